What follows belongs to an exercise in optimizing a design on an open flow for small area, a short achievable clock period and few clock cycles; a production flow would make more cautious choices. At most, simulation tests tie the RTL to the original design; equivalence was not proved. The runs stand in the order in which they began. Some may have run side by side, so a run need not build on the results above it, and the first need not be the original design. The series may have gaps, and a smaller design here may also do less where the tests do not look. Function not checked in runs 3 to 7, 17, 18, 21, 22, 24 to 27 and 32 to 34: the RTL went through the layout flow alone.

==> design/flow/design.v <==
module JAM #(
	parameter LIST_COUNT=8,
	parameter FULL_ARRANGE=40320
)(
input CLK,
input RST,
output reg [2:0] W,
output reg [2:0] J,
input [6:0] Cost,
output reg [3:0] MatchCount,
output reg [9:0] MinCost,
output reg Valid );
localparam idle=3'd0,dict_algorithm_step1=3'd1,dict_algorithm_step2=3'd2,
		   dict_algorithm_swap=3'd3,dict_algorithm_step3=3'd4,
		   tally_cost=3'd5,compare_cost=3'd6,output_total=3'd7;
reg [2:0] state,next_state;
reg [2:0] list [0:7];
reg [9:0] MinCost_temp;
reg [2:0] worker_count;
reg [2:0] min_point_idx;
reg [2:0] interchange_point_idx;
integer i;
always@(posedge CLK or posedge RST)begin
	if(RST)
		Valid <= 1'd0;
	else if(state == output_total)
		Valid <= 1'd1;
end
always@(*)begin
	case(state)
		idle:next_state = tally_cost;
		dict_algorithm_step1: next_state =dict_algorithm_step2;
		dict_algorithm_step2: next_state = dict_algorithm_swap;
		dict_algorithm_swap: next_state = dict_algorithm_step3;
		dict_algorithm_step3: next_state = tally_cost;
		tally_cost: next_state = (worker_count == LIST_COUNT-1)? compare_cost:tally_cost;
		compare_cost:next_state = ({list[0],list[1],list[2],list[3],list[4],list[5],list[6],list[7]} == {3'd7,3'd6,3'd5,3'd4,3'd3,3'd2,3'd1,3'd0})? output_total:dict_algorithm_step1;
		output_total: next_state = output_total;
		default:next_state = idle;
	endcase
end
always@(posedge CLK or posedge RST)begin
	if(RST)
		state <= idle;
	else
		state <= next_state;
end
always@(posedge CLK or posedge RST)begin
	if(RST)begin
		list[0]<=0; list[1]<=1; list[2]<=2; list[3]<=3;
        list[4]<=4; list[5]<=5; list[6]<=6; list[7]<=7;
		interchange_point_idx <= 3'd0;
	end
	else begin
		if(state == dict_algorithm_step1)begin
			for(i=2;i<=LIST_COUNT;i=i+1)begin
				if(list[i-1] > list[i-2])
					interchange_point_idx <= i-2;
			end
		end
		else if(state == dict_algorithm_swap)begin
			list[interchange_point_idx] <= list[min_point_idx];
			list[min_point_idx] <= list[interchange_point_idx];
			end
		else if(state == dict_algorithm_step3)begin
			for(i=1;i<LIST_COUNT;i=i+1)begin
				if((interchange_point_idx+i) > (LIST_COUNT-i) && interchange_point_idx+i < LIST_COUNT)begin
					list[interchange_point_idx+i] <= list[LIST_COUNT-i];
					list[LIST_COUNT-i] <= list[interchange_point_idx+i];
				end
			end
		end
	end
end
always@(posedge CLK or posedge RST)begin
	if(RST)begin
		min_point_idx <= 3'd0;
	end
	else if(state == dict_algorithm_step2) begin
		for(i=0;i<LIST_COUNT;i=i+1)begin
			if(i>interchange_point_idx && list[i]>list[interchange_point_idx])
				min_point_idx <= i;
		end
	end
end
always@(*)begin
	if(state == tally_cost)
		{W,J} = {worker_count,list[worker_count]};
	else
		{W,J} = 6'd0;
end
always@(posedge CLK or posedge RST)begin
	if(RST)begin
		MinCost_temp <= 10'd0;
		worker_count <=3'd0;
		MinCost <= 10'b1111111111;
		MatchCount <= 4'd0;
	end
	else if (state == tally_cost)begin
		MinCost_temp <= MinCost_temp + Cost;
		worker_count <= worker_count +1;		
	end
	else if(state == compare_cost)begin
		worker_count <= 0;
		MinCost_temp <= 0;
		if(MinCost > MinCost_temp)begin
			MinCost <= MinCost_temp;
			MatchCount <= 1'd1;
		end
		if(MinCost == MinCost_temp)begin
			MatchCount <= MatchCount + 1'd1; 
		end
	end
end
endmodule
==> design/flow/run.sh <==
#!/bin/bash
# synth_recipe.tcl (not shown) runs the flow's synth.tcl, then flattens the netlist and writes it again
# the make line also repeats each setting of config.mk as NAME=value (left out here)
make -C /OpenROAD-flow-scripts/flow DESIGN_CONFIG=/design/flow/config.mk WORK_HOME=/design/flow/orfs CLKGATE_MAP_FILE= SYNTH_SCRIPT=/design/flow/synth_recipe.tcl finish
==> design/flow/config.mk <==
export PLATFORM = sky130hd
export DESIGN_NAME = JAM
export DESIGN_NICKNAME = JAM
export VERILOG_FILES = /design/flow/design.v
export SDC_FILE = /design/flow/constraint.sdc
export NUM_CORES = 4
export LEC_CHECK = 0
export CAP_MARGIN = 20
export CORE_MARGIN = 2
export CORE_UTILIZATION = 40
export SLEW_MARGIN = 20
==> design/flow/constraint.sdc <==
create_clock -name core_clock -period 5.0 [get_ports {CLK}]
set_input_delay 1.0000 -clock core_clock [delete_from_list [all_inputs] [get_ports {CLK}]]
set_output_delay 1.0000 -clock core_clock [all_outputs]
set_load 0.01 [all_outputs]
==> results.txt, run 1 <==
result of the run=finished clean; wirelength, routed=31.5 mm; DR vias=8400; Post-DRT Antenna Nets=0; number of violations of the max-capacitance limit=0; setup TNS after final layout=0 ns; number of storage elements in the synthesis netlist=61; Highest Signal Layer=met4; total of cells resized after clock tree synthesis=0; worst slew margin relative to its limit=27.4%; crit path from=interchange_point_idx[1]$_DFFE_PP0P_; cell depth of the worst flop-to-flop path=14; # H-tree levels=3; Worst Path Arrival=4.60 ns; vias in the first global route=7790; number of nets in the final layout=1069; height of the chip=145 um; Post-Place Worst Slack=approximately 0.74 ns; top achievable clock speed=about 230 MHz; routed length on met1=12.8 mm; sequential cell area fraction in the yosys report=between 15 and 20%; warnings from Yosys=2; cell taking the most area after synthesis=ha_1; # Post-CTS Setup Buffers=0; post-synthesis to final-layout area growth=9.64%; die area=21000 um^2; number of port buffers=29; Initial Utilization=40.7%; Hold-fix buffers, CTS=0; cell types occupying the most area after synthesis=ha_1, dfrtp_1, dfstp_2; capturing element type of the critical path=flop; final worst-path cycle share=between 80% and 90%; wire length of the first global-routing pass=47.2 mm; standard-cell rows=51; RSZ-0062 raised after global routing=no; worst-skew pair later-pin latency=0.35 ns; area of the core region=19500 um^2; hold path startpoint=MinCost_temp[8]$_DFFE_PP0P_; count of flip-flops with a built-in enable after synthesis=0; total instance count after detailed placement=1233; Post-route DRC=0; average wire per standard cell=25.2 um; cells after synthesis=984; worst clock skew=between 0.01 and 0.015 ns; detailed placement HPWL=about 22 mm; number of hold-slack violations in the final timing report=0; number of DRC markers in iteration 0=1345; setup violation total in the final timing report=0; post-synth cell types=104; horizontal die dimension=145 um; number of buffers inserted during clock tree synthesis=9; start of the worst register-to-register path=interchange_point_idx[1]$_DFFE_PP0P_; average vias per placed instance=6.72; clock slew at reported path FFs=0.06 ns; worst hold path depth=1; data required time of the worst path=between 5 and 6 ns; largest net degree at the start of global routing=55; share of the synthesized area in the top cell type=around 13%; met3 WL=4.19 mm; Bufs on Longest Clock Path=2; Mapped Avg Cell Area=8.06 um^2; root cell of the clock tree=clkbuf_16; final count of pins violating max slew=0; remaining global-route overflow=0; Worst Path Class, Setup=reg -> reg; hold slack=slightly above 0.5 ns; GRT Resource Usage Total=between 30% and 40%; final estimated routing congestion in global placement=1.01; number of antenna violations at the first check in global routing=0; fraction of layout instances using a drive strength above 1=12.4%; met2 wirelength from detailed routing=12.7 mm; transition time of the tightest slew-check pin=1.08 ns; most common flop cell mapped by yosys=dfrtp_1; proportion of synthesized flip-flops having asynchronous set or reset=100%; IO Pins=30; clock tree from TritonCTS=yes; Post-Synthesis Net Count=1074; worst path setup slack after routing=0.627 ns; Setup crit start kind=flop; clock period minus worst slack=around 4.4 ns; class of the worst hold path=reg -> reg; number of clock sinks=61; worst-path fanout max=10; combined area of all synthesized cells=7930 um^2; non-filler instance count after layout=1250; drt first pass iters=10
[cell type report]
type / count / area, um^2
Tap cell: 265 / 332
Inverter: 69 / 260
Timing Repair Buffer: 53 / 470
Fill cell: 1941 / 10800
Clock inverter: 7 / 75.1
Clock buffer: 9 / 225
Sequential cell: 61 / 1560
Multi-Input combinational cell: 785 / 5770
Antenna cell: 1 / 2.50
[synthesized netlist by cell type (all sizes together), types with 11 or more instances]
library cell   n
a22oi         19
nand2         84
ha            80
dfrtp         39
a32oi         13
dfstp         22
a21oi         51
clkbuf        35
buf           34
nor4          11
nand3         31
nor2          65
and2          11
o21ai         73
inv           68
o22ai         15
nor3          16
nor2b         27
nand2b        12
o211ai        14
a221oi        12
mux2          22
mux2i         34
a31oi         11
[sequential cells by signal (all words and copies together), names as in the netlist]
register / count
list: 24
interchange_point_idx: 3
state: 3
Valid: 1
MinCost: 10
min_point_idx: 3
worker_count: 3
MatchCount: 4
MinCost_temp: 10
[layout by cell type (no fill, tap or decap), types with 6 or more instances in the layout]
cell,Yosys,routed
a21oi_1,51,51
a22oi_1,19,19
nor3_1,15,15
nand4_1,10,10
a2111oi_0,6,6
a221oi_1,10,10
and3_1,10,10
o211ai_1,14,14
o31ai_1,6,6
o221ai_1,9,9
clkbuf_16,0,9
nand2b_1,12,12
a22o_1,6,6
o21a_1,7,7
mux4_2,6,6
inv_1,63,62
a211oi_1,8,8
o21ai_1,10,10
o22ai_1,15,15
mux2_1,10,10
a221o_1,8,8
a32oi_1,13,13
or3_1,6,6
nand3_1,31,31
dfstp_2,22,22
nand2_1,80,80
nor2_1,62,62
nor2b_1,27,27
nor4_1,9,9
mux2_2,12,12
ha_1,80,80
o21ai_0,62,62
a31oi_1,10,10
clkdlybuf4s50_1,0,29
buf_4,8,24
dfrtp_1,39,38
mux2i_1,34,34
and2_1,10,10
[kinds of logic after synthesis]
family                     count (synthesis)  share of synthesized area [%]
AOI/OAI and AO/OA                        324                           29.2
and+or+nand+nor                          313                           21.1
buffers and inverters                    138                           7.61
adders and majority gates                 81                           12.9
muxes                                     62                           9.12
DFF                                       61                           19.6
xor gates and xnor gates                   5                          0.552
[worst max-delay path, stage by stage (launching register included)]
cell       delay, ns
dfrtp_1         0.50
or2_1           0.32
inv_1           0.27
ha_1            0.38
nor2_1          0.11
and3_1          0.24
a211oi_1        0.38
nor2_1          0.11
inv_1           0.26
ha_1            0.30
and3_1          0.15
a2111oi_2       0.53
nor4_2          0.10
a31oi_2         0.23
mux2_2          0.37
[layer usage]
metal,track usage [%],up-vias
met5,0,-
met4,14.9,0
met3,8.36,156
met2,44.2,638
met1,41.1,3876
li1,-,3730
[path summary, 6_finish.rpt]
kind,end,slack [ns]
min in group asynchronous,MatchCount[2]$_DFFE_PP0P_,1.12
worst max-delay path,min_point_idx[1]$_DFFE_PP0P_,0.63
worst min register to register,MinCost_temp[8]$_DFFE_PP0P_,0.50
worst min-delay path,MinCost_temp[8]$_DFFE_PP0P_,0.50
worst max register to register,min_point_idx[1]$_DFFE_PP0P_,0.63
max in group asynchronous,list[5][0]$_DFFE_PP1P_,3.08
[through the flow]
stage                     instance area [um^2]  util [%]
after floorplan                           7930         -
after global placement                    8390      43.1
after detailed placement                  8390      43.1
after CTS                                 8690      44.6
after global routing                      8690      44.7
final                                     8690      44.7
Testbench counts, summed over its fixed seeds: cycles 4,193,264.
Power of run 1 is not shown: the default activity estimate is doubtful for this run.
==> inputs of run 2 (changes only) <==
==> design/flow/design.v (replaced) <==
module JAM (
input CLK,
input RST,
output reg [2:0] W,
output reg [2:0] J,
input [6:0] Cost,
output reg [3:0] MatchCount,
output reg [9:0] MinCost,
output reg Valid );
localparam PASS1 = 2'd0, PASS2 = 2'd1, SEARCH = 2'd2, DONE = 2'd3;
reg [1:0] ph;
reg [6:0] v [0:7];      
reg [6:0] u [0:7];      
reg [2:0] arg [0:7];    
reg [9:0] Q0;           
reg [9:0] Q [1:7];      
reg [2:0] a [0:6];      
reg [2:0] nxj [0:6];    
reg [6:0] hn;           
reg [6:0] m;            
reg [2:0] am;           
integer k;
wire [2:0] d = W;
wire [2:0] j = J;
wire [6:0] vj = v[j];
wire       c_lt_v = Cost < vj;
wire [6:0] vmin = c_lt_v ? Cost : vj;
wire [6:0] t = Cost - vj;
wire       t_lt_m = (j == 3'd0) || (t < m);
wire [6:0] mnew = t_lt_m ? t : m;
wire [2:0] amnew = t_lt_m ? j : am;
reg [7:0] used;
always @(*) begin
	used = 8'd0;
	for (k = 0; k < 7; k = k + 1)
		if (k < d) used = used | (8'd1 << a[k]);
end
wire [2:0] argd = arg[d];
wire       is_top = (j == argd);
wire [9:0] Qd = (d == 3'd0) ? Q0 : Q[d];
wire [9:0] Y = Qd - {3'd0, u[d]} - {3'd0, vj};
wire [10:0] sum = {1'b0, Y} + {4'd0, Cost};
wire       prune = sum > {1'b0, MinCost};
wire       better = sum < {1'b0, MinCost};
wire       leaf = (d == 3'd7);
reg [7:0] gt;
always @(*) begin
	for (k = 0; k < 8; k = k + 1) gt[k] = is_top | (k > j);
end
wire [7:0] cand = ~used & ~(8'd1 << argd) & gt;
wire       has_nx = |cand;
reg  [2:0] nx;
always @(*) begin
	nx = 3'd0;
	for (k = 7; k >= 0; k = k - 1) if (cand[k]) nx = k;
end
wire [7:0] used2 = used | (8'd1 << j);
wire [2:0] argn = arg[d + 3'd1];
reg  [2:0] fu;
always @(*) begin
	fu = 3'd0;
	for (k = 7; k >= 0; k = k - 1) if (!used2[k]) fu = k;
end
wire [2:0] jdesc = used2[argn] ? fu : argn;
reg       bt_ok;
reg [2:0] bt_d;
always @(*) begin
	bt_ok = 1'b0;
	bt_d = 3'd0;
	for (k = 0; k < 7; k = k + 1)
		if (hn[k] && k < d) begin
			bt_ok = 1'b1;
			bt_d = k;
		end
end
always @(posedge CLK or posedge RST) begin
	if (RST) begin
		ph <= PASS1;
		W <= 3'd0;
		J <= 3'd0;
		Valid <= 1'b0;
		MinCost <= 10'h3ff;
		MatchCount <= 4'd0;
		Q0 <= 10'd0;
	end else begin
		case (ph)
		PASS1: begin
			{W, J} <= {W, J} + 6'd1;
			if (d == 3'd7) Q0 <= Q0 + {3'd0, vmin};
			if (d == 3'd7 && j == 3'd7) ph <= PASS2;
		end
		PASS2: begin
			if (j == 3'd7) begin
				Q0 <= Q0 + {3'd0, mnew};
				if (d == 3'd7) begin
					ph <= SEARCH;
					W <= 3'd0;
					J <= arg[0];
				end else
					{W, J} <= {W, J} + 6'd1;
			end else
				{W, J} <= {W, J} + 6'd1;
		end
		SEARCH: begin
			if (leaf) begin
				if (better) begin
					MinCost <= sum[9:0];
					MatchCount <= 4'd1;
				end else if (!prune)
					MatchCount <= MatchCount + 4'd1;
			end
			if (!leaf && !prune) begin
				W <= d + 3'd1;
				J <= jdesc;
			end else if (prune && !leaf && !is_top && has_nx)
				J <= nx;
			else if (bt_ok) begin
				W <= bt_d;
				J <= nxj[bt_d];
			end else begin
				ph <= DONE;
				Valid <= 1'b1;
			end
		end
		default: ;
		endcase
	end
end
always @(posedge CLK) begin
	if (ph == PASS1) begin
		if (d == 3'd0) v[j] <= Cost;
		else v[j] <= vmin;
	end
	if (ph == PASS2) begin
		m <= mnew;
		am <= amnew;
		if (j == 3'd7) begin
			u[d] <= mnew;
			arg[d] <= amnew;
		end
	end
	if (ph == SEARCH && !leaf && !prune) begin
		a[d] <= j;
		nxj[d] <= nx;
		hn[d] <= has_nx;
		Q[d + 3'd1] <= sum[9:0];
	end
end
endmodule
==> results.txt, run 2 <==
area of the multi-input gates=7810 um^2 (+35%); worst clock skew=0.0249 ns (+0.0107 ns); number of DRC markers in iteration 0=1057 (-21%); number of buffers inserted during clock tree synthesis=34 (+25); final worst-path cycle share=130% (+42 points); combined area of all synthesized cells=16200 um^2 (+100%); Mapped Avg Cell Area=11.7 um^2 (+46%); number of antenna cells inserted=0 (-1); leading registers by flop count=Q x70, u x56, v x56; final estimated routing congestion in global placement=0.903 (-11%); horizontal die dimension=205 um (+42%); worst path setup slack after routing=-1.49 ns (-2.12 ns); data required time of the worst path=5.39 ns (+0.16 ns); most frequent cells in the layout=edfxtp_1, buf_4, nand2_1, nor2_1, inv_1; die area=42200 um^2 (+100%); met3 WL=3.22 mm (-23%); Worst Path Class, Setup=reg -> reg; fraction of layout instances using a drive strength above 1=33.5% (+21 points); most common cell after layout, fill and taps aside=edfxtp_1; vias in the first global route=12500 (+61%); wire length of the first global-routing pass=73.0 mm (+55%); GRT Resource Usage Total=22.9% (-7.4 points); root cell of the clock tree=clkbuf_16; count of flip-flops with a built-in enable after synthesis=265 (+265); setup slack, reg-to-reg=-1.49 ns (-2.12 ns); Hold-fix buffers, CTS=0 (unchanged); area used by sequential logic in the layout=8810 um^2 (+470%); class of the worst hold path=reg -> reg; number of hold-slack violations in the final timing report=0 (unchanged); worst slew margin relative to its limit=21.8% (-5.6 points); Worst Path Arrival=6.89 ns (+2.29 ns); IO Pins=30 (unchanged); average vias per placed instance=5.74 (-15%); register with the highest flop count=Q; top post-synthesis cells by count=edfxtp_1, nand2_1, nor2_1, a21oi_1, o21ai_0; standard-cell rows=73 (+43%); Highest Signal Layer=met4; Placed Instance Area=19000 um^2 (+130%); Setup crit start kind=flop; Hold EP=MinCost[0]$_DFFE_PP1P_; Initial Utilization=40.7% (-0.060 points); family of cells with the greatest summed delay on the critical path=compound AO/OA/AOI/OAI gates; cell depth of the worst flop-to-flop path=31 (+17); RSZ-0062 raised after global routing=yes; most common cell type on the critical path=nor2_1; cells after synthesis=1383 (+41%); area of the core region=39900 um^2 (+110%); sequential cell area fraction in the yosys report=54.2% (+35 points); Largest register FFs=70 (+190%); number of nets in the final layout=1728 (+62%); number of clock sinks=298 (+390%); proportion of synthesized flip-flops having asynchronous set or reset=11.1% (-89 points); cell taking the most area after synthesis=edfxtp_1; Bufs on Longest Clock Path=3 (+1); checks that blocked a clean result=setup timing; share of the synthesized area in the top cell type=49.0% (+36 points); cell count along the critical path=31 (+17); number of storage elements in the synthesis netlist=298 (+390%); setup violation total in the final timing report=151 (+151); drt first pass iters=5 (-5); count leader, synth=edfxtp_1; Post-Place Worst Slack=-1.67 ns (-2.41 ns); DR vias=12600 (+50%); area of all placed cells without fillers=21100 um^2 (+140%); post-synth cell types=95 (-8.7%); Post-route DRC=0 (unchanged); detailed placement HPWL=34.9 mm (+60%); height of the chip=205 um (+42%); Post-Synthesis Net Count=1466 (+36%); post-synthesis to final-layout area growth=30.1%; result of the run=finished with violations; number of antenna violations at the first check in global routing=0 (unchanged); hold path startpoint=MinCost[0]$_DFFE_PP1P_; worst hold path depth=2 (+1); slowest cell on the critical path=dfrtp_4; WP buf/inv=2 (unchanged); clock slew at reported path FFs=0.06 ns (about the same); cell types occupying the most area after synthesis=edfxtp_1, ha_1, dfrtp_1; capturing element type of the critical path=flop; top achievable clock speed=154 MHz (-33%); remaining global-route overflow=0 (unchanged); most common flop cell mapped by yosys=edfxtp_1; routed length on met1=20.4 mm (+60%); hold slack=0.490 ns (-0.0147 ns); final-layout fill cell count=3376 (+74%); clock tree from TritonCTS=yes; Largest stage delay, worst path=0.54 ns (about the same); total instance count after detailed placement=2101 (+70%); # H-tree levels=2 (-1); transition time of the tightest slew-check pin=1.16 ns (+0.0856 ns); final count of pins violating max slew=0 (unchanged); average wire per standard cell=21.9 um (-13%); wirelength, routed=48.1 mm (+53%); clock period minus worst slack=6.49 ns (+2.12 ns); number of port buffers=29 (unchanged); number of violations of the max-capacitance limit=0 (unchanged); met2 wirelength from detailed routing=22.8 mm (+79%); endpoint of the most critical register-to-register path=J[0]$_DFFE_PP0P_; start of the worst register-to-register path=W[0]$_DFFE_PP0P_; warnings from Yosys=1 (-1); worst-skew pair later-pin latency=0.53 ns (+0.18 ns); worst-path fanout max=8 (-2); largest net degree at the start of global routing=39 (-29%); Post-DRT Antenna Nets=0 (unchanged); crit path from=W[0]$_DFFE_PP0P_; non-filler instance count after layout=2194 (+76%)
run 2: tightest hold or removal path, cell delays in order (launching register included):
cell and delay [ns]:
dfstp_2 0.38, nand2_1 0.05, o21ai_1 0.06
run 2: metrics by stage:
stage / utilization [%] / setup TNS [ns]
after floorplan: - / -270.69
after global placement: 47.4 / -210.89
after CTS: 51.7 / -191.45
after global routing: 52.9 / -231.79
after detailed placement: 47.5 / -215.22
final: 52.9 / -195.23
run 2: cell type report:
cell class                 count  share of cell area, %
multi-input combinational    956                   37.0
sequential                   298                   41.7
clock buffer                  39                   4.22
tap                          525                   3.11
inverter                      64                   1.20
clock inverter                21                  0.936
timing repair buffer         291                   11.8
run 2: repair_timing:
action                                  4_1_cts  5_1_grt
cloned                                        1        0
buffers inserted                             22       14
resized for setup                           103      101
endpoints found under the setup margin      151      176
pin swaps                                    40       62
run 2: how the worst max path moves through the flow:
| stage | end |
|---|---|
| after floorplan | Q[1][0]$_DFFE_PP_ |
| after CTS | Q[1][7]$_DFFE_PP_ |
| after global routing | J[0]$_DFFE_PP0P_ |
| after detailed placement | J[1]$_DFFE_PP0P_ |
| after global placement | J[1]$_DFFE_PP0P_ |
| final | J[0]$_DFFE_PP0P_ |
run 2: logic make-up after synthesis:
group,after synthesis,share of synthesized area (%)
xor+xnor,34,1.88
simple gates,393,12.1
buf+inv,129,3.49
compound gates,351,15.0
fa+ha+maj,74,6.16
flops,298,54.2
mux,104,7.21
run 2: metal layers:
| metal | vias up | global-route usage, % |
|---|---|---|
| li1 | 5812 | - |
| met1 | 6221 | 31.1 |
| met2 | 449 | 37.2 |
| met3 | 114 | 3.82 |
| met4 | 0 | 7.99 |
| met5 | - | 0 |
Testbench counts for the RTL of run 2, summed over its fixed seeds: cycles 3,046.
Power of run 2 is not shown: the default activity estimate is doubtful for this run.
==> inputs of run 3 (changes only) <==
==> design/flow/design.v (replaced) <==
module JAM (
input CLK,
input RST,
output reg [2:0] W,
output reg [2:0] J,
input [6:0] Cost,
output reg [3:0] MatchCount,
output reg [9:0] MinCost,
output reg Valid );
localparam PASS1 = 3'd0, PASS2 = 3'd1, INIT = 3'd2, SEARCH = 3'd3, FIX = 3'd4, DONE = 3'd5;
reg [2:0] ph;
reg [6:0] v [0:7];      
reg [6:0] u [0:7];      
reg [2:0] arg [0:7];    
reg [7:0] big [0:7];    
reg [9:0] S0;           
reg [6:0] m;            
reg [2:0] am;           
reg [7:0] used;         
reg signed [11:0] R;    
reg [9:0] S [0:6];      
reg [2:0] a [0:6];      
reg [2:0] nxj [0:6];    
reg [6:0] hn;           
integer k;
wire [2:0] d = W;
wire [2:0] j = J;
wire [2:0] dn = d + 3'd1;
wire [6:0] vj = v[j];
wire       c_lt_v = Cost < vj;
wire [6:0] vmin = c_lt_v ? Cost : vj;
wire [6:0] t = Cost - vj;
wire       t_lt_m = (j == 3'd0) || (t < m);
wire [6:0] mnew = t_lt_m ? t : m;
wire [2:0] amnew = t_lt_m ? j : am;
wire signed [11:0] ts = {5'd0, t};
wire       prune = ts > R;
wire       better = ts < R;
wire       leaf = (d == 3'd7);
wire [2:0] argd = arg[d];
wire [6:0] ud = u[d];
wire [6:0] un = u[dn];
wire       is_top = (j == argd);
wire       skipok = R < 12'sd32;
reg [7:0] gt;
always @(*) begin
	for (k = 0; k < 8; k = k + 1) gt[k] = is_top | (k > j);
end
wire [7:0] cand = ~used & ~(8'd1 << argd) & gt & ~(big[d] & {8{skipok}});
wire       has_nx = |cand;
reg  [2:0] nx;
always @(*) begin
	nx = 3'd0;
	for (k = 7; k >= 0; k = k - 1) if (cand[k]) nx = k;
end
wire [7:0] used2 = used | (8'd1 << j);
wire [2:0] argn = arg[dn];
wire signed [11:0] rn = R + $signed({5'd0, un}) - $signed({5'd0, ud});
wire       skipok2 = rn < 12'sd32;
wire [7:0] cand2 = ~used2 & ~(big[dn] & {8{skipok2}});
reg  [2:0] fu;
always @(*) begin
	fu = 3'd0;
	for (k = 7; k >= 0; k = k - 1) if (cand2[k]) fu = k;
end
wire       argn_free = !used2[argn];
wire       dead = !argn_free && (cand2 == 8'd0);    
wire [2:0] jdesc = argn_free ? argn : fu;
reg       bt_ok;
reg [2:0] bt_d;
always @(*) begin
	bt_ok = 1'b0;
	bt_d = 3'd0;
	for (k = 0; k < 7; k = k + 1)
		if (hn[k] && k < d) begin
			bt_ok = 1'b1;
			bt_d = k;
		end
end
reg [7:0] used_bt;
always @(*) begin
	used_bt = 8'd0;
	for (k = 0; k < 7; k = k + 1)
		if (k < bt_d) used_bt = used_bt | (8'd1 << a[k]);
end
wire descend = !leaf && !prune && !dead;
wire sibling = !leaf && !(is_top && prune) && has_nx;
always @(posedge CLK or posedge RST) begin
	if (RST) begin
		ph <= PASS1;
		W <= 3'd0;
		J <= 3'd0;
		Valid <= 1'b0;
		MinCost <= 10'h3ff;
		MatchCount <= 4'd0;
		S0 <= 10'd0;
	end else begin
		case (ph)
		PASS1: begin
			{W, J} <= {W, J} + 6'd1;
			if (d == 3'd7) S0 <= S0 + {3'd0, vmin};
			if (d == 3'd7 && j == 3'd7) ph <= PASS2;
		end
		PASS2: begin
			{W, J} <= {W, J} + 6'd1;
			if (j == 3'd7 && d != 3'd0) S0 <= S0 + {3'd0, mnew};
			if (d == 3'd7 && j == 3'd7) ph <= INIT;
		end
		INIT: begin
			W <= 3'd0;
			J <= arg[0];
			ph <= SEARCH;
		end
		SEARCH: begin
			if (leaf) begin
				if (better) begin
					MinCost <= MinCost - R[9:0] + {3'd0, t};
					MatchCount <= 4'd1;
				end else if (!prune)
					MatchCount <= MatchCount + 4'd1;
			end
			if (descend) begin
				W <= dn;
				J <= jdesc;
			end else if (sibling)
				J <= nx;
			else if (bt_ok) begin
				W <= bt_d;
				J <= nxj[bt_d];
				if (leaf && better) ph <= FIX;
			end else begin
				ph <= DONE;
				Valid <= 1'b1;
			end
		end
		FIX: ph <= SEARCH;
		default: ;
		endcase
	end
end
always @(posedge CLK) begin
	if (ph == PASS1) begin
		if (d == 3'd0) v[j] <= Cost;
		else v[j] <= vmin;
	end
	if (ph == PASS2) begin
		m <= mnew;
		am <= amnew;
		big[d][j] <= (t[6:5] != 2'd0);
		if (j == 3'd7) begin
			u[d] <= mnew;
			arg[d] <= amnew;
		end
	end
	if (ph == INIT) begin
		R <= $signed({2'd0, MinCost}) - $signed({2'd0, S0});
		used <= 8'd0;
	end
	if (ph == FIX)
		R <= $signed({2'd0, MinCost}) - $signed({2'd0, S[d]});
	if (ph == SEARCH) begin
		if (descend) begin
			a[d] <= j;
			nxj[d] <= nx;
			hn[d] <= has_nx;
			S[d] <= MinCost - R[9:0];
			used <= used2;
			R <= R - ts + $signed({5'd0, un});
		end else if (!sibling) begin
			used <= used_bt;
			R <= $signed({2'd0, MinCost}) - $signed({2'd0, S[bt_d]});
		end
	end
end
endmodule
==> results.txt, run 3 <==
remaining global-route overflow=0 (unchanged); Post-Synthesis Net Count=2219 (+51%); GR Util met3=4.38% (+0.56 points); worst path setup slack after routing=-0.556 ns (+0.936 ns); clock tree from TritonCTS=yes; top post-synthesis cells by count=edfxtp_1, nor2_1, nand2_1, inv_1, a21oi_1; number of storage elements in the synthesis netlist=380 (+28%); hold path startpoint=S0[9]$_DFFE_PP0P_; sequential cell area fraction in the yosys report=48.3% (-5.9 points); final count of pins violating max slew=0 (unchanged); worst clock skew=0.0374 ns (+0.0125 ns); transition time of the tightest slew-check pin=0.970 ns (-0.194 ns); hold slack=0.469 ns (-0.0211 ns); Post-route DRC=0 (unchanged); number of hold-slack violations in the final timing report=0 (unchanged); number of port buffers=29 (unchanged); cell taking the most area after synthesis=edfxtp_1; worst-skew pair later-pin latency=0.60 ns (+0.07 ns); RSZ-0062 raised after global routing=yes; post-synth cell types=97 (+2.1%); height of the chip=243 um (+18%); GRT met1 Usage=35.8% (+4.6 points); share of the synthesized area in the top cell type=42.8% (-6.2 points); Mapped Avg Cell Area=11.0 um^2 (-6.4%); non-filler instance count after layout=3198 (+46%); register with the highest flop count=S; standard-cell rows=87 (+19%); most common cell after layout, fill and taps aside=edfxtp_1; Post-DRT Antenna Nets=0 (unchanged); horizontal die dimension=243 um (+18%); # H-tree levels=2 (unchanged); root cell of the clock tree=clkbuf_16; worst slew margin relative to its limit=34.8% (+13 points); final cell utilization of the core=51.4% (-1.5 points); Worst Path Arrival=6.03 ns (-0.86 ns); count of flip-flops with a built-in enable after synthesis=326 (+23%); largest net degree at the start of global routing=39 (unchanged); number of violations of the max-capacitance limit=0 (unchanged); number of clock sinks=380 (+28%); average wire per standard cell=24.3 um (+11%); number of antenna cells inserted=0 (unchanged); Worst Path Class, Setup=reg -> reg; combined area of all synthesized cells=22900 um^2 (+41%); most common flop cell mapped by yosys=edfxtp_1; Bufs on Longest Clock Path=3 (unchanged); Hold-fix buffers, CTS=0 (unchanged); number of nets in the final layout=2545 (+47%); warnings from Yosys=1 (unchanged); proportion of synthesized flip-flops having asynchronous set or reset=8.95% (-2.1 points); setup slack, reg-to-reg=-0.56 ns (+0.94 ns); capturing element type of the critical path=flop; detailed placement HPWL=56.3 mm (+61%); fraction of layout instances using a drive strength above 1=27.4% (-6.1 points); worst hold path depth=1 (-1); number of buffers inserted during clock tree synthesis=43 (+26%); cell depth of the worst flop-to-flop path=25 (-19%); clock slew at reported path FFs=0.07 ns (about the same); post-synthesis to final-layout area growth=26.9%; class of the worst hold path=reg -> reg; final worst-path cycle share=111% (-19 points); checks that blocked a clean result=setup timing; leading registers by flop count=S x70, big x64; GRT Resource Usage Total=25.9% (+3.0 points); number of DRC markers in iteration 0=1967 (+86%); result of the run=finished with violations; Setup crit start kind=flop; total instance count after detailed placement=3066 (+46%); average vias per placed instance=5.99 (+4.3%); area of the core region=56500 um^2 (+42%); DR vias=19200 (+52%); busiest grt layer=met2; start of the worst register-to-register path=W[0]$_DFFE_PP0P_; Hold EP=S0[9]$_DFFE_PP0P_; fraction of met2 tracks used by global routing=41.3% (+4.1 points); IO Pins=30 (unchanged); top achievable clock speed=180 MHz (+17%); cells after synthesis=2082 (+51%); clock period minus worst slack=5.56 ns (-0.936 ns); cell types occupying the most area after synthesis=edfxtp_1, ha_1, mux4_2; worst-path fanout max=8 (unchanged); count leader, synth=edfxtp_1; die area=59200 um^2 (+40%); endpoint of the most critical register-to-register path=J[1]$_DFFE_PP0P_; drt first pass iters=7 (+2); wire length of the first global-routing pass=116 mm (+59%); Initial Utilization=40.5% (-0.16 points); setup violation total in the final timing report=153 (+1.3%); most frequent cells in the layout=edfxtp_1, buf_4, nor2_1, nand2_1, inv_1; data required time of the worst path=5.47 ns (+0.08 ns); Largest register FFs=70 (unchanged); wirelength, routed=77.8 mm (+62%); vias in the first global route=19000 (+51%); number of antenna violations at the first check in global routing=3 (+3); final estimated routing congestion in global placement=0.912 (+1.0%)
==> run 3: logic make-up after synthesis <==
family | after synthesis | synth area share, %
AOI/OAI and AO/OA | 562 | 17.2
xor gates and xnor gates | 47 | 1.80
adders and majority gates | 128 | 7.65
buffers and inverters | 214 | 3.86
DFF | 380 | 48.3
muxes | 147 | 9.24
and+or+nand+nor | 604 | 12.0
==> run 3: worst max-delay path by stage <==
| stage | from | to | slack [ns] | cells past startpoint |
|---|---|---|---|---|
| floorplan | W[1]$_DFFE_PP0P_ | S[3][0]$_DFFE_PP_ | -0.91 | 24 |
| CTS | J[0]$_DFFE_PP0P_ | S0[8]$_DFFE_PP0P_ | -0.51 | 31 |
| detailed placement | Cost[0] | S0[8]$_DFFE_PP0P_ | -0.73 | 25 |
| finish | W[0]$_DFFE_PP0P_ | J[1]$_DFFE_PP0P_ | -0.56 | 25 |
| global route | J[0]$_DFFE_PP0P_ | S0[8]$_DFFE_PP0P_ | -0.79 | 30 |
| global placement | Cost[0] | S0[6]$_DFFE_PP0P_ | -0.60 | 26 |
==> run 3: repair_timing <==
item                       CTS  global route
setup endpoints to repair  155           193
gates resized for setup    112            61
buffers inserted            37            14
cloned                       5             1
pin swaps                   46            42
==> run 3: through the flow <==
stage                     setup TNS [ns]  area [um^2]  worst slack [ns]
after floorplan                  -119.19        23400            -0.907
after CTS                         -57.55        28700            -0.512
final                             -65.32        29000            -0.556
after global routing              -92.72        29000            -0.786
after detailed placement          -81.05        26400            -0.732
after global placement            -68.96        26400            -0.598
==> run 3: layer usage <==
metal,share of wire (%),wire [um]
met1,43,33100
met5,0.013,10
met3,8.3,6430
met4,3.1,2450
met2,46,35800
==> run 3: final cells by class <==
class | count | area, um^2
fillers | 4890 | 27500
multi-input cells | 1489 | 11800
flip-flops and latches | 380 | 11100
repair buffers | 378 | 3320
clock buffers | 49 | 1140
well taps | 756 | 946
inverters | 116 | 450
clock inverters | 30 | 312
==> run 3: worst max-delay path, cell delays in order (launching register included) <==
cell and delay, ns:
dfrtp_4 0.43, inv_4 0.04, ha_4 0.32, buf_12 0.13
mux4_2 0.48, mux2i_1 0.19, buf_4 0.16, fa_1 0.43
inv_2 0.08, ha_4 0.19, o21a_1 0.21, o2bb2ai_4 0.27
buf_6 0.16, nor3_2 0.04, or4_4 0.52, a41oi_4 0.24
buf_12 0.18, o21ai_4 0.08, nand4_1 0.15, buf_4 0.15
o41ai_4 0.08, buf_4 0.17, a41oi_4 0.32, buf_4 0.18
o2111ai_2 0.09, o21a_1 0.13
Power of run 3 is not shown: the default activity estimate is doubtful for this run.
==> inputs of run 4 (changes only) <==
==> design/flow/design.v (replaced) <==
module JAM (
input CLK,
input RST,
output reg [2:0] W,
output reg [2:0] J,
input [6:0] Cost,
output reg [3:0] MatchCount,
output reg [9:0] MinCost,
output reg Valid );
localparam PASS1 = 3'd0, PASS2 = 3'd1, INIT = 3'd2, SEARCH = 3'd3, FIX = 3'd4, DONE = 3'd5;
reg [2:0] ph;
reg [6:0] v [0:7];      
reg [6:0] u [0:7];      
reg [2:0] arg [0:7];    
reg [7:0] big [0:7];    
reg [9:0] S0;           
reg [6:0] m;            
reg [2:0] am;           
reg signed [11:0] R;    
reg [9:0] S [0:6];      
reg [2:0] a [0:6];      
reg [2:0] nxj [0:6];    
reg [6:0] hn;           
reg       bt_ok;        
reg [2:0] bt_d;         
integer k;
wire [2:0] d = W;
wire [2:0] j = J;
wire [2:0] dn = d + 3'd1;
wire [6:0] vj = v[j];
wire       c_lt_v = Cost < vj;
wire [6:0] vmin = c_lt_v ? Cost : vj;
wire [6:0] t = Cost - vj;
wire       t_lt_m = (j == 3'd0) || (t < m);
wire [6:0] mnew = t_lt_m ? t : m;
wire [2:0] amnew = t_lt_m ? j : am;
wire signed [11:0] ts = {5'd0, t};
wire       prune = ts > R;
wire       better = ts < R;
wire       leaf = (d == 3'd7);
reg [7:0] used;
always @(*) begin
	used = 8'd0;
	for (k = 0; k < 7; k = k + 1)
		if (k < d) used = used | (8'd1 << a[k]);
end
wire [2:0] argd = arg[d];
wire [6:0] ud = u[d];
reg [6:0] un;
reg [2:0] argn;
reg [7:0] bign;
always @(*) begin
	un = u[0];
	argn = arg[0];
	bign = big[0];
	for (k = 0; k < 7; k = k + 1)
		if (d == k) begin
			un = u[k + 1];
			argn = arg[k + 1];
			bign = big[k + 1];
		end
end
wire       is_top = (j == argd);
wire       skipok = R < 12'sd32;
reg [7:0] gt;
always @(*) begin
	for (k = 0; k < 8; k = k + 1) gt[k] = is_top | (k > j);
end
wire [7:0] cand = ~used & ~(8'd1 << argd) & gt & ~(big[d] & {8{skipok}});
wire       has_nx = |cand;
reg  [2:0] nx;
always @(*) begin
	nx = 3'd0;
	for (k = 7; k >= 0; k = k - 1) if (cand[k]) nx = k;
end
wire [7:0] used2 = used | (8'd1 << j);
wire signed [7:0] lim2 = 8'sd32 - $signed({1'b0, un});
wire       skipok2 = R < lim2;
wire [7:0] cand2 = ~used2 & ~(bign & {8{skipok2}});
reg  [2:0] fu;
always @(*) begin
	fu = 3'd0;
	for (k = 7; k >= 0; k = k - 1) if (cand2[k]) fu = k;
end
wire       argn_free = !used2[argn];
wire       dead = !argn_free && (cand2 == 8'd0);    
wire [2:0] jdesc = argn_free ? argn : fu;
reg       bt_ok2;
reg [2:0] bt_d2;
always @(*) begin
	bt_ok2 = 1'b0;
	bt_d2 = 3'd0;
	for (k = 0; k < 7; k = k + 1)
		if (hn[k] && k < bt_d) begin
			bt_ok2 = 1'b1;
			bt_d2 = k;
		end
end
wire [2:0] rd = (ph == FIX) ? d : bt_d;
wire signed [11:0] Rbt = $signed({2'd0, MinCost}) - $signed({2'd0, S[rd]});
wire [9:0] Sd = MinCost - R[9:0];    
wire descend = !leaf && !prune && !dead;
wire sibling = !leaf && !(is_top && prune) && has_nx;
always @(posedge CLK or posedge RST) begin
	if (RST) begin
		ph <= PASS1;
		W <= 3'd0;
		J <= 3'd0;
		Valid <= 1'b0;
		MinCost <= 10'h3ff;
		MatchCount <= 4'd0;
		S0 <= 10'd0;
		bt_ok <= 1'b0;
		bt_d <= 3'd0;
	end else begin
		case (ph)
		PASS1: begin
			{W, J} <= {W, J} + 6'd1;
			if (d == 3'd7 && j == 3'd7) ph <= PASS2;
		end
		PASS2: begin
			{W, J} <= {W, J} + 6'd1;
			if (d == 3'd0) S0 <= S0 + {3'd0, vj};
			else if (j == 3'd0 && d != 3'd1) S0 <= S0 + {3'd0, m};    
			if (d == 3'd7 && j == 3'd7) ph <= INIT;
		end
		INIT: begin
			S0 <= S0 + {3'd0, m};    
			W <= 3'd0;
			J <= arg[0];
			bt_ok <= 1'b0;
			ph <= FIX;
		end
		SEARCH: begin
			if (leaf) begin
				if (better) begin
					MinCost <= Sd + {3'd0, t};
					MatchCount <= 4'd1;
				end else if (!prune)
					MatchCount <= MatchCount + 4'd1;
			end
			if (descend) begin
				W <= dn;
				J <= jdesc;
				if (has_nx) begin
					bt_ok <= 1'b1;
					bt_d <= d;
				end
			end else if (sibling)
				J <= nx;
			else if (bt_ok) begin
				W <= bt_d;
				J <= nxj[bt_d];
				bt_ok <= bt_ok2;
				bt_d <= bt_d2;
				if (leaf && better) ph <= FIX;
			end else begin
				ph <= DONE;
				Valid <= 1'b1;
			end
		end
		FIX: ph <= SEARCH;
		default: ;
		endcase
	end
end
always @(posedge CLK) begin
	if (ph == PASS1) begin
		if (d == 3'd0) v[j] <= Cost;
		else v[j] <= vmin;
	end
	if (ph == PASS2) begin
		m <= mnew;
		am <= amnew;
		big[d][j] <= (t[6:5] != 2'd0);
		if (j == 3'd7) begin
			u[d] <= mnew;
			arg[d] <= amnew;
		end
	end
	if (ph == INIT)
		S[0] <= S0 + {3'd0, m};
	if (ph == FIX)
		R <= Rbt;
	if (ph == SEARCH) begin
		if (!leaf) begin
			a[d] <= j;
			nxj[d] <= nx;
			hn[d] <= has_nx;
			S[d] <= Sd;
		end
		if (descend)
			R <= R - ts + $signed({5'd0, un});
		else if (!sibling)
			R <= Rbt;
	end
end
endmodule
==> results.txt, run 4 <==
vias in the first global route=17100 (-10%); cell types occupying the most area after synthesis=edfxtp_1, ha_1, nor2_1; data required time of the worst path=5.42 ns (-0.05 ns); Largest register FFs=70 (unchanged); count leader, synth=edfxtp_1; worst path setup slack after routing=-0.165 ns (+0.391 ns); wire length of the first global-routing pass=102 mm (-13%); number of antenna violations at the first check in global routing=1 (-2); average wire per standard cell=22.7 um (-6.5%); endpoint of the most critical register-to-register path=ph[0]$_DFFE_PP0P_; top achievable clock speed=194 MHz (+7.6%); Setup crit start kind=flop; proportion of synthesized flip-flops having asynchronous set or reset=10.0% (+1.1 points); Worst Path Arrival=5.59 ns (-0.44 ns); clock period minus worst slack=5.17 ns (-0.391 ns); cell taking the most area after synthesis=edfxtp_1; combined area of all synthesized cells=21900 um^2 (-4.2%); Hold-fix buffers, CTS=0 (unchanged); hold path startpoint=S0[9]$_DFFE_PP0P_; drt first pass iters=7 (unchanged); Post-route DRC=0 (unchanged); number of antenna cells inserted=0 (unchanged); RSZ-0062 raised after global routing=yes; Mapped Avg Cell Area=10.9 um^2 (-1.2%); count of flip-flops with a built-in enable after synthesis=329 (+0.92%); clock tree from TritonCTS=yes; Post-Place Worst Slack=-0.443 ns (+0.289 ns); post-synthesis to final-layout area growth=20.9%; setup violation total in the final timing report=23 (-85%); height of the chip=238 um (-2.1%); DR vias=17300 (-9.5%); worst slew margin relative to its limit=34.4% (-0.36 points); post-synth cell types=102 (+5.2%); root cell of the clock tree=clkbuf_16; GRT Resource Usage Total=23.5% (-2.4 points); Post-DRT Antenna Nets=0 (unchanged); number of port buffers=29 (unchanged); number of storage elements in the synthesis netlist=379 (-0.26%); worst clock skew=0.0265 ns (-0.0109 ns); most common cell after layout, fill and taps aside=edfxtp_1; remaining global-route overflow=0 (unchanged); setup slack, reg-to-reg=-0.17 ns (+0.39 ns); number of hold-slack violations in the final timing report=0 (unchanged); capturing element type of the critical path=flop; checks that blocked a clean result=setup timing; area of the core region=54000 um^2 (-4.4%); class of the worst hold path=reg -> reg; start of the worst register-to-register path=W[0]$_DFFE_PP0P_; Bufs on Longest Clock Path=3 (unchanged); sequential cell area fraction in the yosys report=50.5% (+2.2 points); result of the run=finished with violations; worst-skew pair later-pin latency=0.57 ns (-0.03 ns); number of nets in the final layout=2359 (-7.3%); number of buffers inserted during clock tree synthesis=43 (unchanged); most frequent cells in the layout=edfxtp_1, buf_4, nor2_1, nand2_1, a21oi_1; fraction of layout instances using a drive strength above 1=22.4% (-4.9 points); top post-synthesis cells by count=edfxtp_1, nor2_1, nand2_1, a21oi_1, o21ai_0; most common flop cell mapped by yosys=edfxtp_1; Initial Utilization=40.6% (+0.089 points); leading registers by flop count=S x70, big x64; warnings from Yosys=1 (unchanged); standard-cell rows=85 (-2.3%); number of clock sinks=379 (-0.26%); wirelength, routed=67.2 mm (-14%); number of violations of the max-capacitance limit=0 (unchanged); final worst-path cycle share=103% (-7.8 points); largest net degree at the start of global routing=52 (+33%); share of the synthesized area in the top cell type=45.0% (+2.3 points); final count of pins violating max slew=0 (unchanged); horizontal die dimension=238 um (-2.1%); register with the highest flop count=S; cells after synthesis=2020 (-3.0%); Worst Path Class, Setup=reg -> reg; die area=56700 um^2 (-4.1%); final cell utilization of the core=49.1% (-2.3 points); final estimated routing congestion in global placement=0.931 (+2.0%); number of DRC markers in iteration 0=1398 (-29%); worst-path fanout max=7 (-1); average vias per placed instance=5.86 (-2.2%); Post-Synthesis Net Count=2143 (-3.4%); final-layout fill cell count=4827 (-1.3%); worst hold path depth=1 (unchanged); cell depth of the worst flop-to-flop path=27 (+8.0%); # H-tree levels=2 (unchanged); IO Pins=30 (unchanged); detailed placement HPWL=48.7 mm (-14%); Hold EP=S0[9]$_DFFE_PP0P_; clock slew at reported path FFs=0.06 ns (about the same); transition time of the tightest slew-check pin=0.973 ns (+0.00265 ns)
==> run 4: cell types whose count changed after synthesis, sizes merged, moves of 12 or more <==
cell and change:
mux2i -27, a211oi +24, nor2 -19, a21oi +17, o21a -12, a22oi -18, buf +12, mux4 -28
a221oi -37, a22o -12
==> run 4: critical path, stage by stage, from the launching register on <==
cell,delay (ns)
dfrtp_2,0.43
inv_4,0.09
ha_4,0.15
ha_4,0.22
mux2i_1,0.21
nand2_1,0.07
o211ai_1,0.14
a311oi_2,0.18
a211oi_2,0.21
o31ai_2,0.10
buf_4,0.15
nor3_4,0.17
nand3_4,0.12
a21oi_4,0.18
buf_12,0.14
ha_4,0.20
a21oi_2,0.12
o211ai_1,0.14
a211oi_4,0.32
a21oi_4,0.14
buf_6,0.14
a2111oi_4,0.31
a41o_4,0.31
a21bo_4,0.27
buf_6,0.12
o21ai_2,0.13
nor2b_4,0.18
a31oi_1,0.10
==> run 4: logic make-up (layout without fill, tap and decap cells) <==
kind of cell	Yosys count	in the layout	synth area share [%]
adder cells (fa/ha/maj)	114	114	6.95
AO/OA/AOI/OAI	547	547	16.8
multiplexers	103	103	6.04
AND/OR/NAND/NOR	612	612	13.4
buffers and inverters	210	452	4.14
flip-flops	379	379	50.5
XOR/XNOR	55	55	2.20
==> run 4: how the worst max path moves through the flow <==
stage | start | to | slack [ns] | cells after the start
final | W[0]$_DFFE_PP0P_ | ph[0]$_DFFE_PP0P_ | -0.17 | 27
after global routing | W[1]$_DFFE_PP0P_ | J[0]$_DFFE_PP0P_ | -0.45 | 27
after CTS | J[0]$_DFFE_PP0P_ | J[1]$_DFFE_PP0P_ | -0.01 | 24
after detailed placement | Cost[0] | J[1]$_DFFE_PP0P_ | -0.44 | 20
after global placement | Cost[0] | R[10]$_DFF_P_ | -0.33 | 21
after floorplan | W[0]$_DFFE_PP0P_ | J[1]$_DFFE_PP0P_ | -0.44 | 31
==> run 4: cell type report <==
class                   count  area (um^2)  area share, %
flip-flops and latches    379        11100           41.8
repair buffers            274         2270           8.55
inverters                 107          407           1.53
clock inverters            20          201          0.759
multi-input cells        1431        10600           39.9
well taps                 696          871           3.28
clock buffers              51         1110           4.17
==> run 4: repair_timing <==
action / in CTS / in global routing
resized for setup: 49 / 75
pin swaps: 35 / 21
setup endpoints to repair: 30 / 120
hold endpoints to repair: 0 / 0
buffers inserted: 21 / 20
==> run 4: routing by layer <==
layer / GRT usage [%] / routed length (um) / vias to the layer above / share of wire, %
met1: 31.7 / 29300 / 8590 / 44
met5: 0 / 0 / - / 0
met2: 38.3 / 31000 / 625 / 46
met4: 7.90 / 2290 / 0 / 3.4
li1: - / - / 8002 / -
met3: 3.99 / 4620 / 112 / 6.9
==> run 4: through the flow <==
step	instances	setup TNS, ns	area [um^2]	hold WS, ns
floorplan	2020	-6.44	22100	0.462
global route	2958	-7.36	26500	0.514
finish	2958	-1.68	26500	0.488
detailed placement	2847	-9.32	24300	0.484
CTS	2939	-0.0494	26000	0.496
global placement	2847	-5.35	24300	0.478
Power of run 4 is not shown: the default activity estimate is doubtful for this run.
==> inputs of run 5 (changes only) <==
--- a/design/flow/design.v
+++ b/design/flow/design.v
@@ -16,6 +16,7 @@
 reg [9:0] S0;           
 reg [6:0] m;            
 reg [2:0] am;           
+reg [6:0] Vc;           
 reg signed [11:0] R;    
 reg [9:0] S [0:6];      
 reg [2:0] a [0:6];      
@@ -27,7 +28,7 @@
 wire [2:0] d = W;
 wire [2:0] j = J;
 wire [2:0] dn = d + 3'd1;
-wire [6:0] vj = v[j];
+wire [6:0] vj = Vc;
 wire       c_lt_v = Cost < vj;
 wire [6:0] vmin = c_lt_v ? Cost : vj;
 wire [6:0] t = Cost - vj;
@@ -73,6 +74,8 @@
 	nx = 3'd0;
 	for (k = 7; k >= 0; k = k - 1) if (cand[k]) nx = k;
 end
+wire [2:0] jsib = (ph == SEARCH) ? nx : (ph == INIT) ? arg[0] : j + 3'd1;
+wire [6:0] v_sib = v[jsib];
 wire [7:0] used2 = used | (8'd1 << j);
 wire signed [7:0] lim2 = 8'sd32 - $signed({1'b0, un});
 wire       skipok2 = R < lim2;
@@ -85,6 +88,7 @@
 wire       argn_free = !used2[argn];
 wire       dead = !argn_free && (cand2 == 8'd0);    
 wire [2:0] jdesc = argn_free ? argn : fu;
+wire [6:0] v_desc = v[jdesc];
 reg       bt_ok2;
 reg [2:0] bt_d2;
 always @(*) begin
@@ -98,6 +102,7 @@
 end
 wire [2:0] rd = (ph == FIX) ? d : bt_d;
 wire signed [11:0] Rbt = $signed({2'd0, MinCost}) - $signed({2'd0, S[rd]});
+wire [6:0] v_bt = v[nxj[bt_d]];
 wire [9:0] Sd = MinCost - R[9:0];    
 wire descend = !leaf && !prune && !dead;
 wire sibling = !leaf && !(is_top && prune) && has_nx;
@@ -182,6 +187,8 @@
 		S[0] <= S0 + {3'd0, m};
 	if (ph == FIX)
 		R <= Rbt;
+	if (ph == PASS1 || ph == PASS2 || ph == INIT)
+		Vc <= v_sib;
 	if (ph == SEARCH) begin
 		if (!leaf) begin
 			a[d] <= j;
@@ -189,10 +196,15 @@
 			hn[d] <= has_nx;
 			S[d] <= Sd;
 		end
-		if (descend)
+		if (descend) begin
 			R <= R - ts + $signed({5'd0, un});
-		else if (!sibling)
+			Vc <= v_desc;
+		end else if (sibling)
+			Vc <= v_sib;
+		else begin
 			R <= Rbt;
+			Vc <= v_bt;
+		end
 	end
 end
 endmodule
==> results.txt, run 5 <==
post-synthesis to final-layout area growth=20.4%; most common cell after layout, fill and taps aside=edfxtp_1; combined area of all synthesized cells=23600 um^2 (+7.8%); capturing element type of the critical path=flop; compound-gate portion of the synthesized area=16.1% (-0.67 points); combinational family with the most area after synthesis=compound AO/OA/AOI/OAI gates; cell taking the most area after synthesis=edfxtp_1; worst-path fanout max=8 (+1); DR vias=19200 (+11%); share of cell area taken by muxes after synthesis=9.75% (+3.7 points); top post-synthesis cells by count=edfxtp_1, nor2_1, nand2_1, a21oi_1, o21ai_0; post-synthesis share of cell area spent on xor and xnor gates=2.03% (-0.16 points); simple-gate share of the synthesized area=13.8% (+0.43 points); standard-cell rows=89 (+4.7%); post-synth cell types=104 (+2.0%); Post-Synth Adder-Cell Area=6.45% (-0.50 points); transition time of the tightest slew-check pin=1.12 ns (+0.145 ns); final worst-path cycle share=124% (+21 points); number of clock sinks=386 (+1.8%); Post-route DRC=0 (unchanged); area used by sequential logic in the layout=11300 um^2 (+1.8%); count of flip-flops with a built-in enable after synthesis=336 (+2.1%); count leader, synth=edfxtp_1; final-layout fill cell count=5291 (+9.6%); number of storage elements in the synthesis netlist=386 (+1.8%); number of buffers inserted during clock tree synthesis=42 (-2.3%); clock slew at reported path FFs=0.07 ns (about the same); clock period minus worst slack=6.21 ns (+1.04 ns); number of nets in the final layout=2556 (+8.4%); area of the core region=58700 um^2 (+8.6%); IO Pins=30 (unchanged); worst clock skew=0.0318 ns (+0.00527 ns); clock tree from TritonCTS=yes; Worst Path Arrival=6.53 ns (+0.94 ns); root cell of the clock tree=clkbuf_16; largest net degree at the start of global routing=39 (-25%); Setup crit start kind=flop; class of the worst hold path=reg -> reg; number of antenna violations at the first check in global routing=1 (unchanged); die area=61100 um^2 (+7.7%); RSZ-0062 raised after global routing=yes; warnings from Yosys=1 (unchanged); Bufs on Longest Clock Path=3 (unchanged); share of the synthesized area in the top cell type=42.7% (-2.4 points); drt first pass iters=6 (-1); wire length of the first global-routing pass=115 mm (+13%); cells after synthesis=2215 (+9.7%); proportion of synthesized flip-flops having asynchronous set or reset=9.84% (-0.18 points); Post-Place Worst Slack=-1.32 ns (-0.876 ns); final count of pins violating max slew=0 (unchanged); cell types occupying the most area after synthesis=edfxtp_1, ha_1, mux2i_1; number of DRC markers in iteration 0=2003 (+43%); Mapped Avg Cell Area=10.7 um^2 (-1.7%); height of the chip=247 um (+3.8%); Initial Utilization=40.3% (-0.31 points); Post-DRT Antenna Nets=0 (unchanged); number of port buffers=29 (unchanged); most frequent cells in the layout=edfxtp_1, buf_4, nor2_1, nand2_1, a21oi_1; most common flop cell mapped by yosys=edfxtp_1; register with the highest flop count=S; result of the run=finished with violations; area of the multi-input gates=11900 um^2 (+13%); vias in the first global route=18800 (+10%); checks that blocked a clean result=setup timing; fraction of layout instances using a drive strength above 1=22.2% (-0.17 points); Largest register FFs=70 (unchanged); top achievable clock speed=161 MHz (-17%); number of hold-slack violations in the final timing report=0 (unchanged); worst slew margin relative to its limit=25.2% (-9.3 points); leading registers by flop count=S x70, big x64; setup TNS after final layout=-31.67 ns (-29.99 ns); Worst Path Class, Setup=reg -> reg; number of violations of the max-capacitance limit=0 (unchanged); data required time of the worst path=5.32 ns (-0.10 ns); worst path setup slack after routing=-1.21 ns (-1.04 ns); worst-skew pair later-pin latency=0.59 ns (+0.02 ns); horizontal die dimension=247 um (+3.8%); Post-Synthesis Net Count=2338 (+9.1%); setup violation total in the final timing report=33 (+43%); average wire per standard cell=23.6 um (+3.7%); wirelength, routed=76.4 mm (+14%); remaining global-route overflow=0 (unchanged); average vias per placed instance=5.94 (+1.3%); detailed placement HPWL=56.1 mm (+15%); GRT Resource Usage Total=25.0% (+1.5 points); # H-tree levels=2 (unchanged); final estimated routing congestion in global placement=0.984 (+5.7%); sequential cell area fraction in the yosys report=47.8% (-2.8 points)
-- run 5: final cells by class --
class,instances,area share (%)
Multi-Input combinational cell,1602,41.8
Sequential cell,386,39.7
Timing Repair Buffer,297,8.95
Clock buffer,49,3.78
Tap cell,773,3.40
Inverter,104,1.43
Clock inverter,26,0.931
Antenna cell,1,0.00879
-- run 5: final timing paths --
path / start / to / slack [ns] / cells past startpoint
min: S0[9]$_DFFE_PP0P_ / S0[9]$_DFFE_PP0P_ / 0.49 / 1
min in group asynchronous: RST / MatchCount[1]$_DFFE_PP0P_ / 0.96 / 2
min reg2reg: S0[9]$_DFFE_PP0P_ / S0[9]$_DFFE_PP0P_ / 0.49 / 1
max in group asynchronous: RST / W[1]$_DFFE_PP0P_ / 3.37 / 2
max reg2reg: W[1]$_DFFE_PP0P_ / Vc[6]$_DFFE_PP_ / -1.21 / 26
max: W[1]$_DFFE_PP0P_ / Vc[6]$_DFFE_PP_ / -1.21 / 26
-- run 5: what timing repair did --
item,4_1_cts,5_1_grt
endpoints found under the setup margin,33,33
buffers inserted,17,8
pin swaps,35,40
cloned,3,0
hold buffers,0,0
resized for setup,81,57
-- run 5: layer usage --
layer | GRT usage (%) | part of all wire [%] | up-vias | wire length (um)
met5 | 0 | 0.022 | - | 17
met4 | 7.92 | 3.4 | 2 | 2630
met3 | 3.60 | 7.3 | 174 | 5570
met2 | 41.2 | 47 | 750 | 35600
met1 | 33.8 | 43 | 9508 | 32500
li1 | - | - | 8789 | -
-- run 5: logic make-up after synthesis --
group	count (synthesis)
AO/OA/AOI/OAI	564
XOR/XNOR	54
adder cells (fa/ha/maj)	114
buffers and inverters	227
flip-flops	386
multiplexers	184
AND/OR/NAND/NOR	686
-- run 5: stage by stage --
stage               utilization [%]  cells  hold WS (ns)  cell area (um^2)
floorplan                         -   2215         0.459             23800
global placement               44.8   3137         0.479             26300
detailed placement             44.9   3138         0.480             26300
CTS                            48.0   3232         0.492             28200
global route                   48.5   3237         0.526             28500
finish                         48.5   3238         0.491             28500
-- run 5: critical path: stages, from the launching register on --
cell and delay [ns]:
dfrtp_2 0.41, buf_4 0.14, or3b_4 0.45, a211oi_1 0.24, a21oi_1 0.06, a211oi_1 0.21, a221oi_1 0.08, o31ai_1 0.31
inv_1 0.13, and3_4 0.20, nand3b_1 0.14, a21oi_4 0.12, buf_4 0.15, ha_2 0.17, a21oi_2 0.13, o211ai_1 0.13
or4_4 0.59, a21o_4 0.23, a221o_1 0.35, o211ai_1 0.10, o211ai_1 0.18, mux2i_4 0.28, buf_12 0.19, mux4_2 0.52
a22o_1 0.22, o21ai_1 0.12, o21ai_1 0.08
Power of run 5 is not shown: the default activity estimate is doubtful for this run.
==> inputs of run 6 (changes only) <==
--- a/design/flow/design.v
+++ b/design/flow/design.v
@@ -49,16 +49,13 @@
 wire [6:0] ud = u[d];
 reg [6:0] un;
 reg [2:0] argn;
-reg [7:0] bign;
 always @(*) begin
 	un = u[0];
 	argn = arg[0];
-	bign = big[0];
 	for (k = 0; k < 7; k = k + 1)
 		if (d == k) begin
 			un = u[k + 1];
 			argn = arg[k + 1];
-			bign = big[k + 1];
 		end
 end
 wire       is_top = (j == argd);
@@ -77,16 +74,12 @@
 wire [2:0] jsib = (ph == SEARCH) ? nx : (ph == INIT) ? arg[0] : j + 3'd1;
 wire [6:0] v_sib = v[jsib];
 wire [7:0] used2 = used | (8'd1 << j);
-wire signed [7:0] lim2 = 8'sd32 - $signed({1'b0, un});
-wire       skipok2 = R < lim2;
-wire [7:0] cand2 = ~used2 & ~(bign & {8{skipok2}});
 reg  [2:0] fu;
 always @(*) begin
 	fu = 3'd0;
-	for (k = 7; k >= 0; k = k - 1) if (cand2[k]) fu = k;
+	for (k = 7; k >= 0; k = k - 1) if (!used2[k]) fu = k;
 end
 wire       argn_free = !used2[argn];
-wire       dead = !argn_free && (cand2 == 8'd0);    
 wire [2:0] jdesc = argn_free ? argn : fu;
 wire [6:0] v_desc = v[jdesc];
 reg       bt_ok2;
@@ -104,7 +97,7 @@
 wire signed [11:0] Rbt = $signed({2'd0, MinCost}) - $signed({2'd0, S[rd]});
 wire [6:0] v_bt = v[nxj[bt_d]];
 wire [9:0] Sd = MinCost - R[9:0];    
-wire descend = !leaf && !prune && !dead;
+wire descend = !leaf && !prune;
 wire sibling = !leaf && !(is_top && prune) && has_nx;
 always @(posedge CLK or posedge RST) begin
 	if (RST) begin
==> results.txt, run 6 <==
drt first pass iters=5 (-1); post-synth cell types=86 (-17%); vias in the first global route=16900 (-9.9%); Post-route DRC=0 (unchanged); average vias per placed instance=5.79 (-2.5%); Worst Path Class, Setup=in -> reg; number of antenna cells inserted=0 (-1); hold slack=0.489 ns (-0.00196 ns); class of the worst hold path=reg -> reg; area of the core region=56100 um^2 (-4.5%); area of the multi-input gates=10600 um^2 (-11%); number of buffers inserted during clock tree synthesis=45 (+7.1%); Setup crit start kind=input port; number of port buffers=29 (unchanged); Hold-fix buffers, CTS=0 (unchanged); wirelength, routed=66.4 mm (-13%); IO Pins=30 (unchanged); cell depth of the worst flop-to-flop path=23 (-12%); area of all placed cells without fillers=26200 um^2 (-8.1%); cells after synthesis=2070 (-6.5%); worst slew margin relative to its limit=26.1% (+0.90 points); Largest register FFs=70 (unchanged); clock period minus worst slack=4.86 ns (-1.35 ns); number of violations of the max-capacitance limit=0 (unchanged); Placed Instance Area=24600 um^2 (-6.6%); setup violation total in the final timing report=0 (-100%); endpoint of the most critical register-to-register path=R[10]$_DFF_P_; number of storage elements in the synthesis netlist=386 (unchanged); crit path from=Cost[0]; number of clock sinks=386 (unchanged); most frequent cells in the layout=edfxtp_1, nor2_1, buf_4, nand2_1, a21oi_1; hold path startpoint=S0[9]$_DFFE_PP0P_; Initial Utilization=40.2% (-0.075 points); # H-tree levels=2 (unchanged); worst-skew pair later-pin latency=0.60 ns (about the same); sequential cell area fraction in the yosys report=50.1% (+2.3 points); most common flop cell mapped by yosys=edfxtp_1; cell types occupying the most area after synthesis=edfxtp_1, mux2i_1, ha_1; leading registers by flop count=S x70, big x64; result of the run=finished clean; WP buf/inv=3 (-1); series of cell instances along the critical path=clkdlybuf4s50_1, inv_1, ha_1, inv_1, fa_1, ha_1, nor2b_1, o21a_1, o21a_1, o21ai_0, a21oi_2, o31ai_2, a21oi_2, o31ai_2, o21ai_0, mux2_2, nor2_1, mux2_2; DR vias=17300 (-10%); setup slack, reg-to-reg=0.21 ns (+1.42 ns); warnings from Yosys=1 (unchanged); die area=58300 um^2 (-4.6%); data required time of the worst path=5.48 ns (+0.16 ns); proportion of synthesized flip-flops having asynchronous set or reset=9.84% (unchanged); area used by sequential logic in the layout=11300 um^2 (unchanged); Worst Path Arrival=5.34 ns (-1.19 ns); capturing element type of the critical path=flop; Worst Setup EP=bt_d[0]$_DFFE_PP0P_; Post-DRT Antenna Nets=0 (unchanged); transition time of the tightest slew-check pin=1.10 ns (-0.0134 ns); clock tree from TritonCTS=yes; final count of pins violating max slew=0 (unchanged); detailed placement HPWL=47.8 mm (-15%); largest net degree at the start of global routing=42 (+7.7%); combined area of all synthesized cells=22500 um^2 (-4.7%); slowest cell on the critical path=clkdlybuf4s50_1; final-layout fill cell count=5119 (-3.3%); share of the synthesized area in the top cell type=44.8% (+2.1 points); top post-synthesis cells by count=edfxtp_1, nor2_1, a21oi_1, nand2_1, mux2i_1; height of the chip=241 um (-2.3%); start of the worst register-to-register path=W[1]$_DFFE_PP0P_; standard-cell rows=87 (-2.2%); number of DRC markers in iteration 0=1548 (-23%); post-synthesis to final-layout area growth=16.1%; Largest stage delay, worst path=0.49 ns (-0.10 ns); final worst-path cycle share=97.1% (-27 points); count leader, synth=edfxtp_1; wire length of the first global-routing pass=101 mm (-12%); average wire per standard cell=22.2 um (-5.8%); horizontal die dimension=241 um (-2.3%); cell taking the most area after synthesis=edfxtp_1; GRT Resource Usage Total=22.8% (-2.1 points); family of cells with the greatest summed delay on the critical path=compound AO/OA/AOI/OAI gates; most common cell after layout, fill and taps aside=edfxtp_1; number of hold-slack violations in the final timing report=0 (unchanged); root cell of the clock tree=clkbuf_16; Mapped Avg Cell Area=10.9 um^2 (+2.0%); worst clock skew=0.0255 ns (-0.00633 ns); remaining global-route overflow=0 (unchanged); Post-Place Worst Slack=-0.518 ns (+0.801 ns); clock slew at reported path FFs=0.06 ns (about the same); cell count along the critical path=18 (-31%); count of flip-flops with a built-in enable after synthesis=336 (unchanged); worst-path fanout max=5 (-3); fraction of layout instances using a drive strength above 1=17.3% (-4.9 points); top achievable clock speed=206 MHz (+28%); register with the highest flop count=S; number of nets in the final layout=2311 (-9.6%); worst path setup slack after routing=0.143 ns (+1.35 ns); number of antenna violations at the first check in global routing=1 (unchanged); Post-Synthesis Net Count=2181 (-6.7%); final estimated routing congestion in global placement=0.985 (about the same); Bufs on Longest Clock Path=3 (unchanged)
## run 6: through the flow
step | std cells | TNS, ns | util (%)
floorplan | 2070 | 0 | -
global placement | 2907 | -7.56 | 43.9
detailed placement | 2907 | -8.67 | 43.9
global route | 2988 | -0.0253 | 46.7
CTS | 2986 | 0 | 46.4
finish | 2988 | 0 | 46.7
## run 6: what timing repair did
action,4_1_cts,5_1_grt
setup endpoints to repair,3,21
setup buffers,0,2
pin swaps,0,33
resized for setup,4,42
## run 6: worst min-delay path by stage
| stage | to | cells past startpoint |
|---|---|---|
| 3_5_place_dp | S0[9]$_DFFE_PP0P_ | 1 |
| 4_1_cts | S0[9]$_DFFE_PP0P_ | 1 |
| 3_3_place_gp | S0[9]$_DFFE_PP0P_ | 1 |
| 2_1_floorplan | S0[9]$_DFFE_PP0P_ | 1 |
| 6_report | S0[9]$_DFFE_PP0P_ | 1 |
| 5_1_grt | S0[9]$_DFFE_PP0P_ | 1 |
## run 6: area by class of cell
type | count | area share, %
multi-input combinational | 1476 | 40.5
sequential | 386 | 43.2
tap | 756 | 3.61
timing repair buffer | 195 | 6.05
clock inverter | 22 | 0.727
inverter | 96 | 1.40
clock buffer | 57 | 4.56
## run 6: routing by layer
metal  global-route usage (%)  wire (um)  part of all wire, %
met5                        0          0                    0
met4                     7.88       2370                  3.6
met3                     3.35       3820                  5.8
met2                     38.2      31300                   47
met1                     30.4      28900                   43
## run 6: cell families (layout without fill, tap and decap cells)
group	Yosys count	count (layout)	synth area share [%]
AO/OA/AOI/OAI	542	542	15.9
XOR/XNOR	55	55	2.14
adder cells (fa/ha/maj)	102	102	6.09
buffers and inverters	208	370	3.75
flip-flops	386	386	50.1
multiplexers	202	202	10.5
AND/OR/NAND/NOR	575	575	11.5
Power of run 6 is not shown: the default activity estimate is doubtful for this run.
==> inputs of run 7 (changes only) <==
--- a/design/flow/design.v
+++ b/design/flow/design.v
@@ -47,16 +47,18 @@
 end
 wire [2:0] argd = arg[d];
 wire [6:0] ud = u[d];
-reg [6:0] un;
+reg [6:0] Un;           
 reg [2:0] argn;
 always @(*) begin
-	un = u[0];
 	argn = arg[0];
 	for (k = 0; k < 7; k = k + 1)
-		if (d == k) begin
-			un = u[k + 1];
-			argn = arg[k + 1];
-		end
+		if (d == k) argn = arg[k + 1];
+end
+reg [6:0] un2;          
+always @(*) begin
+	un2 = u[0];
+	for (k = 0; k < 6; k = k + 1)
+		if (d == k) un2 = u[k + 2];
 end
 wire       is_top = (j == argd);
 wire       skipok = R < 12'sd32;
@@ -95,6 +97,7 @@
 end
 wire [2:0] rd = (ph == FIX) ? d : bt_d;
 wire signed [11:0] Rbt = $signed({2'd0, MinCost}) - $signed({2'd0, S[rd]});
+wire [6:0] u_bt = u[bt_d + 3'd1];
 wire [6:0] v_bt = v[nxj[bt_d]];
 wire [9:0] Sd = MinCost - R[9:0];    
 wire descend = !leaf && !prune;
@@ -176,8 +179,10 @@
 			arg[d] <= amnew;
 		end
 	end
-	if (ph == INIT)
+	if (ph == INIT) begin
 		S[0] <= S0 + {3'd0, m};
+		Un <= u[1];
+	end
 	if (ph == FIX)
 		R <= Rbt;
 	if (ph == PASS1 || ph == PASS2 || ph == INIT)
@@ -190,12 +195,14 @@
 			S[d] <= Sd;
 		end
 		if (descend) begin
-			R <= R - ts + $signed({5'd0, un});
+			R <= (R + $signed({5'd0, Un})) - ts;
+			Un <= un2;
 			Vc <= v_desc;
 		end else if (sibling)
 			Vc <= v_sib;
 		else begin
 			R <= Rbt;
+			Un <= u_bt;
 			Vc <= v_bt;
 		end
 	end
==> results.txt, run 7 <==
result of the run=finished clean; average vias per placed instance=5.74 (-0.85%); cell depth of the worst flop-to-flop path=16 (-30%); worst clock skew=0.0287 ns (+0.00326 ns); class of the worst hold path=reg -> reg; top achievable clock speed=207 MHz (+0.41%); fraction of layout instances using a drive strength above 1=16.5% (-0.80 points); Largest register FFs=70 (unchanged); cell types occupying the most area after synthesis=edfxtp_1, mux4_2, ha_1; Initial Utilization=40.5% (+0.31 points); Mapped Avg Cell Area=11.4 um^2 (+5.1%); detailed placement HPWL=46.9 mm (-2.0%); area used by sequential logic in the layout=11400 um^2 (+1.2%); most common flop cell mapped by yosys=edfxtp_1; number of hold-slack violations in the final timing report=0 (unchanged); setup violation total in the final timing report=0 (unchanged); leading registers by flop count=S x70, big x64; worst-path fanout max=15 (+10); share of the synthesized area in the top cell type=45.1% (+0.35 points); data required time of the worst path=5.33 ns (-0.15 ns); total instance count after detailed placement=2777 (-4.5%); clock period minus worst slack=4.84 ns (-0.0200 ns); proportion of synthesized flip-flops having asynchronous set or reset=9.67% (-0.18 points); area of the core region=55200 um^2 (-1.5%); combined area of all synthesized cells=22400 um^2 (-0.77%); number of antenna cells inserted=0 (unchanged); IO Pins=30 (unchanged); DR vias=16400 (-5.0%); Post-Synthesis Net Count=2067 (-5.2%); standard-cell rows=86 (-1.1%); final estimated routing congestion in global placement=0.895 (-9.1%); start of the worst register-to-register path=W[0]$_DFFE_PP0P_; number of DRC markers in iteration 0=1412 (-8.8%); post-synth cell types=90 (+4.7%); GRT Resource Usage Total=22.7% (-0.13 points); vias in the first global route=16300 (-4.0%); register with the highest flop count=S; post-synthesis to final-layout area growth=15.6%; capturing element type of the critical path=flop; hold slack=0.499 ns (+0.00957 ns); Hold-fix buffers, CTS=0 (unchanged); Post-route DRC=0 (unchanged); count of flip-flops with a built-in enable after synthesis=336 (unchanged); drt first pass iters=5 (unchanged); final worst-path cycle share=96.7% (-0.40 points); clock slew at reported path FFs=0.06 ns (about the same); worst-skew pair later-pin latency=0.59 ns (about the same); setup slack, reg-to-reg=0.16 ns (-0.05 ns); clock tree from TritonCTS=yes; die area=57800 um^2 (-0.75%); number of port buffers=29 (unchanged); number of storage elements in the synthesis netlist=393 (+1.8%); Setup crit start kind=flop; hold path startpoint=S0[9]$_DFFE_PP0P_; final count of pins violating max slew=0 (unchanged); cell taking the most area after synthesis=edfxtp_1; number of buffers inserted during clock tree synthesis=45 (unchanged); wirelength, routed=65.1 mm (-1.9%); endpoint of the most critical register-to-register path=Vc[2]$_DFFE_PP_; warnings from Yosys=1 (unchanged); top post-synthesis cells by count=edfxtp_1, nor2_1, a21oi_1, nand2_1, o21ai_0; RSZ-0062 raised after global routing=no; transition time of the tightest slew-check pin=1.16 ns (+0.0567 ns); wire length of the first global-routing pass=98.9 mm (-2.1%); count leader, synth=edfxtp_1; final-layout fill cell count=4978 (-2.8%); horizontal die dimension=241 um (-0.38%); sequential cell area fraction in the yosys report=51.1% (+1.0 points); Hold EP=S0[9]$_DFFE_PP0P_; # H-tree levels=2 (unchanged); non-filler instance count after layout=2864 (-4.1%); area of all placed cells without fillers=25900 um^2 (-1.2%); Placed Instance Area=24300 um^2 (-1.1%); largest net degree at the start of global routing=43 (+2.4%); number of violations of the max-capacitance limit=0 (unchanged); number of antenna violations at the first check in global routing=0 (-1); remaining global-route overflow=0 (unchanged); final cell utilization of the core=46.8% (+0.14 points); area of the multi-input gates=10200 um^2 (-4.0%); average wire per standard cell=22.7 um (+2.4%); height of the chip=241 um (-0.38%); Worst Path Arrival=5.17 ns (-0.17 ns); most frequent cells in the layout=edfxtp_1, nor2_1, buf_4, a21oi_1, nand2_1; number of nets in the final layout=2193 (-5.1%); worst slew margin relative to its limit=22.3% (-3.8 points); worst hold path depth=1 (unchanged); Worst Path Class, Setup=reg -> reg; most common cell after layout, fill and taps aside=edfxtp_1; Post-DRT Antenna Nets=0 (unchanged); cells after synthesis=1955 (-5.6%); root cell of the clock tree=clkbuf_16; number of clock sinks=393 (+1.8%); Bufs on Longest Clock Path=3 (unchanged)
[run 7: cell count changes after synthesis, moves of 8 or more]
cell / before / now
a211oi_1: 58 / 42
a21oi_1: 146 / 136
a31oi_1: 15 / 5
mux2_2: 64 / 33
mux2i_1: 116 / 80
mux4_2: 20 / 55
nor2_1: 244 / 234
nor2b_1: 37 / 25
o211ai_1: 15 / 7
o31ai_1: 14 / 5
[run 7: worst max-delay path by stage]
stage | start | endpoint | slack, ns | cells after the start
floorplan | W[0]$_DFFE_PP0P_ | R[9]$_DFF_P_ | 0.23 | 25
global placement | Cost[0] | R[10]$_DFF_P_ | -0.14 | 21
detailed placement | Cost[0] | Vc[0]$_DFFE_PP_ | -0.25 | 20
CTS | W[0]$_DFFE_PP0P_ | Vc[6]$_DFFE_PP_ | 0.18 | 15
global route | W[0]$_DFFE_PP0P_ | Vc[0]$_DFFE_PP_ | 0.01 | 14
finish | W[0]$_DFFE_PP0P_ | Vc[2]$_DFFE_PP_ | 0.16 | 16
[run 7: critical path, cell delays in order, from the launching register on]
cell and delay [ns]:
dfrtp_2 0.55, clkinvlp_4 0.27, ha_1 0.29, ha_1 0.32
mux2i_1 0.22, nand2_2 0.07, a311oi_2 0.33, o22ai_2 0.23
mux2i_1 0.19, o2bb2ai_1 0.17, a221o_1 0.29, mux2_4 0.41
buf_4 0.18, mux4_2 0.49, mux2i_1 0.16, o22ai_1 0.11
a221o_1 0.28
[run 7: area by class of cell]
cell class	instances	area share, %
clock buffers	58	4.67
clock inverters	24	1.01
inverters	90	1.32
multi-input cells	1372	39.4
flip-flops and latches	393	44.2
well taps	748	3.62
repair buffers	179	5.77
[run 7: kinds of logic after synthesis]
| kind of cell | count (synthesis) | synth area share [%] |
|---|---|---|
| AO/OA/AOI/OAI | 485 | 14.1 |
| XOR/XNOR | 52 | 2.04 |
| adder cells (fa/ha/maj) | 103 | 6.20 |
| buffers and inverters | 190 | 3.59 |
| flip-flops | 393 | 51.1 |
| multiplexers | 176 | 11.6 |
| AND/OR/NAND/NOR | 556 | 11.3 |
[run 7: repair_timing]
| action | CTS | global route |
|---|---|---|
| resized for setup | 0 | 7 |
| buffers inserted | 0 | 5 |
| hold endpoints to repair | 0 | 0 |
| endpoints found under the setup margin | 0 | 8 |
[run 7: metrics by stage]
stage	setup WS, ns	TNS, ns
after floorplan	0.225	0
after global placement	-0.145	-2.60
after detailed placement	-0.249	-6.36
after CTS	0.181	0
after global routing	0.0103	0
final	0.163	0
[run 7: metal layers]
metal	wire length (um)	share of wire, %	track usage (%)	up-vias
met5	0	0	0	-
met4	1820	2.8	7.42	0
met3	3420	5.2	2.94	102
met2	31800	49	38.6	545
met1	28200	43	30.1	8145
li1	-	-	-	7638
Power of run 7 is not shown: the default activity estimate is doubtful for this run.
==> inputs of run 8 (changes only) <==
--- a/design/flow/design.v
+++ b/design/flow/design.v
@@ -48,6 +48,7 @@
 wire [2:0] argd = arg[d];
 wire [6:0] ud = u[d];
 reg [6:0] Un;           
+wire signed [11:0] un_s = {5'd0, Un};
 reg [2:0] argn;
 always @(*) begin
 	argn = arg[0];
@@ -96,7 +97,9 @@
 		end
 end
 wire [2:0] rd = (ph == FIX) ? d : bt_d;
-wire signed [11:0] Rbt = $signed({2'd0, MinCost}) - $signed({2'd0, S[rd]});
+wire signed [11:0] mc_s = {2'd0, MinCost};
+wire signed [11:0] sbt_s = {2'd0, S[rd]};
+wire signed [11:0] Rbt = mc_s - sbt_s;
 wire [6:0] u_bt = u[bt_d + 3'd1];
 wire [6:0] v_bt = v[nxj[bt_d]];
 wire [9:0] Sd = MinCost - R[9:0];    
@@ -195,7 +198,7 @@
 			S[d] <= Sd;
 		end
 		if (descend) begin
-			R <= (R + $signed({5'd0, Un})) - ts;
+			R <= (R + un_s) - ts;
 			Un <= un2;
 			Vc <= v_desc;
 		end else if (sibling)
==> results.txt, run 8 <==
worst slew margin relative to its limit=28.9% (+6.6 points); post-synth cell types=107 (+19%); area of the core region=56300 um^2 (+2.0%); sequential cell area fraction in the yosys report=50.3% (-0.85 points); fraction of layout instances using a drive strength above 1=17.3% (+0.80 points); Worst Path Arrival=5.01 ns (-0.16 ns); Bufs on Longest Clock Path=3 (unchanged); result of the run=finished clean; capturing element type of the critical path=flop; worst path setup slack after routing=0.317 ns (+0.153 ns); number of buffers inserted during clock tree synthesis=45 (unchanged); Mapped Avg Cell Area=11.1 um^2 (-2.6%); largest net degree at the start of global routing=63 (+47%); number of nets in the final layout=2268 (+3.4%); top post-synthesis cells by count=edfxtp_1, nor2_1, nand2_1, a21oi_1, o21ai_0; busiest grt layer=met2; crit path from=W[1]$_DFFE_PP0P_; worst clock skew=0.0350 ns (+0.00633 ns); series of cell instances along the critical path=clkinv_1, ha_1, ha_1, mux2i_1, a211oi_1, nor3_1, o21ai_4, mux2_4, o211ai_4, mux4_1, and2_1, nor4_2, o211ai_1; fraction of met2 tracks used by global routing=37.9% (-0.67 points); class of the worst hold path=reg -> reg; area of all placed cells without fillers=26200 um^2 (+1.3%); register with the highest flop count=S; start of the worst register-to-register path=W[1]$_DFFE_PP0P_; Post-Synthesis Net Count=2153 (+4.2%); most common cell after layout, fill and taps aside=edfxtp_1; wire length of the first global-routing pass=103 mm (+4.6%); final estimated routing congestion in global placement=0.954 (+6.5%); count of flip-flops with a built-in enable after synthesis=336 (unchanged); horizontal die dimension=243 um (+0.83%); detailed placement HPWL=48.4 mm (+3.4%); cell taking the most area after synthesis=edfxtp_1; top achievable clock speed=214 MHz (+3.3%); setup TNS after final layout=0 ns (unchanged); warnings from Yosys=1 (unchanged); combined area of all synthesized cells=22800 um^2 (+1.7%); clock slew at reported path FFs=0.06 ns (about the same); count leader, synth=edfxtp_1; proportion of synthesized flip-flops having asynchronous set or reset=9.67% (unchanged); remaining global-route overflow=0 (unchanged); number of violations of the max-capacitance limit=0 (unchanged); number of clock sinks=393 (unchanged); Largest register FFs=70 (unchanged); IO Pins=30 (unchanged); height of the chip=243 um (+0.83%); final count of pins violating max slew=0 (unchanged); compound-gate portion of the synthesized area=15.0% (+0.90 points); number of antenna violations at the first check in global routing=1 (+1); Post-DRT Antenna Nets=0 (unchanged); post-synthesis to final-layout area growth=15.1%; simple-gate share of the synthesized area=12.2% (+0.89 points); number of antenna cells inserted=0 (unchanged); Post-route DRC=0 (unchanged); average vias per placed instance=5.85 (+1.9%); share of the synthesized area in the top cell type=44.3% (-0.75 points); leading registers by flop count=S x70, big x64; standard-cell rows=87 (+1.2%); wirelength, routed=67.2 mm (+3.1%); number of storage elements in the synthesis netlist=393 (unchanged); worst-skew pair later-pin latency=0.60 ns (about the same); Worst Path Class, Setup=reg -> reg; drt first pass iters=6 (+1); setup violation total in the final timing report=0 (unchanged); vias in the first global route=17000 (+4.5%); post-synthesis share of cell area spent on xor and xnor gates=2.07% (+0.037 points); DR vias=17200 (+4.9%); hold path startpoint=Un[0]$_DFF_P_; share of cell area taken by muxes after synthesis=10.8% (-0.89 points); number of hold-slack violations in the final timing report=0 (unchanged); die area=58800 um^2 (+1.7%); most common flop cell mapped by yosys=edfxtp_1; Post-Place Worst Slack=-0.294 ns (-0.0447 ns); average wire per standard cell=22.8 um (+0.21%); Setup crit start kind=flop; number of port buffers=29 (unchanged); GRT Resource Usage Total=22.7% (about the same); cells after synthesis=2041 (+4.4%); most common cell type on the critical path=ha_1; number of DRC markers in iteration 0=1427 (+1.1%); final worst-path cycle share=93.7% (-3.1 points); transition time of the tightest slew-check pin=1.06 ns (-0.0989 ns); clock tree from TritonCTS=yes; Largest stage delay, worst path=0.68 ns (+0.13 ns); Initial Utilization=40.4% (-0.10 points); GRT met1 Usage=30.5% (+0.41 points); clock period minus worst slack=4.68 ns (-0.153 ns); most frequent cells in the layout=edfxtp_1, nor2_1, nand2_1, buf_4, a21oi_1; cell types occupying the most area after synthesis=edfxtp_1, ha_1, nor2_1; combinational family with the most area after synthesis=compound AO/OA/AOI/OAI gates; Post-Synth Adder-Cell Area=6.09% (-0.10 points); slowest cell on the critical path=o211ai_4; worst-path fanout max=19 (+4); # H-tree levels=2 (unchanged); RSZ-0062 raised after global routing=no; GR Util met3=2.96% (+0.019 points); Placed Instance Area=24700 um^2 (+1.4%); final cell utilization of the core=46.5% (-0.32 points); data required time of the worst path=5.33 ns (about the same); root cell of the clock tree=clkbuf_16
==> run 8: final cells by class <==
cell class	instances	area, um^2
multi-input cells	1455	10500
repair buffers	170	1420
well taps	756	946
clock buffers	51	1200
fillers	5133	30100
flip-flops and latches	393	11400
inverters	91	342
clock inverters	31	299
==> run 8: worst paths after layout <==
| path | to | depth (start not counted) | slack (ns) |
|---|---|---|---|
| min | Un[0]$_DFF_P_ | 2 | 0.48 |
| max in group asynchronous | bt_d[0]$_DFFE_PP0P_ | 3 | 3.65 |
| min reg2reg | Un[0]$_DFF_P_ | 2 | 0.48 |
| min in group asynchronous | MatchCount[2]$_DFFE_PP0P_ | 3 | 0.84 |
| max reg2reg | Vc[2]$_DFFE_PP_ | 13 | 0.32 |
| max | Vc[2]$_DFFE_PP_ | 13 | 0.32 |
==> run 8: logic make-up (layout without fill, tap and decap cells) <==
| logic type | count (synthesis) | after routing |
|---|---|---|
| compound gates | 514 | 514 |
| xor+xnor | 53 | 53 |
| fa+ha+maj | 103 | 103 |
| buf+inv | 193 | 343 |
| flops | 393 | 393 |
| mux | 182 | 182 |
| simple gates | 603 | 603 |
==> run 8: metrics by stage <==
stage,cells,hold WS (ns)
floorplan,2041,0.437
global placement,2865,0.461
detailed placement,2865,0.464
CTS,2947,0.481
global route,2947,0.528
finish,2947,0.477
==> run 8: metal layers <==
layer	routed length [um]	vias to the layer above
li1	-	7917
met1	28900	8540
met2	32000	638
met3	4120	131
met4	2180	2
met5	8	-
==> run 8: critical path: cells and delay by family (launching register included) <==
kind / cells / cell delay [ns]
compound gates: 4 / 1.45
buf+inv: 1 / 0.16
simple gates: 3 / 0.53
fa+ha+maj: 2 / 0.52
mux: 3 / 1.16
flops: 1 / 0.58
==> run 8: timing repair <==
| action | CTS | global route |
|---|---|---|
| resized for setup | 0 | 4 |
| setup endpoints to repair | 0 | 6 |
| hold buffers | 0 | 0 |
| setup buffers | 0 | 0 |
Testbench counts for the RTL of run 8, summed over its fixed seeds: cycles 2,334.
Power of run 8 is not shown: the default activity estimate is doubtful for this run.
==> inputs of run 9 (changes only) <==
--- a/design/flow/config.mk
+++ b/design/flow/config.mk
@@ -5,7 +5,8 @@
 export SDC_FILE = /design/flow/constraint.sdc
 export NUM_CORES = 4
 export LEC_CHECK = 0
+export ABC_AREA = 1
 export CAP_MARGIN = 20
 export CORE_MARGIN = 2
-export CORE_UTILIZATION = 40
+export CORE_UTILIZATION = 60
 export SLEW_MARGIN = 20
==> results.txt, run 9 <==
Post-route DRC=0 (unchanged); proportion of synthesized flip-flops having asynchronous set or reset=9.67% (unchanged); class of the worst hold path=reg -> reg; Worst Path Class, Setup=in -> reg; final count of pins violating max slew=0 (unchanged); most frequent cells in the layout=nand2_1, edfxtp_1, inv_1, nor2_1, nand3_1; Post-Place Worst Slack=-0.219 ns (+0.0750 ns); Post-Synthesis Net Count=2799 (+30%); number of clock sinks=393 (unchanged); sequential cell area fraction in the yosys report=50.0% (-0.28 points); Largest stage delay, worst path=0.43 ns (-0.25 ns); top achievable clock speed=214 MHz (+0.44%); detailed placement HPWL=47.5 mm (-2.0%); Bufs on Longest Clock Path=3 (unchanged); final estimated routing congestion in global placement=0.979 (+2.6%); worst-skew pair later-pin latency=0.57 ns (-0.03 ns); slowest cell on the critical path=fa_1; clock period minus worst slack=4.66 ns (-0.0205 ns); combined area of all synthesized cells=22900 um^2 (+0.57%); cell taking the most area after synthesis=edfxtp_1; die area=39700 um^2 (-32%); area of the core region=37600 um^2 (-33%); Placed Instance Area=24100 um^2 (-2.1%); wire length of the first global-routing pass=101 mm (-2.5%); root cell of the clock tree=clkbuf_16; standard-cell rows=71 (-18%); number of port buffers=29 (unchanged); Initial Utilization=60.9% (+20 points); Post-DRT Antenna Nets=0 (unchanged); worst clock skew=0.0160 ns (-0.0190 ns); number of hold-slack violations in the final timing report=0 (unchanged); average vias per placed instance=5.88 (+0.58%); clock tree from TritonCTS=yes; cell types occupying the most area after synthesis=edfxtp_1, nand2_1, inv_1; height of the chip=199 um (-18%); Mapped Avg Cell Area=8.52 um^2 (-24%); number of storage elements in the synthesis netlist=393 (unchanged); area of the multi-input gates=9830 um^2 (-6.7%); WP buf/inv=5 (+4); Setup crit start kind=input port; Largest register FFs=70 (unchanged); horizontal die dimension=199 um (-18%); count of flip-flops with a built-in enable after synthesis=336 (unchanged); cells after synthesis=2687 (+32%); capturing element type of the critical path=flop; number of antenna cells inserted=0 (unchanged); leading registers by flop count=S x70, big x64; number of buffers inserted during clock tree synthesis=43 (-4.4%); number of violations of the max-capacitance limit=0 (unchanged); area of all placed cells without fillers=25600 um^2 (-2.2%); setup slack, reg-to-reg=0.34 ns (+0.02 ns); final worst-path cycle share=93.3% (-0.41 points); result of the run=finished clean; number of DRC markers in iteration 0=1785 (+25%); setup TNS after final layout=0 ns (unchanged); setup violation total in the final timing report=0 (unchanged); GRT Resource Usage Total=33.4% (+11 points); # H-tree levels=2 (unchanged); post-synthesis to final-layout area growth=12.0%; Worst Path Arrival=5.13 ns (+0.12 ns); vias in the first global route=18200 (+7.4%); most common cell after layout, fill and taps aside=nand2_1; family of cells with the greatest summed delay on the critical path=adder cells; post-synth cell types=55 (-49%); fraction of layout instances using a drive strength above 1=8.53% (-8.8 points); warnings from Yosys=1 (unchanged); largest net degree at the start of global routing=43 (-32%); average wire per standard cell=19.9 um (-13%); number of antenna violations at the first check in global routing=1 (unchanged); data required time of the worst path=5.46 ns (+0.13 ns); transition time of the tightest slew-check pin=1.04 ns (-0.0178 ns); final-layout fill cell count=3078 (-40%); drt first pass iters=6 (unchanged); most common flop cell mapped by yosys=edfxtp_1; IO Pins=30 (unchanged); worst path setup slack after routing=0.337 ns (+0.0205 ns); wirelength, routed=65.7 mm (-2.3%); clock slew at reported path FFs=0.06 ns (about the same); top post-synthesis cells by count=nand2_1, edfxtp_1, inv_1, nor2_1, nand3_1; share of the synthesized area in the top cell type=44.1% (-0.25 points); number of nets in the final layout=2870 (+27%); worst slew margin relative to its limit=30.1% (+1.2 points); DR vias=19400 (+13%); remaining global-route overflow=0 (unchanged); register with the highest flop count=S; # Post-CTS Setup Buffers=0 (unchanged); series of cell instances along the critical path=clkdlybuf4s50_1, inv_1, ha_1, inv_1, fa_1, nand3_1, and2_1, nor2_1, o21ai_0, nand2_1, xnor2_1, buf_4, fa_1, ha_1, a21oi_1, o21bai_1, inv_1, nor2_1, or2_2, a21oi_1, a21oi_1, o21ai_0, nand2_1, a22o_1; area used by sequential logic in the layout=11400 um^2 (about the same); worst-path fanout max=4 (-15); count leader, synth=nand2_1; final cell utilization of the core=68.2% (+22 points); RSZ-0062 raised after global routing=no
-- run 9: per-layer routing --
layer	wire [um]	track usage [%]	share of wire (%)
met1	26900	45.2	41
met2	31300	55.6	48
met3	5500	4.84	8.4
met4	2000	11.0	3.0
met5	0	0	0
-- run 9: metrics by stage --
stage | std cells | hold slack, ns
after detailed placement | 3223 | 0.458
final | 3300 | 0.468
after global routing | 3300 | 0.496
after global placement | 3221 | 0.451
after CTS | 3299 | 0.467
after floorplan | 2687 | 0.497
-- run 9: final timing paths --
| path | from | end | cells past startpoint |
|---|---|---|---|
| hold / removal | MatchCount[3]$_DFFE_PP0P_ | MatchCount[3]$_DFFE_PP0P_ | 1 |
| setup reg to reg | W[1]$_DFFE_PP0P_ | Vc[5]$_DFFE_PP_ | 25 |
| hold reg to reg | MatchCount[3]$_DFFE_PP0P_ | MatchCount[3]$_DFFE_PP0P_ | 1 |
| min in group asynchronous | RST | MatchCount[1]$_DFFE_PP0P_ | 3 |
| setup / recovery | Cost[0] | R[10]$_DFF_P_ | 24 |
| max in group asynchronous | RST | MinCost[1]$_DFFE_PP1P_ | 3 |
-- run 9: cell families after synthesis --
kind of cell	synth area share, %
AND/OR/NAND/NOR	22.1
AO/OA/AOI/OAI	12.6
buffers and inverters	7.34
flip-flops	50.0
adder cells (fa/ha/maj)	6.06
XOR/XNOR	1.68
multiplexers	0.180
-- run 9: area by class of cell --
class | count | share of cell area, %
Multi-Input combinational cell | 1868 | 38.4
Clock buffer | 52 | 4.42
Tap cell | 511 | 2.50
Timing Repair Buffer | 134 | 4.21
Sequential cell | 393 | 44.6
Inverter | 318 | 4.66
Clock inverter | 24 | 1.22
-- run 9: worst register-to-register path, cell delays in order, from the launching register on --
cell and delay [ns]:
dfrtp_1 0.56, nor2_2 0.14, nand2_1 0.62, clkinv_1 0.56, nand2_1 0.16, nand2_1 0.06, nand2_1 0.05, nand2_1 0.05
nand2_1 0.05, nand2_1 0.05, nand2_1 0.15, nand2_1 0.17, nand2_1 0.11, nand3_1 0.07, nand2_1 0.08, nand2_1 0.15
nand2_1 0.12, nand2_1 0.07, nand2_2 0.36, inv_2 0.28, nand3_1 0.15, nand2_1 0.10, nand2_1 0.08, nand3_1 0.08
nand2_1 0.06, nand3_1 0.07
-- run 9: repair_timing --
item / 4_1_cts / 5_1_grt
endpoints found under the setup margin: 0 / 7
hold buffers: 0 / 0
resized for setup: 0 / 3
endpoints found under the hold margin: 0 / 0
Power of run 9 is not shown: the default activity estimate is doubtful for this run.
==> inputs of run 10 (changes only) <==
--- a/design/flow/design.v
+++ b/design/flow/design.v
@@ -39,21 +39,17 @@
 wire       prune = ts > R;
 wire       better = ts < R;
 wire       leaf = (d == 3'd7);
-reg [7:0] used;
-always @(*) begin
-	used = 8'd0;
-	for (k = 0; k < 7; k = k + 1)
-		if (k < d) used = used | (8'd1 << a[k]);
-end
+reg [7:0] used;          
 wire [2:0] argd = arg[d];
 wire [6:0] ud = u[d];
 reg [6:0] Un;           
 wire signed [11:0] un_s = {5'd0, Un};
-reg [2:0] argn;
-always @(*) begin
-	argn = arg[0];
-	for (k = 0; k < 7; k = k + 1)
-		if (d == k) argn = arg[k + 1];
+reg [2:0] argn;          
+reg [2:0] argn2;         
+always @(*) begin
+	argn2 = arg[0];
+	for (k = 0; k < 6; k = k + 1)
+		if (d == k) argn2 = arg[k + 2];
 end
 reg [6:0] un2;          
 always @(*) begin
@@ -101,6 +97,13 @@
 wire signed [11:0] sbt_s = {2'd0, S[rd]};
 wire signed [11:0] Rbt = mc_s - sbt_s;
 wire [6:0] u_bt = u[bt_d + 3'd1];
+wire [2:0] arg_bt = arg[bt_d + 3'd1];
+reg [7:0] used_bt;
+always @(*) begin
+	used_bt = 8'd0;
+	for (k = 0; k < 7; k = k + 1)
+		if (k < bt_d) used_bt = used_bt | (8'd1 << a[k]);
+end
 wire [6:0] v_bt = v[nxj[bt_d]];
 wire [9:0] Sd = MinCost - R[9:0];    
 wire descend = !leaf && !prune;
@@ -185,6 +188,8 @@
 	if (ph == INIT) begin
 		S[0] <= S0 + {3'd0, m};
 		Un <= u[1];
+		argn <= arg[1];
+		used <= 8'd0;
 	end
 	if (ph == FIX)
 		R <= Rbt;
@@ -200,12 +205,16 @@
 		if (descend) begin
 			R <= (R + un_s) - ts;
 			Un <= un2;
+			argn <= argn2;
+			used <= used2;
 			Vc <= v_desc;
 		end else if (sibling)
 			Vc <= v_sib;
 		else begin
 			R <= Rbt;
 			Un <= u_bt;
+			argn <= arg_bt;
+			used <= used_bt;
 			Vc <= v_bt;
 		end
 	end
==> design/flow/config.mk (replaced) <==
export PLATFORM = sky130hd
export DESIGN_NAME = JAM
export DESIGN_NICKNAME = JAM
export VERILOG_FILES = /design/flow/design.v
export SDC_FILE = /design/flow/constraint.sdc
export NUM_CORES = 4
export LEC_CHECK = 0
export CAP_MARGIN = 20
export CORE_MARGIN = 2
export CORE_UTILIZATION = 40
export SLEW_MARGIN = 20
==> results.txt, run 10 <==
cell taking the most area after synthesis=edfxtp_1; detailed placement HPWL=49.5 mm (+4.2%); met2 wirelength from detailed routing=33.9 mm (+8.4%); worst path setup slack after routing=0.291 ns (-0.0464 ns); clock period minus worst slack=4.71 ns (+0.0464 ns); height of the chip=245 um (+23%); transition time of the tightest slew-check pin=1.06 ns (+0.0133 ns); number of clock sinks=404 (+2.8%); most frequent cells in the layout=edfxtp_1, nor2_1, a21oi_1, nand2_1, buf_4; worst-path fanout max=3 (-1); average wire per standard cell=23.0 um (+16%); total of cells resized after clock tree synthesis=0 (unchanged); most common flop cell mapped by yosys=edfxtp_1; number of violations of the max-capacitance limit=0 (unchanged); setup violation total in the final timing report=0 (unchanged); worst slew margin relative to its limit=29.2% (-0.89 points); Worst Path Class, Setup=in -> reg; worst clock skew=0.0232 ns (+0.00723 ns); data required time of the worst path=5.47 ns (about the same); register with the highest flop count=S; final count of pins violating max slew=0 (unchanged); capturing element type of the critical path=flop; area of the core region=57500 um^2 (+53%); final-layout fill cell count=5351 (+74%); cell types occupying the most area after synthesis=edfxtp_1, mux2i_1, ha_1; number of DRC markers in iteration 0=1423 (-20%); Post-Place Worst Slack=-0.300 ns (-0.0811 ns); standard-cell rows=88 (+24%); share of the synthesized area in the top cell type=43.5% (-0.62 points); IO Pins=30 (unchanged); horizontal die dimension=245 um (+23%); number of hold-slack violations in the final timing report=0 (unchanged); post-synthesis to final-layout area growth=14.7%; die area=60000 um^2 (+51%); Worst Path Arrival=5.18 ns (+0.05 ns); number of port buffers=29 (unchanged); drt first pass iters=5 (-1); average vias per placed instance=5.83 (-0.85%); leading registers by flop count=S x70, big x64; Largest register FFs=70 (unchanged); final worst-path cycle share=94.2% (+0.93 points); fraction of layout instances using a drive strength above 1=14.4% (+5.9 points); Hold-fix buffers, CTS=0 (unchanged); cells after synthesis=2147 (-20%); number of antenna cells inserted=0 (unchanged); result of the run=finished clean; top post-synthesis cells by count=edfxtp_1, nor2_1, a21oi_1, nand2_1, mux2i_1; Highest Signal Layer=met4; top achievable clock speed=212 MHz (-0.98%); largest net degree at the start of global routing=39 (-9.3%); Setup crit start kind=input port; Bufs on Longest Clock Path=3 (unchanged); count leader, synth=edfxtp_1; wire length of the first global-routing pass=106 mm (+5.4%); Initial Utilization=40.4% (-21 points); combined area of all synthesized cells=23200 um^2 (+1.4%); root cell of the clock tree=clkbuf_16; DR vias=17700 (-8.7%); number of nets in the final layout=2358 (-18%); Post-route DRC=0 (unchanged); number of storage elements in the synthesis netlist=404 (+2.8%); Post-Synthesis Net Count=2261 (-19%); Post-DRT Antenna Nets=0 (unchanged); proportion of synthesized flip-flops having asynchronous set or reset=9.41% (-0.26 points); worst-skew pair later-pin latency=0.59 ns (+0.02 ns); post-synth cell types=80 (+45%); most common cell after layout, fill and taps aside=edfxtp_1; class of the worst hold path=reg -> reg; vias in the first global route=17800 (-2.4%); wirelength, routed=69.9 mm (+6.5%); sequential cell area fraction in the yosys report=50.2% (+0.25 points); met3 WL=4.20 mm (-24%); GRT Resource Usage Total=23.3% (-10 points); routed length on met1=29.3 mm (+8.8%); number of buffers inserted during clock tree synthesis=46 (+7.0%); final estimated routing congestion in global placement=0.970 (-0.88%); clock tree from TritonCTS=yes; number of antenna violations at the first check in global routing=1 (unchanged); # Post-CTS Setup Buffers=0 (unchanged); clock slew at reported path FFs=0.06 ns (about the same); remaining global-route overflow=0 (unchanged); count of flip-flops with a built-in enable after synthesis=336 (unchanged); # H-tree levels=2 (unchanged); warnings from Yosys=1 (unchanged); Mapped Avg Cell Area=10.8 um^2 (+27%); RSZ-0062 raised after global routing=no
-- run 10: cell families (layout without fill, tap and decap cells) --
kind of cell / after synthesis / in the layout / synth area share (%)
fa+ha+maj: 105 / 105 / 6.08
simple gates: 581 / 581 / 10.9
xor+xnor: 49 / 49 / 1.85
buf+inv: 231 / 357 / 3.96
flops: 404 / 404 / 50.2
compound gates: 581 / 581 / 16.6
mux: 196 / 196 / 10.4
-- run 10: layout make-up --
| type | instances | area (um^2) | area share, % |
|---|---|---|---|
| Inverter | 115 | 432 | 1.62 |
| Multi-Input combinational cell | 1512 | 10700 | 40.3 |
| Clock buffer | 60 | 1270 | 4.79 |
| Clock inverter | 17 | 179 | 0.672 |
| Timing Repair Buffer | 165 | 1390 | 5.21 |
| Tap cell | 765 | 957 | 3.60 |
| Sequential cell | 404 | 11700 | 43.8 |
-- run 10: worst paths after layout --
| kind | from | end | slack, ns | cells after the start |
|---|---|---|---|---|
| max | Cost[0] | R[11]$_DFF_P_ | 0.29 | 21 |
| min | Un[0]$_DFF_P_ | Un[0]$_DFF_P_ | 0.48 | 2 |
| max reg2reg | W[0]$_DFFE_PP0P_ | Vc[5]$_DFFE_PP_ | 0.37 | 14 |
| min reg2reg | Un[0]$_DFF_P_ | Un[0]$_DFF_P_ | 0.48 | 2 |
| max in group asynchronous | RST | W[0]$_DFFE_PP0P_ | 3.41 | 2 |
| min in group asynchronous | RST | S0[0]$_DFFE_PP0P_ | 0.95 | 2 |
-- run 10: per-stage QoR --
step,hold slack (ns),TNS [ns],instance area (um^2),instances,utilization (%)
2_1_floorplan,0.437,0,23200,2147,-
3_3_place_gp,0.462,-2.79,25100,2961,43.7
3_5_place_dp,0.467,-4.28,25100,2961,43.7
4_1_cts,0.480,0,26600,3038,46.3
5_1_grt,0.518,0,26600,3038,46.3
6_report,0.477,0,26600,3038,46.3
-- run 10: per-layer routing --
layer	track usage [%]	up-vias
met5	0	-
met4	9.38	0
met3	3.20	138
met2	39.9	649
met1	29.8	8724
li1	-	8201
-- run 10: worst max-delay path: stages --
cell and delay (ns):
clkdlybuf4s50_1 0.40, inv_1 0.07, ha_1 0.14, inv_1 0.06
fa_1 0.38, buf_4 0.15, xor2_2 0.20, inv_1 0.08
fa_1 0.43, ha_1 0.32, buf_4 0.14, a21oi_1 0.19
o21ai_0 0.11, a21oi_1 0.20, o21ai_0 0.12, a21oi_1 0.24
o21bai_1 0.09, a21oi_1 0.21, o21ai_0 0.15, xnor2_1 0.14
a311o_1 0.34
Testbench counts for the RTL of run 10, summed over its fixed seeds: cycles 2,334.
Power of run 10 is not shown: the default activity estimate is doubtful for this run.
==> inputs of run 11 (changes only) <==
--- a/design/flow/config.mk
+++ b/design/flow/config.mk
@@ -8,4 +8,5 @@
 export CAP_MARGIN = 20
 export CORE_MARGIN = 2
 export CORE_UTILIZATION = 40
+export SETUP_SLACK_MARGIN = 1.5
 export SLEW_MARGIN = 20
==> results.txt, run 11 <==
result of the run=finished clean; drt first pass iters=6 (+1); final count of pins violating max slew=0 (unchanged); Post-Place Worst Slack=-0.376 ns (-0.0760 ns); remaining global-route overflow=0 (unchanged); number of nets in the final layout=2454 (+4.1%); count leader, synth=edfxtp_1; height of the chip=245 um (unchanged); horizontal die dimension=245 um (unchanged); cell taking the most area after synthesis=edfxtp_1; worst clock skew=0.0324 ns (+0.00919 ns); area of all placed cells without fillers=28900 um^2 (+8.8%); most frequent cells in the layout=edfxtp_1, nor2_1, buf_4, nand2_1, a21oi_1; data required time of the worst path=5.51 ns (+0.04 ns); proportion of synthesized flip-flops having asynchronous set or reset=9.41% (unchanged); worst hold path depth=1 (-1); number of port buffers=29 (unchanged); capturing element type of the critical path=flop; area of the core region=57500 um^2 (unchanged); top achievable clock speed=249 MHz (+17%); worst slew margin relative to its limit=32.3% (+3.1 points); cell depth of the worst flop-to-flop path=14 (unchanged); class of the worst hold path=reg -> reg; post-synth cell types=80 (unchanged); clock slew at reported path FFs=0.06 ns (about the same); start of the worst register-to-register path=W[0]$_DFFE_PP0P_; endpoint of the most critical register-to-register path=used[6]$_DFF_P_; DR vias=18500 (+4.3%); IO Pins=30 (unchanged); post-synthesis to final-layout area growth=24.7%; clock tree from TritonCTS=yes; final cell utilization of the core=50.4% (+4.1 points); setup slack, reg-to-reg=1.00 ns (+0.63 ns); count of flip-flops with a built-in enable after synthesis=336 (unchanged); root cell of the clock tree=clkbuf_16; final worst-path cycle share=80.3% (-14 points); number of DRC markers in iteration 0=1681 (+18%); wire length of the first global-routing pass=111 mm (+4.2%); number of antenna cells inserted=0 (unchanged); combined area of all synthesized cells=23200 um^2 (unchanged); most common flop cell mapped by yosys=edfxtp_1; register with the highest flop count=S; GRT Resource Usage Total=24.2% (+0.89 points); leading registers by flop count=S x70, big x64; worst-skew pair later-pin latency=0.60 ns (about the same); # H-tree levels=2 (unchanged); fraction of layout instances using a drive strength above 1=24.5% (+10 points); die area=60000 um^2 (unchanged); Hold-fix buffers, CTS=0 (unchanged); Worst Path Arrival=4.53 ns (-0.65 ns); Largest register FFs=70 (unchanged); Worst Path Class, Setup=in -> reg; Post-DRT Antenna Nets=0 (unchanged); sequential cell area fraction in the yosys report=50.2% (unchanged); Initial Utilization=40.4% (unchanged); number of clock sinks=404 (unchanged); Setup crit start kind=input port; share of the synthesized area in the top cell type=43.5% (unchanged); RSZ-0062 raised after global routing=yes; number of hold-slack violations in the final timing report=0 (unchanged); standard-cell rows=88 (unchanged); final estimated routing congestion in global placement=0.914 (-5.8%); setup violation total in the final timing report=0 (unchanged); number of storage elements in the synthesis netlist=404 (unchanged); average vias per placed instance=5.88 (+0.84%); number of antenna violations at the first check in global routing=0 (-1); final-layout fill cell count=5057 (-5.5%); Hold EP=S0[9]$_DFFE_PP0P_; largest net degree at the start of global routing=39 (unchanged); top post-synthesis cells by count=edfxtp_1, nor2_1, a21oi_1, nand2_1, mux2i_1; hold slack=0.495 ns (+0.0187 ns); average wire per standard cell=23.4 um (+1.9%); Placed Instance Area=25400 um^2 (+0.82%); number of violations of the max-capacitance limit=0 (unchanged); clock period minus worst slack=4.02 ns (-0.693 ns); worst-path fanout max=5 (+2); number of buffers inserted during clock tree synthesis=46 (unchanged); Mapped Avg Cell Area=10.8 um^2 (unchanged); wirelength, routed=73.6 mm (+5.3%); warnings from Yosys=1 (unchanged); Post-Synthesis Net Count=2261 (unchanged); Bufs on Longest Clock Path=3 (unchanged); cell types occupying the most area after synthesis=edfxtp_1, mux2i_1, ha_1; cells after synthesis=2147 (unchanged); most common cell after layout, fill and taps aside=edfxtp_1; transition time of the tightest slew-check pin=1.01 ns (-0.0468 ns); Post-route DRC=0 (unchanged); worst path setup slack after routing=0.984 ns (+0.693 ns); hold path startpoint=S0[9]$_DFFE_PP0P_; vias in the first global route=18200 (+2.1%); detailed placement HPWL=49.7 mm (+0.34%)
## run 11: worst max path at each step
stage,start,to,slack (ns),cells after the start
2_1_floorplan,Cost[0],bt_d[1]$_DFFE_PP0P_,0.60,17
3_3_place_gp,Cost[0],Vc[3]$_DFFE_PP_,-0.25,20
3_5_place_dp,Cost[0],Vc[2]$_DFFE_PP_,-0.38,18
4_1_cts,ph[2]$_DFFE_PP0P_,R[9]$_DFF_P_,0.99,19
5_1_grt,Cost[0],bt_d[0]$_DFFE_PP0P_,0.79,22
6_report,Cost[0],bt_d[0]$_DFFE_PP0P_,0.98,22
## run 11: cell families (layout without fill, tap and decap cells)
group	count (synthesis)	count (layout)	synth area share [%]
XOR/XNOR	49	49	1.85
AO/OA/AOI/OAI	581	588	16.6
adder cells (fa/ha/maj)	105	105	6.08
multiplexers	196	196	10.4
flip-flops	404	404	50.2
buffers and inverters	231	453	3.96
AND/OR/NAND/NOR	581	581	10.9
## run 11: layer usage
layer	global-route usage, %	up-vias	part of all wire (%)
met5	0	-	0
met4	8.90	0	3.5
met3	2.66	155	5.8
met2	41.6	707	49
met1	31.6	9186	41
li1	-	8419	-
## run 11: through the flow
step,std cells,TNS (ns)
after floorplan,2147,0
after global placement,2955,-4.86
after detailed placement,2955,-8.73
after CTS,3116,0
after global routing,3141,0
final,3141,0
## run 11: layout make-up
cell class / instances / area (um^2) / share of cell area (%)
Clock buffer: 54 / 1220 / 4.22
Clock inverter: 30 / 300 / 1.04
Inverter: 115 / 457 / 1.58
Multi-Input combinational cell: 1519 / 11800 / 40.8
Sequential cell: 404 / 11700 / 40.3
Tap cell: 765 / 957 / 3.31
Timing Repair Buffer: 254 / 2520 / 8.71
## run 11: what timing repair did
action / CTS / global route
cloned: 10 / 3
pin swaps: 85 / 64
setup buffers: 67 / 21
resized for setup: 166 / 99
hold endpoints to repair: 0 / 0
endpoints found under the setup margin: 334 / 278
## run 11: worst max-delay path, stage by stage
cell       delay (ns)
buf_8            0.11
inv_12           0.05
ha_4             0.12
inv_2            0.04
fa_2             0.38
a21o_1           0.17
a21oi_2          0.15
o21bai_1         0.10
a21oi_2          0.16
xnor2_2          0.09
ha_1             0.32
nand2_2          0.09
nor3_4           0.15
nor4_1           0.07
o21a_1           0.15
buf_6            0.13
a211o_4          0.33
buf_6            0.14
a2111oi_4        0.38
buf_4            0.20
nor2_1           0.05
a31oi_1          0.15
Power of run 11 is not shown: default switching activity piles up to over one toggle a cycle in this logic, so the estimate is an artifact.
==> inputs of run 12 (changes only) <==
--- a/design/flow/design.v
+++ b/design/flow/design.v
@@ -39,17 +39,21 @@
 wire       prune = ts > R;
 wire       better = ts < R;
 wire       leaf = (d == 3'd7);
-reg [7:0] used;          
+reg [7:0] used;
+always @(*) begin
+	used = 8'd0;
+	for (k = 0; k < 7; k = k + 1)
+		if (k < d) used = used | (8'd1 << a[k]);
+end
 wire [2:0] argd = arg[d];
 wire [6:0] ud = u[d];
 reg [6:0] Un;           
 wire signed [11:0] un_s = {5'd0, Un};
-reg [2:0] argn;          
-reg [2:0] argn2;         
-always @(*) begin
-	argn2 = arg[0];
-	for (k = 0; k < 6; k = k + 1)
-		if (d == k) argn2 = arg[k + 2];
+reg [2:0] argn;
+always @(*) begin
+	argn = arg[0];
+	for (k = 0; k < 7; k = k + 1)
+		if (d == k) argn = arg[k + 1];
 end
 reg [6:0] un2;          
 always @(*) begin
@@ -97,13 +101,6 @@
 wire signed [11:0] sbt_s = {2'd0, S[rd]};
 wire signed [11:0] Rbt = mc_s - sbt_s;
 wire [6:0] u_bt = u[bt_d + 3'd1];
-wire [2:0] arg_bt = arg[bt_d + 3'd1];
-reg [7:0] used_bt;
-always @(*) begin
-	used_bt = 8'd0;
-	for (k = 0; k < 7; k = k + 1)
-		if (k < bt_d) used_bt = used_bt | (8'd1 << a[k]);
-end
 wire [6:0] v_bt = v[nxj[bt_d]];
 wire [9:0] Sd = MinCost - R[9:0];    
 wire descend = !leaf && !prune;
@@ -188,8 +185,6 @@
 	if (ph == INIT) begin
 		S[0] <= S0 + {3'd0, m};
 		Un <= u[1];
-		argn <= arg[1];
-		used <= 8'd0;
 	end
 	if (ph == FIX)
 		R <= Rbt;
@@ -205,16 +200,12 @@
 		if (descend) begin
 			R <= (R + un_s) - ts;
 			Un <= un2;
-			argn <= argn2;
-			used <= used2;
 			Vc <= v_desc;
 		end else if (sibling)
 			Vc <= v_sib;
 		else begin
 			R <= Rbt;
 			Un <= u_bt;
-			argn <= arg_bt;
-			used <= used_bt;
 			Vc <= v_bt;
 		end
 	end
--- a/design/flow/config.mk
+++ b/design/flow/config.mk
@@ -8,5 +8,5 @@
 export CAP_MARGIN = 20
 export CORE_MARGIN = 2
 export CORE_UTILIZATION = 40
-export SETUP_SLACK_MARGIN = 1.5
+export SETUP_SLACK_MARGIN = 1.2
 export SLEW_MARGIN = 20
==> results.txt, run 12 <==
wirelength, routed=71.7 mm (-2.7%); transition time of the tightest slew-check pin=1.18 ns (+0.164 ns); setup TNS after final layout=0 ns (unchanged); clock period minus worst slack=4.06 ns (+0.0482 ns); number of nets in the final layout=2351 (-4.2%); register with the highest flop count=S; number of port buffers=29 (unchanged); fraction of layout instances using a drive strength above 1=27.5% (+3.0 points); post-synth cell types=107 (+34%); warnings from Yosys=1 (unchanged); worst-path fanout max=29 (+24); count leader, synth=edfxtp_1; Worst Path Arrival=4.39 ns (-0.14 ns); post-synthesis to final-layout area growth=24.4%; top post-synthesis cells by count=edfxtp_1, nor2_1, nand2_1, a21oi_1, o21ai_0; GRT Resource Usage Total=23.6% (-0.57 points); top achievable clock speed=246 MHz (-1.2%); capturing element type of the critical path=flop; average vias per placed instance=5.91 (+0.57%); final worst-path cycle share=81.3% (+0.96 points); standard-cell rows=87 (-1.1%); share of cell area taken by muxes after synthesis=10.8% (+0.32 points); leading registers by flop count=S x70, big x64; number of violations of the max-capacitance limit=0 (unchanged); Post-Place Worst Slack=-0.258 ns (+0.118 ns); simple-gate share of the synthesized area=12.2% (+1.3 points); class of the worst hold path=reg -> reg; wire length of the first global-routing pass=107 mm (-3.7%); worst-skew pair later-pin latency=0.59 ns (about the same); worst slew margin relative to its limit=21.4% (-11 points); worst path setup slack after routing=0.936 ns (-0.0482 ns); clock slew at reported path FFs=0.06 ns (about the same); number of storage elements in the synthesis netlist=393 (-2.7%); area of all placed cells without fillers=28300 um^2 (-2.2%); combinational family with the most area after synthesis=compound AO/OA/AOI/OAI gates; cell taking the most area after synthesis=edfxtp_1; RSZ-0062 raised after global routing=yes; Mapped Avg Cell Area=11.1 um^2 (+3.1%); final estimated routing congestion in global placement=0.939 (+2.7%); clock tree from TritonCTS=yes; slowest cell on the critical path=mux4_1; Post-route DRC=0 (unchanged); most common cell type on the critical path=buf_12; final count of pins violating max slew=0 (unchanged); Post-DRT Antenna Nets=0 (unchanged); result of the run=finished clean; drt first pass iters=5 (-1); DR vias=17900 (-3.0%); share of the synthesized area in the top cell type=44.3% (+0.87 points); setup violation total in the final timing report=0 (unchanged); Placed Instance Area=24700 um^2 (-2.5%); height of the chip=243 um (-0.97%); hold slack=0.490 ns (-0.00547 ns); Post-Synthesis Net Count=2153 (-4.8%); Post-Synth Adder-Cell Area=6.09% (+0.011 points); Setup crit start kind=flop; largest net degree at the start of global routing=58 (+49%); number of DRC markers in iteration 0=1529 (-9.0%); number of hold-slack violations in the final timing report=0 (unchanged); Bufs on Longest Clock Path=3 (unchanged); compound-gate portion of the synthesized area=15.0% (-1.5 points); sequential cell area fraction in the yosys report=50.3% (about the same); remaining global-route overflow=0 (unchanged); most common flop cell mapped by yosys=edfxtp_1; proportion of synthesized flip-flops having asynchronous set or reset=9.67% (+0.26 points); Largest stage delay, worst path=0.58 ns (+0.20 ns); Worst Path Class, Setup=reg -> reg; worst clock skew=0.0409 ns (+0.00844 ns); die area=58800 um^2 (-1.9%); data required time of the worst path=5.33 ns (-0.18 ns); horizontal die dimension=243 um (-0.97%); average wire per standard cell=23.7 um (+0.91%); final-layout fill cell count=4959 (-1.9%); Initial Utilization=40.4% (+0.052 points); root cell of the clock tree=clkbuf_16; cells after synthesis=2041 (-4.9%); number of clock sinks=393 (-2.7%); number of antenna cells inserted=0 (unchanged); number of antenna violations at the first check in global routing=0 (unchanged); number of buffers inserted during clock tree synthesis=45 (-2.2%); post-synthesis share of cell area spent on xor and xnor gates=2.07% (+0.22 points); count of flip-flops with a built-in enable after synthesis=336 (unchanged); most frequent cells in the layout=edfxtp_1, nor2_1, buf_4, nand2_1, a21oi_1; # H-tree levels=2 (unchanged); IO Pins=30 (unchanged); combined area of all synthesized cells=22800 um^2 (-2.0%); detailed placement HPWL=48.0 mm (-3.3%); area of the core region=56300 um^2 (-2.1%); vias in the first global route=17500 (-3.5%); series of cell instances along the critical path=buf_12, bufbuf_16, nor3_4, nor3_1, a311o_1, or3b_4, mux2_4, o211ai_4, buf_12, mux4_1, and2_1, nor4_2, o211ai_1; most common cell after layout, fill and taps aside=edfxtp_1; Largest register FFs=70 (unchanged); cell types occupying the most area after synthesis=edfxtp_1, ha_1, nor2_1
==> run 12: cell count changes in the layout (fill, tap and decap cells not counted), sizes merged, moves of 12 or more <==
cell / change
nor2: -24
mux2: +28
a21oi: -33
inv: -18
o21ai: -16
nand3: +13
mux2i: -52
a211oi: -12
nor3: +12
==> run 12: cells by family (layout without fill, tap and decap cells) <==
logic type	after synthesis	count (layout)
AOI/OAI and AO/OA	514	517
and+or+nand+nor	603	603
muxes	182	182
adders and majority gates	103	103
DFF	393	393
xor gates and xnor gates	53	53
buffers and inverters	193	422
==> run 12: final timing paths <==
kind | startpoint | depth (start not counted) | end | slack [ns]
max | W[1]$_DFFE_PP0P_ | 13 | Vc[2]$_DFFE_PP_ | 0.94
min | S0[9]$_DFFE_PP0P_ | 1 | S0[9]$_DFFE_PP0P_ | 0.49
max reg2reg | W[1]$_DFFE_PP0P_ | 13 | Vc[2]$_DFFE_PP_ | 0.94
min in group asynchronous | RST | 2 | MatchCount[1]$_DFFE_PP0P_ | 0.93
min reg2reg | S0[9]$_DFFE_PP0P_ | 1 | S0[9]$_DFFE_PP0P_ | 0.49
max in group asynchronous | RST | 2 | W[0]$_DFFE_PP0P_ | 3.42
==> run 12: repair_timing <==
| item | 4_1_cts | 5_1_grt |
|---|---|---|
| setup buffers | 67 | 21 |
| resized for setup | 156 | 103 |
| pin swaps | 65 | 45 |
| endpoints found under the hold margin | 0 | 0 |
| hold buffers | 0 | 0 |
| cloned | 9 | 4 |
| endpoints found under the setup margin | 152 | 144 |
==> run 12: layout make-up <==
cell class / instances / area [um^2] / area share, %
multi-input cells: 1458 / 11600 / 41.1
flip-flops and latches: 393 / 11400 / 40.4
repair buffers: 250 / 2450 / 8.66
clock buffers: 55 / 1190 / 4.22
well taps: 756 / 946 / 3.34
inverters: 91 / 359 / 1.27
clock inverters: 26 / 270 / 0.955
==> run 12: worst max-delay path, delay by kind of cell, from the launching register on <==
kind,cells,cell delay [ns]
and+or+nand+nor,5,1.11
muxes,2,0.89
AOI/OAI and AO/OA,3,0.68
buffers and inverters,3,0.64
DFF,1,0.44
==> run 12: layer usage <==
layer	track usage (%)	vias to the layer above	routed length (um)	part of all wire, %
li1	-	8094	-	-
met1	31.4	8862	30200	42
met2	38.3	739	33200	46
met3	3.53	215	4750	6.6
met4	10.7	0	3600	5.0
met5	0	-	0	0
==> run 12: stage by stage <==
stage          util (%)  cells
2_1_floorplan         -   2041
3_3_place_gp       43.9   2847
3_5_place_dp       43.9   2847
4_1_cts            49.1   3004
5_1_grt            50.3   3029
6_report           50.3   3029
Testbench counts for the RTL of run 12, summed over its fixed seeds: cycles 2,334.
Power of run 12 is not shown: the default activity estimate is doubtful for this run.
==> inputs of run 13 (changes only) <==
--- a/design/flow/design.v
+++ b/design/flow/design.v
@@ -39,21 +39,17 @@
 wire       prune = ts > R;
 wire       better = ts < R;
 wire       leaf = (d == 3'd7);
-reg [7:0] used;
-always @(*) begin
-	used = 8'd0;
-	for (k = 0; k < 7; k = k + 1)
-		if (k < d) used = used | (8'd1 << a[k]);
-end
+reg [7:0] used;          
 wire [2:0] argd = arg[d];
 wire [6:0] ud = u[d];
 reg [6:0] Un;           
 wire signed [11:0] un_s = {5'd0, Un};
-reg [2:0] argn;
-always @(*) begin
-	argn = arg[0];
-	for (k = 0; k < 7; k = k + 1)
-		if (d == k) argn = arg[k + 1];
+reg [2:0] argn;          
+reg [2:0] argn2;         
+always @(*) begin
+	argn2 = arg[0];
+	for (k = 0; k < 6; k = k + 1)
+		if (d == k) argn2 = arg[k + 2];
 end
 reg [6:0] un2;          
 always @(*) begin
@@ -101,6 +97,13 @@
 wire signed [11:0] sbt_s = {2'd0, S[rd]};
 wire signed [11:0] Rbt = mc_s - sbt_s;
 wire [6:0] u_bt = u[bt_d + 3'd1];
+wire [2:0] arg_bt = arg[bt_d + 3'd1];
+reg [7:0] used_bt;
+always @(*) begin
+	used_bt = 8'd0;
+	for (k = 0; k < 7; k = k + 1)
+		if (k < bt_d) used_bt = used_bt | (8'd1 << a[k]);
+end
 wire [6:0] v_bt = v[nxj[bt_d]];
 wire [9:0] Sd = MinCost - R[9:0];    
 wire descend = !leaf && !prune;
@@ -185,6 +188,8 @@
 	if (ph == INIT) begin
 		S[0] <= S0 + {3'd0, m};
 		Un <= u[1];
+		argn <= arg[1];
+		used <= 8'd0;
 	end
 	if (ph == FIX)
 		R <= Rbt;
@@ -200,12 +205,16 @@
 		if (descend) begin
 			R <= (R + un_s) - ts;
 			Un <= un2;
+			argn <= argn2;
+			used <= used2;
 			Vc <= v_desc;
 		end else if (sibling)
 			Vc <= v_sib;
 		else begin
 			R <= Rbt;
 			Un <= u_bt;
+			argn <= arg_bt;
+			used <= used_bt;
 			Vc <= v_bt;
 		end
 	end
--- a/design/flow/config.mk
+++ b/design/flow/config.mk
@@ -8,5 +8,5 @@
 export CAP_MARGIN = 20
 export CORE_MARGIN = 2
 export CORE_UTILIZATION = 40
-export SETUP_SLACK_MARGIN = 1.2
+export SETUP_SLACK_MARGIN = 0.8
 export SLEW_MARGIN = 20
==> results.txt, run 13 <==
result of the run=finished clean; hold path startpoint=Un[0]$_DFF_P_; Worst Path Class, Setup=in -> reg; area of the multi-input gates=11100 um^2 (-4.4%); GRT Resource Usage Total=23.7% (+0.10 points); Setup crit start kind=input port; Post-route DRC=0 (unchanged); average vias per placed instance=5.83 (-1.4%); share of the synthesized area in the top cell type=43.5% (-0.87 points); register with the highest flop count=S; combined area of all synthesized cells=23200 um^2 (+2.0%); count of flip-flops with a built-in enable after synthesis=336 (unchanged); largest net degree at the start of global routing=39 (-33%); worst-path fanout max=3 (-90%); drt first pass iters=6 (+1); Mapped Avg Cell Area=10.8 um^2 (-3.0%); Post-Synthesis Net Count=2261 (+5.0%); cells after synthesis=2147 (+5.2%); Post-Place Worst Slack=-0.310 ns (-0.0527 ns); endpoint of the most critical register-to-register path=R[10]$_DFF_P_; clock period minus worst slack=4.16 ns (+0.0909 ns); number of hold-slack violations in the final timing report=0 (unchanged); final estimated routing congestion in global placement=0.947 (+0.89%); post-synth cell types=80 (-25%); final worst-path cycle share=83.1% (+1.8 points); worst clock skew=0.0274 ns (-0.0135 ns); # H-tree levels=2 (unchanged); number of storage elements in the synthesis netlist=404 (+2.8%); cell types occupying the most area after synthesis=edfxtp_1, mux2i_1, ha_1; area of the core region=57500 um^2 (+2.1%); series of cell instances along the critical path=buf_2, inv_12, ha_4, inv_2, fa_2, inv_2, fa_1, inv_1, fa_1, nor2b_2, o21ai_2, a21boi_2, o21ai_2, a21boi_1, o21ai_0, nand2b_1, a21oi_1, o21bai_1, xor2_1, a311o_1; count leader, synth=edfxtp_1; number of antenna violations at the first check in global routing=1 (+1); number of antenna cells inserted=0 (unchanged); sequential cell area fraction in the yosys report=50.2% (about the same); detailed placement HPWL=49.7 mm (+3.4%); number of nets in the final layout=2375 (+1.0%); wirelength, routed=71.3 mm (-0.46%); average wire per standard cell=23.3 um (-1.6%); worst slew margin relative to its limit=32.0% (+11 points); final-layout fill cell count=5261 (+6.1%); Post-Synth Adder-Cell Area=6.08% (-0.011 points); die area=60000 um^2 (+2.0%); capturing element type of the critical path=flop; clock tree from TritonCTS=yes; horizontal die dimension=245 um (+0.98%); number of clock sinks=404 (+2.8%); Initial Utilization=40.4% (-0.052 points); post-synthesis share of cell area spent on xor and xnor gates=1.85% (-0.22 points); setup slack, reg-to-reg=0.89 ns (-0.05 ns); worst path setup slack after routing=0.845 ns (-0.0909 ns); top achievable clock speed=241 MHz (-2.2%); standard-cell rows=88 (+1.1%); most common flop cell mapped by yosys=edfxtp_1; DR vias=17900 (-0.29%); post-synthesis to final-layout area growth=17.7%; number of violations of the max-capacitance limit=0 (unchanged); class of the worst hold path=reg -> reg; slowest cell on the critical path=fa_2; leading registers by flop count=S x70, big x64; proportion of synthesized flip-flops having asynchronous set or reset=9.41% (-0.26 points); Hold-fix buffers, CTS=0 (unchanged); compound-gate portion of the synthesized area=16.6% (+1.5 points); cell depth of the worst flop-to-flop path=17 (+4); number of DRC markers in iteration 0=1496 (-2.2%); vias in the first global route=17800 (+1.2%); simple-gate share of the synthesized area=10.9% (-1.3 points); wire length of the first global-routing pass=108 mm (+1.4%); area used by sequential logic in the layout=11700 um^2 (+1.9%); fraction of layout instances using a drive strength above 1=17.4% (-10 points); Bufs on Longest Clock Path=3 (unchanged); worst-skew pair later-pin latency=0.59 ns (about the same); transition time of the tightest slew-check pin=1.02 ns (-0.158 ns); data required time of the worst path=5.47 ns (+0.14 ns); root cell of the clock tree=clkbuf_16; most common cell after layout, fill and taps aside=edfxtp_1; combinational family with the most area after synthesis=compound AO/OA/AOI/OAI gates; final count of pins violating max slew=0 (unchanged); Hold EP=Un[0]$_DFF_P_; Post-DRT Antenna Nets=0 (unchanged); Largest stage delay, worst path=0.58 ns (about the same); start of the worst register-to-register path=Vc[1]$_DFFE_PP_; remaining global-route overflow=0 (unchanged); setup violation total in the final timing report=0 (unchanged); IO Pins=30 (unchanged); Worst Path Arrival=4.63 ns (+0.24 ns); number of buffers inserted during clock tree synthesis=46 (+2.2%); worst hold path depth=2 (+1); Largest register FFs=70 (unchanged); share of cell area taken by muxes after synthesis=10.4% (-0.32 points); top post-synthesis cells by count=edfxtp_1, nor2_1, a21oi_1, nand2_1, mux2i_1; warnings from Yosys=1 (unchanged); height of the chip=245 um (+0.98%); number of port buffers=29 (unchanged); cell taking the most area after synthesis=edfxtp_1; RSZ-0062 raised after global routing=yes; clock slew at reported path FFs=0.06 ns (about the same); most frequent cells in the layout=edfxtp_1, nor2_1, nand2_1, a21oi_1, buf_4
run 13: changes by cell type in the layout (fill, tap and decap cells not counted), sizes merged, moves of 9 or more:
cell,before,now
a211oi,42,54
xor2,22,13
nand3,53,40
mux4,42,32
mux2,62,34
dfxtp,19,30
mux2i,78,130
nor2,236,260
nand2,150,161
inv,94,112
nor3,39,27
a21oi,133,165
buf,217,153
o21ai,109,120
run 13: cells by family after synthesis:
| family | Yosys count |
|---|---|
| mux | 196 |
| flops | 404 |
| compound gates | 581 |
| fa+ha+maj | 105 |
| xor+xnor | 49 |
| simple gates | 581 |
| buf+inv | 231 |
run 13: how the worst max path moves through the flow:
stage / cells past startpoint / slack (ns) / end / from
finish: 20 / 0.84 / R[10]$_DFF_P_ / Cost[0]
global placement: 18 / -0.22 / Un[6]$_DFF_P_ / Cost[0]
CTS: 14 / 0.81 / used[6]$_DFF_P_ / W[2]$_DFFE_PP0P_
floorplan: 17 / 0.60 / bt_d[1]$_DFFE_PP0P_ / Cost[0]
detailed placement: 20 / -0.31 / Un[2]$_DFF_P_ / Cost[0]
global route: 20 / 0.67 / R[10]$_DFF_P_ / Cost[0]
run 13: critical path, delay by kind of cell:
kind                       cells  cell delay [ns]
AOI/OAI and AO/OA              8             1.23
and+or+nand+nor                2             0.27
buffers and inverters          5             0.35
xor gates and xnor gates       1             0.09
adders and majority gates      4             1.68
run 13: final cells by class:
| class | count | area share, % |
|---|---|---|
| sequential | 404 | 42.7 |
| multi-input combinational | 1512 | 40.7 |
| timing repair buffer | 182 | 5.75 |
| clock buffer | 59 | 4.62 |
| tap | 765 | 3.50 |
| inverter | 115 | 1.65 |
| clock inverter | 26 | 1.11 |
run 13: through the flow:
step | cell area (um^2) | std cells | setup TNS, ns | hold slack [ns] | utilization [%]
2_1_floorplan | 23400 | 2147 | 0 | 0.437 | -
3_3_place_gp | 25300 | 2958 | -5.16 | 0.476 | 43.9
3_5_place_dp | 25300 | 2959 | -8.19 | 0.462 | 44.0
4_1_cts | 27000 | 3051 | 0 | 0.479 | 46.9
5_1_grt | 27300 | 3063 | 0 | 0.500 | 47.5
6_report | 27300 | 3063 | 0 | 0.478 | 47.5
run 13: metal layers:
layer	global-route usage [%]	wire length, um
met1	30.7	30400
met2	40.3	34100
met3	3.28	3860
met4	9.34	2960
met5	0	15
run 13: repair_timing:
action / CTS / global route
setup endpoints to repair: 139 / 55
resized for setup: 28 / 54
gates cloned: 0 / 1
pin swaps: 6 / 27
buffers inserted: 7 / 10
Testbench counts for the RTL of run 13, summed over its fixed seeds: cycles 2,334.
Power of run 13 is left out: the tool's default activity adds up to more than one toggle a clock period on the data nets, which glitch-free logic cannot reach.
==> inputs of run 14 (changes only) <==
--- a/design/flow/config.mk
+++ b/design/flow/config.mk
@@ -7,6 +7,8 @@
 export LEC_CHECK = 0
 export CAP_MARGIN = 20
 export CORE_MARGIN = 2
-export CORE_UTILIZATION = 40
+export CORE_UTILIZATION = 60
+export CTS_BUF_LIST = sky130_fd_sc_hd__clkbuf_4 sky130_fd_sc_hd__clkbuf_8
+export CTS_CLUSTER_SIZE = 30
 export SETUP_SLACK_MARGIN = 0.8
 export SLEW_MARGIN = 20
==> results.txt, run 14 <==
result of the run=finished clean; largest net degree at the start of global routing=39 (unchanged); sequential cell area fraction in the yosys report=50.2% (unchanged); area of the multi-input gates=11200 um^2 (+0.97%); cell count along the critical path=22 (+10%); worst slew margin relative to its limit=24.5% (-7.5 points); slowest cell on the critical path=fa_1; leading registers by flop count=S x70, big x64; most common cell after layout, fill and taps aside=edfxtp_1; average vias per placed instance=6.45 (+11%); Mapped Avg Cell Area=10.8 um^2 (unchanged); Worst Setup EP=R[11]$_DFF_P_; final count of pins violating max slew=0 (unchanged); family of cells with the greatest summed delay on the critical path=compound AO/OA/AOI/OAI gates; compound-gate portion of the synthesized area=16.6% (unchanged); drt first pass iters=5 (-1); count of flip-flops with a built-in enable after synthesis=336 (unchanged); Largest register FFs=70 (unchanged); cell types occupying the most area after synthesis=edfxtp_1, mux2i_1, ha_1; start of the worst register-to-register path=W[2]$_DFFE_PP0P_; share of cell area taken by muxes after synthesis=10.4% (unchanged); remaining global-route overflow=0 (unchanged); RSZ-0062 raised after global routing=yes; number of violations of the max-capacitance limit=0 (unchanged); endpoint of the most critical register-to-register path=R[11]$_DFF_P_; number of clock sinks=404 (unchanged); Post-Synth Adder-Cell Area=6.08% (unchanged); area used by sequential logic in the layout=11700 um^2 (about the same); clock tree from TritonCTS=yes; setup slack, reg-to-reg=0.88 ns (about the same); WP buf/inv=7 (+2); wire length of the first global-routing pass=106 mm (-2.1%); top achievable clock speed=242 MHz (+0.47%); detailed placement HPWL=47.2 mm (-4.9%); worst-skew pair later-pin latency=0.64 ns (+0.05 ns); register with the highest flop count=S; final worst-path cycle share=82.7% (-0.39 points); Worst Path Arrival=4.65 ns (+0.02 ns); fraction of layout instances using a drive strength above 1=20.6% (+3.1 points); root cell of the clock tree=clkbuf_8; combinational family with the most area after synthesis=compound AO/OA/AOI/OAI gates; series of cell instances along the critical path=buf_8, inv_12, ha_4, inv_4, fa_2, a21o_1, a21oi_2, o21bai_1, a21oi_2, xnor2_2, buf_4, buf_6, inv_4, fa_1, ha_4, buf_4, a21oi_2, o21bai_1, a21oi_2, o21ai_1, xnor2_1, a311o_1; number of port buffers=29 (unchanged); height of the chip=201 um (-18%); Post-DRT Antenna Nets=0 (unchanged); capturing element type of the critical path=flop; number of DRC markers in iteration 0=2074 (+39%); DR vias=18600 (+3.9%); data required time of the worst path=5.52 ns (+0.05 ns); number of antenna cells inserted=0 (unchanged); worst clock skew=0.0270 ns (-0.000459 ns); cells after synthesis=2147 (unchanged); clock slew at reported path FFs=0.06 ns (about the same); number of buffers inserted during clock tree synthesis=69 (+50%); number of storage elements in the synthesis netlist=404 (unchanged); GRT Resource Usage Total=34.3% (+11 points); post-synth cell types=80 (unchanged); simple-gate share of the synthesized area=10.9% (unchanged); average wire per standard cell=24.3 um (+4.5%); crit path from=Cost[0]; IO Pins=30 (unchanged); number of nets in the final layout=2418 (+1.8%); # H-tree levels=3 (+1); vias in the first global route=18000 (+1.3%); count leader, synth=edfxtp_1; transition time of the tightest slew-check pin=1.13 ns (+0.110 ns); final estimated routing congestion in global placement=0.995 (+5.1%); number of hold-slack violations in the final timing report=0 (unchanged); warnings from Yosys=1 (unchanged); Post-Synthesis Net Count=2261 (unchanged); cell taking the most area after synthesis=edfxtp_1; Setup crit start kind=input port; horizontal die dimension=201 um (-18%); worst-path fanout max=2 (-1); proportion of synthesized flip-flops having asynchronous set or reset=9.41% (unchanged); Initial Utilization=60.5% (+20 points); number of antenna violations at the first check in global routing=0 (-1); share of the synthesized area in the top cell type=43.5% (unchanged); die area=40300 um^2 (-33%); Bufs on Longest Clock Path=3 (unchanged); Worst Path Class, Setup=in -> reg; area of the core region=38400 um^2 (-33%); post-synthesis to final-layout area growth=17.3%; most common cell type on the critical path=a21oi_2; combined area of all synthesized cells=23200 um^2 (unchanged); top post-synthesis cells by count=edfxtp_1, nor2_1, a21oi_1, nand2_1, mux2i_1; post-synthesis share of cell area spent on xor and xnor gates=1.85% (unchanged); final-layout fill cell count=2887 (-45%); wirelength, routed=70.0 mm (-1.9%); Post-route DRC=0 (unchanged); class of the worst hold path=reg -> reg; final cell utilization of the core=71.0% (+23 points); most frequent cells in the layout=edfxtp_1, nor2_1, nand2_1, a21oi_1, buf_4; cell depth of the worst flop-to-flop path=15 (-2); most common flop cell mapped by yosys=edfxtp_1; hold path startpoint=S0[9]$_DFFE_PP0P_; Largest stage delay, worst path=0.55 ns (-0.03 ns); standard-cell rows=72 (-18%); setup violation total in the final timing report=0 (unchanged); clock period minus worst slack=4.14 ns (-0.0196 ns)
[run 14: cell count changes in the layout (fill, tap and decap cells not counted), sizes merged]
cell,previous run,this run
dlymetal6s2s,1,0
clkinv,19,27
inv,112,114
bufinv,7,4
clkinvlp,3,4
buf,153,170
clkbuf,60,95
o21ai,120,121
[run 14: how the worst min path moves through the flow]
stage,to,cells past startpoint
floorplan,Un[0]$_DFF_P_,2
global placement,Un[0]$_DFF_P_,2
detailed placement,Un[0]$_DFF_P_,2
CTS,S0[9]$_DFFE_PP0P_,1
global route,S0[9]$_DFFE_PP0P_,1
finish,S0[9]$_DFFE_PP0P_,1
[run 14: cell type report]
cell class / count / area share [%]
clock inverters: 34 / 0.988
flip-flops and latches: 404 / 42.8
repair buffers: 201 / 6.69
clock buffers: 91 / 4.19
inverters: 115 / 1.69
multi-input cells: 1513 / 41.2
well taps: 518 / 2.38
[run 14: kinds of logic after synthesis]
| logic type | count (synthesis) |
|---|---|
| DFF | 404 |
| AOI/OAI and AO/OA | 581 |
| adders and majority gates | 105 |
| muxes | 196 |
| and+or+nand+nor | 581 |
| xor gates and xnor gates | 49 |
| buffers and inverters | 231 |
[run 14: metrics by stage]
| step | instances | setup WS (ns) | instance area (um^2) | TNS [ns] | hold WS, ns |
|---|---|---|---|---|---|
| after floorplan | 2147 | 0.596 | 23400 | 0 | 0.437 |
| after global placement | 2709 | -0.241 | 24900 | -7.25 | 0.452 |
| after detailed placement | 2709 | -0.317 | 24900 | -11.64 | 0.479 |
| after CTS | 2841 | 0.784 | 26500 | 0 | 0.495 |
| after global routing | 2876 | 0.684 | 27200 | 0 | 0.521 |
| final | 2876 | 0.865 | 27200 | 0 | 0.493 |
[run 14: metal layers]
layer / share of wire, % / vias up / GRT usage [%]
met3: 9.0 / 156 / 5.67
met4: 2.6 / 0 / 10.8
li1: - / 8334 / -
met1: 41 / 9148 / 47.6
met2: 47 / 918 / 55.9
met5: 0 / - / 0
[run 14: worst register-to-register path, stage by stage (launching register included)]
cell	delay (ns)
dfrtp_1	0.45
clkinv_1	0.17
buf_4	0.33
o22ai_1	0.22
a211o_1	0.38
o221a_2	0.32
a211o_1	0.37
a211o_1	0.36
o31ai_4	0.34
a21oi_4	0.10
buf_12	0.15
buf_16	0.15
buf_6	0.17
buf_4	0.16
nor4b_4	0.23
a311o_1	0.15
[run 14: repair_timing]
item / CTS / global route
gates cloned: 1 / 3
hold buffers: 0 / 0
pin swaps: 12 / 45
endpoints found under the setup margin: 68 / 58
gates resized for setup: 45 / 90
buffers inserted: 6 / 32
Power of run 14 is left out for the same reason.
==> inputs of run 15 (changes only) <==
==> design/flow/config.mk (replaced) <==
export PLATFORM = sky130hd
export DESIGN_NAME = JAM
export DESIGN_NICKNAME = JAM
export VERILOG_FILES = /design/flow/design.v
export SDC_FILE = /design/flow/constraint.sdc
export NUM_CORES = 4
export LEC_CHECK = 0
export ABC_AREA = 1
export CAP_MARGIN = 20
export CORE_MARGIN = 2
export CORE_UTILIZATION = 40
export SETUP_SLACK_MARGIN = 0.8
export SLEW_MARGIN = 20
==> results.txt, run 15 <==
result of the run=finished clean; leading registers by flop count=S x70, big x64; worst-skew pair later-pin latency=0.59 ns (-0.05 ns); warnings from Yosys=1 (unchanged); most common cell after layout, fill and taps aside=nand2_1; DR vias=20000 (+8.0%); wirelength, routed=74.4 mm (+6.3%); cell taking the most area after synthesis=edfxtp_1; register with the highest flop count=S; die area=60600 um^2 (+51%); clock tree from TritonCTS=yes; Post-DRT Antenna Nets=0 (unchanged); Setup crit start kind=input port; final worst-path cycle share=81.4% (-1.3 points); average vias per placed instance=5.66 (-12%); Worst Path Arrival=4.59 ns (-0.06 ns); Largest register FFs=70 (unchanged); sequential cell area fraction in the yosys report=49.6% (-0.57 points); clock period minus worst slack=4.07 ns (-0.0652 ns); GRT Resource Usage Total=24.4% (-9.9 points); number of storage elements in the synthesis netlist=404 (unchanged); top achievable clock speed=246 MHz (+1.6%); area of the core region=57800 um^2 (+51%); class of the worst hold path=reg -> reg; horizontal die dimension=246 um (+23%); Bufs on Longest Clock Path=3 (unchanged); proportion of synthesized flip-flops having asynchronous set or reset=9.41% (unchanged); detailed placement HPWL=52.9 mm (+12%); top post-synthesis cells by count=nand2_1, edfxtp_1, nor2_1, inv_1, o21ai_0; most frequent cells in the layout=nand2_1, edfxtp_1, nor2_1, inv_1, o21ai_0; setup slack, reg-to-reg=1.02 ns (+0.14 ns); drt first pass iters=6 (+1); Initial Utilization=40.6% (-20 points); wire length of the first global-routing pass=114 mm (+7.2%); number of nets in the final layout=2850 (+18%); data required time of the worst path=5.52 ns (about the same); combined area of all synthesized cells=23500 um^2 (+1.1%); post-synth cell types=66 (-18%); number of clock sinks=404 (unchanged); average wire per standard cell=21.0 um (-14%); Post-route DRC=0 (unchanged); Highest Signal Layer=met5; number of port buffers=29 (unchanged); met2 wirelength from detailed routing=34.5 mm (+3.9%); final count of pins violating max slew=0 (unchanged); clock slew at reported path FFs=0.07 ns (about the same); transition time of the tightest slew-check pin=1.17 ns (+0.0443 ns); final cell utilization of the core=47.0% (-24 points); cells after synthesis=2650 (+23%); number of buffers inserted during clock tree synthesis=46 (-33%); largest net degree at the start of global routing=64 (+64%); RSZ-0062 raised after global routing=yes; setup violation total in the final timing report=0 (unchanged); # H-tree levels=2 (-1); most common flop cell mapped by yosys=edfxtp_1; root cell of the clock tree=clkbuf_16; Post-Synthesis Net Count=2764 (+22%); final estimated routing congestion in global placement=0.948 (-4.8%); Worst Path Class, Setup=in -> reg; Mapped Avg Cell Area=8.86 um^2 (-18%); height of the chip=246 um (+23%); cell types occupying the most area after synthesis=edfxtp_1, nand2_1, o21ai_0; fraction of layout instances using a drive strength above 1=13.5% (-7.1 points); number of violations of the max-capacitance limit=0 (unchanged); number of hold-slack violations in the final timing report=0 (unchanged); worst clock skew=0.0245 ns (-0.00245 ns); worst slew margin relative to its limit=19.9% (-4.6 points); IO Pins=30 (unchanged); remaining global-route overflow=0 (unchanged); met3 WL=5.58 mm (-11%); worst-path fanout max=4 (+2); number of DRC markers in iteration 0=2032 (-2.0%); capturing element type of the critical path=flop; vias in the first global route=19200 (+6.5%); share of the synthesized area in the top cell type=43.0% (-0.49 points); number of antenna cells inserted=0 (unchanged); count leader, synth=nand2_1; post-synthesis to final-layout area growth=15.7%; routed length on met1=31.8 mm (+11%); count of flip-flops with a built-in enable after synthesis=336 (unchanged); standard-cell rows=88 (+22%); number of antenna violations at the first check in global routing=1 (+1)
## run 15: cell count changes after synthesis, sizes merged, moves of 24 or more
cell,change
a211oi,-50
a21oi,-59
inv,+179
mux2,-33
mux2i,-129
mux4,-32
nand2,+320
nand2b,-24
nand3,+125
nor2,+57
o211ai,+61
o21ai,+180
or2,+25
xnor2,-24
## run 15: kinds of logic after synthesis
family / synth area share, %
buf+inv: 7.12
fa+ha+maj: 6.01
simple gates: 19.3
flops: 49.6
xor+xnor: 1.68
compound gates: 16.1
mux: 0.0906
## run 15: layout make-up
cell class                 instances  area (um^2)
clock buffer                      55         1220
clock inverter                    30          324
fill                            5450        30600
inverter                         294         1150
multi-input combinational       1832        10500
sequential                       404        11700
tap                              765          957
timing repair buffer             156         1300
timing repair inverter             2         12.5
## run 15: worst max-delay path, cell delays in order
cell	delay, ns
clkdlybuf4s50_1	0.49
ha_4	0.33
inv_2	0.05
o21bai_2	0.19
xor2_2	0.21
inv_1	0.10
ha_1	0.30
a21oi_1	0.21
o21ai_2	0.08
nand2_1	0.07
nand2_1	0.05
nand2_1	0.07
nand2_2	0.06
inv_2	0.08
nor2_4	0.05
inv_4	0.09
nor2_4	0.04
nor2_2	0.13
nand2_4	0.10
nor2_4	0.21
inv_4	0.09
nand2_8	0.10
buf_4	0.14
clkinvlp_4	0.15
o21ai_0	0.19
## run 15: metrics by stage
step,setup slack (ns),hold WS (ns),setup TNS (ns),cell area (um^2),std cells
global placement,-0.0670,0.447,-0.179,25100,3428
global route,0.737,0.526,0,27200,3538
floorplan,0.804,0.465,0,23500,2650
detailed placement,-0.224,0.473,-5.74,25100,3429
CTS,0.809,0.484,0,26700,3518
finish,0.930,0.493,0,27200,3538
## run 15: worst paths after layout
kind,start,endpoint,depth (start not counted)
max,Cost[4],R[7]$_DFF_P_,25
min,MatchCount[3]$_DFFE_PP0P_,MatchCount[3]$_DFFE_PP0P_,1
max reg2reg,Vc[0]$_DFFE_PP_,used[7]$_DFF_P_,29
min reg2reg,MatchCount[3]$_DFFE_PP0P_,MatchCount[3]$_DFFE_PP0P_,1
max in group asynchronous,RST,W[2]$_DFFE_PP0P_,2
min in group asynchronous,RST,S0[3]$_DFFE_PP0P_,2
## run 15: repair_timing
| action | in CTS | in global routing |
|---|---|---|
| gates resized for setup | 19 | 80 |
| setup buffers | 4 | 18 |
| setup endpoints to repair | 141 | 105 |
| hold buffers | 0 | 0 |
| pin swaps | 6 | 37 |
| gates cloned | 0 | 2 |
## run 15: metal layers
metal  track usage, %  up-vias
li1                 -     9396
met1             33.2     9667
met4             8.01        2
met5                0        -
met2             39.6      801
met3             4.13      176
Power of run 15 is not shown: the default activity estimate is doubtful for this run.
==> inputs of run 16 (changes only) <==
==> design/flow/config.mk (replaced) <==
export PLATFORM = sky130hd
export DESIGN_NAME = JAM
export DESIGN_NICKNAME = JAM
export VERILOG_FILES = /design/flow/design.v
export SDC_FILE = /design/flow/constraint.sdc
export NUM_CORES = 4
export LEC_CHECK = 0
export CAP_MARGIN = 20
export CORE_MARGIN = 2
export CORE_UTILIZATION = 40
export SETUP_SLACK_MARGIN = 0.6
export SLEW_MARGIN = 20
==> results.txt, run 16 <==
slowest cell on the critical path=dfrtp_4; most frequent cells in the layout=edfxtp_1, nor2_1, nand2_1, a21oi_1, buf_4; total instance count after detailed placement=2957 (-14%); final worst-path cycle share=85.4% (+4.0 points); count leader, synth=edfxtp_1; capturing element type of the critical path=flop; register with the highest flop count=S; cell depth of the worst flop-to-flop path=14 (-52%); number of DRC markers in iteration 0=1553 (-24%); detailed placement HPWL=48.9 mm (-7.5%); DR vias=17700 (-12%); top achievable clock speed=234 MHz (-4.7%); warnings from Yosys=1 (unchanged); Mapped Avg Cell Area=10.8 um^2 (+22%); Largest register FFs=70 (unchanged); die area=60000 um^2 (-1.1%); cells after synthesis=2147 (-19%); post-synthesis to final-layout area growth=16.4%; cell taking the most area after synthesis=edfxtp_1; endpoint of the most critical register-to-register path=used[7]$_DFF_P_; combined area of all synthesized cells=23200 um^2 (-1.1%); number of antenna cells inserted=0 (unchanged); family of cells with the greatest summed delay on the critical path=compound AO/OA/AOI/OAI gates; average wire per standard cell=23.1 um (+9.8%); wirelength, routed=70.5 mm (-5.2%); Hold EP=Un[0]$_DFF_P_; Worst Path Arrival=4.72 ns (+0.13 ns); hold path startpoint=Un[0]$_DFF_P_; Bufs on Longest Clock Path=3 (unchanged); number of violations of the max-capacitance limit=0 (unchanged); Hold-fix buffers, CTS=0 (unchanged); share of the synthesized area in the top cell type=43.5% (+0.49 points); IO Pins=30 (unchanged); worst slew margin relative to its limit=27.9% (+8.0 points); class of the worst hold path=reg -> reg; most common flop cell mapped by yosys=edfxtp_1; remaining global-route overflow=0 (unchanged); top post-synthesis cells by count=edfxtp_1, nor2_1, a21oi_1, nand2_1, mux2i_1; height of the chip=245 um (-0.56%); Post-route DRC=0 (unchanged); vias in the first global route=17600 (-8.4%); final estimated routing congestion in global placement=0.972 (+2.6%); worst path setup slack after routing=0.730 ns (-0.199 ns); number of port buffers=29 (unchanged); cell types occupying the most area after synthesis=edfxtp_1, mux2i_1, ha_1; clock tree from TritonCTS=yes; Initial Utilization=40.4% (-0.23 points); worst clock skew=0.0260 ns (+0.00155 ns); setup slack, reg-to-reg=0.73 ns (-0.29 ns); Largest stage delay, worst path=0.50 ns (about the same); # H-tree levels=2 (unchanged); post-synth cell types=80 (+21%); number of storage elements in the synthesis netlist=404 (unchanged); sequential cell area fraction in the yosys report=50.2% (+0.57 points); Setup crit start kind=flop; setup TNS after final layout=0 ns (unchanged); count of flip-flops with a built-in enable after synthesis=336 (unchanged); fraction of layout instances using a drive strength above 1=16.2% (+2.7 points); clock slew at reported path FFs=0.06 ns (about the same); transition time of the tightest slew-check pin=1.08 ns (-0.0938 ns); wire length of the first global-routing pass=107 mm (-5.8%); number of buffers inserted during clock tree synthesis=46 (unchanged); worst hold path depth=2 (+1); number of hold-slack violations in the final timing report=0 (unchanged); Post-Place Worst Slack=-0.201 ns (+0.0231 ns); drt first pass iters=6 (unchanged); setup violation total in the final timing report=0 (unchanged); WP buf/inv=4 (-4); Post-DRT Antenna Nets=0 (unchanged); worst-path fanout max=22 (+18); worst-skew pair later-pin latency=0.59 ns (about the same); data required time of the worst path=5.45 ns (-0.07 ns); non-filler instance count after layout=3053 (-14%); GRT Resource Usage Total=23.4% (-1.0 points); start of the worst register-to-register path=W[0]$_DFFE_PP0P_; number of nets in the final layout=2365 (-17%); proportion of synthesized flip-flops having asynchronous set or reset=9.41% (unchanged); final cell utilization of the core=47.0% (about the same); largest net degree at the start of global routing=39 (-39%); leading registers by flop count=S x70, big x64; number of clock sinks=404 (unchanged); Worst Path Class, Setup=reg -> reg; standard-cell rows=88 (unchanged); RSZ-0062 raised after global routing=no; average vias per placed instance=5.80 (+2.4%); area of the core region=57500 um^2 (-0.57%); most common cell after layout, fill and taps aside=edfxtp_1; root cell of the clock tree=clkbuf_16; Post-Synthesis Net Count=2261 (-18%); series of cell instances along the critical path=buf_8, mux2i_1, o22ai_1, a211o_1, o221a_2, a211o_1, a211o_1, o31ai_1, buf_4, a21oi_4, buf_4, buf_4, o41ai_1, a21oi_1; final count of pins violating max slew=0 (unchanged); clock period minus worst slack=4.27 ns (+0.199 ns); number of antenna violations at the first check in global routing=0 (-1); horizontal die dimension=245 um (-0.56%); result of the run=finished clean
run 16: how the worst max path moves through the flow:
stage / cells past startpoint / end / startpoint
after floorplan: 20 / Vc[5]$_DFFE_PP_ / Cost[0]
after global placement: 21 / R[10]$_DFF_P_ / Cost[0]
final: 14 / used[7]$_DFF_P_ / W[0]$_DFFE_PP0P_
after global routing: 14 / used[5]$_DFF_P_ / W[0]$_DFFE_PP0P_
after detailed placement: 19 / used[3]$_DFF_P_ / Cost[0]
after CTS: 21 / R[10]$_DFF_P_ / ph[0]$_DFFE_PP0P_
run 16: stage by stage:
stage	cell area (um^2)	hold WS, ns
3_3_place_gp	25200	0.463
5_1_grt	27000	0.537
3_5_place_dp	25200	0.470
6_report	27000	0.486
4_1_cts	26800	0.486
2_1_floorplan	23300	0.437
run 16: layout make-up:
| cell class | count | area (um^2) |
|---|---|---|
| fill | 5280 | 30500 |
| sequential | 404 | 11700 |
| clock inverter | 31 | 350 |
| tap | 765 | 957 |
| inverter | 115 | 447 |
| multi-input combinational | 1512 | 10900 |
| clock buffer | 54 | 1210 |
| timing repair buffer | 172 | 1460 |
run 16: repair_timing:
item,in CTS,in global routing
endpoints found under the setup margin,55,60
gates resized for setup,16,43
pin swaps,3,15
buffers inserted,2,9
run 16: cell families after synthesis:
logic type | count (synthesis) | synth area share, %
buf+inv | 231 | 3.96
compound gates | 581 | 16.6
mux | 196 | 10.4
simple gates | 581 | 10.9
fa+ha+maj | 105 | 6.08
xor+xnor | 49 | 1.85
flops | 404 | 50.2
run 16: metal layers:
metal / vias to the layer above / GRT usage (%) / wire length, um / share of wire [%]
li1: 8205 / - / - / -
met1: 8674 / 30.9 / 29500 / 42
met2: 661 / 38.9 / 33700 / 48
met3: 168 / 2.97 / 4380 / 6.2
met4: 0 / 10.1 / 2920 / 4.1
met5: - / 0 / 0 / 0
run 16: tightest hold or removal path: stages, from the launching register on:
cell	delay, ns
dfxtp_1	0.34
a21oi_1	0.05
nor2_1	0.07
Power of run 16 is not shown: the default activity estimate is doubtful for this run.
==> inputs of run 17 (changes only) <==
--- a/design/flow/design.v
+++ b/design/flow/design.v
@@ -12,10 +12,13 @@
 reg [6:0] v [0:7];      
 reg [6:0] u [0:7];      
 reg [2:0] arg [0:7];    
+reg [2:0] arg2 [0:7];   
 reg [7:0] big [0:7];    
 reg [9:0] S0;           
 reg [6:0] m;            
 reg [2:0] am;           
+reg [6:0] m2;           
+reg [2:0] am2;          
 reg [6:0] Vc;           
 reg signed [11:0] R;    
 reg [9:0] S [0:6];      
@@ -35,6 +38,9 @@
 wire       t_lt_m = (j == 3'd0) || (t < m);
 wire [6:0] mnew = t_lt_m ? t : m;
 wire [2:0] amnew = t_lt_m ? j : am;
+wire       t_lt_m2 = (j == 3'd1) || (t < m2);
+wire [6:0] m2new = t_lt_m ? m : t_lt_m2 ? t : m2;
+wire [2:0] am2new = t_lt_m ? am : t_lt_m2 ? j : am2;
 wire signed [11:0] ts = {5'd0, t};
 wire       prune = ts > R;
 wire       better = ts < R;
@@ -45,11 +51,17 @@
 reg [6:0] Un;           
 wire signed [11:0] un_s = {5'd0, Un};
 reg [2:0] argn;          
+reg [2:0] arg2n;         
 reg [2:0] argn2;         
+reg [2:0] arg2n2;        
 always @(*) begin
 	argn2 = arg[0];
+	arg2n2 = arg2[0];
 	for (k = 0; k < 6; k = k + 1)
-		if (d == k) argn2 = arg[k + 2];
+		if (d == k) begin
+			argn2 = arg[k + 2];
+			arg2n2 = arg2[k + 2];
+		end
 end
 reg [6:0] un2;          
 always @(*) begin
@@ -59,17 +71,23 @@
 end
 wire       is_top = (j == argd);
 wire       skipok = R < 12'sd32;
+wire [2:0] arg2d = arg2[d];
+wire       is_sec = (j == arg2d);
+wire       first2 = is_top | is_sec;
+wire [7:0] bigd = big[d];
 reg [7:0] gt;
 always @(*) begin
-	for (k = 0; k < 8; k = k + 1) gt[k] = is_top | (k > j);
-end
-wire [7:0] cand = ~used & ~(8'd1 << argd) & gt & ~(big[d] & {8{skipok}});
-wire       has_nx = |cand;
-reg  [2:0] nx;
-always @(*) begin
-	nx = 3'd0;
-	for (k = 7; k >= 0; k = k - 1) if (cand[k]) nx = k;
-end
+	for (k = 0; k < 8; k = k + 1) gt[k] = first2 | (k > j);
+end
+wire [7:0] cand = ~used & ~(8'd1 << argd) & ~(8'd1 << arg2d) & gt & ~(bigd & {8{skipok}});
+wire       sec_ok = is_top && !used[arg2d] && !(bigd[arg2d] && skipok);
+wire       has_nx = sec_ok || (|cand);
+reg  [2:0] nx0;
+always @(*) begin
+	nx0 = 3'd0;
+	for (k = 7; k >= 0; k = k - 1) if (cand[k]) nx0 = k;
+end
+wire [2:0] nx = sec_ok ? arg2d : nx0;
 wire [2:0] jsib = (ph == SEARCH) ? nx : (ph == INIT) ? arg[0] : j + 3'd1;
 wire [6:0] v_sib = v[jsib];
 wire [7:0] used2 = used | (8'd1 << j);
@@ -79,7 +97,8 @@
 	for (k = 7; k >= 0; k = k - 1) if (!used2[k]) fu = k;
 end
 wire       argn_free = !used2[argn];
-wire [2:0] jdesc = argn_free ? argn : fu;
+wire       arg2n_free = !used2[arg2n];
+wire [2:0] jdesc = argn_free ? argn : arg2n_free ? arg2n : fu;
 wire [6:0] v_desc = v[jdesc];
 reg       bt_ok2;
 reg [2:0] bt_d2;
@@ -98,6 +117,7 @@
 wire signed [11:0] Rbt = mc_s - sbt_s;
 wire [6:0] u_bt = u[bt_d + 3'd1];
 wire [2:0] arg_bt = arg[bt_d + 3'd1];
+wire [2:0] arg2_bt = arg2[bt_d + 3'd1];
 reg [7:0] used_bt;
 always @(*) begin
 	used_bt = 8'd0;
@@ -107,7 +127,7 @@
 wire [6:0] v_bt = v[nxj[bt_d]];
 wire [9:0] Sd = MinCost - R[9:0];    
 wire descend = !leaf && !prune;
-wire sibling = !leaf && !(is_top && prune) && has_nx;
+wire sibling = !leaf && !(first2 && prune) && has_nx;
 always @(posedge CLK or posedge RST) begin
 	if (RST) begin
 		ph <= PASS1;
@@ -179,16 +199,20 @@
 	if (ph == PASS2) begin
 		m <= mnew;
 		am <= amnew;
+		m2 <= m2new;
+		am2 <= am2new;
 		big[d][j] <= (t[6:5] != 2'd0);
 		if (j == 3'd7) begin
 			u[d] <= mnew;
 			arg[d] <= amnew;
+			arg2[d] <= am2new;
 		end
 	end
 	if (ph == INIT) begin
 		S[0] <= S0 + {3'd0, m};
 		Un <= u[1];
 		argn <= arg[1];
+		arg2n <= arg2[1];
 		used <= 8'd0;
 	end
 	if (ph == FIX)
@@ -206,6 +230,7 @@
 			R <= (R + un_s) - ts;
 			Un <= un2;
 			argn <= argn2;
+			arg2n <= arg2n2;
 			used <= used2;
 			Vc <= v_desc;
 		end else if (sibling)
@@ -214,6 +239,7 @@
 			R <= Rbt;
 			Un <= u_bt;
 			argn <= arg_bt;
+			arg2n <= arg2_bt;
 			used <= used_bt;
 			Vc <= v_bt;
 		end
--- a/design/flow/config.mk
+++ b/design/flow/config.mk
@@ -8,5 +8,5 @@
 export CAP_MARGIN = 20
 export CORE_MARGIN = 2
 export CORE_UTILIZATION = 40
-export SETUP_SLACK_MARGIN = 0.6
+export SETUP_SLACK_MARGIN = 0.8
 export SLEW_MARGIN = 20
==> results.txt, run 17 <==
most common cell after layout, fill and taps aside=edfxtp_1; class of the worst hold path=reg -> reg; Mapped Avg Cell Area=11.3 um^2 (+4.1%); # H-tree levels=2 (unchanged); most common flop cell mapped by yosys=edfxtp_1; drt first pass iters=7 (+1); Initial Utilization=40.6% (+0.26 points); area used by sequential logic in the layout=12700 um^2 (+9.3%); remaining global-route overflow=0 (unchanged); Post-route DRC=0 (unchanged); Post-Synthesis Net Count=2357 (+4.2%); warnings from Yosys=1 (unchanged); clock slew at reported path FFs=0.07 ns (about the same); setup violation total in the final timing report=0 (unchanged); most frequent cells in the layout=edfxtp_1, nor2_1, nand2_1, buf_4; DR vias=19200 (+8.2%); hold path startpoint=Un[0]$_DFF_P_; Largest register FFs=70 (unchanged); share of the synthesized area in the top cell type=44.1% (+0.67 points); worst path setup slack after routing=0.870 ns (+0.140 ns); standard-cell rows=91 (+3.4%); number of storage elements in the synthesis netlist=441 (+9.2%); Worst Path Class, Setup=reg -> reg; horizontal die dimension=255 um (+4.1%); area of the multi-input gates=12100 um^2 (+11%); wire length of the first global-routing pass=117 mm (+9.0%); Hold-fix buffers, CTS=0 (unchanged); number of antenna violations at the first check in global routing=0 (unchanged); Post-DRT Antenna Nets=0 (unchanged); Worst Path Arrival=4.48 ns (-0.24 ns); cell types occupying the most area after synthesis=edfxtp_1, mux2i_1, mux4_2; number of nets in the final layout=2503 (+5.8%); root cell of the clock tree=clkbuf_16; final estimated routing congestion in global placement=0.916 (-5.8%); met2 wirelength from detailed routing=37.1 mm (+10%); count leader, synth=edfxtp_1; number of port buffers=29 (unchanged); transition time of the tightest slew-check pin=1.11 ns (+0.0277 ns); height of the chip=255 um (+4.1%); number of DRC markers in iteration 0=1839 (+18%); proportion of synthesized flip-flops having asynchronous set or reset=8.62% (-0.79 points); clock period minus worst slack=4.13 ns (-0.140 ns); wirelength, routed=78.2 mm (+11%); average vias per placed instance=5.88 (+1.3%); clock tree from TritonCTS=yes; data required time of the worst path=5.35 ns (-0.10 ns); cell depth of the worst flop-to-flop path=15 (+1); total instance count after detailed placement=3132 (+5.9%); count of flip-flops with a built-in enable after synthesis=370 (+10%); number of antenna cells inserted=0 (unchanged); top post-synthesis cells by count=edfxtp_1, nor2_1, nand2_1, a21oi_1, mux2i_1; setup TNS after final layout=0 ns (unchanged); combined area of all synthesized cells=25200 um^2 (+8.5%); cell taking the most area after synthesis=edfxtp_1; fraction of layout instances using a drive strength above 1=20.5% (+4.3 points); setup slack, reg-to-reg=0.87 ns (+0.14 ns); worst clock skew=0.0302 ns (+0.00420 ns); Bufs on Longest Clock Path=3 (unchanged); endpoint of the most critical register-to-register path=Vc[0]$_DFFE_PP_; RSZ-0062 raised after global routing=yes; average wire per standard cell=24.0 um (+3.8%); cells after synthesis=2237 (+4.2%); die area=64900 um^2 (+8.3%); capturing element type of the critical path=flop; Highest Signal Layer=met4; worst slew margin relative to its limit=26.1% (-1.8 points); post-synthesis to final-layout area growth=18.8%; vias in the first global route=18700 (+6.2%); Hold EP=Un[0]$_DFF_P_; final worst-path cycle share=82.6% (-2.8 points); register with the highest flop count=S; top achievable clock speed=242 MHz (+3.4%); met3 WL=5.50 mm (+26%); leading registers by flop count=S x70, big x64; Setup crit start kind=flop; number of hold-slack violations in the final timing report=0 (unchanged); detailed placement HPWL=54.6 mm (+12%); worst-skew pair later-pin latency=0.61 ns (+0.02 ns); largest net degree at the start of global routing=41 (+5.1%); number of buffers inserted during clock tree synthesis=50 (+8.7%); non-filler instance count after layout=3261 (+6.8%); worst-path fanout max=26 (+18%); GRT Resource Usage Total=24.0% (+0.52 points); routed length on met1=32.8 mm (+11%); number of violations of the max-capacitance limit=0 (unchanged); area of the core region=61900 um^2 (+7.8%); Post-Place Worst Slack=-0.283 ns (-0.0813 ns); result of the run=finished clean; number of clock sinks=441 (+9.2%); IO Pins=30 (unchanged); final-layout fill cell count=5620 (+6.4%); post-synth cell types=85 (+6.3%); worst hold path depth=2 (unchanged); start of the worst register-to-register path=W[0]$_DFFE_PP0P_; sequential cell area fraction in the yosys report=50.6% (+0.38 points); final count of pins violating max slew=0 (unchanged)
run 17: cell types whose count changed after synthesis, moves of 13 or more:
| cell | delta |
|---|---|
| a22oi_1 | +23 |
| nor2_1 | -22 |
| mux4_2 | +28 |
| o22ai_1 | +14 |
| a21oi_1 | -13 |
| edfxtp_1 | +34 |
| a211oi_1 | -20 |
| a31oi_1 | +14 |
| mux2i_1 | +15 |
run 17: cell families (layout without fill, tap and decap cells):
logic type               Yosys count  count (layout)  share of synthesized area (%)
flip-flops                       441             441                           50.6
AO/OA/AOI/OAI                    582             582                           14.8
XOR/XNOR                          58              58                           2.05
multiplexers                     241             241                           12.8
buffers and inverters            227             414                           3.76
AND/OR/NAND/NOR                  577             577                           10.2
adder cells (fa/ha/maj)          111             111                           5.91
run 17: layer usage:
metal	up-vias	global-route usage, %
met5	-	0
li1	8697	-
met2	768	39.7
met3	172	3.75
met4	0	8.60
met1	9526	31.9
run 17: area by class of cell:
type,instances,share of cell area (%)
multi-input combinational,1569,40.4
tap,837,3.50
clock buffer,59,4.40
clock inverter,34,1.48
inverter,106,1.39
sequential,441,42.6
timing repair buffer,215,6.23
run 17: timing repair:
item,4_1_cts,5_1_grt
pin swaps,7,34
resized for setup,40,94
setup endpoints to repair,213,79
gates cloned,1,1
setup buffers,10,23
run 17: how the worst max path moves through the flow:
stage / start / endpoint / slack [ns] / cells after the start
after floorplan: Cost[0] / bt_d[1]$_DFFE_PP0P_ / 0.61 / 17
after global placement: Cost[0] / R[10]$_DFF_P_ / -0.22 / 21
after detailed placement: Cost[0] / R[10]$_DFF_P_ / -0.28 / 21
after CTS: Cost[0] / R[10]$_DFF_P_ / 0.74 / 21
after global routing: Cost[0] / Vc[6]$_DFFE_PP_ / 0.73 / 21
final: W[0]$_DFFE_PP0P_ / Vc[0]$_DFFE_PP_ / 0.87 / 15
run 17: metrics by stage:
step | utilization [%] | instance area, um^2 | hold WS, ns
2_1_floorplan | - | 25300 | 0.437
3_3_place_gp | 44.1 | 27300 | 0.478
3_5_place_dp | 44.1 | 27300 | 0.462
4_1_cts | 47.3 | 29300 | 0.477
5_1_grt | 48.3 | 29900 | 0.505
6_report | 48.3 | 29900 | 0.483
run 17: worst max-delay path, cell delays in order, from the launching register on:
cell and delay, ns:
dfrtp_2 0.44, buf_12 0.18, mux2i_2 0.19, mux4_2 0.57
buf_6 0.18, mux4_2 0.43, mux2i_1 0.14, o211a_2 0.28
nor3_4 0.06, buf_12 0.13, a31oi_4 0.23, buf_12 0.16
buf_16 0.16, mux2i_1 0.21, mux2i_1 0.13, a221o_1 0.33
Power of run 17 is not shown: the default activity estimate is doubtful for this run.
==> inputs of run 18 (changes only) <==
--- a/design/flow/config.mk
+++ b/design/flow/config.mk
@@ -5,6 +5,7 @@
 export SDC_FILE = /design/flow/constraint.sdc
 export NUM_CORES = 4
 export LEC_CHECK = 0
+export ABC_AREA = 1
 export CAP_MARGIN = 20
 export CORE_MARGIN = 2
 export CORE_UTILIZATION = 40
==> results.txt, run 18 <==
number of buffers inserted during clock tree synthesis=50 (unchanged); number of port buffers=29 (unchanged); WP buf/inv=4 (-1); wirelength, routed=85.4 mm (+9.2%); GRT Resource Usage Total=25.2% (+1.2 points); sequential cell area fraction in the yosys report=48.6% (-2.0 points); # H-tree levels=2 (unchanged); cell taking the most area after synthesis=edfxtp_1; Post-route DRC=0 (unchanged); root cell of the clock tree=clkbuf_16; number of nets in the final layout=3265 (+30%); drt first pass iters=6 (-1); top post-synthesis cells by count=nand2_1, edfxtp_1, inv_1, o21ai_0, nor2_1; most frequent cells in the layout=nand2_1, edfxtp_1, inv_1, o21ai_0, nor2_1; worst-skew pair later-pin latency=0.63 ns (+0.02 ns); worst-path fanout max=3 (-88%); number of storage elements in the synthesis netlist=441 (unchanged); data required time of the worst path=5.54 ns (+0.19 ns); count leader, synth=nand2_1; slowest cell on the critical path=fa_2; final worst-path cycle share=81.1% (-1.5 points); largest net degree at the start of global routing=74 (+80%); remaining global-route overflow=0 (unchanged); number of violations of the max-capacitance limit=0 (unchanged); cells after synthesis=3025 (+35%); transition time of the tightest slew-check pin=1.12 ns (+0.0115 ns); capturing element type of the critical path=flop; number of DRC markers in iteration 0=2092 (+14%); area used by sequential logic in the layout=12700 um^2 (about the same); warnings from Yosys=1 (unchanged); Post-DRT Antenna Nets=0 (unchanged); horizontal die dimension=260 um (+2.0%); Initial Utilization=40.5% (-0.097 points); count of flip-flops with a built-in enable after synthesis=370 (unchanged); fraction of layout instances using a drive strength above 1=13.5% (-6.9 points); final count of pins violating max slew=0 (unchanged); area of the core region=64600 um^2 (+4.3%); number of antenna cells inserted=0 (unchanged); height of the chip=260 um (+2.0%); Largest stage delay, worst path=0.46 ns (-0.11 ns); area of the multi-input gates=11800 um^2 (-2.2%); clock slew at reported path FFs=0.06 ns (about the same); class of the worst hold path=reg -> reg; worst clock skew=0.0365 ns (+0.00623 ns); die area=67500 um^2 (+4.0%); proportion of synthesized flip-flops having asynchronous set or reset=8.62% (unchanged); cell types occupying the most area after synthesis=edfxtp_1, nand2_1, o21ai_0; Bufs on Longest Clock Path=3 (unchanged); Mapped Avg Cell Area=8.65 um^2 (-23%); Largest register FFs=70 (unchanged); setup violation total in the final timing report=0 (unchanged); clock tree from TritonCTS=yes; Post-Synthesis Net Count=3145 (+33%); Worst Path Arrival=4.60 ns (+0.12 ns); final-layout fill cell count=6161 (+9.6%); standard-cell rows=93 (+2.2%); Worst Path Class, Setup=in -> reg; final estimated routing congestion in global placement=0.974 (+6.4%); average wire per standard cell=21.1 um (-12%); top achievable clock speed=247 MHz (+1.9%); wire length of the first global-routing pass=130 mm (+12%); series of cell instances along the critical path=dlygate4sd2_1, ha_4, buf_4, nand3_2, and2_4, buf_4, xor2_2, buf_4, fa_2, ha_4, nand2_1, o21ai_2, a21oi_2, o21bai_1, a21oi_1, o21bai_1, nand2_1, nand2_1, a21oi_2, a21oi_1, o21ai_1, a41oi_1; clock period minus worst slack=4.05 ns (-0.0757 ns); vias in the first global route=21900 (+18%); result of the run=finished clean; leading registers by flop count=S x70, big x64; share of the synthesized area in the top cell type=42.4% (-1.7 points); number of antenna violations at the first check in global routing=0 (unchanged); Setup crit start kind=input port; number of clock sinks=441 (unchanged); RSZ-0062 raised after global routing=yes; combined area of all synthesized cells=26200 um^2 (+4.0%); IO Pins=30 (unchanged); DR vias=22800 (+19%); post-synthesis to final-layout area growth=16.0%; most common cell after layout, fill and taps aside=nand2_1; worst slew margin relative to its limit=24.8% (-1.4 points); most common flop cell mapped by yosys=edfxtp_1; register with the highest flop count=S; hold slack=0.523 ns (+0.0400 ns); number of hold-slack violations in the final timing report=0 (unchanged); post-synth cell types=68 (-20%); average vias per placed instance=5.64 (-4.0%); detailed placement HPWL=60.3 mm (+11%); family of cells with the greatest summed delay on the critical path=compound AO/OA/AOI/OAI gates
[run 18: final timing paths]
kind                            slack, ns  cells after the start                 startpoint                        end
worst max-delay path                 0.95                     22                    Cost[2]              R[11]$_DFF_P_
worst min-delay path                 0.52                      1  MatchCount[3]$_DFFE_PP0P_  MatchCount[3]$_DFFE_PP0P_
worst max register to register       1.03                     24          ph[0]$_DFFE_PP0P_               R[9]$_DFF_P_
worst min register to register       0.52                      1  MatchCount[3]$_DFFE_PP0P_  MatchCount[3]$_DFFE_PP0P_
max in group asynchronous            3.42                      2                        RST          ph[0]$_DFFE_PP0P_
min in group asynchronous            0.91                      2                        RST          S0[7]$_DFFE_PP0P_
[run 18: layer usage]
layer	vias to the layer above	global-route usage [%]	part of all wire (%)
li1	10700	-	-
met1	11000	34.0	43
met2	956	41.0	46
met3	187	3.95	8.2
met4	0	8.73	3.3
met5	-	0	0
[run 18: logic make-up (layout without fill, tap and decap cells)]
group	count (synthesis)	count (layout)	synth area share (%)
compound gates	730	730	16.4
xor+xnor	48	48	1.61
fa+ha+maj	111	111	5.68
buf+inv	505	665	7.75
mux	10	10	0.397
flops	441	441	48.6
simple gates	1180	1180	19.5
[run 18: layout make-up]
type,count,area share [%]
flip-flops and latches,441,41.9
inverters,370,4.73
repair buffers,203,5.46
clock inverters,31,1.10
multi-input cells,2079,38.9
clock buffers,61,4.39
well taps,855,3.52
[run 18: what timing repair did]
item	CTS	global route
pin swaps	4	31
resized for setup	31	52
hold buffers	0	0
setup endpoints to repair	159	70
setup buffers	8	14
[run 18: through the flow]
step / worst slack, ns / TNS (ns) / utilization [%] / instance area (um^2) / instances
after floorplan: 0.656 / 0 / - / 26300 / 3025
after global placement: -0.235 / -2.94 / 43.7 / 28200 / 3925
after detailed placement: -0.265 / -4.54 / 43.7 / 28200 / 3925
after CTS: 0.788 / 0 / 46.5 / 30100 / 4025
after global routing: 0.728 / 0 / 47.0 / 30400 / 4040
final: 0.946 / 0 / 47.0 / 30400 / 4040
[run 18: worst register-to-register path, stage by stage, from the launching register on]
cell and delay [ns]:
dfrtp_2 0.46, nor2_4 0.15, inv_1 0.07, nor2_1 0.12, buf_6 0.14, nand2_1 0.09
o21ai_4 0.13, buf_6 0.21, nor2_1 0.07, o31ai_2 0.24, o21ai_1 0.14, buf_4 0.15
ha_1 0.26, nand2_1 0.04, nor2_1 0.13, a211oi_2 0.07, o21ai_1 0.20, a21oi_1 0.11
o21bai_1 0.20, a21oi_1 0.08, o21ai_0 0.20, xor2_1 0.29, nand2_1 0.10, o21ai_0 0.10
a22o_1 0.15
Power of run 18 is not shown: default switching activity piles up to over one toggle a cycle in this logic, so the estimate is an artifact.
==> inputs of run 19 (changes only) <==
--- a/design/flow/design.v
+++ b/design/flow/design.v
@@ -7,6 +7,7 @@
 output reg [3:0] MatchCount,
 output reg [9:0] MinCost,
 output reg Valid );
+localparam P = 6;    
 localparam PASS1 = 3'd0, PASS2 = 3'd1, INIT = 3'd2, SEARCH = 3'd3, FIX = 3'd4, DONE = 3'd5;
 reg [2:0] ph;
 reg [6:0] v [0:7];      
@@ -35,11 +36,12 @@
 wire       c_lt_v = Cost < vj;
 wire [6:0] vmin = c_lt_v ? Cost : vj;
 wire [6:0] t = Cost - vj;
-wire       t_lt_m = (j == 3'd0) || (t < m);
-wire [6:0] mnew = t_lt_m ? t : m;
+wire [6:0] tp = (ph == PASS1 && c_lt_v) ? 7'd0 : t;
+wire       t_lt_m = (j == 3'd0) || (tp < m);
+wire [6:0] mnew = t_lt_m ? tp : m;
 wire [2:0] amnew = t_lt_m ? j : am;
-wire       t_lt_m2 = (j == 3'd1) || (t < m2);
-wire [6:0] m2new = t_lt_m ? m : t_lt_m2 ? t : m2;
+wire       t_lt_m2 = (j == 3'd1) || (tp < m2);
+wire [6:0] m2new = t_lt_m ? m : t_lt_m2 ? tp : m2;
 wire [2:0] am2new = t_lt_m ? am : t_lt_m2 ? j : am2;
 wire signed [11:0] ts = {5'd0, t};
 wire       prune = ts > R;
@@ -127,7 +129,7 @@
 wire [6:0] v_bt = v[nxj[bt_d]];
 wire [9:0] Sd = MinCost - R[9:0];    
 wire descend = !leaf && !prune;
-wire sibling = !leaf && !(first2 && prune) && has_nx;
+wire sibling = !leaf && !(first2 && prune && d < P) && has_nx;
 always @(posedge CLK or posedge RST) begin
 	if (RST) begin
 		ph <= PASS1;
@@ -143,13 +145,14 @@
 		case (ph)
 		PASS1: begin
 			{W, J} <= {W, J} + 6'd1;
+			if (d > P && j == 3'd0) S0 <= S0 + {3'd0, m};    
 			if (d == 3'd7 && j == 3'd7) ph <= PASS2;
 		end
 		PASS2: begin
 			{W, J} <= {W, J} + 6'd1;
-			if (d == 3'd0) S0 <= S0 + {3'd0, vj};
+			if (d == 3'd1) S0 <= S0 + {3'd0, vj};
 			else if (j == 3'd0 && d != 3'd1) S0 <= S0 + {3'd0, m};    
-			if (d == 3'd7 && j == 3'd7) ph <= INIT;
+			if (d == P - 1 && j == 3'd7) ph <= INIT;
 		end
 		INIT: begin
 			S0 <= S0 + {3'd0, m};    
@@ -196,12 +199,12 @@
 		if (d == 3'd0) v[j] <= Cost;
 		else v[j] <= vmin;
 	end
-	if (ph == PASS2) begin
+	if (ph == PASS2 || (ph == PASS1 && d >= P)) begin
 		m <= mnew;
 		am <= amnew;
 		m2 <= m2new;
 		am2 <= am2new;
-		big[d][j] <= (t[6:5] != 2'd0);
+		big[d][j] <= (tp[6:5] != 2'd0);
 		if (j == 3'd7) begin
 			u[d] <= mnew;
 			arg[d] <= amnew;
@@ -209,7 +212,7 @@
 		end
 	end
 	if (ph == INIT) begin
-		S[0] <= S0 + {3'd0, m};
+		S[0] <= S0 + {3'd0, m};    
 		Un <= u[1];
 		argn <= arg[1];
 		arg2n <= arg2[1];
==> results.txt, run 19 <==
average vias per placed instance=5.64 (about the same); register with the highest flop count=S; cell depth of the worst flop-to-flop path=18 (-25%); number of port buffers=29 (unchanged); number of storage elements in the synthesis netlist=441 (unchanged); warnings from Yosys=1 (unchanged); detailed placement HPWL=60.9 mm (+0.98%); Worst Path Arrival=4.58 ns (-0.02 ns); hold slack=0.474 ns (-0.0494 ns); largest net degree at the start of global routing=71 (-4.1%); RSZ-0062 raised after global routing=yes; die area=67700 um^2 (+0.20%); result of the run=finished clean; horizontal die dimension=260 um (+0.10%); most common cell after layout, fill and taps aside=nand2_1; start of the worst register-to-register path=J[0]$_DFFE_PP0P_; setup slack, reg-to-reg=0.99 ns (-0.04 ns); remaining global-route overflow=0 (unchanged); most frequent cells in the layout=nand2_1, edfxtp_1, inv_1, o21ai_0, nor2_1; sequential cell area fraction in the yosys report=48.5% (-0.10 points); Largest stage delay, worst path=0.35 ns (-0.11 ns); worst clock skew=0.0287 ns (-0.00778 ns); vias in the first global route=21800 (-0.64%); count leader, synth=nand2_1; most common flop cell mapped by yosys=edfxtp_1; proportion of synthesized flip-flops having asynchronous set or reset=8.62% (unchanged); leading registers by flop count=S x70, big x64; number of hold-slack violations in the final timing report=0 (unchanged); area of the core region=64700 um^2 (+0.18%); Setup crit start kind=input port; clock period minus worst slack=4.04 ns (-0.0114 ns); Hold-fix buffers, CTS=0 (unchanged); most common cell type on the critical path=nand2_2; capturing element type of the critical path=flop; cells after synthesis=3091 (+2.2%); height of the chip=260 um (+0.10%); final worst-path cycle share=80.9% (-0.23 points); wire length of the first global-routing pass=131 mm (+0.35%); share of the synthesized area in the top cell type=42.3% (-0.089 points); cell taking the most area after synthesis=edfxtp_1; final estimated routing congestion in global placement=0.941 (-3.4%); worst slew margin relative to its limit=27.9% (+3.1 points); GRT Resource Usage Total=25.3% (+0.17 points); number of antenna cells inserted=0 (unchanged); Post-Synthesis Net Count=3212 (+2.1%); number of buffers inserted during clock tree synthesis=50 (unchanged); Hold EP=Valid$_DFFE_PP0P_; root cell of the clock tree=clkbuf_16; Worst Path Class, Setup=in -> reg; number of nets in the final layout=3313 (+1.5%); drt first pass iters=6 (unchanged); final count of pins violating max slew=0 (unchanged); transition time of the tightest slew-check pin=1.08 ns (-0.0378 ns); standard-cell rows=93 (unchanged); final-layout fill cell count=6166 (+0.081%); DR vias=23100 (+1.2%); post-synthesis to final-layout area growth=15.5%; endpoint of the most critical register-to-register path=Vc[1]$_DFFE_PP_; class of the worst hold path=reg -> reg; average wire per standard cell=21.3 um (+0.92%); WP buf/inv=9 (+5); hold path startpoint=Valid$_DFFE_PP0P_; top post-synthesis cells by count=nand2_1, edfxtp_1, inv_1, o21ai_0, nor2_1; Bufs on Longest Clock Path=3 (unchanged); cell types occupying the most area after synthesis=edfxtp_1, nand2_1, o21ai_0; IO Pins=30 (unchanged); number of violations of the max-capacitance limit=0 (unchanged); top achievable clock speed=247 MHz (+0.28%); count of flip-flops with a built-in enable after synthesis=370 (unchanged); setup violation total in the final timing report=0 (unchanged); slowest cell on the critical path=fa_2; combined area of all synthesized cells=26200 um^2 (+0.21%); worst-skew pair later-pin latency=0.62 ns (about the same); worst hold path depth=2 (+1); Mapped Avg Cell Area=8.49 um^2 (-1.9%); Largest register FFs=70 (unchanged); family of cells with the greatest summed delay on the critical path=compound AO/OA/AOI/OAI gates; number of antenna violations at the first check in global routing=1 (+1); # H-tree levels=2 (unchanged); Post-DRT Antenna Nets=0 (unchanged); worst-path fanout max=5 (+2); data required time of the worst path=5.54 ns (about the same); number of clock sinks=441 (unchanged); fraction of layout instances using a drive strength above 1=11.8% (-1.7 points); Post-route DRC=0 (unchanged); clock tree from TritonCTS=yes; clock slew at reported path FFs=0.06 ns (about the same); post-synth cell types=71 (+4.4%); number of DRC markers in iteration 0=2637 (+26%); wirelength, routed=87.2 mm (+2.1%); Initial Utilization=40.6% (about the same)
==> run 19: cell types whose count changed after synthesis, sizes merged, moves of 17 or more <==
| cell | delta |
|---|---|
| nand2 | +39 |
| o21ai | +31 |
| nor2 | +36 |
| nand3b | -17 |
| o211ai | -17 |
==> run 19: what timing repair did <==
| item | 4_1_cts | 5_1_grt |
|---|---|---|
| setup endpoints to repair | 179 | 192 |
| cloned | 0 | 3 |
| buffers inserted | 0 | 9 |
| pin swaps | 3 | 14 |
| resized for setup | 21 | 67 |
==> run 19: how the worst max path moves through the flow <==
stage | from | to | slack, ns | cells past startpoint
finish | Cost[0] | Un[6]$_DFF_P_ | 0.96 | 29
global route | ph[0]$_DFFE_PP0P_ | R[11]$_DFF_P_ | 0.71 | 26
CTS | J[0]$_DFFE_PP0P_ | Vc[0]$_DFFE_PP_ | 0.81 | 19
detailed placement | Cost[0] | Vc[4]$_DFFE_PP_ | -0.21 | 25
global placement | Cost[0] | Vc[3]$_DFFE_PP_ | -0.09 | 25
floorplan | Cost[0] | Vc[6]$_DFFE_PP_ | 0.67 | 27
==> run 19: per-stage QoR <==
stage | utilization, % | worst slack, ns | cell area (um^2) | std cells | setup TNS (ns)
after floorplan | - | 0.669 | 26300 | 3091 | 0
after global placement | 43.5 | -0.0860 | 28200 | 3983 | -0.495
after detailed placement | 43.5 | -0.206 | 28200 | 3983 | -4.16
after CTS | 46.3 | 0.807 | 29900 | 4076 | 0
after global routing | 46.8 | 0.707 | 30300 | 4088 | 0
final | 46.8 | 0.957 | 30300 | 4088 | 0
==> run 19: final cells by class <==
class / instances / area [um^2] / area share, %
clock buffer: 63 / 1360 / 4.49
clock inverter: 30 / 329 / 1.09
inverter: 374 / 1430 / 4.73
multi-input combinational: 2145 / 11800 / 38.9
sequential: 441 / 12700 / 42.0
tap: 855 / 1070 / 3.53
timing repair buffer: 179 / 1590 / 5.23
timing repair inverter: 1 / 7.51 / 0.0248
==> run 19: logic make-up (layout without fill, tap and decap cells) <==
logic type      after synthesis  count (layout)  synth area share (%)
flops                       441             441                  48.5
mux                           5               5                 0.200
fa+ha+maj                   112             112                  5.71
buf+inv                     505             647                  7.76
xor+xnor                     48              48                  1.60
compound gates              736             736                  16.1
simple gates               1244            1244                  20.1
==> run 19: worst min-delay path: stages, from the launching register on <==
cell,delay (ns)
dfrtp_1,0.35
inv_1,0.04
nand2_1,0.05
==> run 19: per-layer routing <==
| layer | vias up | wire [um] | global-route usage, % |
|---|---|---|---|
| met2 | 969 | 40200 | 41.0 |
| met1 | 11100 | 38100 | 35.4 |
| met5 | - | 0 | 0 |
| met4 | 0 | 2440 | 7.49 |
| li1 | 10800 | - | - |
| met3 | 176 | 6460 | 3.32 |
Testbench counts for the RTL of run 19, summed over its fixed seeds: cycles 1,829.
Power of run 19 is not shown: the default activity estimate is doubtful for this run.
==> inputs of run 20 (changes only) <==
--- a/design/flow/config.mk
+++ b/design/flow/config.mk
@@ -8,6 +8,7 @@
 export ABC_AREA = 1
 export CAP_MARGIN = 20
 export CORE_MARGIN = 2
-export CORE_UTILIZATION = 40
+export CORE_UTILIZATION = 65
+export CTS_BUF_LIST = sky130_fd_sc_hd__clkbuf_8
 export SETUP_SLACK_MARGIN = 0.8
 export SLEW_MARGIN = 20
==> results.txt, run 20 <==
result of the run=finished clean; most common cell after layout, fill and taps aside=nand2_1; RSZ-0062 raised after global routing=yes; height of the chip=205 um (-21%); post-synth cell types=71 (unchanged); final estimated routing congestion in global placement=0.985 (+4.7%); combined area of all synthesized cells=26200 um^2 (unchanged); WP buf/inv=6 (-3); Initial Utilization=65.9% (+25 points); capturing element type of the critical path=flop; class of the worst hold path=reg -> reg; warnings from Yosys=1 (unchanged); average vias per placed instance=6.39 (+13%); number of buffers inserted during clock tree synthesis=75 (+50%); most common cell type on the critical path=nand2_2; Post-route DRC=0 (unchanged); DR vias=24300 (+5.3%); standard-cell rows=73 (-22%); detailed placement HPWL=58.2 mm (-4.5%); hold slack=0.514 ns (+0.0405 ns); Largest register FFs=70 (unchanged); drt first pass iters=7 (+1); Placed Instance Area=27700 um^2 (-1.7%); number of hold-slack violations in the final timing report=0 (unchanged); clock tree from TritonCTS=yes; IO Pins=30 (unchanged); number of DRC markers in iteration 0=3288 (+25%); final worst-path cycle share=83.3% (+2.5 points); count leader, synth=nand2_1; share of the synthesized area in the top cell type=42.3% (unchanged); Worst Path Class, Setup=reg -> reg; post-synthesis to final-layout area growth=13.0%; final count of pins violating max slew=0 (unchanged); top post-synthesis cells by count=nand2_1, edfxtp_1, inv_1, o21ai_0, nor2_1; Hold-fix buffers, CTS=0 (unchanged); average wire per standard cell=22.5 um (+5.3%); Mapped Avg Cell Area=8.49 um^2 (unchanged); worst clock skew=0.0332 ns (+0.00446 ns); Bufs on Longest Clock Path=3 (unchanged); count of flip-flops with a built-in enable after synthesis=370 (unchanged); clock slew at reported path FFs=0.06 ns (about the same); worst-path fanout max=6 (+1); slowest cell on the critical path=edfxtp_1; transition time of the tightest slew-check pin=1.15 ns (+0.0697 ns); Largest stage delay, worst path=0.50 ns (+0.15 ns); Worst Path Arrival=4.74 ns (+0.16 ns); cell taking the most area after synthesis=edfxtp_1; cell types occupying the most area after synthesis=edfxtp_1, nand2_1, o21ai_0; GRT Resource Usage Total=40.3% (+15 points); clock period minus worst slack=4.17 ns (+0.125 ns); Post-DRT Antenna Nets=0 (unchanged); area of the core region=39800 um^2 (-38%); number of port buffers=29 (unchanged); top achievable clock speed=240 MHz (-3.0%); Post-Place Worst Slack=-0.393 ns (-0.187 ns); number of nets in the final layout=3340 (+0.81%); area of all placed cells without fillers=29700 um^2 (-2.2%); Post-Synthesis Net Count=3212 (unchanged); final-layout fill cell count=2858 (-54%); number of antenna violations at the first check in global routing=2 (+1); vias in the first global route=23100 (+6.1%); family of cells with the greatest summed delay on the critical path=compound AO/OA/AOI/OAI gates; wire length of the first global-routing pass=128 mm (-2.3%); wirelength, routed=85.3 mm (-2.1%); # H-tree levels=3 (+1); setup violation total in the final timing report=0 (unchanged); horizontal die dimension=205 um (-21%); most frequent cells in the layout=nand2_1, edfxtp_1, inv_1, o21ai_0, nor2_1; number of clock sinks=441 (unchanged); root cell of the clock tree=clkbuf_8; sequential cell area fraction in the yosys report=48.5% (unchanged); Setup crit start kind=flop; fraction of layout instances using a drive strength above 1=12.9% (+1.0 points); setup TNS after final layout=0 ns (unchanged); worst path setup slack after routing=0.833 ns (-0.125 ns); number of violations of the max-capacitance limit=0 (unchanged); die area=42000 um^2 (-38%); leading registers by flop count=S x70, big x64; data required time of the worst path=5.57 ns (+0.03 ns); worst-skew pair later-pin latency=0.67 ns (+0.05 ns); number of storage elements in the synthesis netlist=441 (unchanged); remaining global-route overflow=0 (unchanged); most common flop cell mapped by yosys=edfxtp_1; register with the highest flop count=S; cells after synthesis=3091 (unchanged); worst slew margin relative to its limit=23.4% (-4.5 points); largest net degree at the start of global routing=71 (unchanged); proportion of synthesized flip-flops having asynchronous set or reset=8.62% (unchanged)
==> run 20: cell types whose count changed in the layout (fill, tap and decap cells not counted), sizes merged <==
cell	before	now
buf	149	151
bufinv	7	2
clkbuf	66	82
clkdlybuf4s50	25	24
clkinv	26	28
clkinvlp	4	5
diode	0	1
dlygate4sd2	0	3
dlymetal6s2s	2	1
inv	368	392
==> run 20: cell type report <==
cell class,count,area [um^2],area share (%)
inverters,374,1440,4.84
flip-flops and latches,441,12700,43.0
well taps,525,657,2.22
clock buffers,79,1090,3.67
repair buffers,182,1610,5.41
diodes,1,2.50,0.00844
multi-input cells,2145,11800,39.9
clock inverters,53,288,0.970
==> run 20: logic make-up (layout without fill, tap and decap cells) <==
group,count (synthesis),after routing,synth area share [%]
buffers and inverters,505,688,7.76
AND/OR/NAND/NOR,1244,1244,20.1
adder cells (fa/ha/maj),112,112,5.71
AO/OA/AOI/OAI,736,736,16.1
other,0,1,0
flip-flops,441,441,48.5
XOR/XNOR,48,48,1.60
multiplexers,5,5,0.200
==> run 20: timing repair <==
action,in CTS,in global routing
resized for setup,28,74
gates cloned,1,3
pin swaps,9,18
endpoints found under the setup margin,174,174
buffers inserted,6,12
==> run 20: metrics by stage <==
stage,utilization [%],cells
floorplan,-,3091
global placement,69.5,3644
detailed placement,69.5,3644
CTS,73.4,3783
global route,74.5,3799
finish,74.5,3800
==> run 20: worst paths after layout <==
check / start / to / slack [ns] / cells past startpoint
max in group asynchronous: RST / W[2]$_DFFE_PP0P_ / 3.77 / 3
setup / recovery: Vc[0]$_DFFE_PP_ / J[2]$_DFFE_PP0P_ / 0.83 / 26
hold / removal: MatchCount[2]$_DFFE_PP0P_ / MatchCount[2]$_DFFE_PP0P_ / 0.51 / 1
hold reg to reg: MatchCount[2]$_DFFE_PP0P_ / MatchCount[2]$_DFFE_PP0P_ / 0.51 / 1
setup reg to reg: Vc[0]$_DFFE_PP_ / J[2]$_DFFE_PP0P_ / 0.83 / 26
min in group asynchronous: RST / S0[7]$_DFFE_PP0P_ / 0.78 / 3
==> run 20: worst reg2reg max path, stage by stage, from the launching register on <==
cell      delay (ns)
edfxtp_1        0.50
ha_4            0.18
inv_2           0.04
fa_2            0.35
a21oi_2         0.16
o21bai_2        0.11
a21oi_2         0.15
o21ai_2         0.08
xnor2_2         0.23
inv_1           0.09
ha_1            0.30
nand2_2         0.08
o21ai_2         0.14
nand2_1         0.08
nand2_2         0.09
xor2_2          0.16
o21ai_2         0.09
nand2_2         0.11
inv_2           0.07
o21ai_4         0.17
buf_4           0.16
buf_4           0.10
buf_4           0.10
nand3_1         0.10
nand2_2         0.18
nor2_1          0.07
a21oi_1         0.19
==> run 20: per-layer routing <==
layer / global-route usage, % / part of all wire, %
met2: 64.2 / 46
met1: 51.6 / 36
met5: 0 / 0.015
met4: 20.7 / 5.5
met3: 9.64 / 13
Power of run 20 is not shown: the default activity estimate is doubtful for this run.
==> inputs of run 21 (changes only) <==
--- a/design/flow/design.v
+++ b/design/flow/design.v
@@ -44,8 +44,11 @@
 wire [6:0] m2new = t_lt_m ? m : t_lt_m2 ? tp : m2;
 wire [2:0] am2new = t_lt_m ? am : t_lt_m2 ? j : am2;
 wire signed [11:0] ts = {5'd0, t};
-wire       prune = ts > R;
-wire       better = ts < R;
+wire signed [11:0] vc_s = {5'd0, Vc};
+wire signed [11:0] Z = R + vc_s;
+wire signed [11:0] cost_s = {5'd0, Cost};
+wire       prune = cost_s > Z;
+wire       better = cost_s < Z;
 wire       leaf = (d == 3'd7);
 reg [7:0] used;          
 wire [2:0] argd = arg[d];
@@ -164,7 +167,7 @@
 		SEARCH: begin
 			if (leaf) begin
 				if (better) begin
-					MinCost <= Sd + {3'd0, t};
+					MinCost <= (MinCost - Z[9:0]) + {3'd0, Cost};    
 					MatchCount <= 4'd1;
 				end else if (!prune)
 					MatchCount <= MatchCount + 4'd1;
@@ -230,7 +233,7 @@
 			S[d] <= Sd;
 		end
 		if (descend) begin
-			R <= (R + un_s) - ts;
+			R <= (Z + un_s) - cost_s;    
 			Un <= un2;
 			argn <= argn2;
 			arg2n <= arg2n2;
--- a/design/flow/config.mk
+++ b/design/flow/config.mk
@@ -8,7 +8,6 @@
 export ABC_AREA = 1
 export CAP_MARGIN = 20
 export CORE_MARGIN = 2
-export CORE_UTILIZATION = 65
-export CTS_BUF_LIST = sky130_fd_sc_hd__clkbuf_8
+export CORE_UTILIZATION = 40
 export SETUP_SLACK_MARGIN = 0.8
 export SLEW_MARGIN = 20
==> results.txt, run 21 <==
result of the run=finished clean; number of buffers inserted during clock tree synthesis=48 (-36%); number of hold-slack violations in the final timing report=0 (unchanged); top post-synthesis cells by count=nand2_1, edfxtp_1, inv_1, nor2_1, o21ai_0; Post-DRT Antenna Nets=0 (unchanged); number of nets in the final layout=3405 (+1.9%); warnings from Yosys=1 (unchanged); leading registers by flop count=S x70, big x64; Largest register FFs=70 (unchanged); horizontal die dimension=265 um (+29%); average vias per placed instance=5.64 (-12%); area used by sequential logic in the layout=12700 um^2 (about the same); Bufs on Longest Clock Path=3 (unchanged); most common cell after layout, fill and taps aside=nand2_1; worst-path fanout max=7 (+1); root cell of the clock tree=clkbuf_16; start of the worst register-to-register path=Vc[2]$_DFFE_PP_; final estimated routing congestion in global placement=0.969 (-1.7%); post-synthesis share of cell area spent on xor and xnor gates=1.84% (+0.23 points); Initial Utilization=40.4% (-25 points); DR vias=23500 (-3.2%); proportion of synthesized flip-flops having asynchronous set or reset=8.62% (unchanged); clock period minus worst slack=4.15 ns (-0.0146 ns); final-layout fill cell count=6431 (+130%); most common flop cell mapped by yosys=edfxtp_1; wirelength, routed=88.3 mm (+3.4%); routed length on met1=37.4 mm (+22%); worst slew margin relative to its limit=22.0% (-1.4 points); average wire per standard cell=21.2 um (-5.8%); number of antenna cells inserted=0 (-1); cell taking the most area after synthesis=edfxtp_1; height of the chip=265 um (+29%); register with the highest flop count=S; worst clock skew=0.0522 ns (+0.0191 ns); cell depth of the worst flop-to-flop path=24 (-7.7%); WP buf/inv=6 (unchanged); non-filler instance count after layout=4170 (+9.7%); final worst-path cycle share=83.1% (-0.29 points); number of port buffers=29 (unchanged); sequential cell area fraction in the yosys report=46.8% (-1.7 points); capturing element type of the critical path=flop; total instance count after detailed placement=4019 (+10%); wire length of the first global-routing pass=133 mm (+3.8%); count leader, synth=nand2_1; series of cell instances along the critical path=ha_4, a21oi_1, nand2_1, xor2_2, inv_1, ha_1, nand2_1, o21a_1, nor2_1, nor2_1, o21ai_2, nand4_1, xnor2_2, inv_2, o21ai_4, buf_6, nand2_8, clkinv_8, buf_4, o21ai_2, o211ai_1, buf_4, nor2_2, a21oi_2; area of the core region=67300 um^2 (+69%); Setup crit start kind=flop; post-synth cell types=75 (+5.6%); largest net degree at the start of global routing=77 (+8.5%); Highest Signal Layer=met5; met2 wirelength from detailed routing=40.0 mm (+2.9%); number of antenna violations at the first check in global routing=1 (-1); remaining global-route overflow=0 (unchanged); number of DRC markers in iteration 0=2620 (-20%); number of storage elements in the synthesis netlist=441 (unchanged); compound-gate portion of the synthesized area=16.3% (+0.15 points); Post-route DRC=0 (unchanged); combinational family with the most area after synthesis=simple AND/OR/NAND/NOR gates; fraction of layout instances using a drive strength above 1=16.3% (+3.5 points); clock tree from TritonCTS=yes; final count of pins violating max slew=0 (unchanged); standard-cell rows=95 (+30%); Mapped Avg Cell Area=8.67 um^2 (+2.1%); cell types occupying the most area after synthesis=edfxtp_1, nand2_1, o21ai_0; class of the worst hold path=reg -> reg; Worst Path Class, Setup=reg -> reg; most frequent cells in the layout=nand2_1, edfxtp_1, inv_1, nor2_1, o21ai_0; hold path startpoint=MatchCount[3]$_DFFE_PP0P_; RSZ-0062 raised after global routing=yes; Hold-fix buffers, CTS=0 (unchanged); IO Pins=30 (unchanged); Post-Synth Adder-Cell Area=6.81% (+1.1 points); post-synthesis to final-layout area growth=17.5%; drt first pass iters=6 (-1); number of clock sinks=441 (unchanged); share of the synthesized area in the top cell type=40.9% (-1.5 points); Largest stage delay, worst path=0.49 ns (about the same); simple-gate share of the synthesized area=20.2% (+0.14 points); count of flip-flops with a built-in enable after synthesis=370 (unchanged); number of violations of the max-capacitance limit=0 (unchanged); vias in the first global route=21900 (-5.5%); worst-skew pair later-pin latency=0.62 ns (-0.05 ns); transition time of the tightest slew-check pin=1.16 ns (+0.00929 ns); met3 WL=7.94 mm (-29%); worst hold path depth=1 (unchanged); setup violation total in the final timing report=0 (unchanged); cell count along the critical path=24 (-7.7%); slowest cell on the critical path=edfxtp_1; Worst Path Arrival=4.64 ns (-0.10 ns); # H-tree levels=2 (-1); die area=70100 um^2 (+67%); share of cell area taken by muxes after synthesis=0.271% (+0.071 points); crit path from=Vc[2]$_DFFE_PP_; top achievable clock speed=241 MHz (+0.35%); GRT Resource Usage Total=24.6% (-16 points); cells after synthesis=3137 (+1.5%); detailed placement HPWL=59.8 mm (+2.9%); family of cells with the greatest summed delay on the critical path=compound AO/OA/AOI/OAI gates; area of the multi-input gates=13200 um^2 (+11%); Post-Synthesis Net Count=3282 (+2.2%); clock slew at reported path FFs=0.07 ns (about the same); combined area of all synthesized cells=27200 um^2 (+3.6%); data required time of the worst path=5.48 ns (-0.09 ns)
[run 21: cell count changes in the layout (fill, tap and decap cells not counted), sizes merged, moves of 12 or more]
cell    change
buf        +29
nor2       +25
o211ai     +15
o21ai      -29
clkbuf     -13
nand2      -29
nand3      +12
ha         +17
inv        -34
[run 21: cell type report]
cell class                      count  area share, %
Clock buffer                       69           4.26
Clock inverter                     18          0.756
Inverter                          364           4.54
Multi-Input combinational cell   2193           41.2
Sequential cell                   441           39.9
Tap cell                          873           3.42
Timing Repair Buffer              209           5.82
Timing Repair inverter              3          0.153
[run 21: kinds of logic after synthesis]
kind of cell	after synthesis
fa+ha+maj	136
buf+inv	504
mux	7
flops	441
simple gates	1248
xor+xnor	57
compound gates	744
[run 21: stage by stage]
stage	setup TNS [ns]	hold WS (ns)	worst slack [ns]	utilization, %	cell area, um^2
floorplan	0	0.470	0.908	-	27200
global placement	-1.88	0.459	-0.0949	42.8	28800
detailed placement	-4.60	0.465	-0.180	42.8	28800
CTS	0	0.478	0.597	46.2	31100
global route	0	0.506	0.598	47.5	31900
finish	0	0.478	0.847	47.5	31900
[run 21: what timing repair did]
item | 4_1_cts | 5_1_grt
gates resized for setup | 116 | 134
cloned | 5 | 0
pin swaps | 58 | 63
endpoints found under the setup margin | 148 | 196
buffers inserted | 22 | 37
[run 21: final timing paths]
path                            slack, ns                   endpoint
worst max-delay path                 0.85          ph[1]$_DFFE_PP0P_
max in group asynchronous            3.43           J[0]$_DFFE_PP0P_
worst min register to register       0.48  MatchCount[3]$_DFFE_PP0P_
worst max register to register       0.85          ph[1]$_DFFE_PP0P_
worst min-delay path                 0.48  MatchCount[3]$_DFFE_PP0P_
min in group asynchronous            0.91  MatchCount[3]$_DFFE_PP0P_
[run 21: layer usage]
layer,track usage (%),up-vias
met3,3.86,170
met4,8.12,2
met2,39.1,1048
met5,0,-
li1,-,11100
met1,34.5,11200
[run 21: worst register-to-register path, cell delays in order (launching register included)]
cell      delay, ns
edfxtp_1       0.49
ha_4           0.29
a21oi_1        0.17
nand2_1        0.16
xor2_2         0.25
inv_1          0.11
ha_1           0.31
nand2_1        0.08
o21a_1         0.18
nor2_1         0.10
nor2_1         0.06
o21ai_2        0.15
nand4_1        0.18
xnor2_2        0.20
inv_2          0.09
o21ai_4        0.09
buf_6          0.14
nand2_8        0.12
clkinv_8       0.09
buf_4          0.14
o21ai_2        0.18
o211ai_1       0.12
buf_4          0.17
nor2_2         0.11
a21oi_2        0.04
Power of run 21 is not shown: the default activity estimate is doubtful for this run.
==> inputs of run 22 (changes only) <==
--- a/design/flow/design.v
+++ b/design/flow/design.v
@@ -44,11 +44,6 @@
 wire [6:0] m2new = t_lt_m ? m : t_lt_m2 ? tp : m2;
 wire [2:0] am2new = t_lt_m ? am : t_lt_m2 ? j : am2;
 wire signed [11:0] ts = {5'd0, t};
-wire signed [11:0] vc_s = {5'd0, Vc};
-wire signed [11:0] Z = R + vc_s;
-wire signed [11:0] cost_s = {5'd0, Cost};
-wire       prune = cost_s > Z;
-wire       better = cost_s < Z;
 wire       leaf = (d == 3'd7);
 reg [7:0] used;          
 wire [2:0] argd = arg[d];
@@ -131,6 +126,38 @@
 end
 wire [6:0] v_bt = v[nxj[bt_d]];
 wire [9:0] Sd = MinCost - R[9:0];    
+wire [12:0] pa = {6'd0, Cost};
+wire [12:0] pb = ~{6'd0, Vc};
+wire [12:0] pc = ~{R[11], R};
+wire [12:0] ps = pa ^ pb ^ pc;
+wire [12:0] pcy = {(pa[11:0] & pb[11:0]) | (pa[11:0] & pc[11:0]) | (pb[11:0] & pc[11:0]), 1'b1};
+wire [12:0] pd = ps + pcy;
+wire       prune = !pd[12];
+wire [12:0] ba = {R[11], R};
+wire [12:0] bb = {6'd0, Vc};
+wire [12:0] bc = ~{6'd0, Cost};
+wire [12:0] bs = ba ^ bb ^ bc;
+wire [12:0] bcy = {(ba[11:0] & bb[11:0]) | (ba[11:0] & bc[11:0]) | (bb[11:0] & bc[11:0]), 1'b0};
+wire [12:0] bd = bs + bcy;
+wire       better = !bd[12];
+wire [11:0] r1x = R;
+wire [11:0] r1y = {5'd0, Un};
+wire [11:0] r1z = {5'd0, Vc};
+wire [11:0] r1s = r1x ^ r1y ^ r1z;
+wire [11:0] r1c = {(r1x[10:0] & r1y[10:0]) | (r1x[10:0] & r1z[10:0]) | (r1y[10:0] & r1z[10:0]), 1'b0};
+wire [11:0] r2w = ~{5'd0, Cost};
+wire [11:0] r2s = r1s ^ r1c ^ r2w;
+wire [11:0] r2c = {(r1s[10:0] & r1c[10:0]) | (r1s[10:0] & r2w[10:0]) | (r1c[10:0] & r2w[10:0]), 1'b1};
+wire [11:0] Rdesc = r2s + r2c;
+wire [9:0] m1x = MinCost;
+wire [9:0] m1y = ~R[9:0];
+wire [9:0] m1z = ~{3'd0, Vc};
+wire [9:0] m1s = m1x ^ m1y ^ m1z;
+wire [9:0] m1c = {(m1x[8:0] & m1y[8:0]) | (m1x[8:0] & m1z[8:0]) | (m1y[8:0] & m1z[8:0]), 1'b1};
+wire [9:0] m2w = {3'd0, Cost};
+wire [9:0] m2s = m1s ^ m1c ^ m2w;
+wire [9:0] m2c = {(m1s[8:0] & m1c[8:0]) | (m1s[8:0] & m2w[8:0]) | (m1c[8:0] & m2w[8:0]), 1'b1};
+wire [9:0] leafcost = m2s + m2c;
 wire descend = !leaf && !prune;
 wire sibling = !leaf && !(first2 && prune && d < P) && has_nx;
 always @(posedge CLK or posedge RST) begin
@@ -167,7 +194,7 @@
 		SEARCH: begin
 			if (leaf) begin
 				if (better) begin
-					MinCost <= (MinCost - Z[9:0]) + {3'd0, Cost};    
+					MinCost <= leafcost;
 					MatchCount <= 4'd1;
 				end else if (!prune)
 					MatchCount <= MatchCount + 4'd1;
@@ -233,7 +260,7 @@
 			S[d] <= Sd;
 		end
 		if (descend) begin
-			R <= (Z + un_s) - cost_s;    
+			R <= Rdesc;
 			Un <= un2;
 			argn <= argn2;
 			arg2n <= arg2n2;
==> results.txt, run 22 <==
setup TNS after final layout=0 ns (unchanged); Post-Synthesis Net Count=3262 (-0.61%); final count of pins violating max slew=0 (unchanged); data required time of the worst path=5.46 ns (-0.02 ns); most common flop cell mapped by yosys=edfxtp_1; number of antenna violations at the first check in global routing=0 (-1); RSZ-0062 raised after global routing=yes; number of port buffers=29 (unchanged); warnings from Yosys=1 (unchanged); Bufs on Longest Clock Path=3 (unchanged); Worst Path Class, Setup=reg -> reg; cell types occupying the most area after synthesis=edfxtp_1, nand2_1, ha_1; cell taking the most area after synthesis=edfxtp_1; clock slew at reported path FFs=0.06 ns (about the same); number of hold-slack violations in the final timing report=0 (unchanged); Initial Utilization=40.3% (-0.16 points); transition time of the tightest slew-check pin=1.12 ns (-0.0404 ns); worst-skew pair later-pin latency=0.63 ns (about the same); Hold-fix buffers, CTS=0 (unchanged); worst slew margin relative to its limit=25.2% (+3.2 points); post-synthesis to final-layout area growth=16.7%; average wire per standard cell=21.3 um (+0.62%); most common cell type on the critical path=nand2_1; final cell utilization of the core=47.0% (-0.50 points); fraction of layout instances using a drive strength above 1=13.4% (-2.9 points); cell depth of the worst flop-to-flop path=27 (+13%); detailed placement HPWL=61.7 mm (+3.0%); number of violations of the max-capacitance limit=0 (unchanged); clock period minus worst slack=4.07 ns (-0.0877 ns); crit path from=ph[1]$_DFFE_PP0P_; count leader, synth=nand2_1; register with the highest flop count=S; Mapped Avg Cell Area=8.72 um^2 (+0.61%); standard-cell rows=95 (unchanged); capturing element type of the critical path=flop; final estimated routing congestion in global placement=0.947 (-2.3%); # H-tree levels=2 (unchanged); worst-path fanout max=6 (-1); number of DRC markers in iteration 0=2582 (-1.5%); vias in the first global route=21600 (-1.1%); share of the synthesized area in the top cell type=41.2% (+0.38 points); number of storage elements in the synthesis netlist=441 (unchanged); number of buffers inserted during clock tree synthesis=51 (+6.3%); DR vias=23200 (-1.5%); top achievable clock speed=246 MHz (+2.2%); post-synth cell types=63 (-16%); start of the worst register-to-register path=ph[1]$_DFFE_PP0P_; area of the core region=66900 um^2 (-0.53%); hold slack=0.498 ns (+0.0191 ns); result of the run=finished clean; largest net degree at the start of global routing=82 (+6.5%); cells after synthesis=3089 (-1.5%); Largest register FFs=70 (unchanged); wire length of the first global-routing pass=132 mm (-0.78%); final worst-path cycle share=81.3% (-1.8 points); setup violation total in the final timing report=0 (unchanged); final-layout fill cell count=6416 (-0.23%); Post-route DRC=0 (unchanged); proportion of synthesized flip-flops having asynchronous set or reset=8.62% (unchanged); Post-DRT Antenna Nets=0 (unchanged); Worst Path Arrival=4.53 ns (-0.11 ns); height of the chip=264 um (-0.46%); horizontal die dimension=264 um (-0.46%); drt first pass iters=8 (+2); GRT Resource Usage Total=24.7% (+0.029 points); top post-synthesis cells by count=nand2_1, edfxtp_1, inv_1, nor2_1, o21ai_0; count of flip-flops with a built-in enable after synthesis=370 (unchanged); combined area of all synthesized cells=26900 um^2 (-0.93%); worst clock skew=0.0323 ns (-0.0199 ns); number of antenna cells inserted=0 (unchanged); hold path startpoint=MinCost[9]$_DFFE_PP1P_; root cell of the clock tree=clkbuf_16; number of nets in the final layout=3409 (+0.12%); average vias per placed instance=5.58 (-1.0%); slowest cell on the critical path=dfrtp_1; area used by sequential logic in the layout=12700 um^2 (about the same); class of the worst hold path=reg -> reg; number of clock sinks=441 (unchanged); wirelength, routed=88.4 mm (+0.13%); area of all placed cells without fillers=31400 um^2 (-1.6%); die area=69400 um^2 (-0.92%); worst hold path depth=2 (+1); most common cell after layout, fill and taps aside=nand2_1; Placed Instance Area=28900 um^2 (+0.23%); area of the multi-input gates=12700 um^2 (-3.6%); clock tree from TritonCTS=yes; Largest stage delay, worst path=0.41 ns (-0.08 ns); sequential cell area fraction in the yosys report=47.3% (+0.44 points); most frequent cells in the layout=nand2_1, edfxtp_1, inv_1, nor2_1, o21ai_0; Setup crit start kind=flop; remaining global-route overflow=0 (unchanged); IO Pins=30 (unchanged); leading registers by flop count=S x70, big x64
run 22: layer usage:
metal	vias to the layer above	global-route usage, %	wire length (um)
li1	11000	-	-
met1	11100	34.4	38300
met2	938	39.6	40700
met3	169	3.32	6490
met4	0	8.22	2810
met5	-	0	0
run 22: worst paths after layout:
kind | end | slack [ns]
setup / recovery | R[11]$_DFF_P_ | 0.93
hold reg to reg | MinCost[9]$_DFFE_PP1P_ | 0.50
setup reg to reg | R[11]$_DFF_P_ | 0.93
max in group asynchronous | W[0]$_DFFE_PP0P_ | 3.51
min in group asynchronous | S0[7]$_DFFE_PP0P_ | 0.67
hold / removal | MinCost[9]$_DFFE_PP1P_ | 0.50
run 22: logic make-up (layout without fill, tap and decap cells):
family                     Yosys count  after routing  share of synthesized area (%)
xor gates and xnor gates            48             48                           1.56
DFF                                441            441                           47.3
muxes                                5              5                          0.195
AOI/OAI and AO/OA                  710            712                           15.8
buffers and inverters              492            678                           7.23
adders and majority gates          164            164                           8.73
and+or+nand+nor                   1229           1229                           19.2
run 22: final cells by class:
class,instances,area share [%]
Tap cell,873,3.47
Clock buffer,62,4.22
Clock inverter,32,1.03
Multi-Input combinational cell,2158,40.4
Inverter,363,4.43
Sequential cell,441,40.5
Timing Repair Buffer,221,5.98
run 22: stage by stage:
stage | worst slack (ns) | instances
final | 0.935 | 4150
after detailed placement | -0.247 | 4000
after global routing | 0.654 | 4150
after CTS | 0.723 | 4097
after global placement | -0.167 | 3998
after floorplan | 0.839 | 3089
run 22: what timing repair did:
| item | CTS | global route |
|---|---|---|
| gates cloned | 0 | 7 |
| setup endpoints to repair | 133 | 154 |
| buffers inserted | 3 | 45 |
| gates resized for setup | 38 | 98 |
| pin swaps | 4 | 31 |
run 22: worst max-delay path, delay by kind of cell, from the launching register on:
family	cells	cell delay, ns
AO/OA/AOI/OAI	12	1.56
AND/OR/NAND/NOR	8	0.85
buffers and inverters	6	0.71
flip-flops	1	0.41
adder cells (fa/ha/maj)	1	0.38
Power of run 22 is left out: the tool's default activity adds up to more than one toggle a clock period on the data nets, which glitch-free logic cannot reach.
==> inputs of run 23 (changes only) <==
--- a/design/flow/design.v
+++ b/design/flow/design.v
@@ -44,6 +44,8 @@
 wire [6:0] m2new = t_lt_m ? m : t_lt_m2 ? tp : m2;
 wire [2:0] am2new = t_lt_m ? am : t_lt_m2 ? j : am2;
 wire signed [11:0] ts = {5'd0, t};
+wire       prune = ts > R;
+wire       better = ts < R;
 wire       leaf = (d == 3'd7);
 reg [7:0] used;          
 wire [2:0] argd = arg[d];
@@ -126,38 +128,6 @@
 end
 wire [6:0] v_bt = v[nxj[bt_d]];
 wire [9:0] Sd = MinCost - R[9:0];    
-wire [12:0] pa = {6'd0, Cost};
-wire [12:0] pb = ~{6'd0, Vc};
-wire [12:0] pc = ~{R[11], R};
-wire [12:0] ps = pa ^ pb ^ pc;
-wire [12:0] pcy = {(pa[11:0] & pb[11:0]) | (pa[11:0] & pc[11:0]) | (pb[11:0] & pc[11:0]), 1'b1};
-wire [12:0] pd = ps + pcy;
-wire       prune = !pd[12];
-wire [12:0] ba = {R[11], R};
-wire [12:0] bb = {6'd0, Vc};
-wire [12:0] bc = ~{6'd0, Cost};
-wire [12:0] bs = ba ^ bb ^ bc;
-wire [12:0] bcy = {(ba[11:0] & bb[11:0]) | (ba[11:0] & bc[11:0]) | (bb[11:0] & bc[11:0]), 1'b0};
-wire [12:0] bd = bs + bcy;
-wire       better = !bd[12];
-wire [11:0] r1x = R;
-wire [11:0] r1y = {5'd0, Un};
-wire [11:0] r1z = {5'd0, Vc};
-wire [11:0] r1s = r1x ^ r1y ^ r1z;
-wire [11:0] r1c = {(r1x[10:0] & r1y[10:0]) | (r1x[10:0] & r1z[10:0]) | (r1y[10:0] & r1z[10:0]), 1'b0};
-wire [11:0] r2w = ~{5'd0, Cost};
-wire [11:0] r2s = r1s ^ r1c ^ r2w;
-wire [11:0] r2c = {(r1s[10:0] & r1c[10:0]) | (r1s[10:0] & r2w[10:0]) | (r1c[10:0] & r2w[10:0]), 1'b1};
-wire [11:0] Rdesc = r2s + r2c;
-wire [9:0] m1x = MinCost;
-wire [9:0] m1y = ~R[9:0];
-wire [9:0] m1z = ~{3'd0, Vc};
-wire [9:0] m1s = m1x ^ m1y ^ m1z;
-wire [9:0] m1c = {(m1x[8:0] & m1y[8:0]) | (m1x[8:0] & m1z[8:0]) | (m1y[8:0] & m1z[8:0]), 1'b1};
-wire [9:0] m2w = {3'd0, Cost};
-wire [9:0] m2s = m1s ^ m1c ^ m2w;
-wire [9:0] m2c = {(m1s[8:0] & m1c[8:0]) | (m1s[8:0] & m2w[8:0]) | (m1c[8:0] & m2w[8:0]), 1'b1};
-wire [9:0] leafcost = m2s + m2c;
 wire descend = !leaf && !prune;
 wire sibling = !leaf && !(first2 && prune && d < P) && has_nx;
 always @(posedge CLK or posedge RST) begin
@@ -194,7 +164,7 @@
 		SEARCH: begin
 			if (leaf) begin
 				if (better) begin
-					MinCost <= leafcost;
+					MinCost <= Sd + {3'd0, t};
 					MatchCount <= 4'd1;
 				end else if (!prune)
 					MatchCount <= MatchCount + 4'd1;
@@ -260,7 +230,7 @@
 			S[d] <= Sd;
 		end
 		if (descend) begin
-			R <= Rdesc;
+			R <= (R + un_s) - ts;
 			Un <= un2;
 			argn <= argn2;
 			arg2n <= arg2n2;
--- a/design/flow/config.mk
+++ b/design/flow/config.mk
@@ -9,5 +9,5 @@
 export CAP_MARGIN = 20
 export CORE_MARGIN = 2
 export CORE_UTILIZATION = 40
-export SETUP_SLACK_MARGIN = 0.8
+export SETUP_SLACK_MARGIN = 1.1
 export SLEW_MARGIN = 20
==> results.txt, run 23 <==
area used by sequential logic in the layout=12700 um^2 (about the same); count leader, synth=nand2_1; number of DRC markers in iteration 0=2604 (+0.85%); clock slew at reported path FFs=0.07 ns (about the same); vias in the first global route=22200 (+2.7%); slowest cell on the critical path=fa_2; area of the multi-input gates=12200 um^2 (-4.2%); Worst Path Arrival=4.62 ns (+0.09 ns); number of clock sinks=441 (unchanged); average wire per standard cell=21.8 um (+2.1%); number of violations of the max-capacitance limit=0 (unchanged); post-synth cell types=71 (+13%); sequential cell area fraction in the yosys report=48.5% (+1.3 points); top post-synthesis cells by count=nand2_1, edfxtp_1, inv_1, o21ai_0, nor2_1; cell taking the most area after synthesis=edfxtp_1; setup violation total in the final timing report=0 (unchanged); transition time of the tightest slew-check pin=1.16 ns (+0.0446 ns); combined area of all synthesized cells=26200 um^2 (-2.6%); Post-route DRC=0 (unchanged); number of buffers inserted during clock tree synthesis=50 (-2.0%); most common flop cell mapped by yosys=edfxtp_1; result of the run=finished clean; Worst Path Class, Setup=in -> reg; register with the highest flop count=S; worst-path fanout max=8 (+2); number of hold-slack violations in the final timing report=0 (unchanged); DR vias=23500 (+1.4%); final estimated routing congestion in global placement=0.947 (about the same); GRT Resource Usage Total=25.7% (+1.1 points); IO Pins=30 (unchanged); detailed placement HPWL=61.5 mm (-0.33%); clock tree from TritonCTS=yes; number of antenna violations at the first check in global routing=0 (unchanged); most common cell type on the critical path=nand2_2; clock period minus worst slack=4.10 ns (+0.0393 ns); die area=67700 um^2 (-2.6%); fraction of layout instances using a drive strength above 1=16.0% (+2.5 points); RSZ-0062 raised after global routing=yes; worst-skew pair later-pin latency=0.62 ns (about the same); number of port buffers=29 (unchanged); final worst-path cycle share=82.1% (+0.79 points); Post-DRT Antenna Nets=0 (unchanged); cells after synthesis=3091 (+0.065%); cell types occupying the most area after synthesis=edfxtp_1, nand2_1, o21ai_0; worst clock skew=0.0280 ns (-0.00439 ns); final count of pins violating max slew=0 (unchanged); Largest register FFs=70 (unchanged); horizontal die dimension=260 um (-1.3%); Setup crit start kind=input port; wire length of the first global-routing pass=133 mm (+1.4%); root cell of the clock tree=clkbuf_16; Placed Instance Area=28200 um^2 (-2.4%); final-layout fill cell count=6095 (-5.0%); proportion of synthesized flip-flops having asynchronous set or reset=8.62% (unchanged); Initial Utilization=40.6% (+0.30 points); standard-cell rows=93 (-2.1%); average vias per placed instance=5.67 (+1.6%); remaining global-route overflow=0 (unchanged); most common cell after layout, fill and taps aside=nand2_1; number of antenna cells inserted=0 (unchanged); capturing element type of the critical path=flop; Post-Synthesis Net Count=3212 (-1.5%); Mapped Avg Cell Area=8.49 um^2 (-2.7%); share of the synthesized area in the top cell type=42.3% (+1.1 points); area of all placed cells without fillers=31100 um^2 (-0.98%); leading registers by flop count=S x70, big x64; worst slew margin relative to its limit=22.2% (-3.0 points); area of the core region=64700 um^2 (-3.3%); data required time of the worst path=5.51 ns (+0.05 ns); wirelength, routed=90.0 mm (+1.9%); top achievable clock speed=244 MHz (-0.96%); warnings from Yosys=1 (unchanged); drt first pass iters=6 (-2); Largest stage delay, worst path=0.36 ns (-0.05 ns); height of the chip=260 um (-1.3%); # H-tree levels=2 (unchanged); number of storage elements in the synthesis netlist=441 (unchanged); class of the worst hold path=reg -> reg; most frequent cells in the layout=nand2_1, edfxtp_1, inv_1, o21ai_0, nor2_1; count of flip-flops with a built-in enable after synthesis=370 (unchanged); post-synthesis to final-layout area growth=18.7%; number of nets in the final layout=3364 (-1.3%); Bufs on Longest Clock Path=3 (unchanged); largest net degree at the start of global routing=71 (-13%)
[run 23: final timing paths]
kind	depth (start not counted)	from	slack, ns	end
setup / recovery	29	Cost[0]	0.90	R[6]$_DFF_P_
hold / removal	2	Valid$_DFFE_PP0P_	0.48	Valid$_DFFE_PP0P_
setup reg to reg	27	Vc[0]$_DFFE_PP_	0.98	R[6]$_DFF_P_
hold reg to reg	2	Valid$_DFFE_PP0P_	0.48	Valid$_DFFE_PP0P_
max in group asynchronous	2	RST	3.35	ph[2]$_DFFE_PP0P_
min in group asynchronous	2	RST	0.94	S0[2]$_DFFE_PP0P_
[run 23: kinds of logic after synthesis]
logic type      after synthesis  share of synthesized area, %
compound gates              736                          16.1
xor+xnor                     48                          1.60
fa+ha+maj                   112                          5.71
buf+inv                     505                          7.76
flops                       441                          48.5
mux                           5                         0.200
simple gates               1244                          20.1
[run 23: cell type report]
type,instances,share of cell area [%]
Sequential cell,441,40.9
Multi-Input combinational cell,2146,39.0
Timing Repair Buffer,230,6.78
Inverter,374,4.64
Clock buffer,56,4.33
Tap cell,855,3.44
Clock inverter,37,0.852
[run 23: layer usage]
layer  up-vias  track usage, %  part of all wire [%]
li1      10900               -                     -
met1     11300            35.3                    43
met2      1076            41.2                    45
met3       204            4.15                   8.1
met4         0            9.06                   3.5
met5         -               0                     0
[run 23: timing repair]
action | CTS | global route
setup endpoints to repair | 210 | 173
cloned | 1 | 9
pin swaps | 19 | 48
buffers inserted | 25 | 30
hold buffers | 0 | 0
hold endpoints to repair | 0 | 0
gates resized for setup | 66 | 151
[run 23: worst max-delay path, delay by kind of cell]
| family | cells | cell delay (ns) |
|---|---|---|
| buf+inv | 9 | 0.90 |
| simple gates | 6 | 0.45 |
| compound gates | 9 | 1.09 |
| xor+xnor | 2 | 0.42 |
| fa+ha+maj | 3 | 0.75 |
[run 23: per-stage QoR]
stage                     util [%]  worst slack, ns  hold WS [ns]  TNS, ns  std cells
after floorplan                  -            0.669         0.456        0       3091
after detailed placement      43.6           -0.169         0.465    -1.56       3981
after global placement        43.6           -0.187         0.452   -0.760       3981
after global routing          48.1            0.665         0.504        0       4139
final                         48.1            0.896         0.476        0       4139
after CTS                     46.7             1.05         0.480        0       4100
Testbench counts for the RTL of run 23, summed over its fixed seeds: cycles 1,829.
Power of run 23 is not shown: the default activity estimate is doubtful for this run.
==> inputs of run 24 (changes only) <==
--- a/design/flow/design.v
+++ b/design/flow/design.v
@@ -44,8 +44,6 @@
 wire [6:0] m2new = t_lt_m ? m : t_lt_m2 ? tp : m2;
 wire [2:0] am2new = t_lt_m ? am : t_lt_m2 ? j : am2;
 wire signed [11:0] ts = {5'd0, t};
-wire       prune = ts > R;
-wire       better = ts < R;
 wire       leaf = (d == 3'd7);
 reg [7:0] used;          
 wire [2:0] argd = arg[d];
@@ -128,6 +126,38 @@
 end
 wire [6:0] v_bt = v[nxj[bt_d]];
 wire [9:0] Sd = MinCost - R[9:0];    
+wire [12:0] pa = {6'd0, Cost};
+wire [12:0] pb = ~{6'd0, Vc};
+wire [12:0] pc = ~{R[11], R};
+wire [12:0] ps = pa ^ pb ^ pc;
+wire [12:0] pcy = {(pa[11:0] & pb[11:0]) | (pa[11:0] & pc[11:0]) | (pb[11:0] & pc[11:0]), 1'b1};
+wire [12:0] pd = ps + pcy;
+wire       prune = !pd[12];
+wire [12:0] ba = {R[11], R};
+wire [12:0] bb = {6'd0, Vc};
+wire [12:0] bc = ~{6'd0, Cost};
+wire [12:0] bs = ba ^ bb ^ bc;
+wire [12:0] bcy = {(ba[11:0] & bb[11:0]) | (ba[11:0] & bc[11:0]) | (bb[11:0] & bc[11:0]), 1'b0};
+wire [12:0] bd = bs + bcy;
+wire       better = !bd[12];
+wire [11:0] r1x = R;
+wire [11:0] r1y = {5'd0, Un};
+wire [11:0] r1z = {5'd0, Vc};
+wire [11:0] r1s = r1x ^ r1y ^ r1z;
+wire [11:0] r1c = {(r1x[10:0] & r1y[10:0]) | (r1x[10:0] & r1z[10:0]) | (r1y[10:0] & r1z[10:0]), 1'b0};
+wire [11:0] r2w = ~{5'd0, Cost};
+wire [11:0] r2s = r1s ^ r1c ^ r2w;
+wire [11:0] r2c = {(r1s[10:0] & r1c[10:0]) | (r1s[10:0] & r2w[10:0]) | (r1c[10:0] & r2w[10:0]), 1'b1};
+wire [11:0] Rdesc = r2s + r2c;
+wire [9:0] m1x = MinCost;
+wire [9:0] m1y = ~R[9:0];
+wire [9:0] m1z = ~{3'd0, Vc};
+wire [9:0] m1s = m1x ^ m1y ^ m1z;
+wire [9:0] m1c = {(m1x[8:0] & m1y[8:0]) | (m1x[8:0] & m1z[8:0]) | (m1y[8:0] & m1z[8:0]), 1'b1};
+wire [9:0] m2w = {3'd0, Cost};
+wire [9:0] m2s = m1s ^ m1c ^ m2w;
+wire [9:0] m2c = {(m1s[8:0] & m1c[8:0]) | (m1s[8:0] & m2w[8:0]) | (m1c[8:0] & m2w[8:0]), 1'b1};
+wire [9:0] leafcost = m2s + m2c;
 wire descend = !leaf && !prune;
 wire sibling = !leaf && !(first2 && prune && d < P) && has_nx;
 always @(posedge CLK or posedge RST) begin
@@ -164,7 +194,7 @@
 		SEARCH: begin
 			if (leaf) begin
 				if (better) begin
-					MinCost <= Sd + {3'd0, t};
+					MinCost <= leafcost;
 					MatchCount <= 4'd1;
 				end else if (!prune)
 					MatchCount <= MatchCount + 4'd1;
@@ -230,7 +260,7 @@
 			S[d] <= Sd;
 		end
 		if (descend) begin
-			R <= (R + un_s) - ts;
+			R <= Rdesc;
 			Un <= un2;
 			argn <= argn2;
 			arg2n <= arg2n2;
==> results.txt, run 24 <==
number of DRC markers in iteration 0=2202 (-15%); class of the worst hold path=reg -> reg; drt first pass iters=6 (unchanged); warnings from Yosys=1 (unchanged); capturing element type of the critical path=flop; number of antenna violations at the first check in global routing=0 (unchanged); fraction of layout instances using a drive strength above 1=15.0% (-0.95 points); area of the core region=66900 um^2 (+3.4%); root cell of the clock tree=clkbuf_16; worst-skew pair later-pin latency=0.61 ns (about the same); Post-Synthesis Net Count=3262 (+1.6%); met3 WL=7.20 mm (-0.89%); number of buffers inserted during clock tree synthesis=49 (-2.0%); final estimated routing congestion in global placement=0.942 (-0.53%); detailed placement HPWL=61.0 mm (-0.67%); remaining global-route overflow=0 (unchanged); cell taking the most area after synthesis=edfxtp_1; Initial Utilization=40.3% (-0.30 points); Highest Signal Layer=met4; post-synth cell types=63 (-11%); transition time of the tightest slew-check pin=1.13 ns (-0.0282 ns); number of violations of the max-capacitance limit=0 (unchanged); average vias per placed instance=5.62 (-0.87%); cell depth of the worst flop-to-flop path=24 (-11%); share of the synthesized area in the top cell type=41.2% (-1.1 points); Largest register FFs=70 (unchanged); most common cell after layout, fill and taps aside=nand2_1; DR vias=23400 (-0.41%); vias in the first global route=22000 (-1.2%); Placed Instance Area=28800 um^2 (+2.2%); count leader, synth=nand2_1; Worst Path Class, Setup=reg -> reg; worst slew margin relative to its limit=24.0% (+1.8 points); Post-Place Worst Slack=-0.144 ns (+0.0257 ns); clock period minus worst slack=4.10 ns (-0.00106 ns); horizontal die dimension=264 um (+1.3%); area of all placed cells without fillers=32000 um^2 (+2.7%); cells after synthesis=3089 (-0.065%); die area=69400 um^2 (+2.6%); Post-route DRC=0 (unchanged); sequential cell area fraction in the yosys report=47.3% (-1.3 points); proportion of synthesized flip-flops having asynchronous set or reset=8.62% (unchanged); number of port buffers=29 (unchanged); worst-path fanout max=7 (-1); register with the highest flop count=S; top post-synthesis cells by count=nand2_1, edfxtp_1, inv_1, nor2_1, o21ai_0; met2 wirelength from detailed routing=41.6 mm (+1.7%); clock slew at reported path FFs=0.07 ns (about the same); combined area of all synthesized cells=26900 um^2 (+2.7%); Setup crit start kind=flop; most frequent cells in the layout=nand2_1, edfxtp_1, inv_1, nor2_1, o21ai_0; routed length on met1=37.7 mm (-2.6%); Worst Path Arrival=4.44 ns (-0.18 ns); wirelength, routed=90.1 mm (about the same); most common flop cell mapped by yosys=edfxtp_1; number of clock sinks=441 (unchanged); wire length of the first global-routing pass=133 mm (about the same); number of storage elements in the synthesis netlist=441 (unchanged); # H-tree levels=2 (unchanged); worst clock skew=0.0329 ns (+0.00498 ns); IO Pins=30 (unchanged); worst path setup slack after routing=0.897 ns (+0.00106 ns); height of the chip=264 um (+1.3%); Post-DRT Antenna Nets=0 (unchanged); leading registers by flop count=S x70, big x64; top achievable clock speed=244 MHz (about the same); Mapped Avg Cell Area=8.72 um^2 (+2.7%); clock tree from TritonCTS=yes; setup violation total in the final timing report=0 (unchanged); number of nets in the final layout=3418 (+1.6%); largest net degree at the start of global routing=82 (+15%); count of flip-flops with a built-in enable after synthesis=370 (unchanged); GRT Resource Usage Total=25.1% (-0.62 points); average wire per standard cell=21.7 um (-0.36%); worst hold path depth=1 (-1); Bufs on Longest Clock Path=3 (unchanged); result of the run=finished clean; post-synthesis to final-layout area growth=18.7% (about the same); final count of pins violating max slew=0 (unchanged); number of hold-slack violations in the final timing report=0 (unchanged); standard-cell rows=95 (+2.2%); final worst-path cycle share=82.1% (about the same); number of antenna cells inserted=0 (unchanged); cell types occupying the most area after synthesis=edfxtp_1, nand2_1, ha_1; RSZ-0062 raised after global routing=yes; data required time of the worst path=5.33 ns (-0.18 ns)
-- run 24: changes by cell type after synthesis, sizes merged, moves of 9 or more --
cell     before  now
a211oi       27    5
o21ai       364  288
nand3       181  225
nor2        320  307
nand4        32   16
o211ai       50  120
nand2       654  621
nor3         27   18
ha           99  124
a21oi       173  153
inv         366  352
o2111ai       3   15
fa           13   40
-- run 24: area by class of cell --
class | count | area, um^2
clock inverter | 35 | 329
fill | 6291 | 34900
tap | 873 | 1090
timing repair buffer | 226 | 2010
inverter | 363 | 1400
multi-input combinational | 2164 | 13200
sequential | 441 | 12700
clock buffer | 56 | 1250
-- run 24: repair_timing --
action,4_1_cts,5_1_grt
pin swaps,22,52
gates cloned,3,10
buffers inserted,29,30
gates resized for setup,89,151
hold buffers,0,0
endpoints found under the setup margin,170,188
-- run 24: path summary, 6_finish.rpt --
check                                          start                   endpoint  slack [ns]
setup reg to reg                     Vc[1]$_DFFE_PP_             m[2]$_DFFE_PN_        0.90
setup / recovery                     Vc[1]$_DFFE_PP_             m[2]$_DFFE_PN_        0.90
min in group asynchronous                        RST  MatchCount[2]$_DFFE_PP0P_        0.94
max in group asynchronous                        RST           W[2]$_DFFE_PP0P_        3.33
hold reg to reg            MatchCount[2]$_DFFE_PP0P_  MatchCount[2]$_DFFE_PP0P_        0.50
hold / removal             MatchCount[2]$_DFFE_PP0P_  MatchCount[2]$_DFFE_PP0P_        0.50
-- run 24: critical path, cell delays in order (launching register included) --
cell and delay, ns:
edfxtp_1 0.55, clkinvlp_4 0.29, ha_4 0.23, inv_2 0.04
nand2_2 0.04, a21oi_2 0.18, nor2_2 0.08, nor2_2 0.15
o21bai_1 0.10, nand2_1 0.09, nand2_1 0.07, a21oi_2 0.21
nand2_4 0.13, nand3_4 0.13, clkinvlp_4 0.15, ha_4 0.30
a21oi_2 0.05, nand3b_1 0.15, o211ai_1 0.12, nand2_2 0.17
buf_4 0.18, buf_6 0.12, buf_12 0.14, nand2_8 0.07
o21ai_4 0.07
-- run 24: per-stage QoR --
stage | TNS, ns | hold WS (ns) | util [%] | cells
global route | 0 | 0.538 | 47.8 | 4158
floorplan | 0 | 0.475 | - | 3089
detailed placement | -7.29 | 0.490 | 43.1 | 3994
global placement | -2.31 | 0.491 | 43.1 | 3994
finish | 0 | 0.503 | 47.8 | 4158
CTS | 0 | 0.499 | 46.2 | 4117
-- run 24: metal layers --
layer  track usage (%)  up-vias
met1              33.9    11100
li1                  -    11000
met4              9.31        0
met3              3.50      223
met5                 0        -
met2              41.1     1012
-- run 24: cell families after synthesis --
logic type | Yosys count | share of synthesized area, %
XOR/XNOR | 48 | 1.56
AO/OA/AOI/OAI | 710 | 15.8
adder cells (fa/ha/maj) | 164 | 8.73
buffers and inverters | 492 | 7.23
AND/OR/NAND/NOR | 1229 | 19.2
flip-flops | 441 | 47.3
multiplexers | 5 | 0.195
Power of run 24 is not shown: default switching activity piles up to over one toggle a cycle in this logic, so the estimate is an artifact.
==> inputs of run 25 (changes only) <==
--- a/design/flow/design.v
+++ b/design/flow/design.v
@@ -15,7 +15,6 @@
 reg [2:0] arg [0:7];    
 reg [2:0] arg2 [0:7];   
 reg [7:0] big [0:7];    
-reg [9:0] S0;           
 reg [6:0] m;            
 reg [2:0] am;           
 reg [6:0] m2;           
@@ -44,6 +43,8 @@
 wire [6:0] m2new = t_lt_m ? m : t_lt_m2 ? tp : m2;
 wire [2:0] am2new = t_lt_m ? am : t_lt_m2 ? j : am2;
 wire signed [11:0] ts = {5'd0, t};
+wire       prune = ts > R;
+wire       better = ts < R;
 wire       leaf = (d == 3'd7);
 reg [7:0] used;          
 wire [2:0] argd = arg[d];
@@ -126,38 +127,6 @@
 end
 wire [6:0] v_bt = v[nxj[bt_d]];
 wire [9:0] Sd = MinCost - R[9:0];    
-wire [12:0] pa = {6'd0, Cost};
-wire [12:0] pb = ~{6'd0, Vc};
-wire [12:0] pc = ~{R[11], R};
-wire [12:0] ps = pa ^ pb ^ pc;
-wire [12:0] pcy = {(pa[11:0] & pb[11:0]) | (pa[11:0] & pc[11:0]) | (pb[11:0] & pc[11:0]), 1'b1};
-wire [12:0] pd = ps + pcy;
-wire       prune = !pd[12];
-wire [12:0] ba = {R[11], R};
-wire [12:0] bb = {6'd0, Vc};
-wire [12:0] bc = ~{6'd0, Cost};
-wire [12:0] bs = ba ^ bb ^ bc;
-wire [12:0] bcy = {(ba[11:0] & bb[11:0]) | (ba[11:0] & bc[11:0]) | (bb[11:0] & bc[11:0]), 1'b0};
-wire [12:0] bd = bs + bcy;
-wire       better = !bd[12];
-wire [11:0] r1x = R;
-wire [11:0] r1y = {5'd0, Un};
-wire [11:0] r1z = {5'd0, Vc};
-wire [11:0] r1s = r1x ^ r1y ^ r1z;
-wire [11:0] r1c = {(r1x[10:0] & r1y[10:0]) | (r1x[10:0] & r1z[10:0]) | (r1y[10:0] & r1z[10:0]), 1'b0};
-wire [11:0] r2w = ~{5'd0, Cost};
-wire [11:0] r2s = r1s ^ r1c ^ r2w;
-wire [11:0] r2c = {(r1s[10:0] & r1c[10:0]) | (r1s[10:0] & r2w[10:0]) | (r1c[10:0] & r2w[10:0]), 1'b1};
-wire [11:0] Rdesc = r2s + r2c;
-wire [9:0] m1x = MinCost;
-wire [9:0] m1y = ~R[9:0];
-wire [9:0] m1z = ~{3'd0, Vc};
-wire [9:0] m1s = m1x ^ m1y ^ m1z;
-wire [9:0] m1c = {(m1x[8:0] & m1y[8:0]) | (m1x[8:0] & m1z[8:0]) | (m1y[8:0] & m1z[8:0]), 1'b1};
-wire [9:0] m2w = {3'd0, Cost};
-wire [9:0] m2s = m1s ^ m1c ^ m2w;
-wire [9:0] m2c = {(m1s[8:0] & m1c[8:0]) | (m1s[8:0] & m2w[8:0]) | (m1c[8:0] & m2w[8:0]), 1'b1};
-wire [9:0] leafcost = m2s + m2c;
 wire descend = !leaf && !prune;
 wire sibling = !leaf && !(first2 && prune && d < P) && has_nx;
 always @(posedge CLK or posedge RST) begin
@@ -166,53 +135,30 @@
 		W <= 3'd0;
 		J <= 3'd0;
 		Valid <= 1'b0;
-		MinCost <= 10'h3ff;
-		MatchCount <= 4'd0;
-		S0 <= 10'd0;
-		bt_ok <= 1'b0;
-		bt_d <= 3'd0;
 	end else begin
 		case (ph)
 		PASS1: begin
 			{W, J} <= {W, J} + 6'd1;
-			if (d > P && j == 3'd0) S0 <= S0 + {3'd0, m};    
 			if (d == 3'd7 && j == 3'd7) ph <= PASS2;
 		end
 		PASS2: begin
 			{W, J} <= {W, J} + 6'd1;
-			if (d == 3'd1) S0 <= S0 + {3'd0, vj};
-			else if (j == 3'd0 && d != 3'd1) S0 <= S0 + {3'd0, m};    
 			if (d == P - 1 && j == 3'd7) ph <= INIT;
 		end
 		INIT: begin
-			S0 <= S0 + {3'd0, m};    
 			W <= 3'd0;
 			J <= arg[0];
-			bt_ok <= 1'b0;
 			ph <= FIX;
 		end
 		SEARCH: begin
-			if (leaf) begin
-				if (better) begin
-					MinCost <= leafcost;
-					MatchCount <= 4'd1;
-				end else if (!prune)
-					MatchCount <= MatchCount + 4'd1;
-			end
 			if (descend) begin
 				W <= dn;
 				J <= jdesc;
-				if (has_nx) begin
-					bt_ok <= 1'b1;
-					bt_d <= d;
-				end
 			end else if (sibling)
 				J <= nx;
 			else if (bt_ok) begin
 				W <= bt_d;
 				J <= nxj[bt_d];
-				bt_ok <= bt_ok2;
-				bt_d <= bt_d2;
 				if (leaf && better) ph <= FIX;
 			end else begin
 				ph <= DONE;
@@ -241,8 +187,19 @@
 			arg2[d] <= am2new;
 		end
 	end
+	if (ph == PASS1 && j == 3'd0) begin
+		if (d == P + 1) S[0] <= {3'd0, m};                   
+		else if (d > P + 1) S[0] <= S[0] + {3'd0, m};        
+	end
+	if (ph == PASS2) begin
+		if (d == 3'd1) S[0] <= S[0] + {3'd0, vj};            
+		else if (j == 3'd0) S[0] <= S[0] + {3'd0, m};        
+	end
 	if (ph == INIT) begin
-		S[0] <= S0 + {3'd0, m};    
+		S[0] <= S[0] + {3'd0, m};    
+		MinCost <= 10'h3ff;
+		MatchCount <= 4'd0;
+		bt_ok <= 1'b0;
 		Un <= u[1];
 		argn <= arg[1];
 		arg2n <= arg2[1];
@@ -253,6 +210,20 @@
 	if (ph == PASS1 || ph == PASS2 || ph == INIT)
 		Vc <= v_sib;
 	if (ph == SEARCH) begin
+		if (leaf) begin
+			if (better) begin
+				MinCost <= Sd + {3'd0, t};
+				MatchCount <= 4'd1;
+			end else if (!prune)
+				MatchCount <= MatchCount + 4'd1;
+		end
+		if (descend && has_nx) begin
+			bt_ok <= 1'b1;
+			bt_d <= d;
+		end else if (!descend && !sibling) begin
+			bt_ok <= bt_ok2;
+			bt_d <= bt_d2;
+		end
 		if (!leaf) begin
 			a[d] <= j;
 			nxj[d] <= nx;
@@ -260,7 +231,7 @@
 			S[d] <= Sd;
 		end
 		if (descend) begin
-			R <= Rdesc;
+			R <= (R + un_s) - ts;
 			Un <= un2;
 			argn <= argn2;
 			arg2n <= arg2n2;
--- a/design/flow/config.mk
+++ b/design/flow/config.mk
@@ -9,5 +9,5 @@
 export CAP_MARGIN = 20
 export CORE_MARGIN = 2
 export CORE_UTILIZATION = 40
-export SETUP_SLACK_MARGIN = 1.1
+export SETUP_SLACK_MARGIN = 0.8
 export SLEW_MARGIN = 20
==> results.txt, run 25 <==
data required time of the worst path=5.36 ns (+0.03 ns); height of the chip=259 um (-1.8%); share of the synthesized area in the top cell type=43.1% (+1.9 points); worst clock skew=0.0349 ns (+0.00194 ns); slowest cell on the critical path=dfrtp_1; Post-route DRC=0 (unchanged); number of antenna violations at the first check in global routing=0 (unchanged); cell taking the most area after synthesis=edfxtp_1; top post-synthesis cells by count=nand2_1, edfxtp_1, inv_1, o21ai_0, nor2_1; series of cell instances along the critical path=inv_2, ha_1, a21oi_1, nor2_1, nor3_1, o21ai_0, nand2_1, inv_1, o21ai_0, buf_4, clkinvlp_4, buf_4, o21ai_0, a21oi_1, o21ai_0, nand3_1, nand2_1, nand2_1; area of the core region=64300 um^2 (-3.8%); number of antenna cells inserted=0 (unchanged); final estimated routing congestion in global placement=0.934 (-0.84%); clock slew at reported path FFs=0.06 ns (about the same); Initial Utilization=40.4% (+0.11 points); post-synthesis to final-layout area growth=16.7%; cell types occupying the most area after synthesis=edfxtp_1, nand2_1, o21ai_0; number of violations of the max-capacitance limit=0 (unchanged); Placed Instance Area=28000 um^2 (-2.7%); remaining global-route overflow=0 (unchanged); most frequent cells in the layout=nand2_1, edfxtp_1, inv_1, o21ai_0, nor2_1; proportion of synthesized flip-flops having asynchronous set or reset=2.30% (-6.3 points); worst-path fanout max=16 (+9); Post-Synthesis Net Count=3199 (-1.9%); number of DRC markers in iteration 0=2293 (+4.1%); average wire per standard cell=21.5 um (-0.72%); vias in the first global route=22300 (+1.7%); number of hold-slack violations in the final timing report=0 (unchanged); WP buf/inv=5 (-1); worst slew margin relative to its limit=21.4% (-2.6 points); leading registers by flop count=S x70, big x64; warnings from Yosys=1 (unchanged); largest net degree at the start of global routing=69 (-16%); number of buffers inserted during clock tree synthesis=49 (unchanged); setup slack, reg-to-reg=0.89 ns (about the same); number of storage elements in the synthesis netlist=434 (-1.6%); family of cells with the greatest summed delay on the critical path=compound AO/OA/AOI/OAI gates; combined area of all synthesized cells=26000 um^2 (-3.6%); IO Pins=30 (unchanged); crit path from=J[1]$_DFFE_PP0P_; post-synth cell types=58 (-7.9%); top achievable clock speed=243 MHz (-0.22%); count leader, synth=nand2_1; sequential cell area fraction in the yosys report=48.0% (+0.74 points); root cell of the clock tree=clkbuf_16; clock period minus worst slack=4.11 ns (+0.00897 ns); Mapped Avg Cell Area=8.44 um^2 (-3.2%); clock tree from TritonCTS=yes; Bufs on Longest Clock Path=3 (unchanged); detailed placement HPWL=62.3 mm (+2.0%); count of flip-flops with a built-in enable after synthesis=373 (+0.81%); number of clock sinks=434 (-1.6%); endpoint of the most critical register-to-register path=Vc[1]$_DFFE_PP_; Worst Setup EP=Vc[1]$_DFFE_PP_; average vias per placed instance=5.67 (+0.76%); cell count along the critical path=18 (-25%); most common flop cell mapped by yosys=edfxtp_1; DR vias=23300 (-0.47%); start of the worst register-to-register path=J[1]$_DFFE_PP0P_; worst-skew pair later-pin latency=0.60 ns (about the same); cell depth of the worst flop-to-flop path=18 (-25%); wirelength, routed=88.4 mm (-1.9%); area of all placed cells without fillers=30300 um^2 (-5.2%); drt first pass iters=6 (unchanged); wire length of the first global-routing pass=133 mm (-0.37%); result of the run=finished clean; final worst-path cycle share=82.2% (+0.18 points); number of port buffers=29 (unchanged); number of nets in the final layout=3334 (-2.5%); transition time of the tightest slew-check pin=1.17 ns (+0.0403 ns); setup violation total in the final timing report=0 (unchanged); Largest register FFs=70 (unchanged); most common cell type on the critical path=o21ai_0; Worst Path Arrival=4.47 ns (+0.03 ns); die area=67000 um^2 (-3.5%); fraction of layout instances using a drive strength above 1=12.6% (-2.4 points); most common cell after layout, fill and taps aside=nand2_1; standard-cell rows=93 (-2.1%); # H-tree levels=2 (unchanged); RSZ-0062 raised after global routing=yes; Setup crit start kind=flop; Post-DRT Antenna Nets=0 (unchanged); Largest stage delay, worst path=0.68 ns (+0.13 ns); horizontal die dimension=259 um (-1.8%); register with the highest flop count=S; capturing element type of the critical path=flop; Worst Path Class, Setup=reg -> reg; class of the worst hold path=reg -> reg; GRT Resource Usage Total=25.9% (+0.80 points); final count of pins violating max slew=0 (unchanged); cells after synthesis=3078 (-0.36%)
## run 25: cells by family after synthesis
group | synth area share (%)
flip-flops | 48.0
multiplexers | 0.356
XOR/XNOR | 1.45
AO/OA/AOI/OAI | 16.1
AND/OR/NAND/NOR | 20.6
adder cells (fa/ha/maj) | 5.77
buffers and inverters | 7.74
## run 25: per-layer routing
layer	up-vias	wire (um)	GRT usage, %
li1	10900	-	-
met5	-	0	0
met3	204	6620	3.25
met4	0	3410	10.9
met1	11100	37600	35.1
met2	1059	40700	41.9
## run 25: worst min-delay path by stage
stage	start	end	slack, ns	cells after the start
floorplan	bt_ok$_DFF_P_	bt_ok$_DFF_P_	0.46	2
global placement	bt_ok$_DFF_P_	bt_ok$_DFF_P_	0.49	2
detailed placement	bt_ok$_DFF_P_	bt_ok$_DFF_P_	0.50	2
CTS	bt_ok$_DFF_P_	bt_ok$_DFF_P_	0.51	2
global route	bt_ok$_DFF_P_	bt_ok$_DFF_P_	0.55	2
finish	bt_ok$_DFF_P_	bt_ok$_DFF_P_	0.53	2
## run 25: worst min-delay path: cells and delay by family (launching register included)
kind,cells,cell delay [ns]
flops,1,0.35
simple gates,2,0.14
## run 25: repair_timing
action / CTS / global route
gates cloned: 0 / 3
gates resized for setup: 21 / 93
hold buffers: 0 / 0
setup endpoints to repair: 127 / 197
setup buffers: 2 / 25
pin swaps: 3 / 39
## run 25: metrics by stage
| step | TNS (ns) | hold slack (ns) | std cells | utilization [%] | worst slack (ns) |
|---|---|---|---|---|---|
| finish | 0 | 0.531 | 4107 | 47.1 | 0.888 |
| global route | 0 | 0.548 | 4107 | 47.1 | 0.684 |
| CTS | 0 | 0.506 | 4079 | 46.3 | 0.781 |
| detailed placement | -3.16 | 0.499 | 3987 | 43.6 | -0.171 |
| global placement | -1.13 | 0.491 | 3987 | 43.6 | -0.0801 |
| floorplan | 0 | 0.458 | 3078 | - | 0.680 |
## run 25: cell type report
class | instances | area, um^2
Multi-Input combinational cell | 2140 | 11900
Fill cell | 6105 | 34000
Clock buffer | 61 | 1320
Timing Repair Buffer | 212 | 1780
Tap cell | 855 | 1070
Sequential cell | 434 | 12500
Clock inverter | 29 | 348
Inverter | 376 | 1460
Power of run 25 is not shown: the default activity estimate is doubtful for this run.
==> inputs of run 26 (changes only) <==
--- a/design/flow/design.v
+++ b/design/flow/design.v
@@ -14,7 +14,8 @@
 reg [6:0] u [0:7];      
 reg [2:0] arg [0:7];    
 reg [2:0] arg2 [0:7];   
-reg [7:0] big [0:7];    
+reg [7:0] bgl [0:7];    
+reg [7:0] bgh [0:7];    
 reg [6:0] m;            
 reg [2:0] am;           
 reg [6:0] m2;           
@@ -75,13 +76,18 @@
 wire [2:0] arg2d = arg2[d];
 wire       is_sec = (j == arg2d);
 wire       first2 = is_top | is_sec;
-wire [7:0] bigd = big[d];
+wire [7:0] bgld = bgl[d];
+wire [7:0] bghd = bgh[d];
+wire       rlt16 = R < 12'sd16;
+wire       rlt32 = R < 12'sd32;
+wire       rlt48 = R < 12'sd48;
+wire [7:0] skipd = (bgld & {8{rlt16}}) | (bghd & {8{rlt32}}) | (bgld & bghd & {8{rlt48}});
 reg [7:0] gt;
 always @(*) begin
 	for (k = 0; k < 8; k = k + 1) gt[k] = first2 | (k > j);
 end
-wire [7:0] cand = ~used & ~(8'd1 << argd) & ~(8'd1 << arg2d) & gt & ~(bigd & {8{skipok}});
-wire       sec_ok = is_top && !used[arg2d] && !(bigd[arg2d] && skipok);
+wire [7:0] cand = ~used & ~(8'd1 << argd) & ~(8'd1 << arg2d) & gt & ~skipd;
+wire       sec_ok = is_top && !used[arg2d] && !skipd[arg2d];
 wire       has_nx = sec_ok || (|cand);
 reg  [2:0] nx0;
 always @(*) begin
@@ -180,7 +186,8 @@
 		am <= amnew;
 		m2 <= m2new;
 		am2 <= am2new;
-		big[d][j] <= (tp[6:5] != 2'd0);
+		bgh[d][j] <= (tp[6:5] != 2'd0);
+		bgl[d][j] <= (tp[6:4] == 3'd1) || (tp[6:4] >= 3'd3);
 		if (j == 3'd7) begin
 			u[d] <= mnew;
 			arg[d] <= amnew;
==> results.txt, run 26 <==
area of the core region=71100 um^2 (+11%); wire length of the first global-routing pass=138 mm (+4.2%); number of violations of the max-capacitance limit=0 (unchanged); register with the highest flop count=S; transition time of the tightest slew-check pin=1.12 ns (-0.0543 ns); Post-Synthesis Net Count=3450 (+7.8%); clock slew at reported path FFs=0.06 ns (about the same); combinational family with the most area after synthesis=simple AND/OR/NAND/NOR gates; post-synth cell types=62 (+6.9%); die area=73600 um^2 (+9.9%); result of the run=finished clean; remaining global-route overflow=0 (unchanged); Largest stage delay, worst path=0.39 ns (-0.29 ns); count of flip-flops with a built-in enable after synthesis=437 (+17%); horizontal die dimension=271 um (+4.8%); final estimated routing congestion in global placement=0.962 (+2.9%); Largest register FFs=70 (unchanged); number of storage elements in the synthesis netlist=498 (+15%); average wire per standard cell=20.8 um (-3.5%); most common cell type on the critical path=nand2_1; number of antenna violations at the first check in global routing=1 (+1); average vias per placed instance=5.53 (-2.4%); worst-skew pair later-pin latency=0.63 ns (+0.03 ns); Worst Path Arrival=4.40 ns (-0.07 ns); top achievable clock speed=249 MHz (+2.3%); worst hold path depth=2 (unchanged); total instance count after detailed placement=4308 (+8.1%); count leader, synth=nand2_1; standard-cell rows=98 (+5.4%); Setup crit start kind=input port; number of clock sinks=498 (+15%); worst clock skew=0.0193 ns (-0.0156 ns); number of port buffers=29 (unchanged); Post-route DRC=0 (unchanged); Post-Synth Adder-Cell Area=5.24% (-0.53 points); clock period minus worst slack=4.02 ns (-0.0918 ns); cell depth of the worst flop-to-flop path=27 (+9); WP buf/inv=6 (+1); vias in the first global route=22900 (+2.5%); cell count along the critical path=28 (+10); non-filler instance count after layout=4442 (+8.2%); fraction of layout instances using a drive strength above 1=11.3% (-1.3 points); wirelength, routed=92.2 mm (+4.3%); largest net degree at the start of global routing=70 (+1.4%); GRT Resource Usage Total=24.4% (-1.5 points); simple-gate share of the synthesized area=21.3% (+0.70 points); sequential cell area fraction in the yosys report=50.4% (+2.3 points); detailed placement HPWL=63.6 mm (+2.1%); leading registers by flop count=S x70, bgh x64, bgl x64; share of the synthesized area in the top cell type=45.9% (+2.8 points); clock tree from TritonCTS=yes; area of all placed cells without fillers=33100 um^2 (+9.2%); compound-gate portion of the synthesized area=14.4% (-1.6 points); setup violation total in the final timing report=0 (unchanged); post-synthesis to final-layout area growth=15.8%; number of DRC markers in iteration 0=2596 (+13%); Hold-fix buffers, CTS=0 (unchanged); final count of pins violating max slew=0 (unchanged); class of the worst hold path=reg -> reg; proportion of synthesized flip-flops having asynchronous set or reset=2.01% (-0.30 points); number of buffers inserted during clock tree synthesis=54 (+10%); number of nets in the final layout=3565 (+6.9%); most frequent cells in the layout=nand2_1, edfxtp_1, inv_1, nor2_1, o21ai_0; worst slew margin relative to its limit=25.1% (+3.6 points); most common cell after layout, fill and taps aside=nand2_1; RSZ-0062 raised after global routing=yes; combined area of all synthesized cells=28600 um^2 (+10%); data required time of the worst path=5.38 ns (+0.02 ns); post-synthesis share of cell area spent on xor and xnor gates=1.38% (-0.071 points); Placed Instance Area=30600 um^2 (+9.0%); root cell of the clock tree=clkbuf_16; cell taking the most area after synthesis=edfxtp_1; height of the chip=271 um (+4.8%); # H-tree levels=2 (unchanged); cell types occupying the most area after synthesis=edfxtp_1, nand2_1, o21ai_0; final worst-path cycle share=80.4% (-1.8 points); Worst Path Class, Setup=in -> reg; warnings from Yosys=1 (unchanged); IO Pins=30 (unchanged); family of cells with the greatest summed delay on the critical path=simple AND/OR/NAND/NOR gates; Bufs on Longest Clock Path=3 (unchanged); number of hold-slack violations in the final timing report=0 (unchanged); top post-synthesis cells by count=nand2_1, edfxtp_1, inv_1, nor2_1, o21ai_0; Post-DRT Antenna Nets=0 (unchanged); worst-path fanout max=5 (-11); Initial Utilization=40.2% (-0.17 points); drt first pass iters=6 (unchanged); slowest cell on the critical path=fa_2; DR vias=24600 (+5.5%); share of cell area taken by muxes after synthesis=0% (-0.36 points); cells after synthesis=3329 (+8.2%); capturing element type of the critical path=flop; Mapped Avg Cell Area=8.59 um^2 (+1.8%); most common flop cell mapped by yosys=edfxtp_1
## run 26: cell type report
type                       instances  area, um^2
clock inverter                    35         400
fill                            6865       38000
sequential                       498       14400
tap                              950        1190
inverter                         378        1470
clock buffer                      67        1460
timing repair inverter             1        7.51
multi-input combinational       2325       12600
antenna                            2        5.00
timing repair buffer             186        1610
## run 26: per-layer routing
layer | track usage [%] | up-vias | part of all wire (%)
li1 | - | 11700 | -
met1 | 34.4 | 11700 | 43
met2 | 38.6 | 994 | 45
met3 | 3.21 | 211 | 7.8
met4 | 8.85 | 0 | 3.7
met5 | 0 | - | 0
## run 26: worst register-to-register path: stages, from the launching register on
cell and delay, ns:
edfxtp_1 0.33, buf_4 0.16, ha_4 0.16, inv_4 0.03
fa_2 0.39, nand3_2 0.08, and2_4 0.14, nor2_2 0.03
o21ai_1 0.13, nand2_1 0.10, xnor2_2 0.23, inv_2 0.09
ha_4 0.27, nand4_1 0.12, nor2_1 0.14, nand2_1 0.09
nand2_1 0.09, nand2_1 0.06, nand2_2 0.12, nor2_4 0.07
a31oi_4 0.22, nand2_2 0.10, nand2_4 0.12, buf_6 0.10
buf_6 0.12, a211oi_1 0.05, o21ai_1 0.17, nand2_1 0.07
## run 26: metrics by stage
step / setup TNS [ns] / utilization [%] / setup slack [ns] / hold WS (ns)
6_report: 0 / 46.6 / 0.979 / 0.505
5_1_grt: 0 / 46.6 / 0.739 / 0.543
4_1_cts: 0 / 45.7 / 0.785 / 0.509
3_5_place_dp: -0.515 / 43.0 / -0.157 / 0.493
3_3_place_gp: -0.105 / 43.0 / -0.0532 / 0.501
2_1_floorplan: 0 / - / 0.802 / 0.463
## run 26: path summary, 6_finish.rpt
kind	slack (ns)	to	start
setup / recovery	0.98	Vc[6]$_DFFE_PP_	Cost[0]
hold / removal	0.50	MinCost[0]$_DFF_P_	MinCost[0]$_DFF_P_
setup reg to reg	0.98	Vc[6]$_DFFE_PP_	Vc[0]$_DFFE_PP_
hold reg to reg	0.50	MinCost[0]$_DFF_P_	MinCost[0]$_DFF_P_
max in group asynchronous	3.88	W[0]$_DFFE_PP0P_	RST
min in group asynchronous	0.74	Valid$_DFFE_PP0P_	RST
## run 26: what timing repair did
action                     in CTS  in global routing
resized for setup              21                107
gates cloned                    1                  3
setup buffers                   1                 24
pin swaps                       7                 37
setup endpoints to repair      89                224
## run 26: cell families (layout without fill, tap and decap cells)
logic type,after synthesis,in the layout
and+or+nand+nor,1449,1449
AOI/OAI and AO/OA,718,719
buffers and inverters,507,667
DFF,498,498
adders and majority gates,112,112
xor gates and xnor gates,45,45
other,0,2
Power of run 26 is not shown: the default activity estimate is doubtful for this run.
==> inputs of run 27 (changes only) <==
--- a/design/flow/design.v
+++ b/design/flow/design.v
@@ -14,8 +14,7 @@
 reg [6:0] u [0:7];      
 reg [2:0] arg [0:7];    
 reg [2:0] arg2 [0:7];   
-reg [7:0] bgl [0:7];    
-reg [7:0] bgh [0:7];    
+reg [7:0] big [0:7];    
 reg [6:0] m;            
 reg [2:0] am;           
 reg [6:0] m2;           
@@ -76,18 +75,13 @@
 wire [2:0] arg2d = arg2[d];
 wire       is_sec = (j == arg2d);
 wire       first2 = is_top | is_sec;
-wire [7:0] bgld = bgl[d];
-wire [7:0] bghd = bgh[d];
-wire       rlt16 = R < 12'sd16;
-wire       rlt32 = R < 12'sd32;
-wire       rlt48 = R < 12'sd48;
-wire [7:0] skipd = (bgld & {8{rlt16}}) | (bghd & {8{rlt32}}) | (bgld & bghd & {8{rlt48}});
+wire [7:0] bigd = big[d];
 reg [7:0] gt;
 always @(*) begin
 	for (k = 0; k < 8; k = k + 1) gt[k] = first2 | (k > j);
 end
-wire [7:0] cand = ~used & ~(8'd1 << argd) & ~(8'd1 << arg2d) & gt & ~skipd;
-wire       sec_ok = is_top && !used[arg2d] && !skipd[arg2d];
+wire [7:0] cand = ~used & ~(8'd1 << argd) & ~(8'd1 << arg2d) & gt & ~(bigd & {8{skipok}});
+wire       sec_ok = is_top && !used[arg2d] && !(bigd[arg2d] && skipok);
 wire       has_nx = sec_ok || (|cand);
 reg  [2:0] nx0;
 always @(*) begin
@@ -186,8 +180,7 @@
 		am <= amnew;
 		m2 <= m2new;
 		am2 <= am2new;
-		bgh[d][j] <= (tp[6:5] != 2'd0);
-		bgl[d][j] <= (tp[6:4] == 3'd1) || (tp[6:4] >= 3'd3);
+		big[d][j] <= (tp[6:5] != 2'd0);
 		if (j == 3'd7) begin
 			u[d] <= mnew;
 			arg[d] <= amnew;
--- a/design/flow/config.mk
+++ b/design/flow/config.mk
@@ -9,5 +9,5 @@
 export CAP_MARGIN = 20
 export CORE_MARGIN = 2
 export CORE_UTILIZATION = 40
-export SETUP_SLACK_MARGIN = 0.8
+export SETUP_SLACK_MARGIN = 0.9
 export SLEW_MARGIN = 20
==> results.txt, run 27 <==
result of the run=finished clean; wire length of the first global-routing pass=132 mm (-4.4%); final estimated routing congestion in global placement=0.934 (-2.8%); proportion of synthesized flip-flops having asynchronous set or reset=2.30% (+0.30 points); # H-tree levels=2 (unchanged); slowest cell on the critical path=edfxtp_1; clock period minus worst slack=4.22 ns (+0.199 ns); worst-path fanout max=9 (+4); transition time of the tightest slew-check pin=1.13 ns (+0.00889 ns); final count of pins violating max slew=0 (unchanged); cell types occupying the most area after synthesis=edfxtp_1, nand2_1, o21ai_0; share of the synthesized area in the top cell type=43.1% (-2.8 points); largest net degree at the start of global routing=69 (-1.4%); leading registers by flop count=S x70, big x64; remaining global-route overflow=0 (unchanged); Largest stage delay, worst path=0.50 ns (+0.11 ns); cell depth of the worst flop-to-flop path=28 (+3.7%); clock tree from TritonCTS=yes; detailed placement HPWL=62.1 mm (-2.2%); worst-skew pair later-pin latency=0.62 ns (about the same); Initial Utilization=40.4% (+0.17 points); sequential cell area fraction in the yosys report=48.0% (-2.3 points); Post-Place Worst Slack=-0.147 ns (+0.0108 ns); RSZ-0062 raised after global routing=yes; warnings from Yosys=1 (unchanged); top achievable clock speed=237 MHz (-4.7%); Worst Path Arrival=4.59 ns (+0.19 ns); cell taking the most area after synthesis=edfxtp_1; worst slew margin relative to its limit=24.5% (-0.59 points); combined area of all synthesized cells=26000 um^2 (-9.1%); GRT Resource Usage Total=26.0% (+1.6 points); worst hold path depth=2 (unchanged); drt first pass iters=6 (unchanged); final-layout fill cell count=6145 (-10%); Hold EP=bt_ok$_DFF_P_; height of the chip=259 um (-4.6%); Hold-fix buffers, CTS=0 (unchanged); number of storage elements in the synthesis netlist=434 (-13%); class of the worst hold path=reg -> reg; number of port buffers=29 (unchanged); hold path startpoint=bt_ok$_DFF_P_; post-synthesis to final-layout area growth=17.9%; IO Pins=30 (unchanged); number of antenna violations at the first check in global routing=0 (-1); Mapped Avg Cell Area=8.44 um^2 (-1.7%); start of the worst register-to-register path=Vc[0]$_DFFE_PP_; count of flip-flops with a built-in enable after synthesis=373 (-15%); number of antenna cells inserted=0 (-2); number of clock sinks=434 (-13%); average vias per placed instance=5.66 (+2.3%); Post-route DRC=0 (unchanged); top post-synthesis cells by count=nand2_1, edfxtp_1, inv_1, o21ai_0, nor2_1; number of DRC markers in iteration 0=2492 (-4.0%); most frequent cells in the layout=nand2_1, edfxtp_1, inv_1, o21ai_0, nor2_1; count leader, synth=nand2_1; Worst Path Class, Setup=reg -> reg; cells after synthesis=3078 (-7.5%); Post-Synthesis Net Count=3199 (-7.3%); worst path setup slack after routing=0.780 ns (-0.199 ns); most common cell after layout, fill and taps aside=nand2_1; number of buffers inserted during clock tree synthesis=49 (-9.3%); final worst-path cycle share=84.4% (+4.0 points); root cell of the clock tree=clkbuf_16; capturing element type of the critical path=flop; post-synth cell types=58 (-6.5%); fraction of layout instances using a drive strength above 1=13.7% (+2.4 points); clock slew at reported path FFs=0.06 ns (about the same); horizontal die dimension=259 um (-4.6%); most common flop cell mapped by yosys=edfxtp_1; Setup crit start kind=flop; register with the highest flop count=S; Largest register FFs=70 (unchanged); setup slack, reg-to-reg=0.78 ns (-0.20 ns); die area=67000 um^2 (-9.0%); vias in the first global route=21800 (-4.6%); area of the core region=64300 um^2 (-9.5%); area of all placed cells without fillers=30600 um^2 (-7.5%); Post-DRT Antenna Nets=0 (unchanged); average wire per standard cell=21.9 um (+5.6%); setup violation total in the final timing report=0 (unchanged); endpoint of the most critical register-to-register path=Vc[6]$_DFFE_PP_; worst clock skew=0.0218 ns (+0.00251 ns); Bufs on Longest Clock Path=3 (unchanged); number of violations of the max-capacitance limit=0 (unchanged); number of nets in the final layout=3350 (-6.0%); data required time of the worst path=5.37 ns (about the same); wirelength, routed=90.4 mm (-2.0%); standard-cell rows=93 (-5.1%); number of hold-slack violations in the final timing report=0 (unchanged); most common cell type on the critical path=nand2_4; Placed Instance Area=28100 um^2 (-8.1%); DR vias=23300 (-5.0%)
[run 27: cell types whose count changed after synthesis, moves of 16 or more]
cell      change
nand2_1     -192
edfxtp_1     -64
nand3_1      +37
nor2_1       -28
o21ai_0      +19
or2_2        +16
[run 27: kinds of logic (layout without fill, tap and decap cells)]
logic type | count (synthesis) | in the layout | synth area share [%]
AOI/OAI and AO/OA | 727 | 727 | 16.1
xor gates and xnor gates | 43 | 43 | 1.45
adders and majority gates | 112 | 112 | 5.77
buffers and inverters | 504 | 694 | 7.74
DFF | 434 | 434 | 48.0
muxes | 9 | 9 | 0.356
and+or+nand+nor | 1249 | 1249 | 20.6
[run 27: critical path: cells and delay by family, from the launching register on]
family / cells / cell delay, ns
DFF: 1 / 0.50
AOI/OAI and AO/OA: 4 / 0.53
and+or+nand+nor: 13 / 1.31
adders and majority gates: 3 / 0.85
xor gates and xnor gates: 1 / 0.24
buffers and inverters: 7 / 0.53
[run 27: worst max-delay path by stage]
stage	to	startpoint	cells after the start
final	Vc[6]$_DFFE_PP_	Vc[0]$_DFFE_PP_	28
after global routing	Vc[4]$_DFFE_PP_	Vc[0]$_DFFE_PP_	28
after CTS	R[9]$_DFF_P_	ph[0]$_DFFE_PP0P_	23
after detailed placement	arg[0][1]$_DFFE_PP_	Cost[0]	20
after global placement	arg[1][1]$_DFFE_PP_	Cost[2]	20
after floorplan	Vc[0]$_DFFE_PP_	Cost[0]	29
[run 27: timing repair]
action | in CTS | in global routing
gates resized for setup | 39 | 118
buffers inserted | 7 | 32
setup endpoints to repair | 175 | 198
pin swaps | 7 | 67
cloned | 0 | 5
[run 27: cell type report]
type	instances	area, um^2	share of cell area (%)
Multi-Input combinational cell	2140	12000	39.3
Tap cell	855	1070	3.49
Inverter	376	1460	4.78
Timing Repair Buffer	228	2030	6.62
Clock inverter	32	277	0.903
Clock buffer	58	1280	4.18
Sequential cell	434	12500	40.8
[run 27: per-layer routing]
layer | vias up | GRT usage (%) | wire, um
met5 | - | 0 | 0
met4 | 0 | 9.91 | 3420
met3 | 201 | 3.33 | 7280
met2 | 1039 | 42.1 | 41500
met1 | 11200 | 35.5 | 38200
li1 | 10900 | - | -
[run 27: per-stage QoR]
step	TNS [ns]	hold slack (ns)	utilization, %	cells
global placement	-1.07	0.497	43.6	3988
floorplan	0	0.458	-	3078
finish	0	0.523	47.6	4123
detailed placement	-3.64	0.508	43.7	3988
CTS	0	0.516	46.3	4085
global route	0	0.552	47.6	4123
Power of run 27 is not shown: the default activity estimate is doubtful for this run.
==> inputs of run 28 (changes only) <==
==> design/flow/design.v: back to that of run 19 <==
==> results.txt, run 28 <==
result of the run=finished clean; # H-tree levels=2 (unchanged); Hold-fix buffers, CTS=0 (unchanged); Post-Place Worst Slack=-0.265 ns (-0.118 ns); largest net degree at the start of global routing=71 (+2.9%); number of port buffers=29 (unchanged); height of the chip=260 um (+0.49%); top achievable clock speed=241 MHz (+1.8%); Mapped Avg Cell Area=8.49 um^2 (+0.58%); GRT Resource Usage Total=25.4% (-0.59 points); final worst-path cycle share=82.9% (-1.5 points); Post-Synth Adder-Cell Area=5.71% (-0.057 points); Largest register FFs=70 (unchanged); final count of pins violating max slew=0 (unchanged); area of the core region=64700 um^2 (+0.54%); wirelength, routed=88.0 mm (-2.7%); RSZ-0062 raised after global routing=yes; setup TNS after final layout=0 ns (unchanged); die area=67700 um^2 (+0.98%); wire length of the first global-routing pass=131 mm (-0.93%); start of the worst register-to-register path=Vc[0]$_DFFE_PP_; count of flip-flops with a built-in enable after synthesis=370 (-0.80%); detailed placement HPWL=61.9 mm (-0.35%); warnings from Yosys=1 (unchanged); capturing element type of the critical path=flop; number of antenna violations at the first check in global routing=0 (unchanged); class of the worst hold path=reg -> reg; remaining global-route overflow=0 (unchanged); post-synthesis to final-layout area growth=16.3%; share of the synthesized area in the top cell type=42.3% (-0.77 points); cell taking the most area after synthesis=edfxtp_1; share of cell area taken by muxes after synthesis=0.200% (-0.16 points); final-layout fill cell count=6159 (+0.23%); post-synthesis share of cell area spent on xor and xnor gates=1.60% (+0.15 points); Post-DRT Antenna Nets=0 (unchanged); Setup crit start kind=input port; worst-skew pair later-pin latency=0.61 ns (about the same); average vias per placed instance=5.66 (about the same); number of nets in the final layout=3325 (-0.75%); cell depth of the worst flop-to-flop path=27 (-3.6%); Worst Path Arrival=4.61 ns (+0.02 ns); transition time of the tightest slew-check pin=1.12 ns (-0.00908 ns); top post-synthesis cells by count=nand2_1, edfxtp_1, inv_1, o21ai_0, nor2_1; simple-gate share of the synthesized area=20.1% (-0.53 points); clock period minus worst slack=4.14 ns (-0.0749 ns); DR vias=23200 (-0.54%); GR Util met3=3.49% (+0.16 points); most common cell after layout, fill and taps aside=nand2_1; Post-Synthesis Net Count=3212 (+0.41%); data required time of the worst path=5.47 ns (+0.10 ns); Worst Setup EP=Vc[4]$_DFFE_PP_; setup violation total in the final timing report=0 (unchanged); clock slew at reported path FFs=0.06 ns (about the same); endpoint of the most critical register-to-register path=Vc[4]$_DFFE_PP_; busiest grt layer=met2; Initial Utilization=40.6% (+0.18 points); IO Pins=30 (unchanged); final estimated routing congestion in global placement=0.953 (+2.0%); proportion of synthesized flip-flops having asynchronous set or reset=8.62% (+6.3 points); sequential cell area fraction in the yosys report=48.5% (+0.53 points); combined area of all synthesized cells=26200 um^2 (+1.0%); Bufs on Longest Clock Path=3 (unchanged); fraction of layout instances using a drive strength above 1=12.9% (-0.77 points); vias in the first global route=22000 (+0.60%); number of buffers inserted during clock tree synthesis=51 (+4.1%); post-synth cell types=71 (+22%); number of hold-slack violations in the final timing report=0 (unchanged); cell types occupying the most area after synthesis=edfxtp_1, nand2_1, o21ai_0; clock tree from TritonCTS=yes; standard-cell rows=93 (unchanged); Worst Path Class, Setup=in -> reg; worst clock skew=0.0200 ns (-0.00178 ns); number of DRC markers in iteration 0=2702 (+8.4%); number of storage elements in the synthesis netlist=441 (+1.6%); leading registers by flop count=S x70, big x64; fraction of met2 tracks used by global routing=41.2% (-0.96 points); number of violations of the max-capacitance limit=0 (unchanged); most common flop cell mapped by yosys=edfxtp_1; GRT met1 Usage=35.0% (-0.53 points); register with the highest flop count=S; compound-gate portion of the synthesized area=16.1% (+0.036 points); worst slew margin relative to its limit=23.4% (-1.0 points); root cell of the clock tree=clkbuf_16; cells after synthesis=3091 (+0.42%); Largest stage delay, worst path=0.40 ns (-0.10 ns); worst-path fanout max=8 (-1); number of clock sinks=441 (+1.6%); horizontal die dimension=260 um (+0.49%); most frequent cells in the layout=nand2_1, edfxtp_1, inv_1, o21ai_0, nor2_1; combinational family with the most area after synthesis=simple AND/OR/NAND/NOR gates; drt first pass iters=6 (unchanged); worst path setup slack after routing=0.855 ns (+0.0749 ns); Post-route DRC=0 (unchanged); setup slack, reg-to-reg=0.87 ns (+0.09 ns); slowest cell on the critical path=fa_2; crit path from=Cost[0]; count leader, synth=nand2_1; average wire per standard cell=21.5 um (-2.1%); number of antenna cells inserted=0 (unchanged)
-- run 28: cell count changes in the layout (fill, tap and decap cells not counted), sizes merged, moves of 16 or more --
cell | before | now
a211oi | 9 | 27
a22oi | 28 | 9
buf | 195 | 160
dfrtp | 10 | 28
dfxtp | 51 | 33
nand2 | 638 | 654
nand3 | 224 | 181
nor2 | 290 | 320
o21ai | 335 | 364
-- run 28: critical path, delay by kind of cell --
family / cells / cell delay [ns]
AND/OR/NAND/NOR: 9 / 0.90
AO/OA/AOI/OAI: 7 / 0.85
adder cells (fa/ha/maj): 3 / 0.82
buffers and inverters: 8 / 0.64
XOR/XNOR: 2 / 0.39
-- run 28: cells by family after synthesis --
group                      Yosys count
AOI/OAI and AO/OA                  736
xor gates and xnor gates            48
adders and majority gates          112
buffers and inverters              505
DFF                                441
muxes                                5
and+or+nand+nor                   1244
-- run 28: how the worst min path moves through the flow --
stage          cells past startpoint           endpoint              start  slack (ns)
6_report                           2  Valid$_DFFE_PP0P_  Valid$_DFFE_PP0P_        0.47
5_1_grt                            2  Valid$_DFFE_PP0P_  Valid$_DFFE_PP0P_        0.51
4_1_cts                            2  Valid$_DFFE_PP0P_  Valid$_DFFE_PP0P_        0.47
3_5_place_dp                       2  Valid$_DFFE_PP0P_  Valid$_DFFE_PP0P_        0.45
3_3_place_gp                       2  Valid$_DFFE_PP0P_  Valid$_DFFE_PP0P_        0.45
2_1_floorplan                      2    used[5]$_DFF_P_    used[5]$_DFF_P_        0.46
-- run 28: per-stage QoR --
step / util (%) / hold slack (ns) / area [um^2] / cells
2_1_floorplan: - / 0.456 / 26300 / 3091
3_3_place_gp: 43.5 / 0.449 / 28100 / 3978
3_5_place_dp: 43.5 / 0.453 / 28100 / 3978
4_1_cts: 46.2 / 0.469 / 29900 / 4078
5_1_grt: 47.2 / 0.508 / 30500 / 4101
6_report: 47.2 / 0.466 / 30500 / 4101
-- run 28: metal layers --
metal | vias up | share of wire (%)
li1 | 10800 | -
met4 | 0 | 3.5
met2 | 1017 | 46
met1 | 11200 | 43
met5 | - | 0
met3 | 190 | 7.9
-- run 28: final cells by class --
cell class	instances	area [um^2]	share of cell area [%]
Sequential cell	441	12700	41.8
Tap cell	855	1070	3.51
Inverter	374	1450	4.76
Clock inverter	23	171	0.562
Timing Repair Buffer	191	1710	5.60
Multi-Input combinational cell	2145	11900	39.0
Clock buffer	72	1450	4.75
-- run 28: what timing repair did --
action                                  4_1_cts  5_1_grt
pin swaps                                    10       62
cloned                                        2        2
resized for setup                            31      103
buffers inserted                              3       21
endpoints found under the setup margin      190      185
Testbench counts for the RTL of run 28, summed over its fixed seeds: cycles 1,829.
Power of run 28 is not shown: the default activity estimate is doubtful for this run.
==> inputs of run 29 (changes only) <==
--- a/design/flow/config.mk
+++ b/design/flow/config.mk
@@ -9,5 +9,6 @@
 export CAP_MARGIN = 20
 export CORE_MARGIN = 2
 export CORE_UTILIZATION = 40
-export SETUP_SLACK_MARGIN = 0.9
+export PLACE_DENSITY = 0.75
+export SETUP_SLACK_MARGIN = 0.8
 export SLEW_MARGIN = 20
==> results.txt, run 29 <==
final estimated routing congestion in global placement=1.01 (+5.9%); Setup crit start kind=input port; setup violation total in the final timing report=0 (unchanged); Largest stage delay, worst path=0.46 ns (+0.06 ns); register with the highest flop count=S; Worst Path Class, Setup=in -> reg; detailed placement HPWL=55.3 mm (-11%); final-layout fill cell count=6059 (-1.6%); number of storage elements in the synthesis netlist=441 (unchanged); Post-DRT Antenna Nets=0 (unchanged); count leader, synth=nand2_1; top post-synthesis cells by count=nand2_1, edfxtp_1, inv_1, o21ai_0, nor2_1; class of the worst hold path=reg -> reg; largest net degree at the start of global routing=71 (unchanged); IO Pins=30 (unchanged); wirelength, routed=81.0 mm (-7.9%); area of the multi-input gates=11900 um^2 (-0.28%); Post-Synthesis Net Count=3212 (unchanged); proportion of synthesized flip-flops having asynchronous set or reset=8.62% (unchanged); setup TNS after final layout=0 ns (unchanged); number of port buffers=29 (unchanged); Bufs on Longest Clock Path=3 (unchanged); Largest register FFs=70 (unchanged); number of DRC markers in iteration 0=2627 (-2.8%); clock period minus worst slack=4.26 ns (+0.119 ns); area of the core region=64700 um^2 (unchanged); worst slew margin relative to its limit=21.0% (-2.4 points); total instance count after detailed placement=3972 (-0.15%); wire length of the first global-routing pass=123 mm (-6.1%); most common cell after layout, fill and taps aside=nand2_1; top achievable clock speed=235 MHz (-2.8%); capturing element type of the critical path=flop; cell types occupying the most area after synthesis=edfxtp_1, nand2_1, o21ai_0; RSZ-0062 raised after global routing=yes; die area=67700 um^2 (unchanged); area used by sequential logic in the layout=12700 um^2 (about the same); worst-skew pair later-pin latency=0.62 ns (about the same); post-synth cell types=71 (unchanged); root cell of the clock tree=clkbuf_16; fraction of layout instances using a drive strength above 1=12.2% (-0.69 points); leading registers by flop count=S x70, big x64; number of antenna violations at the first check in global routing=1 (+1); slowest cell on the critical path=clkdlybuf4s50_1; non-filler instance count after layout=4072 (-0.71%); height of the chip=260 um (unchanged); warnings from Yosys=1 (unchanged); number of violations of the max-capacitance limit=0 (unchanged); sequential cell area fraction in the yosys report=48.5% (unchanged); transition time of the tightest slew-check pin=1.16 ns (+0.0355 ns); number of hold-slack violations in the final timing report=0 (unchanged); cells after synthesis=3091 (unchanged); vias in the first global route=21600 (-1.6%); final worst-path cycle share=85.3% (+2.4 points); Post-route DRC=0 (unchanged); Mapped Avg Cell Area=8.49 um^2 (unchanged); average wire per standard cell=19.9 um (-7.3%); Initial Utilization=40.6% (unchanged); final count of pins violating max slew=0 (unchanged); post-synthesis to final-layout area growth=15.0%; number of antenna cells inserted=0 (unchanged); drt first pass iters=8 (+2); DR vias=23100 (-0.22%); average vias per placed instance=5.68 (+0.49%); remaining global-route overflow=0 (unchanged); cell taking the most area after synthesis=edfxtp_1; most frequent cells in the layout=nand2_1, edfxtp_1, inv_1, o21ai_0, nor2_1; combined area of all synthesized cells=26200 um^2 (unchanged); # H-tree levels=2 (unchanged); number of clock sinks=441 (unchanged); worst clock skew=0.0404 ns (+0.0204 ns); result of the run=finished clean; horizontal die dimension=260 um (unchanged); worst-path fanout max=8 (unchanged); number of nets in the final layout=3304 (-0.63%); clock slew at reported path FFs=0.06 ns (about the same); Worst Path Arrival=4.72 ns (+0.11 ns); most common flop cell mapped by yosys=edfxtp_1; share of the synthesized area in the top cell type=42.3% (unchanged); count of flip-flops with a built-in enable after synthesis=370 (unchanged); number of buffers inserted during clock tree synthesis=46 (-9.8%); clock tree from TritonCTS=yes; data required time of the worst path=5.46 ns (about the same); standard-cell rows=93 (unchanged); GRT Resource Usage Total=23.5% (-1.9 points)
## run 29: cell counts after synthesis
No cell type changed its count.
## run 29: logic make-up after synthesis
kind of cell | share of synthesized area (%)
and+or+nand+nor | 20.1
AOI/OAI and AO/OA | 16.1
buffers and inverters | 7.76
DFF | 48.5
adders and majority gates | 5.71
xor gates and xnor gates | 1.60
muxes | 0.200
## run 29: per-layer routing
metal | up-vias | global-route usage, % | wire [um]
li1 | 10800 | - | -
met1 | 10900 | 31.0 | 32500
met2 | 1255 | 37.7 | 37300
met3 | 211 | 4.28 | 8040
met4 | 2 | 10.3 | 3200
met5 | - | 0 | 10
## run 29: what timing repair did
action,in CTS,in global routing
setup endpoints to repair,124,181
gates resized for setup,29,84
pin swaps,8,40
hold buffers,0,0
cloned,0,1
buffers inserted,4,13
## run 29: critical path, delay by kind of cell
kind,cells,cell delay [ns]
AND/OR/NAND/NOR,10,1.02
XOR/XNOR,2,0.37
adder cells (fa/ha/maj),2,0.64
AO/OA/AOI/OAI,5,0.69
buffers and inverters,6,1.00
## run 29: final timing paths
kind                              startpoint           endpoint  slack [ns]  cells past startpoint
setup / recovery                     Cost[3]    Vc[5]$_DFFE_PP_        0.74                     25
hold / removal             Valid$_DFFE_PP0P_  Valid$_DFFE_PP0P_        0.46                      2
setup reg to reg             Vc[0]$_DFFE_PP_    Vc[5]$_DFFE_PP_        0.77                     26
hold reg to reg            Valid$_DFFE_PP0P_  Valid$_DFFE_PP0P_        0.46                      2
max in group asynchronous                RST   W[1]$_DFFE_PP0P_        3.36                      2
min in group asynchronous                RST  S0[0]$_DFFE_PP0P_        0.96                      2
## run 29: per-stage QoR
stage	worst slack [ns]	util, %	area, um^2	hold WS (ns)
after global placement	-0.108	43.4	28100	0.453
final	0.736	46.6	30200	0.463
after global routing	0.475	46.6	30200	0.506
after CTS	0.773	46.0	29700	0.473
after detailed placement	-0.164	43.4	28100	0.457
after floorplan	0.669	-	26300	0.456
## run 29: layout make-up
type	instances	area share [%]
clock inverters	21	0.942
inverters	374	4.78
well taps	855	3.55
repair buffers	175	4.89
multi-input cells	2145	39.4
flip-flops and latches	441	42.3
clock buffers	61	4.21
Power of run 29 is not shown: the default activity estimate is doubtful for this run.
==> inputs of run 30 (changes only) <==
--- a/design/flow/config.mk
+++ b/design/flow/config.mk
@@ -9,6 +9,6 @@
 export CAP_MARGIN = 20
 export CORE_MARGIN = 2
 export CORE_UTILIZATION = 40
-export PLACE_DENSITY = 0.75
+export CTS_BUF_LIST = sky130_fd_sc_hd__clkbuf_8
 export SETUP_SLACK_MARGIN = 0.8
 export SLEW_MARGIN = 20
==> results.txt, run 30 <==
IO Pins=30 (unchanged); final estimated routing congestion in global placement=0.941 (-6.7%); most frequent cells in the layout=nand2_1, edfxtp_1, inv_1, o21ai_0, nor2_1; area of the multi-input gates=11800 um^2 (-1.1%); family of cells with the greatest summed delay on the critical path=simple AND/OR/NAND/NOR gates; slowest cell on the critical path=clkinvlp_4; final-layout fill cell count=6223 (+2.7%); most common cell type on the critical path=nand2_1; setup violation total in the final timing report=0 (unchanged); post-synth cell types=71 (unchanged); Post-Synthesis Net Count=3212 (unchanged); # H-tree levels=3 (+1); cell taking the most area after synthesis=edfxtp_1; hold slack=0.473 ns (+0.00957 ns); Worst Path Class, Setup=reg -> reg; largest net degree at the start of global routing=71 (unchanged); Worst Setup EP=Vc[1]$_DFFE_PP_; cell count along the critical path=18 (-28%); fraction of layout instances using a drive strength above 1=12.6% (+0.37 points); most common flop cell mapped by yosys=edfxtp_1; clock slew at reported path FFs=0.06 ns (about the same); Post-Place Worst Slack=-0.206 ns (-0.0413 ns); number of clock sinks=441 (unchanged); remaining global-route overflow=0 (unchanged); proportion of synthesized flip-flops having asynchronous set or reset=8.62% (unchanged); average vias per placed instance=5.61 (-1.3%); top post-synthesis cells by count=nand2_1, edfxtp_1, inv_1, o21ai_0, nor2_1; Post-route DRC=0 (unchanged); final count of pins violating max slew=0 (unchanged); share of the synthesized area in the top cell type=42.3% (unchanged); clock period minus worst slack=4.00 ns (-0.266 ns); series of cell instances along the critical path=buf_4, ha_1, ha_1, inv_1, nand2_1, a21oi_1, o21ai_0, nand2_1, a21oi_1, o21ai_0, nand2_1, clkinvlp_4, o21ai_0, o22ai_1, nand2_1, nand3_1, nand2_1, nand2_1; Worst Path Arrival=4.44 ns (-0.28 ns); Setup crit start kind=flop; drt first pass iters=8 (unchanged); combined area of all synthesized cells=26200 um^2 (unchanged); worst clock skew=0.0538 ns (+0.0134 ns); number of port buffers=29 (unchanged); result of the run=finished clean; class of the worst hold path=reg -> reg; worst-skew pair later-pin latency=0.71 ns (+0.09 ns); Largest register FFs=70 (unchanged); crit path from=J[0]$_DFFE_PP0P_; vias in the first global route=22200 (+2.7%); area used by sequential logic in the layout=12700 um^2 (unchanged); worst path setup slack after routing=1.00 ns (+0.266 ns); horizontal die dimension=260 um (unchanged); number of nets in the final layout=3340 (+1.1%); setup slack, reg-to-reg=1.00 ns (+0.23 ns); number of violations of the max-capacitance limit=0 (unchanged); Largest stage delay, worst path=0.42 ns (-0.04 ns); average wire per standard cell=21.2 um (+6.6%); hold path startpoint=Valid$_DFFE_PP0P_; RSZ-0062 raised after global routing=no; number of buffers inserted during clock tree synthesis=80 (+74%); WP buf/inv=3 (-3); count of flip-flops with a built-in enable after synthesis=370 (unchanged); final worst-path cycle share=80.0% (-5.3 points); sequential cell area fraction in the yosys report=48.5% (unchanged); endpoint of the most critical register-to-register path=Vc[1]$_DFFE_PP_; cell depth of the worst flop-to-flop path=18 (-31%); number of antenna violations at the first check in global routing=1 (unchanged); clock tree from TritonCTS=yes; leading registers by flop count=S x70, big x64; data required time of the worst path=5.45 ns (about the same); cells after synthesis=3091 (unchanged); final cell utilization of the core=46.5% (-0.15 points); DR vias=23200 (+0.24%); post-synthesis to final-layout area growth=14.6%; detailed placement HPWL=60.9 mm (+10%); Bufs on Longest Clock Path=3 (unchanged); register with the highest flop count=S; most common cell after layout, fill and taps aside=nand2_1; number of hold-slack violations in the final timing report=0 (unchanged); Post-DRT Antenna Nets=0 (unchanged); warnings from Yosys=1 (unchanged); Initial Utilization=40.6% (unchanged); GRT Resource Usage Total=25.6% (+2.2 points); count leader, synth=nand2_1; Mapped Avg Cell Area=8.49 um^2 (unchanged); standard-cell rows=93 (unchanged); start of the worst register-to-register path=J[0]$_DFFE_PP0P_; wire length of the first global-routing pass=132 mm (+7.1%); cell types occupying the most area after synthesis=edfxtp_1, nand2_1, o21ai_0; number of storage elements in the synthesis netlist=441 (unchanged); Hold-fix buffers, CTS=0 (unchanged); capturing element type of the critical path=flop; worst hold path depth=2 (unchanged); top achievable clock speed=250 MHz (+6.6%); root cell of the clock tree=clkbuf_8; die area=67700 um^2 (unchanged); area of the core region=64700 um^2 (unchanged); number of DRC markers in iteration 0=2662 (+1.3%); worst slew margin relative to its limit=29.0% (+8.0 points); worst-path fanout max=16 (+8); wirelength, routed=87.7 mm (+8.3%); height of the chip=260 um (unchanged); transition time of the tightest slew-check pin=1.06 ns (-0.0930 ns)
==> run 30: cell counts after synthesis <==
Identical to the previous run, type by type.
==> run 30: metrics by stage <==
step	cell area, um^2	std cells	setup TNS, ns
global route	30100	4137	0
finish	30100	4137	0
global placement	28200	3983	-0.495
CTS	29700	4127	0
detailed placement	28200	3983	-4.16
floorplan	26300	3091	0
==> run 30: worst min path at each step <==
stage                     slack, ns           endpoint
after floorplan                0.46    used[5]$_DFF_P_
after global placement         0.45  Valid$_DFFE_PP0P_
after detailed placement       0.46  Valid$_DFFE_PP0P_
after CTS                      0.47  Valid$_DFFE_PP0P_
after global routing           0.49  Valid$_DFFE_PP0P_
final                          0.47  Valid$_DFFE_PP0P_
==> run 30: kinds of logic after synthesis <==
| family | Yosys count | share of synthesized area (%) |
|---|---|---|
| AOI/OAI and AO/OA | 736 | 16.1 |
| adders and majority gates | 112 | 5.71 |
| xor gates and xnor gates | 48 | 1.60 |
| DFF | 441 | 48.5 |
| and+or+nand+nor | 1244 | 20.1 |
| buffers and inverters | 505 | 7.76 |
| muxes | 5 | 0.200 |
==> run 30: cell type report <==
type	count	share of cell area [%]
Antenna cell	1	0.00832
Multi-Input combinational cell	2145	39.1
Clock inverter	61	1.28
Tap cell	855	3.56
Timing Repair inverter	1	0.0250
Inverter	374	4.77
Timing Repair Buffer	176	5.08
Clock buffer	83	3.80
Sequential cell	441	42.4
==> run 30: worst min-delay path, stage by stage, from the launching register on <==
cell and delay [ns]:
dfrtp_1 0.35, inv_1 0.04, nand2_1 0.05
==> run 30: layer usage <==
metal,GRT usage [%],up-vias,wire length (um)
met5,0,-,0
met4,9.60,0,2830
met3,4.17,186,7500
met2,40.9,1061,40100
met1,35.0,11100,37300
li1,-,10900,-
==> run 30: repair_timing <==
| action | in CTS | in global routing |
|---|---|---|
| gates cloned | 0 | 2 |
| endpoints found under the setup margin | 53 | 195 |
| pin swaps | 1 | 13 |
| buffers inserted | 0 | 7 |
| gates resized for setup | 10 | 62 |
Power of run 30 is not shown: the default activity estimate is doubtful for this run.
==> inputs of run 31 (changes only) <==
--- a/design/flow/config.mk
+++ b/design/flow/config.mk
@@ -9,6 +9,6 @@
 export CAP_MARGIN = 20
 export CORE_MARGIN = 2
 export CORE_UTILIZATION = 40
-export CTS_BUF_LIST = sky130_fd_sc_hd__clkbuf_8
+export CTS_BUF_LIST = sky130_fd_sc_hd__clkbuf_4
 export SETUP_SLACK_MARGIN = 0.8
 export SLEW_MARGIN = 20
==> results.txt, run 31 <==
final estimated routing congestion in global placement=0.941 (unchanged); Bufs on Longest Clock Path=3 (unchanged); RSZ-0062 raised after global routing=no; number of port buffers=29 (unchanged); proportion of synthesized flip-flops having asynchronous set or reset=8.62% (unchanged); most frequent cells in the layout=nand2_1, edfxtp_1, inv_1, o21ai_0, nor2_1; clock slew at reported path FFs=0.07 ns (about the same); cell types occupying the most area after synthesis=edfxtp_1, nand2_1, o21ai_0; average vias per placed instance=5.58 (-0.48%); Post-DRT Antenna Nets=0 (unchanged); post-synthesis to final-layout area growth=15.0%; Initial Utilization=40.6% (unchanged); transition time of the tightest slew-check pin=1.07 ns (+0.0129 ns); result of the run=finished clean; clock tree from TritonCTS=yes; setup TNS after final layout=0 ns (unchanged); wire length of the first global-routing pass=132 mm (+0.28%); most common cell after layout, fill and taps aside=nand2_1; number of violations of the max-capacitance limit=0 (unchanged); most common flop cell mapped by yosys=edfxtp_1; worst slew margin relative to its limit=28.2% (-0.86 points); remaining global-route overflow=0 (unchanged); share of the synthesized area in the top cell type=42.3% (unchanged); sequential cell area fraction in the yosys report=48.5% (unchanged); final worst-path cycle share=79.6% (-0.37 points); start of the worst register-to-register path=W[2]$_DFFE_PP0P_; number of clock sinks=441 (unchanged); wirelength, routed=87.9 mm (+0.17%); capturing element type of the critical path=flop; Setup crit start kind=flop; warnings from Yosys=1 (unchanged); Largest register FFs=70 (unchanged); setup violation total in the final timing report=0 (unchanged); Worst Path Class, Setup=reg -> reg; number of storage elements in the synthesis netlist=441 (unchanged); number of nets in the final layout=3377 (+1.1%); # H-tree levels=3 (unchanged); clock period minus worst slack=3.98 ns (-0.0184 ns); cells after synthesis=3091 (unchanged); worst-skew pair later-pin latency=0.93 ns (+0.22 ns); DR vias=23500 (+1.3%); final cell utilization of the core=46.6% (+0.16 points); leading registers by flop count=S x70, big x64; count leader, synth=nand2_1; largest net degree at the start of global routing=71 (unchanged); detailed placement HPWL=60.9 mm (unchanged); data required time of the worst path=5.68 ns (+0.23 ns); Post-route DRC=0 (unchanged); count of flip-flops with a built-in enable after synthesis=370 (unchanged); post-synth cell types=71 (unchanged); worst clock skew=0.0732 ns (+0.0194 ns); top post-synthesis cells by count=nand2_1, edfxtp_1, inv_1, o21ai_0, nor2_1; vias in the first global route=22600 (+1.8%); die area=67700 um^2 (unchanged); Placed Instance Area=28200 um^2 (unchanged); hold slack=0.476 ns (+0.00382 ns); horizontal die dimension=260 um (unchanged); average wire per standard cell=20.9 um (-1.6%); top achievable clock speed=251 MHz (+0.46%); IO Pins=30 (unchanged); area of all placed cells without fillers=30200 um^2 (+0.34%); drt first pass iters=6 (-2); class of the worst hold path=reg -> reg; fraction of layout instances using a drive strength above 1=14.3% (+1.7 points); standard-cell rows=93 (unchanged); number of antenna violations at the first check in global routing=2 (+1); number of hold-slack violations in the final timing report=0 (unchanged); number of buffers inserted during clock tree synthesis=117 (+46%); Worst Path Arrival=4.66 ns (+0.22 ns); combined area of all synthesized cells=26200 um^2 (unchanged); final count of pins violating max slew=0 (unchanged); register with the highest flop count=S; GRT Resource Usage Total=25.6% (about the same); height of the chip=260 um (unchanged); crit path from=W[2]$_DFFE_PP0P_; Post-Synthesis Net Count=3212 (unchanged); root cell of the clock tree=clkbuf_4; worst-path fanout max=28 (+12); hold path startpoint=Valid$_DFFE_PP0P_; Mapped Avg Cell Area=8.49 um^2 (unchanged); cell taking the most area after synthesis=edfxtp_1; number of DRC markers in iteration 0=2394 (-10%); area of the core region=64700 um^2 (unchanged)
run 31: cell counts after synthesis:
Identical to the previous run, type by type.
run 31: metrics by stage:
| step | setup WS, ns | instances |
|---|---|---|
| floorplan | 0.669 | 3091 |
| finish | 1.02 | 4210 |
| global placement | -0.0860 | 3983 |
| global route | 0.756 | 4210 |
| detailed placement | -0.206 | 3983 |
| CTS | 0.808 | 4200 |
run 31: cell type report:
class | instances | area, um^2
multi-input combinational | 2145 | 11700
timing repair inverter | 1 | 7.51
timing repair buffer | 176 | 1530
clock inverter | 58 | 460
antenna | 1 | 2.50
tap | 855 | 1070
sequential | 441 | 12700
clock buffer | 159 | 1190
fill | 6274 | 34500
inverter | 374 | 1440
run 31: cell families (layout without fill, tap and decap cells):
| kind of cell | count (synthesis) | after routing | share of synthesized area [%] |
|---|---|---|---|
| AOI/OAI and AO/OA | 736 | 736 | 16.1 |
| DFF | 441 | 441 | 48.5 |
| adders and majority gates | 112 | 112 | 5.71 |
| other | 0 | 1 | 0 |
| muxes | 5 | 5 | 0.200 |
| buffers and inverters | 505 | 768 | 7.76 |
| and+or+nand+nor | 1244 | 1244 | 20.1 |
| xor gates and xnor gates | 48 | 48 | 1.60 |
run 31: final timing paths:
path	to	slack [ns]	cells after the start
min in group asynchronous	S0[1]$_DFFE_PP0P_	0.64	2
min	Valid$_DFFE_PP0P_	0.48	2
max reg2reg	Vc[1]$_DFFE_PP_	1.02	25
max	Vc[1]$_DFFE_PP_	1.02	25
min reg2reg	Valid$_DFFE_PP0P_	0.48	2
max in group asynchronous	bt_d[0]$_DFFE_PP0P_	3.69	2
run 31: repair_timing:
action                                  in CTS  in global routing
pin swaps                                    0                  8
gates cloned                                 0                  2
endpoints found under the setup margin      11                188
hold endpoints to repair                     0                  0
hold buffers                                 0                  0
buffers inserted                             0                  7
resized for setup                            9                 57
run 31: metal layers:
layer,up-vias,wire length (um),track usage (%)
li1,11000,-,-
met1,11200,37300,34.7
met2,1064,40500,41.2
met3,195,7520,4.45
met4,0,2580,9.59
met5,-,0,0
run 31: critical path: stages, from the launching register on:
cell,delay (ns)
dfrtp_2,0.54
nand2_1,0.32
inv_2,0.29
nand3_1,0.10
nand2_1,0.15
inv_1,0.07
nand2_2,0.21
nor2_1,0.07
nor2_1,0.12
nand3_2,0.12
nand2_2,0.17
inv_2,0.07
nand2_1,0.08
nand3_2,0.10
nand2_1,0.08
nand2_1,0.04
nand2_1,0.05
nand2_1,0.06
nand2_2,0.12
nand3_2,0.18
nand2_8,0.29
nand2_1,0.08
nand3_1,0.11
nand3_1,0.10
nand3_1,0.10
nand2_1,0.08
Power of run 31 is not shown: the default activity estimate is doubtful for this run.
==> inputs of run 32 (changes only) <==
==> design/flow/design.v: back to that of run 25 <==
--- a/design/flow/config.mk
+++ b/design/flow/config.mk
@@ -9,6 +9,6 @@
 export CAP_MARGIN = 20
 export CORE_MARGIN = 2
 export CORE_UTILIZATION = 40
-export CTS_BUF_LIST = sky130_fd_sc_hd__clkbuf_4
+export CTS_BUF_LIST = sky130_fd_sc_hd__clkbuf_8
 export SETUP_SLACK_MARGIN = 0.8
 export SLEW_MARGIN = 20
==> results.txt, run 32 <==
clock tree from TritonCTS=yes; result of the run=finished clean; Post-DRT Antenna Nets=0 (unchanged); Setup crit start kind=flop; most common flop cell mapped by yosys=edfxtp_1; cell types occupying the most area after synthesis=edfxtp_1, nand2_1, o21ai_0; worst-skew pair later-pin latency=0.70 ns (-0.23 ns); Worst Path Class, Setup=reg -> reg; warnings from Yosys=1 (unchanged); Bufs on Longest Clock Path=3 (unchanged); wirelength, routed=89.1 mm (+1.4%); number of buffers inserted during clock tree synthesis=79 (-32%); worst clock skew=0.0500 ns (-0.0233 ns); hold slack=0.541 ns (+0.0648 ns); wire length of the first global-routing pass=133 mm (+0.84%); area of the core region=64300 um^2 (-0.54%); count leader, synth=nand2_1; family of cells with the greatest summed delay on the critical path=compound AO/OA/AOI/OAI gates; proportion of synthesized flip-flops having asynchronous set or reset=2.30% (-6.3 points); number of violations of the max-capacitance limit=0 (unchanged); IO Pins=30 (unchanged); vias in the first global route=22400 (-0.60%); DR vias=23500 (-0.051%); most common cell type on the critical path=nand2_1; remaining global-route overflow=0 (unchanged); height of the chip=259 um (-0.49%); standard-cell rows=93 (unchanged); WP buf/inv=4 (+1); detailed placement HPWL=62.3 mm (+2.2%); top achievable clock speed=248 MHz (-1.2%); cells after synthesis=3078 (-0.42%); count of flip-flops with a built-in enable after synthesis=373 (+0.81%); class of the worst hold path=reg -> reg; number of DRC markers in iteration 0=2492 (+4.1%); worst-path fanout max=26 (-7.1%); GRT Resource Usage Total=26.1% (+0.47 points); capturing element type of the critical path=flop; slowest cell on the critical path=dfrtp_2; number of hold-slack violations in the final timing report=0 (unchanged); fraction of met2 tracks used by global routing=42.4% (+1.2 points); fraction of layout instances using a drive strength above 1=13.6% (-0.75 points); register with the highest flop count=S; most frequent cells in the layout=nand2_1, edfxtp_1, inv_1, o21ai_0, nor2_1; final estimated routing congestion in global placement=0.934 (-0.71%); number of storage elements in the synthesis netlist=434 (-1.6%); Initial Utilization=40.4% (-0.18 points); clock period minus worst slack=4.03 ns (+0.0489 ns); number of port buffers=29 (unchanged); Largest register FFs=70 (unchanged); average vias per placed instance=5.63 (+0.96%); Largest stage delay, worst path=0.45 ns (-0.09 ns); Post-route DRC=0 (unchanged); leading registers by flop count=S x70, big x64; Worst Path Arrival=4.63 ns (-0.03 ns); final worst-path cycle share=80.6% (+0.98 points); Mapped Avg Cell Area=8.44 um^2 (-0.57%); root cell of the clock tree=clkbuf_8; average wire per standard cell=21.4 um (+2.4%); combined area of all synthesized cells=26000 um^2 (-0.99%); die area=67000 um^2 (-0.97%); number of nets in the final layout=3370 (-0.21%); transition time of the tightest slew-check pin=1.18 ns (+0.109 ns); cell taking the most area after synthesis=edfxtp_1; worst slew margin relative to its limit=20.8% (-7.4 points); busiest grt layer=met2; Hold-fix buffers, CTS=0 (unchanged); number of clock sinks=434 (-1.6%); area of all placed cells without fillers=30400 um^2 (+0.67%); share of the synthesized area in the top cell type=43.1% (+0.77 points); most common cell after layout, fill and taps aside=nand2_1; drt first pass iters=6 (unchanged); Post-Synthesis Net Count=3199 (-0.40%); horizontal die dimension=259 um (-0.49%); GR Util met3=3.84% (-0.61 points); Placed Instance Area=28000 um^2 (-0.51%); total instance count after detailed placement=3987 (+0.10%); GRT met1 Usage=35.1% (+0.48 points); top post-synthesis cells by count=nand2_1, edfxtp_1, inv_1, o21ai_0, nor2_1; largest net degree at the start of global routing=69 (-2.8%); final count of pins violating max slew=0 (unchanged); data required time of the worst path=5.60 ns (-0.08 ns); final-layout fill cell count=6126 (-2.4%); clock slew at reported path FFs=0.06 ns (about the same); number of antenna violations at the first check in global routing=1 (-1); setup violation total in the final timing report=0 (unchanged); sequential cell area fraction in the yosys report=48.0% (-0.53 points); RSZ-0062 raised after global routing=yes; post-synth cell types=58 (-18%); # H-tree levels=3 (unchanged); post-synthesis to final-layout area growth=16.9%; non-filler instance count after layout=4168 (-1.0%)
-- run 32: changes by cell type in the layout (fill, tap and decap cells not counted), moves of 22 or more --
cell	delta
nand3_1	+38
nand2_1	-22
clkbuf_8	+91
clkbuf_4	-159
buf_4	+37
nor2_1	-27
-- run 32: kinds of logic (layout without fill, tap and decap cells) --
| logic type | count (synthesis) | after routing | synth area share [%] |
|---|---|---|---|
| and+or+nand+nor | 1249 | 1249 | 20.6 |
| AOI/OAI and AO/OA | 727 | 727 | 16.1 |
| buffers and inverters | 504 | 738 | 7.74 |
| DFF | 434 | 434 | 48.0 |
| adders and majority gates | 112 | 112 | 5.77 |
| xor gates and xnor gates | 43 | 43 | 1.45 |
| muxes | 9 | 9 | 0.356 |
| other | 0 | 1 | 0 |
-- run 32: worst reg2reg max path, delay by kind of cell (launching register included) --
family	cells	cell delay [ns]
AO/OA/AOI/OAI	10	1.63
adder cells (fa/ha/maj)	1	0.27
AND/OR/NAND/NOR	11	0.95
buffers and inverters	4	0.63
flip-flops	1	0.45
-- run 32: repair_timing --
action	4_1_cts	5_1_grt
cloned	0	3
resized for setup	15	104
endpoints found under the setup margin	65	183
buffers inserted	2	31
pin swaps	2	43
-- run 32: layout make-up --
cell class | count | area, um^2 | area share (%)
inverter | 376 | 1460 | 4.80
antenna | 1 | 2.50 | 0.00824
sequential | 434 | 12500 | 41.1
multi-input combinational | 2140 | 11900 | 39.1
tap | 855 | 1070 | 3.52
clock buffer | 91 | 1250 | 4.12
timing repair buffer | 218 | 1830 | 6.03
clock inverter | 53 | 397 | 1.31
-- run 32: final timing paths --
path / depth (start not counted) / slack, ns / startpoint / end
min in group asynchronous: 2 / 0.77 / RST / W[1]$_DFFE_PP0P_
worst min register to register: 2 / 0.54 / bt_ok$_DFF_P_ / bt_ok$_DFF_P_
worst max register to register: 26 / 0.97 / ph[1]$_DFFE_PP0P_ / R[11]$_DFF_P_
worst max-delay path: 26 / 0.97 / ph[1]$_DFFE_PP0P_ / R[11]$_DFF_P_
max in group asynchronous: 2 / 3.87 / RST / ph[1]$_DFFE_PP0P_
worst min-delay path: 2 / 0.54 / bt_ok$_DFF_P_ / bt_ok$_DFF_P_
-- run 32: metal layers --
layer,share of wire [%],up-vias
met5,0,-
met4,3.9,0
met3,7.4,225
met2,46,1068
met1,43,11200
li1,-,11000
-- run 32: metrics by stage --
stage	TNS [ns]	setup slack [ns]	util, %
after floorplan	0	0.680	-
after global placement	-1.13	-0.0801	43.6
after detailed placement	-3.16	-0.171	43.6
after CTS	0	0.750	46.2
after global routing	0	0.625	47.2
final	0	0.971	47.2
Power of run 32 is not shown: the default activity estimate is doubtful for this run.
==> inputs of run 33 (changes only) <==
--- a/design/flow/design.v
+++ b/design/flow/design.v
@@ -15,9 +15,10 @@
 reg [2:0] arg [0:7];    
 reg [2:0] arg2 [0:7];   
 reg [7:0] big [0:7];    
-reg [6:0] m;            
+reg [9:0] S0;           
+reg signed [7:0] m;     
 reg [2:0] am;           
-reg [6:0] m2;           
+reg signed [7:0] m2;    
 reg [2:0] am2;          
 reg [6:0] Vc;           
 reg signed [11:0] R;    
@@ -32,17 +33,18 @@
 wire [2:0] j = J;
 wire [2:0] dn = d + 3'd1;
 wire [6:0] vj = Vc;
-wire       c_lt_v = Cost < vj;
+wire signed [7:0] tw = {1'b0, Cost} - {1'b0, vj};    
+wire       c_lt_v = tw[7];
 wire [6:0] vmin = c_lt_v ? Cost : vj;
-wire [6:0] t = Cost - vj;
-wire [6:0] tp = (ph == PASS1 && c_lt_v) ? 7'd0 : t;
+wire [6:0] t = tw[6:0];
+wire signed [7:0] tp = (ph == PASS1 && c_lt_v) ? 8'sd0 : tw;
 wire       t_lt_m = (j == 3'd0) || (tp < m);
-wire [6:0] mnew = t_lt_m ? tp : m;
+wire signed [7:0] mnew = t_lt_m ? tp : m;
 wire [2:0] amnew = t_lt_m ? j : am;
 wire       t_lt_m2 = (j == 3'd1) || (tp < m2);
-wire [6:0] m2new = t_lt_m ? m : t_lt_m2 ? tp : m2;
+wire signed [7:0] m2new = t_lt_m ? m : t_lt_m2 ? tp : m2;
 wire [2:0] am2new = t_lt_m ? am : t_lt_m2 ? j : am2;
-wire signed [11:0] ts = {5'd0, t};
+wire signed [11:0] ts = {{4{tw[7]}}, tw};
 wire       prune = ts > R;
 wire       better = ts < R;
 wire       leaf = (d == 3'd7);
@@ -132,33 +134,56 @@
 always @(posedge CLK or posedge RST) begin
 	if (RST) begin
 		ph <= PASS1;
-		W <= 3'd0;
+		W <= 3'd1;
 		J <= 3'd0;
 		Valid <= 1'b0;
+		MinCost <= 10'h3ff;
+		MatchCount <= 4'd0;
+		S0 <= 10'd0;
+		bt_ok <= 1'b0;
+		bt_d <= 3'd0;
 	end else begin
 		case (ph)
 		PASS1: begin
 			{W, J} <= {W, J} + 6'd1;
+			if (d > P && j == 3'd0) S0 <= S0 + {3'd0, m[6:0]};    
 			if (d == 3'd7 && j == 3'd7) ph <= PASS2;
 		end
 		PASS2: begin
 			{W, J} <= {W, J} + 6'd1;
+			if (d == 3'd1) S0 <= S0 + {3'd0, vj};
+			else if (j == 3'd0 && d != 3'd1) S0 <= S0 + {3'd0, m[6:0]};    
 			if (d == P - 1 && j == 3'd7) ph <= INIT;
 		end
 		INIT: begin
+			S0 <= S0 + {3'd0, m[6:0]};    
 			W <= 3'd0;
 			J <= arg[0];
+			bt_ok <= 1'b0;
 			ph <= FIX;
 		end
 		SEARCH: begin
+			if (leaf) begin
+				if (better) begin
+					MinCost <= Sd + {3'd0, t};
+					MatchCount <= 4'd1;
+				end else if (!prune)
+					MatchCount <= MatchCount + 4'd1;
+			end
 			if (descend) begin
 				W <= dn;
 				J <= jdesc;
+				if (has_nx) begin
+					bt_ok <= 1'b1;
+					bt_d <= d;
+				end
 			end else if (sibling)
 				J <= nx;
 			else if (bt_ok) begin
 				W <= bt_d;
 				J <= nxj[bt_d];
+				bt_ok <= bt_ok2;
+				bt_d <= bt_d2;
 				if (leaf && better) ph <= FIX;
 			end else begin
 				ph <= DONE;
@@ -172,7 +197,7 @@
 end
 always @(posedge CLK) begin
 	if (ph == PASS1) begin
-		if (d == 3'd0) v[j] <= Cost;
+		if (d == 3'd1) v[j] <= Cost;
 		else v[j] <= vmin;
 	end
 	if (ph == PASS2 || (ph == PASS1 && d >= P)) begin
@@ -180,26 +205,15 @@
 		am <= amnew;
 		m2 <= m2new;
 		am2 <= am2new;
-		big[d][j] <= (tp[6:5] != 2'd0);
+		big[d][j] <= !tp[7] && (tp[6:5] != 2'd0);
 		if (j == 3'd7) begin
-			u[d] <= mnew;
+			u[d] <= mnew[6:0];    
 			arg[d] <= amnew;
 			arg2[d] <= am2new;
 		end
 	end
-	if (ph == PASS1 && j == 3'd0) begin
-		if (d == P + 1) S[0] <= {3'd0, m};                   
-		else if (d > P + 1) S[0] <= S[0] + {3'd0, m};        
-	end
-	if (ph == PASS2) begin
-		if (d == 3'd1) S[0] <= S[0] + {3'd0, vj};            
-		else if (j == 3'd0) S[0] <= S[0] + {3'd0, m};        
-	end
 	if (ph == INIT) begin
-		S[0] <= S[0] + {3'd0, m};    
-		MinCost <= 10'h3ff;
-		MatchCount <= 4'd0;
-		bt_ok <= 1'b0;
+		S[0] <= S0 + {3'd0, m[6:0]};    
 		Un <= u[1];
 		argn <= arg[1];
 		arg2n <= arg2[1];
@@ -210,20 +224,6 @@
 	if (ph == PASS1 || ph == PASS2 || ph == INIT)
 		Vc <= v_sib;
 	if (ph == SEARCH) begin
-		if (leaf) begin
-			if (better) begin
-				MinCost <= Sd + {3'd0, t};
-				MatchCount <= 4'd1;
-			end else if (!prune)
-				MatchCount <= MatchCount + 4'd1;
-		end
-		if (descend && has_nx) begin
-			bt_ok <= 1'b1;
-			bt_d <= d;
-		end else if (!descend && !sibling) begin
-			bt_ok <= bt_ok2;
-			bt_d <= bt_d2;
-		end
 		if (!leaf) begin
 			a[d] <= j;
 			nxj[d] <= nx;
==> results.txt, run 33 <==
worst slew margin relative to its limit=17.9% (-2.9 points); data required time of the worst path=5.61 ns (about the same); Worst Path Class, Setup=in -> reg; area of the core region=65600 um^2 (+2.0%); worst hold path depth=1 (-1); Post-route DRC=0 (unchanged); Initial Utilization=40.3% (-0.097 points); wire length of the first global-routing pass=134 mm (+0.33%); top achievable clock speed=242 MHz (-2.5%); worst-path fanout max=8 (-69%); number of clock sinks=443 (+2.1%); post-synthesis to final-layout area growth=18.0%; result of the run=finished clean; most common cell after layout, fill and taps aside=nand2_1; detailed placement HPWL=61.6 mm (-1.1%); cell depth of the worst flop-to-flop path=28 (+7.7%); clock slew at reported path FFs=0.06 ns (about the same); final worst-path cycle share=82.7% (+2.1 points); capturing element type of the critical path=flop; largest net degree at the start of global routing=79 (+14%); Post-Synthesis Net Count=3183 (-0.50%); proportion of synthesized flip-flops having asynchronous set or reset=8.58% (+6.3 points); wirelength, routed=90.4 mm (+1.5%); drt first pass iters=8 (+2); Mapped Avg Cell Area=8.65 um^2 (+2.5%); DR vias=23600 (+0.64%); horizontal die dimension=261 um (+0.85%); Hold-fix buffers, CTS=0 (unchanged); die area=68100 um^2 (+1.7%); class of the worst hold path=reg -> reg; post-synth cell types=67 (+16%); average vias per placed instance=5.67 (+0.57%); setup violation total in the final timing report=0 (unchanged); clock period minus worst slack=4.13 ns (+0.104 ns); top post-synthesis cells by count=nand2_1, edfxtp_1, inv_1, o21ai_0, nor2_1; share of the synthesized area in the top cell type=42.3% (-0.85 points); count leader, synth=nand2_1; cell types occupying the most area after synthesis=edfxtp_1, nand2_1, o21ai_0; most frequent cells in the layout=nand2_1, edfxtp_1, inv_1, nor2_1, o21ai_0; setup TNS after final layout=0 ns (unchanged); # H-tree levels=3 (unchanged); RSZ-0062 raised after global routing=yes; remaining global-route overflow=0 (unchanged); standard-cell rows=94 (+1.1%); fraction of layout instances using a drive strength above 1=16.2% (+2.6 points); number of hold-slack violations in the final timing report=0 (unchanged); final estimated routing congestion in global placement=0.948 (+1.5%); Largest register FFs=70 (unchanged); average wire per standard cell=21.7 um (+1.4%); worst-skew pair later-pin latency=0.70 ns (about the same); Bufs on Longest Clock Path=3 (unchanged); register with the highest flop count=S; number of antenna violations at the first check in global routing=0 (-1); number of violations of the max-capacitance limit=0 (unchanged); number of buffers inserted during clock tree synthesis=81 (+2.5%); final count of pins violating max slew=0 (unchanged); worst clock skew=0.0612 ns (+0.0112 ns); clock tree from TritonCTS=yes; warnings from Yosys=1 (unchanged); sequential cell area fraction in the yosys report=48.4% (+0.40 points); combined area of all synthesized cells=26400 um^2 (+1.7%); GRT Resource Usage Total=25.8% (-0.27 points); height of the chip=261 um (+0.85%); transition time of the tightest slew-check pin=1.23 ns (+0.0412 ns); number of nets in the final layout=3370 (unchanged); cell taking the most area after synthesis=edfxtp_1; Largest stage delay, worst path=0.32 ns (-0.13 ns); slowest cell on the critical path=ha_4; vias in the first global route=22700 (+1.1%); cells after synthesis=3054 (-0.78%); number of DRC markers in iteration 0=2702 (+8.4%); number of port buffers=29 (unchanged); most common flop cell mapped by yosys=edfxtp_1; root cell of the clock tree=clkbuf_8; IO Pins=30 (unchanged); Setup crit start kind=input port; Post-DRT Antenna Nets=0 (unchanged); final cell utilization of the core=47.5% (+0.34 points); number of storage elements in the synthesis netlist=443 (+2.1%); Worst Path Arrival=4.75 ns (+0.12 ns); leading registers by flop count=S x70, big x64; count of flip-flops with a built-in enable after synthesis=372 (-0.27%)
## run 33: changes by cell type after synthesis, moves of 8 or more
cell	delta
nor2_1	+10
o21ai_0	-8
ha_1	+8
nand3_1	-47
dfxtp_1	-18
dfstp_2	+11
nand3_2	+14
a211oi_1	+11
inv_1	-31
a22oi_1	-13
o21ai_1	+11
dfrtp_1	+17
a21oi_1	+10
nand2_1	-26
## run 33: through the flow
stage	hold WS, ns	cells	cell area (um^2)	setup WS (ns)
after detailed placement	0.456	3992	28700	-0.329
after CTS	0.463	4142	30300	0.779
after global placement	0.448	3991	28700	-0.235
after floorplan	0.476	3054	26500	0.604
final	0.459	4171	31200	0.867
after global routing	0.479	4169	31200	0.621
## run 33: cell type report
type,count,area [um^2]
antenna,2,5.00
clock buffer,82,1130
clock inverter,65,295
fill,6227,34400
inverter,349,1370
multi-input combinational,2134,12400
sequential,443,12800
tap,864,1080
timing repair buffer,230,2100
timing repair inverter,2,17.5
## run 33: critical path: cells and delay by family
kind | cells | cell delay [ns]
adders and majority gates | 2 | 0.60
and+or+nand+nor | 14 | 1.29
xor gates and xnor gates | 1 | 0.20
buffers and inverters | 6 | 0.93
AOI/OAI and AO/OA | 7 | 0.68
## run 33: cells by family after synthesis
kind of cell | count (synthesis) | share of synthesized area, %
muxes | 11 | 0.440
and+or+nand+nor | 1211 | 19.9
buffers and inverters | 477 | 7.26
adders and majority gates | 120 | 6.05
AOI/OAI and AO/OA | 746 | 16.4
xor gates and xnor gates | 46 | 1.52
DFF | 443 | 48.4
## run 33: timing repair
item,in CTS,in global routing
setup buffers,3,21
setup endpoints to repair,179,186
pin swaps,7,49
gates resized for setup,27,163
gates cloned,0,6
## run 33: worst paths after layout
| path | start | to | slack [ns] |
|---|---|---|---|
| setup / recovery | Cost[2] | Un[5]$_DFF_P_ | 0.87 |
| hold / removal | MatchCount[3]$_DFFE_PP0P_ | MatchCount[3]$_DFFE_PP0P_ | 0.46 |
| setup reg to reg | Vc[0]$_DFFE_PP_ | Un[5]$_DFF_P_ | 0.88 |
| hold reg to reg | MatchCount[3]$_DFFE_PP0P_ | MatchCount[3]$_DFFE_PP0P_ | 0.46 |
| max in group asynchronous | RST | bt_d[0]$_DFFE_PP0P_ | 3.45 |
| min in group asynchronous | RST | ph[2]$_DFFE_PP0P_ | 0.86 |
## run 33: per-layer routing
metal | share of wire, % | global-route usage (%)
met2 | 46 | 41.6
met5 | 0 | 0
met3 | 8.5 | 3.93
met1 | 41 | 34.5
met4 | 4.3 | 11.8
Power of run 33 is not shown: the default activity estimate is doubtful for this run.
==> inputs of run 34 (changes only) <==
--- a/design/flow/design.v
+++ b/design/flow/design.v
@@ -11,7 +11,7 @@
 localparam PASS1 = 3'd0, PASS2 = 3'd1, INIT = 3'd2, SEARCH = 3'd3, FIX = 3'd4, DONE = 3'd5;
 reg [2:0] ph;
 reg [6:0] v [0:7];      
-reg [6:0] u [0:7];      
+reg signed [7:0] u [0:7];  
 reg [2:0] arg [0:7];    
 reg [2:0] arg2 [0:7];   
 reg [7:0] big [0:7];    
@@ -50,9 +50,8 @@
 wire       leaf = (d == 3'd7);
 reg [7:0] used;          
 wire [2:0] argd = arg[d];
-wire [6:0] ud = u[d];
-reg [6:0] Un;           
-wire signed [11:0] un_s = {5'd0, Un};
+reg signed [7:0] Un;    
+wire signed [11:0] un_s = {{4{Un[7]}}, Un};
 reg [2:0] argn;          
 reg [2:0] arg2n;         
 reg [2:0] argn2;         
@@ -66,7 +65,7 @@
 			arg2n2 = arg2[k + 2];
 		end
 end
-reg [6:0] un2;          
+reg signed [7:0] un2;   
 always @(*) begin
 	un2 = u[0];
 	for (k = 0; k < 6; k = k + 1)
@@ -118,7 +117,7 @@
 wire signed [11:0] mc_s = {2'd0, MinCost};
 wire signed [11:0] sbt_s = {2'd0, S[rd]};
 wire signed [11:0] Rbt = mc_s - sbt_s;
-wire [6:0] u_bt = u[bt_d + 3'd1];
+wire signed [7:0] u_bt = u[bt_d + 3'd1];
 wire [2:0] arg_bt = arg[bt_d + 3'd1];
 wire [2:0] arg2_bt = arg2[bt_d + 3'd1];
 reg [7:0] used_bt;
@@ -134,7 +133,7 @@
 always @(posedge CLK or posedge RST) begin
 	if (RST) begin
 		ph <= PASS1;
-		W <= 3'd1;
+		W <= 3'd2;
 		J <= 3'd0;
 		Valid <= 1'b0;
 		MinCost <= 10'h3ff;
@@ -146,17 +145,17 @@
 		case (ph)
 		PASS1: begin
 			{W, J} <= {W, J} + 6'd1;
-			if (d > P && j == 3'd0) S0 <= S0 + {3'd0, m[6:0]};    
+			if (d > P && j == 3'd0) S0 <= S0 + {{2{m[7]}}, m};    
 			if (d == 3'd7 && j == 3'd7) ph <= PASS2;
 		end
 		PASS2: begin
 			{W, J} <= {W, J} + 6'd1;
 			if (d == 3'd1) S0 <= S0 + {3'd0, vj};
-			else if (j == 3'd0 && d != 3'd1) S0 <= S0 + {3'd0, m[6:0]};    
+			else if (j == 3'd0 && d != 3'd1) S0 <= S0 + {{2{m[7]}}, m};    
 			if (d == P - 1 && j == 3'd7) ph <= INIT;
 		end
 		INIT: begin
-			S0 <= S0 + {3'd0, m[6:0]};    
+			S0 <= S0 + {{2{m[7]}}, m};    
 			W <= 3'd0;
 			J <= arg[0];
 			bt_ok <= 1'b0;
@@ -197,7 +196,7 @@
 end
 always @(posedge CLK) begin
 	if (ph == PASS1) begin
-		if (d == 3'd1) v[j] <= Cost;
+		if (d == 3'd2) v[j] <= Cost;
 		else v[j] <= vmin;
 	end
 	if (ph == PASS2 || (ph == PASS1 && d >= P)) begin
@@ -207,13 +206,13 @@
 		am2 <= am2new;
 		big[d][j] <= !tp[7] && (tp[6:5] != 2'd0);
 		if (j == 3'd7) begin
-			u[d] <= mnew[6:0];    
+			u[d] <= mnew;
 			arg[d] <= amnew;
 			arg2[d] <= am2new;
 		end
 	end
 	if (ph == INIT) begin
-		S[0] <= S0 + {3'd0, m[6:0]};    
+		S[0] <= S0 + {{2{m[7]}}, m};    
 		Un <= u[1];
 		argn <= arg[1];
 		arg2n <= arg2[1];
==> results.txt, run 34 <==
most common cell type on the critical path=nand2_1; class of the worst hold path=reg -> reg; family of cells with the greatest summed delay on the critical path=buffers and inverters; most frequent cells in the layout=nand2_1, edfxtp_1, inv_1, nor2_1, o21ai_0; Post-route DRC=0 (unchanged); cell taking the most area after synthesis=edfxtp_1; cell count along the critical path=25 (-17%); post-synth cell types=69 (+3.0%); register with the highest flop count=S; average vias per placed instance=5.56 (-1.8%); remaining global-route overflow=0 (unchanged); standard-cell rows=95 (+1.1%); combinational family with the most area after synthesis=simple AND/OR/NAND/NOR gates; simple-gate share of the synthesized area=20.4% (+0.49 points); Post-Place Worst Slack=-0.395 ns (-0.0660 ns); share of the synthesized area in the top cell type=42.1% (-0.18 points); Mapped Avg Cell Area=8.63 um^2 (-0.33%); top achievable clock speed=244 MHz (+0.67%); number of hold-slack violations in the final timing report=0 (unchanged); Post-DRT Antenna Nets=0 (unchanged); number of clock sinks=452 (+2.0%); compound-gate portion of the synthesized area=16.0% (-0.38 points); area used by sequential logic in the layout=13100 um^2 (+2.0%); die area=69900 um^2 (+2.5%); final worst-path cycle share=82.1% (-0.55 points); data required time of the worst path=5.47 ns (-0.14 ns); leading registers by flop count=S x70, big x64, u x64; combined area of all synthesized cells=27100 um^2 (+2.6%); Post-Synth Adder-Cell Area=6.10% (+0.051 points); average wire per standard cell=21.0 um (-3.1%); top post-synthesis cells by count=nand2_1, edfxtp_1, inv_1, o21ai_0, nor2_1; post-synthesis share of cell area spent on xor and xnor gates=1.58% (+0.059 points); worst path setup slack after routing=0.895 ns (+0.0273 ns); DR vias=23800 (+0.85%); worst-skew pair later-pin latency=0.70 ns (about the same); final cell utilization of the core=47.7% (+0.13 points); worst clock skew=0.0414 ns (-0.0197 ns); number of buffers inserted during clock tree synthesis=82 (+1.2%); most common cell after layout, fill and taps aside=nand2_1; area of the multi-input gates=12700 um^2 (+2.4%); count of flip-flops with a built-in enable after synthesis=380 (+2.2%); Worst Path Arrival=4.57 ns (-0.18 ns); number of antenna violations at the first check in global routing=2 (+2); WP buf/inv=7 (+1); wire length of the first global-routing pass=132 mm (-1.6%); number of port buffers=29 (unchanged); warnings from Yosys=1 (unchanged); Initial Utilization=40.4% (+0.096 points); clock tree from TritonCTS=yes; number of storage elements in the synthesis netlist=452 (+2.0%); RSZ-0062 raised after global routing=yes; transition time of the tightest slew-check pin=1.10 ns (-0.128 ns); Hold-fix buffers, CTS=0 (unchanged); result of the run=finished clean; clock slew at reported path FFs=0.06 ns (about the same); setup TNS after final layout=0 ns (unchanged); final count of pins violating max slew=0 (unchanged); GRT Resource Usage Total=24.6% (-1.3 points); slowest cell on the critical path=dlygate4sd2_1; Largest register FFs=70 (unchanged); final-layout fill cell count=6333 (+1.7%); share of cell area taken by muxes after synthesis=0.185% (-0.26 points); worst slew margin relative to its limit=26.0% (+8.2 points); detailed placement HPWL=60.4 mm (-2.0%); most common flop cell mapped by yosys=edfxtp_1; count leader, synth=nand2_1; # H-tree levels=3 (unchanged); horizontal die dimension=264 um (+1.3%); number of violations of the max-capacitance limit=0 (unchanged); cell depth of the worst flop-to-flop path=26 (-7.1%); vias in the first global route=21900 (-3.3%); area of the core region=67200 um^2 (+2.3%); worst hold path depth=2 (+1); Largest stage delay, worst path=0.28 ns (-0.04 ns); Bufs on Longest Clock Path=3 (unchanged); largest net degree at the start of global routing=72 (-8.9%); final estimated routing congestion in global placement=0.934 (-1.5%); cells after synthesis=3143 (+2.9%); sequential cell area fraction in the yosys report=48.2% (-0.26 points); wirelength, routed=90.0 mm (-0.47%); setup violation total in the final timing report=0 (unchanged); worst-path fanout max=6 (-2); Worst Path Class, Setup=in -> reg; Post-Synthesis Net Count=3274 (+2.9%); fraction of layout instances using a drive strength above 1=16.2% (about the same); drt first pass iters=6 (-2); root cell of the clock tree=clkbuf_8; proportion of synthesized flip-flops having asynchronous set or reset=8.41% (-0.17 points); Setup crit start kind=input port; post-synthesis to final-layout area growth=18.1% (about the same); cell types occupying the most area after synthesis=edfxtp_1, nand2_1, o21ai_0; capturing element type of the critical path=flop; number of nets in the final layout=3476 (+3.1%); IO Pins=30 (unchanged); height of the chip=264 um (+1.3%); clock period minus worst slack=4.11 ns (-0.0273 ns); number of DRC markers in iteration 0=2375 (-12%)
==> run 34: final cells by class <==
class	instances	share of cell area, %
inverter	361	4.45
timing repair inverter	2	0.0469
clock buffer	84	3.61
timing repair buffer	247	6.95
clock inverter	65	1.05
tap	873	3.41
multi-input combinational	2199	39.7
antenna	1	0.00782
sequential	452	40.8
==> run 34: worst paths after layout <==
kind / startpoint / end / slack (ns)
setup / recovery: Cost[2] / u[2][5]$_DFFE_PP_ / 0.89
hold / removal: Valid$_DFFE_PP0P_ / Valid$_DFFE_PP0P_ / 0.47
setup reg to reg: ph[1]$_DFFE_PP0P_ / R[9]$_DFF_P_ / 0.91
hold reg to reg: Valid$_DFFE_PP0P_ / Valid$_DFFE_PP0P_ / 0.47
max in group asynchronous: RST / ph[0]$_DFFE_PP0P_ / 3.52
min in group asynchronous: RST / S0[9]$_DFFE_PP0P_ / 0.83
==> run 34: metrics by stage <==
step | area, um^2 | hold WS [ns] | std cells
global route | 32000 | 0.491 | 4284
CTS | 31100 | 0.472 | 4231
global placement | 29300 | 0.453 | 4072
detailed placement | 29300 | 0.457 | 4072
finish | 32000 | 0.466 | 4284
floorplan | 27300 | 0.469 | 3143
==> run 34: kinds of logic (layout without fill, tap and decap cells) <==
| logic type | after synthesis | in the layout |
|---|---|---|
| buf+inv | 498 | 759 |
| simple gates | 1269 | 1271 |
| fa+ha+maj | 122 | 122 |
| xor+xnor | 49 | 49 |
| compound gates | 748 | 752 |
| mux | 5 | 5 |
| flops | 452 | 452 |
| other cells | 0 | 1 |
==> run 34: tightest hold or removal path, stage by stage (launching register included) <==
cell and delay [ns]:
dfrtp_1 0.34, inv_1 0.04, nand2_1 0.05
==> run 34: repair_timing <==
action / in CTS / in global routing
setup endpoints to repair: 181 / 204
buffers inserted: 8 / 40
gates resized for setup: 49 / 127
pin swaps: 10 / 60
cloned: 2 / 11
==> run 34: metal layers <==
layer | global-route usage, % | vias up | share of wire (%)
met1 | 33.0 | 11300 | 43
li1 | - | 11300 | -
met4 | 10.0 | 4 | 4.0
met3 | 3.44 | 205 | 6.9
met5 | 0 | - | 0.022
met2 | 40.0 | 973 | 46
Power of run 34 is not shown: the default activity estimate is doubtful for this run.
==> inputs of run 35 (changes only) <==
--- a/design/flow/design.v
+++ b/design/flow/design.v
@@ -8,6 +8,7 @@
 output reg [9:0] MinCost,
 output reg Valid );
 localparam P = 6;    
+localparam K0 = 3'd3;    
 localparam PASS1 = 3'd0, PASS2 = 3'd1, INIT = 3'd2, SEARCH = 3'd3, FIX = 3'd4, DONE = 3'd5;
 reg [2:0] ph;
 reg [6:0] v [0:7];      
@@ -15,14 +16,14 @@
 reg [2:0] arg [0:7];    
 reg [2:0] arg2 [0:7];   
 reg [7:0] big [0:7];    
-reg [9:0] S0;           
+reg signed [10:0] S0;   
 reg signed [7:0] m;     
 reg [2:0] am;           
 reg signed [7:0] m2;    
 reg [2:0] am2;          
 reg [6:0] Vc;           
 reg signed [11:0] R;    
-reg [9:0] S [0:6];      
+reg signed [10:0] S [0:6];  
 reg [2:0] a [0:6];      
 reg [2:0] nxj [0:6];    
 reg [6:0] hn;           
@@ -115,7 +116,7 @@
 end
 wire [2:0] rd = (ph == FIX) ? d : bt_d;
 wire signed [11:0] mc_s = {2'd0, MinCost};
-wire signed [11:0] sbt_s = {2'd0, S[rd]};
+wire signed [11:0] sbt_s = {S[rd][10], S[rd]};
 wire signed [11:0] Rbt = mc_s - sbt_s;
 wire signed [7:0] u_bt = u[bt_d + 3'd1];
 wire [2:0] arg_bt = arg[bt_d + 3'd1];
@@ -127,35 +128,35 @@
 		if (k < bt_d) used_bt = used_bt | (8'd1 << a[k]);
 end
 wire [6:0] v_bt = v[nxj[bt_d]];
-wire [9:0] Sd = MinCost - R[9:0];    
+wire signed [10:0] Sd = {1'b0, MinCost} - R[10:0];    
 wire descend = !leaf && !prune;
 wire sibling = !leaf && !(first2 && prune && d < P) && has_nx;
 always @(posedge CLK or posedge RST) begin
 	if (RST) begin
 		ph <= PASS1;
-		W <= 3'd2;
+		W <= K0;
 		J <= 3'd0;
 		Valid <= 1'b0;
 		MinCost <= 10'h3ff;
 		MatchCount <= 4'd0;
-		S0 <= 10'd0;
+		S0 <= 11'sd0;
 		bt_ok <= 1'b0;
 		bt_d <= 3'd0;
 	end else begin
 		case (ph)
 		PASS1: begin
 			{W, J} <= {W, J} + 6'd1;
-			if (d > P && j == 3'd0) S0 <= S0 + {{2{m[7]}}, m};    
+			if (d > P && j == 3'd0) S0 <= S0 + {{3{m[7]}}, m};    
 			if (d == 3'd7 && j == 3'd7) ph <= PASS2;
 		end
 		PASS2: begin
 			{W, J} <= {W, J} + 6'd1;
-			if (d == 3'd1) S0 <= S0 + {3'd0, vj};
-			else if (j == 3'd0 && d != 3'd1) S0 <= S0 + {{2{m[7]}}, m};    
+			if (d == 3'd1) S0 <= S0 + {4'd0, vj};
+			else if (j == 3'd0 && d != 3'd1) S0 <= S0 + {{3{m[7]}}, m};    
 			if (d == P - 1 && j == 3'd7) ph <= INIT;
 		end
 		INIT: begin
-			S0 <= S0 + {{2{m[7]}}, m};    
+			S0 <= S0 + {{3{m[7]}}, m};    
 			W <= 3'd0;
 			J <= arg[0];
 			bt_ok <= 1'b0;
@@ -164,7 +165,7 @@
 		SEARCH: begin
 			if (leaf) begin
 				if (better) begin
-					MinCost <= Sd + {3'd0, t};
+					MinCost <= Sd[9:0] + {3'd0, t};
 					MatchCount <= 4'd1;
 				end else if (!prune)
 					MatchCount <= MatchCount + 4'd1;
@@ -196,7 +197,7 @@
 end
 always @(posedge CLK) begin
 	if (ph == PASS1) begin
-		if (d == 3'd2) v[j] <= Cost;
+		if (d == K0) v[j] <= Cost;
 		else v[j] <= vmin;
 	end
 	if (ph == PASS2 || (ph == PASS1 && d >= P)) begin
@@ -212,7 +213,7 @@
 		end
 	end
 	if (ph == INIT) begin
-		S[0] <= S0 + {{2{m[7]}}, m};    
+		S[0] <= S0 + {{3{m[7]}}, m};    
 		Un <= u[1];
 		argn <= arg[1];
 		arg2n <= arg2[1];
==> results.txt, run 35 <==
cell taking the most area after synthesis=edfxtp_1; top post-synthesis cells by count=nand2_1, edfxtp_1, inv_1, nor2_1, o21ai_0; die area=70900 um^2 (+1.4%); RSZ-0062 raised after global routing=yes; Worst Path Arrival=4.66 ns (+0.09 ns); most common flop cell mapped by yosys=edfxtp_1; detailed placement HPWL=61.1 mm (+1.2%); IO Pins=30 (unchanged); remaining global-route overflow=0 (unchanged); cells after synthesis=3187 (+1.4%); standard-cell rows=96 (+1.1%); number of violations of the max-capacitance limit=0 (unchanged); number of antenna violations at the first check in global routing=1 (-1); worst slew margin relative to its limit=28.2% (+2.2 points); Post-DRT Antenna Nets=0 (unchanged); Post-Synthesis Net Count=3320 (+1.4%); total instance count after detailed placement=4123 (+1.3%); most frequent cells in the layout=nand2_1, edfxtp_1, inv_1, nor2_1, o21ai_0; wirelength, routed=87.7 mm (-2.5%); final cell utilization of the core=46.9% (-0.78 points); DR vias=23800 (-0.063%); vias in the first global route=22600 (+3.0%); wire length of the first global-routing pass=134 mm (+2.1%); average vias per placed instance=5.53 (-0.62%); worst clock skew=0.0508 ns (+0.00932 ns); number of nets in the final layout=3489 (+0.37%); root cell of the clock tree=clkbuf_8; area of all placed cells without fillers=32000 um^2 (+0.10%); count leader, synth=nand2_1; most common cell after layout, fill and taps aside=nand2_1; combined area of all synthesized cells=27500 um^2 (+1.4%); non-filler instance count after layout=4308 (+0.56%); largest net degree at the start of global routing=73 (+1.4%); transition time of the tightest slew-check pin=1.07 ns (-0.0323 ns); Hold-fix buffers, CTS=0 (unchanged); drt first pass iters=6 (unchanged); number of hold-slack violations in the final timing report=0 (unchanged); register with the highest flop count=S; most common cell type on the critical path=nand2_1; # H-tree levels=3 (unchanged); post-synth cell types=73 (+5.8%); final count of pins violating max slew=0 (unchanged); area of the core region=68300 um^2 (+1.8%); setup violation total in the final timing report=0 (unchanged); Worst Path Class, Setup=reg -> reg; Largest stage delay, worst path=0.37 ns (+0.09 ns); horizontal die dimension=266 um (+0.70%); clock period minus worst slack=4.03 ns (-0.0728 ns); worst-path fanout max=7 (+1); number of storage elements in the synthesis netlist=460 (+1.8%); Mapped Avg Cell Area=8.63 um^2 (about the same); fraction of layout instances using a drive strength above 1=14.9% (-1.3 points); slowest cell on the critical path=dfrtp_2; top achievable clock speed=248 MHz (+1.8%); Largest register FFs=77 (+10%); clock slew at reported path FFs=0.06 ns (about the same); number of buffers inserted during clock tree synthesis=83 (+1.2%); final-layout fill cell count=6625 (+4.6%); data required time of the worst path=5.63 ns (+0.16 ns); clock tree from TritonCTS=yes; number of DRC markers in iteration 0=2289 (-3.6%); Post-route DRC=0 (unchanged); number of port buffers=29 (unchanged); proportion of synthesized flip-flops having asynchronous set or reset=8.48% (+0.071 points); share of the synthesized area in the top cell type=42.3% (+0.17 points); result of the run=finished clean; GRT Resource Usage Total=24.7% (+0.17 points); number of clock sinks=460 (+1.8%); average wire per standard cell=20.4 um (-3.1%); Initial Utilization=40.2% (-0.14 points); cell types occupying the most area after synthesis=edfxtp_1, nand2_1, o21ai_0; post-synthesis to final-layout area growth=16.5%; class of the worst hold path=reg -> reg; count of flip-flops with a built-in enable after synthesis=387 (+1.8%); final estimated routing congestion in global placement=0.977 (+4.6%); final worst-path cycle share=80.6% (-1.5 points); warnings from Yosys=1 (unchanged); Bufs on Longest Clock Path=3 (unchanged); leading registers by flop count=S x77, big x64, u x64; worst-skew pair later-pin latency=0.72 ns (+0.02 ns); height of the chip=266 um (+0.70%); Setup crit start kind=flop; sequential cell area fraction in the yosys report=48.3% (+0.18 points); Placed Instance Area=29700 um^2 (+1.4%); capturing element type of the critical path=flop
## run 35: changes by cell type in the layout (fill, tap and decap cells not counted), moves of 12 or more
cell / previous run / this run
nor2_1: 300 / 330
or2_2: 23 / 11
o21ai_1: 49 / 71
nand3_1: 198 / 217
nand2_1: 572 / 555
o22ai_1: 23 / 40
## run 35: metal layers
metal	vias up	share of wire, %	global-route usage (%)
li1	11400	-	-
met1	11300	44	34.4
met2	913	45	38.8
met3	193	7.7	4.22
met4	0	3.3	8.93
met5	-	0	0
## run 35: per-stage QoR
step	TNS, ns	worst slack (ns)	hold slack, ns
after global placement	-18.15	-0.267	0.491
after floorplan	0	0.457	0.465
final	0	0.968	0.504
after detailed placement	-32.18	-0.410	0.502
after CTS	0	0.791	0.510
after global routing	0	0.707	0.532
## run 35: logic make-up (layout without fill, tap and decap cells)
logic type      after synthesis  count (layout)  share of synthesized area, %
buf+inv                     524             761                          7.75
fa+ha+maj                   124             124                          6.11
compound gates              775             775                          16.3
simple gates               1250            1251                          19.7
other cells                   0               1                             0
xor+xnor                     46              46                          1.49
mux                           8               8                         0.300
flops                       460             460                          48.3
## run 35: timing repair
action	4_1_cts	5_1_grt
cloned	0	1
pin swaps	7	27
endpoints found under the setup margin	189	190
resized for setup	31	91
setup buffers	13	15
## run 35: cell type report
cell class              count  area [um^2]  area share, %
flip-flops and latches    460        13300           41.5
multi-input cells        2204        12600           39.2
well taps                 882         1100           3.44
inverters                 382         1480           4.60
clock inverters            62          392           1.22
diodes                      1         2.50        0.00781
repair buffers            225         1920           6.01
clock buffers              92         1270           3.95
## run 35: worst paths after layout
check                                             to  slack [ns]                      start  depth (start not counted)
setup / recovery                       R[11]$_DFF_P_        0.97          ph[0]$_DFFE_PP0P_                         28
hold / removal             MatchCount[2]$_DFFE_PP0P_        0.50  MatchCount[2]$_DFFE_PP0P_                          1
setup reg to reg                       R[11]$_DFF_P_        0.97          ph[0]$_DFFE_PP0P_                         28
hold reg to reg            MatchCount[2]$_DFFE_PP0P_        0.50  MatchCount[2]$_DFFE_PP0P_                          1
max in group asynchronous           J[2]$_DFFE_PP0P_        3.49                        RST                          2
min in group asynchronous  MatchCount[3]$_DFFE_PP0P_        0.84                        RST                          2
## run 35: worst max-delay path: cells and delay by family (launching register included)
family                     cells  cell delay [ns]
buffers and inverters          6             0.79
adders and majority gates      1             0.34
DFF                            1             0.37
and+or+nand+nor                9             0.73
AOI/OAI and AO/OA             12             1.69
Testbench counts for the RTL of run 35, summed over its fixed seeds: cycles 1,509.
Power of run 35 is not shown: the default activity estimate is doubtful for this run.
==> inputs of run 36 (changes only) <==
--- a/design/flow/config.mk
+++ b/design/flow/config.mk
@@ -10,5 +10,5 @@
 export CORE_MARGIN = 2
 export CORE_UTILIZATION = 40
 export CTS_BUF_LIST = sky130_fd_sc_hd__clkbuf_8
-export SETUP_SLACK_MARGIN = 0.8
+export SETUP_SLACK_MARGIN = 0.6
 export SLEW_MARGIN = 20
==> results.txt, run 36 <==
result of the run=finished clean; worst-path fanout max=8 (+1); final count of pins violating max slew=0 (unchanged); Post-DRT Antenna Nets=0 (unchanged); largest net degree at the start of global routing=73 (unchanged); sequential cell area fraction in the yosys report=48.3% (unchanged); wire length of the first global-routing pass=135 mm (+0.74%); worst clock skew=0.0513 ns (+0.000502 ns); count leader, synth=nand2_1; average vias per placed instance=5.55 (+0.32%); top achievable clock speed=240 MHz (-3.2%); Hold-fix buffers, CTS=0 (unchanged); Setup crit start kind=input port; most common cell after layout, fill and taps aside=nand2_1; number of DRC markers in iteration 0=2643 (+15%); capturing element type of the critical path=flop; cell types occupying the most area after synthesis=edfxtp_1, nand2_1, o21ai_0; top post-synthesis cells by count=nand2_1, edfxtp_1, inv_1, nor2_1, o21ai_0; area of the core region=68300 um^2 (unchanged); die area=70900 um^2 (unchanged); DR vias=23900 (+0.23%); share of the synthesized area in the top cell type=42.3% (unchanged); worst slew margin relative to its limit=22.7% (-5.5 points); setup TNS after final layout=0 ns (unchanged); number of hold-slack violations in the final timing report=0 (unchanged); number of port buffers=29 (unchanged); # H-tree levels=3 (unchanged); clock period minus worst slack=4.17 ns (+0.134 ns); average wire per standard cell=20.7 um (+1.7%); Largest register FFs=77 (unchanged); standard-cell rows=96 (unchanged); number of clock sinks=460 (unchanged); final estimated routing congestion in global placement=0.950 (-2.7%); combined area of all synthesized cells=27500 um^2 (unchanged); clock tree from TritonCTS=yes; number of nets in the final layout=3488 (-0.029%); Mapped Avg Cell Area=8.63 um^2 (unchanged); final worst-path cycle share=83.3% (+2.7 points); count of flip-flops with a built-in enable after synthesis=387 (unchanged); post-synthesis to final-layout area growth=15.2%; IO Pins=30 (unchanged); number of storage elements in the synthesis netlist=460 (unchanged); final-layout fill cell count=6581 (-0.66%); Post-Synthesis Net Count=3320 (unchanged); setup violation total in the final timing report=0 (unchanged); number of buffers inserted during clock tree synthesis=81 (-2.4%); proportion of synthesized flip-flops having asynchronous set or reset=8.48% (unchanged); vias in the first global route=22500 (-0.56%); RSZ-0062 raised after global routing=yes; remaining global-route overflow=0 (unchanged); most common flop cell mapped by yosys=edfxtp_1; register with the highest flop count=S; cells after synthesis=3187 (unchanged); Post-route DRC=0 (unchanged); leading registers by flop count=S x77, big x64, u x64; root cell of the clock tree=clkbuf_8; Bufs on Longest Clock Path=3 (unchanged); Placed Instance Area=29800 um^2 (+0.13%); most frequent cells in the layout=nand2_1, edfxtp_1, inv_1, nor2_1, o21ai_0; clock slew at reported path FFs=0.06 ns (about the same); class of the worst hold path=reg -> reg; number of antenna violations at the first check in global routing=2 (+1); detailed placement HPWL=61.4 mm (+0.53%); drt first pass iters=5 (-1); warnings from Yosys=1 (unchanged); worst-skew pair later-pin latency=0.71 ns (about the same); number of violations of the max-capacitance limit=0 (unchanged); Worst Path Class, Setup=in -> reg; horizontal die dimension=266 um (unchanged); fraction of layout instances using a drive strength above 1=13.4% (-1.6 points); GRT Resource Usage Total=25.0% (+0.29 points); data required time of the worst path=5.37 ns (-0.26 ns); transition time of the tightest slew-check pin=1.16 ns (+0.0899 ns); height of the chip=266 um (unchanged); post-synth cell types=73 (unchanged); cell taking the most area after synthesis=edfxtp_1; worst path setup slack after routing=0.834 ns (-0.134 ns); Initial Utilization=40.2% (unchanged); Worst Path Arrival=4.54 ns (-0.12 ns); Post-Place Worst Slack=-0.436 ns (-0.0265 ns); wirelength, routed=89.1 mm (+1.6%); area of all placed cells without fillers=31700 um^2 (-1.1%)
run 36: cell count changes in the layout (fill, tap and decap cells not counted), moves of 5 or more:
| cell | before | now |
|---|---|---|
| nand2_1 | 555 | 565 |
| clkbuf_8 | 92 | 83 |
| o21ai_0 | 296 | 310 |
| inv_1 | 362 | 374 |
| buf_4 | 175 | 185 |
| a21oi_1 | 158 | 165 |
| buf_6 | 10 | 3 |
| o21ai_2 | 9 | 4 |
| a21oi_2 | 13 | 7 |
| nand2_2 | 25 | 18 |
| o21ai_1 | 71 | 63 |
run 36: path summary, 6_finish.rpt:
path | from | end | slack (ns) | depth (start not counted)
min in group asynchronous | RST | MatchCount[3]$_DFFE_PP0P_ | 0.77 | 3
setup / recovery | Cost[4] | m2[0]$_DFFE_PP_ | 0.83 | 21
max in group asynchronous | RST | bt_d[0]$_DFFE_PP0P_ | 3.77 | 3
hold reg to reg | MatchCount[2]$_DFFE_PP0P_ | MatchCount[2]$_DFFE_PP0P_ | 0.49 | 1
setup reg to reg | W[1]$_DFFE_PP1P_ | Vc[5]$_DFFE_PP_ | 0.84 | 23
hold / removal | MatchCount[2]$_DFFE_PP0P_ | MatchCount[2]$_DFFE_PP0P_ | 0.49 | 1
run 36: per-layer routing:
metal / up-vias / GRT usage, % / wire [um]
met4: 0 / 8.70 / 2940
met1: 11300 / 35.1 / 38700
met5: - / 0 / 0
met3: 185 / 3.43 / 6960
li1: 11400 / - / -
met2: 1067 / 39.6 / 40500
run 36: critical path, cell delays in order:
cell             delay [ns]
clkdlybuf4s50_1        0.46
ha_1                   0.36
inv_1                  0.09
o21bai_1               0.20
nand2_1                0.07
nand2_1                0.10
a21oi_4                0.07
buf_12                 0.14
nand2_1                0.12
inv_1                  0.08
nor2_2                 0.20
ha_1                   0.29
a21oi_1                0.20
nor2_1                 0.06
a211oi_1               0.25
nand3_1                0.16
nand3_1                0.14
buf_4                  0.12
inv_1                  0.05
a21oi_1                0.14
buf_4                  0.21
run 36: through the flow:
step / utilization [%] / cells / hold slack (ns)
after floorplan: - / 3187 / 0.465
after global placement: 43.5 / 4133 / 0.485
after detailed placement: 43.5 / 4134 / 0.486
after CTS: 45.9 / 4290 / 0.495
after global routing: 46.4 / 4304 / 0.512
final: 46.4 / 4304 / 0.492
run 36: kinds of logic after synthesis:
family	count (synthesis)	synth area share, %
flip-flops	460	48.3
multiplexers	8	0.300
AO/OA/AOI/OAI	775	16.3
XOR/XNOR	46	1.49
AND/OR/NAND/NOR	1250	19.7
buffers and inverters	524	7.75
adder cells (fa/ha/maj)	124	6.11
run 36: layout make-up:
type,instances,area (um^2),area share [%]
inverters,382,1470,4.65
repair buffers,226,1890,5.96
flip-flops and latches,460,13300,42.0
diodes,1,2.50,0.00790
multi-input cells,2204,12400,39.0
clock inverters,66,414,1.31
clock buffers,83,1140,3.61
well taps,882,1100,3.48
run 36: repair_timing:
item,CTS,global route
resized for setup,14,43
pin swaps,2,12
setup endpoints to repair,63,194
gates cloned,0,1
buffers inserted,7,9
Power of run 36 is not shown: the default activity estimate is doubtful for this run.
==> inputs of run 37 (changes only) <==
--- a/design/flow/config.mk
+++ b/design/flow/config.mk
@@ -10,5 +10,5 @@
 export CORE_MARGIN = 2
 export CORE_UTILIZATION = 40
 export CTS_BUF_LIST = sky130_fd_sc_hd__clkbuf_8
-export SETUP_SLACK_MARGIN = 0.6
+export SETUP_SLACK_MARGIN = 0.7
 export SLEW_MARGIN = 20
==> results.txt, run 37 <==
result of the run=finished clean; Largest register FFs=77 (unchanged); final count of pins violating max slew=0 (unchanged); total instance count after detailed placement=4147 (+0.31%); data required time of the worst path=5.59 ns (+0.22 ns); Largest stage delay, worst path=0.45 ns (about the same); worst clock skew=0.0609 ns (+0.00964 ns); Worst Path Class, Setup=in -> reg; IO Pins=30 (unchanged); non-filler instance count after layout=4324 (+0.46%); top achievable clock speed=242 MHz (+0.97%); class of the worst hold path=reg -> reg; Setup crit start kind=input port; height of the chip=266 um (unchanged); Worst Path Arrival=4.72 ns (+0.18 ns); fraction of layout instances using a drive strength above 1=14.4% (+1.1 points); drt first pass iters=5 (unchanged); vias in the first global route=22600 (+0.51%); GRT Resource Usage Total=25.0% (-0.031 points); wirelength, routed=89.5 mm (+0.39%); number of storage elements in the synthesis netlist=460 (unchanged); average wire per standard cell=20.7 um (about the same); leading registers by flop count=S x77, big x64, u x64; worst-path fanout max=16 (+8); series of cell instances along the critical path=clkdlybuf4s50_1, ha_1, inv_1, o21bai_1, xor2_1, inv_1, ha_1, a21oi_1, o21ai_2, nand2_1, o2111ai_2, xor2_2, o21ai_2, nand2_4, inv_4, o21ai_4, buf_6, nor2_4, buf_12, nand2_1, o2111ai_2, o21ai_1, inv_1; most common cell type on the critical path=inv_1; count of flip-flops with a built-in enable after synthesis=387 (unchanged); setup TNS after final layout=0 ns (unchanged); worst slew margin relative to its limit=27.7% (+5.0 points); detailed placement HPWL=62.6 mm (+2.0%); horizontal die dimension=266 um (unchanged); worst-skew pair later-pin latency=0.72 ns (about the same); Mapped Avg Cell Area=8.63 um^2 (unchanged); number of DRC markers in iteration 0=2432 (-8.0%); share of the synthesized area in the top cell type=42.3% (unchanged); number of port buffers=29 (unchanged); number of clock sinks=460 (unchanged); final-layout fill cell count=6634 (+0.81%); sequential cell area fraction in the yosys report=48.3% (unchanged); clock period minus worst slack=4.13 ns (-0.0402 ns); cells after synthesis=3187 (unchanged); post-synth cell types=73 (unchanged); warnings from Yosys=1 (unchanged); number of nets in the final layout=3506 (+0.52%); clock slew at reported path FFs=0.06 ns (about the same); clock tree from TritonCTS=yes; Post-Synthesis Net Count=3320 (unchanged); die area=70900 um^2 (unchanged); capturing element type of the critical path=flop; DR vias=23900 (-0.017%); combined area of all synthesized cells=27500 um^2 (unchanged); worst hold path depth=2 (+1); final worst-path cycle share=82.5% (-0.80 points); wire length of the first global-routing pass=135 mm (-0.48%); Post-DRT Antenna Nets=0 (unchanged); setup violation total in the final timing report=0 (unchanged); root cell of the clock tree=clkbuf_8; area of the multi-input gates=12400 um^2 (+0.64%); cell taking the most area after synthesis=edfxtp_1; cell depth of the worst flop-to-flop path=23 (unchanged); top post-synthesis cells by count=nand2_1, edfxtp_1, inv_1, nor2_1, o21ai_0; post-synthesis to final-layout area growth=15.9%; number of hold-slack violations in the final timing report=0 (unchanged); average vias per placed instance=5.52 (-0.48%); proportion of synthesized flip-flops having asynchronous set or reset=8.48% (unchanged); number of violations of the max-capacitance limit=0 (unchanged); number of buffers inserted during clock tree synthesis=82 (+1.2%); slowest cell on the critical path=clkdlybuf4s50_1; most frequent cells in the layout=nand2_1, edfxtp_1, inv_1, nor2_1, o21ai_0; RSZ-0062 raised after global routing=yes; area used by sequential logic in the layout=13300 um^2 (about the same); register with the highest flop count=S; most common cell after layout, fill and taps aside=nand2_1; final estimated routing congestion in global placement=0.931 (-2.0%); Bufs on Longest Clock Path=3 (unchanged); most common flop cell mapped by yosys=edfxtp_1; largest net degree at the start of global routing=73 (unchanged); number of antenna violations at the first check in global routing=2 (unchanged); count leader, synth=nand2_1; # H-tree levels=3 (unchanged); standard-cell rows=96 (unchanged); area of the core region=68300 um^2 (unchanged); cell types occupying the most area after synthesis=edfxtp_1, nand2_1, o21ai_0; Initial Utilization=40.2% (unchanged); Post-route DRC=0 (unchanged); transition time of the tightest slew-check pin=1.08 ns (-0.0748 ns); remaining global-route overflow=0 (unchanged)
-- run 37: cell types whose count changed in the layout (fill, tap and decap cells not counted), sizes merged --
cell      change
buf          +16
bufinv        -2
clkbuf        +2
clkinv        -4
clkinvlp      +4
diode         +1
inv           +3
nand2         +1
nor2          -1
-- run 37: cells by family (layout without fill, tap and decap cells) --
logic type                 count (synthesis)  in the layout  share of synthesized area, %
AOI/OAI and AO/OA                        775            775                          16.3
xor gates and xnor gates                  46             46                          1.49
adders and majority gates                124            124                          6.11
buffers and inverters                    524            776                          7.75
DFF                                      460            460                          48.3
muxes                                      8              8                         0.300
other                                      0              2                             0
and+or+nand+nor                         1250           1251                          19.7
-- run 37: area by class of cell --
type | count | area share [%]
Multi-Input combinational cell | 2204 | 39.0
Timing Repair Buffer | 241 | 6.25
Timing Repair inverter | 2 | 0.0471
Clock inverter | 65 | 1.12
Antenna cell | 2 | 0.0157
Tap cell | 882 | 3.46
Inverter | 382 | 4.62
Clock buffer | 86 | 3.71
Sequential cell | 460 | 41.7
-- run 37: through the flow --
stage | hold slack [ns] | area [um^2] | setup WS, ns | util (%)
after floorplan | 0.465 | 27600 | 0.457 | -
after global placement | 0.448 | 29900 | -0.406 | 43.7
after detailed placement | 0.465 | 29900 | -0.501 | 43.7
after CTS | 0.481 | 31500 | 0.706 | 46.1
after global routing | 0.495 | 31900 | 0.655 | 46.6
final | 0.475 | 31900 | 0.874 | 46.6
-- run 37: metal layers --
metal  global-route usage [%]  share of wire [%]  vias to the layer above
met5                        0                  0                        -
met1                     33.4                 42                    11300
li1                         -                  -                    11400
met2                     40.8                 47                      978
met3                     4.75                8.1                      184
met4                     8.15                2.9                        0
-- run 37: critical path, delay by kind of cell --
family,cells,cell delay (ns)
adder cells (fa/ha/maj),2,0.62
buffers and inverters,7,1.05
AND/OR/NAND/NOR,4,0.31
AO/OA/AOI/OAI,8,1.22
XOR/XNOR,2,0.49
-- run 37: worst paths after layout --
check,startpoint,endpoint,slack (ns)
max,Cost[4],arg2n[1]$_DFF_P_,0.87
min,Valid$_DFFE_PP0P_,Valid$_DFFE_PP0P_,0.47
max reg2reg,Vc[0]$_DFFE_PP_,R[10]$_DFF_P_,0.90
min reg2reg,Valid$_DFFE_PP0P_,Valid$_DFFE_PP0P_,0.47
max in group asynchronous,RST,ph[0]$_DFFE_PP0P_,3.47
min in group asynchronous,RST,S0[2]$_DFFE_PP0P_,0.81
-- run 37: timing repair --
action	4_1_cts	5_1_grt
hold buffers	0	0
gates resized for setup	20	67
cloned	0	3
endpoints found under the setup margin	178	197
setup buffers	8	13
pin swaps	7	24
Power of run 37 is not shown: the default activity estimate is doubtful for this run.
==> inputs of run 38 (changes only) <==
==> design/flow/config.mk (replaced) <==
export PLATFORM = sky130hd
export DESIGN_NAME = JAM
export DESIGN_NICKNAME = JAM
export VERILOG_FILES = /design/flow/design.v
export SDC_FILE = /design/flow/constraint.sdc
export NUM_CORES = 4
export LEC_CHECK = 0
export CAP_MARGIN = 20
export CORE_MARGIN = 2
export CORE_UTILIZATION = 40
export CTS_BUF_LIST = sky130_fd_sc_hd__clkbuf_8
export SETUP_SLACK_MARGIN = 0.8
export SLEW_MARGIN = 20
==> results.txt, run 38 <==
average vias per placed instance=5.98 (+8.4%); count of flip-flops with a built-in enable after synthesis=387 (unchanged); worst-skew pair later-pin latency=0.69 ns (-0.03 ns); Post-Place Worst Slack=-0.596 ns (-0.0943 ns); Post-route DRC=0 (unchanged); remaining global-route overflow=0 (unchanged); Worst Path Arrival=4.97 ns (+0.25 ns); number of nets in the final layout=2786 (-21%); Largest stage delay, worst path=0.70 ns (+0.25 ns); number of port buffers=29 (unchanged); clock tree from TritonCTS=yes; root cell of the clock tree=clkbuf_8; count leader, synth=edfxtp_1; wirelength, routed=89.9 mm (+0.46%); result of the run=finished clean; Initial Utilization=40.3% (+0.058 points); final count of pins violating max slew=0 (unchanged); IO Pins=30 (unchanged); crit path from=W[0]$_DFFE_PP1P_; Largest register FFs=77 (unchanged); share of the synthesized area in the top cell type=43.0% (+0.76 points); capturing element type of the critical path=flop; post-synth cell types=97 (+33%); number of hold-slack violations in the final timing report=0 (unchanged); Worst Setup EP=Vc[6]$_DFFE_PP_; series of cell instances along the critical path=buf_12, clkbuf_16, mux4_2, nand2_2, nand2_4, buf_12, xnor2_4, buf_6, a211oi_4, o22ai_2, a311oi_2, o22ai_2, a21oi_4, buf_12, mux4_2, a22oi_2, o21ai_1; top achievable clock speed=219 MHz (-9.5%); proportion of synthesized flip-flops having asynchronous set or reset=8.48% (unchanged); transition time of the tightest slew-check pin=1.14 ns (+0.0599 ns); largest net degree at the start of global routing=45 (-38%); number of storage elements in the synthesis netlist=460 (unchanged); non-filler instance count after layout=3592 (-17%); clock period minus worst slack=4.56 ns (+0.431 ns); cell depth of the worst flop-to-flop path=17 (-26%); Worst Path Class, Setup=reg -> reg; Bufs on Longest Clock Path=3 (unchanged); hold slack=0.511 ns (+0.0362 ns); final-layout fill cell count=5919 (-11%); post-synthesis to final-layout area growth=24.9%; worst slew margin relative to its limit=23.8% (-3.9 points); detailed placement HPWL=60.4 mm (-3.7%); leading registers by flop count=S x77, big x64, u x64; warnings from Yosys=1 (unchanged); Mapped Avg Cell Area=11.4 um^2 (+32%); cell taking the most area after synthesis=edfxtp_1; class of the worst hold path=reg -> reg; final worst-path cycle share=91.1% (+8.6 points); Setup crit start kind=flop; vias in the first global route=21000 (-7.2%); number of antenna violations at the first check in global routing=1 (-1); Post-Synthesis Net Count=2511 (-24%); register with the highest flop count=S; sequential cell area fraction in the yosys report=49.2% (+0.87 points); final estimated routing congestion in global placement=0.934 (+0.35%); most common flop cell mapped by yosys=edfxtp_1; GRT Resource Usage Total=24.7% (-0.33 points); drt first pass iters=6 (+1); final cell utilization of the core=50.3% (+3.7 points); standard-cell rows=95 (-1.0%); average wire per standard cell=25.0 um (+21%); Post-DRT Antenna Nets=0 (unchanged); worst-path fanout max=7 (-9); most common cell after layout, fill and taps aside=edfxtp_1; cell types occupying the most area after synthesis=edfxtp_1, mux4_2, ha_1; cells after synthesis=2378 (-25%); top post-synthesis cells by count=edfxtp_1, nor2_1, a21oi_1, nand2_1, inv_1; fraction of layout instances using a drive strength above 1=29.0% (+15 points); setup slack, reg-to-reg=0.44 ns (-0.46 ns); total instance count after detailed placement=3345 (-19%); # H-tree levels=3 (unchanged); start of the worst register-to-register path=W[0]$_DFFE_PP1P_; setup violation total in the final timing report=0 (unchanged); endpoint of the most critical register-to-register path=Vc[6]$_DFFE_PP_; area of the core region=67000 um^2 (-1.9%); worst clock skew=0.0390 ns (-0.0219 ns); number of clock sinks=460 (unchanged); slowest cell on the critical path=dfstp_2; combined area of all synthesized cells=27000 um^2 (-1.8%); DR vias=21500 (-10%); die area=69600 um^2 (-1.7%); number of buffers inserted during clock tree synthesis=81 (-1.2%); horizontal die dimension=264 um (-0.88%); RSZ-0062 raised after global routing=yes; worst path setup slack after routing=0.443 ns (-0.431 ns); data required time of the worst path=5.41 ns (-0.18 ns); most frequent cells in the layout=edfxtp_1, nor2_1, buf_4, nand2_1, a21oi_1; wire length of the first global-routing pass=130 mm (-3.3%); most common cell type on the critical path=buf_12; Hold-fix buffers, CTS=0 (unchanged); height of the chip=264 um (-0.88%); clock slew at reported path FFs=0.07 ns (about the same); number of violations of the max-capacitance limit=0 (unchanged); number of DRC markers in iteration 0=2066 (-15%)
## run 38: changes by cell type in the layout (fill, tap and decap cells not counted), moves of 76 or more
cell,delta
nand2_1,-409
inv_1,-250
o21ai_0,-242
nand3_1,-183
nor2_1,-116
mux2i_1,+92
mux4_2,+76
## run 38: worst max-delay path, delay by kind of cell, from the launching register on
| kind | cells | cell delay, ns |
|---|---|---|
| AO/OA/AOI/OAI | 7 | 1.41 |
| multiplexers | 2 | 1.06 |
| buffers and inverters | 5 | 0.77 |
| flip-flops | 1 | 0.70 |
| AND/OR/NAND/NOR | 2 | 0.18 |
| XOR/XNOR | 1 | 0.18 |
## run 38: timing repair
item | 4_1_cts | 5_1_grt
cloned | 7 | 20
setup endpoints to repair | 211 | 200
pin swaps | 35 | 106
resized for setup | 95 | 208
buffers inserted | 27 | 44
## run 38: logic make-up after synthesis
kind of cell / share of synthesized area, %
compound gates: 15.8
xor+xnor: 1.91
fa+ha+maj: 6.22
buf+inv: 3.96
flops: 49.2
mux: 12.9
simple gates: 10.0
## run 38: layout make-up
cell class | instances | area, um^2 | area share (%)
clock inverter | 56 | 410 | 1.22
clock buffer | 92 | 1270 | 3.75
inverter | 118 | 459 | 1.36
antenna | 1 | 2.50 | 0.00742
multi-input combinational | 1681 | 14000 | 41.5
tap | 873 | 1090 | 3.24
timing repair buffer | 311 | 3210 | 9.50
sequential | 460 | 13300 | 39.4
## run 38: routing by layer
layer	GRT usage, %	part of all wire [%]	up-vias
li1	-	-	9608
met1	33.5	42	10700
met5	0	0	-
met4	9.08	3.8	0
met3	4.38	8.0	203
met2	39.6	46	954
## run 38: worst min path at each step
| stage | depth (start not counted) | endpoint | from |
|---|---|---|---|
| 6_report | 2 | Un[0]$_DFF_P_ | u[1][0]$_DFFE_PP_ |
| 5_1_grt | 2 | Un[0]$_DFF_P_ | u[1][0]$_DFFE_PP_ |
| 2_1_floorplan | 2 | Un[0]$_DFF_P_ | u[1][0]$_DFFE_PP_ |
| 3_5_place_dp | 2 | Un[0]$_DFF_P_ | u[1][0]$_DFFE_PP_ |
| 4_1_cts | 2 | Un[0]$_DFF_P_ | u[1][0]$_DFFE_PP_ |
| 3_3_place_gp | 2 | Un[0]$_DFF_P_ | u[1][0]$_DFFE_PP_ |
## run 38: metrics by stage
stage               area [um^2]  setup TNS (ns)
global route              33700               0
finish                    33700               0
global placement          29700          -57.67
floorplan                 27400               0
CTS                       32100               0
detailed placement        29700          -69.25
Power of run 38 is not shown: the default activity estimate is doubtful for this run.
==> inputs of run 39 (changes only) <==
--- a/design/flow/design.v
+++ b/design/flow/design.v
@@ -99,9 +99,24 @@
 	fu = 3'd0;
 	for (k = 7; k >= 0; k = k - 1) if (!used2[k]) fu = k;
 end
+reg  [7:0] bign;
+always @(*) begin
+	bign = big[0];
+	for (k = 0; k < 7; k = k + 1)
+		if (d == k) bign = big[k + 1];
+end
+wire signed [11:0] lim2 = 12'sd32 - un_s;
+wire       skipok2 = (d >= K0) && (R < lim2);
+wire [7:0] cand2 = ~used2 & ~(bign & {8{skipok2}});
+reg  [2:0] fu2;
+always @(*) begin
+	fu2 = 3'd0;
+	for (k = 7; k >= 0; k = k - 1) if (cand2[k]) fu2 = k;
+end
 wire       argn_free = !used2[argn];
 wire       arg2n_free = !used2[arg2n];
-wire [2:0] jdesc = argn_free ? argn : arg2n_free ? arg2n : fu;
+wire [2:0] jdesc = argn_free ? argn : arg2n_free ? arg2n : fu2;
+wire       dead = !argn_free && !arg2n_free && (cand2 == 8'd0);
 wire [6:0] v_desc = v[jdesc];
 reg       bt_ok2;
 reg [2:0] bt_d2;
@@ -129,7 +144,7 @@
 end
 wire [6:0] v_bt = v[nxj[bt_d]];
 wire signed [10:0] Sd = {1'b0, MinCost} - R[10:0];    
-wire descend = !leaf && !prune;
+wire descend = !leaf && !prune && !dead;
 wire sibling = !leaf && !(first2 && prune && d < P) && has_nx;
 always @(posedge CLK or posedge RST) begin
 	if (RST) begin
--- a/design/flow/config.mk
+++ b/design/flow/config.mk
@@ -5,6 +5,7 @@
 export SDC_FILE = /design/flow/constraint.sdc
 export NUM_CORES = 4
 export LEC_CHECK = 0
+export ABC_AREA = 1
 export CAP_MARGIN = 20
 export CORE_MARGIN = 2
 export CORE_UTILIZATION = 40
==> results.txt, run 39 <==
result of the run=finished clean; Worst Path Class, Setup=reg -> reg; root cell of the clock tree=clkbuf_8; data required time of the worst path=5.63 ns (+0.22 ns); number of violations of the max-capacitance limit=0 (unchanged); top post-synthesis cells by count=nand2_1, edfxtp_1, nor2_1, inv_1, o21ai_0; worst-skew pair later-pin latency=0.71 ns (+0.02 ns); most common cell after layout, fill and taps aside=nand2_1; non-filler instance count after layout=4553 (+27%); cells after synthesis=3357 (+41%); warnings from Yosys=1 (unchanged); most common cell type on the critical path=nand2_1; number of hold-slack violations in the final timing report=0 (unchanged); Hold-fix buffers, CTS=0 (unchanged); number of clock sinks=460 (unchanged); number of buffers inserted during clock tree synthesis=82 (+1.2%); IO Pins=30 (unchanged); Setup crit start kind=flop; number of port buffers=29 (unchanged); height of the chip=270 um (+2.3%); total instance count after detailed placement=4347 (+30%); final cell utilization of the core=47.4% (-3.0 points); final worst-path cycle share=81.1% (-10 points); vias in the first global route=23500 (+12%); cell taking the most area after synthesis=edfxtp_1; Post-Place Worst Slack=-0.0516 ns (+0.544 ns); class of the worst hold path=reg -> reg; clock period minus worst slack=4.06 ns (-0.499 ns); area of the multi-input gates=13400 um^2 (-4.6%); Largest stage delay, worst path=0.65 ns (-0.05 ns); post-synth cell types=65 (-33%); proportion of synthesized flip-flops having asynchronous set or reset=8.48% (unchanged); setup violation total in the final timing report=0 (unchanged); final-layout fill cell count=6748 (+14%); worst clock skew=0.0494 ns (+0.0104 ns); Worst Path Arrival=4.68 ns (-0.29 ns); capturing element type of the critical path=flop; clock tree from TritonCTS=yes; area of the core region=70000 um^2 (+4.5%); wire length of the first global-routing pass=142 mm (+8.7%); sequential cell area fraction in the yosys report=47.0% (-2.2 points); wirelength, routed=95.4 mm (+6.1%); most frequent cells in the layout=nand2_1, edfxtp_1, inv_1, nor2_1, o21ai_0; GRT Resource Usage Total=25.3% (+0.60 points); worst path setup slack after routing=0.943 ns (+0.499 ns); top achievable clock speed=246 MHz (+12%); Post-DRT Antenna Nets=0 (unchanged); leading registers by flop count=S x77, big x64, u x64; count of flip-flops with a built-in enable after synthesis=387 (unchanged); average wire per standard cell=21.0 um (-16%); # H-tree levels=3 (unchanged); drt first pass iters=6 (unchanged); largest net degree at the start of global routing=77 (+71%); final estimated routing congestion in global placement=0.975 (+4.4%); most common flop cell mapped by yosys=edfxtp_1; post-synthesis to final-layout area growth=17.2%; cell types occupying the most area after synthesis=edfxtp_1, nand2_1, o21ai_0; transition time of the tightest slew-check pin=1.13 ns (-0.00909 ns); RSZ-0062 raised after global routing=no; share of the synthesized area in the top cell type=41.1% (-2.0 points); number of nets in the final layout=3681 (+32%); worst slew margin relative to its limit=24.3% (+0.51 points); Initial Utilization=40.4% (+0.12 points); DR vias=25300 (+18%); register with the highest flop count=S; clock slew at reported path FFs=0.06 ns (about the same); Largest register FFs=77 (unchanged); setup TNS after final layout=0 ns (unchanged); average vias per placed instance=5.56 (-7.1%); die area=72900 um^2 (+4.7%); number of storage elements in the synthesis netlist=460 (unchanged); Post-Synthesis Net Count=3497 (+39%); count leader, synth=nand2_1; remaining global-route overflow=0 (unchanged); detailed placement HPWL=66.6 mm (+10%); horizontal die dimension=270 um (+2.3%); number of antenna violations at the first check in global routing=2 (+1); Post-route DRC=0 (unchanged); area used by sequential logic in the layout=13300 um^2 (about the same); number of DRC markers in iteration 0=2629 (+27%); slowest cell on the critical path=dfstp_2; combined area of all synthesized cells=28300 um^2 (+4.8%); final count of pins violating max slew=0 (unchanged); Mapped Avg Cell Area=8.43 um^2 (-26%); fraction of layout instances using a drive strength above 1=14.5% (-14 points); worst-path fanout max=16 (+9); standard-cell rows=97 (+2.1%); Bufs on Longest Clock Path=3 (unchanged)
==> run 39: cell types whose count changed after synthesis, sizes merged, moves of 39 or more <==
cell,before,now
mux2,59,1
nor2,243,355
mux2i,108,6
a22oi,41,2
nand3,36,264
mux4,76,0
o21ai,124,344
inv,115,355
nand2,163,728
==> run 39: final cells by class <==
class	instances	share of cell area [%]
Tap cell	940	3.55
Antenna cell	2	0.0151
Sequential cell	460	40.1
Clock inverter	66	1.38
Timing Repair Buffer	253	6.73
Timing Repair inverter	1	0.0151
Inverter	362	4.24
Multi-Input combinational cell	2381	40.3
Clock buffer	88	3.65
==> run 39: worst max-delay path: cells and delay by family, from the launching register on <==
| kind | cells | cell delay (ns) |
|---|---|---|
| fa+ha+maj | 1 | 0.31 |
| compound gates | 7 | 1.18 |
| flops | 1 | 0.65 |
| buf+inv | 5 | 0.74 |
| simple gates | 13 | 1.08 |
==> run 39: what timing repair did <==
action / in CTS / in global routing
setup endpoints to repair: 136 / 207
gates cloned: 1 / 4
pin swaps: 1 / 37
buffers inserted: 5 / 39
gates resized for setup: 29 / 105
==> run 39: cell families after synthesis <==
| family | count (synthesis) | share of synthesized area [%] |
|---|---|---|
| AOI/OAI and AO/OA | 759 | 15.9 |
| xor gates and xnor gates | 63 | 1.95 |
| adders and majority gates | 131 | 6.24 |
| buffers and inverters | 519 | 7.58 |
| DFF | 460 | 47.0 |
| muxes | 7 | 0.252 |
| and+or+nand+nor | 1418 | 21.1 |
==> run 39: worst paths after layout <==
check,start,endpoint,slack [ns],cells after the start
max,W[0]$_DFFE_PP1P_,R[11]$_DFF_P_,0.94,26
min,MatchCount[3]$_DFFE_PP0P_,MatchCount[3]$_DFFE_PP0P_,0.47,1
max reg2reg,W[0]$_DFFE_PP1P_,R[11]$_DFF_P_,0.94,26
min reg2reg,MatchCount[3]$_DFFE_PP0P_,MatchCount[3]$_DFFE_PP0P_,0.47,1
max in group asynchronous,RST,bt_d[1]$_DFFE_PP0P_,3.54,2
min in group asynchronous,RST,MatchCount[3]$_DFFE_PP0P_,0.82,2
==> run 39: layer usage <==
metal	vias to the layer above	routed length [um]	global-route usage (%)
met3	206	8440	5.33
met5	-	0	0
met1	12000	40400	34.0
met2	1095	43200	39.9
met4	0	3320	9.59
li1	12000	-	-
==> run 39: through the flow <==
step / hold slack (ns) / cell area [um^2]
5_1_grt: 0.522 / 33200
4_1_cts: 0.469 / 32400
3_3_place_gp: 0.449 / 30600
3_5_place_dp: 0.460 / 30600
6_report: 0.468 / 33200
2_1_floorplan: 0.470 / 28400
Testbench counts for the RTL of run 39, summed over its fixed seeds: cycles 1,441.
Power of run 39 is left out: the tool's default activity adds up to more than one toggle a clock period on the data nets, which glitch-free logic cannot reach.
==> inputs of run 40 (changes only) <==
--- a/design/flow/config.mk
+++ b/design/flow/config.mk
@@ -8,7 +8,7 @@
 export ABC_AREA = 1
 export CAP_MARGIN = 20
 export CORE_MARGIN = 2
-export CORE_UTILIZATION = 40
+export CORE_UTILIZATION = 50
 export CTS_BUF_LIST = sky130_fd_sc_hd__clkbuf_8
 export SETUP_SLACK_MARGIN = 0.8
 export SLEW_MARGIN = 20
==> results.txt, run 40 <==
combined area of all synthesized cells=28300 um^2 (unchanged); IO Pins=30 (unchanged); Post-Synthesis Net Count=3497 (unchanged); area of the core region=56200 um^2 (-20%); final count of pins violating max slew=0 (unchanged); remaining global-route overflow=0 (unchanged); Setup crit start kind=flop; Bufs on Longest Clock Path=3 (unchanged); most frequent cells in the layout=nand2_1, edfxtp_1, inv_1, nor2_1, o21ai_0; standard-cell rows=87 (-10%); average vias per placed instance=5.96 (+7.2%); Post-route DRC=0 (unchanged); number of violations of the max-capacitance limit=0 (unchanged); clock period minus worst slack=4.08 ns (+0.0196 ns); wirelength, routed=101 mm (+5.6%); warnings from Yosys=1 (unchanged); drt first pass iters=6 (unchanged); area of all placed cells without fillers=33300 um^2 (+0.35%); capturing element type of the critical path=flop; sequential cell area fraction in the yosys report=47.0% (unchanged); worst-skew pair later-pin latency=0.71 ns (about the same); fraction of layout instances using a drive strength above 1=15.2% (+0.72 points); leading registers by flop count=S x77, big x64, u x64; post-synth cell types=65 (unchanged); cell types occupying the most area after synthesis=edfxtp_1, nand2_1, o21ai_0; root cell of the clock tree=clkbuf_8; Worst Path Class, Setup=reg -> reg; largest net degree at the start of global routing=76 (-1.3%); number of hold-slack violations in the final timing report=0 (unchanged); clock slew at reported path FFs=0.06 ns (about the same); share of the synthesized area in the top cell type=41.1% (unchanged); result of the run=finished clean; final cell utilization of the core=59.3% (+12 points); Mapped Avg Cell Area=8.43 um^2 (unchanged); GRT Resource Usage Total=32.8% (+7.5 points); Worst Path Arrival=4.52 ns (-0.16 ns); number of buffers inserted during clock tree synthesis=81 (-1.2%); worst-path fanout max=20 (+4); wire length of the first global-routing pass=146 mm (+3.3%); RSZ-0062 raised after global routing=yes; clock tree from TritonCTS=yes; Placed Instance Area=30400 um^2 (-0.81%); # H-tree levels=3 (unchanged); number of antenna violations at the first check in global routing=3 (+1); number of DRC markers in iteration 0=2850 (+8.4%); Post-DRT Antenna Nets=0 (unchanged); Initial Utilization=50.4% (+10 points); count of flip-flops with a built-in enable after synthesis=387 (unchanged); final worst-path cycle share=81.5% (+0.39 points); most common cell after layout, fill and taps aside=nand2_1; number of port buffers=29 (unchanged); vias in the first global route=24500 (+4.0%); setup violation total in the final timing report=0 (unchanged); count leader, synth=nand2_1; proportion of synthesized flip-flops having asynchronous set or reset=8.48% (unchanged); final estimated routing congestion in global placement=0.965 (-1.0%); worst slew margin relative to its limit=24.0% (-0.34 points); top post-synthesis cells by count=nand2_1, edfxtp_1, nor2_1, inv_1, o21ai_0; class of the worst hold path=reg -> reg; average wire per standard cell=23.1 um (+10%); register with the highest flop count=S; number of clock sinks=460 (unchanged); detailed placement HPWL=68.9 mm (+3.6%); Largest register FFs=77 (unchanged); transition time of the tightest slew-check pin=1.13 ns (+0.00314 ns); Hold-fix buffers, CTS=0 (unchanged); DR vias=26000 (+2.8%); number of nets in the final layout=3683 (+0.054%); height of the chip=242 um (-10%); horizontal die dimension=242 um (-10%); worst clock skew=0.0268 ns (-0.0226 ns); post-synthesis to final-layout area growth=17.6%; most common flop cell mapped by yosys=edfxtp_1; top achievable clock speed=245 MHz (-0.48%); die area=58500 um^2 (-20%); setup TNS after final layout=0 ns (unchanged); data required time of the worst path=5.44 ns (-0.19 ns); cell taking the most area after synthesis=edfxtp_1; number of storage elements in the synthesis netlist=460 (unchanged); cells after synthesis=3357 (unchanged)
run 40: cell counts after synthesis:
No cell type changed its count.
run 40: per-stage QoR:
step,instances,hold WS [ns],worst slack (ns)
2_1_floorplan,3357,0.470,0.766
6_report,4369,0.464,0.923
5_1_grt,4369,0.485,0.680
3_5_place_dp,4160,0.469,-0.148
3_3_place_gp,4160,0.462,-0.0695
4_1_cts,4323,0.475,0.804
run 40: what timing repair did:
item	in CTS	in global routing
pin swaps	9	55
setup endpoints to repair	147	202
setup buffers	10	33
gates cloned	1	12
gates resized for setup	36	136
run 40: area by class of cell:
class / instances / area (um^2)
Antenna cell: 1 / 2.50
Clock buffer: 89 / 1220
Clock inverter: 63 / 438
Fill cell: 5070 / 22900
Inverter: 362 / 1410
Multi-Input combinational cell: 2380 / 13500
Sequential cell: 460 / 13300
Tap cell: 756 / 946
Timing Repair Buffer: 256 / 2390
Timing Repair inverter: 2 / 17.5
run 40: cells by family after synthesis:
| kind of cell | share of synthesized area (%) |
|---|---|
| adders and majority gates | 6.24 |
| muxes | 0.252 |
| AOI/OAI and AO/OA | 15.9 |
| DFF | 47.0 |
| and+or+nand+nor | 21.1 |
| buffers and inverters | 7.58 |
| xor gates and xnor gates | 1.95 |
run 40: final timing paths:
kind	slack [ns]	startpoint	end	depth (start not counted)
max in group asynchronous	3.44	RST	ph[0]$_DFFE_PP0P_	2
min reg2reg	0.46	MatchCount[3]$_DFFE_PP0P_	MatchCount[3]$_DFFE_PP0P_	1
min	0.46	MatchCount[3]$_DFFE_PP0P_	MatchCount[3]$_DFFE_PP0P_	1
min in group asynchronous	0.87	RST	S0[4]$_DFFE_PP0P_	2
max	0.92	W[1]$_DFFE_PP1P_	Vc[0]$_DFFE_PP_	23
max reg2reg	0.92	W[1]$_DFFE_PP1P_	Vc[0]$_DFFE_PP_	23
run 40: per-layer routing:
metal  up-vias  track usage [%]  wire length [um]
met2      1301             52.6             46400
met3       284             6.21              8820
met5         -                0                25
li1      12000                -                 -
met4         4             13.5              4370
met1     12400             43.7             41100
run 40: critical path, stage by stage (launching register included):
cell and delay, ns:
dfstp_4 0.69, buf_4 0.17, buf_4 0.12, nor2_4 0.05
nand2_2 0.12, buf_6 0.22, nor2_1 0.06, nor3_1 0.24
nand3_1 0.20, o21ai_1 0.19, inv_1 0.06, nand4_1 0.08
nand3_1 0.12, nand2_2 0.17, inv_2 0.07, nand2_1 0.27
nand3_4 0.29, buf_12 0.26, nand3_1 0.07, nand2_1 0.06
nand2_1 0.06, nand3_1 0.08, nand3_2 0.07, nand2_1 0.06
Power of run 40 is left out for the same reason.
==> inputs of run 41 (changes only) <==
--- a/design/flow/config.mk
+++ b/design/flow/config.mk
@@ -8,7 +8,7 @@
 export ABC_AREA = 1
 export CAP_MARGIN = 20
 export CORE_MARGIN = 2
-export CORE_UTILIZATION = 50
+export CORE_UTILIZATION = 40
 export CTS_BUF_LIST = sky130_fd_sc_hd__clkbuf_8
-export SETUP_SLACK_MARGIN = 0.8
+export SETUP_SLACK_MARGIN = 0.9
 export SLEW_MARGIN = 20
==> results.txt, run 41 <==
count of flip-flops with a built-in enable after synthesis=387 (unchanged); capturing element type of the critical path=flop; cell types occupying the most area after synthesis=edfxtp_1, nand2_1, o21ai_0; combined area of all synthesized cells=28300 um^2 (unchanged); die area=72900 um^2 (+25%); average wire per standard cell=21.4 um (-7.1%); Bufs on Longest Clock Path=3 (unchanged); most common flop cell mapped by yosys=edfxtp_1; top achievable clock speed=248 MHz (+0.91%); cell taking the most area after synthesis=edfxtp_1; Mapped Avg Cell Area=8.43 um^2 (unchanged); number of storage elements in the synthesis netlist=460 (unchanged); number of clock sinks=460 (unchanged); warnings from Yosys=1 (unchanged); wire length of the first global-routing pass=146 mm (-0.18%); root cell of the clock tree=clkbuf_8; total instance count after detailed placement=4350 (+4.6%); proportion of synthesized flip-flops having asynchronous set or reset=8.48% (unchanged); number of port buffers=29 (unchanged); result of the run=finished clean; final worst-path cycle share=80.8% (-0.74 points); post-synthesis to final-layout area growth=18.0%; number of violations of the max-capacitance limit=0 (unchanged); clock tree from TritonCTS=yes; IO Pins=30 (unchanged); largest net degree at the start of global routing=77 (+1.3%); clock period minus worst slack=4.04 ns (-0.0369 ns); Hold-fix buffers, CTS=0 (unchanged); Initial Utilization=40.4% (-10 points); sequential cell area fraction in the yosys report=47.0% (unchanged); leading registers by flop count=S x77, big x64, u x64; Worst Path Class, Setup=in -> reg; height of the chip=270 um (+12%); share of the synthesized area in the top cell type=41.1% (unchanged); fraction of layout instances using a drive strength above 1=15.4% (+0.14 points); Post-DRT Antenna Nets=0 (unchanged); number of nets in the final layout=3674 (-0.24%); worst-path fanout max=7 (-65%); average vias per placed instance=5.62 (-5.7%); number of DRC markers in iteration 0=3022 (+6.0%); area of the core region=70000 um^2 (+25%); Post-route DRC=0 (unchanged); top post-synthesis cells by count=nand2_1, edfxtp_1, nor2_1, inv_1, o21ai_0; Largest register FFs=77 (unchanged); transition time of the tightest slew-check pin=1.14 ns (+0.00106 ns); data required time of the worst path=5.44 ns (about the same); worst slew margin relative to its limit=22.3% (-1.6 points); Setup crit start kind=input port; standard-cell rows=97 (+11%); detailed placement HPWL=67.1 mm (-2.7%); most frequent cells in the layout=nand2_1, edfxtp_1, inv_1, nor2_1, o21ai_0; non-filler instance count after layout=4540 (+3.9%); worst clock skew=0.0378 ns (+0.0110 ns); setup violation total in the final timing report=0 (unchanged); post-synth cell types=65 (unchanged); cells after synthesis=3357 (unchanged); final estimated routing congestion in global placement=0.974 (+1.0%); count leader, synth=nand2_1; worst-skew pair later-pin latency=0.69 ns (-0.02 ns); final cell utilization of the core=47.7% (-12 points); number of antenna violations at the first check in global routing=2 (-1); clock slew at reported path FFs=0.06 ns (about the same); register with the highest flop count=S; most common cell after layout, fill and taps aside=nand2_1; wirelength, routed=97.3 mm (-3.4%); number of buffers inserted during clock tree synthesis=81 (unchanged); remaining global-route overflow=0 (unchanged); final-layout fill cell count=6789 (+34%); vias in the first global route=24100 (-1.4%); # H-tree levels=3 (unchanged); final count of pins violating max slew=0 (unchanged); Worst Path Arrival=4.48 ns (-0.04 ns); class of the worst hold path=reg -> reg; Post-Synthesis Net Count=3497 (unchanged); number of hold-slack violations in the final timing report=0 (unchanged); RSZ-0062 raised after global routing=yes; DR vias=25500 (-2.0%); drt first pass iters=8 (+2); GRT Resource Usage Total=26.1% (-6.7 points); horizontal die dimension=270 um (+12%)
[run 41: cell counts after synthesis]
No cell type changed its count.
[run 41: routing by layer]
| metal | global-route usage (%) | vias to the layer above | part of all wire [%] | wire [um] |
|---|---|---|---|---|
| met3 | 3.70 | 214 | 8.2 | 7930 |
| met1 | 36.3 | 12100 | 43 | 41700 |
| met2 | 40.8 | 1179 | 45 | 43900 |
| met4 | 10.7 | 0 | 3.9 | 3750 |
| met5 | 0 | - | 0 | 0 |
| li1 | - | 12000 | - | - |
[run 41: logic make-up (layout without fill, tap and decap cells)]
| logic type | Yosys count | in the layout | synth area share, % |
|---|---|---|---|
| simple gates | 1418 | 1419 | 21.1 |
| xor+xnor | 63 | 63 | 1.95 |
| flops | 460 | 460 | 47.0 |
| other cells | 0 | 1 | 0 |
| buf+inv | 519 | 759 | 7.58 |
| mux | 7 | 7 | 0.252 |
| fa+ha+maj | 131 | 131 | 6.24 |
| compound gates | 759 | 760 | 15.9 |
[run 41: worst paths after layout]
kind	from	end	slack [ns]	cells after the start
max	Cost[2]	Vc[3]$_DFFE_PP_	0.96	25
min	MatchCount[3]$_DFFE_PP0P_	MatchCount[3]$_DFFE_PP0P_	0.47	1
max reg2reg	W[0]$_DFFE_PP1P_	Vc[6]$_DFFE_PP_	0.98	29
min reg2reg	MatchCount[3]$_DFFE_PP0P_	MatchCount[3]$_DFFE_PP0P_	0.47	1
max in group asynchronous	RST	ph[1]$_DFFE_PP0P_	3.78	3
min in group asynchronous	RST	MatchCount[3]$_DFFE_PP0P_	0.78	3
[run 41: stage by stage]
| stage | setup TNS, ns | worst slack (ns) | hold WS (ns) | cell area, um^2 |
|---|---|---|---|---|
| floorplan | 0 | 0.766 | 0.470 | 28400 |
| global placement | -0.211 | -0.0737 | 0.445 | 30600 |
| detailed placement | -1.79 | -0.104 | 0.462 | 30600 |
| CTS | 0 | 0.895 | 0.472 | 32600 |
| global route | 0 | 0.749 | 0.504 | 33400 |
| finish | 0 | 0.960 | 0.466 | 33400 |
[run 41: what timing repair did]
| item | in CTS | in global routing |
|---|---|---|
| setup endpoints to repair | 189 | 204 |
| pin swaps | 15 | 48 |
| gates cloned | 1 | 2 |
| buffers inserted | 11 | 27 |
| gates resized for setup | 56 | 143 |
[run 41: cell type report]
class                           instances  area, um^2  area share [%]
Multi-Input combinational cell       2380       13700            41.0
Sequential cell                       460       13300            39.8
Timing Repair Buffer                  249        2230            6.69
Inverter                              362        1420            4.24
Clock buffer                           86        1180            3.54
Tap cell                              940        1180            3.52
Clock inverter                         62         403            1.21
Antenna cell                            1        2.50         0.00749
[run 41: critical path, cell delays in order]
cell and delay [ns]:
dlygate4sd2_1 0.27, ha_4 0.29, buf_4 0.10, inv_1 0.06
o31ai_4 0.25, buf_4 0.15, xor2_1 0.24, inv_1 0.10
ha_1 0.29, nand2_1 0.09, nor3_4 0.18, nand2_1 0.09
o2111ai_2 0.09, xnor2_2 0.12, o21ai_2 0.12, nand2_1 0.11
inv_2 0.08, nand2_4 0.08, buf_12 0.15, nand2_8 0.07
inv_4 0.04, nor2_4 0.19, clkinv_4 0.15, nand3_1 0.11
nand2_1 0.05
Power of run 41 is left out for the same reason.

-- afterwards: timing with drivers on the ports --
Ports are ideal in the flow. The routed layouts listed here were re-timed in OpenROAD. Step 1: set_driving_cell puts a clkbuf_16 on CLK and a buf_2 on each other input, an assumption about the parent block. Step 2 moves the port delays by t, midway between the first and last clock arrival at a register: inputs arrive t later, outputs are due t later. That takes back most of the time a late clock gives input paths. Slacks: ideal / step 1 / step 2; pairs: ideal / step 1.
run | t (ns) | slack for setup (ns) | worst setup path at the end
run 1 | 0.385 | 0.627 / 0.627 / 0.627 | register to register
run 2 | 0.564 | -1.492 / -1.492 / -1.492 | register to register
run 3 | 0.639 | -0.556 / -0.556 / -0.672 | input to register
run 4 | 0.617 | -0.165 / -0.165 / -0.283 | input to register
run 5 | 0.634 | -1.208 / -1.208 / -1.208 | register to register
run 6 | 0.647 | 0.143 / 0.180 / -0.466 | input to register
run 7 | 0.638 | 0.163 / 0.163 / -0.296 | input to register
run 8 | 0.639 | 0.317 / 0.317 / -0.254 | input to register
run 9 | 0.619 | 0.337 / 0.341 / -0.247 | input to register
run 10 | 0.637 | 0.291 / 0.332 / -0.305 | input to register
run 11 | 0.649 | 0.984 / 1.002 / 0.358 | input to register
run 12 | 0.635 | 0.936 / 0.936 / 0.355 | input to register
run 13 | 0.637 | 0.845 / 0.878 / 0.241 | input to register
run 14 | 0.675 | 0.865 / 0.876 / 0.201 | input to register
run 15 | 0.641 | 0.930 / 0.970 / 0.329 | input to register
run 16 | 0.637 | 0.730 / 0.730 / 0.192 | input to register
run 17 | 0.657 | 0.870 / 0.870 / 0.238 | input to register
run 18 | 0.674 | 0.946 / 0.990 / 0.316 | input to register
run 19 | 0.661 | 0.957 / 0.976 / 0.316 | input to register
run 20 | 0.710 | 0.833 / 0.833 / 0.134 | input to register
run 21 | 0.654 | 0.847 / 0.847 / 0.316 | input to register
run 22 | 0.684 | 0.935 / 0.935 / 0.332 | input to register
run 23 | 0.668 | 0.896 / 0.912 / 0.244 | input to register
run 24 | 0.661 | 0.897 / 0.897 / 0.345 | input to register
run 25 | 0.649 | 0.888 / 0.888 / 0.374 | input to register
run 26 | 0.688 | 0.979 / 0.982 / 0.328 | input to register
run 27 | 0.673 | 0.780 / 0.780 / 0.159 | input to register
run 28 | 0.661 | 0.855 / 0.866 / 0.205 | input to register
run 29 | 0.653 | 0.736 / 0.752 / 0.099 | input to register
run 30 | 0.740 | 1.002 / 1.002 / 0.304 | input to register
run 31 | 0.950 | 1.020 / 1.020 / 0.250 | input to register
run 32 | 0.737 | 0.971 / 0.971 / 0.325 | input to register
run 33 | 0.730 | 0.867 / 0.880 / 0.168 | input to register
run 34 | 0.737 | 0.895 / 0.908 / 0.191 | input to register
run 35 | 0.752 | 0.968 / 0.968 / 0.292 | input to register
run 36 | 0.739 | 0.834 / 0.840 / 0.126 | input to register
run 37 | 0.749 | 0.874 / 0.896 / 0.150 | input to register
run 38 | 0.729 | 0.443 / 0.443 / -0.133 | input to register
run 39 | 0.751 | 0.943 / 0.943 / 0.391 | input to register
run 40 | 0.748 | 0.923 / 0.923 / 0.223 | input to register
run 41 | 0.729 | 0.960 / 0.983 / 0.271 | input to register
Met with ideal ports but missed after step 2: setup timing in 6 of these runs. The setup slack of run 31, which loses most, moves by 0.000 ns with the drivers and by -0.770 ns with both steps.
